This is an optimization exercise on Yosys and OpenROAD, whose aim is small area, a short achievable clock period and few clock cycles per item, not a production implementation. Where RTL was checked, it was by simulation tests only, not by an equivalence proof against the original. Order is by start time. A run may have started before the one above it ended, and the first run may already hold edits. The series may have gaps, and a smaller design here may also do less where the tests do not look. Only the layout flow was run in runs 2 to 5, 11, 12, 14, 15, 17 to 19 and 27 to 29; the RTL was not checked for function there. Power is estimated from default activity; no workload was simulated.

### flow/design.v
`timescale 1ns / 1ps
module booth_multiplier #(
    parameter int N = 64
)(
    input  logic                    clk,
    input  logic                    rst,
    input  logic                    start,
    input  logic signed [N-1:0]     multiplicand,
    input  logic signed [N-1:0]     multiplier,
    output logic signed [(2*N)-1:0] product,
    output logic                    done
);
    logic signed [N:0]   A;         
    logic signed [N-1:0] Q;         
    logic                Q_1;       
    logic signed [N:0]   M;         
    logic [$clog2(N):0]  count;
    logic signed [N:0]   A_temp;
    always_ff @(posedge clk or posedge rst) begin
        if (rst) begin
            A       <= '0;
            Q       <= '0;
            Q_1     <= 1'b0;
            M       <= '0;
            count   <= '0;
            done    <= 1'b0;
            product <= '0;
        end
        else begin
            if (start) begin
                A      <= '0;
                Q      <= multiplier;
                Q_1    <= 1'b0;
                M      <= {multiplicand[N-1], multiplicand};   
                count  <= N;
                done   <= 1'b0;
            end
            else if (count != 0) begin
                case ({Q[0], Q_1})
                    2'b01: A_temp = A + M;
                    2'b10: A_temp = A - M;
                    default: A_temp = A;
                endcase
                {A, Q, Q_1} <= {A_temp[N], A_temp, Q};
                count <= count - 1;
            end
            else if (!done) begin
                product <= {A[N-1:0], Q};
                done    <= 1'b1;
            end
        end
    end
endmodule
### flow/config.mk
export PLATFORM = sky130hd
export DESIGN_NAME = booth_multiplier
export DESIGN_NICKNAME = booth_multiplier
export VERILOG_FILES = /design/flow/design.v
export SDC_FILE = /design/flow/constraint.sdc
export NUM_CORES = 4
export LEC_CHECK = 0
export CAP_MARGIN = 20
export CORE_MARGIN = 2
export CORE_UTILIZATION = 40
export SLEW_MARGIN = 20
### flow/constraint.sdc
create_clock -name core_clock -period 6.0 [get_ports {clk}]
set_input_delay 1.2000 -clock core_clock [delete_from_list [all_inputs] [get_ports {clk}]]
set_output_delay 1.2000 -clock core_clock [all_outputs]
set_load 0.01 [all_outputs]
### flow/run.sh
#!/bin/bash
# synth_recipe.tcl (not shown) runs the flow's synth.tcl, then flattens the netlist and writes it again
# the make line also repeats each setting of config.mk as NAME=value (left out here)
make -C /OpenROAD-flow-scripts/flow DESIGN_CONFIG=/design/flow/config.mk WORK_HOME=/design/flow/orfs CLKGATE_MAP_FILE= SYNTH_SCRIPT=/design/flow/synth_recipe.tcl finish
==> impl_metrics.csv, run 1 <==
group,metric,value,unit
status,outcome,"timing/DRC/antenna clean",
drt,vias,14600,
clock_tree,cts.sinks,329,
power,p_sw,4.30,mW
place,hpwlAfterDp,36300,µm
drt,drt_iter0_markers,1020,
power,peakVddDrop,257,µV
setup_path,path_class,"reg2reg",
power,clkPwrFrac,0.209,
place,portBuffers,259,
clock_tree,ctsHoldBuffers,0,
setup_path,cp-end-kind,"flop",
setup_path,cpMostUsedCell,"a21o_1",
drt,met3_length,1990,µm
timing,worstMarginPinSlew,1.07,ns
timing,whs,0.503,ns
layout,fin_util,0.497,
min_path,hold_class,"reg2reg",
place,gp_congestion,0.924,
clock_tree,worst_skew_pair.late_latency,0.56,ns
global_routing,grt_pass1_vias,14500,
synth,ys.flop_type,"dfrtp_1",
run,maxCapViolations,0,
layout,fin_nets,2263,
floorplan,die_h,220,µm
floorplan,boundaryPins,260,
timing,drv_slew,0,
clock_tree,cts_buffer_depth,3,
setup_path,crit_buf_inv,0,
setup_path,path_cells,"or4_4 -> nor4_4 -> nand3_2 -> or3_4 -> nor2_1 -> a21oi_1 -> xnor2_1 -> ha_1 -> a21o_1 -> a21o_1 -> a21oi_1 -> o21ai_0 -> a21o_1 -> a31o_2 -> a41o_2 -> a311oi_1 -> xor2_1 -> a211oi_1",
global_routing,track_usage,0.212,
synth,async_reset_ff_frac,1.00,
synth,ys_ff_latch,329,
setup_path,max_stage_delay,0.59,ns
timing,skew,0.0164,ns
power,p_per_area,480,nW/µm²
drt,avgViaCountPerCell,5.43,
drt,wl,51100,µm
clock_tree,htreeDepth,2,
power,combPwrFrac,0.476,
synth,synth_edf_count,0,
synth,syn_avg_cell_area,10.0,µm²
global_routing,gr-total-overflow,0,
setup_path,critPathRequiredTime,6.46,ns
place,place_ws,0.700,ns
drt,drc,0,
timing,layout_setup_ws,0.620,ns
timing,rsz0062_at_grt,"no",
drt,firstDrtPassIters,5,
global_routing,grt_pass1_wl,81300,µm
timing,fin_setup_tns,0,ns
power,swShare,0.389,
clock_tree,ctsResizeCount,0,
floorplan,design.die.area,48300,µm²
clock_tree,cts_tree,"done",
drt,final_antenna_net_count,0,
floorplan,rows,79,
clock_tree,cts_buffers,39,
clock_tree,cts-root-buf,"clkbuf_16",
synth,ys_seq_area_frac,0.442,
timing,max_freq,0.186,GHz
layout,fillers,4296,
power,power,11.0,mW
drt,wl_met2,24400,µm
setup_path,critPathArrivalTime,5.84,ns
global_routing,grt_max_degree,141,
timing,setup_viol,0,
layout,area_growth,23.5,%
setup_path,critPathMaxFanout,7,
drt,routedWlPerCell,18.9,µm
power,seqPwrFrac,0.315,
power,power.leakage,10.1,nW
timing,final_hold_viol_count,0,
floorplan,initial_core_util,0.402,
clock_tree,post_cts_buffers,0,
timing,relSlewSlack,0.286,
synth,yosysWarningCount,1,
setup_path,critPathSlowestCell,"or4_4",
setup_path,start_kind,"flop",
floorplan,dieWidth,220,µm
synth,synth_area,18600,µm²
global_routing,antenna_found_initial,1,
power,p_int,6.74,mW
setup_path,path_delay_family,"compound AO/OA/AOI/OAI gates",
synth,ys_types,80,
clock_tree,clkTransAtPathRegs,0.06,ns
floorplan,core,46300,µm²
synth,netlist_instances,1856,
layout,drive_gt1_frac,0.138,
drt,met1_length,23500,µm
timing,period_minus_slack,5.38,ns
timing,fin_crit_sh,0.897,
drt,routed.top_layer,"met4",
==> layer usage <==
| metal | global-route usage | up-vias |
|---|---|---|
| li1 | - | 7076 |
| met1 | 0.294 | 7203 |
| met2 | 0.343 | 298 |
| met3 | 0.0288 | 72 |
| met4 | 0.0647 | 0 |
| met5 | 0 | - |
==> power by group through the flow <==
stage	Clock [mW]	Combinational (mW)	Sequential [mW]
6_report	2.31	5.26	3.47
5_1_grt	2.47	5.81	3.57
4_1_cts	2.37	5.26	3.49
3_5_place_dp	0	5.23	3.52
3_3_place_gp	0	5.22	3.50
2_1_floorplan	0	3.36	3.48
==> cell usage after synthesis, types with 18 or more instances <==
cell      number  area, µm²
a211oi_1      18        135
a21o_1        40        300
a21oi_1      127        636
clkbuf_1      98        368
dfrtp_1      329       8230
ha_1          67        838
inv_1         36        135
mux2_2       181       2040
mux2i_1       70        701
nand2_1      169        634
nor2_1       133        499
nor3_1        22        110
o211ai_1      35        263
o21ai_0      169        846
xnor2_1       88        771
xor2_1        32        280
==> path summary, 6_finish.rpt <==
path,from,end,slack (ns),cells past startpoint
hold / removal,product[97]$_DFFE_PP0P_,product[97]$_DFFE_PP0P_,0.50,1
setup / recovery,M[15]$_DFFE_PP0P_,A[58]$_DFFE_PP0P_,0.62,18
max in group asynchronous,rst,A[41]$_DFFE_PP0P_,3.57,3
setup reg to reg,M[15]$_DFFE_PP0P_,A[58]$_DFFE_PP0P_,0.62,18
hold reg to reg,product[97]$_DFFE_PP0P_,product[97]$_DFFE_PP0P_,0.50,1
min in group asynchronous,rst,product[54]$_DFFE_PP0P_,1.17,2
==> cell type report <==
cell class	instances	area, µm²	area share
inverter	36	139	0.00604
sequential	329	8230	0.358
timing repair buffer	276	2770	0.121
multi-input combinational	1382	9860	0.429
clock inverter	12	120	0.00522
clock buffer	57	1100	0.0480
antenna	1	2.50	0.000109
tap	607	759	0.0330
==> kinds of logic (layout without fill, tap and decap cells) <==
logic type	Yosys count	count (layout)	synth area share
mux	251	251	0.147
buf+inv	145	381	0.0292
xor+xnor	120	120	0.0565
fa+ha+maj	68	68	0.0461
compound gates	491	491	0.164
flops	329	329	0.442
other cells	0	1	0
simple gates	452	452	0.115
==> placed cells by master (no fill, tap or decap), types with 35 or more instances in the layout <==
master           Yosys  layout
dfrtp_1            329     329
clkdlybuf4s50_1      0     258
mux2_2             181     181
nand2_1            169     169
o21ai_0            169     169
nor2_1             133     132
a21oi_1            127     127
xnor2_1             88      88
mux2i_1             70      70
ha_1                67      66
a21o_1              40      40
clkbuf_16            0      39
inv_1               36      35
o211ai_1            35      35
==> flip-flops by register name, summed over array words and instances, names as in the netlist <==
name,count
product,128
count,7
Q_1,1
M,64
A,64
done,1
Q,64
==> worst register-to-register path: cells and delay by family (launching register included) <==
family	cells	cell delay, ns
AO/OA/AOI/OAI	10	2.26
AND/OR/NAND/NOR	5	1.95
flip-flops	1	0.44
adder cells (fa/ha/maj)	1	0.37
XOR/XNOR	2	0.28
==> per-stage QoR <==
step	instances	instance area, µm²
floorplan	1856	18600
finish	2700	23000
CTS	2699	23000
global route	2699	23000
global placement	2630	21800
detailed placement	2630	21800
Testbench counts, summed over its fixed seeds: cycles 19,008, items 288.
==> inputs of run 2 (changes only) <==
==> flow/design.v (replaced) <==
module booth_multiplier #(
    parameter int N = 64
)(
    input  logic                    clk,
    input  logic                    rst,
    input  logic                    start,
    input  logic signed [N-1:0]     multiplicand,
    input  logic signed [N-1:0]     multiplier,
    output logic signed [(2*N)-1:0] product,
    output logic                    done
);
    logic [63:0]   M;           
    logic [63:0]   Q;           
    logic [65:0]   S, C;        
    logic [7:0]    SL, CL;      
    logic [3:0]    one, two, ng;    
    logic [2:0]    cnt;
    logic          busy, fin;
    logic [8:0]    lsum;
    logic          cout;
    assign lsum = {1'b0, SL} + {1'b0, CL};
    assign cout = lsum[8];
    function automatic logic [2:0] recode(input logic [2:0] b);
        recode[2] = b[1] ^ b[0];
        recode[1] = (b[2] & ~b[1] & ~b[0]) | (~b[2] & b[1] & b[0]);
        recode[0] = b[2];
    endfunction
    logic [8:0] nb;       
    logic [3:0] one_n, two_n, ng_n;
    always_comb begin
        if (start) nb = {multiplier[7:0], 1'b0};
        else       nb = Q[15:7];
        for (int j = 0; j < 4; j++)
            {one_n[j], two_n[j], ng_n[j]} = recode(nb[2*j +: 3]);
    end
    logic [65:0] pp0;
    logic [65:0] pp1;
    logic [65:0] pp2;
    logic [65:0] pp3;
    always_comb begin
        pp0[0] = ng[0] ^ (one[0] & M[0]);
        for (int i = 1; i < 64; i++) pp0[i] = ng[0] ^ ((one[0] & M[i]) | (two[0] & M[i-1]));
        pp0[64] = ng[0] ^ ((one[0] | two[0]) & M[63]);
        pp0[65] = ~pp0[64];
        pp1[0] = ng[1] ^ (one[1] & M[0]);
        for (int i = 1; i < 64; i++) pp1[i] = ng[1] ^ ((one[1] & M[i]) | (two[1] & M[i-1]));
        pp1[64] = ng[1] ^ ((one[1] | two[1]) & M[63]);
        pp1[65] = ~pp1[64];
        pp2[0] = ng[2] ^ (one[2] & M[0]);
        for (int i = 1; i < 64; i++) pp2[i] = ng[2] ^ ((one[2] & M[i]) | (two[2] & M[i-1]));
        pp2[64] = ng[2] ^ ((one[2] | two[2]) & M[63]);
        pp2[65] = ~pp2[64];
        pp3[0] = ng[3] ^ (one[3] & M[0]);
        for (int i = 1; i < 64; i++) pp3[i] = ng[3] ^ ((one[3] & M[i]) | (two[3] & M[i-1]));
        pp3[64] = ng[3] ^ ((one[3] | two[3]) & M[63]);
        pp3[65] = ~pp3[64];
    end
    logic hs0, hc0, hs1, hc1, hs2, hc2, hs3, hc3;
    logic hs4, hc4, hs5, hc5, hs6, hc6, hs7, hc7;
    logic hs8, hc8, hs9, hc9, hs10, hc10, hs11, hc11;
    logic hs12, hc12, hs13, hc13, hs14, hc14, hs15, hc15;
    logic hs16, hc16, hs17, hc17, hs18, hc18, hs19, hc19;
    logic hs20, hc20, hs21, hc21, hs22, hc22, hs23, hc23;
    logic hs24, hc24, hs25, hc25, hs26, hc26, hs27, hc27;
    logic hs28, hc28, hs29, hc29, hs30, hc30, hs31, hc31;
    logic hs32, hc32, hs33, hc33, hs34, hc34, hs35, hc35;
    logic hs36, hc36, hs37, hc37, hs38, hc38, hs39, hc39;
    logic hs40, hc40, hs41, hc41, hs42, hc42, hs43, hc43;
    logic hs44, hc44, hs45, hc45, hs46, hc46, hs47, hc47;
    logic hs48, hc48, hs49, hc49, hs50, hc50, hs51, hc51;
    logic hs52, hc52, hs53, hc53, hs54, hc54, hs55, hc55;
    logic hs56, hc56, hs57, hc57, hs58, hc58, hs59, hc59;
    logic hs60, hc60, hs61, hc61, hs62, hc62, fs63, fc63;
    logic hs64, hc64, fs65, fc65, hs66, hc66, fs67, fc67;
    logic fs68, fc68, fs69, fc69, fs70, fc70, fs71, fc71;
    logic fs72, fc72, fs73, fc73, fs74, fc74, fs75, fc75;
    logic fs76, fc76, fs77, fc77, fs78, fc78, fs79, fc79;
    logic fs80, fc80, fs81, fc81, fs82, fc82, fs83, fc83;
    logic fs84, fc84, fs85, fc85, fs86, fc86, fs87, fc87;
    logic fs88, fc88, fs89, fc89, fs90, fc90, fs91, fc91;
    logic fs92, fc92, fs93, fc93, fs94, fc94, fs95, fc95;
    logic fs96, fc96, fs97, fc97, fs98, fc98, fs99, fc99;
    logic fs100, fc100, fs101, fc101, fs102, fc102, fs103, fc103;
    logic fs104, fc104, fs105, fc105, fs106, fc106, fs107, fc107;
    logic fs108, fc108, fs109, fc109, fs110, fc110, fs111, fc111;
    logic fs112, fc112, fs113, fc113, fs114, fc114, fs115, fc115;
    logic fs116, fc116, fs117, fc117, fs118, fc118, fs119, fc119;
    logic fs120, fc120, fs121, fc121, fs122, fc122, fs123, fc123;
    logic fs124, fc124, fs125, fc125, fs126, fc126, fs127, fc127;
    logic fs128, fc128, fs129, fc129, fs130, fc130, fs131, fc131;
    logic fs132, fc132, fs133, fc133, fs134, fc134, fs135, fc135;
    logic fs136, fc136, fs137, fc137, fs138, fc138, fs139, fc139;
    logic fs140, fc140, fs141, fc141, fs142, fc142, fs143, fc143;
    logic fs144, fc144, fs145, fc145, fs146, fc146, fs147, fc147;
    logic fs148, fc148, fs149, fc149, fs150, fc150, fs151, fc151;
    logic fs152, fc152, fs153, fc153, fs154, fc154, fs155, fc155;
    logic fs156, fc156, fs157, fc157, fs158, fc158, fs159, fc159;
    logic fs160, fc160, fs161, fc161, fs162, fc162, fs163, fc163;
    logic fs164, fc164, fs165, fc165, fs166, fc166, fs167, fc167;
    logic fs168, fc168, fs169, fc169, fs170, fc170, fs171, fc171;
    logic fs172, fc172, fs173, fc173, fs174, fc174, fs175, fc175;
    logic fs176, fc176, fs177, fc177, fs178, fc178, fs179, fc179;
    logic fs180, fc180, fs181, fc181, fs182, fc182, fs183, fc183;
    logic fs184, fc184, fs185, fc185, fs186, fc186, fs187, fc187;
    logic hs188, hc188, hs189, hc189, hs190, hc190, fs191, fc191;
    logic fs192, fc192, fs193, fc193, fs194, fc194, fs195, fc195;
    logic fs196, fc196, fs197, fc197, fs198, fc198, fs199, fc199;
    logic fs200, fc200, fs201, fc201, fs202, fc202, fs203, fc203;
    logic fs204, fc204, fs205, fc205, fs206, fc206, fs207, fc207;
    logic fs208, fc208, fs209, fc209, fs210, fc210, fs211, fc211;
    logic fs212, fc212, fs213, fc213, fs214, fc214, fs215, fc215;
    logic fs216, fc216, fs217, fc217, fs218, fc218, fs219, fc219;
    logic fs220, fc220, fs221, fc221, fs222, fc222, fs223, fc223;
    logic fs224, fc224, fs225, fc225, fs226, fc226, fs227, fc227;
    logic fs228, fc228, fs229, fc229, fs230, fc230, fs231, fc231;
    logic fs232, fc232, fs233, fc233, fs234, fc234, fs235, fc235;
    logic fs236, fc236, fs237, fc237, fs238, fc238, fs239, fc239;
    logic fs240, fc240, fs241, fc241, fs242, fc242, fs243, fc243;
    logic fs244, fc244, fs245, fc245, fs246, fc246, fs247, fc247;
    logic fs248, fc248, fs249, fc249, fs250, fc250, fs251, fc251;
    logic fs252, fc252, fs253, fc253, fs254, fc254, fs255, fc255;
    logic fs256, fc256, fs257, fc257, fs258, fc258, hs259, hc259;
    logic fs260, fc260, fs261, fc261, fs262, fc262, fs263, fc263;
    logic fs264, fc264, fs265, fc265, fs266, fc266, fs267, fc267;
    logic fs268, fc268, fs269, fc269, fs270, fc270, fs271, fc271;
    logic fs272, fc272, fs273, fc273, fs274, fc274, fs275, fc275;
    logic fs276, fc276, fs277, fc277, fs278, fc278, fs279, fc279;
    logic fs280, fc280, fs281, fc281, fs282, fc282, fs283, fc283;
    logic fs284, fc284, fs285, fc285, fs286, fc286, fs287, fc287;
    logic fs288, fc288, fs289, fc289, fs290, fc290, fs291, fc291;
    logic fs292, fc292, fs293, fc293, fs294, fc294, fs295, fc295;
    logic fs296, fc296, fs297, fc297, fs298, fc298, fs299, fc299;
    logic fs300, fc300, fs301, fc301, fs302, fc302, fs303, fc303;
    logic fs304, fc304, fs305, fc305, fs306, fc306, fs307, fc307;
    logic fs308, fc308, fs309, fc309, fs310, fc310, fs311, fc311;
    logic fs312, fc312, fs313, fc313, fs314, fc314, fs315, fc315;
    logic fs316, fc316, fs317, fc317, fs318, fc318, fs319, fc319;
    logic fs320, fc320, fs321, fc321, fs322, fc322, fs323, fc323;
    logic fs324, fc324, fs325, fc325, fs326, fc326, fs327, fc327;
    logic fs328, fc328, hs329, hc329;
    bm_ha u_hs0 (.a(S[6]), .b(C[6]), .s(hs0), .co(hc0));
    bm_ha u_hs1 (.a(S[7]), .b(C[7]), .s(hs1), .co(hc1));
    bm_ha u_hs2 (.a(S[8]), .b(C[8]), .s(hs2), .co(hc2));
    bm_ha u_hs3 (.a(S[9]), .b(C[9]), .s(hs3), .co(hc3));
    bm_ha u_hs4 (.a(S[10]), .b(C[10]), .s(hs4), .co(hc4));
    bm_ha u_hs5 (.a(S[11]), .b(C[11]), .s(hs5), .co(hc5));
    bm_ha u_hs6 (.a(S[12]), .b(C[12]), .s(hs6), .co(hc6));
    bm_ha u_hs7 (.a(S[13]), .b(C[13]), .s(hs7), .co(hc7));
    bm_ha u_hs8 (.a(S[14]), .b(C[14]), .s(hs8), .co(hc8));
    bm_ha u_hs9 (.a(S[15]), .b(C[15]), .s(hs9), .co(hc9));
    bm_ha u_hs10 (.a(S[16]), .b(C[16]), .s(hs10), .co(hc10));
    bm_ha u_hs11 (.a(S[17]), .b(C[17]), .s(hs11), .co(hc11));
    bm_ha u_hs12 (.a(S[18]), .b(C[18]), .s(hs12), .co(hc12));
    bm_ha u_hs13 (.a(S[19]), .b(C[19]), .s(hs13), .co(hc13));
    bm_ha u_hs14 (.a(S[20]), .b(C[20]), .s(hs14), .co(hc14));
    bm_ha u_hs15 (.a(S[21]), .b(C[21]), .s(hs15), .co(hc15));
    bm_ha u_hs16 (.a(S[22]), .b(C[22]), .s(hs16), .co(hc16));
    bm_ha u_hs17 (.a(S[23]), .b(C[23]), .s(hs17), .co(hc17));
    bm_ha u_hs18 (.a(S[24]), .b(C[24]), .s(hs18), .co(hc18));
    bm_ha u_hs19 (.a(S[25]), .b(C[25]), .s(hs19), .co(hc19));
    bm_ha u_hs20 (.a(S[26]), .b(C[26]), .s(hs20), .co(hc20));
    bm_ha u_hs21 (.a(S[27]), .b(C[27]), .s(hs21), .co(hc21));
    bm_ha u_hs22 (.a(S[28]), .b(C[28]), .s(hs22), .co(hc22));
    bm_ha u_hs23 (.a(S[29]), .b(C[29]), .s(hs23), .co(hc23));
    bm_ha u_hs24 (.a(S[30]), .b(C[30]), .s(hs24), .co(hc24));
    bm_ha u_hs25 (.a(S[31]), .b(C[31]), .s(hs25), .co(hc25));
    bm_ha u_hs26 (.a(S[32]), .b(C[32]), .s(hs26), .co(hc26));
    bm_ha u_hs27 (.a(S[33]), .b(C[33]), .s(hs27), .co(hc27));
    bm_ha u_hs28 (.a(S[34]), .b(C[34]), .s(hs28), .co(hc28));
    bm_ha u_hs29 (.a(S[35]), .b(C[35]), .s(hs29), .co(hc29));
    bm_ha u_hs30 (.a(S[36]), .b(C[36]), .s(hs30), .co(hc30));
    bm_ha u_hs31 (.a(S[37]), .b(C[37]), .s(hs31), .co(hc31));
    bm_ha u_hs32 (.a(S[38]), .b(C[38]), .s(hs32), .co(hc32));
    bm_ha u_hs33 (.a(S[39]), .b(C[39]), .s(hs33), .co(hc33));
    bm_ha u_hs34 (.a(S[40]), .b(C[40]), .s(hs34), .co(hc34));
    bm_ha u_hs35 (.a(S[41]), .b(C[41]), .s(hs35), .co(hc35));
    bm_ha u_hs36 (.a(S[42]), .b(C[42]), .s(hs36), .co(hc36));
    bm_ha u_hs37 (.a(S[43]), .b(C[43]), .s(hs37), .co(hc37));
    bm_ha u_hs38 (.a(S[44]), .b(C[44]), .s(hs38), .co(hc38));
    bm_ha u_hs39 (.a(S[45]), .b(C[45]), .s(hs39), .co(hc39));
    bm_ha u_hs40 (.a(S[46]), .b(C[46]), .s(hs40), .co(hc40));
    bm_ha u_hs41 (.a(S[47]), .b(C[47]), .s(hs41), .co(hc41));
    bm_ha u_hs42 (.a(S[48]), .b(C[48]), .s(hs42), .co(hc42));
    bm_ha u_hs43 (.a(S[49]), .b(C[49]), .s(hs43), .co(hc43));
    bm_ha u_hs44 (.a(S[50]), .b(C[50]), .s(hs44), .co(hc44));
    bm_ha u_hs45 (.a(S[51]), .b(C[51]), .s(hs45), .co(hc45));
    bm_ha u_hs46 (.a(S[52]), .b(C[52]), .s(hs46), .co(hc46));
    bm_ha u_hs47 (.a(S[53]), .b(C[53]), .s(hs47), .co(hc47));
    bm_ha u_hs48 (.a(S[54]), .b(C[54]), .s(hs48), .co(hc48));
    bm_ha u_hs49 (.a(S[55]), .b(C[55]), .s(hs49), .co(hc49));
    bm_ha u_hs50 (.a(S[56]), .b(C[56]), .s(hs50), .co(hc50));
    bm_ha u_hs51 (.a(S[57]), .b(C[57]), .s(hs51), .co(hc51));
    bm_ha u_hs52 (.a(S[58]), .b(C[58]), .s(hs52), .co(hc52));
    bm_ha u_hs53 (.a(S[59]), .b(C[59]), .s(hs53), .co(hc53));
    bm_ha u_hs54 (.a(S[60]), .b(C[60]), .s(hs54), .co(hc54));
    bm_ha u_hs55 (.a(S[61]), .b(C[61]), .s(hs55), .co(hc55));
    bm_ha u_hs56 (.a(S[62]), .b(C[62]), .s(hs56), .co(hc56));
    bm_ha u_hs57 (.a(S[63]), .b(C[63]), .s(hs57), .co(hc57));
    bm_ha u_hs58 (.a(S[64]), .b(C[64]), .s(hs58), .co(hc58));
    bm_ha u_hs59 (.a(S[65]), .b(C[65]), .s(hs59), .co(hc59));
    bm_ha u_hs60 (.a(S[0]), .b(C[0]), .s(hs60), .co(hc60));
    bm_ha u_hs61 (.a(S[2]), .b(C[2]), .s(hs61), .co(hc61));
    bm_ha u_hs62 (.a(S[3]), .b(C[3]), .s(hs62), .co(hc62));
    bm_fa u_fs63 (.a(S[4]), .b(C[4]), .c(pp0[4]), .s(fs63), .co(fc63));
    bm_ha u_hs64 (.a(pp1[2]), .b(pp2[0]), .s(hs64), .co(hc64));
    bm_fa u_fs65 (.a(S[5]), .b(C[5]), .c(pp0[5]), .s(fs65), .co(fc65));
    bm_ha u_hs66 (.a(pp1[3]), .b(pp2[1]), .s(hs66), .co(hc66));
    bm_fa u_fs67 (.a(hs0), .b(pp0[6]), .c(pp1[4]), .s(fs67), .co(fc67));
    bm_fa u_fs68 (.a(pp2[2]), .b(pp3[0]), .c(ng[3]), .s(fs68), .co(fc68));
    bm_fa u_fs69 (.a(hc0), .b(hs1), .c(pp0[7]), .s(fs69), .co(fc69));
    bm_fa u_fs70 (.a(pp1[5]), .b(pp2[3]), .c(pp3[1]), .s(fs70), .co(fc70));
    bm_fa u_fs71 (.a(hc1), .b(hs2), .c(pp0[8]), .s(fs71), .co(fc71));
    bm_fa u_fs72 (.a(pp1[6]), .b(pp2[4]), .c(pp3[2]), .s(fs72), .co(fc72));
    bm_fa u_fs73 (.a(hc2), .b(hs3), .c(pp0[9]), .s(fs73), .co(fc73));
    bm_fa u_fs74 (.a(pp1[7]), .b(pp2[5]), .c(pp3[3]), .s(fs74), .co(fc74));
    bm_fa u_fs75 (.a(hc3), .b(hs4), .c(pp0[10]), .s(fs75), .co(fc75));
    bm_fa u_fs76 (.a(pp1[8]), .b(pp2[6]), .c(pp3[4]), .s(fs76), .co(fc76));
    bm_fa u_fs77 (.a(hc4), .b(hs5), .c(pp0[11]), .s(fs77), .co(fc77));
    bm_fa u_fs78 (.a(pp1[9]), .b(pp2[7]), .c(pp3[5]), .s(fs78), .co(fc78));
    bm_fa u_fs79 (.a(hc5), .b(hs6), .c(pp0[12]), .s(fs79), .co(fc79));
    bm_fa u_fs80 (.a(pp1[10]), .b(pp2[8]), .c(pp3[6]), .s(fs80), .co(fc80));
    bm_fa u_fs81 (.a(hc6), .b(hs7), .c(pp0[13]), .s(fs81), .co(fc81));
    bm_fa u_fs82 (.a(pp1[11]), .b(pp2[9]), .c(pp3[7]), .s(fs82), .co(fc82));
    bm_fa u_fs83 (.a(hc7), .b(hs8), .c(pp0[14]), .s(fs83), .co(fc83));
    bm_fa u_fs84 (.a(pp1[12]), .b(pp2[10]), .c(pp3[8]), .s(fs84), .co(fc84));
    bm_fa u_fs85 (.a(hc8), .b(hs9), .c(pp0[15]), .s(fs85), .co(fc85));
    bm_fa u_fs86 (.a(pp1[13]), .b(pp2[11]), .c(pp3[9]), .s(fs86), .co(fc86));
    bm_fa u_fs87 (.a(hc9), .b(hs10), .c(pp0[16]), .s(fs87), .co(fc87));
    bm_fa u_fs88 (.a(pp1[14]), .b(pp2[12]), .c(pp3[10]), .s(fs88), .co(fc88));
    bm_fa u_fs89 (.a(hc10), .b(hs11), .c(pp0[17]), .s(fs89), .co(fc89));
    bm_fa u_fs90 (.a(pp1[15]), .b(pp2[13]), .c(pp3[11]), .s(fs90), .co(fc90));
    bm_fa u_fs91 (.a(hc11), .b(hs12), .c(pp0[18]), .s(fs91), .co(fc91));
    bm_fa u_fs92 (.a(pp1[16]), .b(pp2[14]), .c(pp3[12]), .s(fs92), .co(fc92));
    bm_fa u_fs93 (.a(hc12), .b(hs13), .c(pp0[19]), .s(fs93), .co(fc93));
    bm_fa u_fs94 (.a(pp1[17]), .b(pp2[15]), .c(pp3[13]), .s(fs94), .co(fc94));
    bm_fa u_fs95 (.a(hc13), .b(hs14), .c(pp0[20]), .s(fs95), .co(fc95));
    bm_fa u_fs96 (.a(pp1[18]), .b(pp2[16]), .c(pp3[14]), .s(fs96), .co(fc96));
    bm_fa u_fs97 (.a(hc14), .b(hs15), .c(pp0[21]), .s(fs97), .co(fc97));
    bm_fa u_fs98 (.a(pp1[19]), .b(pp2[17]), .c(pp3[15]), .s(fs98), .co(fc98));
    bm_fa u_fs99 (.a(hc15), .b(hs16), .c(pp0[22]), .s(fs99), .co(fc99));
    bm_fa u_fs100 (.a(pp1[20]), .b(pp2[18]), .c(pp3[16]), .s(fs100), .co(fc100));
    bm_fa u_fs101 (.a(hc16), .b(hs17), .c(pp0[23]), .s(fs101), .co(fc101));
    bm_fa u_fs102 (.a(pp1[21]), .b(pp2[19]), .c(pp3[17]), .s(fs102), .co(fc102));
    bm_fa u_fs103 (.a(hc17), .b(hs18), .c(pp0[24]), .s(fs103), .co(fc103));
    bm_fa u_fs104 (.a(pp1[22]), .b(pp2[20]), .c(pp3[18]), .s(fs104), .co(fc104));
    bm_fa u_fs105 (.a(hc18), .b(hs19), .c(pp0[25]), .s(fs105), .co(fc105));
    bm_fa u_fs106 (.a(pp1[23]), .b(pp2[21]), .c(pp3[19]), .s(fs106), .co(fc106));
    bm_fa u_fs107 (.a(hc19), .b(hs20), .c(pp0[26]), .s(fs107), .co(fc107));
    bm_fa u_fs108 (.a(pp1[24]), .b(pp2[22]), .c(pp3[20]), .s(fs108), .co(fc108));
    bm_fa u_fs109 (.a(hc20), .b(hs21), .c(pp0[27]), .s(fs109), .co(fc109));
    bm_fa u_fs110 (.a(pp1[25]), .b(pp2[23]), .c(pp3[21]), .s(fs110), .co(fc110));
    bm_fa u_fs111 (.a(hc21), .b(hs22), .c(pp0[28]), .s(fs111), .co(fc111));
    bm_fa u_fs112 (.a(pp1[26]), .b(pp2[24]), .c(pp3[22]), .s(fs112), .co(fc112));
    bm_fa u_fs113 (.a(hc22), .b(hs23), .c(pp0[29]), .s(fs113), .co(fc113));
    bm_fa u_fs114 (.a(pp1[27]), .b(pp2[25]), .c(pp3[23]), .s(fs114), .co(fc114));
    bm_fa u_fs115 (.a(hc23), .b(hs24), .c(pp0[30]), .s(fs115), .co(fc115));
    bm_fa u_fs116 (.a(pp1[28]), .b(pp2[26]), .c(pp3[24]), .s(fs116), .co(fc116));
    bm_fa u_fs117 (.a(hc24), .b(hs25), .c(pp0[31]), .s(fs117), .co(fc117));
    bm_fa u_fs118 (.a(pp1[29]), .b(pp2[27]), .c(pp3[25]), .s(fs118), .co(fc118));
    bm_fa u_fs119 (.a(hc25), .b(hs26), .c(pp0[32]), .s(fs119), .co(fc119));
    bm_fa u_fs120 (.a(pp1[30]), .b(pp2[28]), .c(pp3[26]), .s(fs120), .co(fc120));
    bm_fa u_fs121 (.a(hc26), .b(hs27), .c(pp0[33]), .s(fs121), .co(fc121));
    bm_fa u_fs122 (.a(pp1[31]), .b(pp2[29]), .c(pp3[27]), .s(fs122), .co(fc122));
    bm_fa u_fs123 (.a(hc27), .b(hs28), .c(pp0[34]), .s(fs123), .co(fc123));
    bm_fa u_fs124 (.a(pp1[32]), .b(pp2[30]), .c(pp3[28]), .s(fs124), .co(fc124));
    bm_fa u_fs125 (.a(hc28), .b(hs29), .c(pp0[35]), .s(fs125), .co(fc125));
    bm_fa u_fs126 (.a(pp1[33]), .b(pp2[31]), .c(pp3[29]), .s(fs126), .co(fc126));
    bm_fa u_fs127 (.a(hc29), .b(hs30), .c(pp0[36]), .s(fs127), .co(fc127));
    bm_fa u_fs128 (.a(pp1[34]), .b(pp2[32]), .c(pp3[30]), .s(fs128), .co(fc128));
    bm_fa u_fs129 (.a(hc30), .b(hs31), .c(pp0[37]), .s(fs129), .co(fc129));
    bm_fa u_fs130 (.a(pp1[35]), .b(pp2[33]), .c(pp3[31]), .s(fs130), .co(fc130));
    bm_fa u_fs131 (.a(hc31), .b(hs32), .c(pp0[38]), .s(fs131), .co(fc131));
    bm_fa u_fs132 (.a(pp1[36]), .b(pp2[34]), .c(pp3[32]), .s(fs132), .co(fc132));
    bm_fa u_fs133 (.a(hc32), .b(hs33), .c(pp0[39]), .s(fs133), .co(fc133));
    bm_fa u_fs134 (.a(pp1[37]), .b(pp2[35]), .c(pp3[33]), .s(fs134), .co(fc134));
    bm_fa u_fs135 (.a(hc33), .b(hs34), .c(pp0[40]), .s(fs135), .co(fc135));
    bm_fa u_fs136 (.a(pp1[38]), .b(pp2[36]), .c(pp3[34]), .s(fs136), .co(fc136));
    bm_fa u_fs137 (.a(hc34), .b(hs35), .c(pp0[41]), .s(fs137), .co(fc137));
    bm_fa u_fs138 (.a(pp1[39]), .b(pp2[37]), .c(pp3[35]), .s(fs138), .co(fc138));
    bm_fa u_fs139 (.a(hc35), .b(hs36), .c(pp0[42]), .s(fs139), .co(fc139));
    bm_fa u_fs140 (.a(pp1[40]), .b(pp2[38]), .c(pp3[36]), .s(fs140), .co(fc140));
    bm_fa u_fs141 (.a(hc36), .b(hs37), .c(pp0[43]), .s(fs141), .co(fc141));
    bm_fa u_fs142 (.a(pp1[41]), .b(pp2[39]), .c(pp3[37]), .s(fs142), .co(fc142));
    bm_fa u_fs143 (.a(hc37), .b(hs38), .c(pp0[44]), .s(fs143), .co(fc143));
    bm_fa u_fs144 (.a(pp1[42]), .b(pp2[40]), .c(pp3[38]), .s(fs144), .co(fc144));
    bm_fa u_fs145 (.a(hc38), .b(hs39), .c(pp0[45]), .s(fs145), .co(fc145));
    bm_fa u_fs146 (.a(pp1[43]), .b(pp2[41]), .c(pp3[39]), .s(fs146), .co(fc146));
    bm_fa u_fs147 (.a(hc39), .b(hs40), .c(pp0[46]), .s(fs147), .co(fc147));
    bm_fa u_fs148 (.a(pp1[44]), .b(pp2[42]), .c(pp3[40]), .s(fs148), .co(fc148));
    bm_fa u_fs149 (.a(hc40), .b(hs41), .c(pp0[47]), .s(fs149), .co(fc149));
    bm_fa u_fs150 (.a(pp1[45]), .b(pp2[43]), .c(pp3[41]), .s(fs150), .co(fc150));
    bm_fa u_fs151 (.a(hc41), .b(hs42), .c(pp0[48]), .s(fs151), .co(fc151));
    bm_fa u_fs152 (.a(pp1[46]), .b(pp2[44]), .c(pp3[42]), .s(fs152), .co(fc152));
    bm_fa u_fs153 (.a(hc42), .b(hs43), .c(pp0[49]), .s(fs153), .co(fc153));
    bm_fa u_fs154 (.a(pp1[47]), .b(pp2[45]), .c(pp3[43]), .s(fs154), .co(fc154));
    bm_fa u_fs155 (.a(hc43), .b(hs44), .c(pp0[50]), .s(fs155), .co(fc155));
    bm_fa u_fs156 (.a(pp1[48]), .b(pp2[46]), .c(pp3[44]), .s(fs156), .co(fc156));
    bm_fa u_fs157 (.a(hc44), .b(hs45), .c(pp0[51]), .s(fs157), .co(fc157));
    bm_fa u_fs158 (.a(pp1[49]), .b(pp2[47]), .c(pp3[45]), .s(fs158), .co(fc158));
    bm_fa u_fs159 (.a(hc45), .b(hs46), .c(pp0[52]), .s(fs159), .co(fc159));
    bm_fa u_fs160 (.a(pp1[50]), .b(pp2[48]), .c(pp3[46]), .s(fs160), .co(fc160));
    bm_fa u_fs161 (.a(hc46), .b(hs47), .c(pp0[53]), .s(fs161), .co(fc161));
    bm_fa u_fs162 (.a(pp1[51]), .b(pp2[49]), .c(pp3[47]), .s(fs162), .co(fc162));
    bm_fa u_fs163 (.a(hc47), .b(hs48), .c(pp0[54]), .s(fs163), .co(fc163));
    bm_fa u_fs164 (.a(pp1[52]), .b(pp2[50]), .c(pp3[48]), .s(fs164), .co(fc164));
    bm_fa u_fs165 (.a(hc48), .b(hs49), .c(pp0[55]), .s(fs165), .co(fc165));
    bm_fa u_fs166 (.a(pp1[53]), .b(pp2[51]), .c(pp3[49]), .s(fs166), .co(fc166));
    bm_fa u_fs167 (.a(hc49), .b(hs50), .c(pp0[56]), .s(fs167), .co(fc167));
    bm_fa u_fs168 (.a(pp1[54]), .b(pp2[52]), .c(pp3[50]), .s(fs168), .co(fc168));
    bm_fa u_fs169 (.a(hc50), .b(hs51), .c(pp0[57]), .s(fs169), .co(fc169));
    bm_fa u_fs170 (.a(pp1[55]), .b(pp2[53]), .c(pp3[51]), .s(fs170), .co(fc170));
    bm_fa u_fs171 (.a(hc51), .b(hs52), .c(pp0[58]), .s(fs171), .co(fc171));
    bm_fa u_fs172 (.a(pp1[56]), .b(pp2[54]), .c(pp3[52]), .s(fs172), .co(fc172));
    bm_fa u_fs173 (.a(hc52), .b(hs53), .c(pp0[59]), .s(fs173), .co(fc173));
    bm_fa u_fs174 (.a(pp1[57]), .b(pp2[55]), .c(pp3[53]), .s(fs174), .co(fc174));
    bm_fa u_fs175 (.a(hc53), .b(hs54), .c(pp0[60]), .s(fs175), .co(fc175));
    bm_fa u_fs176 (.a(pp1[58]), .b(pp2[56]), .c(pp3[54]), .s(fs176), .co(fc176));
    bm_fa u_fs177 (.a(hc54), .b(hs55), .c(pp0[61]), .s(fs177), .co(fc177));
    bm_fa u_fs178 (.a(pp1[59]), .b(pp2[57]), .c(pp3[55]), .s(fs178), .co(fc178));
    bm_fa u_fs179 (.a(hc55), .b(hs56), .c(pp0[62]), .s(fs179), .co(fc179));
    bm_fa u_fs180 (.a(pp1[60]), .b(pp2[58]), .c(pp3[56]), .s(fs180), .co(fc180));
    bm_fa u_fs181 (.a(hc56), .b(hs57), .c(pp0[63]), .s(fs181), .co(fc181));
    bm_fa u_fs182 (.a(pp1[61]), .b(pp2[59]), .c(pp3[57]), .s(fs182), .co(fc182));
    bm_fa u_fs183 (.a(hc57), .b(hs58), .c(pp0[64]), .s(fs183), .co(fc183));
    bm_fa u_fs184 (.a(pp1[62]), .b(pp2[60]), .c(pp3[58]), .s(fs184), .co(fc184));
    bm_fa u_fs185 (.a(hc58), .b(hs59), .c(pp0[65]), .s(fs185), .co(fc185));
    bm_fa u_fs186 (.a(pp1[63]), .b(pp2[61]), .c(pp3[59]), .s(fs186), .co(fc186));
    bm_fa u_fs187 (.a(hc59), .b(pp1[64]), .c(pp2[62]), .s(fs187), .co(fc187));
    bm_ha u_hs188 (.a(pp3[60]), .b(1'b1), .s(hs188), .co(hc188));
    bm_ha u_hs189 (.a(pp1[65]), .b(pp2[63]), .s(hs189), .co(hc189));
    bm_ha u_hs190 (.a(hs60), .b(pp0[0]), .s(hs190), .co(hc190));
    bm_fa u_fs191 (.a(hc60), .b(S[1]), .c(C[1]), .s(fs191), .co(fc191));
    bm_fa u_fs192 (.a(hs61), .b(pp0[2]), .c(pp1[0]), .s(fs192), .co(fc192));
    bm_fa u_fs193 (.a(hc61), .b(hs62), .c(pp0[3]), .s(fs193), .co(fc193));
    bm_fa u_fs194 (.a(hc62), .b(fs63), .c(hs64), .s(fs194), .co(fc194));
    bm_fa u_fs195 (.a(fc63), .b(hc64), .c(fs65), .s(fs195), .co(fc195));
    bm_fa u_fs196 (.a(fc65), .b(hc66), .c(fs67), .s(fs196), .co(fc196));
    bm_fa u_fs197 (.a(fc67), .b(fc68), .c(fs69), .s(fs197), .co(fc197));
    bm_fa u_fs198 (.a(fc69), .b(fc70), .c(fs71), .s(fs198), .co(fc198));
    bm_fa u_fs199 (.a(fc71), .b(fc72), .c(fs73), .s(fs199), .co(fc199));
    bm_fa u_fs200 (.a(fc73), .b(fc74), .c(fs75), .s(fs200), .co(fc200));
    bm_fa u_fs201 (.a(fc75), .b(fc76), .c(fs77), .s(fs201), .co(fc201));
    bm_fa u_fs202 (.a(fc77), .b(fc78), .c(fs79), .s(fs202), .co(fc202));
    bm_fa u_fs203 (.a(fc79), .b(fc80), .c(fs81), .s(fs203), .co(fc203));
    bm_fa u_fs204 (.a(fc81), .b(fc82), .c(fs83), .s(fs204), .co(fc204));
    bm_fa u_fs205 (.a(fc83), .b(fc84), .c(fs85), .s(fs205), .co(fc205));
    bm_fa u_fs206 (.a(fc85), .b(fc86), .c(fs87), .s(fs206), .co(fc206));
    bm_fa u_fs207 (.a(fc87), .b(fc88), .c(fs89), .s(fs207), .co(fc207));
    bm_fa u_fs208 (.a(fc89), .b(fc90), .c(fs91), .s(fs208), .co(fc208));
    bm_fa u_fs209 (.a(fc91), .b(fc92), .c(fs93), .s(fs209), .co(fc209));
    bm_fa u_fs210 (.a(fc93), .b(fc94), .c(fs95), .s(fs210), .co(fc210));
    bm_fa u_fs211 (.a(fc95), .b(fc96), .c(fs97), .s(fs211), .co(fc211));
    bm_fa u_fs212 (.a(fc97), .b(fc98), .c(fs99), .s(fs212), .co(fc212));
    bm_fa u_fs213 (.a(fc99), .b(fc100), .c(fs101), .s(fs213), .co(fc213));
    bm_fa u_fs214 (.a(fc101), .b(fc102), .c(fs103), .s(fs214), .co(fc214));
    bm_fa u_fs215 (.a(fc103), .b(fc104), .c(fs105), .s(fs215), .co(fc215));
    bm_fa u_fs216 (.a(fc105), .b(fc106), .c(fs107), .s(fs216), .co(fc216));
    bm_fa u_fs217 (.a(fc107), .b(fc108), .c(fs109), .s(fs217), .co(fc217));
    bm_fa u_fs218 (.a(fc109), .b(fc110), .c(fs111), .s(fs218), .co(fc218));
    bm_fa u_fs219 (.a(fc111), .b(fc112), .c(fs113), .s(fs219), .co(fc219));
    bm_fa u_fs220 (.a(fc113), .b(fc114), .c(fs115), .s(fs220), .co(fc220));
    bm_fa u_fs221 (.a(fc115), .b(fc116), .c(fs117), .s(fs221), .co(fc221));
    bm_fa u_fs222 (.a(fc117), .b(fc118), .c(fs119), .s(fs222), .co(fc222));
    bm_fa u_fs223 (.a(fc119), .b(fc120), .c(fs121), .s(fs223), .co(fc223));
    bm_fa u_fs224 (.a(fc121), .b(fc122), .c(fs123), .s(fs224), .co(fc224));
    bm_fa u_fs225 (.a(fc123), .b(fc124), .c(fs125), .s(fs225), .co(fc225));
    bm_fa u_fs226 (.a(fc125), .b(fc126), .c(fs127), .s(fs226), .co(fc226));
    bm_fa u_fs227 (.a(fc127), .b(fc128), .c(fs129), .s(fs227), .co(fc227));
    bm_fa u_fs228 (.a(fc129), .b(fc130), .c(fs131), .s(fs228), .co(fc228));
    bm_fa u_fs229 (.a(fc131), .b(fc132), .c(fs133), .s(fs229), .co(fc229));
    bm_fa u_fs230 (.a(fc133), .b(fc134), .c(fs135), .s(fs230), .co(fc230));
    bm_fa u_fs231 (.a(fc135), .b(fc136), .c(fs137), .s(fs231), .co(fc231));
    bm_fa u_fs232 (.a(fc137), .b(fc138), .c(fs139), .s(fs232), .co(fc232));
    bm_fa u_fs233 (.a(fc139), .b(fc140), .c(fs141), .s(fs233), .co(fc233));
    bm_fa u_fs234 (.a(fc141), .b(fc142), .c(fs143), .s(fs234), .co(fc234));
    bm_fa u_fs235 (.a(fc143), .b(fc144), .c(fs145), .s(fs235), .co(fc235));
    bm_fa u_fs236 (.a(fc145), .b(fc146), .c(fs147), .s(fs236), .co(fc236));
    bm_fa u_fs237 (.a(fc147), .b(fc148), .c(fs149), .s(fs237), .co(fc237));
    bm_fa u_fs238 (.a(fc149), .b(fc150), .c(fs151), .s(fs238), .co(fc238));
    bm_fa u_fs239 (.a(fc151), .b(fc152), .c(fs153), .s(fs239), .co(fc239));
    bm_fa u_fs240 (.a(fc153), .b(fc154), .c(fs155), .s(fs240), .co(fc240));
    bm_fa u_fs241 (.a(fc155), .b(fc156), .c(fs157), .s(fs241), .co(fc241));
    bm_fa u_fs242 (.a(fc157), .b(fc158), .c(fs159), .s(fs242), .co(fc242));
    bm_fa u_fs243 (.a(fc159), .b(fc160), .c(fs161), .s(fs243), .co(fc243));
    bm_fa u_fs244 (.a(fc161), .b(fc162), .c(fs163), .s(fs244), .co(fc244));
    bm_fa u_fs245 (.a(fc163), .b(fc164), .c(fs165), .s(fs245), .co(fc245));
    bm_fa u_fs246 (.a(fc165), .b(fc166), .c(fs167), .s(fs246), .co(fc246));
    bm_fa u_fs247 (.a(fc167), .b(fc168), .c(fs169), .s(fs247), .co(fc247));
    bm_fa u_fs248 (.a(fc169), .b(fc170), .c(fs171), .s(fs248), .co(fc248));
    bm_fa u_fs249 (.a(fc171), .b(fc172), .c(fs173), .s(fs249), .co(fc249));
    bm_fa u_fs250 (.a(fc173), .b(fc174), .c(fs175), .s(fs250), .co(fc250));
    bm_fa u_fs251 (.a(fc175), .b(fc176), .c(fs177), .s(fs251), .co(fc251));
    bm_fa u_fs252 (.a(fc177), .b(fc178), .c(fs179), .s(fs252), .co(fc252));
    bm_fa u_fs253 (.a(fc179), .b(fc180), .c(fs181), .s(fs253), .co(fc253));
    bm_fa u_fs254 (.a(fc181), .b(fc182), .c(fs183), .s(fs254), .co(fc254));
    bm_fa u_fs255 (.a(fc183), .b(fc184), .c(fs185), .s(fs255), .co(fc255));
    bm_fa u_fs256 (.a(fc185), .b(fc186), .c(fs187), .s(fs256), .co(fc256));
    bm_fa u_fs257 (.a(fc187), .b(hc188), .c(hs189), .s(fs257), .co(fc257));
    bm_fa u_fs258 (.a(hc189), .b(pp2[64]), .c(pp3[62]), .s(fs258), .co(fc258));
    bm_ha u_hs259 (.a(hs190), .b(ng[0]), .s(hs259), .co(hc259));
    bm_fa u_fs260 (.a(hc190), .b(fs191), .c(pp0[1]), .s(fs260), .co(fc260));
    bm_fa u_fs261 (.a(fc191), .b(fs192), .c(ng[1]), .s(fs261), .co(fc261));
    bm_fa u_fs262 (.a(fc192), .b(fs193), .c(pp1[1]), .s(fs262), .co(fc262));
    bm_fa u_fs263 (.a(fc193), .b(fs194), .c(ng[2]), .s(fs263), .co(fc263));
    bm_fa u_fs264 (.a(fc194), .b(fs195), .c(hs66), .s(fs264), .co(fc264));
    bm_fa u_fs265 (.a(fc195), .b(fs196), .c(fs68), .s(fs265), .co(fc265));
    bm_fa u_fs266 (.a(fc196), .b(fs197), .c(fs70), .s(fs266), .co(fc266));
    bm_fa u_fs267 (.a(fc197), .b(fs198), .c(fs72), .s(fs267), .co(fc267));
    bm_fa u_fs268 (.a(fc198), .b(fs199), .c(fs74), .s(fs268), .co(fc268));
    bm_fa u_fs269 (.a(fc199), .b(fs200), .c(fs76), .s(fs269), .co(fc269));
    bm_fa u_fs270 (.a(fc200), .b(fs201), .c(fs78), .s(fs270), .co(fc270));
    bm_fa u_fs271 (.a(fc201), .b(fs202), .c(fs80), .s(fs271), .co(fc271));
    bm_fa u_fs272 (.a(fc202), .b(fs203), .c(fs82), .s(fs272), .co(fc272));
    bm_fa u_fs273 (.a(fc203), .b(fs204), .c(fs84), .s(fs273), .co(fc273));
    bm_fa u_fs274 (.a(fc204), .b(fs205), .c(fs86), .s(fs274), .co(fc274));
    bm_fa u_fs275 (.a(fc205), .b(fs206), .c(fs88), .s(fs275), .co(fc275));
    bm_fa u_fs276 (.a(fc206), .b(fs207), .c(fs90), .s(fs276), .co(fc276));
    bm_fa u_fs277 (.a(fc207), .b(fs208), .c(fs92), .s(fs277), .co(fc277));
    bm_fa u_fs278 (.a(fc208), .b(fs209), .c(fs94), .s(fs278), .co(fc278));
    bm_fa u_fs279 (.a(fc209), .b(fs210), .c(fs96), .s(fs279), .co(fc279));
    bm_fa u_fs280 (.a(fc210), .b(fs211), .c(fs98), .s(fs280), .co(fc280));
    bm_fa u_fs281 (.a(fc211), .b(fs212), .c(fs100), .s(fs281), .co(fc281));
    bm_fa u_fs282 (.a(fc212), .b(fs213), .c(fs102), .s(fs282), .co(fc282));
    bm_fa u_fs283 (.a(fc213), .b(fs214), .c(fs104), .s(fs283), .co(fc283));
    bm_fa u_fs284 (.a(fc214), .b(fs215), .c(fs106), .s(fs284), .co(fc284));
    bm_fa u_fs285 (.a(fc215), .b(fs216), .c(fs108), .s(fs285), .co(fc285));
    bm_fa u_fs286 (.a(fc216), .b(fs217), .c(fs110), .s(fs286), .co(fc286));
    bm_fa u_fs287 (.a(fc217), .b(fs218), .c(fs112), .s(fs287), .co(fc287));
    bm_fa u_fs288 (.a(fc218), .b(fs219), .c(fs114), .s(fs288), .co(fc288));
    bm_fa u_fs289 (.a(fc219), .b(fs220), .c(fs116), .s(fs289), .co(fc289));
    bm_fa u_fs290 (.a(fc220), .b(fs221), .c(fs118), .s(fs290), .co(fc290));
    bm_fa u_fs291 (.a(fc221), .b(fs222), .c(fs120), .s(fs291), .co(fc291));
    bm_fa u_fs292 (.a(fc222), .b(fs223), .c(fs122), .s(fs292), .co(fc292));
    bm_fa u_fs293 (.a(fc223), .b(fs224), .c(fs124), .s(fs293), .co(fc293));
    bm_fa u_fs294 (.a(fc224), .b(fs225), .c(fs126), .s(fs294), .co(fc294));
    bm_fa u_fs295 (.a(fc225), .b(fs226), .c(fs128), .s(fs295), .co(fc295));
    bm_fa u_fs296 (.a(fc226), .b(fs227), .c(fs130), .s(fs296), .co(fc296));
    bm_fa u_fs297 (.a(fc227), .b(fs228), .c(fs132), .s(fs297), .co(fc297));
    bm_fa u_fs298 (.a(fc228), .b(fs229), .c(fs134), .s(fs298), .co(fc298));
    bm_fa u_fs299 (.a(fc229), .b(fs230), .c(fs136), .s(fs299), .co(fc299));
    bm_fa u_fs300 (.a(fc230), .b(fs231), .c(fs138), .s(fs300), .co(fc300));
    bm_fa u_fs301 (.a(fc231), .b(fs232), .c(fs140), .s(fs301), .co(fc301));
    bm_fa u_fs302 (.a(fc232), .b(fs233), .c(fs142), .s(fs302), .co(fc302));
    bm_fa u_fs303 (.a(fc233), .b(fs234), .c(fs144), .s(fs303), .co(fc303));
    bm_fa u_fs304 (.a(fc234), .b(fs235), .c(fs146), .s(fs304), .co(fc304));
    bm_fa u_fs305 (.a(fc235), .b(fs236), .c(fs148), .s(fs305), .co(fc305));
    bm_fa u_fs306 (.a(fc236), .b(fs237), .c(fs150), .s(fs306), .co(fc306));
    bm_fa u_fs307 (.a(fc237), .b(fs238), .c(fs152), .s(fs307), .co(fc307));
    bm_fa u_fs308 (.a(fc238), .b(fs239), .c(fs154), .s(fs308), .co(fc308));
    bm_fa u_fs309 (.a(fc239), .b(fs240), .c(fs156), .s(fs309), .co(fc309));
    bm_fa u_fs310 (.a(fc240), .b(fs241), .c(fs158), .s(fs310), .co(fc310));
    bm_fa u_fs311 (.a(fc241), .b(fs242), .c(fs160), .s(fs311), .co(fc311));
    bm_fa u_fs312 (.a(fc242), .b(fs243), .c(fs162), .s(fs312), .co(fc312));
    bm_fa u_fs313 (.a(fc243), .b(fs244), .c(fs164), .s(fs313), .co(fc313));
    bm_fa u_fs314 (.a(fc244), .b(fs245), .c(fs166), .s(fs314), .co(fc314));
    bm_fa u_fs315 (.a(fc245), .b(fs246), .c(fs168), .s(fs315), .co(fc315));
    bm_fa u_fs316 (.a(fc246), .b(fs247), .c(fs170), .s(fs316), .co(fc316));
    bm_fa u_fs317 (.a(fc247), .b(fs248), .c(fs172), .s(fs317), .co(fc317));
    bm_fa u_fs318 (.a(fc248), .b(fs249), .c(fs174), .s(fs318), .co(fc318));
    bm_fa u_fs319 (.a(fc249), .b(fs250), .c(fs176), .s(fs319), .co(fc319));
    bm_fa u_fs320 (.a(fc250), .b(fs251), .c(fs178), .s(fs320), .co(fc320));
    bm_fa u_fs321 (.a(fc251), .b(fs252), .c(fs180), .s(fs321), .co(fc321));
    bm_fa u_fs322 (.a(fc252), .b(fs253), .c(fs182), .s(fs322), .co(fc322));
    bm_fa u_fs323 (.a(fc253), .b(fs254), .c(fs184), .s(fs323), .co(fc323));
    bm_fa u_fs324 (.a(fc254), .b(fs255), .c(fs186), .s(fs324), .co(fc324));
    bm_fa u_fs325 (.a(fc255), .b(fs256), .c(hs188), .s(fs325), .co(fc325));
    bm_fa u_fs326 (.a(fc256), .b(fs257), .c(pp3[61]), .s(fs326), .co(fc326));
    bm_fa u_fs327 (.a(fc257), .b(fs258), .c(1'b1), .s(fs327), .co(fc327));
    bm_fa u_fs328 (.a(fc258), .b(pp2[65]), .c(pp3[63]), .s(fs328), .co(fc328));
    bm_ha u_hs329 (.a(pp3[64]), .b(1'b1), .s(hs329), .co(hc329));
    logic [65:0] S_t, C_t;
    logic [7:0] SL_t, CL_t;
    assign SL_t[0] = hs259;
    assign CL_t[0] = cout;
    assign SL_t[1] = hc259;
    assign CL_t[1] = fs260;
    assign SL_t[2] = fc260;
    assign CL_t[2] = fs261;
    assign SL_t[3] = fc261;
    assign CL_t[3] = fs262;
    assign SL_t[4] = fc262;
    assign CL_t[4] = fs263;
    assign SL_t[5] = fc263;
    assign CL_t[5] = fs264;
    assign SL_t[6] = fc264;
    assign CL_t[6] = fs265;
    assign SL_t[7] = fc265;
    assign CL_t[7] = fs266;
    assign S_t[0] = fc266;
    assign C_t[0] = fs267;
    assign S_t[1] = fc267;
    assign C_t[1] = fs268;
    assign S_t[2] = fc268;
    assign C_t[2] = fs269;
    assign S_t[3] = fc269;
    assign C_t[3] = fs270;
    assign S_t[4] = fc270;
    assign C_t[4] = fs271;
    assign S_t[5] = fc271;
    assign C_t[5] = fs272;
    assign S_t[6] = fc272;
    assign C_t[6] = fs273;
    assign S_t[7] = fc273;
    assign C_t[7] = fs274;
    assign S_t[8] = fc274;
    assign C_t[8] = fs275;
    assign S_t[9] = fc275;
    assign C_t[9] = fs276;
    assign S_t[10] = fc276;
    assign C_t[10] = fs277;
    assign S_t[11] = fc277;
    assign C_t[11] = fs278;
    assign S_t[12] = fc278;
    assign C_t[12] = fs279;
    assign S_t[13] = fc279;
    assign C_t[13] = fs280;
    assign S_t[14] = fc280;
    assign C_t[14] = fs281;
    assign S_t[15] = fc281;
    assign C_t[15] = fs282;
    assign S_t[16] = fc282;
    assign C_t[16] = fs283;
    assign S_t[17] = fc283;
    assign C_t[17] = fs284;
    assign S_t[18] = fc284;
    assign C_t[18] = fs285;
    assign S_t[19] = fc285;
    assign C_t[19] = fs286;
    assign S_t[20] = fc286;
    assign C_t[20] = fs287;
    assign S_t[21] = fc287;
    assign C_t[21] = fs288;
    assign S_t[22] = fc288;
    assign C_t[22] = fs289;
    assign S_t[23] = fc289;
    assign C_t[23] = fs290;
    assign S_t[24] = fc290;
    assign C_t[24] = fs291;
    assign S_t[25] = fc291;
    assign C_t[25] = fs292;
    assign S_t[26] = fc292;
    assign C_t[26] = fs293;
    assign S_t[27] = fc293;
    assign C_t[27] = fs294;
    assign S_t[28] = fc294;
    assign C_t[28] = fs295;
    assign S_t[29] = fc295;
    assign C_t[29] = fs296;
    assign S_t[30] = fc296;
    assign C_t[30] = fs297;
    assign S_t[31] = fc297;
    assign C_t[31] = fs298;
    assign S_t[32] = fc298;
    assign C_t[32] = fs299;
    assign S_t[33] = fc299;
    assign C_t[33] = fs300;
    assign S_t[34] = fc300;
    assign C_t[34] = fs301;
    assign S_t[35] = fc301;
    assign C_t[35] = fs302;
    assign S_t[36] = fc302;
    assign C_t[36] = fs303;
    assign S_t[37] = fc303;
    assign C_t[37] = fs304;
    assign S_t[38] = fc304;
    assign C_t[38] = fs305;
    assign S_t[39] = fc305;
    assign C_t[39] = fs306;
    assign S_t[40] = fc306;
    assign C_t[40] = fs307;
    assign S_t[41] = fc307;
    assign C_t[41] = fs308;
    assign S_t[42] = fc308;
    assign C_t[42] = fs309;
    assign S_t[43] = fc309;
    assign C_t[43] = fs310;
    assign S_t[44] = fc310;
    assign C_t[44] = fs311;
    assign S_t[45] = fc311;
    assign C_t[45] = fs312;
    assign S_t[46] = fc312;
    assign C_t[46] = fs313;
    assign S_t[47] = fc313;
    assign C_t[47] = fs314;
    assign S_t[48] = fc314;
    assign C_t[48] = fs315;
    assign S_t[49] = fc315;
    assign C_t[49] = fs316;
    assign S_t[50] = fc316;
    assign C_t[50] = fs317;
    assign S_t[51] = fc317;
    assign C_t[51] = fs318;
    assign S_t[52] = fc318;
    assign C_t[52] = fs319;
    assign S_t[53] = fc319;
    assign C_t[53] = fs320;
    assign S_t[54] = fc320;
    assign C_t[54] = fs321;
    assign S_t[55] = fc321;
    assign C_t[55] = fs322;
    assign S_t[56] = fc322;
    assign C_t[56] = fs323;
    assign S_t[57] = fc323;
    assign C_t[57] = fs324;
    assign S_t[58] = fc324;
    assign C_t[58] = fs325;
    assign S_t[59] = fc325;
    assign C_t[59] = fs326;
    assign S_t[60] = fc326;
    assign C_t[60] = fs327;
    assign S_t[61] = fc327;
    assign C_t[61] = fs328;
    assign S_t[62] = fc328;
    assign C_t[62] = hs329;
    assign S_t[63] = hc329;
    assign C_t[63] = pp3[65];
    assign S_t[64] = 1'b1;
    assign C_t[64] = 1'b0;
    assign S_t[65] = 1'b0;
    assign C_t[65] = 1'b0;
    logic [71:0] cpa;
    assign cpa = {S[63:0], SL} + {C[63:0], CL};
    localparam logic [65:0] S_INIT = 66'd1 << 65;
    always_ff @(posedge clk) begin
        if (start) begin
            M   <= multiplicand;
            Q   <= multiplier;
            S   <= S_INIT;
            C   <= '0;
            SL  <= '0;
            CL  <= '0;
            cnt <= '0;
        end else if (busy) begin
            Q   <= {lsum[7:0], Q[63:8]};
            S   <= S_t;
            C   <= C_t;
            SL  <= SL_t;
            CL  <= CL_t;
            cnt <= cnt + 1'b1;
        end else begin
            if (fin) Q <= {cpa[7:0], Q[63:8]};
            S   <= {2'd0, cpa[71:8]};
            C   <= '0;
            SL  <= '0;
            CL  <= '0;
        end
        if (start || busy) begin
            one <= one_n;
            two <= two_n;
            ng  <= ng_n;
        end
    end
    always_ff @(posedge clk or posedge rst) begin
        if (rst) begin
            busy <= 1'b0;
            fin  <= 1'b0;
            done <= 1'b0;
        end else begin
            if (start) begin
                busy <= 1'b1;
                fin  <= 1'b0;
                done <= 1'b0;
            end else begin
                if (busy && cnt == 7) begin
                    busy <= 1'b0;
                    fin  <= 1'b1;
                end
                if (fin) begin
                    fin  <= 1'b0;
                    done <= 1'b1;
                end
            end
        end
    end
    assign product = {S[63:0], Q};
endmodule
module bm_fa (input logic a, input logic b, input logic c, output logic s, output logic co);
    assign s  = a ^ b ^ c;
    assign co = (a & b) | (a & c) | (b & c);
endmodule
module bm_ha (input logic a, input logic b, output logic s, output logic co);
    assign s  = a ^ b;
    assign co = a & b;
endmodule
--- a/flow/config.mk
+++ b/flow/config.mk
@@ -9,3 +9,6 @@
 export CORE_MARGIN = 2
 export CORE_UTILIZATION = 40
+export SETUP_SLACK_MARGIN = 3.0
 export SLEW_MARGIN = 20
+export SYNTH_HIERARCHICAL = 1
+export SYNTH_MINIMUM_KEEP_SIZE = 0
==> impl_metrics.csv, run 2 <==
group,metric,value,unit
synth,syn_avg_cell_area,10.6,µm²
status,outcome,"timing/DRC/antenna clean",
power,p_per_area,571,nW/µm²
setup_path,critPathRequiredTime,6.46,ns
clock_tree,clkTransAtPathRegs,0.06,ns
clock_tree,cts_tree,"done",
clock_tree,cts-root-buf,"clkbuf_16",
place,gp_congestion,0.883,
floorplan,design.die.area,65200,µm²
layout,top_register,"S",
timing,rsz0062_at_grt,"yes",
setup_path,cp-end-kind,"flop",
setup_path,critPathArrivalTime,3.69,ns
floorplan,core,62700,µm²
layout,n_antenna_cell,0,
timing,setup_viol,0,
layout,final_cell_mix,"xnor2_1, clkdlybuf4s50_1, a22oi_1, fa_1, nand2_1",
synth,synth_area,25300,µm²
timing,fin_crit_sh,0.540,
power,peakVddDrop,239,µV
layout,drive_gt1_frac,0.186,
setup_path,critPathSlowestCell,"fa_2",
setup_path,cpMostUsedCell,"a211o_1",
synth,ys_top_cells_by_count,"xnor2_1, fa_1, a22oi_1",
synth,netlist_instances,2389,
drt,drt_iter0_markers,1356,
floorplan,initial_core_util,0.403,
place,placed_cells,3239,
setup_path,path_cells,"ha_4 -> inv_2 -> fa_2 -> nor2b_4 -> o2111ai_2 -> a21o_1 -> a211o_1 -> a211o_1 -> a31oi_4 -> a41o_4 -> a21oi_2 -> o2111a_1 -> a221o_1",
global_routing,gr-total-overflow,0,
timing,skew,0.0141,ns
setup_path,critPathMaxFanout,5,
place,hpwlAfterDp,53200,µm
timing,period_minus_slack,3.24,ns
global_routing,grt_max_degree,66,
clock_tree,cts.sinks,292,
clock_tree,htreeDepth,2,
power,power.leakage,11.8,nW
synth,synth_area_leaders,"fa_1, edfxtp_1, dfxtp_1",
layout,largest_reg_flops,66,
floorplan,boundaryPins,260,
setup_path,max_stage_delay,0.36,ns
drt,firstDrtPassIters,7,
layout,fin_nets,3032,
timing,max_freq,0.309,GHz
drt,vias,19100,
synth,ys_types,75,
synth,synth_top_area_frac,0.207,
drt,drc,0,
global_routing,antenna_found_initial,1,
drt,avgViaCountPerCell,5.67,
synth,async_reset_ff_frac,0.0103,
clock_tree,cts_buffer_depth,3,
min_path,hold_class,"reg2reg",
drt,wl,80800,µm
floorplan,die_h,255,µm
layout,layout_commonest_cell,"xnor2_1",
timing,fin_setup_tns,0,ns
setup_path,path_class,"reg2reg",
clock_tree,worst_skew_pair.late_latency,0.57,ns
run,maxCapViolations,0,
layout,fin_cells,3373,
synth,ys_ff_latch,292,
synth,synth_edf_count,140,
timing,drv_slew,0,
clock_tree,cts_buffers,38,
timing,final_hold_viol_count,0,
floorplan,dieWidth,255,µm
layout,area_growth,24.2,%
timing,worstMarginPinSlew,0.966,ns
synth,ys_seq_area_frac,0.287,
global_routing,grt_pass1_wl,115000,µm
global_routing,grt_pass1_vias,19900,
global_routing,track_usage,0.221,
synth,yosysWarningCount,7,
drt,routedWlPerCell,24.0,µm
place,portBuffers,259,
timing,relSlewSlack,0.356,
power,power,17.9,mW
drt,final_antenna_net_count,0,
setup_path,start_kind,"flop",
synth,synth.largest_area_cell,"fa_1",
floorplan,rows,92,
synth,yosysMostFrequentCell,"xnor2_1",
synth,ys.flop_type,"dfxtp_1",
run 2: cell types whose count changed after synthesis, sizes merged, moves of 62 or more:
| cell | delta |
|---|---|
| a22oi | +251 |
| and2 | +75 |
| buf | +111 |
| dfrtp | -326 |
| dfxtp | +149 |
| edfxtp | +140 |
| fa | +260 |
| ha | +76 |
| mux2 | -130 |
| mux2i | -62 |
| nor2 | -65 |
| o21ai | -76 |
| xnor2 | +219 |
run 2: per-module statistics from Yosys (local to each module, per instance):
module            cells inside  copies in the design  flip-flops and latches  cell area, µm²
bm_ha                        1                    70                       0            12.5
booth_multiplier          2059                     1                     292           19200
bm_fa                        1                   260                       0            20.0
run 2: cell families after synthesis:
| family | Yosys count | synth area share |
|---|---|---|
| DFF | 292 | 0.287 |
| buffers and inverters | 318 | 0.0601 |
| other | 2 | 0.000297 |
| xor gates and xnor gates | 327 | 0.113 |
| AOI/OAI and AO/OA | 586 | 0.159 |
| adders and majority gates | 404 | 0.277 |
| muxes | 59 | 0.0259 |
| and+or+nand+nor | 401 | 0.0769 |
run 2: path summary, 6_finish.rpt:
path / start / to / slack (ns) / depth (start not counted)
setup / recovery: SL[0]$_SDFF_PP0_ / S[56]$_SDFF_PP0_ / 2.76 / 13
hold / removal: fin$_DFF_PP0_ / fin$_DFF_PP0_ / 0.48 / 1
setup reg to reg: SL[0]$_SDFF_PP0_ / S[56]$_SDFF_PP0_ / 2.76 / 13
hold reg to reg: fin$_DFF_PP0_ / fin$_DFF_PP0_ / 0.48 / 1
max in group asynchronous: rst / done$_DFFE_PP0P_ / 4.90 / 2
min in group asynchronous: rst / busy$_DFFE_PP0P_ / 0.88 / 2
run 2: routing by layer:
layer,track usage,share of wire,vias up
li1,-,-,8560
met1,0.284,0.40,9628
met2,0.379,0.48,794
met3,0.0438,0.080,157
met4,0.0552,0.034,2
met5,0,0.00042,-
run 2: area by class of cell:
cell class,count,area (µm²)
clock inverter,21,263
tap,846,1060
inverter,39,150
fill,5541,31300
multi-input combinational,1782,17800
sequential,292,7300
clock buffer,49,1040
timing repair buffer,344,3800
run 2: metrics by stage:
stage | util | hold slack, ns | worst slack, ns | area (µm²)
3_5_place_dp | 0.442 | 0.469 | 2.33 | 27700
2_1_floorplan | - | 0.432 | 3.01 | 25300
6_report | 0.500 | 0.484 | 2.76 | 31400
5_1_grt | 0.500 | 0.521 | 2.66 | 31400
4_1_cts | 0.472 | 0.481 | 2.65 | 29600
3_3_place_gp | 0.442 | 0.465 | 2.32 | 27700
run 2: where the power goes:
group	total, mW	switching, mW	internal (mW)	leakage [nW]
Sequential	3.35	0.604	2.75	2.73
Combinational	12.2	6.26	5.90	8.48
Clock	2.40	0.948	1.46	0.635
run 2: worst max-delay path, delay by kind of cell, from the launching register on:
family	cells	cell delay, ns
AO/OA/AOI/OAI	9	2.10
adder cells (fa/ha/maj)	2	0.50
flip-flops	1	0.34
AND/OR/NAND/NOR	1	0.14
buffers and inverters	1	0.04
run 2: what timing repair did:
| item | CTS | global route |
|---|---|---|
| pin swaps | 27 | 113 |
| resized for setup | 100 | 280 |
| hold buffers | 0 | 0 |
| buffers inserted | 16 | 33 |
| endpoints found under the setup margin | 133 | 127 |
| cloned | 0 | 15 |
==> inputs of run 3 (changes only) <==
--- a/flow/config.mk
+++ b/flow/config.mk
@@ -9,5 +9,4 @@
 export CORE_MARGIN = 2
 export CORE_UTILIZATION = 40
-export SETUP_SLACK_MARGIN = 3.0
 export SLEW_MARGIN = 20
 export SYNTH_HIERARCHICAL = 1
==> impl_metrics.csv, run 3 <==
group,metric,value,unit
status,outcome,"timing/DRC/antenna clean",
clock_tree,cts_tree,"done",
run,maxCapViolations,0,
clock_tree,ctsResizeCount,0,
layout,fin_util,0.461,
drt,drt_iter0_markers,1302,
drt,wl,71800,µm
timing,fin_setup_tns,0,ns
synth,synth.largest_area_cell,"fa_1",
layout,layout_commonest_cell,"xnor2_1",
timing,skew,0.0219,ns
drt,avgViaCountPerCell,5.55,
setup_path,critPathArrivalTime,4.07,ns
layout,top_register,"S",
synth,yosysMostFrequentCell,"xnor2_1",
layout,fillers,5843,
global_routing,gr-total-overflow,0,
floorplan,design.die.area,65200,µm²
place,portBuffers,259,
global_routing,track_usage,0.220,
timing,relSlewSlack,0.280,
layout,area_growth,14.4,%
place,hpwlAfterDp,53700,µm
synth,syn_avg_cell_area,10.6,µm²
drt,vias,18400,
drt,firstDrtPassIters,6,
synth,async_reset_ff_frac,0.0103,
clock_tree,cts_buffer_depth,3,
layout,final_cell_mix,"xnor2_1, fa_1, clkdlybuf4s50_1, a22oi_1, nand2_1",
clock_tree,ctsHoldBuffers,0,
clock_tree,cts-root-buf,"clkbuf_16",
clock_tree,cts_buffers,37,
timing,setup_viol,0,
floorplan,core,62700,µm²
setup_path,critPathMaxFanout,8,
synth,ys_ff_latch,292,
timing,fin_crit_sh,0.612,
global_routing,grt_pass1_wl,115000,µm
synth,ys_types,75,
synth,synth_area_leaders,"fa_1, edfxtp_1, dfxtp_1",
drt,routedWlPerCell,21.7,µm
clock_tree,worst_skew_pair.late_latency,0.57,ns
min_path,hold_class,"reg2reg",
floorplan,die_h,255,µm
synth,synth_top_area_frac,0.207,
synth,synth_edf_count,140,
layout,n_antenna_cell,0,
place,gp_congestion,0.907,
floorplan,initial_core_util,0.403,
synth,ys.flop_type,"dfxtp_1",
global_routing,antenna_found_initial,0,
layout,largest_reg_flops,66,
clock_tree,post_cts_buffers,0,
global_routing,grt_max_degree,66,
clock_tree,htreeDepth,2,
timing,rsz0062_at_grt,"no",
floorplan,rows,92,
timing,max_freq,0.272,GHz
floorplan,dieWidth,255,µm
global_routing,grt_pass1_vias,19600,
power,p_per_area,568,nW/µm²
clock_tree,cts.sinks,292,
synth,netlist_instances,2389,
power,peakVddDrop,256,µV
synth,yosysWarningCount,7,
setup_path,start_kind,"flop",
setup_path,critPathRequiredTime,6.40,ns
synth,synth_area,25300,µm²
setup_path,cp-end-kind,"flop",
drt,drc,0,
timing,drv_slew,0,
drt,final_antenna_net_count,0,
timing,final_hold_viol_count,0,
clock_tree,clkTransAtPathRegs,0.06,ns
layout,drive_gt1_frac,0.0614,
power,power.leakage,11.1,nW
floorplan,boundaryPins,260,
timing,period_minus_slack,3.67,ns
setup_path,path_class,"reg2reg",
layout,fin_nets,2969,
timing,worstMarginPinSlew,1.08,ns
synth,ys_top_cells_by_count,"xnor2_1, fa_1, a22oi_1",
synth,ys_seq_area_frac,0.287,
[run 3: final timing paths]
path	from	to	slack, ns	cells past startpoint
min	done$_DFFE_PP0P_	done$_DFFE_PP0P_	0.49	2
max	S[10]$_SDFF_PP0_	S[50]$_SDFF_PP0_	2.33	11
max in group asynchronous	rst	busy$_DFFE_PP0P_	4.93	2
min in group asynchronous	rst	done$_DFFE_PP0P_	0.86	2
min reg2reg	done$_DFFE_PP0P_	done$_DFFE_PP0P_	0.49	2
max reg2reg	S[10]$_SDFF_PP0_	S[50]$_SDFF_PP0_	2.33	11
[run 3: worst max-delay path, cell delays in order, from the launching register on]
cell and delay (ns):
dfxtp_1 0.41, ha_1 0.35, nand4_1 0.21, nor3_1 0.12, and3_1 0.24, a32o_1 0.25, a2111oi_0 0.64, a2111oi_1 0.19
nor3_1 0.67, o21bai_1 0.18, xnor2_1 0.19, o21ai_1 0.07
[run 3: final cells by class]
class | count | area [µm²] | area share
Tap cell | 846 | 1060 | 0.0366
Multi-Input combinational cell | 1782 | 16500 | 0.571
Sequential cell | 292 | 7260 | 0.251
Clock buffer | 49 | 1030 | 0.0356
Clock inverter | 16 | 145 | 0.00502
Timing Repair Buffer | 282 | 2770 | 0.0956
Inverter | 39 | 146 | 0.00506
[run 3: cells by family (layout without fill, tap and decap cells)]
family / after synthesis / in the layout / share of synthesized area
buffers and inverters: 318 / 386 / 0.0601
muxes: 59 / 59 / 0.0259
DFF: 292 / 292 / 0.287
and+or+nand+nor: 401 / 401 / 0.0769
xor gates and xnor gates: 327 / 327 / 0.113
adders and majority gates: 404 / 404 / 0.277
AOI/OAI and AO/OA: 586 / 586 / 0.159
other: 2 / 5 / 0.000297
[run 3: per-module statistics from Yosys (local to each module, per instance)]
module	cells inside	flops+latches	cell area [µm²]
booth_multiplier	2059	292	19200
bm_fa	1	0	20.0
bm_ha	1	0	12.5
[run 3: through the flow]
| stage | total power, mW | setup WS, ns | hold WS (ns) | instances | instance area (µm²) |
|---|---|---|---|---|---|
| floorplan | 10.8 | 1.95 | 0.423 | 2392 | 25300 |
| global placement | 14.3 | 2.25 | 0.478 | 3241 | 27700 |
| detailed placement | 14.3 | 2.19 | 0.491 | 3241 | 27700 |
| CTS | 16.7 | 2.26 | 0.504 | 3306 | 28900 |
| global route | 18.2 | 1.95 | 0.540 | 3306 | 28900 |
| finish | 16.4 | 2.33 | 0.495 | 3306 | 28900 |
[run 3: per-layer routing]
layer | routed length (µm) | vias to the layer above | share of wire | GRT usage
li1 | - | 8404 | - | -
met1 | 30700 | 9190 | 0.43 | 0.288
met2 | 35200 | 659 | 0.49 | 0.375
met3 | 4490 | 105 | 0.062 | 0.0423
met4 | 1510 | 0 | 0.021 | 0.0565
met5 | 0 | - | 0 | 0
[run 3: report_power, final]
| part | switching, mW | internal, mW | total, mW |
|---|---|---|---|
| Sequential | 0.530 | 2.73 | 3.26 |
| Clock | 0.941 | 1.27 | 2.21 |
| Combinational | 5.80 | 5.16 | 11.0 |
| Total | 7.27 | 9.16 | 16.4 |
==> inputs of run 4 (changes only) <==
==> flow/design.v (replaced) <==
module booth_multiplier #(
    parameter int N = 64
)(
    input  logic                    clk,
    input  logic                    rst,
    input  logic                    start,
    input  logic signed [N-1:0]     multiplicand,
    input  logic signed [N-1:0]     multiplier,
    output logic signed [(2*N)-1:0] product,
    output logic                    done
);
    logic [63:0]   M;           
    logic [63:0]   Q;           
    logic [65:0]   S, C;        
    logic [7:0]    SL, CL;      
    logic [3:0]    one, two, ng;    
    logic [2:0]    cnt;
    logic          busy, fin;
    logic [8:0]    lsum;
    logic          cout;
    assign lsum = {1'b0, SL} + {1'b0, CL};
    assign cout = lsum[8];
    function automatic logic [2:0] recode(input logic [2:0] b);
        recode[2] = b[1] ^ b[0];
        recode[1] = (b[2] & ~b[1] & ~b[0]) | (~b[2] & b[1] & b[0]);
        recode[0] = b[2];
    endfunction
    logic [8:0] nb;       
    logic [3:0] one_n, two_n, ng_n;
    always_comb begin
        if (start) nb = {multiplier[7:0], 1'b0};
        else       nb = Q[15:7];
        for (int j = 0; j < 4; j++)
            {one_n[j], two_n[j], ng_n[j]} = recode(nb[2*j +: 3]);
    end
    logic [65:0] pp0;
    logic [65:0] pp1;
    logic [65:0] pp2;
    logic [65:0] pp3;
    always_comb begin
        pp0[0] = ng[0] ^ (one[0] & M[0]);
        for (int i = 1; i < 64; i++) pp0[i] = ng[0] ^ ((one[0] & M[i]) | (two[0] & M[i-1]));
        pp0[64] = ng[0] ^ ((one[0] | two[0]) & M[63]);
        pp0[65] = ~pp0[64];
        pp1[0] = ng[1] ^ (one[1] & M[0]);
        for (int i = 1; i < 64; i++) pp1[i] = ng[1] ^ ((one[1] & M[i]) | (two[1] & M[i-1]));
        pp1[64] = ng[1] ^ ((one[1] | two[1]) & M[63]);
        pp1[65] = ~pp1[64];
        pp2[0] = ng[2] ^ (one[2] & M[0]);
        for (int i = 1; i < 64; i++) pp2[i] = ng[2] ^ ((one[2] & M[i]) | (two[2] & M[i-1]));
        pp2[64] = ng[2] ^ ((one[2] | two[2]) & M[63]);
        pp2[65] = ~pp2[64];
        pp3[0] = ng[3] ^ (one[3] & M[0]);
        for (int i = 1; i < 64; i++) pp3[i] = ng[3] ^ ((one[3] & M[i]) | (two[3] & M[i-1]));
        pp3[64] = ng[3] ^ ((one[3] | two[3]) & M[63]);
        pp3[65] = ~pp3[64];
    end
    logic hs0, hc0, fs1, fc1, fs2, fc2, hs3, hc3;
    logic fs4, fc4, fs5, fc5, fs6, fc6, fs7, fc7;
    logic fs8, fc8, fs9, fc9, fs10, fc10, fs11, fc11;
    logic fs12, fc12, fs13, fc13, fs14, fc14, fs15, fc15;
    logic fs16, fc16, fs17, fc17, fs18, fc18, fs19, fc19;
    logic fs20, fc20, fs21, fc21, fs22, fc22, fs23, fc23;
    logic fs24, fc24, fs25, fc25, fs26, fc26, fs27, fc27;
    logic fs28, fc28, fs29, fc29, fs30, fc30, fs31, fc31;
    logic fs32, fc32, fs33, fc33, fs34, fc34, fs35, fc35;
    logic fs36, fc36, fs37, fc37, fs38, fc38, fs39, fc39;
    logic fs40, fc40, fs41, fc41, fs42, fc42, fs43, fc43;
    logic fs44, fc44, fs45, fc45, fs46, fc46, fs47, fc47;
    logic fs48, fc48, fs49, fc49, fs50, fc50, fs51, fc51;
    logic fs52, fc52, fs53, fc53, fs54, fc54, fs55, fc55;
    logic fs56, fc56, fs57, fc57, fs58, fc58, fs59, fc59;
    logic fs60, fc60, fs61, fc61, fs62, fc62, fs63, fc63;
    logic fs64, fc64, fs65, fc65, fs66, fc66, fs67, fc67;
    logic fs68, fc68, fs69, fc69, fs70, fc70, fs71, fc71;
    logic fs72, fc72, fs73, fc73, fs74, fc74, fs75, fc75;
    logic fs76, fc76, fs77, fc77, fs78, fc78, fs79, fc79;
    logic fs80, fc80, fs81, fc81, fs82, fc82, fs83, fc83;
    logic fs84, fc84, fs85, fc85, fs86, fc86, fs87, fc87;
    logic fs88, fc88, fs89, fc89, fs90, fc90, fs91, fc91;
    logic fs92, fc92, fs93, fc93, fs94, fc94, fs95, fc95;
    logic fs96, fc96, fs97, fc97, fs98, fc98, fs99, fc99;
    logic fs100, fc100, fs101, fc101, fs102, fc102, fs103, fc103;
    logic fs104, fc104, fs105, fc105, fs106, fc106, fs107, fc107;
    logic fs108, fc108, fs109, fc109, fs110, fc110, fs111, fc111;
    logic fs112, fc112, fs113, fc113, fs114, fc114, fs115, fc115;
    logic fs116, fc116, fs117, fc117, fs118, fc118, fs119, fc119;
    logic fs120, fc120, fs121, fc121, fs122, fc122, hs123, hc123;
    logic hs124, hc124, fs125, fc125, fs126, fc126, fs127, fc127;
    logic fs128, fc128, fs129, fc129, fs130, fc130, fs131, fc131;
    logic fs132, fc132, fs133, fc133, fs134, fc134, fs135, fc135;
    logic fs136, fc136, fs137, fc137, fs138, fc138, fs139, fc139;
    logic fs140, fc140, fs141, fc141, fs142, fc142, fs143, fc143;
    logic fs144, fc144, fs145, fc145, fs146, fc146, fs147, fc147;
    logic fs148, fc148, fs149, fc149, fs150, fc150, fs151, fc151;
    logic fs152, fc152, fs153, fc153, fs154, fc154, fs155, fc155;
    logic fs156, fc156, fs157, fc157, fs158, fc158, fs159, fc159;
    logic fs160, fc160, fs161, fc161, fs162, fc162, fs163, fc163;
    logic fs164, fc164, fs165, fc165, fs166, fc166, fs167, fc167;
    logic fs168, fc168, fs169, fc169, fs170, fc170, fs171, fc171;
    logic fs172, fc172, fs173, fc173, fs174, fc174, fs175, fc175;
    logic fs176, fc176, fs177, fc177, fs178, fc178, fs179, fc179;
    logic fs180, fc180, fs181, fc181, fs182, fc182, fs183, fc183;
    logic fs184, fc184, fs185, fc185, fs186, fc186, fs187, fc187;
    logic fs188, fc188, fs189, fc189, fs190, fc190, hs191, hc191;
    logic hs192, hc192, fs193, fc193, fs194, fc194, fs195, fc195;
    logic fs196, fc196, fs197, fc197, fs198, fc198, fs199, fc199;
    logic fs200, fc200, fs201, fc201, fs202, fc202, fs203, fc203;
    logic fs204, fc204, fs205, fc205, fs206, fc206, fs207, fc207;
    logic fs208, fc208, fs209, fc209, fs210, fc210, fs211, fc211;
    logic fs212, fc212, fs213, fc213, fs214, fc214, fs215, fc215;
    logic fs216, fc216, fs217, fc217, fs218, fc218, fs219, fc219;
    logic fs220, fc220, fs221, fc221, fs222, fc222, fs223, fc223;
    logic fs224, fc224, fs225, fc225, fs226, fc226, fs227, fc227;
    logic fs228, fc228, fs229, fc229, fs230, fc230, fs231, fc231;
    logic fs232, fc232, fs233, fc233, fs234, fc234, fs235, fc235;
    logic fs236, fc236, fs237, fc237, fs238, fc238, fs239, fc239;
    logic fs240, fc240, fs241, fc241, fs242, fc242, fs243, fc243;
    logic fs244, fc244, fs245, fc245, fs246, fc246, fs247, fc247;
    logic fs248, fc248, fs249, fc249, fs250, fc250, fs251, fc251;
    logic fs252, fc252, fs253, fc253, fs254, fc254, fs255, fc255;
    logic fs256, fc256, fs257, fc257, fs258, fc258, fs259, fc259;
    logic fs260, fc260, fs261, fc261, hs262, hc262;
    bm_ha u_hs0 (.a(S[4]), .b(C[4]), .s(hs0), .co(hc0));
    bm_fa u_fs1 (.a(S[5]), .b(C[5]), .c(pp0[5]), .s(fs1), .co(fc1));
    bm_fa u_fs2 (.a(S[6]), .b(C[6]), .c(pp0[6]), .s(fs2), .co(fc2));
    bm_ha u_hs3 (.a(pp1[4]), .b(pp2[2]), .s(hs3), .co(hc3));
    bm_fa u_fs4 (.a(S[7]), .b(C[7]), .c(pp0[7]), .s(fs4), .co(fc4));
    bm_fa u_fs5 (.a(pp1[5]), .b(pp2[3]), .c(pp3[1]), .s(fs5), .co(fc5));
    bm_fa u_fs6 (.a(S[8]), .b(C[8]), .c(pp0[8]), .s(fs6), .co(fc6));
    bm_fa u_fs7 (.a(pp1[6]), .b(pp2[4]), .c(pp3[2]), .s(fs7), .co(fc7));
    bm_fa u_fs8 (.a(S[9]), .b(C[9]), .c(pp0[9]), .s(fs8), .co(fc8));
    bm_fa u_fs9 (.a(pp1[7]), .b(pp2[5]), .c(pp3[3]), .s(fs9), .co(fc9));
    bm_fa u_fs10 (.a(S[10]), .b(C[10]), .c(pp0[10]), .s(fs10), .co(fc10));
    bm_fa u_fs11 (.a(pp1[8]), .b(pp2[6]), .c(pp3[4]), .s(fs11), .co(fc11));
    bm_fa u_fs12 (.a(S[11]), .b(C[11]), .c(pp0[11]), .s(fs12), .co(fc12));
    bm_fa u_fs13 (.a(pp1[9]), .b(pp2[7]), .c(pp3[5]), .s(fs13), .co(fc13));
    bm_fa u_fs14 (.a(S[12]), .b(C[12]), .c(pp0[12]), .s(fs14), .co(fc14));
    bm_fa u_fs15 (.a(pp1[10]), .b(pp2[8]), .c(pp3[6]), .s(fs15), .co(fc15));
    bm_fa u_fs16 (.a(S[13]), .b(C[13]), .c(pp0[13]), .s(fs16), .co(fc16));
    bm_fa u_fs17 (.a(pp1[11]), .b(pp2[9]), .c(pp3[7]), .s(fs17), .co(fc17));
    bm_fa u_fs18 (.a(S[14]), .b(C[14]), .c(pp0[14]), .s(fs18), .co(fc18));
    bm_fa u_fs19 (.a(pp1[12]), .b(pp2[10]), .c(pp3[8]), .s(fs19), .co(fc19));
    bm_fa u_fs20 (.a(S[15]), .b(C[15]), .c(pp0[15]), .s(fs20), .co(fc20));
    bm_fa u_fs21 (.a(pp1[13]), .b(pp2[11]), .c(pp3[9]), .s(fs21), .co(fc21));
    bm_fa u_fs22 (.a(S[16]), .b(C[16]), .c(pp0[16]), .s(fs22), .co(fc22));
    bm_fa u_fs23 (.a(pp1[14]), .b(pp2[12]), .c(pp3[10]), .s(fs23), .co(fc23));
    bm_fa u_fs24 (.a(S[17]), .b(C[17]), .c(pp0[17]), .s(fs24), .co(fc24));
    bm_fa u_fs25 (.a(pp1[15]), .b(pp2[13]), .c(pp3[11]), .s(fs25), .co(fc25));
    bm_fa u_fs26 (.a(S[18]), .b(C[18]), .c(pp0[18]), .s(fs26), .co(fc26));
    bm_fa u_fs27 (.a(pp1[16]), .b(pp2[14]), .c(pp3[12]), .s(fs27), .co(fc27));
    bm_fa u_fs28 (.a(S[19]), .b(C[19]), .c(pp0[19]), .s(fs28), .co(fc28));
    bm_fa u_fs29 (.a(pp1[17]), .b(pp2[15]), .c(pp3[13]), .s(fs29), .co(fc29));
    bm_fa u_fs30 (.a(S[20]), .b(C[20]), .c(pp0[20]), .s(fs30), .co(fc30));
    bm_fa u_fs31 (.a(pp1[18]), .b(pp2[16]), .c(pp3[14]), .s(fs31), .co(fc31));
    bm_fa u_fs32 (.a(S[21]), .b(C[21]), .c(pp0[21]), .s(fs32), .co(fc32));
    bm_fa u_fs33 (.a(pp1[19]), .b(pp2[17]), .c(pp3[15]), .s(fs33), .co(fc33));
    bm_fa u_fs34 (.a(S[22]), .b(C[22]), .c(pp0[22]), .s(fs34), .co(fc34));
    bm_fa u_fs35 (.a(pp1[20]), .b(pp2[18]), .c(pp3[16]), .s(fs35), .co(fc35));
    bm_fa u_fs36 (.a(S[23]), .b(C[23]), .c(pp0[23]), .s(fs36), .co(fc36));
    bm_fa u_fs37 (.a(pp1[21]), .b(pp2[19]), .c(pp3[17]), .s(fs37), .co(fc37));
    bm_fa u_fs38 (.a(S[24]), .b(C[24]), .c(pp0[24]), .s(fs38), .co(fc38));
    bm_fa u_fs39 (.a(pp1[22]), .b(pp2[20]), .c(pp3[18]), .s(fs39), .co(fc39));
    bm_fa u_fs40 (.a(S[25]), .b(C[25]), .c(pp0[25]), .s(fs40), .co(fc40));
    bm_fa u_fs41 (.a(pp1[23]), .b(pp2[21]), .c(pp3[19]), .s(fs41), .co(fc41));
    bm_fa u_fs42 (.a(S[26]), .b(C[26]), .c(pp0[26]), .s(fs42), .co(fc42));
    bm_fa u_fs43 (.a(pp1[24]), .b(pp2[22]), .c(pp3[20]), .s(fs43), .co(fc43));
    bm_fa u_fs44 (.a(S[27]), .b(C[27]), .c(pp0[27]), .s(fs44), .co(fc44));
    bm_fa u_fs45 (.a(pp1[25]), .b(pp2[23]), .c(pp3[21]), .s(fs45), .co(fc45));
    bm_fa u_fs46 (.a(S[28]), .b(C[28]), .c(pp0[28]), .s(fs46), .co(fc46));
    bm_fa u_fs47 (.a(pp1[26]), .b(pp2[24]), .c(pp3[22]), .s(fs47), .co(fc47));
    bm_fa u_fs48 (.a(S[29]), .b(C[29]), .c(pp0[29]), .s(fs48), .co(fc48));
    bm_fa u_fs49 (.a(pp1[27]), .b(pp2[25]), .c(pp3[23]), .s(fs49), .co(fc49));
    bm_fa u_fs50 (.a(S[30]), .b(C[30]), .c(pp0[30]), .s(fs50), .co(fc50));
    bm_fa u_fs51 (.a(pp1[28]), .b(pp2[26]), .c(pp3[24]), .s(fs51), .co(fc51));
    bm_fa u_fs52 (.a(S[31]), .b(C[31]), .c(pp0[31]), .s(fs52), .co(fc52));
    bm_fa u_fs53 (.a(pp1[29]), .b(pp2[27]), .c(pp3[25]), .s(fs53), .co(fc53));
    bm_fa u_fs54 (.a(S[32]), .b(C[32]), .c(pp0[32]), .s(fs54), .co(fc54));
    bm_fa u_fs55 (.a(pp1[30]), .b(pp2[28]), .c(pp3[26]), .s(fs55), .co(fc55));
    bm_fa u_fs56 (.a(S[33]), .b(C[33]), .c(pp0[33]), .s(fs56), .co(fc56));
    bm_fa u_fs57 (.a(pp1[31]), .b(pp2[29]), .c(pp3[27]), .s(fs57), .co(fc57));
    bm_fa u_fs58 (.a(S[34]), .b(C[34]), .c(pp0[34]), .s(fs58), .co(fc58));
    bm_fa u_fs59 (.a(pp1[32]), .b(pp2[30]), .c(pp3[28]), .s(fs59), .co(fc59));
    bm_fa u_fs60 (.a(S[35]), .b(C[35]), .c(pp0[35]), .s(fs60), .co(fc60));
    bm_fa u_fs61 (.a(pp1[33]), .b(pp2[31]), .c(pp3[29]), .s(fs61), .co(fc61));
    bm_fa u_fs62 (.a(S[36]), .b(C[36]), .c(pp0[36]), .s(fs62), .co(fc62));
    bm_fa u_fs63 (.a(pp1[34]), .b(pp2[32]), .c(pp3[30]), .s(fs63), .co(fc63));
    bm_fa u_fs64 (.a(S[37]), .b(C[37]), .c(pp0[37]), .s(fs64), .co(fc64));
    bm_fa u_fs65 (.a(pp1[35]), .b(pp2[33]), .c(pp3[31]), .s(fs65), .co(fc65));
    bm_fa u_fs66 (.a(S[38]), .b(C[38]), .c(pp0[38]), .s(fs66), .co(fc66));
    bm_fa u_fs67 (.a(pp1[36]), .b(pp2[34]), .c(pp3[32]), .s(fs67), .co(fc67));
    bm_fa u_fs68 (.a(S[39]), .b(C[39]), .c(pp0[39]), .s(fs68), .co(fc68));
    bm_fa u_fs69 (.a(pp1[37]), .b(pp2[35]), .c(pp3[33]), .s(fs69), .co(fc69));
    bm_fa u_fs70 (.a(S[40]), .b(C[40]), .c(pp0[40]), .s(fs70), .co(fc70));
    bm_fa u_fs71 (.a(pp1[38]), .b(pp2[36]), .c(pp3[34]), .s(fs71), .co(fc71));
    bm_fa u_fs72 (.a(S[41]), .b(C[41]), .c(pp0[41]), .s(fs72), .co(fc72));
    bm_fa u_fs73 (.a(pp1[39]), .b(pp2[37]), .c(pp3[35]), .s(fs73), .co(fc73));
    bm_fa u_fs74 (.a(S[42]), .b(C[42]), .c(pp0[42]), .s(fs74), .co(fc74));
    bm_fa u_fs75 (.a(pp1[40]), .b(pp2[38]), .c(pp3[36]), .s(fs75), .co(fc75));
    bm_fa u_fs76 (.a(S[43]), .b(C[43]), .c(pp0[43]), .s(fs76), .co(fc76));
    bm_fa u_fs77 (.a(pp1[41]), .b(pp2[39]), .c(pp3[37]), .s(fs77), .co(fc77));
    bm_fa u_fs78 (.a(S[44]), .b(C[44]), .c(pp0[44]), .s(fs78), .co(fc78));
    bm_fa u_fs79 (.a(pp1[42]), .b(pp2[40]), .c(pp3[38]), .s(fs79), .co(fc79));
    bm_fa u_fs80 (.a(S[45]), .b(C[45]), .c(pp0[45]), .s(fs80), .co(fc80));
    bm_fa u_fs81 (.a(pp1[43]), .b(pp2[41]), .c(pp3[39]), .s(fs81), .co(fc81));
    bm_fa u_fs82 (.a(S[46]), .b(C[46]), .c(pp0[46]), .s(fs82), .co(fc82));
    bm_fa u_fs83 (.a(pp1[44]), .b(pp2[42]), .c(pp3[40]), .s(fs83), .co(fc83));
    bm_fa u_fs84 (.a(S[47]), .b(C[47]), .c(pp0[47]), .s(fs84), .co(fc84));
    bm_fa u_fs85 (.a(pp1[45]), .b(pp2[43]), .c(pp3[41]), .s(fs85), .co(fc85));
    bm_fa u_fs86 (.a(S[48]), .b(C[48]), .c(pp0[48]), .s(fs86), .co(fc86));
    bm_fa u_fs87 (.a(pp1[46]), .b(pp2[44]), .c(pp3[42]), .s(fs87), .co(fc87));
    bm_fa u_fs88 (.a(S[49]), .b(C[49]), .c(pp0[49]), .s(fs88), .co(fc88));
    bm_fa u_fs89 (.a(pp1[47]), .b(pp2[45]), .c(pp3[43]), .s(fs89), .co(fc89));
    bm_fa u_fs90 (.a(S[50]), .b(C[50]), .c(pp0[50]), .s(fs90), .co(fc90));
    bm_fa u_fs91 (.a(pp1[48]), .b(pp2[46]), .c(pp3[44]), .s(fs91), .co(fc91));
    bm_fa u_fs92 (.a(S[51]), .b(C[51]), .c(pp0[51]), .s(fs92), .co(fc92));
    bm_fa u_fs93 (.a(pp1[49]), .b(pp2[47]), .c(pp3[45]), .s(fs93), .co(fc93));
    bm_fa u_fs94 (.a(S[52]), .b(C[52]), .c(pp0[52]), .s(fs94), .co(fc94));
    bm_fa u_fs95 (.a(pp1[50]), .b(pp2[48]), .c(pp3[46]), .s(fs95), .co(fc95));
    bm_fa u_fs96 (.a(S[53]), .b(C[53]), .c(pp0[53]), .s(fs96), .co(fc96));
    bm_fa u_fs97 (.a(pp1[51]), .b(pp2[49]), .c(pp3[47]), .s(fs97), .co(fc97));
    bm_fa u_fs98 (.a(S[54]), .b(C[54]), .c(pp0[54]), .s(fs98), .co(fc98));
    bm_fa u_fs99 (.a(pp1[52]), .b(pp2[50]), .c(pp3[48]), .s(fs99), .co(fc99));
    bm_fa u_fs100 (.a(S[55]), .b(C[55]), .c(pp0[55]), .s(fs100), .co(fc100));
    bm_fa u_fs101 (.a(pp1[53]), .b(pp2[51]), .c(pp3[49]), .s(fs101), .co(fc101));
    bm_fa u_fs102 (.a(S[56]), .b(C[56]), .c(pp0[56]), .s(fs102), .co(fc102));
    bm_fa u_fs103 (.a(pp1[54]), .b(pp2[52]), .c(pp3[50]), .s(fs103), .co(fc103));
    bm_fa u_fs104 (.a(S[57]), .b(C[57]), .c(pp0[57]), .s(fs104), .co(fc104));
    bm_fa u_fs105 (.a(pp1[55]), .b(pp2[53]), .c(pp3[51]), .s(fs105), .co(fc105));
    bm_fa u_fs106 (.a(S[58]), .b(C[58]), .c(pp0[58]), .s(fs106), .co(fc106));
    bm_fa u_fs107 (.a(pp1[56]), .b(pp2[54]), .c(pp3[52]), .s(fs107), .co(fc107));
    bm_fa u_fs108 (.a(S[59]), .b(C[59]), .c(pp0[59]), .s(fs108), .co(fc108));
    bm_fa u_fs109 (.a(pp1[57]), .b(pp2[55]), .c(pp3[53]), .s(fs109), .co(fc109));
    bm_fa u_fs110 (.a(S[60]), .b(C[60]), .c(pp0[60]), .s(fs110), .co(fc110));
    bm_fa u_fs111 (.a(pp1[58]), .b(pp2[56]), .c(pp3[54]), .s(fs111), .co(fc111));
    bm_fa u_fs112 (.a(S[61]), .b(C[61]), .c(pp0[61]), .s(fs112), .co(fc112));
    bm_fa u_fs113 (.a(pp1[59]), .b(pp2[57]), .c(pp3[55]), .s(fs113), .co(fc113));
    bm_fa u_fs114 (.a(S[62]), .b(C[62]), .c(pp0[62]), .s(fs114), .co(fc114));
    bm_fa u_fs115 (.a(pp1[60]), .b(pp2[58]), .c(pp3[56]), .s(fs115), .co(fc115));
    bm_fa u_fs116 (.a(S[63]), .b(C[63]), .c(pp0[63]), .s(fs116), .co(fc116));
    bm_fa u_fs117 (.a(pp1[61]), .b(pp2[59]), .c(pp3[57]), .s(fs117), .co(fc117));
    bm_fa u_fs118 (.a(S[64]), .b(C[64]), .c(pp0[64]), .s(fs118), .co(fc118));
    bm_fa u_fs119 (.a(pp1[62]), .b(pp2[60]), .c(pp3[58]), .s(fs119), .co(fc119));
    bm_fa u_fs120 (.a(S[65]), .b(C[65]), .c(pp0[65]), .s(fs120), .co(fc120));
    bm_fa u_fs121 (.a(pp1[63]), .b(pp2[61]), .c(pp3[59]), .s(fs121), .co(fc121));
    bm_fa u_fs122 (.a(pp1[64]), .b(pp2[62]), .c(pp3[60]), .s(fs122), .co(fc122));
    bm_ha u_hs123 (.a(S[0]), .b(C[0]), .s(hs123), .co(hc123));
    bm_ha u_hs124 (.a(S[1]), .b(C[1]), .s(hs124), .co(hc124));
    bm_fa u_fs125 (.a(S[2]), .b(C[2]), .c(pp0[2]), .s(fs125), .co(fc125));
    bm_fa u_fs126 (.a(S[3]), .b(C[3]), .c(pp0[3]), .s(fs126), .co(fc126));
    bm_fa u_fs127 (.a(hs0), .b(pp0[4]), .c(pp1[2]), .s(fs127), .co(fc127));
    bm_fa u_fs128 (.a(hc0), .b(fs1), .c(pp1[3]), .s(fs128), .co(fc128));
    bm_fa u_fs129 (.a(fc1), .b(fs2), .c(hs3), .s(fs129), .co(fc129));
    bm_fa u_fs130 (.a(fc2), .b(hc3), .c(fs4), .s(fs130), .co(fc130));
    bm_fa u_fs131 (.a(fc4), .b(fc5), .c(fs6), .s(fs131), .co(fc131));
    bm_fa u_fs132 (.a(fc6), .b(fc7), .c(fs8), .s(fs132), .co(fc132));
    bm_fa u_fs133 (.a(fc8), .b(fc9), .c(fs10), .s(fs133), .co(fc133));
    bm_fa u_fs134 (.a(fc10), .b(fc11), .c(fs12), .s(fs134), .co(fc134));
    bm_fa u_fs135 (.a(fc12), .b(fc13), .c(fs14), .s(fs135), .co(fc135));
    bm_fa u_fs136 (.a(fc14), .b(fc15), .c(fs16), .s(fs136), .co(fc136));
    bm_fa u_fs137 (.a(fc16), .b(fc17), .c(fs18), .s(fs137), .co(fc137));
    bm_fa u_fs138 (.a(fc18), .b(fc19), .c(fs20), .s(fs138), .co(fc138));
    bm_fa u_fs139 (.a(fc20), .b(fc21), .c(fs22), .s(fs139), .co(fc139));
    bm_fa u_fs140 (.a(fc22), .b(fc23), .c(fs24), .s(fs140), .co(fc140));
    bm_fa u_fs141 (.a(fc24), .b(fc25), .c(fs26), .s(fs141), .co(fc141));
    bm_fa u_fs142 (.a(fc26), .b(fc27), .c(fs28), .s(fs142), .co(fc142));
    bm_fa u_fs143 (.a(fc28), .b(fc29), .c(fs30), .s(fs143), .co(fc143));
    bm_fa u_fs144 (.a(fc30), .b(fc31), .c(fs32), .s(fs144), .co(fc144));
    bm_fa u_fs145 (.a(fc32), .b(fc33), .c(fs34), .s(fs145), .co(fc145));
    bm_fa u_fs146 (.a(fc34), .b(fc35), .c(fs36), .s(fs146), .co(fc146));
    bm_fa u_fs147 (.a(fc36), .b(fc37), .c(fs38), .s(fs147), .co(fc147));
    bm_fa u_fs148 (.a(fc38), .b(fc39), .c(fs40), .s(fs148), .co(fc148));
    bm_fa u_fs149 (.a(fc40), .b(fc41), .c(fs42), .s(fs149), .co(fc149));
    bm_fa u_fs150 (.a(fc42), .b(fc43), .c(fs44), .s(fs150), .co(fc150));
    bm_fa u_fs151 (.a(fc44), .b(fc45), .c(fs46), .s(fs151), .co(fc151));
    bm_fa u_fs152 (.a(fc46), .b(fc47), .c(fs48), .s(fs152), .co(fc152));
    bm_fa u_fs153 (.a(fc48), .b(fc49), .c(fs50), .s(fs153), .co(fc153));
    bm_fa u_fs154 (.a(fc50), .b(fc51), .c(fs52), .s(fs154), .co(fc154));
    bm_fa u_fs155 (.a(fc52), .b(fc53), .c(fs54), .s(fs155), .co(fc155));
    bm_fa u_fs156 (.a(fc54), .b(fc55), .c(fs56), .s(fs156), .co(fc156));
    bm_fa u_fs157 (.a(fc56), .b(fc57), .c(fs58), .s(fs157), .co(fc157));
    bm_fa u_fs158 (.a(fc58), .b(fc59), .c(fs60), .s(fs158), .co(fc158));
    bm_fa u_fs159 (.a(fc60), .b(fc61), .c(fs62), .s(fs159), .co(fc159));
    bm_fa u_fs160 (.a(fc62), .b(fc63), .c(fs64), .s(fs160), .co(fc160));
    bm_fa u_fs161 (.a(fc64), .b(fc65), .c(fs66), .s(fs161), .co(fc161));
    bm_fa u_fs162 (.a(fc66), .b(fc67), .c(fs68), .s(fs162), .co(fc162));
    bm_fa u_fs163 (.a(fc68), .b(fc69), .c(fs70), .s(fs163), .co(fc163));
    bm_fa u_fs164 (.a(fc70), .b(fc71), .c(fs72), .s(fs164), .co(fc164));
    bm_fa u_fs165 (.a(fc72), .b(fc73), .c(fs74), .s(fs165), .co(fc165));
    bm_fa u_fs166 (.a(fc74), .b(fc75), .c(fs76), .s(fs166), .co(fc166));
    bm_fa u_fs167 (.a(fc76), .b(fc77), .c(fs78), .s(fs167), .co(fc167));
    bm_fa u_fs168 (.a(fc78), .b(fc79), .c(fs80), .s(fs168), .co(fc168));
    bm_fa u_fs169 (.a(fc80), .b(fc81), .c(fs82), .s(fs169), .co(fc169));
    bm_fa u_fs170 (.a(fc82), .b(fc83), .c(fs84), .s(fs170), .co(fc170));
    bm_fa u_fs171 (.a(fc84), .b(fc85), .c(fs86), .s(fs171), .co(fc171));
    bm_fa u_fs172 (.a(fc86), .b(fc87), .c(fs88), .s(fs172), .co(fc172));
    bm_fa u_fs173 (.a(fc88), .b(fc89), .c(fs90), .s(fs173), .co(fc173));
    bm_fa u_fs174 (.a(fc90), .b(fc91), .c(fs92), .s(fs174), .co(fc174));
    bm_fa u_fs175 (.a(fc92), .b(fc93), .c(fs94), .s(fs175), .co(fc175));
    bm_fa u_fs176 (.a(fc94), .b(fc95), .c(fs96), .s(fs176), .co(fc176));
    bm_fa u_fs177 (.a(fc96), .b(fc97), .c(fs98), .s(fs177), .co(fc177));
    bm_fa u_fs178 (.a(fc98), .b(fc99), .c(fs100), .s(fs178), .co(fc178));
    bm_fa u_fs179 (.a(fc100), .b(fc101), .c(fs102), .s(fs179), .co(fc179));
    bm_fa u_fs180 (.a(fc102), .b(fc103), .c(fs104), .s(fs180), .co(fc180));
    bm_fa u_fs181 (.a(fc104), .b(fc105), .c(fs106), .s(fs181), .co(fc181));
    bm_fa u_fs182 (.a(fc106), .b(fc107), .c(fs108), .s(fs182), .co(fc182));
    bm_fa u_fs183 (.a(fc108), .b(fc109), .c(fs110), .s(fs183), .co(fc183));
    bm_fa u_fs184 (.a(fc110), .b(fc111), .c(fs112), .s(fs184), .co(fc184));
    bm_fa u_fs185 (.a(fc112), .b(fc113), .c(fs114), .s(fs185), .co(fc185));
    bm_fa u_fs186 (.a(fc114), .b(fc115), .c(fs116), .s(fs186), .co(fc186));
    bm_fa u_fs187 (.a(fc116), .b(fc117), .c(fs118), .s(fs187), .co(fc187));
    bm_fa u_fs188 (.a(fc118), .b(fc119), .c(fs120), .s(fs188), .co(fc188));
    bm_fa u_fs189 (.a(fc120), .b(fc121), .c(fs122), .s(fs189), .co(fc189));
    bm_fa u_fs190 (.a(fc122), .b(pp1[65]), .c(pp2[63]), .s(fs190), .co(fc190));
    bm_ha u_hs191 (.a(pp2[64]), .b(pp3[62]), .s(hs191), .co(hc191));
    bm_ha u_hs192 (.a(hs123), .b(pp0[0]), .s(hs192), .co(hc192));
    bm_fa u_fs193 (.a(hc123), .b(hs124), .c(pp0[1]), .s(fs193), .co(fc193));
    bm_fa u_fs194 (.a(hc124), .b(fs125), .c(pp1[0]), .s(fs194), .co(fc194));
    bm_fa u_fs195 (.a(fc125), .b(fs126), .c(pp1[1]), .s(fs195), .co(fc195));
    bm_fa u_fs196 (.a(fc126), .b(fs127), .c(pp2[0]), .s(fs196), .co(fc196));
    bm_fa u_fs197 (.a(fc127), .b(fs128), .c(pp2[1]), .s(fs197), .co(fc197));
    bm_fa u_fs198 (.a(fc128), .b(fs129), .c(pp3[0]), .s(fs198), .co(fc198));
    bm_fa u_fs199 (.a(fc129), .b(fs130), .c(fs5), .s(fs199), .co(fc199));
    bm_fa u_fs200 (.a(fc130), .b(fs131), .c(fs7), .s(fs200), .co(fc200));
    bm_fa u_fs201 (.a(fc131), .b(fs132), .c(fs9), .s(fs201), .co(fc201));
    bm_fa u_fs202 (.a(fc132), .b(fs133), .c(fs11), .s(fs202), .co(fc202));
    bm_fa u_fs203 (.a(fc133), .b(fs134), .c(fs13), .s(fs203), .co(fc203));
    bm_fa u_fs204 (.a(fc134), .b(fs135), .c(fs15), .s(fs204), .co(fc204));
    bm_fa u_fs205 (.a(fc135), .b(fs136), .c(fs17), .s(fs205), .co(fc205));
    bm_fa u_fs206 (.a(fc136), .b(fs137), .c(fs19), .s(fs206), .co(fc206));
    bm_fa u_fs207 (.a(fc137), .b(fs138), .c(fs21), .s(fs207), .co(fc207));
    bm_fa u_fs208 (.a(fc138), .b(fs139), .c(fs23), .s(fs208), .co(fc208));
    bm_fa u_fs209 (.a(fc139), .b(fs140), .c(fs25), .s(fs209), .co(fc209));
    bm_fa u_fs210 (.a(fc140), .b(fs141), .c(fs27), .s(fs210), .co(fc210));
    bm_fa u_fs211 (.a(fc141), .b(fs142), .c(fs29), .s(fs211), .co(fc211));
    bm_fa u_fs212 (.a(fc142), .b(fs143), .c(fs31), .s(fs212), .co(fc212));
    bm_fa u_fs213 (.a(fc143), .b(fs144), .c(fs33), .s(fs213), .co(fc213));
    bm_fa u_fs214 (.a(fc144), .b(fs145), .c(fs35), .s(fs214), .co(fc214));
    bm_fa u_fs215 (.a(fc145), .b(fs146), .c(fs37), .s(fs215), .co(fc215));
    bm_fa u_fs216 (.a(fc146), .b(fs147), .c(fs39), .s(fs216), .co(fc216));
    bm_fa u_fs217 (.a(fc147), .b(fs148), .c(fs41), .s(fs217), .co(fc217));
    bm_fa u_fs218 (.a(fc148), .b(fs149), .c(fs43), .s(fs218), .co(fc218));
    bm_fa u_fs219 (.a(fc149), .b(fs150), .c(fs45), .s(fs219), .co(fc219));
    bm_fa u_fs220 (.a(fc150), .b(fs151), .c(fs47), .s(fs220), .co(fc220));
    bm_fa u_fs221 (.a(fc151), .b(fs152), .c(fs49), .s(fs221), .co(fc221));
    bm_fa u_fs222 (.a(fc152), .b(fs153), .c(fs51), .s(fs222), .co(fc222));
    bm_fa u_fs223 (.a(fc153), .b(fs154), .c(fs53), .s(fs223), .co(fc223));
    bm_fa u_fs224 (.a(fc154), .b(fs155), .c(fs55), .s(fs224), .co(fc224));
    bm_fa u_fs225 (.a(fc155), .b(fs156), .c(fs57), .s(fs225), .co(fc225));
    bm_fa u_fs226 (.a(fc156), .b(fs157), .c(fs59), .s(fs226), .co(fc226));
    bm_fa u_fs227 (.a(fc157), .b(fs158), .c(fs61), .s(fs227), .co(fc227));
    bm_fa u_fs228 (.a(fc158), .b(fs159), .c(fs63), .s(fs228), .co(fc228));
    bm_fa u_fs229 (.a(fc159), .b(fs160), .c(fs65), .s(fs229), .co(fc229));
    bm_fa u_fs230 (.a(fc160), .b(fs161), .c(fs67), .s(fs230), .co(fc230));
    bm_fa u_fs231 (.a(fc161), .b(fs162), .c(fs69), .s(fs231), .co(fc231));
    bm_fa u_fs232 (.a(fc162), .b(fs163), .c(fs71), .s(fs232), .co(fc232));
    bm_fa u_fs233 (.a(fc163), .b(fs164), .c(fs73), .s(fs233), .co(fc233));
    bm_fa u_fs234 (.a(fc164), .b(fs165), .c(fs75), .s(fs234), .co(fc234));
    bm_fa u_fs235 (.a(fc165), .b(fs166), .c(fs77), .s(fs235), .co(fc235));
    bm_fa u_fs236 (.a(fc166), .b(fs167), .c(fs79), .s(fs236), .co(fc236));
    bm_fa u_fs237 (.a(fc167), .b(fs168), .c(fs81), .s(fs237), .co(fc237));
    bm_fa u_fs238 (.a(fc168), .b(fs169), .c(fs83), .s(fs238), .co(fc238));
    bm_fa u_fs239 (.a(fc169), .b(fs170), .c(fs85), .s(fs239), .co(fc239));
    bm_fa u_fs240 (.a(fc170), .b(fs171), .c(fs87), .s(fs240), .co(fc240));
    bm_fa u_fs241 (.a(fc171), .b(fs172), .c(fs89), .s(fs241), .co(fc241));
    bm_fa u_fs242 (.a(fc172), .b(fs173), .c(fs91), .s(fs242), .co(fc242));
    bm_fa u_fs243 (.a(fc173), .b(fs174), .c(fs93), .s(fs243), .co(fc243));
    bm_fa u_fs244 (.a(fc174), .b(fs175), .c(fs95), .s(fs244), .co(fc244));
    bm_fa u_fs245 (.a(fc175), .b(fs176), .c(fs97), .s(fs245), .co(fc245));
    bm_fa u_fs246 (.a(fc176), .b(fs177), .c(fs99), .s(fs246), .co(fc246));
    bm_fa u_fs247 (.a(fc177), .b(fs178), .c(fs101), .s(fs247), .co(fc247));
    bm_fa u_fs248 (.a(fc178), .b(fs179), .c(fs103), .s(fs248), .co(fc248));
    bm_fa u_fs249 (.a(fc179), .b(fs180), .c(fs105), .s(fs249), .co(fc249));
    bm_fa u_fs250 (.a(fc180), .b(fs181), .c(fs107), .s(fs250), .co(fc250));
    bm_fa u_fs251 (.a(fc181), .b(fs182), .c(fs109), .s(fs251), .co(fc251));
    bm_fa u_fs252 (.a(fc182), .b(fs183), .c(fs111), .s(fs252), .co(fc252));
    bm_fa u_fs253 (.a(fc183), .b(fs184), .c(fs113), .s(fs253), .co(fc253));
    bm_fa u_fs254 (.a(fc184), .b(fs185), .c(fs115), .s(fs254), .co(fc254));
    bm_fa u_fs255 (.a(fc185), .b(fs186), .c(fs117), .s(fs255), .co(fc255));
    bm_fa u_fs256 (.a(fc186), .b(fs187), .c(fs119), .s(fs256), .co(fc256));
    bm_fa u_fs257 (.a(fc187), .b(fs188), .c(fs121), .s(fs257), .co(fc257));
    bm_fa u_fs258 (.a(fc188), .b(fs189), .c(1'b1), .s(fs258), .co(fc258));
    bm_fa u_fs259 (.a(fc189), .b(fs190), .c(pp3[61]), .s(fs259), .co(fc259));
    bm_fa u_fs260 (.a(fc190), .b(hs191), .c(1'b1), .s(fs260), .co(fc260));
    bm_fa u_fs261 (.a(hc191), .b(pp2[65]), .c(pp3[63]), .s(fs261), .co(fc261));
    bm_ha u_hs262 (.a(pp3[64]), .b(1'b1), .s(hs262), .co(hc262));
    logic [65:0] S_t, C_t;
    logic [7:0] SL_t, CL_t;
    assign SL_t[0] = hs192;
    assign CL_t[0] = cout;
    assign SL_t[1] = hc192;
    assign CL_t[1] = fs193;
    assign SL_t[2] = fc193;
    assign CL_t[2] = fs194;
    assign SL_t[3] = fc194;
    assign CL_t[3] = fs195;
    assign SL_t[4] = fc195;
    assign CL_t[4] = fs196;
    assign SL_t[5] = fc196;
    assign CL_t[5] = fs197;
    assign SL_t[6] = fc197;
    assign CL_t[6] = fs198;
    assign SL_t[7] = fc198;
    assign CL_t[7] = fs199;
    assign S_t[0] = fc199;
    assign C_t[0] = fs200;
    assign S_t[1] = fc200;
    assign C_t[1] = fs201;
    assign S_t[2] = fc201;
    assign C_t[2] = fs202;
    assign S_t[3] = fc202;
    assign C_t[3] = fs203;
    assign S_t[4] = fc203;
    assign C_t[4] = fs204;
    assign S_t[5] = fc204;
    assign C_t[5] = fs205;
    assign S_t[6] = fc205;
    assign C_t[6] = fs206;
    assign S_t[7] = fc206;
    assign C_t[7] = fs207;
    assign S_t[8] = fc207;
    assign C_t[8] = fs208;
    assign S_t[9] = fc208;
    assign C_t[9] = fs209;
    assign S_t[10] = fc209;
    assign C_t[10] = fs210;
    assign S_t[11] = fc210;
    assign C_t[11] = fs211;
    assign S_t[12] = fc211;
    assign C_t[12] = fs212;
    assign S_t[13] = fc212;
    assign C_t[13] = fs213;
    assign S_t[14] = fc213;
    assign C_t[14] = fs214;
    assign S_t[15] = fc214;
    assign C_t[15] = fs215;
    assign S_t[16] = fc215;
    assign C_t[16] = fs216;
    assign S_t[17] = fc216;
    assign C_t[17] = fs217;
    assign S_t[18] = fc217;
    assign C_t[18] = fs218;
    assign S_t[19] = fc218;
    assign C_t[19] = fs219;
    assign S_t[20] = fc219;
    assign C_t[20] = fs220;
    assign S_t[21] = fc220;
    assign C_t[21] = fs221;
    assign S_t[22] = fc221;
    assign C_t[22] = fs222;
    assign S_t[23] = fc222;
    assign C_t[23] = fs223;
    assign S_t[24] = fc223;
    assign C_t[24] = fs224;
    assign S_t[25] = fc224;
    assign C_t[25] = fs225;
    assign S_t[26] = fc225;
    assign C_t[26] = fs226;
    assign S_t[27] = fc226;
    assign C_t[27] = fs227;
    assign S_t[28] = fc227;
    assign C_t[28] = fs228;
    assign S_t[29] = fc228;
    assign C_t[29] = fs229;
    assign S_t[30] = fc229;
    assign C_t[30] = fs230;
    assign S_t[31] = fc230;
    assign C_t[31] = fs231;
    assign S_t[32] = fc231;
    assign C_t[32] = fs232;
    assign S_t[33] = fc232;
    assign C_t[33] = fs233;
    assign S_t[34] = fc233;
    assign C_t[34] = fs234;
    assign S_t[35] = fc234;
    assign C_t[35] = fs235;
    assign S_t[36] = fc235;
    assign C_t[36] = fs236;
    assign S_t[37] = fc236;
    assign C_t[37] = fs237;
    assign S_t[38] = fc237;
    assign C_t[38] = fs238;
    assign S_t[39] = fc238;
    assign C_t[39] = fs239;
    assign S_t[40] = fc239;
    assign C_t[40] = fs240;
    assign S_t[41] = fc240;
    assign C_t[41] = fs241;
    assign S_t[42] = fc241;
    assign C_t[42] = fs242;
    assign S_t[43] = fc242;
    assign C_t[43] = fs243;
    assign S_t[44] = fc243;
    assign C_t[44] = fs244;
    assign S_t[45] = fc244;
    assign C_t[45] = fs245;
    assign S_t[46] = fc245;
    assign C_t[46] = fs246;
    assign S_t[47] = fc246;
    assign C_t[47] = fs247;
    assign S_t[48] = fc247;
    assign C_t[48] = fs248;
    assign S_t[49] = fc248;
    assign C_t[49] = fs249;
    assign S_t[50] = fc249;
    assign C_t[50] = fs250;
    assign S_t[51] = fc250;
    assign C_t[51] = fs251;
    assign S_t[52] = fc251;
    assign C_t[52] = fs252;
    assign S_t[53] = fc252;
    assign C_t[53] = fs253;
    assign S_t[54] = fc253;
    assign C_t[54] = fs254;
    assign S_t[55] = fc254;
    assign C_t[55] = fs255;
    assign S_t[56] = fc255;
    assign C_t[56] = fs256;
    assign S_t[57] = fc256;
    assign C_t[57] = fs257;
    assign S_t[58] = fc257;
    assign C_t[58] = fs258;
    assign S_t[59] = fc258;
    assign C_t[59] = fs259;
    assign S_t[60] = fc259;
    assign C_t[60] = fs260;
    assign S_t[61] = fc260;
    assign C_t[61] = fs261;
    assign S_t[62] = fc261;
    assign C_t[62] = hs262;
    assign S_t[63] = hc262;
    assign C_t[63] = pp3[65];
    assign S_t[64] = 1'b1;
    assign C_t[64] = 1'b0;
    assign S_t[65] = 1'b0;
    assign C_t[65] = 1'b0;
    logic [71:0] cpa;
    assign cpa = {S[63:0], SL} + {C[63:0], CL};
    localparam logic [65:0] S_INIT = 66'd1 << 65;
    logic [65:0] C_INIT;
    always_comb begin
        C_INIT = '0;
        for (int i = 0; i < 32; i++) C_INIT[2*i] = multiplier[2*i+1];
    end
    always_ff @(posedge clk) begin
        if (start) begin
            M   <= multiplicand;
            Q   <= multiplier;
            S   <= S_INIT;
            C   <= C_INIT;
            SL  <= '0;
            CL  <= '0;
            cnt <= '0;
        end else if (busy) begin
            Q   <= {lsum[7:0], Q[63:8]};
            S   <= S_t;
            C   <= C_t;
            SL  <= SL_t;
            CL  <= CL_t;
            cnt <= cnt + 1'b1;
        end else begin
            if (fin) Q <= {cpa[7:0], Q[63:8]};
            S   <= {2'd0, cpa[71:8]};
            C   <= '0;
            SL  <= '0;
            CL  <= '0;
        end
        if (start || busy) begin
            one <= one_n;
            two <= two_n;
            ng  <= ng_n;
        end
    end
    always_ff @(posedge clk or posedge rst) begin
        if (rst) begin
            busy <= 1'b0;
            fin  <= 1'b0;
            done <= 1'b0;
        end else begin
            if (start) begin
                busy <= 1'b1;
                fin  <= 1'b0;
                done <= 1'b0;
            end else begin
                if (busy && cnt == 7) begin
                    busy <= 1'b0;
                    fin  <= 1'b1;
                end
                if (fin) begin
                    fin  <= 1'b0;
                    done <= 1'b1;
                end
            end
        end
    end
    assign product = {S[63:0], Q};
endmodule
module bm_fa (input logic a, input logic b, input logic c, output logic s, output logic co);
    assign s  = a ^ b ^ c;
    assign co = (a & b) | (a & c) | (b & c);
endmodule
module bm_ha (input logic a, input logic b, output logic s, output logic co);
    assign s  = a ^ b;
    assign co = a & b;
endmodule
--- a/flow/config.mk
+++ b/flow/config.mk
@@ -9,4 +9,5 @@
 export CORE_MARGIN = 2
 export CORE_UTILIZATION = 40
+export SETUP_SLACK_MARGIN = 3.5
 export SLEW_MARGIN = 20
 export SYNTH_HIERARCHICAL = 1
==> impl_metrics.csv, run 4 <==
group,metric,value,unit
setup_path,critPathRequiredTime,6.43,ns
synth,syn_avg_cell_area,10.5,µm²
layout,largest_reg_flops,66,
min_path,hold_class,"reg2reg",
synth,ys_top_cells_by_count,"xnor2_1, fa_1, a22oi_1",
drt,final_antenna_net_count,0,
clock_tree,cts_buffers,39,
power,peakVddDrop,286,µV
floorplan,initial_core_util,0.406,
place,hpwlAfterDp,56900,µm
layout,drive_gt1_frac,0.332,
timing,worstMarginPinSlew,1.03,ns
setup_path,cp_num_cells,13,
timing,max_freq,0.304,GHz
drt,wl,93900,µm
layout,fillers,5056,
clock_tree,clkTransAtPathRegs,0.06,ns
floorplan,core,60500,µm²
place,placed_cells,3124,
layout,final_cell_mix,"xnor2_1, fa_2, a22oi_1, edfxtp_1, clkdlybuf4s50_1",
drt,vias,20000,
setup_path,path_delay_family,"compound AO/OA/AOI/OAI gates",
layout,fin_nets,2977,
synth,yosysMostFrequentCell,"xnor2_1",
timing,fin_setup_tns,0,ns
drt,avgViaCountPerCell,6.02,
floorplan,rows,90,
synth,synth.largest_area_cell,"fa_1",
min_path,min_path_cells,1,
synth,yosysWarningCount,7,
drt,drc,0,
synth,ys_types,73,
timing,rsz0062_at_grt,"yes",
synth,async_reset_ff_frac,0.0103,
synth,ys_ff_latch,292,
synth,ys.flop_type,"dfxtp_1",
drt,routedWlPerCell,28.3,µm
clock_tree,cts_buffer_depth,3,
floorplan,boundaryPins,260,
timing,final_hold_viol_count,0,
synth,synth_area,24500,µm²
setup_path,rr_worst_depth,13,
setup_path,r2r_slack,2.71,ns
timing,period_minus_slack,3.29,ns
synth,ys_seq_area_frac,0.296,
synth,synth_area_leaders,"fa_1, edfxtp_1, dfxtp_1",
setup_path,max_stage_delay,0.55,ns
global_routing,grt_pass1_vias,20900,
synth,netlist_instances,2335,
global_routing,track_usage,0.293,
layout,layout_commonest_cell,"xnor2_1",
clock_tree,cts_tree,"done",
min_path,min_from,"fin$_DFF_PP0_",
power,p_per_area,580,nW/µm²
global_routing,grt_max_degree,67,
setup_path,cp-end-kind,"flop",
place,gp_congestion,0.920,
layout,fin_cells,3324,
timing,relSlewSlack,0.316,
setup_path,path_cells,"ha_4 -> inv_2 -> fa_2 -> nand2b_4 -> a211o_1 -> a211o_1 -> a21oi_4 -> o211ai_4 -> a2111oi_4 -> o211ai_4 -> o31ai_2 -> xnor2_1 -> o21ai_1",
setup_path,crit_buf_inv,1,
clock_tree,htreeDepth,2,
setup_path,critPathSlowestCell,"a2111oi_4",
power,power,18.9,mW
layout,area_growth,32.9,%
synth,synth_top_area_frac,0.210,
global_routing,gr-total-overflow,0,
timing,fin_crit_sh,0.549,
layout,top_register,"S",
power,power.leakage,12.1,nW
setup_path,start_kind,"flop",
synth,synth_edf_count,140,
status,outcome,"timing/DRC/antenna clean",
setup_path,worstReg2RegEnd,"S[58]$_SDFF_PP0_",
timing,skew,0.0221,ns
global_routing,grt_pass1_wl,138000,µm
floorplan,dieWidth,252,µm
setup_path,path_class,"reg2reg",
drt,drt_iter0_markers,1829,
place,portBuffers,259,
global_routing,antenna_found_initial,3,
timing,setup_viol,0,
clock_tree,cts-root-buf,"clkbuf_16",
floorplan,design.die.area,63300,µm²
drt,firstDrtPassIters,8,
run,maxCapViolations,0,
clock_tree,cts.sinks,292,
clock_tree,worst_skew_pair.late_latency,0.57,ns
timing,drv_slew,0,
timing,whs,0.459,ns
floorplan,die_h,252,µm
setup_path,critPathMaxFanout,4,
min_path,min_to,"fin$_DFF_PP0_",
setup_path,rr_startpoint,"SL[0]$_SDFF_PP0_",
setup_path,critPathArrivalTime,3.72,ns
## run 4: cell count changes after synthesis, sizes merged, moves of 7 or more
cell,previous run,this run
ha,143,80
and2,85,49
a22o,2,30
a21o,34,48
clkbuf,157,170
buf,122,110
nand2,150,138
nand3,14,25
xor2,20,30
nor3,13,20
o211ai,5,12
xnor2,307,300
## run 4: Yosys stat by module (local to each module, per instance)
module            cells inside  times used  cell area (µm²)
booth_multiplier          2072           1            19300
bm_fa                        1         256             20.0
bm_ha                        1           7             12.5
## run 4: through the flow
| step | utilization | cell area (µm²) | worst slack, ns |
|---|---|---|---|
| after floorplan | - | 25600 | 3.16 |
| after global routing | 0.539 | 32600 | 2.65 |
| after detailed placement | 0.456 | 27600 | 2.15 |
| after CTS | 0.528 | 31900 | 2.76 |
| final | 0.539 | 32600 | 2.71 |
| after global placement | 0.456 | 27600 | 2.17 |
## run 4: worst max-delay path by stage
| stage | start | end | slack [ns] |
|---|---|---|---|
| after CTS | SL[0]$_SDFF_PP0_ | S[58]$_SDFF_PP0_ | 2.76 |
| after detailed placement | start | S[56]$_SDFF_PP0_ | 2.15 |
| final | SL[0]$_SDFF_PP0_ | S[58]$_SDFF_PP0_ | 2.71 |
| after global routing | SL[0]$_SDFF_PP0_ | S[58]$_SDFF_PP0_ | 2.65 |
| after floorplan | SL[0]$_SDFF_PP0_ | S[58]$_SDFF_PP0_ | 3.16 |
| after global placement | start | S[42]$_SDFF_PP0_ | 2.17 |
## run 4: logic make-up after synthesis
kind of cell / count (synthesis) / synth area share
other: 2 / 0.000306
XOR/XNOR: 330 / 0.118
buffers and inverters: 322 / 0.0624
AO/OA/AOI/OAI: 632 / 0.176
flip-flops: 292 / 0.296
AND/OR/NAND/NOR: 362 / 0.0704
adder cells (fa/ha/maj): 337 / 0.251
multiplexers: 58 / 0.0263
## run 4: what timing repair did
action / 4_1_cts / 5_1_grt
pin swaps: 230 / 106
cloned: 26 / 1
setup buffers: 78 / 21
hold buffers: 0 / 0
endpoints found under the setup margin: 364 / 183
gates resized for setup: 635 / 146
## run 4: area by class of cell
cell class              instances  area [µm²]  share of cell area
well taps                     782         978              0.0300
clock buffers                  57        1200              0.0368
clock inverters                13        92.6             0.00284
flip-flops and latches        292        7400               0.227
diodes                          4        10.0            0.000307
inverters                      42         160             0.00491
multi-input cells            1724       18100               0.556
repair buffers                410        4640               0.142
## run 4: power by group
| part | switching [mW] | total [mW] | internal (mW) |
|---|---|---|---|
| Sequential | 0.814 | 3.62 | 2.80 |
| Clock | 0.958 | 2.38 | 1.43 |
| Combinational | 6.66 | 12.9 | 6.25 |
| Total | 8.43 | 18.9 | 10.5 |
## run 4: routing by layer
metal	GRT usage	wire length, µm	up-vias
met1	0.383	38300	10200
met2	0.473	43500	1032
met5	0	12	-
met3	0.0664	7920	245
met4	0.112	4220	2
li1	-	-	8535
## run 4: worst register-to-register path: stages, from the launching register on
cell and delay, ns:
dfxtp_2 0.34, ha_4 0.13, inv_2 0.03, fa_2 0.33
nand2b_4 0.15, a211o_1 0.30, a211o_1 0.33, a21oi_4 0.19
o211ai_4 0.15, a2111oi_4 0.55, o211ai_4 0.16, o31ai_2 0.23
xnor2_1 0.19, o21ai_1 0.08
==> inputs of run 5 (changes only) <==
--- a/flow/config.mk
+++ b/flow/config.mk
@@ -9,5 +9,5 @@
 export CORE_MARGIN = 2
 export CORE_UTILIZATION = 40
-export SETUP_SLACK_MARGIN = 3.5
+export SETUP_SLACK_MARGIN = 3.0
 export SLEW_MARGIN = 20
 export SYNTH_HIERARCHICAL = 1
==> impl_metrics.csv, run 5 <==
group,metric,value,unit
setup_path,critPathMaxFanout,4,
setup_path,rr_startpoint,"SL[0]$_SDFF_PP0_",
drt,routedWlPerCell,23.4,µm
place,place_area,26900,µm²
global_routing,antenna_found_initial,1,
setup_path,path_cells,"ha_4 -> inv_2 -> fa_2 -> nand2b_4 -> a211o_1 -> a211o_1 -> a21oi_4 -> o211ai_4 -> a2111oi_4 -> o211ai_2 -> o31ai_2 -> xnor2_1 -> o21ai_1",
clock_tree,cts_buffer_depth,3,
clock_tree,cts.sinks,292,
layout,layout_commonest_cell,"xnor2_1",
place,hpwlAfterDp,55700,µm
floorplan,boundaryPins,260,
synth,synth_top_area_frac,0.210,
layout,largest_reg_flops,66,
place,portBuffers,259,
drt,wl,75000,µm
synth,yosysWarningCount,7,
power,p_per_area,578,nW/µm²
global_routing,grt_max_degree,86,
drt,vias,18600,
timing,drv_slew,0,
clock_tree,cts-root-buf,"clkbuf_16",
floorplan,rows,90,
synth,ys_top_cells_by_count,"xnor2_1, fa_1, a22oi_1",
setup_path,path_class,"reg2reg",
synth,yosysMostFrequentCell,"xnor2_1",
timing,max_freq,0.309,GHz
layout,area_growth,17.1,%
power,swShare,0.449,
timing,skew,0.0124,ns
floorplan,die_h,252,µm
timing,fin_setup_tns,0,ns
setup_path,r2r_slack,2.77,ns
power,p_int,9.15,mW
status,outcome,"timing/DRC/antenna clean",
floorplan,core,60500,µm²
synth,ys.flop_type,"dfxtp_1",
global_routing,track_usage,0.233,
layout,post-route-cell-area,28700,µm²
synth,netlist_instances,2335,
min_path,min_from,"done$_DFFE_PP0P_",
timing,setup_viol,0,
drt,drt_iter0_markers,1679,
synth,syn_avg_cell_area,10.5,µm²
setup_path,path_delay_family,"compound AO/OA/AOI/OAI gates",
power,combPwrFrac,0.661,
run,maxCapViolations,0,
power,clkPwrFrac,0.130,
drt,firstDrtPassIters,6,
setup_path,cpMostUsedCell,"a211o_1",
synth,synth.largest_area_cell,"fa_1",
min_path,min_to,"done$_DFFE_PP0P_",
layout,fin_nets,2868,
power,peakVddDrop,258,µV
synth,ys_seq_area_frac,0.296,
drt,avgViaCountPerCell,5.80,
synth,ys_ff_latch,292,
setup_path,critPathArrivalTime,3.66,ns
place,gp_congestion,0.931,
setup_path,worstReg2RegEnd,"S[58]$_SDFF_PP0_",
clock_tree,cts_buffers,36,
timing,period_minus_slack,3.23,ns
setup_path,cp-end-kind,"flop",
power,power.leakage,10.8,nW
setup_path,critPathSlowestCell,"a2111oi_4",
layout,final_cell_mix,"xnor2_1, clkdlybuf4s50_1, fa_1, a22oi_1, dfxtp_1",
setup_path,critPathRequiredTime,6.42,ns
synth,synth_edf_count,140,
clock_tree,htreeDepth,2,
layout,fillers,5489,
global_routing,grt_pass1_wl,115000,µm
min_path,hold_class,"reg2reg",
clock_tree,cts_tree,"done",
synth,synth_area,24500,µm²
setup_path,rr_worst_depth,13,
layout,top_register,"S",
power,seqPwrFrac,0.210,
setup_path,crit_buf_inv,1,
timing,worstMarginPinSlew,1.00,ns
synth,synth_area_leaders,"fa_1, edfxtp_1, dfxtp_1",
setup_path,start_kind,"flop",
synth,async_reset_ff_frac,0.0103,
drt,drc,0,
floorplan,initial_core_util,0.406,
timing,relSlewSlack,0.332,
layout,n_antenna_cell,0,
min_path,min_path_cells,2,
timing,fin_crit_sh,0.539,
global_routing,gr-total-overflow,0,
clock_tree,clkTransAtPathRegs,0.06,ns
clock_tree,worst_skew_pair.late_latency,0.55,ns
floorplan,dieWidth,252,µm
drt,final_antenna_net_count,0,
setup_path,max_stage_delay,0.39,ns
synth,ys_types,73,
power,p_sw,7.46,mW
timing,rsz0062_at_grt,"yes",
floorplan,design.die.area,63300,µm²
timing,final_hold_viol_count,0,
layout,drive_gt1_frac,0.0882,
global_routing,grt_pass1_vias,19000,
[run 5: cell counts after synthesis]
No cell type changed its count.
[run 5: through the flow]
stage | power [mW] | hold WS [ns] | utilization | instances | worst slack [ns]
detailed placement | 14.2 | 0.487 | 0.445 | 3122 | 2.29
floorplan | 10.9 | 0.423 | - | 2338 | 3.00
global route | 18.2 | 0.515 | 0.475 | 3207 | 2.67
CTS | 16.6 | 0.502 | 0.470 | 3197 | 2.65
global placement | 14.2 | 0.478 | 0.445 | 3122 | 2.38
finish | 16.6 | 0.498 | 0.475 | 3207 | 2.77
[run 5: per-module statistics from Yosys (local to each module, per instance)]
module            area (µm²)  times used
booth_multiplier       19300           1
bm_fa                   20.0         256
bm_ha                   12.5           7
[run 5: worst max path at each step]
stage / start / to / cells past startpoint
after global placement: start / S[42]$_SDFF_PP0_ / 6
after floorplan: ng[1]$_DFFE_PP_ / C[26]$_DFF_P_ / 7
after detailed placement: start / S[42]$_SDFF_PP0_ / 6
after global routing: S[1]$_SDFF_PP0_ / S[60]$_SDFF_PP0_ / 13
after CTS: CL[0]$_SDFF_PP0_ / S[58]$_SDFF_PP0_ / 13
final: SL[0]$_SDFF_PP0_ / S[58]$_SDFF_PP0_ / 13
[run 5: cell type report]
class                           instances  area [µm²]  area share
Timing Repair Buffer                  304        3140       0.109
Inverter                               42         160     0.00558
Tap cell                              782         978      0.0341
Clock buffer                           53        1050      0.0365
Clock inverter                         10        80.1     0.00279
Sequential cell                       292        7270       0.253
Multi-Input combinational cell       1724       16000       0.559
[run 5: power groups by stage]
stage                     clock network, mW  logic [mW]  registers (mW)
after global routing                   2.27        12.4            3.55
final                                  2.15        11.0            3.48
after floorplan                           0        7.72            3.15
after global placement                    0        10.6            3.52
after CTS                              2.19        10.9            3.49
after detailed placement                  0        10.7            3.51
[run 5: timing repair]
action | in CTS | in global routing
gates resized for setup | 77 | 46
cloned | 0 | 1
hold endpoints to repair | 0 | 0
buffers inserted | 12 | 9
setup endpoints to repair | 130 | 121
hold buffers | 0 | 0
pin swaps | 19 | 23
[run 5: tightest hold or removal path: cells and delay by family, from the launching register on]
| kind | cells | cell delay [ns] |
|---|---|---|
| flip-flops | 1 | 0.34 |
| AND/OR/NAND/NOR | 2 | 0.12 |
[run 5: per-layer routing]
layer,wire length (µm),GRT usage,vias up
met1,33000,0.327,9446
met2,35500,0.380,733
met5,0,0,-
met4,1830,0.0548,0
li1,-,-,8292
met3,4620,0.0335,122
[run 5: kinds of logic after synthesis]
family / after synthesis / synth area share
XOR/XNOR: 330 / 0.118
AND/OR/NAND/NOR: 362 / 0.0704
multiplexers: 58 / 0.0263
adder cells (fa/ha/maj): 337 / 0.251
AO/OA/AOI/OAI: 632 / 0.176
buffers and inverters: 322 / 0.0624
other: 2 / 0.000306
flip-flops: 292 / 0.296
==> inputs of run 6 (changes only) <==
--- a/flow/design.v
+++ b/flow/design.v
@@ -15,4 +15,6 @@
     logic [7:0]    SL, CL;      
     logic [3:0]    one, two, ng;    
+    logic [3:0]    oneb, twob, ngb;    
+    logic          first;       
     logic [2:0]    cnt;
     logic          busy, fin;
@@ -40,20 +42,26 @@
     always_comb begin
         pp0[0] = ng[0] ^ (one[0] & M[0]);
-        for (int i = 1; i < 64; i++) pp0[i] = ng[0] ^ ((one[0] & M[i]) | (two[0] & M[i-1]));
-        pp0[64] = ng[0] ^ ((one[0] | two[0]) & M[63]);
+        for (int i = 1; i < 33; i++) pp0[i] = ng[0] ^ ((one[0] & M[i]) | (two[0] & M[i-1]));
+        for (int i = 33; i < 64; i++) pp0[i] = ngb[0] ^ ((oneb[0] & M[i]) | (twob[0] & M[i-1]));
+        pp0[64] = ngb[0] ^ ((oneb[0] | twob[0]) & M[63]);
         pp0[65] = ~pp0[64];
         pp1[0] = ng[1] ^ (one[1] & M[0]);
-        for (int i = 1; i < 64; i++) pp1[i] = ng[1] ^ ((one[1] & M[i]) | (two[1] & M[i-1]));
-        pp1[64] = ng[1] ^ ((one[1] | two[1]) & M[63]);
+        for (int i = 1; i < 33; i++) pp1[i] = ng[1] ^ ((one[1] & M[i]) | (two[1] & M[i-1]));
+        for (int i = 33; i < 64; i++) pp1[i] = ngb[1] ^ ((oneb[1] & M[i]) | (twob[1] & M[i-1]));
+        pp1[64] = ngb[1] ^ ((oneb[1] | twob[1]) & M[63]);
         pp1[65] = ~pp1[64];
         pp2[0] = ng[2] ^ (one[2] & M[0]);
-        for (int i = 1; i < 64; i++) pp2[i] = ng[2] ^ ((one[2] & M[i]) | (two[2] & M[i-1]));
-        pp2[64] = ng[2] ^ ((one[2] | two[2]) & M[63]);
+        for (int i = 1; i < 33; i++) pp2[i] = ng[2] ^ ((one[2] & M[i]) | (two[2] & M[i-1]));
+        for (int i = 33; i < 64; i++) pp2[i] = ngb[2] ^ ((oneb[2] & M[i]) | (twob[2] & M[i-1]));
+        pp2[64] = ngb[2] ^ ((oneb[2] | twob[2]) & M[63]);
         pp2[65] = ~pp2[64];
         pp3[0] = ng[3] ^ (one[3] & M[0]);
-        for (int i = 1; i < 64; i++) pp3[i] = ng[3] ^ ((one[3] & M[i]) | (two[3] & M[i-1]));
-        pp3[64] = ng[3] ^ ((one[3] | two[3]) & M[63]);
+        for (int i = 1; i < 33; i++) pp3[i] = ng[3] ^ ((one[3] & M[i]) | (two[3] & M[i-1]));
+        for (int i = 33; i < 64; i++) pp3[i] = ngb[3] ^ ((oneb[3] & M[i]) | (twob[3] & M[i-1]));
+        pp3[64] = ngb[3] ^ ((oneb[3] | twob[3]) & M[63]);
         pp3[65] = ~pp3[64];
     end
+    logic [65:0] Sg;    
+    assign Sg = first ? '0 : S;
     logic hs0, hc0, fs1, fc1, fs2, fc2, hs3, hc3;
     logic fs4, fc4, fs5, fc5, fs6, fc6, fs7, fc7;
@@ -122,131 +130,131 @@
     logic fs256, fc256, fs257, fc257, fs258, fc258, fs259, fc259;
     logic fs260, fc260, fs261, fc261, hs262, hc262;
-    bm_ha u_hs0 (.a(S[4]), .b(C[4]), .s(hs0), .co(hc0));
-    bm_fa u_fs1 (.a(S[5]), .b(C[5]), .c(pp0[5]), .s(fs1), .co(fc1));
-    bm_fa u_fs2 (.a(S[6]), .b(C[6]), .c(pp0[6]), .s(fs2), .co(fc2));
+    bm_ha u_hs0 (.a(Sg[4]), .b(C[4]), .s(hs0), .co(hc0));
+    bm_fa u_fs1 (.a(Sg[5]), .b(C[5]), .c(pp0[5]), .s(fs1), .co(fc1));
+    bm_fa u_fs2 (.a(Sg[6]), .b(C[6]), .c(pp0[6]), .s(fs2), .co(fc2));
     bm_ha u_hs3 (.a(pp1[4]), .b(pp2[2]), .s(hs3), .co(hc3));
-    bm_fa u_fs4 (.a(S[7]), .b(C[7]), .c(pp0[7]), .s(fs4), .co(fc4));
+    bm_fa u_fs4 (.a(Sg[7]), .b(C[7]), .c(pp0[7]), .s(fs4), .co(fc4));
     bm_fa u_fs5 (.a(pp1[5]), .b(pp2[3]), .c(pp3[1]), .s(fs5), .co(fc5));
-    bm_fa u_fs6 (.a(S[8]), .b(C[8]), .c(pp0[8]), .s(fs6), .co(fc6));
+    bm_fa u_fs6 (.a(Sg[8]), .b(C[8]), .c(pp0[8]), .s(fs6), .co(fc6));
     bm_fa u_fs7 (.a(pp1[6]), .b(pp2[4]), .c(pp3[2]), .s(fs7), .co(fc7));
-    bm_fa u_fs8 (.a(S[9]), .b(C[9]), .c(pp0[9]), .s(fs8), .co(fc8));
+    bm_fa u_fs8 (.a(Sg[9]), .b(C[9]), .c(pp0[9]), .s(fs8), .co(fc8));
     bm_fa u_fs9 (.a(pp1[7]), .b(pp2[5]), .c(pp3[3]), .s(fs9), .co(fc9));
-    bm_fa u_fs10 (.a(S[10]), .b(C[10]), .c(pp0[10]), .s(fs10), .co(fc10));
+    bm_fa u_fs10 (.a(Sg[10]), .b(C[10]), .c(pp0[10]), .s(fs10), .co(fc10));
     bm_fa u_fs11 (.a(pp1[8]), .b(pp2[6]), .c(pp3[4]), .s(fs11), .co(fc11));
-    bm_fa u_fs12 (.a(S[11]), .b(C[11]), .c(pp0[11]), .s(fs12), .co(fc12));
+    bm_fa u_fs12 (.a(Sg[11]), .b(C[11]), .c(pp0[11]), .s(fs12), .co(fc12));
     bm_fa u_fs13 (.a(pp1[9]), .b(pp2[7]), .c(pp3[5]), .s(fs13), .co(fc13));
-    bm_fa u_fs14 (.a(S[12]), .b(C[12]), .c(pp0[12]), .s(fs14), .co(fc14));
+    bm_fa u_fs14 (.a(Sg[12]), .b(C[12]), .c(pp0[12]), .s(fs14), .co(fc14));
     bm_fa u_fs15 (.a(pp1[10]), .b(pp2[8]), .c(pp3[6]), .s(fs15), .co(fc15));
-    bm_fa u_fs16 (.a(S[13]), .b(C[13]), .c(pp0[13]), .s(fs16), .co(fc16));
+    bm_fa u_fs16 (.a(Sg[13]), .b(C[13]), .c(pp0[13]), .s(fs16), .co(fc16));
     bm_fa u_fs17 (.a(pp1[11]), .b(pp2[9]), .c(pp3[7]), .s(fs17), .co(fc17));
-    bm_fa u_fs18 (.a(S[14]), .b(C[14]), .c(pp0[14]), .s(fs18), .co(fc18));
+    bm_fa u_fs18 (.a(Sg[14]), .b(C[14]), .c(pp0[14]), .s(fs18), .co(fc18));
     bm_fa u_fs19 (.a(pp1[12]), .b(pp2[10]), .c(pp3[8]), .s(fs19), .co(fc19));
-    bm_fa u_fs20 (.a(S[15]), .b(C[15]), .c(pp0[15]), .s(fs20), .co(fc20));
+    bm_fa u_fs20 (.a(Sg[15]), .b(C[15]), .c(pp0[15]), .s(fs20), .co(fc20));
     bm_fa u_fs21 (.a(pp1[13]), .b(pp2[11]), .c(pp3[9]), .s(fs21), .co(fc21));
-    bm_fa u_fs22 (.a(S[16]), .b(C[16]), .c(pp0[16]), .s(fs22), .co(fc22));
+    bm_fa u_fs22 (.a(Sg[16]), .b(C[16]), .c(pp0[16]), .s(fs22), .co(fc22));
     bm_fa u_fs23 (.a(pp1[14]), .b(pp2[12]), .c(pp3[10]), .s(fs23), .co(fc23));
-    bm_fa u_fs24 (.a(S[17]), .b(C[17]), .c(pp0[17]), .s(fs24), .co(fc24));
+    bm_fa u_fs24 (.a(Sg[17]), .b(C[17]), .c(pp0[17]), .s(fs24), .co(fc24));
     bm_fa u_fs25 (.a(pp1[15]), .b(pp2[13]), .c(pp3[11]), .s(fs25), .co(fc25));
-    bm_fa u_fs26 (.a(S[18]), .b(C[18]), .c(pp0[18]), .s(fs26), .co(fc26));
+    bm_fa u_fs26 (.a(Sg[18]), .b(C[18]), .c(pp0[18]), .s(fs26), .co(fc26));
     bm_fa u_fs27 (.a(pp1[16]), .b(pp2[14]), .c(pp3[12]), .s(fs27), .co(fc27));
-    bm_fa u_fs28 (.a(S[19]), .b(C[19]), .c(pp0[19]), .s(fs28), .co(fc28));
+    bm_fa u_fs28 (.a(Sg[19]), .b(C[19]), .c(pp0[19]), .s(fs28), .co(fc28));
     bm_fa u_fs29 (.a(pp1[17]), .b(pp2[15]), .c(pp3[13]), .s(fs29), .co(fc29));
-    bm_fa u_fs30 (.a(S[20]), .b(C[20]), .c(pp0[20]), .s(fs30), .co(fc30));
+    bm_fa u_fs30 (.a(Sg[20]), .b(C[20]), .c(pp0[20]), .s(fs30), .co(fc30));
     bm_fa u_fs31 (.a(pp1[18]), .b(pp2[16]), .c(pp3[14]), .s(fs31), .co(fc31));
-    bm_fa u_fs32 (.a(S[21]), .b(C[21]), .c(pp0[21]), .s(fs32), .co(fc32));
+    bm_fa u_fs32 (.a(Sg[21]), .b(C[21]), .c(pp0[21]), .s(fs32), .co(fc32));
     bm_fa u_fs33 (.a(pp1[19]), .b(pp2[17]), .c(pp3[15]), .s(fs33), .co(fc33));
-    bm_fa u_fs34 (.a(S[22]), .b(C[22]), .c(pp0[22]), .s(fs34), .co(fc34));
+    bm_fa u_fs34 (.a(Sg[22]), .b(C[22]), .c(pp0[22]), .s(fs34), .co(fc34));
     bm_fa u_fs35 (.a(pp1[20]), .b(pp2[18]), .c(pp3[16]), .s(fs35), .co(fc35));
-    bm_fa u_fs36 (.a(S[23]), .b(C[23]), .c(pp0[23]), .s(fs36), .co(fc36));
+    bm_fa u_fs36 (.a(Sg[23]), .b(C[23]), .c(pp0[23]), .s(fs36), .co(fc36));
     bm_fa u_fs37 (.a(pp1[21]), .b(pp2[19]), .c(pp3[17]), .s(fs37), .co(fc37));
-    bm_fa u_fs38 (.a(S[24]), .b(C[24]), .c(pp0[24]), .s(fs38), .co(fc38));
+    bm_fa u_fs38 (.a(Sg[24]), .b(C[24]), .c(pp0[24]), .s(fs38), .co(fc38));
     bm_fa u_fs39 (.a(pp1[22]), .b(pp2[20]), .c(pp3[18]), .s(fs39), .co(fc39));
-    bm_fa u_fs40 (.a(S[25]), .b(C[25]), .c(pp0[25]), .s(fs40), .co(fc40));
+    bm_fa u_fs40 (.a(Sg[25]), .b(C[25]), .c(pp0[25]), .s(fs40), .co(fc40));
     bm_fa u_fs41 (.a(pp1[23]), .b(pp2[21]), .c(pp3[19]), .s(fs41), .co(fc41));
-    bm_fa u_fs42 (.a(S[26]), .b(C[26]), .c(pp0[26]), .s(fs42), .co(fc42));
+    bm_fa u_fs42 (.a(Sg[26]), .b(C[26]), .c(pp0[26]), .s(fs42), .co(fc42));
     bm_fa u_fs43 (.a(pp1[24]), .b(pp2[22]), .c(pp3[20]), .s(fs43), .co(fc43));
-    bm_fa u_fs44 (.a(S[27]), .b(C[27]), .c(pp0[27]), .s(fs44), .co(fc44));
+    bm_fa u_fs44 (.a(Sg[27]), .b(C[27]), .c(pp0[27]), .s(fs44), .co(fc44));
     bm_fa u_fs45 (.a(pp1[25]), .b(pp2[23]), .c(pp3[21]), .s(fs45), .co(fc45));
-    bm_fa u_fs46 (.a(S[28]), .b(C[28]), .c(pp0[28]), .s(fs46), .co(fc46));
+    bm_fa u_fs46 (.a(Sg[28]), .b(C[28]), .c(pp0[28]), .s(fs46), .co(fc46));
     bm_fa u_fs47 (.a(pp1[26]), .b(pp2[24]), .c(pp3[22]), .s(fs47), .co(fc47));
-    bm_fa u_fs48 (.a(S[29]), .b(C[29]), .c(pp0[29]), .s(fs48), .co(fc48));
+    bm_fa u_fs48 (.a(Sg[29]), .b(C[29]), .c(pp0[29]), .s(fs48), .co(fc48));
     bm_fa u_fs49 (.a(pp1[27]), .b(pp2[25]), .c(pp3[23]), .s(fs49), .co(fc49));
-    bm_fa u_fs50 (.a(S[30]), .b(C[30]), .c(pp0[30]), .s(fs50), .co(fc50));
+    bm_fa u_fs50 (.a(Sg[30]), .b(C[30]), .c(pp0[30]), .s(fs50), .co(fc50));
     bm_fa u_fs51 (.a(pp1[28]), .b(pp2[26]), .c(pp3[24]), .s(fs51), .co(fc51));
-    bm_fa u_fs52 (.a(S[31]), .b(C[31]), .c(pp0[31]), .s(fs52), .co(fc52));
+    bm_fa u_fs52 (.a(Sg[31]), .b(C[31]), .c(pp0[31]), .s(fs52), .co(fc52));
     bm_fa u_fs53 (.a(pp1[29]), .b(pp2[27]), .c(pp3[25]), .s(fs53), .co(fc53));
-    bm_fa u_fs54 (.a(S[32]), .b(C[32]), .c(pp0[32]), .s(fs54), .co(fc54));
+    bm_fa u_fs54 (.a(Sg[32]), .b(C[32]), .c(pp0[32]), .s(fs54), .co(fc54));
     bm_fa u_fs55 (.a(pp1[30]), .b(pp2[28]), .c(pp3[26]), .s(fs55), .co(fc55));
-    bm_fa u_fs56 (.a(S[33]), .b(C[33]), .c(pp0[33]), .s(fs56), .co(fc56));
+    bm_fa u_fs56 (.a(Sg[33]), .b(C[33]), .c(pp0[33]), .s(fs56), .co(fc56));
     bm_fa u_fs57 (.a(pp1[31]), .b(pp2[29]), .c(pp3[27]), .s(fs57), .co(fc57));
-    bm_fa u_fs58 (.a(S[34]), .b(C[34]), .c(pp0[34]), .s(fs58), .co(fc58));
+    bm_fa u_fs58 (.a(Sg[34]), .b(C[34]), .c(pp0[34]), .s(fs58), .co(fc58));
     bm_fa u_fs59 (.a(pp1[32]), .b(pp2[30]), .c(pp3[28]), .s(fs59), .co(fc59));
-    bm_fa u_fs60 (.a(S[35]), .b(C[35]), .c(pp0[35]), .s(fs60), .co(fc60));
+    bm_fa u_fs60 (.a(Sg[35]), .b(C[35]), .c(pp0[35]), .s(fs60), .co(fc60));
     bm_fa u_fs61 (.a(pp1[33]), .b(pp2[31]), .c(pp3[29]), .s(fs61), .co(fc61));
-    bm_fa u_fs62 (.a(S[36]), .b(C[36]), .c(pp0[36]), .s(fs62), .co(fc62));
+    bm_fa u_fs62 (.a(Sg[36]), .b(C[36]), .c(pp0[36]), .s(fs62), .co(fc62));
     bm_fa u_fs63 (.a(pp1[34]), .b(pp2[32]), .c(pp3[30]), .s(fs63), .co(fc63));
-    bm_fa u_fs64 (.a(S[37]), .b(C[37]), .c(pp0[37]), .s(fs64), .co(fc64));
+    bm_fa u_fs64 (.a(Sg[37]), .b(C[37]), .c(pp0[37]), .s(fs64), .co(fc64));
     bm_fa u_fs65 (.a(pp1[35]), .b(pp2[33]), .c(pp3[31]), .s(fs65), .co(fc65));
-    bm_fa u_fs66 (.a(S[38]), .b(C[38]), .c(pp0[38]), .s(fs66), .co(fc66));
+    bm_fa u_fs66 (.a(Sg[38]), .b(C[38]), .c(pp0[38]), .s(fs66), .co(fc66));
     bm_fa u_fs67 (.a(pp1[36]), .b(pp2[34]), .c(pp3[32]), .s(fs67), .co(fc67));
-    bm_fa u_fs68 (.a(S[39]), .b(C[39]), .c(pp0[39]), .s(fs68), .co(fc68));
+    bm_fa u_fs68 (.a(Sg[39]), .b(C[39]), .c(pp0[39]), .s(fs68), .co(fc68));
     bm_fa u_fs69 (.a(pp1[37]), .b(pp2[35]), .c(pp3[33]), .s(fs69), .co(fc69));
-    bm_fa u_fs70 (.a(S[40]), .b(C[40]), .c(pp0[40]), .s(fs70), .co(fc70));
+    bm_fa u_fs70 (.a(Sg[40]), .b(C[40]), .c(pp0[40]), .s(fs70), .co(fc70));
     bm_fa u_fs71 (.a(pp1[38]), .b(pp2[36]), .c(pp3[34]), .s(fs71), .co(fc71));
-    bm_fa u_fs72 (.a(S[41]), .b(C[41]), .c(pp0[41]), .s(fs72), .co(fc72));
+    bm_fa u_fs72 (.a(Sg[41]), .b(C[41]), .c(pp0[41]), .s(fs72), .co(fc72));
     bm_fa u_fs73 (.a(pp1[39]), .b(pp2[37]), .c(pp3[35]), .s(fs73), .co(fc73));
-    bm_fa u_fs74 (.a(S[42]), .b(C[42]), .c(pp0[42]), .s(fs74), .co(fc74));
+    bm_fa u_fs74 (.a(Sg[42]), .b(C[42]), .c(pp0[42]), .s(fs74), .co(fc74));
     bm_fa u_fs75 (.a(pp1[40]), .b(pp2[38]), .c(pp3[36]), .s(fs75), .co(fc75));
-    bm_fa u_fs76 (.a(S[43]), .b(C[43]), .c(pp0[43]), .s(fs76), .co(fc76));
+    bm_fa u_fs76 (.a(Sg[43]), .b(C[43]), .c(pp0[43]), .s(fs76), .co(fc76));
     bm_fa u_fs77 (.a(pp1[41]), .b(pp2[39]), .c(pp3[37]), .s(fs77), .co(fc77));
-    bm_fa u_fs78 (.a(S[44]), .b(C[44]), .c(pp0[44]), .s(fs78), .co(fc78));
+    bm_fa u_fs78 (.a(Sg[44]), .b(C[44]), .c(pp0[44]), .s(fs78), .co(fc78));
     bm_fa u_fs79 (.a(pp1[42]), .b(pp2[40]), .c(pp3[38]), .s(fs79), .co(fc79));
-    bm_fa u_fs80 (.a(S[45]), .b(C[45]), .c(pp0[45]), .s(fs80), .co(fc80));
+    bm_fa u_fs80 (.a(Sg[45]), .b(C[45]), .c(pp0[45]), .s(fs80), .co(fc80));
     bm_fa u_fs81 (.a(pp1[43]), .b(pp2[41]), .c(pp3[39]), .s(fs81), .co(fc81));
-    bm_fa u_fs82 (.a(S[46]), .b(C[46]), .c(pp0[46]), .s(fs82), .co(fc82));
+    bm_fa u_fs82 (.a(Sg[46]), .b(C[46]), .c(pp0[46]), .s(fs82), .co(fc82));
     bm_fa u_fs83 (.a(pp1[44]), .b(pp2[42]), .c(pp3[40]), .s(fs83), .co(fc83));
-    bm_fa u_fs84 (.a(S[47]), .b(C[47]), .c(pp0[47]), .s(fs84), .co(fc84));
+    bm_fa u_fs84 (.a(Sg[47]), .b(C[47]), .c(pp0[47]), .s(fs84), .co(fc84));
     bm_fa u_fs85 (.a(pp1[45]), .b(pp2[43]), .c(pp3[41]), .s(fs85), .co(fc85));
-    bm_fa u_fs86 (.a(S[48]), .b(C[48]), .c(pp0[48]), .s(fs86), .co(fc86));
+    bm_fa u_fs86 (.a(Sg[48]), .b(C[48]), .c(pp0[48]), .s(fs86), .co(fc86));
     bm_fa u_fs87 (.a(pp1[46]), .b(pp2[44]), .c(pp3[42]), .s(fs87), .co(fc87));
-    bm_fa u_fs88 (.a(S[49]), .b(C[49]), .c(pp0[49]), .s(fs88), .co(fc88));
+    bm_fa u_fs88 (.a(Sg[49]), .b(C[49]), .c(pp0[49]), .s(fs88), .co(fc88));
     bm_fa u_fs89 (.a(pp1[47]), .b(pp2[45]), .c(pp3[43]), .s(fs89), .co(fc89));
-    bm_fa u_fs90 (.a(S[50]), .b(C[50]), .c(pp0[50]), .s(fs90), .co(fc90));
+    bm_fa u_fs90 (.a(Sg[50]), .b(C[50]), .c(pp0[50]), .s(fs90), .co(fc90));
     bm_fa u_fs91 (.a(pp1[48]), .b(pp2[46]), .c(pp3[44]), .s(fs91), .co(fc91));
-    bm_fa u_fs92 (.a(S[51]), .b(C[51]), .c(pp0[51]), .s(fs92), .co(fc92));
+    bm_fa u_fs92 (.a(Sg[51]), .b(C[51]), .c(pp0[51]), .s(fs92), .co(fc92));
     bm_fa u_fs93 (.a(pp1[49]), .b(pp2[47]), .c(pp3[45]), .s(fs93), .co(fc93));
-    bm_fa u_fs94 (.a(S[52]), .b(C[52]), .c(pp0[52]), .s(fs94), .co(fc94));
+    bm_fa u_fs94 (.a(Sg[52]), .b(C[52]), .c(pp0[52]), .s(fs94), .co(fc94));
     bm_fa u_fs95 (.a(pp1[50]), .b(pp2[48]), .c(pp3[46]), .s(fs95), .co(fc95));
-    bm_fa u_fs96 (.a(S[53]), .b(C[53]), .c(pp0[53]), .s(fs96), .co(fc96));
+    bm_fa u_fs96 (.a(Sg[53]), .b(C[53]), .c(pp0[53]), .s(fs96), .co(fc96));
     bm_fa u_fs97 (.a(pp1[51]), .b(pp2[49]), .c(pp3[47]), .s(fs97), .co(fc97));
-    bm_fa u_fs98 (.a(S[54]), .b(C[54]), .c(pp0[54]), .s(fs98), .co(fc98));
+    bm_fa u_fs98 (.a(Sg[54]), .b(C[54]), .c(pp0[54]), .s(fs98), .co(fc98));
     bm_fa u_fs99 (.a(pp1[52]), .b(pp2[50]), .c(pp3[48]), .s(fs99), .co(fc99));
-    bm_fa u_fs100 (.a(S[55]), .b(C[55]), .c(pp0[55]), .s(fs100), .co(fc100));
+    bm_fa u_fs100 (.a(Sg[55]), .b(C[55]), .c(pp0[55]), .s(fs100), .co(fc100));
     bm_fa u_fs101 (.a(pp1[53]), .b(pp2[51]), .c(pp3[49]), .s(fs101), .co(fc101));
-    bm_fa u_fs102 (.a(S[56]), .b(C[56]), .c(pp0[56]), .s(fs102), .co(fc102));
+    bm_fa u_fs102 (.a(Sg[56]), .b(C[56]), .c(pp0[56]), .s(fs102), .co(fc102));
     bm_fa u_fs103 (.a(pp1[54]), .b(pp2[52]), .c(pp3[50]), .s(fs103), .co(fc103));
-    bm_fa u_fs104 (.a(S[57]), .b(C[57]), .c(pp0[57]), .s(fs104), .co(fc104));
+    bm_fa u_fs104 (.a(Sg[57]), .b(C[57]), .c(pp0[57]), .s(fs104), .co(fc104));
     bm_fa u_fs105 (.a(pp1[55]), .b(pp2[53]), .c(pp3[51]), .s(fs105), .co(fc105));
-    bm_fa u_fs106 (.a(S[58]), .b(C[58]), .c(pp0[58]), .s(fs106), .co(fc106));
+    bm_fa u_fs106 (.a(Sg[58]), .b(C[58]), .c(pp0[58]), .s(fs106), .co(fc106));
     bm_fa u_fs107 (.a(pp1[56]), .b(pp2[54]), .c(pp3[52]), .s(fs107), .co(fc107));
-    bm_fa u_fs108 (.a(S[59]), .b(C[59]), .c(pp0[59]), .s(fs108), .co(fc108));
+    bm_fa u_fs108 (.a(Sg[59]), .b(C[59]), .c(pp0[59]), .s(fs108), .co(fc108));
     bm_fa u_fs109 (.a(pp1[57]), .b(pp2[55]), .c(pp3[53]), .s(fs109), .co(fc109));
-    bm_fa u_fs110 (.a(S[60]), .b(C[60]), .c(pp0[60]), .s(fs110), .co(fc110));
+    bm_fa u_fs110 (.a(Sg[60]), .b(C[60]), .c(pp0[60]), .s(fs110), .co(fc110));
     bm_fa u_fs111 (.a(pp1[58]), .b(pp2[56]), .c(pp3[54]), .s(fs111), .co(fc111));
-    bm_fa u_fs112 (.a(S[61]), .b(C[61]), .c(pp0[61]), .s(fs112), .co(fc112));
+    bm_fa u_fs112 (.a(Sg[61]), .b(C[61]), .c(pp0[61]), .s(fs112), .co(fc112));
     bm_fa u_fs113 (.a(pp1[59]), .b(pp2[57]), .c(pp3[55]), .s(fs113), .co(fc113));
-    bm_fa u_fs114 (.a(S[62]), .b(C[62]), .c(pp0[62]), .s(fs114), .co(fc114));
+    bm_fa u_fs114 (.a(Sg[62]), .b(C[62]), .c(pp0[62]), .s(fs114), .co(fc114));
     bm_fa u_fs115 (.a(pp1[60]), .b(pp2[58]), .c(pp3[56]), .s(fs115), .co(fc115));
-    bm_fa u_fs116 (.a(S[63]), .b(C[63]), .c(pp0[63]), .s(fs116), .co(fc116));
+    bm_fa u_fs116 (.a(Sg[63]), .b(C[63]), .c(pp0[63]), .s(fs116), .co(fc116));
     bm_fa u_fs117 (.a(pp1[61]), .b(pp2[59]), .c(pp3[57]), .s(fs117), .co(fc117));
-    bm_fa u_fs118 (.a(S[64]), .b(C[64]), .c(pp0[64]), .s(fs118), .co(fc118));
+    bm_fa u_fs118 (.a(Sg[64]), .b(C[64]), .c(pp0[64]), .s(fs118), .co(fc118));
     bm_fa u_fs119 (.a(pp1[62]), .b(pp2[60]), .c(pp3[58]), .s(fs119), .co(fc119));
-    bm_fa u_fs120 (.a(S[65]), .b(C[65]), .c(pp0[65]), .s(fs120), .co(fc120));
+    bm_fa u_fs120 (.a(Sg[65]), .b(C[65]), .c(pp0[65]), .s(fs120), .co(fc120));
     bm_fa u_fs121 (.a(pp1[63]), .b(pp2[61]), .c(pp3[59]), .s(fs121), .co(fc121));
     bm_fa u_fs122 (.a(pp1[64]), .b(pp2[62]), .c(pp3[60]), .s(fs122), .co(fc122));
-    bm_ha u_hs123 (.a(S[0]), .b(C[0]), .s(hs123), .co(hc123));
-    bm_ha u_hs124 (.a(S[1]), .b(C[1]), .s(hs124), .co(hc124));
-    bm_fa u_fs125 (.a(S[2]), .b(C[2]), .c(pp0[2]), .s(fs125), .co(fc125));
-    bm_fa u_fs126 (.a(S[3]), .b(C[3]), .c(pp0[3]), .s(fs126), .co(fc126));
+    bm_ha u_hs123 (.a(Sg[0]), .b(C[0]), .s(hs123), .co(hc123));
+    bm_ha u_hs124 (.a(Sg[1]), .b(C[1]), .s(hs124), .co(hc124));
+    bm_fa u_fs125 (.a(Sg[2]), .b(C[2]), .c(pp0[2]), .s(fs125), .co(fc125));
+    bm_fa u_fs126 (.a(Sg[3]), .b(C[3]), .c(pp0[3]), .s(fs126), .co(fc126));
     bm_fa u_fs127 (.a(hs0), .b(pp0[4]), .c(pp1[2]), .s(fs127), .co(fc127));
     bm_fa u_fs128 (.a(hc0), .b(fs1), .c(pp1[3]), .s(fs128), .co(fc128));
@@ -537,8 +545,8 @@
     logic [71:0] cpa;
     assign cpa = {S[63:0], SL} + {C[63:0], CL};
-    localparam logic [65:0] S_INIT = 66'd1 << 65;
     logic [65:0] C_INIT;
     always_comb begin
         C_INIT = '0;
+        C_INIT[65] = 1'b1;
         for (int i = 0; i < 32; i++) C_INIT[2*i] = multiplier[2*i+1];
     end
@@ -547,20 +555,19 @@
             M   <= multiplicand;
             Q   <= multiplier;
-            S   <= S_INIT;
-            C   <= C_INIT;
-            SL  <= '0;
-            CL  <= '0;
             cnt <= '0;
         end else if (busy) begin
             Q   <= {lsum[7:0], Q[63:8]};
+            cnt <= cnt + 1'b1;
+        end else if (fin) begin
+            Q   <= {cpa[7:0], Q[63:8]};
+        end
+        if (busy) begin
             S   <= S_t;
             C   <= C_t;
             SL  <= SL_t;
             CL  <= CL_t;
-            cnt <= cnt + 1'b1;
         end else begin
-            if (fin) Q <= {cpa[7:0], Q[63:8]};
             S   <= {2'd0, cpa[71:8]};
-            C   <= '0;
+            C   <= start ? C_INIT : '0;
             SL  <= '0;
             CL  <= '0;
@@ -571,11 +578,16 @@
             ng  <= ng_n;
         end
+        oneb <= one_n;
+        twob <= two_n;
+        ngb  <= ng_n;
     end
     always_ff @(posedge clk or posedge rst) begin
         if (rst) begin
-            busy <= 1'b0;
-            fin  <= 1'b0;
-            done <= 1'b0;
+            busy  <= 1'b0;
+            fin   <= 1'b0;
+            done  <= 1'b0;
+            first <= 1'b0;
         end else begin
+            first <= start;
             if (start) begin
                 busy <= 1'b1;
--- a/flow/config.mk
+++ b/flow/config.mk
@@ -9,4 +9,5 @@
 export CORE_MARGIN = 2
 export CORE_UTILIZATION = 40
+export CTS_BUF_LIST = sky130_fd_sc_hd__clkbuf_4 sky130_fd_sc_hd__clkbuf_8
 export SETUP_SLACK_MARGIN = 3.0
 export SLEW_MARGIN = 20
==> impl_metrics.csv, run 6 <==
group,metric,value,unit
timing,drv_slew,0,
drt,final_antenna_net_count,0,
synth,yosys.area_share.simple,0.0917,
synth,ys_seq_area_frac,0.300,
timing,fin_crit_sh,0.516,
synth,ys.flop_type,"dfxtp_1",
clock_tree,worst_skew_pair.late_latency,0.71,ns
drt,avgViaCountPerCell,5.68,
status,outcome,"timing/DRC/antenna clean",
global_routing,gr-total-overflow,0,
synth,synth_compound_area_frac,0.168,
synth,synth_edf_count,140,
floorplan,dieWidth,255,µm
floorplan,initial_core_util,0.406,
drt,drc,0,
layout,reg_top3,"C: 65 flops, S: 65 flops",
run,maxCapViolations,0,
setup_path,critPathMaxFanout,5,
clock_tree,cts_buffers,60,
synth,synthAdderAreaFrac,0.245,
clock_tree,cts.sinks,305,
timing,max_freq,0.323,GHz
setup_path,max_stage_delay,0.42,ns
floorplan,core,61900,µm²
place,hpwlAfterDp,60800,µm
timing,skew,0.0561,ns
setup_path,critPathArrivalTime,3.62,ns
drt,firstDrtPassIters,7,
global_routing,track_usage,0.251,
timing,setup_viol,0,
setup_path,path_cells,"ha_4 -> inv_2 -> fa_2 -> nand2b_4 -> a21oi_4 -> o21ai_4 -> a2111oi_4 -> nor3_2 -> buf_4 -> o211ai_4 -> o21ai_4 -> buf_4 -> o31ai_4 -> xnor2_1 -> o21ai_1",
global_routing,grt_pass1_wl,123000,µm
timing,final_hold_viol_count,0,
timing,rsz0062_at_grt,"yes",
layout,final_cell_mix,"xnor2_1, fa_1, clkdlybuf4s50_1, a22oi_1, nand2_1",
synth,ys_types,71,
setup_path,critPathRequiredTime,6.52,ns
min_path,hold_class,"reg2reg",
global_routing,antenna_found_initial,1,
clock_tree,htreeDepth,2,
place,gp_congestion,0.906,
synth,syn_avg_cell_area,10.2,µm²
clock_tree,cts_tree,"done",
setup_path,start_kind,"flop",
timing,worstMarginPinSlew,1.08,ns
layout,fin_nets,3052,
layout,n_antenna_cell,0,
floorplan,die_h,255,µm
synth,ys_top_cells_by_count,"xnor2_1, fa_1, a22oi_1",
timing,layout_setup_ws,2.90,ns
synth,muxShareOfSynthArea,0.0157,
synth,synth_area,25100,µm²
synth,netlist_instances,2459,
clock_tree,clkTransAtPathRegs,0.07,ns
timing,period_minus_slack,3.10,ns
global_routing,grt_pass1_vias,20100,
synth,synth.largest_area_cell,"fa_1",
drt,routedWlPerCell,24.2,µm
setup_path,critPathSlowestCell,"a2111oi_4",
synth,ys_ff_latch,305,
setup_path,cp-end-kind,"flop",
floorplan,boundaryPins,260,
drt,drt_iter0_markers,1912,
setup_path,path_class,"reg2reg",
synth,synth_top_family_by_area,"adder cells",
clock_tree,cts-root-buf,"clkbuf_8",
synth,synth-xor-area-share,0.117,
synth,synth_top_area_frac,0.205,
layout,drive_gt1_frac,0.141,
timing,relSlewSlack,0.277,
floorplan,design.die.area,64800,µm²
place,place_ws,2.37,ns
place,portBuffers,259,
synth,yosysWarningCount,7,
layout,layout_commonest_cell,"xnor2_1",
drt,wl,84000,µm
timing,fin_setup_tns,0,ns
layout,area_growth,20.0,%
drt,vias,19700,
floorplan,rows,91,
clock_tree,cts_buffer_depth,3,
synth,synth_area_leaders,"fa_1, edfxtp_1, dfxtp_1",
synth,yosysMostFrequentCell,"xnor2_1",
global_routing,grt_max_degree,89,
synth,async_reset_ff_frac,0.0131,
run 6: changes by cell type after synthesis, moves of 6 or more:
cell,before,now
a21oi_1,110,85
inv_1,41,56
a22o_1,30,0
a211oi_1,9,3
o21ai_1,5,14
a21o_1,48,29
mux2_2,51,28
nand3_1,25,15
nor2b_1,3,73
o21ai_0,94,170
nand2_1,138,205
dfxtp_1,149,161
nor2_1,67,49
run 6: per-stage QoR:
| stage | cell area, µm² | util | hold slack [ns] | cells |
|---|---|---|---|---|
| after floorplan | 25100 | - | 0.342 | 2462 |
| after global placement | 27600 | 0.445 | 0.457 | 3298 |
| after detailed placement | 27600 | 0.445 | 0.478 | 3298 |
| after CTS | 29500 | 0.476 | 0.489 | 3440 |
| after global routing | 30100 | 0.487 | 0.513 | 3472 |
| final | 30100 | 0.487 | 0.487 | 3472 |
run 6: critical path, delay by kind of cell, from the launching register on:
kind	cells	cell delay [ns]
xor+xnor	1	0.15
fa+ha+maj	2	0.47
buf+inv	3	0.38
simple gates	2	0.23
compound gates	7	1.36
flops	1	0.34
run 6: cell families after synthesis:
kind of cell | Yosys count
AOI/OAI and AO/OA | 636
and+or+nand+nor | 472
adders and majority gates | 337
buffers and inverters | 336
xor gates and xnor gates | 335
DFF | 305
muxes | 36
other | 2
run 6: what timing repair did:
item,4_1_cts,5_1_grt
hold buffers,0,0
cloned,0,1
pin swaps,23,32
gates resized for setup,90,93
setup buffers,29,31
endpoints found under the setup margin,139,56
run 6: worst paths after layout:
kind | start | endpoint | slack, ns | cells past startpoint
worst min-delay path | fin$_DFF_PP0_ | fin$_DFF_PP0_ | 0.49 | 1
max in group asynchronous | rst | busy$_DFFE_PP0P_ | 5.14 | 2
worst min register to register | fin$_DFF_PP0_ | fin$_DFF_PP0_ | 0.49 | 1
worst max register to register | SL[0]$_SDFF_PN0_ | S[52]$_DFF_P_ | 2.90 | 15
min in group asynchronous | rst | fin$_DFF_PP0_ | 0.68 | 2
worst max-delay path | SL[0]$_SDFF_PN0_ | S[52]$_DFF_P_ | 2.90 | 15
run 6: cell type report:
type	count	area, µm²
Fill cell	5756	31800
Multi-Input combinational cell	1821	16600
Sequential cell	305	7610
Timing Repair Buffer	339	3340
Clock buffer	91	1120
Tap cell	837	1050
Clock inverter	22	219
Inverter	57	214
run 6: per-layer routing:
| layer | vias to the layer above | track usage | wire (µm) | part of all wire |
|---|---|---|---|---|
| li1 | 8712 | - | - | - |
| met1 | 9889 | 0.345 | 35900 | 0.43 |
| met2 | 960 | 0.396 | 39000 | 0.46 |
| met3 | 149 | 0.0542 | 6800 | 0.081 |
| met4 | 2 | 0.0794 | 2290 | 0.027 |
| met5 | - | 0 | 13 | 0.00015 |
run 6: Yosys stat by module (local to each module, per instance):
module / cell area [µm²] / cells / times used
booth_multiplier: 19900 / 2196 / 1
bm_ha: 12.5 / 1 / 7
bm_fa: 20.0 / 1 / 256
Testbench counts for the RTL of run 6, summed over its fixed seeds: cycles 2,880, items 288.
Power of run 6 is not shown: the default activity estimate is doubtful for this run.
==> inputs of run 7 (changes only) <==
--- a/flow/config.mk
+++ b/flow/config.mk
@@ -9,5 +9,4 @@
 export CORE_MARGIN = 2
 export CORE_UTILIZATION = 40
-export CTS_BUF_LIST = sky130_fd_sc_hd__clkbuf_4 sky130_fd_sc_hd__clkbuf_8
 export SETUP_SLACK_MARGIN = 3.0
 export SLEW_MARGIN = 20
==> impl_metrics.csv, run 7 <==
group,metric,value,unit
status,outcome,"timing/DRC/antenna clean",
setup_path,path_delay_family,"compound AO/OA/AOI/OAI gates",
layout,area_growth,19.9,%
setup_path,critPathSlowestCell,"a2111oi_4",
drt,drt_iter0_markers,1882,
setup_path,crit_buf_inv,2,
timing,final_hold_viol_count,0,
place,portBuffers,259,
timing,setup_viol,0,
timing,relSlewSlack,0.268,
place,hpwlAfterDp,60800,µm
synth,ys.flop_type,"dfxtp_1",
drt,drc,0,
setup_path,rr_worst_depth,14,
layout,layout_commonest_cell,"xnor2_1",
clock_tree,cts_tree,"done",
synth,ys_types,71,
setup_path,start_kind,"flop",
timing,max_freq,0.326,GHz
setup_path,path_class,"reg2reg",
synth,netlist_instances,2459,
min_path,hold_class,"reg2reg",
global_routing,grt_pass1_vias,19900,
floorplan,boundaryPins,260,
clock_tree,cts.sinks,305,
setup_path,r2r_slack,2.94,ns
setup_path,cp-end-kind,"flop",
drt,final_antenna_net_count,0,
clock_tree,cts_buffer_depth,3,
timing,worstMarginPinSlew,1.10,ns
setup_path,rr_startpoint,"SL[0]$_SDFF_PN0_",
global_routing,gr-total-overflow,0,
min_path,min_to,"fin$_DFF_PP0_",
timing,period_minus_slack,3.06,ns
floorplan,design.die.area,64800,µm²
synth,yosysMostFrequentCell,"xnor2_1",
clock_tree,cts_buffers,40,
clock_tree,ctsHoldBuffers,0,
setup_path,cpMostUsedCell,"o21ai_4",
synth,ys_top_cells_by_count,"xnor2_1, fa_1, a22oi_1",
timing,rsz0062_at_grt,"yes",
place,gp_congestion,0.906,
clock_tree,worst_skew_pair.late_latency,0.59,ns
floorplan,die_h,255,µm
setup_path,critPathRequiredTime,6.42,ns
setup_path,max_stage_delay,0.42,ns
setup_path,critPathArrivalTime,3.48,ns
layout,drive_gt1_frac,0.120,
drt,routedWlPerCell,24.4,µm
synth,synth.largest_area_cell,"fa_1",
timing,drv_slew,0,
drt,vias,19600,
synth,synth_top_area_frac,0.205,
global_routing,grt_max_degree,89,
min_path,min_path_cells,1,
floorplan,dieWidth,255,µm
global_routing,antenna_found_initial,1,
floorplan,rows,91,
synth,async_reset_ff_frac,0.0131,
layout,final_cell_mix,"xnor2_1, clkdlybuf4s50_1, fa_1, a22oi_1, nand2_1",
clock_tree,htreeDepth,2,
layout,reg_top3,"C: 65 flops, S: 65 flops",
setup_path,critPathMaxFanout,5,
synth,ys_ff_latch,305,
synth,syn_avg_cell_area,10.2,µm²
timing,skew,0.0288,ns
timing,fin_setup_tns,0,ns
drt,firstDrtPassIters,6,
synth,synth_edf_count,140,
run,maxCapViolations,0,
layout,fin_nets,3027,
floorplan,initial_core_util,0.406,
timing,fin_crit_sh,0.511,
synth,synth_area_leaders,"fa_1, edfxtp_1, dfxtp_1",
global_routing,track_usage,0.250,
clock_tree,cts-root-buf,"clkbuf_16",
clock_tree,clkTransAtPathRegs,0.06,ns
floorplan,core,61900,µm²
setup_path,worstReg2RegEnd,"S[56]$_DFF_P_",
drt,avgViaCountPerCell,5.71,
setup_path,path_cells,"ha_4 -> inv_2 -> fa_2 -> nand2b_4 -> a21oi_4 -> o21ai_4 -> a2111oi_4 -> nor3_2 -> buf_4 -> o211ai_4 -> o21ai_4 -> o41ai_4 -> xnor2_1 -> o21ai_1",
synth,ys_seq_area_frac,0.300,
layout,n_antenna_cell,0,
synth,synth_area,25100,µm²
synth,yosysWarningCount,7,
drt,wl,83600,µm
global_routing,grt_pass1_wl,123000,µm
min_path,min_from,"fin$_DFF_PP0_",
run 7: cell count changes in the layout (fill, tap and decap cells not counted), sizes merged:
| cell | before | now |
|---|---|---|
| clkbuf | 91 | 55 |
| buf | 81 | 76 |
| clkdlybuf4s50 | 253 | 258 |
| inv | 57 | 58 |
| dlymetal6s2s | 2 | 0 |
| dlygate4sd2 | 3 | 0 |
| clkinvlp | 4 | 3 |
| clkinv | 15 | 11 |
run 7: kinds of logic after synthesis:
group / count (synthesis) / synth area share
muxes: 36 / 0.0157
and+or+nand+nor: 472 / 0.0917
adders and majority gates: 337 / 0.245
AOI/OAI and AO/OA: 636 / 0.168
DFF: 305 / 0.300
other: 2 / 0.000299
xor gates and xnor gates: 335 / 0.117
buffers and inverters: 336 / 0.0631
run 7: per-layer routing:
layer | wire, µm | global-route usage
met5 | 13 | 0
met4 | 2300 | 0.0742
met3 | 6740 | 0.0522
met2 | 38800 | 0.395
met1 | 35700 | 0.346
run 7: area by class of cell:
type / count / area [µm²]
clock inverters: 18 / 199
multi-input cells: 1821 / 16600
well taps: 837 / 1050
repair buffers: 334 / 3330
fillers: 5740 / 31800
inverters: 57 / 214
clock buffers: 55 / 1160
flip-flops and latches: 305 / 7610
run 7: timing repair:
action	in CTS	in global routing
endpoints found under the setup margin	132	41
gates cloned	0	0
resized for setup	79	86
pin swaps	18	32
buffers inserted	27	29
run 7: how the worst max path moves through the flow:
stage                                start            end  cells past startpoint
after floorplan             ngb[1]$_DFF_P_  S[58]$_DFF_P_                      8
after global placement     twob[1]$_DFF_P_  C[44]$_DFF_P_                      7
after detailed placement   twob[0]$_DFF_P_  S[58]$_DFF_P_                      8
after CTS                 CL[0]$_SDFF_PN0_  S[56]$_DFF_P_                     14
after global routing         S[16]$_DFF_P_  S[56]$_DFF_P_                     12
final                     SL[0]$_SDFF_PN0_  S[56]$_DFF_P_                     14
run 7: per-stage QoR:
| step | util | cell area, µm² | setup WS (ns) | cells | hold WS [ns] |
|---|---|---|---|---|---|
| final | 0.486 | 30100 | 2.94 | 3427 | 0.487 |
| after detailed placement | 0.445 | 27600 | 2.37 | 3298 | 0.478 |
| after floorplan | - | 25100 | 3.14 | 2462 | 0.342 |
| after global routing | 0.486 | 30100 | 2.81 | 3427 | 0.511 |
| after global placement | 0.445 | 27600 | 2.42 | 3298 | 0.457 |
| after CTS | 0.476 | 29500 | 2.91 | 3398 | 0.488 |
run 7: modules after synthesis, one instance, submodules excluded:
module,flip-flops and latches,cells
bm_fa,0,1
bm_ha,0,1
booth_multiplier,305,2196
run 7: worst reg2reg max path: cells and delay by family, from the launching register on:
family	cells	cell delay, ns
AO/OA/AOI/OAI	7	1.48
AND/OR/NAND/NOR	2	0.23
XOR/XNOR	1	0.17
flip-flops	1	0.34
adder cells (fa/ha/maj)	2	0.47
buffers and inverters	2	0.21
Power of run 7 is not shown: the default activity estimate is doubtful for this run.
==> inputs of run 8 (changes only) <==
==> flow/flow/run.sh (new file) <==
#!/bin/bash
# Own layout flow: the standard flow, with the port buffers made from
# sky130_fd_sc_hd__buf_2 cells instead of the default cell.
set -e
cp standard.sh standard_sh.txt
echo "export BUFFER_PORTS_ARGS = -buffer_cell sky130_fd_sc_hd__buf_2" >> config.mk
bash standard.sh > standard.log 2>&1
==> flow/standard.sh (new file) <==
#!/bin/bash
# synth_recipe.tcl (not shown) runs the flow's synth.tcl, then flattens the netlist and writes it again
# the make line also repeats each setting of config.mk as NAME=value (left out here)
make -C /OpenROAD-flow-scripts/flow DESIGN_CONFIG=/design/flow/config.mk WORK_HOME=/design/flow/orfs CLKGATE_MAP_FILE= SYNTH_SCRIPT=/design/flow/synth_recipe.tcl "${@:-finish}"
--- a/flow/config.mk
+++ b/flow/config.mk
@@ -13,2 +13,3 @@
 export SYNTH_HIERARCHICAL = 1
 export SYNTH_MINIMUM_KEEP_SIZE = 0
+export BUFFER_PORTS_ARGS = -buffer_cell sky130_fd_sc_hd__buf_2
removed: flow/run.sh
==> impl_metrics.csv, run 8 <==
group,metric,value,unit
setup_path,cp-end-kind,"flop",
clock_tree,clkTransAtPathRegs,0.06,ns
setup_path,critPathRequiredTime,6.47,ns
clock_tree,ctsHoldBuffers,0,
synth,synth_area_leaders,"fa_1, edfxtp_1, dfxtp_1",
floorplan,dieWidth,255,µm
synth,yosysMostFrequentCell,"xnor2_1",
place,portBuffers,259,
setup_path,critPathMaxFanout,8,
floorplan,core,61900,µm²
timing,worstMarginPinSlew,0.861,ns
timing,layout_setup_ws,3.01,ns
drt,drc,0,
clock_tree,cts_tree,"done",
floorplan,design.die.area,64800,µm²
drt,routedWlPerCell,23.8,µm
timing,final_hold_viol_count,0,
timing,skew,0.0308,ns
timing,period_minus_slack,2.99,ns
synth,synth_edf_count,140,
drt,firstDrtPassIters,6,
synth,synth.largest_area_cell,"fa_1",
clock_tree,htreeDepth,2,
synth,ys_types,71,
clock_tree,cts-root-buf,"clkbuf_16",
timing,setup_viol,0,
clock_tree,cts.sinks,305,
layout,fin_nets,3005,
layout,drive_gt1_frac,0.227,
floorplan,rows,91,
layout,n_antenna_cell,0,
setup_path,path_delay_family,"adder cells",
setup_path,critPathSlowestCell,"edfxtp_1",
timing,relSlewSlack,0.426,
timing,fin_crit_sh,0.498,
drt,final_antenna_net_count,0,
layout,reg_top3,"C: 65 flops, S: 65 flops",
min_path,hold_class,"in2async",
clock_tree,cts_buffers,41,
setup_path,crit_buf_inv,1,
drt,wl,80900,µm
clock_tree,worst_skew_pair.late_latency,0.59,ns
place,gp_congestion,0.933,
synth,async_reset_ff_frac,0.0131,
layout,area_growth,14.5,%
synth,synth_top_area_frac,0.205,
setup_path,path_cells,"o21ai_0 -> xnor2_1 -> inv_1 -> fa_1 -> fa_1 -> fa_1 -> and2_1 -> a31o_1",
synth,ys_seq_area_frac,0.300,
layout,layout_commonest_cell,"xnor2_1",
drt,avgViaCountPerCell,5.69,
synth,ys_top_cells_by_count,"xnor2_1, fa_1, a22oi_1",
global_routing,grt_pass1_vias,19600,
setup_path,start_kind,"flop",
synth,netlist_instances,2459,
floorplan,initial_core_util,0.406,
timing,fin_setup_tns,0,ns
drt,drt_iter0_markers,1742,
place,place_ws,2.49,ns
setup_path,path_class,"reg2reg",
synth,ys_ff_latch,305,
synth,yosysWarningCount,7,
place,hpwlAfterDp,60600,µm
global_routing,gr-total-overflow,0,
drt,vias,19400,
setup_path,critPathArrivalTime,3.46,ns
timing,drv_slew,0,
setup_path,max_stage_delay,0.60,ns
global_routing,antenna_found_initial,0,
synth,syn_avg_cell_area,10.2,µm²
global_routing,grt_pass1_wl,122000,µm
timing,max_freq,0.335,GHz
clock_tree,cts_buffer_depth,3,
global_routing,track_usage,0.247,
floorplan,die_h,255,µm
status,outcome,"timing/DRC/antenna clean",
setup_path,cpMostUsedCell,"fa_1",
run,maxCapViolations,0,
synth,ys.flop_type,"dfxtp_1",
floorplan,boundaryPins,260,
global_routing,grt_max_degree,100,
layout,final_cell_mix,"xnor2_1, buf_2, fa_1, a22oi_1, nand2_1",
synth,synth_area,25100,µm²
timing,rsz0062_at_grt,"yes",
## run 8: cell counts after synthesis
Identical to the previous run, type by type.
## run 8: Yosys stat by module (local to each module, per instance)
module | flip-flops and latches | cell area (µm²) | cells | times used
bm_fa | 0 | 20.0 | 1 | 256
booth_multiplier | 305 | 19900 | 2196 | 1
bm_ha | 0 | 12.5 | 1 | 7
## run 8: per-layer routing
| metal | vias to the layer above | track usage | share of wire |
|---|---|---|---|
| li1 | 8608 | - | - |
| met1 | 9772 | 0.343 | 0.42 |
| met2 | 901 | 0.401 | 0.47 |
| met3 | 91 | 0.0442 | 0.081 |
| met4 | 0 | 0.0571 | 0.020 |
| met5 | - | 0 | 0 |
## run 8: final timing paths
kind / depth (start not counted) / startpoint / endpoint / slack (ns)
max in group asynchronous: 2 / rst / first$_DFF_PP0_ / 5.36
worst min-delay path: 2 / rst / done$_DFFE_PP0P_ / 0.48
min in group core_clock: 1 / fin$_DFF_PP0_ / fin$_DFF_PP0_ / 0.48
worst max-delay path: 8 / M[63]$_DFFE_PP_ / S[58]$_DFF_P_ / 3.01
worst min register to register: 1 / fin$_DFF_PP0_ / fin$_DFF_PP0_ / 0.48
worst max register to register: 8 / M[63]$_DFFE_PP_ / S[58]$_DFF_P_ / 3.01
## run 8: kinds of logic (layout without fill, tap and decap cells)
family,Yosys count,in the layout,share of synthesized area
mux,36,36,0.0157
other cells,2,5,0.000299
compound gates,636,636,0.168
fa+ha+maj,337,337,0.245
flops,305,305,0.300
xor+xnor,335,335,0.117
simple gates,472,472,0.0917
buf+inv,336,444,0.0631
## run 8: final cells by class
type	instances	area [µm²]
Clock buffer	56	1140
Clock inverter	20	196
Fill cell	5797	33200
Inverter	57	214
Multi-Input combinational cell	1821	16700
Sequential cell	305	7620
Tap cell	837	1050
Timing Repair Buffer	311	1810
## run 8: worst reg2reg max path, stage by stage (launching register included)
cell and delay, ns:
edfxtp_1 0.60, o21ai_0 0.20, xnor2_1 0.30, inv_1 0.10, fa_1 0.50, fa_1 0.44, fa_1 0.39, and2_1 0.17
a31o_1 0.18
## run 8: timing repair
action,in CTS,in global routing
pin swaps,23,28
setup buffers,12,17
endpoints found under the setup margin,131,59
resized for setup,96,132
## run 8: through the flow
stage / cells / utilization / hold WS, ns / cell area (µm²)
after floorplan: 2462 / - / 0.342 / 25100
after global placement: 3301 / 0.424 / 0.446 / 26300
after detailed placement: 3301 / 0.425 / 0.468 / 26300
after CTS: 3389 / 0.454 / 0.453 / 28100
after global routing: 3407 / 0.464 / 0.483 / 28800
final: 3407 / 0.464 / 0.477 / 28800
Power of run 8 is not shown: the default activity estimate is doubtful for this run.
==> inputs of run 9 (changes only) <==
--- a/flow/config.mk
+++ b/flow/config.mk
@@ -9,5 +9,5 @@
 export CORE_MARGIN = 2
 export CORE_UTILIZATION = 40
-export SETUP_SLACK_MARGIN = 3.0
+export SETUP_SLACK_MARGIN = 3.3
 export SLEW_MARGIN = 20
 export SYNTH_HIERARCHICAL = 1
==> impl_metrics.csv, run 9 <==
group,metric,value,unit
status,outcome,"timing/DRC/antenna clean",
timing,rsz0062_at_grt,"yes",
clock_tree,cts_buffers,40,
layout,reg_top3,"C: 65 flops, S: 65 flops",
synth,synth_area,25100,µm²
synth,syn_avg_cell_area,10.2,µm²
synth,yosysWarningCount,7,
global_routing,grt_pass1_vias,20800,
floorplan,initial_core_util,0.406,
floorplan,boundaryPins,260,
drt,avgViaCountPerCell,5.72,
drt,wl,86900,µm
clock_tree,ctsHoldBuffers,0,
synth,synth_top_area_frac,0.205,
floorplan,die_h,255,µm
synth,synth_area_leaders,"fa_1, edfxtp_1, dfxtp_1",
timing,drv_slew,0,
synth,synth-xor-area-share,0.117,
global_routing,grt_pass1_wl,130000,µm
layout,area_growth,28.2,%
synth,synth.largest_area_cell,"fa_1",
timing,period_minus_slack,3.02,ns
synth,yosys.area_share.simple,0.0917,
timing,setup_viol,0,
setup_path,max_stage_delay,0.35,ns
global_routing,grt_max_degree,102,
setup_path,path_class,"reg2reg",
layout,n_antenna_cell,0,
drt,routedWlPerCell,24.5,µm
timing,skew,0.0132,ns
setup_path,critPathArrivalTime,3.47,ns
timing,fin_crit_sh,0.503,
floorplan,dieWidth,255,µm
global_routing,track_usage,0.266,
setup_path,critPathMaxFanout,2,
layout,fillers,5512,
setup_path,start_kind,"flop",
synth,synth_top_family_by_area,"adder cells",
setup_path,path_delay_family,"compound AO/OA/AOI/OAI gates",
timing,fin_setup_tns,0,ns
timing,final_hold_viol_count,0,
floorplan,core,61900,µm²
synth,synthAdderAreaFrac,0.245,
layout,layout_commonest_cell,"buf_2",
drt,vias,20300,
synth,ys_types,71,
layout,drive_gt1_frac,0.412,
drt,drc,0,
synth,ys_ff_latch,305,
synth,async_reset_ff_frac,0.0131,
synth,ys.flop_type,"dfxtp_1",
setup_path,crit_buf_inv,1,
global_routing,antenna_found_initial,1,
synth,ys_top_cells_by_count,"xnor2_1, fa_1, a22oi_1",
setup_path,cp-end-kind,"flop",
setup_path,critPathRequiredTime,6.46,ns
clock_tree,cts-root-buf,"clkbuf_16",
drt,drt_iter0_markers,1760,
run,maxCapViolations,0,
synth,netlist_instances,2459,
drt,firstDrtPassIters,7,
min_path,hold_class,"reg2reg",
place,gp_congestion,0.883,
drt,final_antenna_net_count,0,
global_routing,gr-total-overflow,0,
layout,final_cell_mix,"buf_2, xnor2_1, nand2_1, edfxtp_1",
timing,max_freq,0.332,GHz
synth,ys_seq_area_frac,0.300,
place,portBuffers,259,
synth,synth_edf_count,140,
clock_tree,cts_tree,"done",
floorplan,rows,91,
clock_tree,cts.sinks,305,
timing,relSlewSlack,0.256,
setup_path,path_cells,"ha_4 -> a21o_1 -> or2_4 -> o21ai_4 -> a2111oi_4 -> buf_4 -> o311a_4 -> o21ai_4 -> nand2_4 -> o211ai_1 -> nand3_1 -> a31o_1",
clock_tree,clkTransAtPathRegs,0.06,ns
clock_tree,htreeDepth,2,
layout,fin_nets,3148,
synth,synth_compound_area_frac,0.168,
synth,yosysMostFrequentCell,"xnor2_1",
setup_path,cpMostUsedCell,"o21ai_4",
synth,muxShareOfSynthArea,0.0157,
place,hpwlAfterDp,60200,µm
clock_tree,cts_buffer_depth,3,
timing,worstMarginPinSlew,1.12,ns
clock_tree,worst_skew_pair.late_latency,0.57,ns
floorplan,design.die.area,64800,µm²
setup_path,critPathSlowestCell,"o311a_4",
run 9: cell counts after synthesis:
Identical to the previous run, type by type.
run 9: worst paths after layout:
kind | slack (ns) | start | to | depth (start not counted)
max | 2.98 | CL[5]$_SDFF_PN0_ | S[58]$_DFF_P_ | 12
min in group asynchronous | 0.51 | rst | done$_DFFE_PP0P_ | 2
min reg2reg | 0.46 | fin$_DFF_PP0_ | fin$_DFF_PP0_ | 1
min | 0.46 | fin$_DFF_PP0_ | fin$_DFF_PP0_ | 1
max in group asynchronous | 5.32 | rst | busy$_DFFE_PP0P_ | 2
max reg2reg | 2.98 | CL[5]$_SDFF_PN0_ | S[58]$_DFF_P_ | 12
run 9: kinds of logic after synthesis:
group	after synthesis
AOI/OAI and AO/OA	636
and+or+nand+nor	472
adders and majority gates	337
buffers and inverters	336
xor gates and xnor gates	335
DFF	305
muxes	36
other	2
run 9: area by class of cell:
class,count,area [µm²],area share
multi-input cells,1821,18500,0.575
repair buffers,455,3500,0.109
clock inverters,15,123,0.00381
well taps,837,1050,0.0325
inverters,57,214,0.00664
clock buffers,56,1120,0.0348
flip-flops and latches,305,7690,0.239
run 9: what timing repair did:
action                                  4_1_cts  5_1_grt
pin swaps                                   240      222
resized for setup                           506      263
setup buffers                               119       48
endpoints found under the setup margin      134      130
cloned                                        7        0
run 9: metal layers:
metal | vias to the layer above | global-route usage | share of wire
met3 | 170 | 0.0400 | 0.077
li1 | 8910 | - | -
met5 | - | 0 | 0
met2 | 971 | 0.430 | 0.47
met1 | 10200 | 0.364 | 0.42
met4 | 0 | 0.0924 | 0.034
run 9: per-module statistics from Yosys, one instance, submodules excluded:
module	cells	cell area [µm²]	times used
bm_fa	1	20.0	256
booth_multiplier	2196	19900	1
bm_ha	1	12.5	7
run 9: metrics by stage:
stage	util	instance area (µm²)	std cells	setup slack (ns)	hold WS, ns
5_1_grt	0.520	32200	3546	2.91	0.479
4_1_cts	0.497	30800	3497	3.00	0.462
6_report	0.520	32200	3546	2.98	0.463
2_1_floorplan	-	25200	2462	3.32	0.342
3_5_place_dp	0.425	26300	3300	2.50	0.450
3_3_place_gp	0.425	26300	3300	2.26	0.446
Power of run 9 is not shown: the default activity estimate is doubtful for this run.
==> inputs of run 10 (changes only) <==
--- a/flow/config.mk
+++ b/flow/config.mk
@@ -8,6 +8,6 @@
 export CAP_MARGIN = 20
 export CORE_MARGIN = 2
-export CORE_UTILIZATION = 40
-export SETUP_SLACK_MARGIN = 3.3
+export CORE_UTILIZATION = 60
+export SETUP_SLACK_MARGIN = 3.0
 export SLEW_MARGIN = 20
 export SYNTH_HIERARCHICAL = 1
==> impl_metrics.csv, run 10 <==
group,metric,value,unit
place,gp_congestion,0.970,
setup_path,crit_buf_inv,1,
timing,rsz0062_at_grt,"yes",
setup_path,max_stage_delay,0.42,ns
synth,ys_seq_area_frac,0.300,
global_routing,met1_usage,0.486,
layout,fin_cells,3100,
synth,yosysWarningCount,7,
drt,drt_iter0_markers,2166,
run,maxCapViolations,0,
timing,final_hold_viol_count,0,
synth,synth.largest_area_cell,"fa_1",
setup_path,worstReg2RegEnd,"S[46]$_DFF_P_",
synth,ys_ff_latch,305,
setup_path,rr_worst_depth,13,
timing,period_minus_slack,3.06,ns
floorplan,core,41100,µm²
global_routing,grt_pass1_vias,20000,
setup_path,cp-end-kind,"flop",
clock_tree,cts_buffer_depth,3,
timing,max_freq,0.327,GHz
timing,drv_slew,0,
setup_path,critPathSlowestCell,"a2111oi_4",
setup_path,path_cells,"ha_4 -> inv_2 -> fa_2 -> nand2b_4 -> a21oi_4 -> o21ai_4 -> a2111oi_4 -> o311a_1 -> nor2_4 -> o31ai_4 -> a21bo_2 -> xnor2_2 -> o21ai_1",
global_routing,track_usage,0.351,
global_routing,met3_usage,0.0718,
clock_tree,cts-root-buf,"clkbuf_16",
floorplan,boundaryPins,260,
min_path,min_from,"fin$_DFF_PP0_",
place,portBuffers,259,
clock_tree,cts_tree,"done",
setup_path,r2r_slack,2.94,ns
synth,ys.flop_type,"dfxtp_1",
timing,skew,0.0251,ns
place,hpwlAfterDp,55800,µm
setup_path,rr_startpoint,"CL[0]$_SDFF_PN0_",
synth,synth_area,25100,µm²
timing,relSlewSlack,0.260,
floorplan,initial_core_util,0.611,
global_routing,antenna_found_initial,2,
synth,synth_area_leaders,"fa_1, edfxtp_1, dfxtp_1",
global_routing,met2_usage,0.544,
layout,area_growth,11.6,%
status,outcome,"timing/DRC/antenna clean",
timing,setup_viol,0,
min_path,min_path_cells,1,
drt,final_antenna_net_count,0,
setup_path,critPathArrivalTime,3.48,ns
timing,whs,0.483,ns
floorplan,dieWidth,209,µm
clock_tree,cts_buffers,38,
drt,wl,76700,µm
place,placed_cells,3001,
drt,routedWlPerCell,24.7,µm
layout,drive_gt1_frac,0.212,
layout,post-route-cell-area,28000,µm²
drt,vias,19500,
setup_path,path_delay_family,"compound AO/OA/AOI/OAI gates",
clock_tree,ctsHoldBuffers,0,
synth,syn_avg_cell_area,10.2,µm²
drt,firstDrtPassIters,6,
layout,layout_commonest_cell,"xnor2_1",
clock_tree,worst_skew_pair.late_latency,0.58,ns
layout,layout.area.seq,7590,µm²
setup_path,start_kind,"flop",
synth,async_reset_ff_frac,0.0131,
layout,multi_input_area,16500,µm²
layout,fillers,3237,
min_path,hold_class,"reg2reg",
floorplan,design.die.area,43500,µm²
setup_path,critPathMaxFanout,3,
drt,drc,0,
min_path,min_to,"fin$_DFF_PP0_",
place,place_area,26000,µm²
timing,fin_setup_tns,0,ns
clock_tree,cts.sinks,305,
floorplan,rows,74,
global_routing,grt_pass1_wl,117000,µm
synth,synth_top_area_frac,0.205,
clock_tree,clkTransAtPathRegs,0.06,ns
drt,avgViaCountPerCell,6.30,
synth,ys_types,71,
global_routing,gr-total-overflow,0,
timing,worstMarginPinSlew,1.11,ns
layout,reg_top3,"C: 65 flops, S: 65 flops",
layout,final_cell_mix,"xnor2_1, buf_2, fa_1, a22oi_1, nand2_1",
setup_path,path_class,"reg2reg",
synth,yosysMostFrequentCell,"xnor2_1",
floorplan,die_h,209,µm
synth,synth_edf_count,140,
synth,ys_top_cells_by_count,"xnor2_1, fa_1, a22oi_1",
timing,fin_crit_sh,0.510,
synth,netlist_instances,2459,
setup_path,critPathRequiredTime,6.42,ns
clock_tree,htreeDepth,2,
layout,fin_nets,3006,
global_routing,busiest_layer,"met2",
global_routing,grt_max_degree,91,
[run 10: Yosys stat by module (local to each module, per instance)]
module | cells inside | area [µm²]
booth_multiplier | 2196 | 19900
bm_ha | 1 | 12.5
bm_fa | 1 | 20.0
[run 10: logic make-up (layout without fill, tap and decap cells)]
kind of cell    after synthesis  after routing  share of synthesized area
buf+inv                     336            441                     0.0631
fa+ha+maj                   337            337                      0.245
compound gates              636            636                      0.168
simple gates                472            472                     0.0917
xor+xnor                    335            335                      0.117
mux                          36             36                     0.0157
flops                       305            305                      0.300
other cells                   2              6                   0.000299
[run 10: final cells by class]
class	instances	share of cell area
antenna	1	0.0000893
clock buffer	45	0.0352
clock inverter	24	0.00817
inverter	57	0.00763
multi-input combinational	1821	0.589
sequential	305	0.271
tap	532	0.0237
timing repair buffer	315	0.0658
[run 10: timing repair]
item / in CTS / in global routing
gates resized for setup: 48 / 119
pin swaps: 11 / 32
endpoints found under the hold margin: 0 / 0
setup buffers: 5 / 24
setup endpoints to repair: 131 / 92
[run 10: worst register-to-register path: cells and delay by family, from the launching register on]
| family | cells | cell delay [ns] |
|---|---|---|
| adder cells (fa/ha/maj) | 2 | 0.50 |
| buffers and inverters | 1 | 0.04 |
| AND/OR/NAND/NOR | 2 | 0.24 |
| flip-flops | 1 | 0.34 |
| XOR/XNOR | 1 | 0.12 |
| AO/OA/AOI/OAI | 7 | 1.67 |
[run 10: layer usage]
| layer | up-vias | share of wire |
|---|---|---|
| met1 | 9656 | 0.42 |
| met3 | 198 | 0.088 |
| li1 | 8604 | - |
| met2 | 1071 | 0.46 |
| met5 | - | 0.00017 |
| met4 | 2 | 0.035 |
[run 10: per-stage QoR]
stage           util  setup WS, ns
2_1_floorplan      -          3.14
3_3_place_gp   0.631          2.64
3_5_place_dp   0.631          2.61
4_1_cts        0.666          2.93
5_1_grt        0.682          2.83
6_report       0.682          2.94
[run 10: worst max-delay path by stage]
stage / startpoint / to / slack [ns] / depth (start not counted)
6_report: CL[0]$_SDFF_PN0_ / S[46]$_DFF_P_ / 2.94 / 13
5_1_grt: CL[0]$_SDFF_PN0_ / S[58]$_DFF_P_ / 2.83 / 14
4_1_cts: SL[0]$_SDFF_PN0_ / S[58]$_DFF_P_ / 2.93 / 14
3_5_place_dp: start / one[3]$_DFFE_PP_ / 2.61 / 5
3_3_place_gp: two[0]$_DFFE_PP_ / C[12]$_DFF_P_ / 2.64 / 7
2_1_floorplan: ngb[1]$_DFF_P_ / S[58]$_DFF_P_ / 3.14 / 8
Power of run 10 is not shown: the default activity estimate is doubtful for this run.
==> inputs of run 11 (changes only) <==
--- a/flow/design.v
+++ b/flow/design.v
@@ -28,12 +28,17 @@
         recode[0] = b[2];
     endfunction
-    logic [8:0] nb;       
-    logic [3:0] one_n, two_n, ng_n;
+    logic [8:0] nbi, nbq;
+    logic [3:0] one_i, two_i, ng_i, one_q, two_q, ng_q, one_n, two_n, ng_n;
+    assign nbi = {multiplier[7:0], 1'b0};
+    assign nbq = Q[15:7];
     always_comb begin
-        if (start) nb = {multiplier[7:0], 1'b0};
-        else       nb = Q[15:7];
-        for (int j = 0; j < 4; j++)
-            {one_n[j], two_n[j], ng_n[j]} = recode(nb[2*j +: 3]);
+        for (int j = 0; j < 4; j++) begin
+            {one_i[j], two_i[j], ng_i[j]} = recode(nbi[2*j +: 3]);
+            {one_q[j], two_q[j], ng_q[j]} = recode(nbq[2*j +: 3]);
+        end
     end
+    assign one_n = start ? one_i : one_q;
+    assign two_n = start ? two_i : two_q;
+    assign ng_n  = start ? ng_i  : ng_q;
     logic [65:0] pp0;
     logic [65:0] pp1;
--- a/flow/config.mk
+++ b/flow/config.mk
@@ -9,5 +9,5 @@
 export CORE_MARGIN = 2
 export CORE_UTILIZATION = 60
-export SETUP_SLACK_MARGIN = 3.0
+export SETUP_SLACK_MARGIN = 2.7
 export SLEW_MARGIN = 20
 export SYNTH_HIERARCHICAL = 1
==> impl_metrics.csv, run 11 <==
group,metric,value,unit
clock_tree,cts_tree,"done",
clock_tree,htreeDepth,2,
floorplan,dieWidth,210,µm
synth,ys_seq_area_frac,0.296,
synth,synth_top_area_frac,0.202,
layout,layout_commonest_cell,"xnor2_1",
place,hpwlAfterDp,56000,µm
place,place_area,26200,µm²
layout,post-route-cell-area,27500,µm²
synth,synth_area,25400,µm²
timing,skew,0.0128,ns
drt,avgViaCountPerCell,6.28,
setup_path,path_delay_family,"compound AO/OA/AOI/OAI gates",
timing,fin_setup_tns,0,ns
setup_path,path_cells,"ha_1 -> and3_1 -> nand4_2 -> or2_1 -> a2111oi_4 -> o311ai_4 -> o211ai_2 -> nand2_1 -> o2111a_1 -> a221o_1",
layout,n_antenna_cell,0,
synth,ys.flop_type,"dfxtp_1",
synth,synth-xor-area-share,0.111,
setup_path,start_kind,"flop",
clock_tree,clkTransAtPathRegs,0.06,ns
floorplan,initial_core_util,0.607,
layout,fin_cells,3131,
synth,syn_avg_cell_area,10.1,µm²
clock_tree,cts-root-buf,"clkbuf_16",
global_routing,antenna_found_initial,0,
timing,rsz0062_at_grt,"yes",
timing,relSlewSlack,0.288,
setup_path,critPathSlowestCell,"ha_1",
setup_path,critPathArrivalTime,3.63,ns
global_routing,grt_pass1_wl,117000,µm
setup_path,path_class,"reg2reg",
timing,period_minus_slack,3.18,ns
synth,yosys.area_share.simple,0.0991,
floorplan,boundaryPins,260,
layout,area_growth,8.27,%
global_routing,busiest_layer,"met2",
drt,drc,0,
global_routing,grt_max_degree,154,
place,portBuffers,259,
floorplan,core,41900,µm²
synth,ys_ff_latch,305,
timing,final_hold_viol_count,0,
drt,firstDrtPassIters,6,
synth,synth_top_family_by_area,"adder cells",
synth,ys_top_cells_by_count,"xnor2_1, fa_1, a22oi_1",
clock_tree,ctsHoldBuffers,0,
clock_tree,cts.sinks,305,
floorplan,rows,75,
drt,drt_iter0_markers,1808,
synth,synth_area_leaders,"fa_1, edfxtp_1, dfxtp_1",
setup_path,cp-end-kind,"flop",
drt,wl,75000,µm
synth,synth.largest_area_cell,"fa_1",
global_routing,gr-total-overflow,0,
setup_path,critPathRequiredTime,6.45,ns
timing,worstMarginPinSlew,1.07,ns
min_path,hold_class,"reg2reg",
synth,yosysMostFrequentCell,"xnor2_1",
setup_path,max_stage_delay,0.46,ns
layout,drive_gt1_frac,0.155,
status,outcome,"timing/DRC/antenna clean",
timing,setup_viol,0,
synth,async_reset_ff_frac,0.0131,
synth,yosysWarningCount,7,
global_routing,met1_usage,0.463,
layout,reg_top3,"C: 65 flops, S: 65 flops",
clock_tree,cts_buffer_depth,3,
layout,fin_util,0.657,
drt,final_antenna_net_count,0,
timing,fin_crit_sh,0.531,
global_routing,met2_usage,0.576,
layout,final_cell_mix,"xnor2_1, buf_2, fa_1, a22oi_1, nand2_1",
clock_tree,worst_skew_pair.late_latency,0.56,ns
run,maxCapViolations,0,
timing,drv_slew,0,
drt,routedWlPerCell,23.9,µm
floorplan,design.die.area,44100,µm²
place,gp_congestion,0.961,
drt,vias,19700,
place,placed_cells,3059,
timing,max_freq,0.314,GHz
global_routing,grt_pass1_vias,20100,
setup_path,crit_buf_inv,0,
synth,muxShareOfSynthArea,0.0164,
clock_tree,cts_buffers,39,
synth,synthAdderAreaFrac,0.242,
synth,synth_compound_area_frac,0.173,
synth,ys_types,75,
global_routing,met3_usage,0.0531,
floorplan,die_h,210,µm
synth,synth_edf_count,140,
synth,netlist_instances,2521,
layout,fin_nets,3030,
global_routing,track_usage,0.344,
setup_path,critPathMaxFanout,7,
## run 11: cell types whose count changed in the layout (fill, tap and decap cells not counted), moves of 20 or more
cell and change:
nor2_1 +25, a21oi_1 +29, dfxtp_2 -29, ha_1 +26, ha_2 -20, dfxtp_1 +31
## run 11: logic make-up (layout without fill, tap and decap cells)
family	Yosys count	count (layout)
mux	38	38
buf+inv	339	407
xor+xnor	323	323
flops	305	305
simple gates	515	515
other cells	2	5
compound gates	662	662
fa+ha+maj	337	337
## run 11: Yosys stat by module (local to each module, per instance)
module	area, µm²	times used
booth_multiplier	20200	1
bm_ha	12.5	7
bm_fa	20.0	256
## run 11: worst paths after layout
check	depth (start not counted)	slack, ns	end	from
worst max register to register	10	2.82	S[60]$_DFF_P_	S[8]$_DFF_P_
worst min-delay path	1	0.47	fin$_DFF_PP0_	fin$_DFF_PP0_
max in group asynchronous	2	5.30	busy$_DFFE_PP0P_	rst
worst min register to register	1	0.47	fin$_DFF_PP0_	fin$_DFF_PP0_
min in group asynchronous	2	0.53	first$_DFF_PP0_	rst
worst max-delay path	10	2.82	S[60]$_DFF_P_	S[8]$_DFF_P_
## run 11: cell type report
class	instances	area, µm²
repair buffers	286	1520
flip-flops and latches	305	7540
multi-input cells	1880	16400
clock buffers	63	1180
well taps	539	674
inverters	50	188
fillers	3486	14400
clock inverters	8	48.8
## run 11: per-stage QoR
step,worst slack [ns],hold WS [ns]
6_report,2.82,0.467
3_5_place_dp,2.65,0.448
5_1_grt,2.66,0.489
4_1_cts,2.73,0.462
3_3_place_gp,2.66,0.444
2_1_floorplan,3.05,0.417
## run 11: layer usage
layer	share of wire	wire length, µm
met1	0.42	31500
met2	0.49	36400
met3	0.063	4760
met4	0.030	2250
met5	0	0
## run 11: timing repair
action	CTS	global route
pin swaps	0	3
endpoints found under the setup margin	8	20
setup buffers	0	1
gates resized for setup	4	10
Power of run 11 is not shown: the default activity estimate is doubtful for this run.
==> inputs of run 12 (changes only) <==
--- a/flow/config.mk
+++ b/flow/config.mk
@@ -9,5 +9,5 @@
 export CORE_MARGIN = 2
 export CORE_UTILIZATION = 60
-export SETUP_SLACK_MARGIN = 2.7
+export SETUP_SLACK_MARGIN = 3.0
 export SLEW_MARGIN = 20
 export SYNTH_HIERARCHICAL = 1
==> impl_metrics.csv, run 12 <==
group,metric,value,unit
synth,ys_seq_area_frac,0.296,
setup_path,critPathRequiredTime,6.42,ns
layout,final_cell_mix,"xnor2_1, buf_2, a22oi_1, fa_1, nand2_1",
setup_path,rr_worst_depth,11,
place,gp_congestion,0.961,
timing,worstMarginPinSlew,1.07,ns
timing,setup_viol,0,
drt,firstDrtPassIters,6,
setup_path,critPathMaxFanout,6,
clock_tree,cts.sinks,305,
timing,skew,0.0148,ns
layout,layout_commonest_cell,"xnor2_1",
synth,netlist_instances,2521,
global_routing,track_usage,0.347,
drt,routedWlPerCell,24.1,µm
synth,synth_edf_count,140,
status,outcome,"timing/DRC/antenna clean",
floorplan,core,41900,µm²
timing,final_hold_viol_count,0,
setup_path,cp-end-kind,"flop",
synth,syn_avg_cell_area,10.1,µm²
timing,drv_slew,0,
floorplan,die_h,210,µm
clock_tree,clkTransAtPathRegs,0.06,ns
min_path,min_path_cells,1,
run,maxCapViolations,0,
drt,wl,75900,µm
floorplan,rows,75,
place,portBuffers,259,
floorplan,boundaryPins,260,
clock_tree,cts_buffer_depth,3,
place,place_ws,2.65,ns
layout,fin_nets,3051,
layout,drive_gt1_frac,0.196,
global_routing,grt_pass1_wl,118000,µm
synth,yosysMostFrequentCell,"xnor2_1",
floorplan,design.die.area,44100,µm²
place,placed_cells,3059,
synth,yosysWarningCount,7,
synth,ys_ff_latch,305,
timing,period_minus_slack,3.05,ns
layout,reg_top3,"C: 65 flops, S: 65 flops",
synth,synth.largest_area_cell,"fa_1",
layout,post-route-cell-area,28300,µm²
synth,async_reset_ff_frac,0.0131,
place,hpwlAfterDp,56000,µm
min_path,hold_class,"reg2reg",
clock_tree,cts_tree,"done",
timing,rsz0062_at_grt,"yes",
setup_path,path_class,"reg2reg",
layout,n_antenna_cell,0,
synth,synth_area,25400,µm²
clock_tree,cts-root-buf,"clkbuf_16",
layout,fin_cells,3152,
setup_path,critPathArrivalTime,3.47,ns
global_routing,grt_pass1_vias,20200,
clock_tree,worst_skew_pair.late_latency,0.56,ns
timing,max_freq,0.328,GHz
layout,fillers,3399,
clock_tree,cts_buffers,39,
drt,drc,0,
drt,drt_iter0_markers,1697,
global_routing,antenna_found_initial,0,
synth,ys_types,75,
floorplan,initial_core_util,0.607,
drt,avgViaCountPerCell,6.28,
timing,layout_setup_ws,2.95,ns
global_routing,gr-total-overflow,0,
floorplan,dieWidth,210,µm
layout,area_growth,11.2,%
timing,fin_crit_sh,0.508,
drt,final_antenna_net_count,0,
synth,ys.flop_type,"dfxtp_1",
clock_tree,htreeDepth,2,
timing,relSlewSlack,0.289,
place,place_area,26200,µm²
synth,synth_area_leaders,"fa_1, edfxtp_1, dfxtp_1",
global_routing,grt_max_degree,154,
setup_path,start_kind,"flop",
synth,synth_top_area_frac,0.202,
drt,vias,19800,
synth,ys_top_cells_by_count,"xnor2_1, fa_1, a22oi_1",
timing,fin_setup_tns,0,ns
clock_tree,ctsHoldBuffers,0,
-- run 12: cell counts after synthesis --
Identical to the previous run, type by type.
-- run 12: timing repair --
action	CTS	global route
setup endpoints to repair	132	44
setup buffers	6	16
pin swaps	8	25
endpoints found under the hold margin	0	0
gates resized for setup	38	128
-- run 12: kinds of logic after synthesis --
| group | Yosys count | synth area share |
|---|---|---|
| AO/OA/AOI/OAI | 662 | 0.173 |
| AND/OR/NAND/NOR | 515 | 0.0991 |
| buffers and inverters | 339 | 0.0626 |
| adder cells (fa/ha/maj) | 337 | 0.242 |
| XOR/XNOR | 323 | 0.111 |
| flip-flops | 305 | 0.296 |
| multiplexers | 38 | 0.0164 |
| other | 2 | 0.000295 |
-- run 12: cell type report --
class                   instances  area [µm²]  area share
well taps                     539         674      0.0238
clock inverters                 8        48.8     0.00172
clock buffers                  63        1180      0.0418
multi-input cells            1880       16800       0.594
flip-flops and latches        305        7600       0.269
inverters                      50         188     0.00663
repair buffers                307        1790      0.0632
-- run 12: critical path, cell delays in order (launching register included) --
cell and delay (ns):
dfxtp_1 0.44, ha_1 0.36, nand4_1 0.17, nor2_1 0.08, o2bb2ai_2 0.13, a41o_1 0.28
o311ai_4 0.43, o211ai_2 0.18, buf_4 0.17, a311o_1 0.37, xnor2_1 0.21, o21ai_1 0.07
-- run 12: modules after synthesis, one instance, submodules excluded --
module	flops+latches	times used	cells	cell area, µm²
booth_multiplier	305	1	2258	20200
bm_ha	0	7	1	12.5
bm_fa	0	256	1	20.0
-- run 12: final timing paths --
| path | startpoint | end | slack (ns) |
|---|---|---|---|
| worst max-delay path | S[14]$_DFF_P_ | S[48]$_DFF_P_ | 2.95 |
| worst min-delay path | fin$_DFF_PP0_ | fin$_DFF_PP0_ | 0.46 |
| worst max register to register | S[14]$_DFF_P_ | S[48]$_DFF_P_ | 2.95 |
| worst min register to register | fin$_DFF_PP0_ | fin$_DFF_PP0_ | 0.46 |
| max in group asynchronous | rst | busy$_DFFE_PP0P_ | 5.29 |
| min in group asynchronous | rst | done$_DFFE_PP0P_ | 0.53 |
-- run 12: metal layers --
layer / track usage / routed length, µm / vias up
met3: 0.0554 / 5380 / 139
li1: - / - / 8851
met5: 0 / 0 / -
met1: 0.464 / 31400 / 9978
met4: 0.106 / 2080 / 0
met2: 0.583 / 37000 / 837
-- run 12: per-stage QoR --
stage          hold slack (ns)  utilization
2_1_floorplan            0.417            -
3_3_place_gp             0.444        0.626
3_5_place_dp             0.448        0.626
4_1_cts                  0.462        0.660
5_1_grt                  0.489        0.674
6_report                 0.464        0.674
Power of run 12 is not shown: the default activity estimate is doubtful for this run.
==> inputs of run 13 (changes only) <==
--- a/flow/design.v
+++ b/flow/design.v
@@ -28,17 +28,12 @@
         recode[0] = b[2];
     endfunction
-    logic [8:0] nbi, nbq;
-    logic [3:0] one_i, two_i, ng_i, one_q, two_q, ng_q, one_n, two_n, ng_n;
-    assign nbi = {multiplier[7:0], 1'b0};
-    assign nbq = Q[15:7];
+    logic [8:0] nb;       
+    logic [3:0] one_n, two_n, ng_n;
     always_comb begin
-        for (int j = 0; j < 4; j++) begin
-            {one_i[j], two_i[j], ng_i[j]} = recode(nbi[2*j +: 3]);
-            {one_q[j], two_q[j], ng_q[j]} = recode(nbq[2*j +: 3]);
-        end
+        if (start) nb = {multiplier[7:0], 1'b0};
+        else       nb = Q[15:7];
+        for (int j = 0; j < 4; j++)
+            {one_n[j], two_n[j], ng_n[j]} = recode(nb[2*j +: 3]);
     end
-    assign one_n = start ? one_i : one_q;
-    assign two_n = start ? two_i : two_q;
-    assign ng_n  = start ? ng_i  : ng_q;
     logic [65:0] pp0;
     logic [65:0] pp1;
--- a/flow/config.mk
+++ b/flow/config.mk
@@ -9,4 +9,6 @@
 export CORE_MARGIN = 2
 export CORE_UTILIZATION = 60
+export CTS_BUF_LIST = sky130_fd_sc_hd__clkbuf_8
+export CTS_CLUSTER_SIZE = 40
 export SETUP_SLACK_MARGIN = 3.0
 export SLEW_MARGIN = 20
==> impl_metrics.csv, run 13 <==
group,metric,value,unit
clock_tree,cts_tree,"done",
setup_path,path_cells,"ha_2 -> and3_1 -> and4_1 -> o21ai_2 -> nand3_2 -> a21oi_4 -> o31ai_4 -> buf_4 -> a31o_4 -> a31oi_1 -> xnor2_1 -> o21ai_0",
layout,reg_top3,"C: 65 flops, S: 65 flops",
global_routing,gr-total-overflow,0,
synth,ys_top_cells_by_count,"xnor2_1, fa_1, a22oi_1",
drt,drt_iter0_markers,2133,
synth,synth_top_family_by_area,"adder cells",
setup_path,crit_buf_inv,1,
place,hpwlAfterDp,55800,µm
timing,layout_setup_ws,3.03,ns
layout,fin_nets,3025,
drt,routedWlPerCell,24.9,µm
global_routing,antenna_found_initial,0,
synth,ys_seq_area_frac,0.300,
floorplan,rows,74,
synth,muxShareOfSynthArea,0.0157,
synth,yosysMostFrequentCell,"xnor2_1",
synth,synth_edf_count,140,
setup_path,critPathSlowestCell,"dfxtp_4",
floorplan,design.die.area,43500,µm²
clock_tree,cts-root-buf,"clkbuf_8",
place,portBuffers,259,
synth,yosysWarningCount,7,
synth,synth.largest_area_cell,"fa_1",
timing,skew,0.0337,ns
synth,ys_types,71,
run,maxCapViolations,0,
setup_path,critPathRequiredTime,6.49,ns
global_routing,grt_max_degree,91,
clock_tree,clkTransAtPathRegs,0.07,ns
timing,fin_crit_sh,0.495,
layout,drive_gt1_frac,0.213,
place,gp_congestion,0.970,
clock_tree,worst_skew_pair.late_latency,0.66,ns
global_routing,grt_pass1_vias,20000,
global_routing,grt_pass1_wl,119000,µm
drt,drc,0,
layout,fin_util,0.679,
synth,syn_avg_cell_area,10.2,µm²
synth,synth_top_area_frac,0.205,
synth,synth_area_leaders,"fa_1, edfxtp_1, dfxtp_1",
synth,synth_compound_area_frac,0.168,
status,outcome,"timing/DRC/antenna clean",
clock_tree,cts_buffer_depth,3,
place,placed_cells,3001,
clock_tree,cts.sinks,305,
clock_tree,cts_buffers,55,
layout,area_growth,11.1,%
drt,final_antenna_net_count,0,
floorplan,die_h,209,µm
timing,relSlewSlack,0.266,
synth,netlist_instances,2459,
floorplan,boundaryPins,260,
setup_path,max_stage_delay,0.39,ns
layout,layout_commonest_cell,"xnor2_1",
synth,async_reset_ff_frac,0.0131,
setup_path,critPathArrivalTime,3.46,ns
floorplan,dieWidth,209,µm
drt,vias,19800,
layout,final_cell_mix,"xnor2_1, buf_2, fa_1, a22oi_1, nand2_1",
layout,fin_cells,3134,
setup_path,cp-end-kind,"flop",
drt,firstDrtPassIters,6,
synth,synth_area,25100,µm²
drt,wl,78100,µm
synth,synth-xor-area-share,0.117,
global_routing,track_usage,0.353,
setup_path,start_kind,"flop",
synth,ys_ff_latch,305,
synth,ys.flop_type,"dfxtp_1",
timing,worstMarginPinSlew,1.10,ns
setup_path,path_class,"reg2reg",
timing,setup_viol,0,
synth,yosys.area_share.simple,0.0917,
floorplan,initial_core_util,0.611,
floorplan,core,41100,µm²
setup_path,critPathMaxFanout,6,
timing,rsz0062_at_grt,"yes",
min_path,hold_class,"in2async",
setup_path,path_delay_family,"compound AO/OA/AOI/OAI gates",
place,place_ws,2.61,ns
timing,period_minus_slack,2.97,ns
clock_tree,htreeDepth,2,
timing,drv_slew,0,
drt,avgViaCountPerCell,6.33,
timing,fin_setup_tns,0,ns
timing,final_hold_viol_count,0,
synth,synthAdderAreaFrac,0.245,
timing,max_freq,0.337,GHz
run 13: cell types whose count changed in the layout (fill, tap and decap cells not counted), moves of 17 or more:
cell       change
clkbuf_1      -17
clkbuf_16     -41
clkbuf_8      +58
inv_1         +27
nor2_1        -25
run 13: final timing paths:
check,startpoint,end,slack (ns),depth (start not counted)
setup reg to reg,C[2]$_DFF_P_,S[51]$_DFF_P_,3.03,12
min in group core_clock,fin$_DFF_PP0_,fin$_DFF_PP0_,0.49,1
max in group asynchronous,rst,busy$_DFFE_PP0P_,5.42,2
hold / removal,rst,first$_DFF_PP0_,0.41,2
hold reg to reg,fin$_DFF_PP0_,fin$_DFF_PP0_,0.49,1
setup / recovery,C[2]$_DFF_P_,S[51]$_DFF_P_,3.03,12
run 13: per-module statistics from Yosys, one instance, submodules excluded:
module,copies in the design,area [µm²],flip-flops and latches
booth_multiplier,1,19900,305
bm_ha,7,12.5,0
bm_fa,256,20.0,0
run 13: repair_timing:
| action | CTS | global route |
|---|---|---|
| cloned | 0 | 2 |
| hold buffers | 0 | 0 |
| resized for setup | 43 | 125 |
| setup buffers | 5 | 24 |
| pin swaps | 9 | 20 |
| endpoints found under the setup margin | 132 | 83 |
run 13: area by class of cell:
class / instances / area, µm²
Antenna cell: 1 / 2.50
Clock buffer: 60 / 826
Clock inverter: 41 / 219
Fill cell: 3265 / 13200
Inverter: 57 / 214
Multi-Input combinational cell: 1821 / 16500
Sequential cell: 305 / 7590
Tap cell: 532 / 666
Timing Repair Buffer: 317 / 1900
run 13: per-stage QoR:
stage	area [µm²]	hold WS (ns)
global route	27900	0.401
floorplan	25100	0.342
CTS	27200	0.366
global placement	25900	0.444
detailed placement	26000	0.462
finish	27900	0.406
run 13: layer usage:
layer	share of wire	GRT usage	vias to the layer above
met2	0.46	0.553	1180
met5	0	0	-
met1	0.41	0.489	9815
met4	0.034	0.126	0
met3	0.097	0.0741	193
li1	-	-	8649
run 13: cell families after synthesis:
logic type,count (synthesis)
and+or+nand+nor,472
DFF,305
xor gates and xnor gates,335
AOI/OAI and AO/OA,636
muxes,36
buffers and inverters,336
adders and majority gates,337
other,2
run 13: worst reg2reg max path: cells and delay by family (launching register included):
kind	cells	cell delay (ns)
AOI/OAI and AO/OA	6	1.11
and+or+nand+nor	3	0.61
DFF	1	0.39
adders and majority gates	1	0.32
buffers and inverters	1	0.19
xor gates and xnor gates	1	0.18
Testbench counts for the RTL of run 13, summed over its fixed seeds: cycles 2,880, items 288.
Power of run 13 is not shown: the default activity estimate is doubtful for this run.
==> inputs of run 14 (changes only) <==
--- a/flow/design.v
+++ b/flow/design.v
@@ -16,5 +16,4 @@
     logic [3:0]    one, two, ng;    
     logic [3:0]    oneb, twob, ngb;    
-    logic          first;       
     logic [2:0]    cnt;
     logic          busy, fin;
@@ -63,5 +62,5 @@
     end
     logic [65:0] Sg;    
-    assign Sg = first ? '0 : S;
+    assign Sg = S;
     logic hs0, hc0, fs1, fc1, fs2, fc2, hs3, hc3;
     logic fs4, fc4, fs5, fc5, fs6, fc6, fs7, fc7;
@@ -568,5 +567,5 @@
             CL  <= CL_t;
         end else begin
-            S   <= {2'd0, cpa[71:8]};
+            S   <= start ? '0 : {2'd0, cpa[71:8]};
             C   <= start ? C_INIT : '0;
             SL  <= '0;
@@ -587,7 +586,5 @@
             fin   <= 1'b0;
             done  <= 1'b0;
-            first <= 1'b0;
         end else begin
-            first <= start;
             if (start) begin
                 busy <= 1'b1;
==> flow/flow/run.sh (replaced) <==
#!/bin/bash
# Own layout flow: the standard flow, with the port buffers made from
# sky130_fd_sc_hd__buf_1 cells instead of the default cell.
set -e
cp standard.sh standard_sh.txt
echo "export BUFFER_PORTS_ARGS = -buffer_cell sky130_fd_sc_hd__buf_1" >> config.mk
bash standard.sh > standard.log 2>&1
--- a/flow/config.mk
+++ b/flow/config.mk
@@ -9,9 +9,7 @@
 export CORE_MARGIN = 2
 export CORE_UTILIZATION = 60
-export CTS_BUF_LIST = sky130_fd_sc_hd__clkbuf_8
-export CTS_CLUSTER_SIZE = 40
 export SETUP_SLACK_MARGIN = 3.0
 export SLEW_MARGIN = 20
 export SYNTH_HIERARCHICAL = 1
 export SYNTH_MINIMUM_KEEP_SIZE = 0
-export BUFFER_PORTS_ARGS = -buffer_cell sky130_fd_sc_hd__buf_2
+export BUFFER_PORTS_ARGS = -buffer_cell sky130_fd_sc_hd__buf_1
==> impl_metrics.csv, run 14 <==
group,metric,value,unit
clock_tree,cts_tree,"done",
synth,netlist_instances,2379,
floorplan,die_h,207,µm
layout,area_growth,11.9,%
layout,final_cell_mix,"xnor2_1, buf_1, fa_1, a22oi_1, nand2_1",
global_routing,grt_max_degree,92,
drt,vias,19300,
global_routing,antenna_found_initial,0,
layout,top_register,"C",
layout,layout_commonest_cell,"xnor2_1",
setup_path,start_kind,"flop",
drt,drc,0,
clock_tree,cts_buffer_depth,3,
synth,yosysWarningCount,7,
drt,final_antenna_net_count,0,
clock_tree,cts.sinks,304,
timing,worstMarginPinSlew,0.769,ns
timing,period_minus_slack,3.39,ns
clock_tree,htreeDepth,2,
setup_path,max_stage_delay,0.35,ns
layout,largest_reg_flops,65,
floorplan,boundaryPins,260,
setup_path,critPathArrivalTime,3.83,ns
timing,drv_slew,0,
layout,fin_cells,3042,
timing,relSlewSlack,0.487,
place,portBuffers,259,
layout,fin_util,0.678,
synth,synth.largest_area_cell,"fa_1",
setup_path,critPathSlowestCell,"fa_2",
drt,wl,76200,µm
floorplan,core,40600,µm²
timing,whs,0.475,ns
timing,skew,0.0204,ns
setup_path,critPathMaxFanout,3,
setup_path,path_cells,"ha_4 -> inv_2 -> fa_2 -> and2b_2 -> o2111ai_4 -> buf_6 -> buf_6 -> a211oi_4 -> nor2_4 -> o22a_4 -> a21o_1 -> o31a_1 -> or3_4 -> nand4_1 -> o311ai_2",
synth,synth_edf_count,140,
run,maxCapViolations,0,
place,gp_congestion,0.916,
synth,synth_top_area_frac,0.209,
setup_path,crit_buf_inv,3,
timing,fin_setup_tns,0,ns
clock_tree,ctsHoldBuffers,0,
layout,n_antenna_cell,0,
synth,ys_types,71,
setup_path,path_class,"reg2reg",
timing,setup_viol,0,
clock_tree,cts_buffers,38,
synth,ys_top_cells_by_count,"xnor2_1, fa_1, a22oi_1",
synth,ys.flop_type,"dfxtp_1",
global_routing,grt_pass1_vias,19400,
floorplan,design.die.area,42700,µm²
synth,synth_area,24600,µm²
drt,avgViaCountPerCell,6.36,
global_routing,track_usage,0.351,
drt,firstDrtPassIters,6,
setup_path,cp-end-kind,"flop",
floorplan,initial_core_util,0.606,
setup_path,path_delay_family,"compound AO/OA/AOI/OAI gates",
synth,ys_ff_latch,304,
min_path,hold_class,"in2async",
timing,max_freq,0.295,GHz
timing,rsz0062_at_grt,"yes",
drt,drt_iter0_markers,1965,
global_routing,grt_pass1_wl,114000,µm
clock_tree,worst_skew_pair.late_latency,0.57,ns
synth,yosysMostFrequentCell,"xnor2_1",
clock_tree,clkTransAtPathRegs,0.06,ns
floorplan,rows,74,
setup_path,cpMostUsedCell,"buf_6",
clock_tree,cts-root-buf,"clkbuf_16",
floorplan,dieWidth,207,µm
global_routing,gr-total-overflow,0,
timing,final_hold_viol_count,0,
drt,routedWlPerCell,25.0,µm
setup_path,critPathRequiredTime,6.44,ns
place,placed_cells,2925,
place,hpwlAfterDp,55400,µm
synth,async_reset_ff_frac,0.00987,
synth,ys_seq_area_frac,0.305,
layout,fin_nets,2949,
status,outcome,"timing/DRC/antenna clean",
synth,syn_avg_cell_area,10.4,µm²
timing,fin_crit_sh,0.565,
layout,drive_gt1_frac,0.104,
synth,synth_area_leaders,"fa_1, edfxtp_1, dfxtp_1",
==> run 14: cell types whose count changed in the layout (fill, tap and decap cells not counted), sizes merged, moves of 7 or more <==
cell	delta
o21ai	-24
a211oi	+8
a21o	+8
o21a	+8
a22o	+8
nand2	-15
clkbuf	-7
o31ai	+10
inv	-17
buf	+21
clkinv	-8
nor2b	-68
o211ai	-8
==> run 14: routing by layer <==
metal,vias up,GRT usage,wire length [µm]
met2,1027,0.562,35600
met1,9668,0.491,31800
met3,169,0.0631,6400
li1,8470,-,-
met4,0,0.103,2410
met5,-,0,0
==> run 14: repair_timing <==
action,CTS,global route
resized for setup,82,83
pin swaps,23,32
setup endpoints to repair,86,59
setup buffers,25,21
gates cloned,0,1
==> run 14: final cells by class <==
class / instances / area, µm²
clock inverter: 16 / 123
inverter: 57 / 214
clock buffer: 53 / 1090
timing repair buffer: 338 / 1810
fill: 3182 / 13100
multi-input combinational: 1742 / 16100
tap: 532 / 666
sequential: 304 / 7530
==> run 14: path summary, 6_finish.rpt <==
kind	slack, ns	depth (start not counted)	startpoint	endpoint
hold / removal	0.47	2	rst	busy$_DFFE_PP0P_
min in group core_clock	0.48	1	fin$_DFF_PP0_	fin$_DFF_PP0_
max in group asynchronous	5.37	2	rst	busy$_DFFE_PP0P_
setup reg to reg	2.61	15	CL[0]$_SDFF_PN0_	product[124]$_DFF_P_
hold reg to reg	0.47	1	fin$_DFF_PP0_	fin$_DFF_PP0_
setup / recovery	2.61	15	CL[0]$_SDFF_PN0_	product[124]$_DFF_P_
==> run 14: modules after synthesis (local to each module, per instance) <==
module / times used / cell area, µm²
booth_multiplier: 1 / 19400
bm_ha: 7 / 12.5
bm_fa: 256 / 20.0
==> run 14: cell families (layout without fill, tap and decap cells) <==
| kind of cell | count (synthesis) | in the layout | share of synthesized area |
|---|---|---|---|
| AOI/OAI and AO/OA | 647 | 647 | 0.175 |
| xor gates and xnor gates | 329 | 329 | 0.117 |
| adders and majority gates | 337 | 337 | 0.250 |
| buffers and inverters | 336 | 464 | 0.0641 |
| DFF | 304 | 304 | 0.305 |
| muxes | 34 | 34 | 0.0152 |
| other | 2 | 5 | 0.000305 |
| and+or+nand+nor | 390 | 390 | 0.0738 |
==> run 14: through the flow <==
stage	setup slack (ns)	area, µm²
6_report	2.61	27500
5_1_grt	2.54	27500
3_3_place_gp	2.42	25200
4_1_cts	2.55	27000
2_1_floorplan	2.90	24700
3_5_place_dp	2.41	25200
Power of run 14 is not shown: the default activity estimate is doubtful for this run.
==> inputs of run 15 (changes only) <==
--- a/flow/config.mk
+++ b/flow/config.mk
@@ -9,4 +9,5 @@
 export CORE_MARGIN = 2
 export CORE_UTILIZATION = 60
+export CTS_BUF_LIST = sky130_fd_sc_hd__clkbuf_4
 export SETUP_SLACK_MARGIN = 3.0
 export SLEW_MARGIN = 20
==> impl_metrics.csv, run 15 <==
group,metric,value,unit
run,maxCapViolations,0,
timing,worstMarginPinSlew,0.769,ns
timing,setup_viol,0,
layout,area_growth,12.0,%
layout,fin_nets,3005,
status,outcome,"timing/DRC/antenna clean",
setup_path,cp-end-kind,"flop",
layout,largest_reg_flops,65,
clock_tree,cts-root-buf,"clkbuf_4",
setup_path,start_kind,"flop",
layout,top_register,"C",
synth,async_reset_ff_frac,0.00987,
timing,skew,0.0352,ns
floorplan,die_h,207,µm
timing,fin_setup_tns,0,ns
floorplan,boundaryPins,260,
layout,final_cell_mix,"xnor2_1, buf_1, fa_1, a22oi_1, nand2_1",
synth,synth_top_area_frac,0.209,
clock_tree,worst_skew_pair.late_latency,0.83,ns
timing,rsz0062_at_grt,"yes",
synth,ys_seq_area_frac,0.305,
global_routing,grt_pass1_vias,19900,
synth,ys_ff_latch,304,
drt,met1_length,31400,µm
synth,ys_types,71,
setup_path,max_stage_delay,0.36,ns
place,place_area,25200,µm²
drt,wl_met2,36300,µm
layout,layout_commonest_cell,"xnor2_1",
drt,drt_iter0_markers,2000,
drt,wl,77800,µm
timing,period_minus_slack,3.56,ns
place,gp_congestion,0.916,
clock_tree,cts_tree,"done",
synth,yosysMostFrequentCell,"xnor2_1",
clock_tree,ctsHoldBuffers,0,
clock_tree,cts_buffer_depth,3,
timing,fin_crit_sh,0.593,
place,hpwlAfterDp,55400,µm
setup_path,path_cells,"ha_4 -> inv_2 -> fa_2 -> and2b_2 -> o2111ai_4 -> buf_6 -> buf_6 -> buf_6 -> a211oi_4 -> nor2_4 -> o22a_2 -> a21o_1 -> o31a_1 -> or3_4 -> nand4_1 -> o311ai_2",
timing,max_freq,0.281,GHz
floorplan,core,40600,µm²
setup_path,critPathRequiredTime,6.69,ns
synth,synth_edf_count,140,
layout,post-route-cell-area,27600,µm²
drt,final_antenna_net_count,0,
setup_path,cpMostUsedCell,"buf_6",
floorplan,dieWidth,207,µm
synth,yosysWarningCount,7,
synth,synth_area_leaders,"fa_1, edfxtp_1, dfxtp_1",
synth,synth_area,24600,µm²
synth,ys_top_cells_by_count,"xnor2_1, fa_1, a22oi_1",
clock_tree,clkTransAtPathRegs,0.08,ns
setup_path,critPathMaxFanout,3,
setup_path,rr_worst_depth,16,
synth,syn_avg_cell_area,10.4,µm²
layout,drive_gt1_frac,0.133,
synth,ys.flop_type,"dfxtp_1",
min_path,hold_class,"in2async",
global_routing,grt_pass1_wl,115000,µm
place,portBuffers,259,
clock_tree,cts.sinks,304,
global_routing,antenna_found_initial,2,
synth,synth.largest_area_cell,"fa_1",
synth,netlist_instances,2379,
drt,vias,19800,
timing,final_hold_viol_count,0,
timing,relSlewSlack,0.487,
clock_tree,htreeDepth,3,
global_routing,grt_max_degree,92,
setup_path,critPathSlowestCell,"or3_4",
global_routing,gr-total-overflow,0,
clock_tree,cts_buffers,89,
drt,routed.top_layer,"met4",
setup_path,path_class,"reg2reg",
floorplan,rows,74,
timing,drv_slew,0,
drt,firstDrtPassIters,6,
floorplan,initial_core_util,0.606,
drt,routedWlPerCell,24.7,µm
drt,avgViaCountPerCell,6.30,
global_routing,track_usage,0.355,
drt,drc,0,
drt,met3_length,7190,µm
floorplan,design.die.area,42700,µm²
setup_path,critPathArrivalTime,4.25,ns
==> run 15: final timing paths <==
check                                 startpoint              endpoint  slack [ns]
worst max-delay path            CL[0]$_SDFF_PN0_  product[124]$_DFF_P_        2.44
worst min-delay path                         rst      busy$_DFFE_PP0P_        0.23
worst max register to register  CL[0]$_SDFF_PN0_  product[124]$_DFF_P_        2.44
worst min register to register     fin$_DFF_PP0_         fin$_DFF_PP0_        0.48
max in group asynchronous                    rst      busy$_DFFE_PP0P_        5.62
min in group core_clock            fin$_DFF_PP0_         fin$_DFF_PP0_        0.48
==> run 15: critical path, delay by kind of cell (launching register included) <==
kind	cells	cell delay, ns
AOI/OAI and AO/OA	6	1.41
and+or+nand+nor	4	0.80
adders and majority gates	2	0.46
buffers and inverters	4	0.40
DFF	1	0.34
==> run 15: logic make-up (layout without fill, tap and decap cells) <==
family	Yosys count	count (layout)	synth area share
multiplexers	34	34	0.0152
buffers and inverters	336	568	0.0641
AND/OR/NAND/NOR	390	390	0.0738
flip-flops	304	304	0.305
XOR/XNOR	329	329	0.117
AO/OA/AOI/OAI	647	647	0.175
adder cells (fa/ha/maj)	337	337	0.250
other	2	6	0.000305
==> run 15: timing repair <==
| action | in CTS | in global routing |
|---|---|---|
| endpoints found under the setup margin | 82 | 59 |
| resized for setup | 76 | 94 |
| cloned | 0 | 3 |
| pin swaps | 30 | 35 |
| setup buffers | 28 | 21 |
==> run 15: layout make-up <==
cell class	count	area, µm²
well taps	532	666
clock buffers	124	931
inverters	57	214
flip-flops and latches	304	7540
multi-input cells	1742	16100
diodes	1	2.50
repair buffers	343	1910
fillers	3264	13100
clock inverters	44	258
==> run 15: per-module statistics from Yosys, one instance, submodules excluded <==
module / copies in the design / cells / cell area (µm²)
bm_fa: 256 / 1 / 20.0
booth_multiplier: 1 / 2116 / 19400
bm_ha: 7 / 1 / 12.5
==> run 15: metal layers <==
metal / GRT usage / up-vias
met5: 0 / -
met4: 0.124 / 0
li1: - / 8636
met2: 0.568 / 1129
met3: 0.0780 / 213
met1: 0.479 / 9853
==> run 15: through the flow <==
stage               std cells  hold slack (ns)  utilization  setup slack, ns
detailed placement       2925            0.462        0.620             2.41
CTS                      3121            0.165        0.663             2.47
global placement         2925            0.446        0.620             2.42
finish                   3147            0.227        0.679             2.44
floorplan                2382            0.402            -             2.90
global route             3147            0.185        0.679             2.41
Power of run 15 is not shown: the default activity estimate is doubtful for this run.
==> inputs of run 16 (changes only) <==
--- a/flow/design.v
+++ b/flow/design.v
@@ -16,4 +16,5 @@
     logic [3:0]    one, two, ng;    
     logic [3:0]    oneb, twob, ngb;    
+    logic          first;       
     logic [2:0]    cnt;
     logic          busy, fin;
@@ -62,5 +63,5 @@
     end
     logic [65:0] Sg;    
-    assign Sg = S;
+    assign Sg = first ? '0 : S;
     logic hs0, hc0, fs1, fc1, fs2, fc2, hs3, hc3;
     logic fs4, fc4, fs5, fc5, fs6, fc6, fs7, fc7;
@@ -567,5 +568,5 @@
             CL  <= CL_t;
         end else begin
-            S   <= start ? '0 : {2'd0, cpa[71:8]};
+            S   <= {2'd0, cpa[71:8]};
             C   <= start ? C_INIT : '0;
             SL  <= '0;
@@ -586,5 +587,7 @@
             fin   <= 1'b0;
             done  <= 1'b0;
+            first <= 1'b0;
         end else begin
+            first <= start;
             if (start) begin
                 busy <= 1'b1;
--- a/flow/config.mk
+++ b/flow/config.mk
@@ -9,5 +9,4 @@
 export CORE_MARGIN = 2
 export CORE_UTILIZATION = 60
-export CTS_BUF_LIST = sky130_fd_sc_hd__clkbuf_4
 export SETUP_SLACK_MARGIN = 3.0
 export SLEW_MARGIN = 20
==> impl_metrics.csv, run 16 <==
group,metric,value,unit
status,outcome,"timing/DRC/antenna clean",
setup_path,crit_start,"SL[0]$_SDFF_PN0_",
clock_tree,cts.sinks,305,
global_routing,grt_pass1_wl,119000,µm
timing,skew,0.0227,ns
layout,drive_gt1_frac,0.0945,
place,portBuffers,259,
clock_tree,cts_tree,"done",
synth,synthAdderAreaFrac,0.245,
floorplan,design.die.area,43500,µm²
setup_path,critPathMaxFanout,5,
floorplan,die_h,209,µm
setup_path,critPathSlowestCell,"a2111oi_4",
layout,n_antenna_cell,0,
drt,final_antenna_net_count,0,
layout,reg_top3,"C: 65 flops, S: 65 flops",
setup_path,cpMostUsedCell,"o21ai_4",
clock_tree,cts_buffer_depth,3,
place,place_area,25600,µm²
timing,setup_viol,0,
setup_path,critPathArrivalTime,3.39,ns
setup_path,crit_buf_inv,1,
timing,final_hold_viol_count,0,
drt,vias,19600,
min_path,hold_class,"reg2reg",
clock_tree,clkTransAtPathRegs,0.06,ns
floorplan,dieWidth,209,µm
layout,area_growth,9.50,%
floorplan,rows,74,
setup_path,max_stage_delay,0.40,ns
drt,wl,77700,µm
setup_path,start_kind,"flop",
global_routing,track_usage,0.355,
timing,fin_setup_tns,0,ns
synth,synth.largest_area_cell,"fa_1",
synth,synth_edf_count,140,
synth,synth_compound_area_frac,0.168,
setup_path,path_delay_family,"compound AO/OA/AOI/OAI gates",
global_routing,grt_max_degree,132,
place,place_ws,2.62,ns
timing,fin_crit_sh,0.494,
setup_path,rr_startpoint,"SL[0]$_SDFF_PN0_",
synth,netlist_instances,2459,
floorplan,boundaryPins,260,
clock_tree,cts-root-buf,"clkbuf_16",
layout,fillers,3378,
timing,max_freq,0.337,GHz
drt,routedWlPerCell,25.1,µm
timing,worstMarginPinSlew,1.10,ns
floorplan,initial_core_util,0.611,
synth,synth_top_area_frac,0.205,
clock_tree,htreeDepth,2,
drt,firstDrtPassIters,6,
synth,ys_seq_area_frac,0.300,
setup_path,cp-end-kind,"flop",
synth,ys_ff_latch,305,
global_routing,antenna_found_initial,2,
floorplan,core,41100,µm²
timing,rsz0062_at_grt,"yes",
synth,muxShareOfSynthArea,0.0157,
timing,relSlewSlack,0.267,
synth,syn_avg_cell_area,10.2,µm²
run,maxCapViolations,0,
synth,yosys.area_share.simple,0.0917,
place,gp_congestion,0.955,
clock_tree,ctsHoldBuffers,0,
synth,synth_top_family_by_area,"adder cells",
timing,drv_slew,0,
setup_path,path_cells,"ha_4 -> inv_2 -> fa_2 -> nand2b_4 -> a21oi_4 -> o21ai_4 -> a2111oi_4 -> nor3_4 -> o211ai_2 -> o21ai_4 -> o41ai_4 -> xnor2_1 -> o21ai_1",
place,hpwlAfterDp,55500,µm
synth,ys_top_cells_by_count,"xnor2_1, fa_1, a22oi_1",
global_routing,gr-total-overflow,0,
min_path,min_path_cells,1,
synth,synth_area_leaders,"fa_1, edfxtp_1, dfxtp_1",
synth,yosysWarningCount,7,
clock_tree,cts_buffers,38,
synth,synth-xor-area-share,0.117,
setup_path,critPathRequiredTime,6.42,ns
layout,fin_nets,2999,
synth,yosysMostFrequentCell,"xnor2_1",
layout,post-route-cell-area,27500,µm²
min_path,min_from,"fin$_DFF_PP0_",
layout,final_cell_mix,"xnor2_1, buf_1, fa_1, a22oi_1, nand2_1",
clock_tree,worst_skew_pair.late_latency,0.57,ns
setup_path,rr_worst_depth,13,
setup_path,path_class,"reg2reg",
synth,ys_types,71,
drt,drc,0,
setup_path,cp_num_cells,13,
synth,synth_area,25100,µm²
global_routing,grt_pass1_vias,20200,
synth,async_reset_ff_frac,0.0131,
timing,period_minus_slack,2.96,ns
layout,layout_commonest_cell,"xnor2_1",
drt,avgViaCountPerCell,6.35,
synth,ys.flop_type,"dfxtp_1",
timing,layout_setup_ws,3.04,ns
drt,drt_iter0_markers,2367,
run 16: changes by cell type in the layout (fill, tap and decap cells not counted), sizes merged, moves of 15 or more:
cell,before,now
o21ai,162,186
nand2,190,205
buf,338,305
nor2b,5,73
clkinv,36,12
clkbuf,129,57
run 16: cell type report:
class / count / area (µm²) / share of cell area
Timing Repair Buffer: 308 / 1510 / 0.0549
Clock buffer: 54 / 1090 / 0.0397
Clock inverter: 15 / 82.6 / 0.00300
Tap cell: 532 / 666 / 0.0242
Inverter: 57 / 214 / 0.00778
Multi-Input combinational cell: 1821 / 16400 / 0.595
Sequential cell: 305 / 7570 / 0.275
run 16: worst register-to-register path: stages, from the launching register on:
cell	delay, ns
dfxtp_2	0.34
ha_4	0.13
inv_2	0.04
fa_2	0.35
nand2b_4	0.16
a21oi_4	0.22
o21ai_4	0.11
a2111oi_4	0.40
nor3_4	0.10
o211ai_2	0.21
o21ai_4	0.16
o41ai_4	0.37
xnor2_1	0.16
o21ai_1	0.07
run 16: metrics by stage:
step,utilization,hold slack [ns],std cells
2_1_floorplan,-,0.342,2462
3_3_place_gp,0.623,0.446,2999
3_5_place_dp,0.623,0.451,2999
4_1_cts,0.659,0.458,3075
5_1_grt,0.669,0.493,3092
6_report,0.669,0.455,3092
run 16: metal layers:
layer,track usage,wire [µm],part of all wire
met3,0.0828,7370,0.095
met5,0,22,0.00028
met1,0.490,32000,0.41
met4,0.132,2520,0.032
met2,0.551,35900,0.46
run 16: worst paths after layout:
| path | end | slack [ns] |
|---|---|---|
| min in group asynchronous | first$_DFF_PP0_ | 0.49 |
| worst min-delay path | fin$_DFF_PP0_ | 0.45 |
| max in group asynchronous | busy$_DFFE_PP0P_ | 5.33 |
| worst max-delay path | S[56]$_DFF_P_ | 3.04 |
| worst min register to register | fin$_DFF_PP0_ | 0.45 |
| worst max register to register | S[56]$_DFF_P_ | 3.04 |
run 16: kinds of logic after synthesis:
kind of cell    after synthesis
mux                          36
simple gates                472
fa+ha+maj                   337
buf+inv                     336
xor+xnor                    335
compound gates              636
flops                       305
other cells                   2
run 16: Yosys stat by module (local to each module, per instance):
| module | cells | times used | flops+latches | area (µm²) |
|---|---|---|---|---|
| bm_fa | 1 | 256 | 0 | 20.0 |
| bm_ha | 1 | 7 | 0 | 12.5 |
| booth_multiplier | 2196 | 1 | 305 | 19900 |
run 16: repair_timing:
action                     4_1_cts  5_1_grt
resized for setup               54       86
pin swaps                       15       21
setup endpoints to repair      113       68
setup buffers                    7       16
gates cloned                     0        1
Testbench counts for the RTL of run 16, summed over its fixed seeds: cycles 2,880, items 288.
Power of run 16 is not shown: the default activity estimate is doubtful for this run.
==> inputs of run 17 (changes only) <==
--- a/flow/design.v
+++ b/flow/design.v
@@ -14,5 +14,5 @@
     logic [65:0]   S, C;        
     logic [7:0]    SL, CL;      
-    logic [3:0]    one, two, ng;    
+    logic [3:0]    one, two, ng;       
     logic [3:0]    oneb, twob, ngb;    
     logic          first;       
@@ -20,7 +20,7 @@
     logic          busy, fin;
     logic [8:0]    lsum;
-    logic          cout;
-    assign lsum = {1'b0, SL} + {1'b0, CL};
-    assign cout = lsum[8];
+    logic          cout_g;
+    assign lsum   = {1'b0, SL} + {1'b0, CL};
+    assign cout_g = first ? 1'b0 : lsum[8];
     function automatic logic [2:0] recode(input logic [2:0] b);
         recode[2] = b[1] ^ b[0];
@@ -62,6 +62,12 @@
         pp3[65] = ~pp3[64];
     end
-    logic [65:0] Sg;    
+    logic [65:0] Sg, Cg, C_INIT;
+    always_comb begin
+        C_INIT = '0;
+        C_INIT[65] = 1'b1;
+        for (int i = 0; i < 32; i++) C_INIT[2*i] = Q[2*i+1];
+    end
     assign Sg = first ? '0 : S;
+    assign Cg = first ? C_INIT : C;
     logic hs0, hc0, fs1, fc1, fs2, fc2, hs3, hc3;
     logic fs4, fc4, fs5, fc5, fs6, fc6, fs7, fc7;
@@ -130,131 +136,131 @@
     logic fs256, fc256, fs257, fc257, fs258, fc258, fs259, fc259;
     logic fs260, fc260, fs261, fc261, hs262, hc262;
-    bm_ha u_hs0 (.a(Sg[4]), .b(C[4]), .s(hs0), .co(hc0));
-    bm_fa u_fs1 (.a(Sg[5]), .b(C[5]), .c(pp0[5]), .s(fs1), .co(fc1));
-    bm_fa u_fs2 (.a(Sg[6]), .b(C[6]), .c(pp0[6]), .s(fs2), .co(fc2));
+    bm_ha u_hs0 (.a(Sg[4]), .b(Cg[4]), .s(hs0), .co(hc0));
+    bm_fa u_fs1 (.a(Sg[5]), .b(Cg[5]), .c(pp0[5]), .s(fs1), .co(fc1));
+    bm_fa u_fs2 (.a(Sg[6]), .b(Cg[6]), .c(pp0[6]), .s(fs2), .co(fc2));
     bm_ha u_hs3 (.a(pp1[4]), .b(pp2[2]), .s(hs3), .co(hc3));
-    bm_fa u_fs4 (.a(Sg[7]), .b(C[7]), .c(pp0[7]), .s(fs4), .co(fc4));
+    bm_fa u_fs4 (.a(Sg[7]), .b(Cg[7]), .c(pp0[7]), .s(fs4), .co(fc4));
     bm_fa u_fs5 (.a(pp1[5]), .b(pp2[3]), .c(pp3[1]), .s(fs5), .co(fc5));
-    bm_fa u_fs6 (.a(Sg[8]), .b(C[8]), .c(pp0[8]), .s(fs6), .co(fc6));
+    bm_fa u_fs6 (.a(Sg[8]), .b(Cg[8]), .c(pp0[8]), .s(fs6), .co(fc6));
     bm_fa u_fs7 (.a(pp1[6]), .b(pp2[4]), .c(pp3[2]), .s(fs7), .co(fc7));
-    bm_fa u_fs8 (.a(Sg[9]), .b(C[9]), .c(pp0[9]), .s(fs8), .co(fc8));
+    bm_fa u_fs8 (.a(Sg[9]), .b(Cg[9]), .c(pp0[9]), .s(fs8), .co(fc8));
     bm_fa u_fs9 (.a(pp1[7]), .b(pp2[5]), .c(pp3[3]), .s(fs9), .co(fc9));
-    bm_fa u_fs10 (.a(Sg[10]), .b(C[10]), .c(pp0[10]), .s(fs10), .co(fc10));
+    bm_fa u_fs10 (.a(Sg[10]), .b(Cg[10]), .c(pp0[10]), .s(fs10), .co(fc10));
     bm_fa u_fs11 (.a(pp1[8]), .b(pp2[6]), .c(pp3[4]), .s(fs11), .co(fc11));
-    bm_fa u_fs12 (.a(Sg[11]), .b(C[11]), .c(pp0[11]), .s(fs12), .co(fc12));
+    bm_fa u_fs12 (.a(Sg[11]), .b(Cg[11]), .c(pp0[11]), .s(fs12), .co(fc12));
     bm_fa u_fs13 (.a(pp1[9]), .b(pp2[7]), .c(pp3[5]), .s(fs13), .co(fc13));
-    bm_fa u_fs14 (.a(Sg[12]), .b(C[12]), .c(pp0[12]), .s(fs14), .co(fc14));
+    bm_fa u_fs14 (.a(Sg[12]), .b(Cg[12]), .c(pp0[12]), .s(fs14), .co(fc14));
     bm_fa u_fs15 (.a(pp1[10]), .b(pp2[8]), .c(pp3[6]), .s(fs15), .co(fc15));
-    bm_fa u_fs16 (.a(Sg[13]), .b(C[13]), .c(pp0[13]), .s(fs16), .co(fc16));
+    bm_fa u_fs16 (.a(Sg[13]), .b(Cg[13]), .c(pp0[13]), .s(fs16), .co(fc16));
     bm_fa u_fs17 (.a(pp1[11]), .b(pp2[9]), .c(pp3[7]), .s(fs17), .co(fc17));
-    bm_fa u_fs18 (.a(Sg[14]), .b(C[14]), .c(pp0[14]), .s(fs18), .co(fc18));
+    bm_fa u_fs18 (.a(Sg[14]), .b(Cg[14]), .c(pp0[14]), .s(fs18), .co(fc18));
     bm_fa u_fs19 (.a(pp1[12]), .b(pp2[10]), .c(pp3[8]), .s(fs19), .co(fc19));
-    bm_fa u_fs20 (.a(Sg[15]), .b(C[15]), .c(pp0[15]), .s(fs20), .co(fc20));
+    bm_fa u_fs20 (.a(Sg[15]), .b(Cg[15]), .c(pp0[15]), .s(fs20), .co(fc20));
     bm_fa u_fs21 (.a(pp1[13]), .b(pp2[11]), .c(pp3[9]), .s(fs21), .co(fc21));
-    bm_fa u_fs22 (.a(Sg[16]), .b(C[16]), .c(pp0[16]), .s(fs22), .co(fc22));
+    bm_fa u_fs22 (.a(Sg[16]), .b(Cg[16]), .c(pp0[16]), .s(fs22), .co(fc22));
     bm_fa u_fs23 (.a(pp1[14]), .b(pp2[12]), .c(pp3[10]), .s(fs23), .co(fc23));
-    bm_fa u_fs24 (.a(Sg[17]), .b(C[17]), .c(pp0[17]), .s(fs24), .co(fc24));
+    bm_fa u_fs24 (.a(Sg[17]), .b(Cg[17]), .c(pp0[17]), .s(fs24), .co(fc24));
     bm_fa u_fs25 (.a(pp1[15]), .b(pp2[13]), .c(pp3[11]), .s(fs25), .co(fc25));
-    bm_fa u_fs26 (.a(Sg[18]), .b(C[18]), .c(pp0[18]), .s(fs26), .co(fc26));
+    bm_fa u_fs26 (.a(Sg[18]), .b(Cg[18]), .c(pp0[18]), .s(fs26), .co(fc26));
     bm_fa u_fs27 (.a(pp1[16]), .b(pp2[14]), .c(pp3[12]), .s(fs27), .co(fc27));
-    bm_fa u_fs28 (.a(Sg[19]), .b(C[19]), .c(pp0[19]), .s(fs28), .co(fc28));
+    bm_fa u_fs28 (.a(Sg[19]), .b(Cg[19]), .c(pp0[19]), .s(fs28), .co(fc28));
     bm_fa u_fs29 (.a(pp1[17]), .b(pp2[15]), .c(pp3[13]), .s(fs29), .co(fc29));
-    bm_fa u_fs30 (.a(Sg[20]), .b(C[20]), .c(pp0[20]), .s(fs30), .co(fc30));
+    bm_fa u_fs30 (.a(Sg[20]), .b(Cg[20]), .c(pp0[20]), .s(fs30), .co(fc30));
     bm_fa u_fs31 (.a(pp1[18]), .b(pp2[16]), .c(pp3[14]), .s(fs31), .co(fc31));
-    bm_fa u_fs32 (.a(Sg[21]), .b(C[21]), .c(pp0[21]), .s(fs32), .co(fc32));
+    bm_fa u_fs32 (.a(Sg[21]), .b(Cg[21]), .c(pp0[21]), .s(fs32), .co(fc32));
     bm_fa u_fs33 (.a(pp1[19]), .b(pp2[17]), .c(pp3[15]), .s(fs33), .co(fc33));
-    bm_fa u_fs34 (.a(Sg[22]), .b(C[22]), .c(pp0[22]), .s(fs34), .co(fc34));
+    bm_fa u_fs34 (.a(Sg[22]), .b(Cg[22]), .c(pp0[22]), .s(fs34), .co(fc34));
     bm_fa u_fs35 (.a(pp1[20]), .b(pp2[18]), .c(pp3[16]), .s(fs35), .co(fc35));
-    bm_fa u_fs36 (.a(Sg[23]), .b(C[23]), .c(pp0[23]), .s(fs36), .co(fc36));
+    bm_fa u_fs36 (.a(Sg[23]), .b(Cg[23]), .c(pp0[23]), .s(fs36), .co(fc36));
     bm_fa u_fs37 (.a(pp1[21]), .b(pp2[19]), .c(pp3[17]), .s(fs37), .co(fc37));
-    bm_fa u_fs38 (.a(Sg[24]), .b(C[24]), .c(pp0[24]), .s(fs38), .co(fc38));
+    bm_fa u_fs38 (.a(Sg[24]), .b(Cg[24]), .c(pp0[24]), .s(fs38), .co(fc38));
     bm_fa u_fs39 (.a(pp1[22]), .b(pp2[20]), .c(pp3[18]), .s(fs39), .co(fc39));
-    bm_fa u_fs40 (.a(Sg[25]), .b(C[25]), .c(pp0[25]), .s(fs40), .co(fc40));
+    bm_fa u_fs40 (.a(Sg[25]), .b(Cg[25]), .c(pp0[25]), .s(fs40), .co(fc40));
     bm_fa u_fs41 (.a(pp1[23]), .b(pp2[21]), .c(pp3[19]), .s(fs41), .co(fc41));
-    bm_fa u_fs42 (.a(Sg[26]), .b(C[26]), .c(pp0[26]), .s(fs42), .co(fc42));
+    bm_fa u_fs42 (.a(Sg[26]), .b(Cg[26]), .c(pp0[26]), .s(fs42), .co(fc42));
     bm_fa u_fs43 (.a(pp1[24]), .b(pp2[22]), .c(pp3[20]), .s(fs43), .co(fc43));
-    bm_fa u_fs44 (.a(Sg[27]), .b(C[27]), .c(pp0[27]), .s(fs44), .co(fc44));
+    bm_fa u_fs44 (.a(Sg[27]), .b(Cg[27]), .c(pp0[27]), .s(fs44), .co(fc44));
     bm_fa u_fs45 (.a(pp1[25]), .b(pp2[23]), .c(pp3[21]), .s(fs45), .co(fc45));
-    bm_fa u_fs46 (.a(Sg[28]), .b(C[28]), .c(pp0[28]), .s(fs46), .co(fc46));
+    bm_fa u_fs46 (.a(Sg[28]), .b(Cg[28]), .c(pp0[28]), .s(fs46), .co(fc46));
     bm_fa u_fs47 (.a(pp1[26]), .b(pp2[24]), .c(pp3[22]), .s(fs47), .co(fc47));
-    bm_fa u_fs48 (.a(Sg[29]), .b(C[29]), .c(pp0[29]), .s(fs48), .co(fc48));
+    bm_fa u_fs48 (.a(Sg[29]), .b(Cg[29]), .c(pp0[29]), .s(fs48), .co(fc48));
     bm_fa u_fs49 (.a(pp1[27]), .b(pp2[25]), .c(pp3[23]), .s(fs49), .co(fc49));
-    bm_fa u_fs50 (.a(Sg[30]), .b(C[30]), .c(pp0[30]), .s(fs50), .co(fc50));
+    bm_fa u_fs50 (.a(Sg[30]), .b(Cg[30]), .c(pp0[30]), .s(fs50), .co(fc50));
     bm_fa u_fs51 (.a(pp1[28]), .b(pp2[26]), .c(pp3[24]), .s(fs51), .co(fc51));
-    bm_fa u_fs52 (.a(Sg[31]), .b(C[31]), .c(pp0[31]), .s(fs52), .co(fc52));
+    bm_fa u_fs52 (.a(Sg[31]), .b(Cg[31]), .c(pp0[31]), .s(fs52), .co(fc52));
     bm_fa u_fs53 (.a(pp1[29]), .b(pp2[27]), .c(pp3[25]), .s(fs53), .co(fc53));
-    bm_fa u_fs54 (.a(Sg[32]), .b(C[32]), .c(pp0[32]), .s(fs54), .co(fc54));
+    bm_fa u_fs54 (.a(Sg[32]), .b(Cg[32]), .c(pp0[32]), .s(fs54), .co(fc54));
     bm_fa u_fs55 (.a(pp1[30]), .b(pp2[28]), .c(pp3[26]), .s(fs55), .co(fc55));
-    bm_fa u_fs56 (.a(Sg[33]), .b(C[33]), .c(pp0[33]), .s(fs56), .co(fc56));
+    bm_fa u_fs56 (.a(Sg[33]), .b(Cg[33]), .c(pp0[33]), .s(fs56), .co(fc56));
     bm_fa u_fs57 (.a(pp1[31]), .b(pp2[29]), .c(pp3[27]), .s(fs57), .co(fc57));
-    bm_fa u_fs58 (.a(Sg[34]), .b(C[34]), .c(pp0[34]), .s(fs58), .co(fc58));
+    bm_fa u_fs58 (.a(Sg[34]), .b(Cg[34]), .c(pp0[34]), .s(fs58), .co(fc58));
     bm_fa u_fs59 (.a(pp1[32]), .b(pp2[30]), .c(pp3[28]), .s(fs59), .co(fc59));
-    bm_fa u_fs60 (.a(Sg[35]), .b(C[35]), .c(pp0[35]), .s(fs60), .co(fc60));
+    bm_fa u_fs60 (.a(Sg[35]), .b(Cg[35]), .c(pp0[35]), .s(fs60), .co(fc60));
     bm_fa u_fs61 (.a(pp1[33]), .b(pp2[31]), .c(pp3[29]), .s(fs61), .co(fc61));
-    bm_fa u_fs62 (.a(Sg[36]), .b(C[36]), .c(pp0[36]), .s(fs62), .co(fc62));
+    bm_fa u_fs62 (.a(Sg[36]), .b(Cg[36]), .c(pp0[36]), .s(fs62), .co(fc62));
     bm_fa u_fs63 (.a(pp1[34]), .b(pp2[32]), .c(pp3[30]), .s(fs63), .co(fc63));
-    bm_fa u_fs64 (.a(Sg[37]), .b(C[37]), .c(pp0[37]), .s(fs64), .co(fc64));
+    bm_fa u_fs64 (.a(Sg[37]), .b(Cg[37]), .c(pp0[37]), .s(fs64), .co(fc64));
     bm_fa u_fs65 (.a(pp1[35]), .b(pp2[33]), .c(pp3[31]), .s(fs65), .co(fc65));
-    bm_fa u_fs66 (.a(Sg[38]), .b(C[38]), .c(pp0[38]), .s(fs66), .co(fc66));
+    bm_fa u_fs66 (.a(Sg[38]), .b(Cg[38]), .c(pp0[38]), .s(fs66), .co(fc66));
     bm_fa u_fs67 (.a(pp1[36]), .b(pp2[34]), .c(pp3[32]), .s(fs67), .co(fc67));
-    bm_fa u_fs68 (.a(Sg[39]), .b(C[39]), .c(pp0[39]), .s(fs68), .co(fc68));
+    bm_fa u_fs68 (.a(Sg[39]), .b(Cg[39]), .c(pp0[39]), .s(fs68), .co(fc68));
     bm_fa u_fs69 (.a(pp1[37]), .b(pp2[35]), .c(pp3[33]), .s(fs69), .co(fc69));
-    bm_fa u_fs70 (.a(Sg[40]), .b(C[40]), .c(pp0[40]), .s(fs70), .co(fc70));
+    bm_fa u_fs70 (.a(Sg[40]), .b(Cg[40]), .c(pp0[40]), .s(fs70), .co(fc70));
     bm_fa u_fs71 (.a(pp1[38]), .b(pp2[36]), .c(pp3[34]), .s(fs71), .co(fc71));
-    bm_fa u_fs72 (.a(Sg[41]), .b(C[41]), .c(pp0[41]), .s(fs72), .co(fc72));
+    bm_fa u_fs72 (.a(Sg[41]), .b(Cg[41]), .c(pp0[41]), .s(fs72), .co(fc72));
     bm_fa u_fs73 (.a(pp1[39]), .b(pp2[37]), .c(pp3[35]), .s(fs73), .co(fc73));
-    bm_fa u_fs74 (.a(Sg[42]), .b(C[42]), .c(pp0[42]), .s(fs74), .co(fc74));
+    bm_fa u_fs74 (.a(Sg[42]), .b(Cg[42]), .c(pp0[42]), .s(fs74), .co(fc74));
     bm_fa u_fs75 (.a(pp1[40]), .b(pp2[38]), .c(pp3[36]), .s(fs75), .co(fc75));
-    bm_fa u_fs76 (.a(Sg[43]), .b(C[43]), .c(pp0[43]), .s(fs76), .co(fc76));
+    bm_fa u_fs76 (.a(Sg[43]), .b(Cg[43]), .c(pp0[43]), .s(fs76), .co(fc76));
     bm_fa u_fs77 (.a(pp1[41]), .b(pp2[39]), .c(pp3[37]), .s(fs77), .co(fc77));
-    bm_fa u_fs78 (.a(Sg[44]), .b(C[44]), .c(pp0[44]), .s(fs78), .co(fc78));
+    bm_fa u_fs78 (.a(Sg[44]), .b(Cg[44]), .c(pp0[44]), .s(fs78), .co(fc78));
     bm_fa u_fs79 (.a(pp1[42]), .b(pp2[40]), .c(pp3[38]), .s(fs79), .co(fc79));
-    bm_fa u_fs80 (.a(Sg[45]), .b(C[45]), .c(pp0[45]), .s(fs80), .co(fc80));
+    bm_fa u_fs80 (.a(Sg[45]), .b(Cg[45]), .c(pp0[45]), .s(fs80), .co(fc80));
     bm_fa u_fs81 (.a(pp1[43]), .b(pp2[41]), .c(pp3[39]), .s(fs81), .co(fc81));
-    bm_fa u_fs82 (.a(Sg[46]), .b(C[46]), .c(pp0[46]), .s(fs82), .co(fc82));
+    bm_fa u_fs82 (.a(Sg[46]), .b(Cg[46]), .c(pp0[46]), .s(fs82), .co(fc82));
     bm_fa u_fs83 (.a(pp1[44]), .b(pp2[42]), .c(pp3[40]), .s(fs83), .co(fc83));
-    bm_fa u_fs84 (.a(Sg[47]), .b(C[47]), .c(pp0[47]), .s(fs84), .co(fc84));
+    bm_fa u_fs84 (.a(Sg[47]), .b(Cg[47]), .c(pp0[47]), .s(fs84), .co(fc84));
     bm_fa u_fs85 (.a(pp1[45]), .b(pp2[43]), .c(pp3[41]), .s(fs85), .co(fc85));
-    bm_fa u_fs86 (.a(Sg[48]), .b(C[48]), .c(pp0[48]), .s(fs86), .co(fc86));
+    bm_fa u_fs86 (.a(Sg[48]), .b(Cg[48]), .c(pp0[48]), .s(fs86), .co(fc86));
     bm_fa u_fs87 (.a(pp1[46]), .b(pp2[44]), .c(pp3[42]), .s(fs87), .co(fc87));
-    bm_fa u_fs88 (.a(Sg[49]), .b(C[49]), .c(pp0[49]), .s(fs88), .co(fc88));
+    bm_fa u_fs88 (.a(Sg[49]), .b(Cg[49]), .c(pp0[49]), .s(fs88), .co(fc88));
     bm_fa u_fs89 (.a(pp1[47]), .b(pp2[45]), .c(pp3[43]), .s(fs89), .co(fc89));
-    bm_fa u_fs90 (.a(Sg[50]), .b(C[50]), .c(pp0[50]), .s(fs90), .co(fc90));
+    bm_fa u_fs90 (.a(Sg[50]), .b(Cg[50]), .c(pp0[50]), .s(fs90), .co(fc90));
     bm_fa u_fs91 (.a(pp1[48]), .b(pp2[46]), .c(pp3[44]), .s(fs91), .co(fc91));
-    bm_fa u_fs92 (.a(Sg[51]), .b(C[51]), .c(pp0[51]), .s(fs92), .co(fc92));
+    bm_fa u_fs92 (.a(Sg[51]), .b(Cg[51]), .c(pp0[51]), .s(fs92), .co(fc92));
     bm_fa u_fs93 (.a(pp1[49]), .b(pp2[47]), .c(pp3[45]), .s(fs93), .co(fc93));
-    bm_fa u_fs94 (.a(Sg[52]), .b(C[52]), .c(pp0[52]), .s(fs94), .co(fc94));
+    bm_fa u_fs94 (.a(Sg[52]), .b(Cg[52]), .c(pp0[52]), .s(fs94), .co(fc94));
     bm_fa u_fs95 (.a(pp1[50]), .b(pp2[48]), .c(pp3[46]), .s(fs95), .co(fc95));
-    bm_fa u_fs96 (.a(Sg[53]), .b(C[53]), .c(pp0[53]), .s(fs96), .co(fc96));
+    bm_fa u_fs96 (.a(Sg[53]), .b(Cg[53]), .c(pp0[53]), .s(fs96), .co(fc96));
     bm_fa u_fs97 (.a(pp1[51]), .b(pp2[49]), .c(pp3[47]), .s(fs97), .co(fc97));
-    bm_fa u_fs98 (.a(Sg[54]), .b(C[54]), .c(pp0[54]), .s(fs98), .co(fc98));
+    bm_fa u_fs98 (.a(Sg[54]), .b(Cg[54]), .c(pp0[54]), .s(fs98), .co(fc98));
     bm_fa u_fs99 (.a(pp1[52]), .b(pp2[50]), .c(pp3[48]), .s(fs99), .co(fc99));
-    bm_fa u_fs100 (.a(Sg[55]), .b(C[55]), .c(pp0[55]), .s(fs100), .co(fc100));
+    bm_fa u_fs100 (.a(Sg[55]), .b(Cg[55]), .c(pp0[55]), .s(fs100), .co(fc100));
     bm_fa u_fs101 (.a(pp1[53]), .b(pp2[51]), .c(pp3[49]), .s(fs101), .co(fc101));
-    bm_fa u_fs102 (.a(Sg[56]), .b(C[56]), .c(pp0[56]), .s(fs102), .co(fc102));
+    bm_fa u_fs102 (.a(Sg[56]), .b(Cg[56]), .c(pp0[56]), .s(fs102), .co(fc102));
     bm_fa u_fs103 (.a(pp1[54]), .b(pp2[52]), .c(pp3[50]), .s(fs103), .co(fc103));
-    bm_fa u_fs104 (.a(Sg[57]), .b(C[57]), .c(pp0[57]), .s(fs104), .co(fc104));
+    bm_fa u_fs104 (.a(Sg[57]), .b(Cg[57]), .c(pp0[57]), .s(fs104), .co(fc104));
     bm_fa u_fs105 (.a(pp1[55]), .b(pp2[53]), .c(pp3[51]), .s(fs105), .co(fc105));
-    bm_fa u_fs106 (.a(Sg[58]), .b(C[58]), .c(pp0[58]), .s(fs106), .co(fc106));
+    bm_fa u_fs106 (.a(Sg[58]), .b(Cg[58]), .c(pp0[58]), .s(fs106), .co(fc106));
     bm_fa u_fs107 (.a(pp1[56]), .b(pp2[54]), .c(pp3[52]), .s(fs107), .co(fc107));
-    bm_fa u_fs108 (.a(Sg[59]), .b(C[59]), .c(pp0[59]), .s(fs108), .co(fc108));
+    bm_fa u_fs108 (.a(Sg[59]), .b(Cg[59]), .c(pp0[59]), .s(fs108), .co(fc108));
     bm_fa u_fs109 (.a(pp1[57]), .b(pp2[55]), .c(pp3[53]), .s(fs109), .co(fc109));
-    bm_fa u_fs110 (.a(Sg[60]), .b(C[60]), .c(pp0[60]), .s(fs110), .co(fc110));
+    bm_fa u_fs110 (.a(Sg[60]), .b(Cg[60]), .c(pp0[60]), .s(fs110), .co(fc110));
     bm_fa u_fs111 (.a(pp1[58]), .b(pp2[56]), .c(pp3[54]), .s(fs111), .co(fc111));
-    bm_fa u_fs112 (.a(Sg[61]), .b(C[61]), .c(pp0[61]), .s(fs112), .co(fc112));
+    bm_fa u_fs112 (.a(Sg[61]), .b(Cg[61]), .c(pp0[61]), .s(fs112), .co(fc112));
     bm_fa u_fs113 (.a(pp1[59]), .b(pp2[57]), .c(pp3[55]), .s(fs113), .co(fc113));
-    bm_fa u_fs114 (.a(Sg[62]), .b(C[62]), .c(pp0[62]), .s(fs114), .co(fc114));
+    bm_fa u_fs114 (.a(Sg[62]), .b(Cg[62]), .c(pp0[62]), .s(fs114), .co(fc114));
     bm_fa u_fs115 (.a(pp1[60]), .b(pp2[58]), .c(pp3[56]), .s(fs115), .co(fc115));
-    bm_fa u_fs116 (.a(Sg[63]), .b(C[63]), .c(pp0[63]), .s(fs116), .co(fc116));
+    bm_fa u_fs116 (.a(Sg[63]), .b(Cg[63]), .c(pp0[63]), .s(fs116), .co(fc116));
     bm_fa u_fs117 (.a(pp1[61]), .b(pp2[59]), .c(pp3[57]), .s(fs117), .co(fc117));
-    bm_fa u_fs118 (.a(Sg[64]), .b(C[64]), .c(pp0[64]), .s(fs118), .co(fc118));
+    bm_fa u_fs118 (.a(Sg[64]), .b(Cg[64]), .c(pp0[64]), .s(fs118), .co(fc118));
     bm_fa u_fs119 (.a(pp1[62]), .b(pp2[60]), .c(pp3[58]), .s(fs119), .co(fc119));
-    bm_fa u_fs120 (.a(Sg[65]), .b(C[65]), .c(pp0[65]), .s(fs120), .co(fc120));
+    bm_fa u_fs120 (.a(Sg[65]), .b(Cg[65]), .c(pp0[65]), .s(fs120), .co(fc120));
     bm_fa u_fs121 (.a(pp1[63]), .b(pp2[61]), .c(pp3[59]), .s(fs121), .co(fc121));
     bm_fa u_fs122 (.a(pp1[64]), .b(pp2[62]), .c(pp3[60]), .s(fs122), .co(fc122));
-    bm_ha u_hs123 (.a(Sg[0]), .b(C[0]), .s(hs123), .co(hc123));
-    bm_ha u_hs124 (.a(Sg[1]), .b(C[1]), .s(hs124), .co(hc124));
-    bm_fa u_fs125 (.a(Sg[2]), .b(C[2]), .c(pp0[2]), .s(fs125), .co(fc125));
-    bm_fa u_fs126 (.a(Sg[3]), .b(C[3]), .c(pp0[3]), .s(fs126), .co(fc126));
+    bm_ha u_hs123 (.a(Sg[0]), .b(Cg[0]), .s(hs123), .co(hc123));
+    bm_ha u_hs124 (.a(Sg[1]), .b(Cg[1]), .s(hs124), .co(hc124));
+    bm_fa u_fs125 (.a(Sg[2]), .b(Cg[2]), .c(pp0[2]), .s(fs125), .co(fc125));
+    bm_fa u_fs126 (.a(Sg[3]), .b(Cg[3]), .c(pp0[3]), .s(fs126), .co(fc126));
     bm_fa u_fs127 (.a(hs0), .b(pp0[4]), .c(pp1[2]), .s(fs127), .co(fc127));
     bm_fa u_fs128 (.a(hc0), .b(fs1), .c(pp1[3]), .s(fs128), .co(fc128));
@@ -396,5 +402,5 @@
     logic [7:0] SL_t, CL_t;
     assign SL_t[0] = hs192;
-    assign CL_t[0] = cout;
+    assign CL_t[0] = cout_g;
     assign SL_t[1] = hc192;
     assign CL_t[1] = fs193;
@@ -545,10 +551,4 @@
     logic [71:0] cpa;
     assign cpa = {S[63:0], SL} + {C[63:0], CL};
-    logic [65:0] C_INIT;
-    always_comb begin
-        C_INIT = '0;
-        C_INIT[65] = 1'b1;
-        for (int i = 0; i < 32; i++) C_INIT[2*i] = multiplier[2*i+1];
-    end
     always_ff @(posedge clk) begin
         if (start) begin
@@ -561,16 +561,10 @@
         end else if (fin) begin
             Q   <= {cpa[7:0], Q[63:8]};
+            M   <= cpa[71:8];
         end
-        if (busy) begin
-            S   <= S_t;
-            C   <= C_t;
-            SL  <= SL_t;
-            CL  <= CL_t;
-        end else begin
-            S   <= {2'd0, cpa[71:8]};
-            C   <= start ? C_INIT : '0;
-            SL  <= '0;
-            CL  <= '0;
-        end
+        S  <= S_t;
+        C  <= C_t;
+        SL <= SL_t;
+        CL <= CL_t;
         if (start || busy) begin
             one <= one_n;
@@ -606,5 +600,5 @@
         end
     end
-    assign product = {S[63:0], Q};
+    assign product = {M, Q};
 endmodule
 module bm_fa (input logic a, input logic b, input logic c, output logic s, output logic co);
==> impl_metrics.csv, run 17 <==
group,metric,value,unit
drt,avgViaCountPerCell,6.43,
timing,period_minus_slack,3.24,ns
synth,ys_types,75,
min_path,hold_class,"in2async",
place,portBuffers,259,
clock_tree,cts_tree,"done",
floorplan,core,40800,µm²
global_routing,grt_pass1_wl,119000,µm
drt,drt_iter0_markers,1953,
setup_path,cpMostUsedCell,"buf_4",
synth,syn_avg_cell_area,10.6,µm²
drt,firstDrtPassIters,5,
drt,drc,0,
synth,synth.largest_area_cell,"fa_1",
synth,synth_area_leaders,"fa_1, edfxtp_1, dfxtp_1",
status,outcome,"timing/DRC/antenna clean",
clock_tree,cts.sinks,303,
timing,drv_slew,0,
synth,ys_top_cells_by_count,"xnor2_1, fa_1, a22oi_1",
synth,yosysMostFrequentCell,"xnor2_1",
global_routing,track_usage,0.359,
global_routing,met1_usage,0.497,
clock_tree,cts_buffer_depth,3,
timing,relSlewSlack,0.249,
global_routing,met3_usage,0.0610,
setup_path,path_class,"reg2reg",
floorplan,boundaryPins,260,
timing,worstMarginPinSlew,1.13,ns
layout,layout_commonest_cell,"xnor2_1",
drt,routedWlPerCell,25.6,µm
setup_path,path_cells,"ha_4 -> inv_2 -> fa_2 -> nor2b_4 -> o2111ai_4 -> buf_4 -> a21o_1 -> a211oi_4 -> o211ai_1 -> a21oi_2 -> o21ai_2 -> buf_4 -> a21oi_1 -> a311oi_1",
layout,fin_nets,2956,
layout,area_growth,13.8,%
setup_path,start_kind,"flop",
run,maxCapViolations,0,
drt,vias,19600,
setup_path,cp-end-kind,"flop",
layout,drive_gt1_frac,0.141,
timing,max_freq,0.309,GHz
global_routing,busiest_layer,"met2",
clock_tree,clkTransAtPathRegs,0.07,ns
clock_tree,worst_skew_pair.late_latency,0.56,ns
setup_path,critPathRequiredTime,6.30,ns
timing,skew,0.0240,ns
global_routing,grt_pass1_vias,19900,
synth,async_reset_ff_frac,0.0132,
floorplan,rows,74,
global_routing,antenna_found_initial,3,
timing,final_hold_viol_count,0,
synth,ys_seq_area_frac,0.301,
floorplan,dieWidth,207,µm
synth,ys.flop_type,"dfxtp_1",
global_routing,met2_usage,0.575,
setup_path,critPathMaxFanout,4,
drt,final_antenna_net_count,0,
synth,synth_edf_count,140,
clock_tree,cts_buffers,37,
setup_path,critPathSlowestCell,"fa_2",
global_routing,grt_max_degree,124,
timing,fin_crit_sh,0.540,
clock_tree,cts-root-buf,"clkbuf_16",
synth,yosysWarningCount,7,
place,hpwlAfterDp,55500,µm
synth,netlist_instances,2339,
setup_path,max_stage_delay,0.38,ns
clock_tree,ctsHoldBuffers,0,
timing,rsz0062_at_grt,"yes",
global_routing,gr-total-overflow,0,
floorplan,initial_core_util,0.608,
synth,ys_ff_latch,303,
floorplan,design.die.area,43000,µm²
synth,synth_area,24800,µm²
timing,fin_setup_tns,0,ns
floorplan,die_h,207,µm
clock_tree,htreeDepth,2,
setup_path,critPathArrivalTime,3.54,ns
place,gp_congestion,0.955,
drt,wl,78200,µm
layout,final_cell_mix,"xnor2_1, buf_1, fa_1, a22oi_1, edfxtp_1",
synth,synth_top_area_frac,0.207,
timing,setup_viol,0,
run 17: changes by cell type after synthesis, moves of 9 or more:
| cell | previous run | this run |
|---|---|---|
| buf_4 | 64 | 6 |
| inv_1 | 56 | 45 |
| and2_1 | 52 | 7 |
| o21ai_1 | 14 | 3 |
| nor2_1 | 49 | 66 |
| xnor2_1 | 303 | 291 |
| nand2_1 | 205 | 140 |
| a21o_1 | 29 | 43 |
| o21ai_0 | 170 | 103 |
| mux2_2 | 28 | 85 |
| xor2_1 | 32 | 23 |
| nor2b_1 | 73 | 102 |
| buf_1 | 35 | 18 |
run 17: final timing paths:
kind	cells after the start	slack, ns	start	to
min	2	0.48	rst	first$_DFF_PP0_
min in group core_clock	1	0.52	fin$_DFF_PP0_	fin$_DFF_PP0_
min reg2reg	1	0.52	fin$_DFF_PP0_	fin$_DFF_PP0_
max in group asynchronous	2	5.35	rst	first$_DFF_PP0_
max reg2reg	14	2.76	CL[0]$_SDFF_PP0_	M[52]$_DFFE_PP_
max	14	2.76	CL[0]$_SDFF_PP0_	M[52]$_DFFE_PP_
run 17: layout make-up:
| type | count | area, µm² |
|---|---|---|
| clock inverter | 16 | 146 |
| antenna | 1 | 2.50 |
| timing repair inverter | 1 | 5.00 |
| inverter | 45 | 173 |
| fill | 3175 | 12600 |
| multi-input combinational | 1781 | 17100 |
| timing repair buffer | 319 | 1550 |
| clock buffer | 52 | 1070 |
| tap | 532 | 666 |
| sequential | 303 | 7530 |
run 17: cells by family after synthesis:
group | count (synthesis) | share of synthesized area
AO/OA/AOI/OAI | 618 | 0.172
buffers and inverters | 258 | 0.0435
multiplexers | 93 | 0.0418
flip-flops | 303 | 0.301
other | 2 | 0.000302
adder cells (fa/ha/maj) | 337 | 0.247
AND/OR/NAND/NOR | 414 | 0.0828
XOR/XNOR | 314 | 0.111
run 17: repair_timing:
| action | in CTS | in global routing |
|---|---|---|
| pin swaps | 29 | 54 |
| resized for setup | 92 | 105 |
| cloned | 1 | 0 |
| endpoints found under the setup margin | 128 | 65 |
| setup buffers | 17 | 21 |
run 17: worst max-delay path, delay by kind of cell (launching register included):
kind,cells,cell delay (ns)
AOI/OAI and AO/OA,8,1.58
adders and majority gates,2,0.52
buffers and inverters,3,0.38
DFF,1,0.34
and+or+nand+nor,1,0.16
run 17: routing by layer:
layer / part of all wire / vias to the layer above
li1: - / 8565
met1: 0.41 / 9806
met2: 0.47 / 1054
met3: 0.086 / 180
met4: 0.036 / 0
met5: 0 / -
run 17: per-stage QoR:
stage | util | hold slack [ns] | cell area, µm² | cells | setup slack, ns
final | 0.692 | 0.481 | 28300 | 3050 | 2.76
after global routing | 0.692 | 0.479 | 28300 | 3050 | 2.67
after CTS | 0.677 | 0.464 | 27700 | 3027 | 2.93
after detailed placement | 0.632 | 0.513 | 25800 | 2941 | 2.32
after global placement | 0.632 | 0.480 | 25800 | 2941 | 2.40
after floorplan | - | 0.465 | 24900 | 2342 | 3.05
run 17: modules after synthesis (local to each module, per instance):
module            cell area, µm²  cells  flops+latches
booth_multiplier           19600   2076            303
bm_fa                       20.0      1              0
bm_ha                       12.5      1              0
Power of run 17 is not shown: the default activity estimate is doubtful for this run.
## Run 18: large edit since run 17, in outline
flow/design.v: 611 -> 1366 lines; modules unchanged: 2
  booth_multiplier: edited, 603 -> 603 lines
  bm_cpa: new, 730 lines, not shown
  bm_x: new, 3 lines
  bm_xn: new, 3 lines
  bm_gp: new, 4 lines
  bm_aoi: new, 3 lines
  bm_oai: new, 3 lines
  bm_nand: new, 3 lines
  bm_nor: new, 3 lines
  bm_inv: new, 3 lines
==> module booth_multiplier, changes in run 18 <==
@@ -550,5 +550,5 @@
     assign C_t[65] = 1'b0;
     logic [71:0] cpa;
-    assign cpa = {S[63:0], SL} + {C[63:0], CL};
+    bm_cpa u_cpa (.a({S[63:0], SL}), .b({C[63:0], CL}), .s(cpa));
     always_ff @(posedge clk) begin
         if (start) begin
==> module bm_x as of run 18 <==
module bm_x (input logic a, input logic b, output logic y);
    assign y = a ^ b;
endmodule
==> module bm_xn as of run 18 <==
module bm_xn (input logic a, input logic b, output logic y);
    assign y = ~(a ^ b);
endmodule
==> module bm_gp as of run 18 <==
module bm_gp (input logic a, input logic b, output logic gn, output logic pn);
    assign gn = ~(a & b);
    assign pn = ~(a | b);
endmodule
==> module bm_aoi as of run 18 <==
module bm_aoi (input logic g1, input logic p1, input logic g0, output logic y);
    assign y = ~(g1 | (p1 & g0));
endmodule
==> module bm_oai as of run 18 <==
module bm_oai (input logic g1, input logic p1, input logic g0, output logic y);
    assign y = ~(g1 & (p1 | g0));
endmodule
==> module bm_nand as of run 18 <==
module bm_nand (input logic a, input logic b, output logic y);
    assign y = ~(a & b);
endmodule
==> module bm_nor as of run 18 <==
module bm_nor (input logic a, input logic b, output logic y);
    assign y = ~(a | b);
endmodule
==> module bm_inv as of run 18 <==
module bm_inv (input logic a, output logic y);
    assign y = ~a;
endmodule
==> impl_metrics.csv, run 18 <==
group,metric,value,unit
place,place_ws,2.44,ns
timing,rsz0062_at_grt,"no",
setup_path,critPathSlowestCell,"buf_4",
setup_path,critPathMaxFanout,51,
status,outcome,"timing/DRC/antenna clean",
synth,syn_avg_cell_area,10.5,µm²
timing,fin_crit_sh,0.484,
clock_tree,clkTransAtPathRegs,0.06,ns
layout,final_cell_mix,"xnor2_1, buf_1, fa_1, a22oi_1, nor2_1",
clock_tree,htreeDepth,2,
place,placed_cells,3056,
synth,yosysWarningCount,7,
synth,netlist_instances,2409,
clock_tree,cts_tree,"done",
clock_tree,cts.sinks,303,
timing,whs,0.511,ns
setup_path,cp-end-kind,"flop",
drt,wl,73800,µm
synth,synth_area,25200,µm²
timing,final_hold_viol_count,0,
clock_tree,worst_skew_pair.late_latency,0.55,ns
place,gp_congestion,0.913,
timing,worstMarginPinSlew,1.07,ns
timing,drv_slew,0,
global_routing,gr-total-overflow,0,
floorplan,initial_core_util,0.605,
global_routing,antenna_found_initial,0,
layout,fin_nets,2964,
drt,firstDrtPassIters,6,
global_routing,grt_max_degree,65,
floorplan,boundaryPins,260,
global_routing,grt_pass1_vias,19000,
layout,n_antenna_cell,0,
floorplan,rows,75,
timing,max_freq,0.345,GHz
setup_path,path_cells,"clkbuf_4 -> buf_4 -> nor2_1 -> a22o_1 -> or3b_1",
layout,area_growth,9.00,%
timing,fin_setup_tns,0,ns
drt,vias,18700,
floorplan,die_h,209,µm
place,portBuffers,259,
place,hpwlAfterDp,54800,µm
setup_path,path_delay_family,"buffers and inverters",
setup_path,max_stage_delay,0.61,ns
timing,relSlewSlack,0.289,
drt,routedWlPerCell,23.6,µm
setup_path,critPathArrivalTime,3.20,ns
setup_path,start_kind,"primary input",
timing,layout_setup_ws,3.10,ns
layout,fin_cells,3124,
clock_tree,cts_buffers,35,
timing,setup_viol,0,
clock_tree,cts-root-buf,"clkbuf_16",
global_routing,grt_pass1_wl,114000,µm
floorplan,core,41700,µm²
global_routing,track_usage,0.342,
floorplan,dieWidth,209,µm
clock_tree,ctsHoldBuffers,0,
clock_tree,cts_buffer_depth,3,
layout,fillers,3420,
drt,drc,0,
min_path,hold_class,"reg2reg",
setup_path,crit_buf_inv,2,
setup_path,path_class,"in2reg",
timing,period_minus_slack,2.90,ns
timing,skew,0.0147,ns
drt,drt_iter0_markers,1744,
run,maxCapViolations,0,
drt,avgViaCountPerCell,5.99,
setup_path,critPathRequiredTime,6.30,ns
drt,final_antenna_net_count,0,
layout,layout_commonest_cell,"xnor2_1",
layout,drive_gt1_frac,0.142,
floorplan,design.die.area,43700,µm²
## run 18: through the flow
step	util	area (µm²)
global placement	0.628	26200
floorplan	-	25200
finish	0.659	27500
CTS	0.659	27500
global route	0.659	27500
detailed placement	0.628	26200
## run 18: area by class of cell
class	instances	area, µm²	area share
Clock inverter	15	134	0.00487
Multi-Input combinational cell	1780	16300	0.594
Sequential cell	303	7510	0.273
Tap cell	539	674	0.0246
Inverter	150	563	0.0205
Clock buffer	48	1040	0.0378
Timing Repair Buffer	289	1250	0.0455
## run 18: final timing paths
path,from,to,slack [ns],depth (start not counted)
hold / removal,cnt[2]$_SDFFE_PP0P_,cnt[2]$_SDFFE_PP0P_,0.51,2
setup / recovery,start,Q[63]$_DFFE_PP_,3.10,5
max in group asynchronous,rst,first$_DFF_PP0_,5.29,2
min in group asynchronous,rst,first$_DFF_PP0_,0.53,2
hold reg to reg,cnt[2]$_SDFFE_PP0P_,cnt[2]$_SDFFE_PP0P_,0.51,2
setup reg to reg,S[1]$_DFF_P_,M[57]$_DFFE_PP_,3.16,11
## run 18: metal layers
metal | GRT usage | routed length [µm] | part of all wire | vias to the layer above
met5 | 0 | 0 | 0 | -
met4 | 0.0739 | 1560 | 0.021 | 0
met3 | 0.0517 | 5060 | 0.069 | 104
met2 | 0.557 | 35200 | 0.48 | 766
met1 | 0.487 | 32000 | 0.43 | 9463
li1 | - | - | - | 8380
## run 18: repair_timing
| action | CTS | global route |
|---|---|---|
| endpoints found under the hold margin | 0 | 0 |
| cloned | 0 | 0 |
| buffers inserted | 5 | 0 |
| gates resized for setup | 4 | 5 |
| endpoints found under the setup margin | 85 | 28 |
## run 18: worst min-delay path, delay by kind of cell, from the launching register on
family	cells	cell delay (ns)
mux	1	0.07
simple gates	1	0.07
flops	1	0.33
Power of run 18 is not shown: the default activity estimate is doubtful for this run.
==> inputs of run 19 (changes only) <==
--- a/flow/config.mk
+++ b/flow/config.mk
@@ -9,5 +9,5 @@
 export CORE_MARGIN = 2
 export CORE_UTILIZATION = 60
-export SETUP_SLACK_MARGIN = 3.0
+export SETUP_SLACK_MARGIN = 3.3
 export SLEW_MARGIN = 20
 export SYNTH_HIERARCHICAL = 1
==> impl_metrics.csv, run 19 <==
group,metric,value,unit
timing,setup_viol,0,
status,outcome,"timing/DRC/antenna clean",
clock_tree,clkTransAtPathRegs,0.06,ns
global_routing,track_usage,0.345,
place,hpwlAfterDp,54300,µm
setup_path,critPathArrivalTime,3.31,ns
setup_path,cp-end-kind,"flop",
floorplan,dieWidth,209,µm
synth,syn_avg_cell_area,10.5,µm²
timing,drv_slew,0,
drt,avgViaCountPerCell,6.09,
setup_path,path_class,"reg2reg",
clock_tree,cts.sinks,303,
synth,netlist_instances,2409,
setup_path,critPathMaxFanout,9,
run,maxCapViolations,0,
floorplan,rows,75,
global_routing,antenna_found_initial,0,
synth,yosysWarningCount,7,
timing,max_freq,0.357,GHz
global_routing,grt_max_degree,65,
clock_tree,cts_buffer_depth,3,
timing,skew,0.0281,ns
layout,fin_nets,2996,
place,portBuffers,259,
drt,routedWlPerCell,24.9,µm
floorplan,initial_core_util,0.605,
drt,wl,78500,µm
layout,area_growth,13.5,%
floorplan,design.die.area,43700,µm²
timing,fin_setup_tns,0,ns
clock_tree,ctsHoldBuffers,0,
drt,vias,19200,
drt,drt_iter0_markers,1677,
global_routing,grt_pass1_vias,19100,
clock_tree,worst_skew_pair.late_latency,0.57,ns
place,gp_congestion,0.874,
clock_tree,htreeDepth,2,
setup_path,critPathRequiredTime,6.51,ns
timing,worstMarginPinSlew,1.09,ns
timing,final_hold_viol_count,0,
floorplan,die_h,209,µm
layout,layout.area.seq,7520,µm²
layout,multi_input_area,16700,µm²
layout,final_cell_mix,"xnor2_1, buf_1, a22oi_1, fa_1, nand2_1",
timing,whs,0.507,ns
timing,relSlewSlack,0.273,
global_routing,gr-total-overflow,0,
floorplan,boundaryPins,260,
timing,period_minus_slack,2.80,ns
layout,n_antenna_cell,0,
clock_tree,cts-root-buf,"clkbuf_16",
global_routing,grt_pass1_wl,115000,µm
floorplan,core,41700,µm²
layout,layout_commonest_cell,"xnor2_1",
timing,rsz0062_at_grt,"yes",
layout,fin_util,0.686,
min_path,hold_class,"in2async",
layout,fillers,3310,
clock_tree,cts_buffers,38,
timing,fin_crit_sh,0.467,
layout,drive_gt1_frac,0.206,
synth,synth_area,25200,µm²
drt,final_antenna_net_count,0,
drt,firstDrtPassIters,6,
drt,drc,0,
setup_path,start_kind,"flop",
clock_tree,cts_tree,"done",
==> run 19: metal layers <==
metal | GRT usage | vias to the layer above | share of wire
li1 | - | 8450 | -
met1 | 0.489 | 9655 | 0.41
met2 | 0.548 | 968 | 0.47
met3 | 0.0500 | 166 | 0.083
met4 | 0.118 | 0 | 0.039
met5 | 0 | - | 0
==> run 19: through the flow <==
step / instance area (µm²) / std cells / setup WS, ns
floorplan: 25200 / 2412 / 3.36
global placement: 26200 / 3054 / 2.60
finish: 28600 / 3159 / 3.20
global route: 28600 / 3159 / 3.16
detailed placement: 26200 / 3054 / 2.57
CTS: 27800 / 3133 / 3.20
==> run 19: critical path, stage by stage, from the launching register on <==
cell and delay (ns):
dfrtp_4 0.55, buf_12 0.14, buf_16 0.14, mux2_2 0.36
fa_2 0.55, fa_2 0.45, fa_2 0.53
==> run 19: final timing paths <==
| path | from | end | slack, ns | cells past startpoint |
|---|---|---|---|---|
| min in group core_clock | fin$_DFF_PP0_ | fin$_DFF_PP0_ | 0.51 | 1 |
| max in group asynchronous | rst | first$_DFF_PP0_ | 5.28 | 2 |
| worst max-delay path | first$_DFF_PP0_ | C[52]$_DFF_P_ | 3.20 | 6 |
| worst min-delay path | rst | first$_DFF_PP0_ | 0.51 | 2 |
| worst max register to register | first$_DFF_PP0_ | C[52]$_DFF_P_ | 3.20 | 6 |
| worst min register to register | fin$_DFF_PP0_ | fin$_DFF_PP0_ | 0.51 | 1 |
==> run 19: final cells by class <==
class | count | share of cell area
sequential | 303 | 0.263
tap | 539 | 0.0236
timing repair buffer | 318 | 0.0644
inverter | 150 | 0.0197
clock inverter | 15 | 0.00499
multi-input combinational | 1780 | 0.585
clock buffer | 54 | 0.0393
==> run 19: what timing repair did <==
item | in CTS | in global routing
buffers inserted | 7 | 20
endpoints found under the setup margin | 152 | 164
gates cloned | 3 | 6
pin swaps | 8 | 38
resized for setup | 52 | 156
Power of run 19 is not shown: the default activity estimate is doubtful for this run.
==> inputs of run 20 (changes only) <==
--- a/flow/design.v
+++ b/flow/design.v
@@ -31,6 +31,6 @@
     logic [3:0] one_n, two_n, ng_n;
     always_comb begin
-        if (start) nb = {multiplier[7:0], 1'b0};
-        else       nb = Q[15:7];
+        if (busy) nb = Q[15:7];
+        else      nb = {multiplier[7:0], 1'b0};
         for (int j = 0; j < 4; j++)
             {one_n[j], two_n[j], ng_n[j]} = recode(nb[2*j +: 3]);
@@ -552,15 +552,12 @@
     bm_cpa u_cpa (.a({S[63:0], SL}), .b({C[63:0], CL}), .s(cpa));
     always_ff @(posedge clk) begin
-        if (start) begin
-            M   <= multiplicand;
-            Q   <= multiplier;
+        if (start || fin)
+            M <= fin ? cpa[71:8] : multiplicand;
+        if (start || busy || fin)
+            Q <= (busy || fin) ? {lsum[7:0], Q[63:8]} : multiplier;
+        if (start)
             cnt <= '0;
-        end else if (busy) begin
-            Q   <= {lsum[7:0], Q[63:8]};
+        else if (busy)
             cnt <= cnt + 1'b1;
-        end else if (fin) begin
-            Q   <= {cpa[7:0], Q[63:8]};
-            M   <= cpa[71:8];
-        end
         S  <= S_t;
         C  <= C_t;
==> impl_metrics.csv, run 20 <==
group,metric,value,unit
min_path,hold_class,"in2async",
floorplan,design.die.area,43200,µm²
clock_tree,cts_tree,"done",
timing,worstMarginPinSlew,1.02,ns
setup_path,rr_worst_depth,6,
clock_tree,cts_buffers,38,
setup_path,cp_num_cells,6,
timing,max_freq,0.351,GHz
layout,layout_commonest_cell,"xnor2_1",
drt,vias,19000,
synth,yosysWarningCount,7,
setup_path,critPathRequiredTime,6.43,ns
global_routing,grt_pass1_wl,116000,µm
global_routing,track_usage,0.347,
setup_path,max_stage_delay,0.59,ns
clock_tree,worst_skew_pair.late_latency,0.57,ns
timing,skew,0.0211,ns
synth,syn_avg_cell_area,10.5,µm²
status,outcome,"timing/DRC/antenna clean",
setup_path,start_kind,"flop",
global_routing,grt_pass1_vias,19300,
timing,fin_setup_tns,0,ns
setup_path,cpMostUsedCell,"fa_2",
clock_tree,cts-root-buf,"clkbuf_16",
clock_tree,cts.sinks,303,
timing,whs,0.487,ns
timing,setup_viol,0,
clock_tree,htreeDepth,2,
clock_tree,cts_buffer_depth,3,
setup_path,crit_buf_inv,2,
timing,fin_crit_sh,0.475,
clock_tree,clkTransAtPathRegs,0.06,ns
layout,n_antenna_cell,0,
setup_path,path_delay_family,"adder cells",
place,portBuffers,259,
setup_path,cp-end-kind,"flop",
floorplan,dieWidth,208,µm
layout,area_growth,14.0,%
place,gp_congestion,0.924,
timing,relSlewSlack,0.320,
drt,drc,0,
synth,synth_area,25000,µm²
place,hpwlAfterDp,54600,µm
setup_path,critPathMaxFanout,8,
layout,final_cell_mix,"xnor2_1, buf_1, a22oi_1, fa_1, nand2_1",
timing,rsz0062_at_grt,"yes",
floorplan,initial_core_util,0.610,
timing,period_minus_slack,2.85,ns
floorplan,boundaryPins,260,
drt,firstDrtPassIters,6,
setup_path,path_class,"reg2reg",
global_routing,grt_max_degree,65,
run,maxCapViolations,0,
floorplan,core,40900,µm²
global_routing,gr-total-overflow,0,
setup_path,critPathArrivalTime,3.28,ns
synth,netlist_instances,2380,
layout,drive_gt1_frac,0.171,
drt,wl,76700,µm
floorplan,die_h,208,µm
drt,drt_iter0_markers,1824,
drt,final_antenna_net_count,0,
layout,fin_nets,2970,
drt,routedWlPerCell,24.5,µm
floorplan,rows,74,
drt,avgViaCountPerCell,6.06,
setup_path,path_cells,"buf_12 -> buf_4 -> mux2_4 -> fa_2 -> fa_2 -> fa_1",
global_routing,antenna_found_initial,3,
timing,final_hold_viol_count,0,
timing,drv_slew,0,
setup_path,critPathSlowestCell,"fa_2",
-- run 20: stage by stage --
stage,utilization,instances,area [µm²],worst slack (ns)
after floorplan,-,2383,25000,3.33
after global placement,0.635,3019,26000,2.66
after global routing,0.695,3127,28500,3.16
final,0.695,3127,28500,3.15
after detailed placement,0.635,3019,26000,2.59
after CTS,0.677,3104,27700,3.17
-- run 20: worst paths after layout --
kind,endpoint,startpoint,slack [ns]
hold / removal,busy$_DFFE_PP0P_,rst,0.49
hold reg to reg,done$_DFFE_PP0P_,done$_DFFE_PP0P_,0.52
setup reg to reg,C[40]$_DFF_P_,first$_DFF_PP0_,3.15
setup / recovery,C[40]$_DFF_P_,first$_DFF_PP0_,3.15
min in group core_clock,done$_DFFE_PP0P_,done$_DFFE_PP0P_,0.52
max in group asynchronous,fin$_DFF_PP0_,rst,5.34
-- run 20: area by class of cell --
type | count | area, µm²
clock buffers | 56 | 1060
clock inverters | 14 | 145
fillers | 3169 | 12500
inverters | 133 | 499
multi-input cells | 1769 | 16800
flip-flops and latches | 303 | 7530
well taps | 532 | 666
repair buffers | 320 | 1770
-- run 20: repair_timing --
item                       in CTS  in global routing
gates cloned                    2                  2
pin swaps                      28                 47
setup buffers                  13                 21
resized for setup             107                160
hold buffers                    0                  0
setup endpoints to repair     224                136
-- run 20: worst register-to-register path, stage by stage (launching register included) --
cell,delay [ns]
dfrtp_4,0.58
buf_12,0.20
buf_4,0.14
mux2_4,0.31
fa_2,0.59
fa_2,0.46
fa_1,0.45
-- run 20: metal layers --
layer | routed length (µm) | GRT usage | up-vias | share of wire
met5 | 38 | 0 | - | 0.00050
met4 | 2480 | 0.118 | 6 | 0.032
met3 | 6080 | 0.0515 | 165 | 0.079
met2 | 36200 | 0.561 | 947 | 0.47
met1 | 31900 | 0.482 | 9463 | 0.42
li1 | - | - | 8380 | -
Testbench counts for the RTL of run 20, summed over its fixed seeds: cycles 2,880, items 288.
Power of run 20 is left out: the tool's default activity adds up to more than one toggle a clock period on the data nets, which glitch-free logic cannot reach.
==> inputs of run 21 (changes only) <==
--- a/flow/config.mk
+++ b/flow/config.mk
@@ -9,5 +9,5 @@
 export CORE_MARGIN = 2
 export CORE_UTILIZATION = 60
-export SETUP_SLACK_MARGIN = 3.3
+export SETUP_SLACK_MARGIN = 3.0
 export SLEW_MARGIN = 20
 export SYNTH_HIERARCHICAL = 1
==> impl_metrics.csv, run 21 <==
group,metric,value,unit
clock_tree,cts_buffer_depth,3,
global_routing,met1_usage,0.482,
layout,fillers,3317,
setup_path,r2r_slack,3.13,ns
global_routing,met3_usage,0.0463,
layout,layout_commonest_cell,"xnor2_1",
floorplan,dieWidth,208,µm
timing,relSlewSlack,0.321,
setup_path,path_class,"reg2reg",
synth,netlist_instances,2380,
setup_path,path_cells,"nor2_1 -> nor2_1 -> nand2_1 -> nor2_1 -> nand2_1 -> nor2_1 -> nand2_1 -> o21ai_2 -> a21oi_2 -> xnor2_1 -> mux2_1",
layout,area_growth,9.52,%
drt,vias,18600,
timing,fin_setup_tns,0,ns
clock_tree,clkTransAtPathRegs,0.06,ns
drt,wl,73600,µm
global_routing,grt_max_degree,65,
place,gp_congestion,0.924,
drt,final_antenna_net_count,0,
timing,setup_viol,0,
global_routing,track_usage,0.342,
floorplan,design.die.area,43200,µm²
clock_tree,cts_tree,"done",
global_routing,grt_pass1_wl,114000,µm
clock_tree,cts-root-buf,"clkbuf_16",
setup_path,cp-end-kind,"flop",
drt,firstDrtPassIters,6,
timing,rsz0062_at_grt,"no",
setup_path,critPathMaxFanout,4,
layout,drive_gt1_frac,0.0935,
run,maxCapViolations,0,
floorplan,initial_core_util,0.610,
clock_tree,cts_buffers,38,
setup_path,critPathRequiredTime,6.32,ns
setup_path,max_stage_delay,0.43,ns
place,hpwlAfterDp,54600,µm
timing,final_hold_viol_count,0,
timing,period_minus_slack,2.87,ns
synth,syn_avg_cell_area,10.5,µm²
clock_tree,worst_skew_pair.late_latency,0.57,ns
timing,max_freq,0.349,GHz
min_path,hold_class,"in2async",
global_routing,grt_pass1_vias,19100,
global_routing,gr-total-overflow,0,
floorplan,core,40900,µm²
drt,routedWlPerCell,23.8,µm
layout,fin_nets,2941,
setup_path,cpMostUsedCell,"nor2_1",
timing,worstMarginPinSlew,1.02,ns
timing,fin_crit_sh,0.478,
layout,n_antenna_cell,0,
drt,drt_iter0_markers,1795,
floorplan,boundaryPins,260,
drt,avgViaCountPerCell,6.01,
synth,synth_area,25000,µm²
clock_tree,cts.sinks,303,
drt,drc,0,
global_routing,met2_usage,0.549,
setup_path,path_delay_family,"simple AND/OR/NAND/NOR gates",
timing,skew,0.0217,ns
global_routing,antenna_found_initial,1,
status,outcome,"timing/DRC/antenna clean",
floorplan,die_h,208,µm
setup_path,critPathSlowestCell,"dfxtp_1",
synth,yosysWarningCount,7,
setup_path,start_kind,"flop",
setup_path,critPathArrivalTime,3.19,ns
global_routing,busiest_layer,"met2",
floorplan,rows,74,
timing,drv_slew,0,
layout,final_cell_mix,"xnor2_1, buf_1, fa_1, a22oi_1, nor2_1",
place,portBuffers,259,
clock_tree,htreeDepth,2,
setup_path,crit_buf_inv,0,
run 21: path summary, 6_finish.rpt:
kind                                       start                to  depth (start not counted)
worst max register to register     C[37]$_DFF_P_   M[61]$_DFFE_PP_                         11
worst max-delay path               C[37]$_DFF_P_   M[61]$_DFFE_PP_                         11
worst min register to register  done$_DFFE_PP0P_  done$_DFFE_PP0P_                          2
min in group core_clock         done$_DFFE_PP0P_  done$_DFFE_PP0P_                          2
worst min-delay path                         rst  busy$_DFFE_PP0P_                          2
max in group asynchronous                    rst     fin$_DFF_PP0_                          2
run 21: timing repair:
action / CTS / global route
resized for setup: 6 / 8
pin swaps: 0 / 1
endpoints found under the setup margin: 99 / 26
setup buffers: 4 / 5
hold buffers: 0 / 0
run 21: layout make-up:
| type | count | area (µm²) | area share |
|---|---|---|---|
| flip-flops and latches | 303 | 7520 | 0.275 |
| inverters | 133 | 499 | 0.0183 |
| clock buffers | 56 | 1060 | 0.0388 |
| well taps | 532 | 666 | 0.0244 |
| multi-input cells | 1769 | 16200 | 0.593 |
| repair buffers | 291 | 1240 | 0.0454 |
| clock inverters | 14 | 145 | 0.00531 |
run 21: layer usage:
layer / wire [µm] / vias to the layer above
li1: - / 8319
met1: 31500 / 9278
met2: 34800 / 862
met3: 5090 / 144
met4: 2230 / 2
met5: 13 / -
run 21: worst reg2reg max path, stage by stage, from the launching register on:
cell and delay (ns):
dfxtp_1 0.43, nor2_1 0.11, nor2_1 0.31, nand2_1 0.17
nor2_1 0.26, nand2_1 0.13, nor2_1 0.19, nand2_1 0.09
o21ai_2 0.37, a21oi_2 0.11, xnor2_1 0.15, mux2_1 0.30
run 21: metrics by stage:
step	cells	hold WS [ns]	worst slack [ns]	utilization	cell area, µm²
final	3098	0.488	3.13	0.668	27300
after global routing	3098	0.504	3.00	0.668	27300
after CTS	3093	0.475	3.04	0.666	27300
after detailed placement	3019	0.496	2.59	0.635	26000
after global placement	3019	0.476	2.66	0.635	26000
after floorplan	2383	0.465	3.33	-	25000
Power of run 21 is left out for the same reason.
==> inputs of run 22 (changes only) <==
--- a/flow/design.v
+++ b/flow/design.v
@@ -17,4 +17,5 @@
     logic [3:0]    oneb, twob, ngb;    
     logic          first;       
+    logic          firstc;      
     logic [2:0]    cnt;
     logic          busy, fin;
@@ -69,5 +70,5 @@
     end
     assign Sg = first ? '0 : S;
-    assign Cg = first ? C_INIT : C;
+    assign Cg = firstc ? C_INIT : C;
     logic hs0, hc0, fs1, fc1, fs2, fc2, hs3, hc3;
     logic fs4, fc4, fs5, fc5, fs6, fc6, fs7, fc7;
@@ -560,4 +561,5 @@
         else if (busy)
             cnt <= cnt + 1'b1;
+        firstc <= start;
         S  <= S_t;
         C  <= C_t;
--- a/flow/config.mk
+++ b/flow/config.mk
@@ -9,5 +9,5 @@
 export CORE_MARGIN = 2
 export CORE_UTILIZATION = 60
-export SETUP_SLACK_MARGIN = 3.0
+export SETUP_SLACK_MARGIN = 3.15
 export SLEW_MARGIN = 20
 export SYNTH_HIERARCHICAL = 1
==> impl_metrics.csv, run 22 <==
group,metric,value,unit
status,outcome,"timing/DRC/antenna clean",
timing,fin_setup_tns,0,ns
layout,final_cell_mix,"xnor2_1, buf_1, fa_1, a22oi_1, nor2_1",
setup_path,start_kind,"flop",
clock_tree,clkTransAtPathRegs,0.06,ns
setup_path,path_class,"reg2reg",
clock_tree,cts-root-buf,"clkbuf_16",
clock_tree,cts_buffers,36,
floorplan,dieWidth,208,µm
clock_tree,cts_tree,"done",
clock_tree,ctsHoldBuffers,0,
layout,drive_gt1_frac,0.0953,
global_routing,gr-total-overflow,0,
min_path,hold_class,"in2async",
drt,final_antenna_net_count,0,
global_routing,grt_pass1_vias,19000,
drt,routedWlPerCell,24.1,µm
setup_path,critPathArrivalTime,3.22,ns
layout,n_antenna_cell,0,
layout,layout_commonest_cell,"xnor2_1",
layout,area_growth,9.83,%
timing,whs,0.499,ns
timing,final_hold_viol_count,0,
place,place_ws,2.52,ns
setup_path,critPathRequiredTime,6.44,ns
synth,synth_area,25000,µm²
synth,netlist_instances,2381,
drt,firstDrtPassIters,6,
timing,setup_viol,0,
timing,drv_slew,0,
timing,fin_crit_sh,0.464,
place,gp_congestion,0.922,
global_routing,grt_max_degree,67,
run,maxCapViolations,0,
timing,layout_setup_ws,3.22,ns
setup_path,critPathMaxFanout,33,
global_routing,track_usage,0.346,
global_routing,grt_pass1_wl,115000,µm
layout,fin_nets,2938,
floorplan,boundaryPins,260,
place,portBuffers,259,
floorplan,rows,74,
clock_tree,worst_skew_pair.late_latency,0.56,ns
drt,wl,74500,µm
drt,avgViaCountPerCell,6.05,
timing,skew,0.0117,ns
timing,period_minus_slack,2.78,ns
floorplan,core,40900,µm²
timing,worstMarginPinSlew,1.09,ns
timing,max_freq,0.359,GHz
setup_path,cp-end-kind,"flop",
drt,drc,0,
floorplan,initial_core_util,0.610,
synth,yosysWarningCount,7,
global_routing,antenna_found_initial,1,
synth,syn_avg_cell_area,10.5,µm²
drt,vias,18700,
layout,fillers,3317,
timing,relSlewSlack,0.273,
timing,rsz0062_at_grt,"yes",
floorplan,design.die.area,43300,µm²
clock_tree,htreeDepth,2,
place,hpwlAfterDp,54800,µm
drt,drt_iter0_markers,1616,
clock_tree,cts_buffer_depth,3,
clock_tree,cts.sinks,304,
floorplan,die_h,208,µm
run 22: changes by cell type in the layout (fill, tap and decap cells not counted), sizes merged:
| cell | before | now |
|---|---|---|
| clkbuf | 56 | 46 |
| inv | 134 | 136 |
| dfxtp | 159 | 160 |
| clkinv | 11 | 8 |
| nor2 | 169 | 170 |
| clkinvlp | 0 | 5 |
| buf | 291 | 288 |
| bufinv | 2 | 4 |
run 22: timing repair:
item | 4_1_cts | 5_1_grt
gates cloned | 1 | 0
endpoints found under the setup margin | 158 | 25
resized for setup | 16 | 20
pin swaps | 1 | 1
buffers inserted | 3 | 3
run 22: area by class of cell:
| cell class | instances | area, µm² | area share |
|---|---|---|---|
| multi-input cells | 1770 | 16300 | 0.593 |
| flip-flops and latches | 304 | 7540 | 0.275 |
| repair buffers | 288 | 1250 | 0.0457 |
| clock buffers | 46 | 993 | 0.0362 |
| well taps | 532 | 666 | 0.0243 |
| inverters | 133 | 499 | 0.0182 |
| clock inverters | 20 | 220 | 0.00803 |
run 22: per-stage QoR:
step,utilization,instances,area (µm²)
after detailed placement,0.636,3020,26000
final,0.670,3093,27400
after CTS,0.668,3090,27300
after global placement,0.636,3020,26000
after floorplan,-,2384,25000
after global routing,0.670,3093,27400
run 22: worst paths after layout:
kind | endpoint | slack, ns | cells after the start | from
setup / recovery | C[13]$_DFF_P_ | 3.22 | 5 | ng[2]$_DFFE_PP_
max in group asynchronous | fin$_DFF_PP0_ | 5.31 | 2 | rst
setup reg to reg | C[13]$_DFF_P_ | 3.22 | 5 | ng[2]$_DFFE_PP_
min in group core_clock | cnt[2]$_SDFFE_PP0P_ | 0.52 | 2 | cnt[2]$_SDFFE_PP0P_
hold reg to reg | cnt[2]$_SDFFE_PP0P_ | 0.52 | 2 | cnt[2]$_SDFFE_PP0P_
hold / removal | done$_DFFE_PP0P_ | 0.50 | 2 | rst
run 22: metal layers:
layer / global-route usage / routed length [µm] / share of wire / vias to the layer above
met2: 0.560 / 35600 / 0.48 / 831
met4: 0.122 / 2400 / 0.032 / 2
li1: - / - / - / 8320
met1: 0.469 / 31000 / 0.42 / 9422
met3: 0.0635 / 5550 / 0.074 / 136
met5: 0 / 13 / 0.00017 / -
run 22: critical path, stage by stage (launching register included):
cell	delay, ns
edfxtp_1	0.32
buf_4	0.58
xnor2_1	0.22
fa_1	0.48
fa_1	0.59
fa_1	0.44
Testbench counts for the RTL of run 22, summed over its fixed seeds: cycles 2,880, items 288.
Power of run 22 is left out for the same reason.
==> inputs of run 23 (changes only) <==
--- a/flow/config.mk
+++ b/flow/config.mk
@@ -9,5 +9,5 @@
 export CORE_MARGIN = 2
 export CORE_UTILIZATION = 60
-export SETUP_SLACK_MARGIN = 3.15
+export SETUP_SLACK_MARGIN = 3.4
 export SLEW_MARGIN = 20
 export SYNTH_HIERARCHICAL = 1
==> impl_metrics.csv, run 23 <==
group,metric,value,unit
drt,wl,80900,µm
place,hpwlAfterDp,54800,µm
floorplan,rows,74,
global_routing,track_usage,0.361,
timing,skew,0.0137,ns
global_routing,grt_max_degree,67,
synth,syn_avg_cell_area,10.5,µm²
drt,drc,0,
layout,drive_gt1_frac,0.239,
timing,fin_setup_tns,0,ns
timing,period_minus_slack,2.69,ns
setup_path,path_cells,"clkbuf_2 -> buf_1",
global_routing,grt_pass1_vias,19700,
drt,vias,19600,
layout,multi_input_area,17300,µm²
clock_tree,cts.sinks,304,
floorplan,design.die.area,43300,µm²
min_path,hold_class,"in2async",
floorplan,core,40900,µm²
floorplan,initial_core_util,0.610,
layout,fillers,3058,
setup_path,cp-end-kind,"output pin",
setup_path,r2r_slack,3.31,ns
clock_tree,ctsHoldBuffers,0,
setup_path,critPathArrivalTime,1.49,ns
clock_tree,clkTransAtPathRegs,0.06,ns
timing,max_freq,0.371,GHz
clock_tree,cts_tree,"done",
setup_path,critPathRequiredTime,4.80,ns
drt,routedWlPerCell,25.4,µm
setup_path,rr_worst_depth,6,
setup_path,path_class,"reg2out",
layout,final_cell_mix,"xnor2_1, buf_1, fa_1, a22oi_1, nand2_1",
timing,setup_viol,0,
global_routing,antenna_found_initial,2,
clock_tree,cts_buffers,36,
timing,relSlewSlack,0.265,
layout,area_growth,18.7,%
floorplan,die_h,208,µm
layout,n_antenna_cell,0,
run,maxCapViolations,0,
clock_tree,cts-root-buf,"clkbuf_16",
drt,firstDrtPassIters,5,
layout,fin_nets,3034,
status,outcome,"timing/DRC/antenna clean",
clock_tree,worst_skew_pair.late_latency,0.57,ns
layout,layout.area.seq,7580,µm²
timing,fin_crit_sh,0.449,
setup_path,max_stage_delay,0.52,ns
global_routing,grt_pass1_wl,119000,µm
setup_path,start_kind,"flop",
clock_tree,htreeDepth,2,
synth,netlist_instances,2381,
drt,drt_iter0_markers,1861,
place,gp_congestion,0.922,
drt,avgViaCountPerCell,6.15,
global_routing,gr-total-overflow,0,
timing,final_hold_viol_count,0,
synth,synth_area,25000,µm²
setup_path,worstReg2RegEnd,"C[4]$_DFF_P_",
setup_path,critPathMaxFanout,6,
setup_path,critPathSlowestCell,"edfxtp_1",
timing,rsz0062_at_grt,"yes",
drt,final_antenna_net_count,0,
clock_tree,cts_buffer_depth,3,
synth,yosysWarningCount,7,
place,portBuffers,259,
timing,drv_slew,0,
timing,worstMarginPinSlew,1.10,ns
layout,layout_commonest_cell,"xnor2_1",
floorplan,dieWidth,208,µm
setup_path,rr_startpoint,"firstc$_DFF_P_",
floorplan,boundaryPins,260,
## run 23: metal layers
layer / vias to the layer above / global-route usage / part of all wire
met5: - / 0 / 0.00032
met3: 254 / 0.0820 / 0.086
met4: 4 / 0.152 / 0.046
li1: 8517 / - / -
met1: 9838 / 0.470 / 0.39
met2: 994 / 0.582 / 0.48
## run 23: how the worst max path moves through the flow
stage | startpoint | to | slack [ns] | depth (start not counted)
after floorplan | firstc$_DFF_P_ | C[0]$_DFF_P_ | 3.38 | 6
after global placement | firstc$_DFF_P_ | C[38]$_DFF_P_ | 2.59 | 5
after detailed placement | firstc$_DFF_P_ | C[42]$_DFF_P_ | 2.52 | 5
after CTS | firstc$_DFF_P_ | C[46]$_DFF_P_ | 3.32 | 6
after global routing | two[0]$_DFFE_PP_ | C[8]$_DFF_P_ | 3.26 | 6
final | M[41]$_DFFE_PP_ | product[105] | 3.31 | 2
## run 23: repair_timing
item / in CTS / in global routing
setup endpoints to repair: 236 / 157
setup buffers: 38 / 57
pin swaps: 47 / 117
gates resized for setup: 166 / 259
gates cloned: 4 / 4
## run 23: final cells by class
class | count | share of cell area
Multi-Input combinational cell | 1770 | 0.582
Timing Repair Buffer | 384 | 0.0821
Sequential cell | 304 | 0.256
Inverter | 133 | 0.0168
Clock buffer | 46 | 0.0335
Clock inverter | 20 | 0.00743
Tap cell | 532 | 0.0224
## run 23: per-stage QoR
step	utilization	area, µm²	hold WS, ns	setup WS (ns)	std cells
2_1_floorplan	-	25000	0.465	3.38	2384
6_report	0.725	29700	0.497	3.31	3189
3_5_place_dp	0.636	26000	0.501	2.52	3020
4_1_cts	0.690	28200	0.481	3.32	3128
3_3_place_gp	0.636	26000	0.479	2.59	3020
5_1_grt	0.725	29700	0.502	3.26	3189
## run 23: critical path, delay by kind of cell, from the launching register on
| kind | cells | cell delay [ns] |
|---|---|---|
| flip-flops | 1 | 0.52 |
| buffers and inverters | 2 | 0.41 |
Power of run 23 is left out for the same reason.
==> inputs of run 24 (changes only) <==
--- a/flow/config.mk
+++ b/flow/config.mk
@@ -9,5 +9,5 @@
 export CORE_MARGIN = 2
 export CORE_UTILIZATION = 60
-export SETUP_SLACK_MARGIN = 3.4
+export SETUP_SLACK_MARGIN = 3.25
 export SLEW_MARGIN = 20
 export SYNTH_HIERARCHICAL = 1
==> impl_metrics.csv, run 24 <==
group,metric,value,unit
status,outcome,"timing/DRC/antenna clean",
layout,layout_commonest_cell,"xnor2_1",
layout,fin_nets,2939,
drt,routedWlPerCell,24.4,µm
timing,setup_viol,0,
global_routing,grt_pass1_wl,115000,µm
setup_path,critPathSlowestCell,"dfxtp_1",
setup_path,path_class,"reg2reg",
drt,wl,75400,µm
floorplan,die_h,208,µm
layout,area_growth,10.7,%
global_routing,track_usage,0.346,
setup_path,path_delay_family,"simple AND/OR/NAND/NOR gates",
setup_path,cp-end-kind,"flop",
global_routing,gr-total-overflow,0,
run,maxCapViolations,0,
drt,drt_iter0_markers,1626,
timing,rsz0062_at_grt,"yes",
place,portBuffers,259,
global_routing,grt_max_degree,67,
layout,fillers,3292,
setup_path,path_cells,"nor2_1 -> nor2_2 -> nand2_1 -> nor2_1 -> nand2_1 -> nor2_1 -> nand2_1 -> o21ai_4 -> a21oi_2 -> xnor2_1 -> mux2_1",
timing,period_minus_slack,2.69,ns
timing,relSlewSlack,0.271,
clock_tree,worst_skew_pair.late_latency,0.56,ns
timing,fin_crit_sh,0.449,
drt,vias,18800,
setup_path,start_kind,"flop",
min_path,hold_class,"in2async",
synth,netlist_instances,2381,
synth,yosysWarningCount,7,
clock_tree,cts.sinks,304,
clock_tree,cts-root-buf,"clkbuf_16",
layout,layout.area.seq,7550,µm²
setup_path,critPathMaxFanout,4,
global_routing,antenna_found_initial,1,
clock_tree,ctsHoldBuffers,0,
drt,avgViaCountPerCell,6.08,
timing,worstMarginPinSlew,1.09,ns
clock_tree,cts_buffer_depth,3,
clock_tree,clkTransAtPathRegs,0.06,ns
synth,syn_avg_cell_area,10.5,µm²
floorplan,boundaryPins,260,
timing,final_hold_viol_count,0,
setup_path,max_stage_delay,0.47,ns
place,place_ws,2.52,ns
floorplan,dieWidth,208,µm
floorplan,core,40900,µm²
timing,max_freq,0.371,GHz
layout,drive_gt1_frac,0.112,
layout,final_cell_mix,"xnor2_1, buf_1, fa_1, a22oi_1, nand2_1",
timing,fin_setup_tns,0,ns
floorplan,rows,74,
clock_tree,cts_buffers,36,
drt,drc,0,
layout,n_antenna_cell,0,
place,hpwlAfterDp,54800,µm
clock_tree,htreeDepth,2,
place,gp_congestion,0.922,
synth,synth_area,25000,µm²
global_routing,grt_pass1_vias,19000,
drt,firstDrtPassIters,6,
floorplan,design.die.area,43300,µm²
drt,final_antenna_net_count,0,
timing,drv_slew,0,
layout,multi_input_area,16400,µm²
setup_path,crit_buf_inv,0,
setup_path,critPathRequiredTime,6.31,ns
floorplan,initial_core_util,0.610,
clock_tree,cts_tree,"done",
setup_path,critPathArrivalTime,3.00,ns
timing,skew,0.0107,ns
timing,layout_setup_ws,3.31,ns
[run 24: final cells by class]
class                           count  share of cell area
Multi-Input combinational cell   1770               0.592
Sequential cell                   304               0.273
Timing Repair Buffer              289              0.0488
Clock buffer                       46              0.0359
Tap cell                          532              0.0241
Inverter                          133              0.0181
Clock inverter                     20             0.00797
[run 24: final timing paths]
kind,startpoint,end,slack (ns),depth (start not counted)
setup / recovery,C[16]$_DFF_P_,M[59]$_DFFE_PP_,3.31,11
max in group asynchronous,rst,fin$_DFF_PP0_,5.32,2
hold reg to reg,cnt[2]$_SDFFE_PP0P_,cnt[2]$_SDFFE_PP0P_,0.52,2
hold / removal,rst,done$_DFFE_PP0P_,0.50,2
min in group core_clock,cnt[2]$_SDFFE_PP0P_,cnt[2]$_SDFFE_PP0P_,0.52,2
setup reg to reg,C[16]$_DFF_P_,M[59]$_DFFE_PP_,3.31,11
[run 24: metrics by stage]
stage / util / cell area [µm²] / instances / hold slack, ns
final: 0.675 / 27600 / 3094 / 0.495
after CTS: 0.669 / 27400 / 3091 / 0.481
after floorplan: - / 25000 / 2384 / 0.465
after global routing: 0.675 / 27600 / 3094 / 0.501
after detailed placement: 0.636 / 26000 / 3020 / 0.501
after global placement: 0.636 / 26000 / 3020 / 0.479
[run 24: layer usage]
metal  part of all wire  track usage  vias up
met3              0.080       0.0646      159
li1                   -            -     8326
met5            0.00017            0        -
met2               0.48        0.560      876
met1               0.41        0.469     9462
met4              0.036        0.123        2
[run 24: worst register-to-register path, stage by stage (launching register included)]
cell	delay [ns]
dfxtp_1	0.47
nor2_1	0.12
nor2_2	0.19
nand2_1	0.14
nor2_1	0.23
nand2_1	0.14
nor2_1	0.18
nand2_1	0.11
o21ai_4	0.28
a21oi_2	0.10
xnor2_1	0.17
mux2_1	0.30
[run 24: what timing repair did]
action,4_1_cts,5_1_grt
setup endpoints to repair,178,114
gates resized for setup,27,68
cloned,1,1
pin swaps,1,3
setup buffers,4,2
Power of run 24 is left out for the same reason.
==> inputs of run 25 (changes only) <==
--- a/flow/config.mk
+++ b/flow/config.mk
@@ -8,5 +8,5 @@
 export CAP_MARGIN = 20
 export CORE_MARGIN = 2
-export CORE_UTILIZATION = 60
+export CORE_UTILIZATION = 70
 export SETUP_SLACK_MARGIN = 3.25
 export SLEW_MARGIN = 20
==> impl_metrics.csv, run 25 <==
group,metric,value,unit
clock_tree,htreeDepth,2,
min_path,hold_class,"in2async",
setup_path,critPathRequiredTime,6.43,ns
timing,max_freq,0.367,GHz
timing,worstMarginPinSlew,0.997,ns
setup_path,max_stage_delay,0.56,ns
synth,yosysWarningCount,7,
timing,final_hold_viol_count,0,
synth,syn_avg_cell_area,10.5,µm²
place,placed_cells,2953,
floorplan,core,35400,µm²
global_routing,gr-total-overflow,0,
layout,final_cell_mix,"xnor2_1, buf_1, fa_1, a22oi_1, dfxtp_1",
setup_path,path_delay_family,"adder cells",
drt,routedWlPerCell,25.1,µm
layout,fillers,2405,
floorplan,rows,69,
drt,wl,76000,µm
setup_path,critPathMaxFanout,23,
layout,fin_cells,3032,
clock_tree,clkTransAtPathRegs,0.06,ns
timing,fin_setup_tns,0,ns
global_routing,antenna_found_initial,5,
clock_tree,cts-root-buf,"clkbuf_16",
global_routing,grt_pass1_wl,114000,µm
setup_path,path_cells,"buf_6 -> a22oi_1 -> xnor2_1 -> fa_1 -> fa_1 -> fa_1",
layout,area_growth,10.9,%
status,outcome,"timing/DRC/antenna clean",
timing,setup_viol,0,
place,hpwlAfterDp,53200,µm
layout,post-route-cell-area,27700,µm²
clock_tree,worst_skew_pair.late_latency,0.56,ns
global_routing,grt_max_degree,65,
floorplan,die_h,193,µm
setup_path,start_kind,"flop",
floorplan,boundaryPins,260,
floorplan,design.die.area,37200,µm²
layout,drive_gt1_frac,0.115,
setup_path,cpMostUsedCell,"fa_1",
timing,rsz0062_at_grt,"yes",
clock_tree,cts_buffers,36,
setup_path,critPathSlowestCell,"fa_1",
drt,drc,0,
setup_path,crit_buf_inv,1,
drt,vias,19600,
timing,period_minus_slack,2.72,ns
drt,avgViaCountPerCell,6.48,
clock_tree,cts.sinks,304,
timing,skew,0.0147,ns
drt,firstDrtPassIters,6,
run,maxCapViolations,0,
setup_path,cp-end-kind,"flop",
synth,synth_area,25000,µm²
clock_tree,cts_tree,"done",
drt,final_antenna_net_count,0,
synth,netlist_instances,2381,
timing,drv_slew,0,
layout,fin_nets,2950,
drt,drt_iter0_markers,2090,
place,gp_congestion,0.935,
setup_path,path_class,"reg2reg",
floorplan,dieWidth,193,µm
timing,relSlewSlack,0.335,
floorplan,initial_core_util,0.706,
timing,fin_crit_sh,0.454,
place,place_area,26000,µm²
setup_path,critPathArrivalTime,3.16,ns
place,portBuffers,259,
layout,layout_commonest_cell,"xnor2_1",
clock_tree,cts_buffer_depth,3,
global_routing,grt_pass1_vias,20100,
global_routing,track_usage,0.411,
-- run 25: worst paths after layout --
kind / startpoint / endpoint / slack, ns / depth (start not counted)
min in group core_clock: done$_DFFE_PP0P_ / done$_DFFE_PP0P_ / 0.52 / 2
min: rst / busy$_DFFE_PP0P_ / 0.49 / 2
max: two[0]$_DFFE_PP_ / C[13]$_DFF_P_ / 3.28 / 6
min reg2reg: done$_DFFE_PP0P_ / done$_DFFE_PP0P_ / 0.52 / 2
max in group asynchronous: rst / first$_DFF_PP0_ / 5.34 / 2
max reg2reg: two[0]$_DFFE_PP_ / C[13]$_DFF_P_ / 3.28 / 6
-- run 25: through the flow --
step,worst slack [ns],util,hold slack [ns]
2_1_floorplan,3.38,-,0.465
3_3_place_gp,2.61,0.733,0.479
3_5_place_dp,2.57,0.733,0.500
4_1_cts,3.26,0.775,0.470
5_1_grt,3.21,0.782,0.496
6_report,3.28,0.782,0.487
-- run 25: final cells by class --
type	instances	area, µm²	share of cell area
Antenna cell	1	2.50	0.0000904
Clock buffer	52	1100	0.0399
Clock inverter	11	114	0.00411
Inverter	133	499	0.0180
Multi-Input combinational cell	1771	16400	0.593
Sequential cell	304	7530	0.272
Tap cell	461	577	0.0208
Timing Repair Buffer	299	1440	0.0520
-- run 25: layer usage --
layer  vias to the layer above  track usage  routed length, µm
met5                         -            0                 39
met4                         6        0.216               4240
met3                       283       0.0833               7170
met2                      1254        0.662              35900
met1                      9785        0.527              28700
li1                       8321            -                  -
-- run 25: timing repair --
action	in CTS	in global routing
gates resized for setup	34	76
cloned	1	1
endpoints found under the setup margin	308	88
setup buffers	11	2
hold buffers	0	0
pin swaps	1	3
Power of run 25 is left out for the same reason.
==> inputs of run 26 (changes only) <==
--- a/flow/config.mk
+++ b/flow/config.mk
@@ -8,6 +8,6 @@
 export CAP_MARGIN = 20
 export CORE_MARGIN = 2
-export CORE_UTILIZATION = 70
-export SETUP_SLACK_MARGIN = 3.25
+export CORE_UTILIZATION = 60
+export SETUP_SLACK_MARGIN = 3.3
 export SLEW_MARGIN = 20
 export SYNTH_HIERARCHICAL = 1
==> impl_metrics.csv, run 26 <==
group,metric,value,unit
timing,max_freq,0.378,GHz
setup_path,worstReg2RegEnd,"C[42]$_DFF_P_",
floorplan,rows,74,
place,hpwlAfterDp,54800,µm
clock_tree,ctsHoldBuffers,0,
setup_path,critPathMaxFanout,32,
layout,final_cell_mix,"xnor2_1, buf_1, fa_1, a22oi_1, nand2_1",
setup_path,start_kind,"flop",
synth,netlist_instances,2381,
setup_path,critPathArrivalTime,3.08,ns
global_routing,grt_pass1_vias,19000,
drt,routedWlPerCell,24.5,µm
clock_tree,htreeDepth,2,
clock_tree,clkTransAtPathRegs,0.06,ns
setup_path,r2r_slack,3.35,ns
setup_path,path_class,"reg2reg",
timing,layout_setup_ws,3.35,ns
clock_tree,cts_buffer_depth,3,
setup_path,max_stage_delay,0.74,ns
floorplan,initial_core_util,0.610,
timing,drv_slew,0,
global_routing,antenna_found_initial,1,
place,gp_congestion,0.922,
synth,synth_area,25000,µm²
clock_tree,cts.sinks,304,
drt,avgViaCountPerCell,6.10,
min_path,hold_class,"in2async",
setup_path,cp-end-kind,"flop",
drt,vias,18900,
floorplan,core,40900,µm²
setup_path,path_delay_family,"adder cells",
clock_tree,cts-root-buf,"clkbuf_16",
timing,fin_setup_tns,0,ns
synth,yosysWarningCount,7,
layout,fillers,3245,
setup_path,path_cells,"xnor2_1 -> fa_1 -> fa_1 -> fa_1",
drt,firstDrtPassIters,8,
setup_path,critPathRequiredTime,6.44,ns
timing,setup_viol,0,
place,place_ws,2.52,ns
drt,drt_iter0_markers,1704,
setup_path,critPathSlowestCell,"dfxtp_4",
clock_tree,cts_buffers,36,
global_routing,grt_pass1_wl,115000,µm
status,outcome,"timing/DRC/antenna clean",
global_routing,track_usage,0.346,
layout,drive_gt1_frac,0.136,
synth,syn_avg_cell_area,10.5,µm²
layout,fin_nets,2949,
timing,relSlewSlack,0.286,
clock_tree,cts_tree,"done",
global_routing,grt_max_degree,67,
timing,worstMarginPinSlew,1.07,ns
place,portBuffers,259,
global_routing,gr-total-overflow,0,
drt,final_antenna_net_count,0,
setup_path,cpMostUsedCell,"fa_1",
run,maxCapViolations,0,
drt,drc,0,
timing,rsz0062_at_grt,"yes",
setup_path,rr_worst_depth,4,
setup_path,rr_startpoint,"ngb[3]$_DFF_P_",
layout,n_antenna_cell,0,
setup_path,crit_buf_inv,0,
drt,wl,76100,µm
clock_tree,worst_skew_pair.late_latency,0.56,ns
floorplan,design.die.area,43300,µm²
timing,skew,0.00973,ns
timing,fin_crit_sh,0.441,
timing,final_hold_viol_count,0,
layout,area_growth,11.9,%
floorplan,dieWidth,208,µm
floorplan,die_h,208,µm
floorplan,boundaryPins,260,
timing,period_minus_slack,2.65,ns
layout,layout_commonest_cell,"xnor2_1",
run 26: worst max-delay path by stage:
stage                          startpoint  cells past startpoint  slack [ns]               to
after CTS                 oneb[1]$_DFF_P_                      6        3.30    C[38]$_DFF_P_
after global placement     firstc$_DFF_P_                      5        2.59    C[38]$_DFF_P_
after detailed placement   firstc$_DFF_P_                      5        2.52    C[42]$_DFF_P_
after global routing         C[0]$_DFF_P_                     11        3.24  M[61]$_DFFE_PP_
final                      ngb[3]$_DFF_P_                      4        3.35    C[42]$_DFF_P_
after floorplan            firstc$_DFF_P_                      6        3.38     C[0]$_DFF_P_
run 26: timing repair:
| item | in CTS | in global routing |
|---|---|---|
| setup endpoints to repair | 219 | 99 |
| cloned | 1 | 1 |
| resized for setup | 42 | 119 |
| setup buffers | 4 | 12 |
| pin swaps | 1 | 13 |
run 26: per-layer routing:
| metal | track usage | vias up | routed length [µm] |
|---|---|---|---|
| li1 | - | 8342 | - |
| met4 | 0.123 | 2 | 2800 |
| met3 | 0.0651 | 171 | 6190 |
| met2 | 0.561 | 913 | 36300 |
| met1 | 0.468 | 9511 | 30800 |
| met5 | 0 | - | 13 |
run 26: layout make-up:
cell class                      instances  area (µm²)  area share
Clock inverter                         20         220     0.00788
Tap cell                              532         666      0.0238
Inverter                              133         499      0.0179
Sequential cell                       304        7560       0.270
Timing Repair Buffer                  299        1500      0.0537
Multi-Input combinational cell       1770       16500       0.591
Clock buffer                           46         993      0.0355
run 26: per-stage QoR:
step            util  std cells  hold slack [ns]  cell area (µm²)
2_1_floorplan      -       2384            0.465            25000
3_3_place_gp   0.636       3020            0.479            26000
3_5_place_dp   0.636       3020            0.501            26000
4_1_cts        0.671       3091            0.481            27400
5_1_grt        0.683       3104            0.501            28000
6_report       0.683       3104            0.501            28000
Power of run 26 is left out for the same reason.
==> inputs of run 27 (changes only) <==
--- a/flow/design.v
+++ b/flow/design.v
@@ -610,5 +610,5 @@
 endmodule
 module bm_cpa (input logic [71:0] a, input logic [71:0] b, output logic [71:0] s);
-    logic G0, G1, P1, G2, P2, G3, P3, G4, P4, G5, P5, G6, P6, G7, P7, G8, P8, G9, P9, G10, P10, G11, P11, G12, P12, G13, P13, G14, P14, G15, P15, G16, P16, G17, P17, G18, P18, G19, P19, G20, P20, G21, P21, G22, P22, G23, P23, G24, P24, G25, P25, G26, P26, G27, P27, G28, P28, G29, P29, G30, P30, G31, P31, G32, P32, G33, P33, G34, P34, G35, P35, G36, G37, P37, G38, P38, G39, P39, G40, P40, G41, P41, G42, P42, G43, P43, G44, P44, G45, P45, G46, P46, G47, P47, G48, P48, G49, P49, G50, P50, G51, P51, G52, P52, G53, P53, G54, P54, G55, P55, G56, P56, G57, P57, G58, P58, G59, P59, G60, P60, G61, P61, G62, P62, G63, P63, G64, P64, G65, P65, G66, P66, G67, P67, G68, P68, G69, P69, G70, P70, I71, G72, G73, G74, P74, G75, P75, G76, P76, G77, P77, G78, P78, G79, P79, G80, P80, G81, P81, G82, P82, G83, P83, G84, P84, G85, P85, G86, P86, G87, P87, G88, P88, G89, P89, G90, P90, G91, P91, G92, P92, G93, P93, G94, P94, G95, P95, G96, P96, G97, P97, G98, P98, G99, P99, G100, P100, G101, P101, G102, P102, G103, P103, G104, P104, G105, P105, I106, I107, G108, G109, G110, G111, G112, P112, G113, P113, G114, P114, G115, P115, G116, P116, G117, P117, G118, P118, G119, P119, G120, P120, G121, P121, G122, P122, G123, P123, G124, P124, G125, P125, G126, P126, G127, P127, G128, P128, G129, P129, G130, P130, G131, P131, G132, P132, G133, P133, G134, P134, G135, P135, G136, P136, G137, P137, G138, P138, G139, P139, I140, I141, I142, I143, G144, G145, G146, G147, G148, G149, G150, G151, G152, P152, G153, P153, G154, P154, G155, P155, G156, P156, G157, P157, G158, P158, G159, P159, G160, P160, G161, P161, G162, P162, G163, P163, G164, P164, G165, P165, G166, P166, G167, P167, G168, P168, G169, P169, G170, P170, G171, P171, I172, I173, I174, I175, I176, I177, I178, I179, G180, G181, G182, G183, G184, G185, G186, G187, G188, G189, G190, G191, G192, G193, G194, G195, G196, P196, G197, P197, G198, P198, G199, P199, I200, I201, I202, I203, I204, I205, I206, I207, I208, I209, I210, I211, I212, I213, I214, I215, G216, G217, G218, G219, I220, I221, I222, I223, I224, I225, I226, I227, I228, I229, I230, I231, I232, I233, I234, I235, I236, I237, I238, I239, I240, I241, I242, I243, I244, I245, I246, I247, I248, I249, I250, I251, I252, J252, G253, I254, J254, G255, I256, J256, G257, I258, J258, G259, I260, J260, G261, I262, J262, G263, I264, J264, G265, I266, J266, G267, I268, J268, G269, I270, J270, G271, I272, J272, G273, I274, J274, G275, I276, J276, G277, I278, J278, G279, I280, J280, G281, I282, J282, G283, I284, J284, G285, I286, J286, G287, I288, J288, G289, I290, J290, G291, I292, J292, G293, I294, J294, G295, I296, J296, G297, I298, J298, G299, I300, J300, G301, I302, J302, G303, I304, J304, G305, I306, J306, G307, I308, J308, G309, I310, J310, G311, I312, J312, G313, I314, J314, G315, I316, J316, G317, I318, J318, G319, I320, J320, G321;
+    logic G0, G1, P1, G2, P2, G3, P3, G4, P4, G5, P5, G6, P6, G7, P7, G8, P8, G9, P9, G10, P10, G11, P11, G12, P12, G13, P13, G14, P14, G15, P15, G16, P16, G17, P17, G18, P18, G19, P19, G20, P20, G21, P21, G22, P22, G23, P23, G24, P24, G25, P25, G26, P26, G27, P27, G28, P28, G29, P29, G30, P30, G31, P31, G32, P32, G33, P33, G34, P34, G35, P35, G36, G37, P37, G38, P38, G39, P39, G40, P40, G41, P41, G42, P42, G43, P43, G44, P44, G45, P45, G46, P46, G47, P47, G48, P48, G49, P49, G50, P50, G51, P51, G52, P52, G53, P53, G54, P54, G55, P55, G56, P56, G57, P57, G58, P58, G59, P59, G60, P60, G61, P61, G62, P62, G63, P63, G64, P64, G65, P65, G66, P66, G67, P67, G68, P68, G69, P69, G70, P70, I71, G72, G73, G74, P74, G75, P75, G76, P76, G77, P77, G78, P78, G79, P79, G80, P80, G81, P81, G82, P82, G83, P83, G84, P84, G85, P85, G86, P86, G87, P87, G88, P88, G89, P89, G90, P90, G91, P91, G92, P92, G93, P93, G94, P94, G95, P95, G96, P96, G97, P97, G98, P98, G99, P99, G100, P100, G101, P101, G102, P102, G103, P103, G104, P104, G105, P105, G106, I107, G108, G109, G110, G111, P111, G112, P112, G113, P113, G114, P114, G115, P115, G116, P116, G117, P117, G118, P118, G119, P119, G120, P120, G121, P121, G122, P122, G123, P123, G124, P124, G125, P125, G126, P126, G127, P127, G128, P128, G129, P129, G130, P130, G131, P131, G132, P132, G133, P133, G134, P134, G135, P135, G136, P136, G137, P137, G138, P138, G139, G140, I141, G142, I143, G144, G145, G146, G147, G148, G149, P149, G150, P150, G151, P151, G152, P152, G153, P153, G154, P154, G155, P155, G156, P156, G157, P157, G158, P158, G159, P159, G160, P160, G161, P161, G162, P162, G163, P163, G164, P164, G165, P165, G166, P166, G167, P167, G168, P168, G169, G170, G171, G172, I173, G174, I175, G176, I177, G178, I179, G180, G181, G182, G183, G184, G185, G186, G187, G188, G189, P189, G190, P190, G191, P191, G192, P192, G193, G194, G195, G196, G197, G198, G199, G200, G201, G202, G203, G204, I205, G206, I207, G208, I209, G210, I211, G212, I213, G214, I215, G216, I217, G218, I219, G220, G221, G222, G223, G224, G225, G226, G227, G228, G229, G230, G231, G232, G233, G234, G235, G236, I237, G238, I239, G240, I241, G242;
     logic [71:0] p, gn, pn;
     bm_x  ux0 (.a(a[0]), .b(b[0]), .y(p[0]));
@@ -963,379 +963,265 @@
     bm_oai u_G105 (.g1(G70), .p1(P70), .g0(G68), .y(G105));
     bm_nor u_P105 (.a(P70), .b(P68), .y(P105));
-    bm_inv u_I106 (.a(I71), .y(I106));
+    bm_aoi u_G106 (.g1(G74), .p1(P74), .g0(G0), .y(G106));
     bm_inv u_I107 (.a(G36), .y(I107));
-    bm_aoi u_G108 (.g1(G74), .p1(P74), .g0(I106), .y(G108));
-    bm_aoi u_G109 (.g1(G75), .p1(P75), .g0(I107), .y(G109));
-    bm_aoi u_G110 (.g1(G76), .p1(P76), .g0(G72), .y(G110));
-    bm_aoi u_G111 (.g1(G77), .p1(P77), .g0(G73), .y(G111));
-    bm_aoi u_G112 (.g1(G78), .p1(P78), .g0(G74), .y(G112));
-    bm_nand u_P112 (.a(P78), .b(P74), .y(P112));
-    bm_aoi u_G113 (.g1(G79), .p1(P79), .g0(G75), .y(G113));
-    bm_nand u_P113 (.a(P79), .b(P75), .y(P113));
-    bm_aoi u_G114 (.g1(G80), .p1(P80), .g0(G76), .y(G114));
-    bm_nand u_P114 (.a(P80), .b(P76), .y(P114));
-    bm_aoi u_G115 (.g1(G81), .p1(P81), .g0(G77), .y(G115));
-    bm_nand u_P115 (.a(P81), .b(P77), .y(P115));
-    bm_aoi u_G116 (.g1(G82), .p1(P82), .g0(G78), .y(G116));
-    bm_nand u_P116 (.a(P82), .b(P78), .y(P116));
-    bm_aoi u_G117 (.g1(G83), .p1(P83), .g0(G79), .y(G117));
-    bm_nand u_P117 (.a(P83), .b(P79), .y(P117));
-    bm_aoi u_G118 (.g1(G84), .p1(P84), .g0(G80), .y(G118));
-    bm_nand u_P118 (.a(P84), .b(P80), .y(P118));
-    bm_aoi u_G119 (.g1(G85), .p1(P85), .g0(G81), .y(G119));
-    bm_nand u_P119 (.a(P85), .b(P81), .y(P119));
-    bm_aoi u_G120 (.g1(G86), .p1(P86), .g0(G82), .y(G120));
-    bm_nand u_P120 (.a(P86), .b(P82), .y(P120));
-    bm_aoi u_G121 (.g1(G87), .p1(P87), .g0(G83), .y(G121));
-    bm_nand u_P121 (.a(P87), .b(P83), .y(P121));
-    bm_aoi u_G122 (.g1(G88), .p1(P88), .g0(G84), .y(G122));
-    bm_nand u_P122 (.a(P88), .b(P84), .y(P122));
-    bm_aoi u_G123 (.g1(G89), .p1(P89), .g0(G85), .y(G123));
-    bm_nand u_P123 (.a(P89), .b(P85), .y(P123));
-    bm_aoi u_G124 (.g1(G90), .p1(P90), .g0(G86), .y(G124));
-    bm_nand u_P124 (.a(P90), .b(P86), .y(P124));
-    bm_aoi u_G125 (.g1(G91), .p1(P91), .g0(G87), .y(G125));
-    bm_nand u_P125 (.a(P91), .b(P87), .y(P125));
-    bm_aoi u_G126 (.g1(G92), .p1(P92), .g0(G88), .y(G126));
-    bm_nand u_P126 (.a(P92), .b(P88), .y(P126));
-    bm_aoi u_G127 (.g1(G93), .p1(P93), .g0(G89), .y(G127));
-    bm_nand u_P127 (.a(P93), .b(P89), .y(P127));
-    bm_aoi u_G128 (.g1(G94), .p1(P94), .g0(G90), .y(G128));
-    bm_nand u_P128 (.a(P94), .b(P90), .y(P128));
-    bm_aoi u_G129 (.g1(G95), .p1(P95), .g0(G91), .y(G129));
-    bm_nand u_P129 (.a(P95), .b(P91), .y(P129));
-    bm_aoi u_G130 (.g1(G96), .p1(P96), .g0(G92), .y(G130));
-    bm_nand u_P130 (.a(P96), .b(P92), .y(P130));
-    bm_aoi u_G131 (.g1(G97), .p1(P97), .g0(G93), .y(G131));
-    bm_nand u_P131 (.a(P97), .b(P93), .y(P131));
-    bm_aoi u_G132 (.g1(G98), .p1(P98), .g0(G94), .y(G132));
-    bm_nand u_P132 (.a(P98), .b(P94), .y(P132));
-    bm_aoi u_G133 (.g1(G99), .p1(P99), .g0(G95), .y(G133));
-    bm_nand u_P133 (.a(P99), .b(P95), .y(P133));
-    bm_aoi u_G134 (.g1(G100), .p1(P100), .g0(G96), .y(G134));
-    bm_nand u_P134 (.a(P100), .b(P96), .y(P134));
-    bm_aoi u_G135 (.g1(G101), .p1(P101), .g0(G97), .y(G135));
-    bm_nand u_P135 (.a(P101), .b(P97), .y(P135));
-    bm_aoi u_G136 (.g1(G102), .p1(P102), .g0(G98), .y(G136));
-    bm_nand u_P136 (.a(P102), .b(P98), .y(P136));
-    bm_aoi u_G137 (.g1(G103), .p1(P103), .g0(G99), .y(G137));
-    bm_nand u_P137 (.a(P103), .b(P99), .y(P137));
-    bm_aoi u_G138 (.g1(G104), .p1(P104), .g0(G100), .y(G138));
-    bm_nand u_P138 (.a(P104), .b(P100), .y(P138));
-    bm_aoi u_G139 (.g1(G105), .p1(P105), .g0(G101), .y(G139));
-    bm_nand u_P139 (.a(P105), .b(P101), .y(P139));
-    bm_inv u_I140 (.a(I106), .y(I140));
-    bm_inv u_I141 (.a(I107), .y(I141));
-    bm_inv u_I142 (.a(G72), .y(I142));
+    bm_aoi u_G108 (.g1(G75), .p1(P75), .g0(I107), .y(G108));
+    bm_aoi u_G109 (.g1(G76), .p1(P76), .g0(G72), .y(G109));
+    bm_aoi u_G110 (.g1(G77), .p1(P77), .g0(G73), .y(G110));
+    bm_aoi u_G111 (.g1(G78), .p1(P78), .g0(G74), .y(G111));
+    bm_nand u_P111 (.a(P78), .b(P74), .y(P111));
+    bm_aoi u_G112 (.g1(G79), .p1(P79), .g0(G75), .y(G112));
+    bm_nand u_P112 (.a(P79), .b(P75), .y(P112));
+    bm_aoi u_G113 (.g1(G80), .p1(P80), .g0(G76), .y(G113));
+    bm_nand u_P113 (.a(P80), .b(P76), .y(P113));
+    bm_aoi u_G114 (.g1(G81), .p1(P81), .g0(G77), .y(G114));
+    bm_nand u_P114 (.a(P81), .b(P77), .y(P114));
+    bm_aoi u_G115 (.g1(G82), .p1(P82), .g0(G78), .y(G115));
+    bm_nand u_P115 (.a(P82), .b(P78), .y(P115));
+    bm_aoi u_G116 (.g1(G83), .p1(P83), .g0(G79), .y(G116));
+    bm_nand u_P116 (.a(P83), .b(P79), .y(P116));
+    bm_aoi u_G117 (.g1(G84), .p1(P84), .g0(G80), .y(G117));
+    bm_nand u_P117 (.a(P84), .b(P80), .y(P117));
+    bm_aoi u_G118 (.g1(G85), .p1(P85), .g0(G81), .y(G118));
+    bm_nand u_P118 (.a(P85), .b(P81), .y(P118));
+    bm_aoi u_G119 (.g1(G86), .p1(P86), .g0(G82), .y(G119));
+    bm_nand u_P119 (.a(P86), .b(P82), .y(P119));
+    bm_aoi u_G120 (.g1(G87), .p1(P87), .g0(G83), .y(G120));
+    bm_nand u_P120 (.a(P87), .b(P83), .y(P120));
+    bm_aoi u_G121 (.g1(G88), .p1(P88), .g0(G84), .y(G121));
+    bm_nand u_P121 (.a(P88), .b(P84), .y(P121));
+    bm_aoi u_G122 (.g1(G89), .p1(P89), .g0(G85), .y(G122));
+    bm_nand u_P122 (.a(P89), .b(P85), .y(P122));
+    bm_aoi u_G123 (.g1(G90), .p1(P90), .g0(G86), .y(G123));
+    bm_nand u_P123 (.a(P90), .b(P86), .y(P123));
+    bm_aoi u_G124 (.g1(G91), .p1(P91), .g0(G87), .y(G124));
+    bm_nand u_P124 (.a(P91), .b(P87), .y(P124));
+    bm_aoi u_G125 (.g1(G92), .p1(P92), .g0(G88), .y(G125));
+    bm_nand u_P125 (.a(P92), .b(P88), .y(P125));
+    bm_aoi u_G126 (.g1(G93), .p1(P93), .g0(G89), .y(G126));
+    bm_nand u_P126 (.a(P93), .b(P89), .y(P126));
+    bm_aoi u_G127 (.g1(G94), .p1(P94), .g0(G90), .y(G127));
+    bm_nand u_P127 (.a(P94), .b(P90), .y(P127));
+    bm_aoi u_G128 (.g1(G95), .p1(P95), .g0(G91), .y(G128));
+    bm_nand u_P128 (.a(P95), .b(P91), .y(P128));
+    bm_aoi u_G129 (.g1(G96), .p1(P96), .g0(G92), .y(G129));
+    bm_nand u_P129 (.a(P96), .b(P92), .y(P129));
+    bm_aoi u_G130 (.g1(G97), .p1(P97), .g0(G93), .y(G130));
+    bm_nand u_P130 (.a(P97), .b(P93), .y(P130));
+    bm_aoi u_G131 (.g1(G98), .p1(P98), .g0(G94), .y(G131));
+    bm_nand u_P131 (.a(P98), .b(P94), .y(P131));
+    bm_aoi u_G132 (.g1(G99), .p1(P99), .g0(G95), .y(G132));
+    bm_nand u_P132 (.a(P99), .b(P95), .y(P132));
+    bm_aoi u_G133 (.g1(G100), .p1(P100), .g0(G96), .y(G133));
+    bm_nand u_P133 (.a(P100), .b(P96), .y(P133));
+    bm_aoi u_G134 (.g1(G101), .p1(P101), .g0(G97), .y(G134));
+    bm_nand u_P134 (.a(P101), .b(P97), .y(P134));
+    bm_aoi u_G135 (.g1(G102), .p1(P102), .g0(G98), .y(G135));
+    bm_nand u_P135 (.a(P102), .b(P98), .y(P135));
+    bm_aoi u_G136 (.g1(G103), .p1(P103), .g0(G99), .y(G136));
+    bm_nand u_P136 (.a(P103), .b(P99), .y(P136));
+    bm_aoi u_G137 (.g1(G104), .p1(P104), .g0(G100), .y(G137));
+    bm_nand u_P137 (.a(P104), .b(P100), .y(P137));
+    bm_aoi u_G138 (.g1(G105), .p1(P105), .g0(G101), .y(G138));
+    bm_nand u_P138 (.a(P105), .b(P101), .y(P138));
+    bm_oai u_G139 (.g1(G111), .p1(P111), .g0(I71), .y(G139));
+    bm_oai u_G140 (.g1(G112), .p1(P112), .g0(G36), .y(G140));
+    bm_inv u_I141 (.a(G72), .y(I141));
+    bm_oai u_G142 (.g1(G113), .p1(P113), .g0(I141), .y(G142));
     bm_inv u_I143 (.a(G73), .y(I143));
-    bm_oai u_G144 (.g1(G112), .p1(P112), .g0(I140), .y(G144));
-    bm_oai u_G145 (.g1(G113), .p1(P113), .g0(I141), .y(G145));
-    bm_oai u_G146 (.g1(G114), .p1(P114), .g0(I142), .y(G146));
-    bm_oai u_G147 (.g1(G115), .p1(P115), .g0(I143), .y(G147));
-    bm_oai u_G148 (.g1(G116), .p1(P116), .g0(G108), .y(G148));
-    bm_oai u_G149 (.g1(G117), .p1(P117), .g0(G109), .y(G149));
-    bm_oai u_G150 (.g1(G118), .p1(P118), .g0(G110), .y(G150));
-    bm_oai u_G151 (.g1(G119), .p1(P119), .g0(G111), .y(G151));
-    bm_oai u_G152 (.g1(G120), .p1(P120), .g0(G112), .y(G152));
-    bm_nor u_P152 (.a(P120), .b(P112), .y(P152));
-    bm_oai u_G153 (.g1(G121), .p1(P121), .g0(G113), .y(G153));
-    bm_nor u_P153 (.a(P121), .b(P113), .y(P153));
-    bm_oai u_G154 (.g1(G122), .p1(P122), .g0(G114), .y(G154));
-    bm_nor u_P154 (.a(P122), .b(P114), .y(P154));
-    bm_oai u_G155 (.g1(G123), .p1(P123), .g0(G115), .y(G155));
-    bm_nor u_P155 (.a(P123), .b(P115), .y(P155));
-    bm_oai u_G156 (.g1(G124), .p1(P124), .g0(G116), .y(G156));
-    bm_nor u_P156 (.a(P124), .b(P116), .y(P156));
-    bm_oai u_G157 (.g1(G125), .p1(P125), .g0(G117), .y(G157));
-    bm_nor u_P157 (.a(P125), .b(P117), .y(P157));
-    bm_oai u_G158 (.g1(G126), .p1(P126), .g0(G118), .y(G158));
-    bm_nor u_P158 (.a(P126), .b(P118), .y(P158));
-    bm_oai u_G159 (.g1(G127), .p1(P127), .g0(G119), .y(G159));
-    bm_nor u_P159 (.a(P127), .b(P119), .y(P159));
-    bm_oai u_G160 (.g1(G128), .p1(P128), .g0(G120), .y(G160));
-    bm_nor u_P160 (.a(P128), .b(P120), .y(P160));
-    bm_oai u_G161 (.g1(G129), .p1(P129), .g0(G121), .y(G161));
-    bm_nor u_P161 (.a(P129), .b(P121), .y(P161));
-    bm_oai u_G162 (.g1(G130), .p1(P130), .g0(G122), .y(G162));
-    bm_nor u_P162 (.a(P130), .b(P122), .y(P162));
-    bm_oai u_G163 (.g1(G131), .p1(P131), .g0(G123), .y(G163));
-    bm_nor u_P163 (.a(P131), .b(P123), .y(P163));
-    bm_oai u_G164 (.g1(G132), .p1(P132), .g0(G124), .y(G164));
-    bm_nor u_P164 (.a(P132), .b(P124), .y(P164));
-    bm_oai u_G165 (.g1(G133), .p1(P133), .g0(G125), .y(G165));
-    bm_nor u_P165 (.a(P133), .b(P125), .y(P165));
-    bm_oai u_G166 (.g1(G134), .p1(P134), .g0(G126), .y(G166));
-    bm_nor u_P166 (.a(P134), .b(P126), .y(P166));
-    bm_oai u_G167 (.g1(G135), .p1(P135), .g0(G127), .y(G167));
-    bm_nor u_P167 (.a(P135), .b(P127), .y(P167));
-    bm_oai u_G168 (.g1(G136), .p1(P136), .g0(G128), .y(G168));
-    bm_nor u_P168 (.a(P136), .b(P128), .y(P168));
-    bm_oai u_G169 (.g1(G137), .p1(P137), .g0(G129), .y(G169));
-    bm_nor u_P169 (.a(P137), .b(P129), .y(P169));
-    bm_oai u_G170 (.g1(G138), .p1(P138), .g0(G130), .y(G170));
-    bm_nor u_P170 (.a(P138), .b(P130), .y(P170));
-    bm_oai u_G171 (.g1(G139), .p1(P139), .g0(G131), .y(G171));
-    bm_nor u_P171 (.a(P139), .b(P131), .y(P171));
-    bm_inv u_I172 (.a(I140), .y(I172));
-    bm_inv u_I173 (.a(I141), .y(I173));
-    bm_inv u_I174 (.a(I142), .y(I174));
-    bm_inv u_I175 (.a(I143), .y(I175));
-    bm_inv u_I176 (.a(G108), .y(I176));
+    bm_oai u_G144 (.g1(G114), .p1(P114), .g0(I143), .y(G144));
+    bm_oai u_G145 (.g1(G115), .p1(P115), .g0(G106), .y(G145));
+    bm_oai u_G146 (.g1(G116), .p1(P116), .g0(G108), .y(G146));
+    bm_oai u_G147 (.g1(G117), .p1(P117), .g0(G109), .y(G147));
+    bm_oai u_G148 (.g1(G118), .p1(P118), .g0(G110), .y(G148));
+    bm_oai u_G149 (.g1(G119), .p1(P119), .g0(G111), .y(G149));
+    bm_nor u_P149 (.a(P119), .b(P111), .y(P149));
+    bm_oai u_G150 (.g1(G120), .p1(P120), .g0(G112), .y(G150));
+    bm_nor u_P150 (.a(P120), .b(P112), .y(P150));
+    bm_oai u_G151 (.g1(G121), .p1(P121), .g0(G113), .y(G151));
+    bm_nor u_P151 (.a(P121), .b(P113), .y(P151));
+    bm_oai u_G152 (.g1(G122), .p1(P122), .g0(G114), .y(G152));
+    bm_nor u_P152 (.a(P122), .b(P114), .y(P152));
+    bm_oai u_G153 (.g1(G123), .p1(P123), .g0(G115), .y(G153));
+    bm_nor u_P153 (.a(P123), .b(P115), .y(P153));
+    bm_oai u_G154 (.g1(G124), .p1(P124), .g0(G116), .y(G154));
+    bm_nor u_P154 (.a(P124), .b(P116), .y(P154));
+    bm_oai u_G155 (.g1(G125), .p1(P125), .g0(G117), .y(G155));
+    bm_nor u_P155 (.a(P125), .b(P117), .y(P155));
+    bm_oai u_G156 (.g1(G126), .p1(P126), .g0(G118), .y(G156));
+    bm_nor u_P156 (.a(P126), .b(P118), .y(P156));
+    bm_oai u_G157 (.g1(G127), .p1(P127), .g0(G119), .y(G157));
+    bm_nor u_P157 (.a(P127), .b(P119), .y(P157));
+    bm_oai u_G158 (.g1(G128), .p1(P128), .g0(G120), .y(G158));
+    bm_nor u_P158 (.a(P128), .b(P120), .y(P158));
+    bm_oai u_G159 (.g1(G129), .p1(P129), .g0(G121), .y(G159));
+    bm_nor u_P159 (.a(P129), .b(P121), .y(P159));
+    bm_oai u_G160 (.g1(G130), .p1(P130), .g0(G122), .y(G160));
+    bm_nor u_P160 (.a(P130), .b(P122), .y(P160));
+    bm_oai u_G161 (.g1(G131), .p1(P131), .g0(G123), .y(G161));
+    bm_nor u_P161 (.a(P131), .b(P123), .y(P161));
+    bm_oai u_G162 (.g1(G132), .p1(P132), .g0(G124), .y(G162));
+    bm_nor u_P162 (.a(P132), .b(P124), .y(P162));
+    bm_oai u_G163 (.g1(G133), .p1(P133), .g0(G125), .y(G163));
+    bm_nor u_P163 (.a(P133), .b(P125), .y(P163));
+    bm_oai u_G164 (.g1(G134), .p1(P134), .g0(G126), .y(G164));
+    bm_nor u_P164 (.a(P134), .b(P126), .y(P164));
+    bm_oai u_G165 (.g1(G135), .p1(P135), .g0(G127), .y(G165));
+    bm_nor u_P165 (.a(P135), .b(P127), .y(P165));
+    bm_oai u_G166 (.g1(G136), .p1(P136), .g0(G128), .y(G166));
+    bm_nor u_P166 (.a(P136), .b(P128), .y(P166));
+    bm_oai u_G167 (.g1(G137), .p1(P137), .g0(G129), .y(G167));
+    bm_nor u_P167 (.a(P137), .b(P129), .y(P167));
+    bm_oai u_G168 (.g1(G138), .p1(P138), .g0(G130), .y(G168));
+    bm_nor u_P168 (.a(P138), .b(P130), .y(P168));
+    bm_aoi u_G169 (.g1(G149), .p1(P149), .g0(G0), .y(G169));
+    bm_aoi u_G170 (.g1(G150), .p1(P150), .g0(I107), .y(G170));
+    bm_aoi u_G171 (.g1(G151), .p1(P151), .g0(G72), .y(G171));
+    bm_aoi u_G172 (.g1(G152), .p1(P152), .g0(G73), .y(G172));
+    bm_inv u_I173 (.a(G106), .y(I173));
+    bm_aoi u_G174 (.g1(G153), .p1(P153), .g0(I173), .y(G174));
+    bm_inv u_I175 (.a(G108), .y(I175));
+    bm_aoi u_G176 (.g1(G154), .p1(P154), .g0(I175), .y(G176));
     bm_inv u_I177 (.a(G109), .y(I177));
-    bm_inv u_I178 (.a(G110), .y(I178));
-    bm_inv u_I179 (.a(G111), .y(I179));
-    bm_aoi u_G180 (.g1(G152), .p1(P152), .g0(I172), .y(G180));
-    bm_aoi u_G181 (.g1(G153), .p1(P153), .g0(I173), .y(G181));
-    bm_aoi u_G182 (.g1(G154), .p1(P154), .g0(I174), .y(G182));
-    bm_aoi u_G183 (.g1(G155), .p1(P155), .g0(I175), .y(G183));
-    bm_aoi u_G184 (.g1(G156), .p1(P156), .g0(I176), .y(G184));
-    bm_aoi u_G185 (.g1(G157), .p1(P157), .g0(I177), .y(G185));
-    bm_aoi u_G186 (.g1(G158), .p1(P158), .g0(I178), .y(G186));
-    bm_aoi u_G187 (.g1(G159), .p1(P159), .g0(I179), .y(G187));
-    bm_aoi u_G188 (.g1(G160), .p1(P160), .g0(G144), .y(G188));
-    bm_aoi u_G189 (.g1(G161), .p1(P161), .g0(G145), .y(G189));
-    bm_aoi u_G190 (.g1(G162), .p1(P162), .g0(G146), .y(G190));
-    bm_aoi u_G191 (.g1(G163), .p1(P163), .g0(G147), .y(G191));
-    bm_aoi u_G192 (.g1(G164), .p1(P164), .g0(G148), .y(G192));
-    bm_aoi u_G193 (.g1(G165), .p1(P165), .g0(G149), .y(G193));
-    bm_aoi u_G194 (.g1(G166), .p1(P166), .g0(G150), .y(G194));
-    bm_aoi u_G195 (.g1(G167), .p1(P167), .g0(G151), .y(G195));
-    bm_aoi u_G196 (.g1(G168), .p1(P168), .g0(G152), .y(G196));
-    bm_nand u_P196 (.a(P168), .b(P152), .y(P196));
-    bm_aoi u_G197 (.g1(G169), .p1(P169), .g0(G153), .y(G197));
-    bm_nand u_P197 (.a(P169), .b(P153), .y(P197));
-    bm_aoi u_G198 (.g1(G170), .p1(P170), .g0(G154), .y(G198));
-    bm_nand u_P198 (.a(P170), .b(P154), .y(P198));
-    bm_aoi u_G199 (.g1(G171), .p1(P171), .g0(G155), .y(G199));
-    bm_nand u_P199 (.a(P171), .b(P155), .y(P199));
-    bm_inv u_I200 (.a(I172), .y(I200));
-    bm_inv u_I201 (.a(I173), .y(I201));
-    bm_inv u_I202 (.a(I174), .y(I202));
-    bm_inv u_I203 (.a(I175), .y(I203));
-    bm_inv u_I204 (.a(I176), .y(I204));
-    bm_inv u_I205 (.a(I177), .y(I205));
-    bm_inv u_I206 (.a(I178), .y(I206));
-    bm_inv u_I207 (.a(I179), .y(I207));
-    bm_inv u_I208 (.a(G144), .y(I208));
-    bm_inv u_I209 (.a(G145), .y(I209));
-    bm_inv u_I210 (.a(G146), .y(I210));
-    bm_inv u_I211 (.a(G147), .y(I211));
-    bm_inv u_I212 (.a(G148), .y(I212));
-    bm_inv u_I213 (.a(G149), .y(I213));
-    bm_inv u_I214 (.a(G150), .y(I214));
-    bm_inv u_I215 (.a(G151), .y(I215));
-    bm_oai u_G216 (.g1(G196), .p1(P196), .g0(I200), .y(G216));
-    bm_oai u_G217 (.g1(G197), .p1(P197), .g0(I201), .y(G217));
-    bm_oai u_G218 (.g1(G198), .p1(P198), .g0(I202), .y(G218));
-    bm_oai u_G219 (.g1(G199), .p1(P199), .g0(I203), .y(G219));
-    bm_inv u_I220 (.a(I200), .y(I220));
-    bm_inv u_I221 (.a(I201), .y(I221));
-    bm_inv u_I222 (.a(I202), .y(I222));
-    bm_inv u_I223 (.a(I203), .y(I223));
-    bm_inv u_I224 (.a(I204), .y(I224));
-    bm_inv u_I225 (.a(I205), .y(I225));
-    bm_inv u_I226 (.a(I206), .y(I226));
-    bm_inv u_I227 (.a(I207), .y(I227));
-    bm_inv u_I228 (.a(I208), .y(I228));
-    bm_inv u_I229 (.a(I209), .y(I229));
-    bm_inv u_I230 (.a(I210), .y(I230));
-    bm_inv u_I231 (.a(I211), .y(I231));
-    bm_inv u_I232 (.a(I212), .y(I232));
-    bm_inv u_I233 (.a(I213), .y(I233));
-    bm_inv u_I234 (.a(I214), .y(I234));
-    bm_inv u_I235 (.a(I215), .y(I235));
-    bm_inv u_I236 (.a(G180), .y(I236));
-    bm_inv u_I237 (.a(G181), .y(I237));
-    bm_inv u_I238 (.a(G182), .y(I238));
-    bm_inv u_I239 (.a(G183), .y(I239));
-    bm_inv u_I240 (.a(G184), .y(I240));
-    bm_inv u_I241 (.a(G185), .y(I241));
-    bm_inv u_I242 (.a(G186), .y(I242));
-    bm_inv u_I243 (.a(G187), .y(I243));
-    bm_inv u_I244 (.a(G188), .y(I244));
-    bm_inv u_I245 (.a(G189), .y(I245));
-    bm_inv u_I246 (.a(G190), .y(I246));
-    bm_inv u_I247 (.a(G191), .y(I247));
-    bm_inv u_I248 (.a(G192), .y(I248));
-    bm_inv u_I249 (.a(G193), .y(I249));
-    bm_inv u_I250 (.a(G194), .y(I250));
-    bm_inv u_I251 (.a(G195), .y(I251));
-    bm_inv u_I252 (.a(gn[2]), .y(I252));
-    bm_inv u_J252 (.a(pn[2]), .y(J252));
-    bm_aoi u_G253 (.g1(I252), .p1(J252), .g0(I220), .y(G253));
-    bm_inv u_I254 (.a(gn[4]), .y(I254));
-    bm_inv u_J254 (.a(pn[4]), .y(J254));
-    bm_aoi u_G255 (.g1(I254), .p1(J254), .g0(I221), .y(G255));
-    bm_inv u_I256 (.a(gn[6]), .y(I256));
-    bm_inv u_J256 (.a(pn[6]), .y(J256));
-    bm_aoi u_G257 (.g1(I256), .p1(J256), .g0(I222), .y(G257));
-    bm_inv u_I258 (.a(gn[8]), .y(I258));
-    bm_inv u_J258 (.a(pn[8]), .y(J258));
-    bm_aoi u_G259 (.g1(I258), .p1(J258), .g0(I223), .y(G259));
-    bm_inv u_I260 (.a(gn[10]), .y(I260));
-    bm_inv u_J260 (.a(pn[10]), .y(J260));
-    bm_aoi u_G261 (.g1(I260), .p1(J260), .g0(I224), .y(G261));
-    bm_inv u_I262 (.a(gn[12]), .y(I262));
-    bm_inv u_J262 (.a(pn[12]), .y(J262));
-    bm_aoi u_G263 (.g1(I262), .p1(J262), .g0(I225), .y(G263));
-    bm_inv u_I264 (.a(gn[14]), .y(I264));
-    bm_inv u_J264 (.a(pn[14]), .y(J264));
-    bm_aoi u_G265 (.g1(I264), .p1(J264), .g0(I226), .y(G265));
-    bm_inv u_I266 (.a(gn[16]), .y(I266));
-    bm_inv u_J266 (.a(pn[16]), .y(J266));
-    bm_aoi u_G267 (.g1(I266), .p1(J266), .g0(I227), .y(G267));
-    bm_inv u_I268 (.a(gn[18]), .y(I268));
-    bm_inv u_J268 (.a(pn[18]), .y(J268));
-    bm_aoi u_G269 (.g1(I268), .p1(J268), .g0(I228), .y(G269));
-    bm_inv u_I270 (.a(gn[20]), .y(I270));
-    bm_inv u_J270 (.a(pn[20]), .y(J270));
-    bm_aoi u_G271 (.g1(I270), .p1(J270), .g0(I229), .y(G271));
-    bm_inv u_I272 (.a(gn[22]), .y(I272));
-    bm_inv u_J272 (.a(pn[22]), .y(J272));
-    bm_aoi u_G273 (.g1(I272), .p1(J272), .g0(I230), .y(G273));
-    bm_inv u_I274 (.a(gn[24]), .y(I274));
-    bm_inv u_J274 (.a(pn[24]), .y(J274));
-    bm_aoi u_G275 (.g1(I274), .p1(J274), .g0(I231), .y(G275));
-    bm_inv u_I276 (.a(gn[26]), .y(I276));
-    bm_inv u_J276 (.a(pn[26]), .y(J276));
-    bm_aoi u_G277 (.g1(I276), .p1(J276), .g0(I232), .y(G277));
-    bm_inv u_I278 (.a(gn[28]), .y(I278));
-    bm_inv u_J278 (.a(pn[28]), .y(J278));
-    bm_aoi u_G279 (.g1(I278), .p1(J278), .g0(I233), .y(G279));
-    bm_inv u_I280 (.a(gn[30]), .y(I280));
-    bm_inv u_J280 (.a(pn[30]), .y(J280));
-    bm_aoi u_G281 (.g1(I280), .p1(J280), .g0(I234), .y(G281));
-    bm_inv u_I282 (.a(gn[32]), .y(I282));
-    bm_inv u_J282 (.a(pn[32]), .y(J282));
-    bm_aoi u_G283 (.g1(I282), .p1(J282), .g0(I235), .y(G283));
-    bm_inv u_I284 (.a(gn[34]), .y(I284));
-    bm_inv u_J284 (.a(pn[34]), .y(J284));
-    bm_aoi u_G285 (.g1(I284), .p1(J284), .g0(I236), .y(G285));
-    bm_inv u_I286 (.a(gn[36]), .y(I286));
-    bm_inv u_J286 (.a(pn[36]), .y(J286));
-    bm_aoi u_G287 (.g1(I286), .p1(J286), .g0(I237), .y(G287));
-    bm_inv u_I288 (.a(gn[38]), .y(I288));
-    bm_inv u_J288 (.a(pn[38]), .y(J288));
-    bm_aoi u_G289 (.g1(I288), .p1(J288), .g0(I238), .y(G289));
-    bm_inv u_I290 (.a(gn[40]), .y(I290));
-    bm_inv u_J290 (.a(pn[40]), .y(J290));
-    bm_aoi u_G291 (.g1(I290), .p1(J290), .g0(I239), .y(G291));
-    bm_inv u_I292 (.a(gn[42]), .y(I292));
-    bm_inv u_J292 (.a(pn[42]), .y(J292));
-    bm_aoi u_G293 (.g1(I292), .p1(J292), .g0(I240), .y(G293));
-    bm_inv u_I294 (.a(gn[44]), .y(I294));
-    bm_inv u_J294 (.a(pn[44]), .y(J294));
-    bm_aoi u_G295 (.g1(I294), .p1(J294), .g0(I241), .y(G295));
-    bm_inv u_I296 (.a(gn[46]), .y(I296));
-    bm_inv u_J296 (.a(pn[46]), .y(J296));
-    bm_aoi u_G297 (.g1(I296), .p1(J296), .g0(I242), .y(G297));
-    bm_inv u_I298 (.a(gn[48]), .y(I298));
-    bm_inv u_J298 (.a(pn[48]), .y(J298));
-    bm_aoi u_G299 (.g1(I298), .p1(J298), .g0(I243), .y(G299));
-    bm_inv u_I300 (.a(gn[50]), .y(I300));
-    bm_inv u_J300 (.a(pn[50]), .y(J300));
-    bm_aoi u_G301 (.g1(I300), .p1(J300), .g0(I244), .y(G301));
-    bm_inv u_I302 (.a(gn[52]), .y(I302));
-    bm_inv u_J302 (.a(pn[52]), .y(J302));
-    bm_aoi u_G303 (.g1(I302), .p1(J302), .g0(I245), .y(G303));
-    bm_inv u_I304 (.a(gn[54]), .y(I304));
-    bm_inv u_J304 (.a(pn[54]), .y(J304));
-    bm_aoi u_G305 (.g1(I304), .p1(J304), .g0(I246), .y(G305));
-    bm_inv u_I306 (.a(gn[56]), .y(I306));
-    bm_inv u_J306 (.a(pn[56]), .y(J306));
-    bm_aoi u_G307 (.g1(I306), .p1(J306), .g0(I247), .y(G307));
-    bm_inv u_I308 (.a(gn[58]), .y(I308));
-    bm_inv u_J308 (.a(pn[58]), .y(J308));
-    bm_aoi u_G309 (.g1(I308), .p1(J308), .g0(I248), .y(G309));
-    bm_inv u_I310 (.a(gn[60]), .y(I310));
-    bm_inv u_J310 (.a(pn[60]), .y(J310));
-    bm_aoi u_G311 (.g1(I310), .p1(J310), .g0(I249), .y(G311));
-    bm_inv u_I312 (.a(gn[62]), .y(I312));
-    bm_inv u_J312 (.a(pn[62]), .y(J312));
-    bm_aoi u_G313 (.g1(I312), .p1(J312), .g0(I250), .y(G313));
-    bm_inv u_I314 (.a(gn[64]), .y(I314));
-    bm_inv u_J314 (.a(pn[64]), .y(J314));
-    bm_aoi u_G315 (.g1(I314), .p1(J314), .g0(I251), .y(G315));
-    bm_inv u_I316 (.a(gn[66]), .y(I316));
-    bm_inv u_J316 (.a(pn[66]), .y(J316));
-    bm_aoi u_G317 (.g1(I316), .p1(J316), .g0(G216), .y(G317));
-    bm_inv u_I318 (.a(gn[68]), .y(I318));
-    bm_inv u_J318 (.a(pn[68]), .y(J318));
-    bm_aoi u_G319 (.g1(I318), .p1(J318), .g0(G217), .y(G319));
-    bm_inv u_I320 (.a(gn[70]), .y(I320));
-    bm_inv u_J320 (.a(pn[70]), .y(J320));
-    bm_aoi u_G321 (.g1(I320), .p1(J320), .g0(G218), .y(G321));
+    bm_aoi u_G178 (.g1(G155), .p1(P155), .g0(I177), .y(G178));
+    bm_inv u_I179 (.a(G110), .y(I179));
+    bm_aoi u_G180 (.g1(G156), .p1(P156), .g0(I179), .y(G180));
+    bm_aoi u_G181 (.g1(G157), .p1(P157), .g0(G139), .y(G181));
+    bm_aoi u_G182 (.g1(G158), .p1(P158), .g0(G140), .y(G182));
+    bm_aoi u_G183 (.g1(G159), .p1(P159), .g0(G142), .y(G183));
+    bm_aoi u_G184 (.g1(G160), .p1(P160), .g0(G144), .y(G184));
+    bm_aoi u_G185 (.g1(G161), .p1(P161), .g0(G145), .y(G185));
+    bm_aoi u_G186 (.g1(G162), .p1(P162), .g0(G146), .y(G186));
+    bm_aoi u_G187 (.g1(G163), .p1(P163), .g0(G147), .y(G187));
+    bm_aoi u_G188 (.g1(G164), .p1(P164), .g0(G148), .y(G188));
+    bm_aoi u_G189 (.g1(G165), .p1(P165), .g0(G149), .y(G189));
+    bm_nand u_P189 (.a(P165), .b(P149), .y(P189));
+    bm_aoi u_G190 (.g1(G166), .p1(P166), .g0(G150), .y(G190));
+    bm_nand u_P190 (.a(P166), .b(P150), .y(P190));
+    bm_aoi u_G191 (.g1(G167), .p1(P167), .g0(G151), .y(G191));
+    bm_nand u_P191 (.a(P167), .b(P151), .y(P191));
+    bm_aoi u_G192 (.g1(G168), .p1(P168), .g0(G152), .y(G192));
+    bm_nand u_P192 (.a(P168), .b(P152), .y(P192));
+    bm_oai u_G193 (.g1(G189), .p1(P189), .g0(I71), .y(G193));
+    bm_oai u_G194 (.g1(G190), .p1(P190), .g0(G36), .y(G194));
+    bm_oai u_G195 (.g1(G191), .p1(P191), .g0(I141), .y(G195));
+    bm_oai u_G196 (.g1(G192), .p1(P192), .g0(I143), .y(G196));
+    bm_oai u_G197 (.g1(gn[2]), .p1(pn[2]), .g0(I71), .y(G197));
+    bm_oai u_G198 (.g1(gn[4]), .p1(pn[4]), .g0(G36), .y(G198));
+    bm_oai u_G199 (.g1(gn[6]), .p1(pn[6]), .g0(I141), .y(G199));
+    bm_oai u_G200 (.g1(gn[8]), .p1(pn[8]), .g0(I143), .y(G200));
+    bm_oai u_G201 (.g1(gn[10]), .p1(pn[10]), .g0(G106), .y(G201));
+    bm_oai u_G202 (.g1(gn[12]), .p1(pn[12]), .g0(G108), .y(G202));
+    bm_oai u_G203 (.g1(gn[14]), .p1(pn[14]), .g0(G109), .y(G203));
+    bm_oai u_G204 (.g1(gn[16]), .p1(pn[16]), .g0(G110), .y(G204));
+    bm_inv u_I205 (.a(G139), .y(I205));
+    bm_oai u_G206 (.g1(gn[18]), .p1(pn[18]), .g0(I205), .y(G206));
+    bm_inv u_I207 (.a(G140), .y(I207));
+    bm_oai u_G208 (.g1(gn[20]), .p1(pn[20]), .g0(I207), .y(G208));
+    bm_inv u_I209 (.a(G142), .y(I209));
+    bm_oai u_G210 (.g1(gn[22]), .p1(pn[22]), .g0(I209), .y(G210));
+    bm_inv u_I211 (.a(G144), .y(I211));
+    bm_oai u_G212 (.g1(gn[24]), .p1(pn[24]), .g0(I211), .y(G212));
+    bm_inv u_I213 (.a(G145), .y(I213));
+    bm_oai u_G214 (.g1(gn[26]), .p1(pn[26]), .g0(I213), .y(G214));
+    bm_inv u_I215 (.a(G146), .y(I215));
+    bm_oai u_G216 (.g1(gn[28]), .p1(pn[28]), .g0(I215), .y(G216));
+    bm_inv u_I217 (.a(G147), .y(I217));
+    bm_oai u_G218 (.g1(gn[30]), .p1(pn[30]), .g0(I217), .y(G218));
+    bm_inv u_I219 (.a(G148), .y(I219));
+    bm_oai u_G220 (.g1(gn[32]), .p1(pn[32]), .g0(I219), .y(G220));
+    bm_oai u_G221 (.g1(gn[34]), .p1(pn[34]), .g0(G169), .y(G221));
+    bm_oai u_G222 (.g1(gn[36]), .p1(pn[36]), .g0(G170), .y(G222));
+    bm_oai u_G223 (.g1(gn[38]), .p1(pn[38]), .g0(G171), .y(G223));
+    bm_oai u_G224 (.g1(gn[40]), .p1(pn[40]), .g0(G172), .y(G224));
+    bm_oai u_G225 (.g1(gn[42]), .p1(pn[42]), .g0(G174), .y(G225));
+    bm_oai u_G226 (.g1(gn[44]), .p1(pn[44]), .g0(G176), .y(G226));
+    bm_oai u_G227 (.g1(gn[46]), .p1(pn[46]), .g0(G178), .y(G227));
+    bm_oai u_G228 (.g1(gn[48]), .p1(pn[48]), .g0(G180), .y(G228));
+    bm_oai u_G229 (.g1(gn[50]), .p1(pn[50]), .g0(G181), .y(G229));
+    bm_oai u_G230 (.g1(gn[52]), .p1(pn[52]), .g0(G182), .y(G230));
+    bm_oai u_G231 (.g1(gn[54]), .p1(pn[54]), .g0(G183), .y(G231));
+    bm_oai u_G232 (.g1(gn[56]), .p1(pn[56]), .g0(G184), .y(G232));
+    bm_oai u_G233 (.g1(gn[58]), .p1(pn[58]), .g0(G185), .y(G233));
+    bm_oai u_G234 (.g1(gn[60]), .p1(pn[60]), .g0(G186), .y(G234));
+    bm_oai u_G235 (.g1(gn[62]), .p1(pn[62]), .g0(G187), .y(G235));
+    bm_oai u_G236 (.g1(gn[64]), .p1(pn[64]), .g0(G188), .y(G236));
+    bm_inv u_I237 (.a(G193), .y(I237));
+    bm_oai u_G238 (.g1(gn[66]), .p1(pn[66]), .g0(I237), .y(G238));
+    bm_inv u_I239 (.a(G194), .y(I239));
+    bm_oai u_G240 (.g1(gn[68]), .p1(pn[68]), .g0(I239), .y(G240));
+    bm_inv u_I241 (.a(G195), .y(I241));
+    bm_oai u_G242 (.g1(gn[70]), .p1(pn[70]), .g0(I241), .y(G242));
     assign s[0] = p[0];
     bm_xn us1 (.a(p[1]), .b(gn[0]), .y(s[1]));
-    bm_x  us2 (.a(p[2]), .b(I220), .y(s[2]));
-    bm_xn us3 (.a(p[3]), .b(G253), .y(s[3]));
-    bm_x  us4 (.a(p[4]), .b(I221), .y(s[4]));
-    bm_xn us5 (.a(p[5]), .b(G255), .y(s[5]));
-    bm_x  us6 (.a(p[6]), .b(I222), .y(s[6]));
-    bm_xn us7 (.a(p[7]), .b(G257), .y(s[7]));
-    bm_x  us8 (.a(p[8]), .b(I223), .y(s[8]));
-    bm_xn us9 (.a(p[9]), .b(G259), .y(s[9]));
-    bm_x  us10 (.a(p[10]), .b(I224), .y(s[10]));
-    bm_xn us11 (.a(p[11]), .b(G261), .y(s[11]));
-    bm_x  us12 (.a(p[12]), .b(I225), .y(s[12]));
-    bm_xn us13 (.a(p[13]), .b(G263), .y(s[13]));
-    bm_x  us14 (.a(p[14]), .b(I226), .y(s[14]));
-    bm_xn us15 (.a(p[15]), .b(G265), .y(s[15]));
-    bm_x  us16 (.a(p[16]), .b(I227), .y(s[16]));
-    bm_xn us17 (.a(p[17]), .b(G267), .y(s[17]));
-    bm_x  us18 (.a(p[18]), .b(I228), .y(s[18]));
-    bm_xn us19 (.a(p[19]), .b(G269), .y(s[19]));
-    bm_x  us20 (.a(p[20]), .b(I229), .y(s[20]));
-    bm_xn us21 (.a(p[21]), .b(G271), .y(s[21]));
-    bm_x  us22 (.a(p[22]), .b(I230), .y(s[22]));
-    bm_xn us23 (.a(p[23]), .b(G273), .y(s[23]));
-    bm_x  us24 (.a(p[24]), .b(I231), .y(s[24]));
-    bm_xn us25 (.a(p[25]), .b(G275), .y(s[25]));
-    bm_x  us26 (.a(p[26]), .b(I232), .y(s[26]));
-    bm_xn us27 (.a(p[27]), .b(G277), .y(s[27]));
-    bm_x  us28 (.a(p[28]), .b(I233), .y(s[28]));
-    bm_xn us29 (.a(p[29]), .b(G279), .y(s[29]));
-    bm_x  us30 (.a(p[30]), .b(I234), .y(s[30]));
-    bm_xn us31 (.a(p[31]), .b(G281), .y(s[31]));
-    bm_x  us32 (.a(p[32]), .b(I235), .y(s[32]));
-    bm_xn us33 (.a(p[33]), .b(G283), .y(s[33]));
-    bm_x  us34 (.a(p[34]), .b(I236), .y(s[34]));
-    bm_xn us35 (.a(p[35]), .b(G285), .y(s[35]));
-    bm_x  us36 (.a(p[36]), .b(I237), .y(s[36]));
-    bm_xn us37 (.a(p[37]), .b(G287), .y(s[37]));
-    bm_x  us38 (.a(p[38]), .b(I238), .y(s[38]));
-    bm_xn us39 (.a(p[39]), .b(G289), .y(s[39]));
-    bm_x  us40 (.a(p[40]), .b(I239), .y(s[40]));
-    bm_xn us41 (.a(p[41]), .b(G291), .y(s[41]));
-    bm_x  us42 (.a(p[42]), .b(I240), .y(s[42]));
-    bm_xn us43 (.a(p[43]), .b(G293), .y(s[43]));
-    bm_x  us44 (.a(p[44]), .b(I241), .y(s[44]));
-    bm_xn us45 (.a(p[45]), .b(G295), .y(s[45]));
-    bm_x  us46 (.a(p[46]), .b(I242), .y(s[46]));
-    bm_xn us47 (.a(p[47]), .b(G297), .y(s[47]));
-    bm_x  us48 (.a(p[48]), .b(I243), .y(s[48]));
-    bm_xn us49 (.a(p[49]), .b(G299), .y(s[49]));
-    bm_x  us50 (.a(p[50]), .b(I244), .y(s[50]));
-    bm_xn us51 (.a(p[51]), .b(G301), .y(s[51]));
-    bm_x  us52 (.a(p[52]), .b(I245), .y(s[52]));
-    bm_xn us53 (.a(p[53]), .b(G303), .y(s[53]));
-    bm_x  us54 (.a(p[54]), .b(I246), .y(s[54]));
-    bm_xn us55 (.a(p[55]), .b(G305), .y(s[55]));
-    bm_x  us56 (.a(p[56]), .b(I247), .y(s[56]));
-    bm_xn us57 (.a(p[57]), .b(G307), .y(s[57]));
-    bm_x  us58 (.a(p[58]), .b(I248), .y(s[58]));
-    bm_xn us59 (.a(p[59]), .b(G309), .y(s[59]));
-    bm_x  us60 (.a(p[60]), .b(I249), .y(s[60]));
-    bm_xn us61 (.a(p[61]), .b(G311), .y(s[61]));
-    bm_x  us62 (.a(p[62]), .b(I250), .y(s[62]));
-    bm_xn us63 (.a(p[63]), .b(G313), .y(s[63]));
-    bm_x  us64 (.a(p[64]), .b(I251), .y(s[64]));
-    bm_xn us65 (.a(p[65]), .b(G315), .y(s[65]));
-    bm_x  us66 (.a(p[66]), .b(G216), .y(s[66]));
-    bm_xn us67 (.a(p[67]), .b(G317), .y(s[67]));
-    bm_x  us68 (.a(p[68]), .b(G217), .y(s[68]));
-    bm_xn us69 (.a(p[69]), .b(G319), .y(s[69]));
-    bm_x  us70 (.a(p[70]), .b(G218), .y(s[70]));
-    bm_xn us71 (.a(p[71]), .b(G321), .y(s[71]));
+    bm_x  us2 (.a(p[2]), .b(G0), .y(s[2]));
+    bm_x  us3 (.a(p[3]), .b(G197), .y(s[3]));
+    bm_xn us4 (.a(p[4]), .b(G36), .y(s[4]));
+    bm_x  us5 (.a(p[5]), .b(G198), .y(s[5]));
+    bm_x  us6 (.a(p[6]), .b(G72), .y(s[6]));
+    bm_x  us7 (.a(p[7]), .b(G199), .y(s[7]));
+    bm_x  us8 (.a(p[8]), .b(G73), .y(s[8]));
+    bm_x  us9 (.a(p[9]), .b(G200), .y(s[9]));
+    bm_xn us10 (.a(p[10]), .b(G106), .y(s[10]));
+    bm_x  us11 (.a(p[11]), .b(G201), .y(s[11]));
+    bm_xn us12 (.a(p[12]), .b(G108), .y(s[12]));
+    bm_x  us13 (.a(p[13]), .b(G202), .y(s[13]));
+    bm_xn us14 (.a(p[14]), .b(G109), .y(s[14]));
+    bm_x  us15 (.a(p[15]), .b(G203), .y(s[15]));
+    bm_xn us16 (.a(p[16]), .b(G110), .y(s[16]));
+    bm_x  us17 (.a(p[17]), .b(G204), .y(s[17]));
+    bm_x  us18 (.a(p[18]), .b(G139), .y(s[18]));
+    bm_x  us19 (.a(p[19]), .b(G206), .y(s[19]));
+    bm_x  us20 (.a(p[20]), .b(G140), .y(s[20]));
+    bm_x  us21 (.a(p[21]), .b(G208), .y(s[21]));
+    bm_x  us22 (.a(p[22]), .b(G142), .y(s[22]));
+    bm_x  us23 (.a(p[23]), .b(G210), .y(s[23]));
+    bm_x  us24 (.a(p[24]), .b(G144), .y(s[24]));
+    bm_x  us25 (.a(p[25]), .b(G212), .y(s[25]));
+    bm_x  us26 (.a(p[26]), .b(G145), .y(s[26]));
+    bm_x  us27 (.a(p[27]), .b(G214), .y(s[27]));
+    bm_x  us28 (.a(p[28]), .b(G146), .y(s[28]));
+    bm_x  us29 (.a(p[29]), .b(G216), .y(s[29]));
+    bm_x  us30 (.a(p[30]), .b(G147), .y(s[30]));
+    bm_x  us31 (.a(p[31]), .b(G218), .y(s[31]));
+    bm_x  us32 (.a(p[32]), .b(G148), .y(s[32]));
+    bm_x  us33 (.a(p[33]), .b(G220), .y(s[33]));
+    bm_xn us34 (.a(p[34]), .b(G169), .y(s[34]));
+    bm_x  us35 (.a(p[35]), .b(G221), .y(s[35]));
+    bm_xn us36 (.a(p[36]), .b(G170), .y(s[36]));
+    bm_x  us37 (.a(p[37]), .b(G222), .y(s[37]));
+    bm_xn us38 (.a(p[38]), .b(G171), .y(s[38]));
+    bm_x  us39 (.a(p[39]), .b(G223), .y(s[39]));
+    bm_xn us40 (.a(p[40]), .b(G172), .y(s[40]));
+    bm_x  us41 (.a(p[41]), .b(G224), .y(s[41]));
+    bm_xn us42 (.a(p[42]), .b(G174), .y(s[42]));
+    bm_x  us43 (.a(p[43]), .b(G225), .y(s[43]));
+    bm_xn us44 (.a(p[44]), .b(G176), .y(s[44]));
+    bm_x  us45 (.a(p[45]), .b(G226), .y(s[45]));
+    bm_xn us46 (.a(p[46]), .b(G178), .y(s[46]));
+    bm_x  us47 (.a(p[47]), .b(G227), .y(s[47]));
+    bm_xn us48 (.a(p[48]), .b(G180), .y(s[48]));
+    bm_x  us49 (.a(p[49]), .b(G228), .y(s[49]));
+    bm_xn us50 (.a(p[50]), .b(G181), .y(s[50]));
+    bm_x  us51 (.a(p[51]), .b(G229), .y(s[51]));
+    bm_xn us52 (.a(p[52]), .b(G182), .y(s[52]));
+    bm_x  us53 (.a(p[53]), .b(G230), .y(s[53]));
+    bm_xn us54 (.a(p[54]), .b(G183), .y(s[54]));
+    bm_x  us55 (.a(p[55]), .b(G231), .y(s[55]));
+    bm_xn us56 (.a(p[56]), .b(G184), .y(s[56]));
+    bm_x  us57 (.a(p[57]), .b(G232), .y(s[57]));
+    bm_xn us58 (.a(p[58]), .b(G185), .y(s[58]));
+    bm_x  us59 (.a(p[59]), .b(G233), .y(s[59]));
+    bm_xn us60 (.a(p[60]), .b(G186), .y(s[60]));
+    bm_x  us61 (.a(p[61]), .b(G234), .y(s[61]));
+    bm_xn us62 (.a(p[62]), .b(G187), .y(s[62]));
+    bm_x  us63 (.a(p[63]), .b(G235), .y(s[63]));
+    bm_xn us64 (.a(p[64]), .b(G188), .y(s[64]));
+    bm_x  us65 (.a(p[65]), .b(G236), .y(s[65]));
+    bm_x  us66 (.a(p[66]), .b(G193), .y(s[66]));
+    bm_x  us67 (.a(p[67]), .b(G238), .y(s[67]));
+    bm_x  us68 (.a(p[68]), .b(G194), .y(s[68]));
+    bm_x  us69 (.a(p[69]), .b(G240), .y(s[69]));
+    bm_x  us70 (.a(p[70]), .b(G195), .y(s[70]));
+    bm_x  us71 (.a(p[71]), .b(G242), .y(s[71]));
 endmodule
 module bm_x (input logic a, input logic b, output logic y);
==> impl_metrics.csv, run 27 <==
group,metric,value,unit
setup_path,start_kind,"flop",
timing,max_freq,0.369,GHz
synth,synth_area,24500,µm²
setup_path,path_class,"reg2reg",
floorplan,dieWidth,206,µm
clock_tree,cts_tree,"done",
timing,worstMarginPinSlew,1.02,ns
synth,syn_avg_cell_area,10.7,µm²
global_routing,gr-total-overflow,0,
drt,vias,18800,
layout,area_growth,14.4,%
timing,fin_setup_tns,0,ns
global_routing,grt_pass1_wl,114000,µm
timing,setup_viol,0,
setup_path,rr_startpoint,"S[18]$_DFF_P_",
drt,firstDrtPassIters,8,
floorplan,boundaryPins,260,
timing,final_hold_viol_count,0,
floorplan,rows,73,
layout,fillers,3077,
status,outcome,"timing/DRC/antenna clean",
layout,layout_commonest_cell,"xnor2_1",
clock_tree,worst_skew_pair.late_latency,0.57,ns
floorplan,design.die.area,42400,µm²
timing,fin_crit_sh,0.452,
drt,routedWlPerCell,25.9,µm
clock_tree,cts.sinks,304,
drt,drt_iter0_markers,1801,
min_path,hold_class,"in2async",
clock_tree,clkTransAtPathRegs,0.06,ns
setup_path,crit_start,"S[18]$_DFF_P_",
clock_tree,cts_buffers,37,
timing,rsz0062_at_grt,"yes",
floorplan,initial_core_util,0.612,
timing,period_minus_slack,2.71,ns
drt,final_antenna_net_count,0,
place,hpwlAfterDp,53800,µm
global_routing,grt_pass1_vias,18800,
place,placed_cells,2912,
drt,wl,78300,µm
run,maxCapViolations,0,
place,gp_congestion,0.903,
layout,fin_cells,3025,
global_routing,antenna_found_initial,2,
clock_tree,cts_buffer_depth,3,
drt,avgViaCountPerCell,6.22,
place,portBuffers,259,
layout,final_cell_mix,"xnor2_1, buf_1, fa_1, a22oi_1, mux2_1",
setup_path,critPathMaxFanout,4,
timing,drv_slew,0,
synth,yosysWarningCount,7,
drt,drc,0,
setup_path,critPathRequiredTime,6.32,ns
setup_path,critPathArrivalTime,3.03,ns
layout,drive_gt1_frac,0.149,
clock_tree,cts-root-buf,"clkbuf_16",
timing,skew,0.0220,ns
clock_tree,ctsHoldBuffers,0,
floorplan,die_h,206,µm
clock_tree,htreeDepth,2,
timing,relSlewSlack,0.319,
setup_path,cp-end-kind,"flop",
floorplan,core,40000,µm²
timing,whs,0.509,ns
global_routing,track_usage,0.362,
global_routing,grt_max_degree,46,
layout,fin_util,0.700,
layout,fin_nets,2874,
synth,netlist_instances,2276,
run 27: critical path: stages (launching register included):
cell     delay (ns)
dfxtp_1        0.42
nor2_1         0.10
nor2_2         0.22
nand2_1        0.22
nor2_4         0.19
nand2_1        0.14
nor2_2         0.16
nand2_1        0.11
o21ai_4        0.21
inv_1          0.06
o21ai_1        0.18
xor2_1         0.14
mux2_1         0.31
run 27: layout make-up:
class	instances	area, µm²	area share
Inverter	28	105	0.00375
Clock buffer	51	1120	0.0402
Multi-Input combinational cell	1772	16600	0.595
Antenna cell	2	5.00	0.000179
Clock inverter	17	149	0.00532
Sequential cell	304	7570	0.270
Tap cell	525	657	0.0235
Timing Repair Buffer	326	1740	0.0620
run 27: timing repair:
| action | 4_1_cts | 5_1_grt |
|---|---|---|
| setup endpoints to repair | 339 | 135 |
| gates cloned | 3 | 1 |
| setup buffers | 12 | 27 |
| pin swaps | 3 | 12 |
| gates resized for setup | 62 | 165 |
run 27: worst paths after layout:
path | end | slack, ns | depth (start not counted)
max in group asynchronous | first$_DFF_PP0_ | 5.29 | 2
min in group core_clock | cnt[1]$_SDFFE_PP0P_ | 0.52 | 2
worst min-delay path | done$_DFFE_PP0P_ | 0.51 | 2
worst min register to register | cnt[1]$_SDFFE_PP0P_ | 0.52 | 2
worst max register to register | M[59]$_DFFE_PP_ | 3.29 | 12
worst max-delay path | M[59]$_DFFE_PP_ | 3.29 | 12
run 27: metrics by stage:
stage / worst slack (ns) / cell area (µm²)
floorplan: 3.38 / 24500
global placement: 2.58 / 25500
detailed placement: 2.54 / 25500
CTS: 3.22 / 27200
global route: 3.20 / 28000
finish: 3.29 / 28000
run 27: layer usage:
metal,part of all wire,track usage,up-vias
met5,0,0,-
met3,0.082,0.0585,145
met4,0.033,0.114,0
met2,0.48,0.598,916
met1,0.40,0.491,9571
li1,-,-,8192
Power of run 27 is left out for the same reason.
==> inputs of run 28 (changes only) <==
--- a/flow/config.mk
+++ b/flow/config.mk
@@ -9,5 +9,5 @@
 export CORE_MARGIN = 2
 export CORE_UTILIZATION = 60
-export SETUP_SLACK_MARGIN = 3.3
+export SETUP_SLACK_MARGIN = 3.15
 export SLEW_MARGIN = 20
 export SYNTH_HIERARCHICAL = 1
==> impl_metrics.csv, run 28 <==
group,metric,value,unit
status,outcome,"timing/DRC/antenna clean",
timing,fin_setup_tns,0,ns
global_routing,grt_max_degree,65,
layout,final_cell_mix,"xnor2_1, buf_1, fa_1, a22oi_1, dfxtp_1",
setup_path,worstReg2RegEnd,"M[39]$_DFFE_PP_",
layout,layout_commonest_cell,"xnor2_1",
floorplan,dieWidth,206,µm
floorplan,die_h,206,µm
synth,yosysWarningCount,7,
setup_path,path_delay_family,"compound AO/OA/AOI/OAI gates",
clock_tree,htreeDepth,2,
global_routing,gr-total-overflow,0,
drt,routedWlPerCell,25.2,µm
drt,wl,75400,µm
timing,worstMarginPinSlew,1.10,ns
synth,netlist_instances,2276,
setup_path,crit_buf_inv,1,
setup_path,max_stage_delay,0.38,ns
min_path,hold_class,"in2async",
synth,synth_area,24500,µm²
layout,area_growth,11.2,%
floorplan,boundaryPins,260,
timing,max_freq,0.356,GHz
timing,skew,0.0255,ns
setup_path,cpMostUsedCell,"a21oi_2",
clock_tree,cts_buffers,37,
floorplan,initial_core_util,0.612,
global_routing,grt_pass1_wl,114000,µm
setup_path,critPathMaxFanout,4,
layout,drive_gt1_frac,0.102,
timing,drv_slew,0,
run,maxCapViolations,0,
global_routing,track_usage,0.358,
setup_path,cp-end-kind,"flop",
floorplan,core,40000,µm²
setup_path,path_class,"reg2reg",
global_routing,grt_pass1_vias,18600,
drt,drt_iter0_markers,1771,
timing,setup_viol,0,
timing,fin_crit_sh,0.469,
setup_path,critPathSlowestCell,"a21oi_2",
clock_tree,cts_buffer_depth,3,
floorplan,rows,73,
setup_path,start_kind,"flop",
drt,final_antenna_net_count,0,
setup_path,crit_start,"C[5]$_DFF_P_",
place,portBuffers,259,
setup_path,critPathArrivalTime,3.12,ns
drt,vias,18500,
clock_tree,cts_tree,"done",
clock_tree,ctsHoldBuffers,0,
setup_path,rr_startpoint,"C[5]$_DFF_P_",
drt,drc,0,
layout,fin_util,0.680,
clock_tree,cts-root-buf,"clkbuf_16",
setup_path,path_cells,"nor2_1 -> o21ai_2 -> a21oi_2 -> o21ai_1 -> a21oi_2 -> inv_1 -> a21oi_2 -> o21ai_1 -> xor2_1 -> mux2_1",
clock_tree,cts.sinks,304,
drt,firstDrtPassIters,6,
setup_path,r2r_slack,3.19,ns
setup_path,cp_num_cells,10,
floorplan,design.die.area,42400,µm²
drt,avgViaCountPerCell,6.19,
layout,fin_nets,2845,
clock_tree,clkTransAtPathRegs,0.06,ns
timing,rsz0062_at_grt,"yes",
timing,final_hold_viol_count,0,
timing,period_minus_slack,2.81,ns
timing,relSlewSlack,0.269,
synth,syn_avg_cell_area,10.7,µm²
place,gp_congestion,0.903,
global_routing,antenna_found_initial,2,
clock_tree,worst_skew_pair.late_latency,0.57,ns
place,hpwlAfterDp,53800,µm
setup_path,critPathRequiredTime,6.31,ns
setup_path,rr_worst_depth,10,
-- run 28: what timing repair did --
action | 4_1_cts | 5_1_grt
resized for setup | 24 | 48
gates cloned | 2 | 0
endpoints found under the setup margin | 258 | 41
buffers inserted | 6 | 6
pin swaps | 2 | 1
-- run 28: final cells by class --
cell class	instances	area, µm²
Clock buffer	51	1120
Tap cell	525	657
Sequential cell	304	7530
Multi-Input combinational cell	1771	16300
Timing Repair Buffer	298	1360
Fill cell	3158	12800
Inverter	28	105
Clock inverter	17	149
Antenna cell	2	5.00
-- run 28: worst register-to-register path, cell delays in order, from the launching register on --
cell     delay [ns]
dfxtp_1        0.34
nor2_1         0.27
o21ai_2        0.16
a21oi_2        0.16
o21ai_1        0.14
a21oi_2        0.38
inv_1          0.11
a21oi_2        0.31
o21ai_1        0.16
xor2_1         0.21
mux2_1         0.31
-- run 28: layer usage --
| metal | up-vias | global-route usage | share of wire |
|---|---|---|---|
| li1 | 8129 | - | - |
| met1 | 9407 | 0.493 | 0.41 |
| met2 | 868 | 0.590 | 0.48 |
| met3 | 142 | 0.0547 | 0.076 |
| met4 | 0 | 0.107 | 0.031 |
| met5 | - | 0 | 0 |
-- run 28: how the worst max path moves through the flow --
stage                     slack (ns)              end
after CTS                       3.02  M[59]$_DFFE_PP_
after global routing            3.07  M[59]$_DFFE_PP_
after detailed placement        2.54     C[0]$_DFF_P_
final                           3.19  M[39]$_DFFE_PP_
after global placement          2.58    CL[6]$_DFF_P_
after floorplan                 3.38     C[0]$_DFF_P_
-- run 28: metrics by stage --
stage | hold slack [ns] | instance area (µm²) | cells | worst slack [ns]
5_1_grt | 0.504 | 27200 | 2996 | 3.07
4_1_cts | 0.497 | 27000 | 2988 | 3.02
3_3_place_gp | 0.480 | 25500 | 2912 | 2.58
2_1_floorplan | 0.465 | 24500 | 2279 | 3.38
3_5_place_dp | 0.506 | 25500 | 2912 | 2.54
6_report | 0.512 | 27200 | 2996 | 3.19
Power of run 28 is left out for the same reason.
==> inputs of run 29 (changes only) <==
--- a/flow/config.mk
+++ b/flow/config.mk
@@ -9,5 +9,5 @@
 export CORE_MARGIN = 2
 export CORE_UTILIZATION = 60
-export SETUP_SLACK_MARGIN = 3.15
+export SETUP_SLACK_MARGIN = 3.25
 export SLEW_MARGIN = 20
 export SYNTH_HIERARCHICAL = 1
==> impl_metrics.csv, run 29 <==
group,metric,value,unit
setup_path,rr_startpoint,"S[6]$_DFF_P_",
timing,final_hold_viol_count,0,
layout,fin_util,0.687,
setup_path,r2r_slack,3.19,ns
global_routing,track_usage,0.360,
clock_tree,worst_skew_pair.late_latency,0.57,ns
timing,drv_slew,0,
clock_tree,cts.sinks,304,
place,gp_congestion,0.903,
setup_path,rr_worst_depth,10,
global_routing,grt_pass1_wl,114000,µm
timing,layout_setup_ws,3.19,ns
setup_path,critPathArrivalTime,3.11,ns
place,place_ws,2.54,ns
floorplan,dieWidth,206,µm
drt,drc,0,
setup_path,start_kind,"flop",
drt,drt_iter0_markers,1740,
timing,period_minus_slack,2.81,ns
setup_path,critPathRequiredTime,6.30,ns
drt,wl,76700,µm
timing,worstMarginPinSlew,0.998,ns
timing,relSlewSlack,0.335,
layout,final_cell_mix,"xnor2_1, buf_1, fa_1, a22oi_1",
place,hpwlAfterDp,53800,µm
synth,yosysWarningCount,7,
floorplan,core,40000,µm²
layout,multi_input_area,16400,µm²
setup_path,path_class,"reg2reg",
timing,skew,0.0256,ns
timing,fin_crit_sh,0.469,
setup_path,cp-end-kind,"flop",
clock_tree,clkTransAtPathRegs,0.06,ns
floorplan,initial_core_util,0.612,
layout,drive_gt1_frac,0.116,
drt,vias,18500,
global_routing,grt_max_degree,65,
layout,layout.area.seq,7540,µm²
layout,area_growth,12.4,%
run,maxCapViolations,0,
layout,layout_commonest_cell,"xnor2_1",
layout,fillers,3122,
floorplan,design.die.area,42400,µm²
drt,avgViaCountPerCell,6.17,
setup_path,worstReg2RegEnd,"M[45]$_DFFE_PP_",
timing,setup_viol,0,
timing,max_freq,0.356,GHz
timing,rsz0062_at_grt,"yes",
layout,fin_nets,2852,
min_path,hold_class,"in2async",
setup_path,path_cells,"nor2_1 -> nor2_2 -> nand2_1 -> nor2_1 -> nand2_1 -> o21ai_1 -> a21oi_2 -> o21ai_1 -> xor2_1 -> mux2_1",
floorplan,die_h,206,µm
clock_tree,cts_buffer_depth,3,
clock_tree,cts_buffers,37,
timing,fin_setup_tns,0,ns
clock_tree,cts-root-buf,"clkbuf_16",
clock_tree,cts_tree,"done",
setup_path,critPathMaxFanout,4,
setup_path,path_delay_family,"compound AO/OA/AOI/OAI gates",
synth,netlist_instances,2276,
global_routing,antenna_found_initial,2,
clock_tree,ctsHoldBuffers,0,
synth,synth_area,24500,µm²
status,outcome,"timing/DRC/antenna clean",
setup_path,crit_buf_inv,0,
timing,whs,0.516,ns
synth,syn_avg_cell_area,10.7,µm²
global_routing,gr-total-overflow,0,
drt,routedWlPerCell,25.5,µm
floorplan,boundaryPins,260,
place,portBuffers,259,
floorplan,rows,73,
setup_path,max_stage_delay,0.43,ns
drt,final_antenna_net_count,0,
setup_path,critPathSlowestCell,"dfxtp_1",
clock_tree,htreeDepth,2,
drt,firstDrtPassIters,7,
global_routing,grt_pass1_vias,18700,
[run 29: changes by cell type in the layout (fill, tap and decap cells not counted), sizes merged]
cell | previous run | this run
buf | 298 | 302
or3 | 2 | 3
clkbuf | 51 | 53
[run 29: layout make-up]
type | count | area share
Sequential cell | 304 | 0.274
Multi-Input combinational cell | 1772 | 0.598
Timing Repair Buffer | 304 | 0.0540
Clock buffer | 51 | 0.0409
Antenna cell | 2 | 0.000182
Inverter | 28 | 0.00382
Clock inverter | 17 | 0.00541
Tap cell | 525 | 0.0239
[run 29: routing by layer]
metal | GRT usage | routed length, µm | vias up
li1 | - | - | 8153
met1 | 0.491 | 31400 | 9385
met2 | 0.595 | 37000 | 846
met3 | 0.0579 | 5630 | 153
met4 | 0.104 | 2650 | 0
met5 | 0 | 0 | -
[run 29: worst max-delay path by stage]
stage,slack (ns),cells past startpoint,to,from
2_1_floorplan,3.38,6,C[0]$_DFF_P_,firstc$_DFF_P_
3_3_place_gp,2.58,5,CL[6]$_DFF_P_,firstc$_DFF_P_
3_5_place_dp,2.54,5,C[0]$_DFF_P_,firstc$_DFF_P_
4_1_cts,3.25,12,M[59]$_DFFE_PP_,C[26]$_DFF_P_
5_1_grt,3.15,12,M[59]$_DFFE_PP_,C[0]$_DFF_P_
6_report,3.19,10,M[45]$_DFFE_PP_,S[6]$_DFF_P_
[run 29: metrics by stage]
stage	instances	area, µm²
floorplan	2279	24500
global placement	2912	25500
detailed placement	2912	25500
CTS	2994	27100
global route	3003	27500
finish	3003	27500
[run 29: timing repair]
action / in CTS / in global routing
endpoints found under the setup margin: 335 / 175
resized for setup: 47 / 84
cloned: 2 / 1
pin swaps: 3 / 2
setup buffers: 12 / 6
Power of run 29 is left out for the same reason.
==> inputs of run 30 (changes only) <==
==> flow/design.v: back to that of run 22 <==
--- a/flow/config.mk
+++ b/flow/config.mk
@@ -8,6 +8,6 @@
 export CAP_MARGIN = 20
 export CORE_MARGIN = 2
-export CORE_UTILIZATION = 60
-export SETUP_SLACK_MARGIN = 3.25
+export CORE_UTILIZATION = 50
+export SETUP_SLACK_MARGIN = 3.3
 export SLEW_MARGIN = 20
 export SYNTH_HIERARCHICAL = 1
==> impl_metrics.csv, run 30 <==
group,metric,value,unit
clock_tree,worst_skew_pair.late_latency,0.56,ns
timing,fin_setup_tns,0,ns
floorplan,die_h,228,µm
floorplan,design.die.area,51800,µm²
timing,relSlewSlack,0.292,
drt,firstDrtPassIters,6,
synth,syn_avg_cell_area,10.5,µm²
timing,max_freq,0.374,GHz
run,maxCapViolations,0,
drt,drt_iter0_markers,1493,
timing,skew,0.0149,ns
layout,layout.area.seq,7540,µm²
layout,fillers,4316,
status,outcome,"timing/DRC/antenna clean",
place,portBuffers,259,
clock_tree,cts_buffer_depth,3,
clock_tree,cts_tree,"done",
timing,setup_viol,0,
synth,yosysWarningCount,7,
floorplan,dieWidth,228,µm
global_routing,antenna_found_initial,1,
setup_path,worstReg2RegEnd,"C[25]$_DFF_P_",
synth,netlist_instances,2381,
clock_tree,cts_buffers,38,
timing,layout_setup_ws,3.33,ns
setup_path,cp-end-kind,"flop",
timing,fin_crit_sh,0.445,
place,gp_congestion,0.909,
timing,final_hold_viol_count,0,
setup_path,critPathArrivalTime,3.11,ns
drt,vias,18700,
global_routing,grt_max_degree,74,
setup_path,critPathMaxFanout,17,
floorplan,rows,81,
floorplan,boundaryPins,260,
drt,wl,77000,µm
layout,fin_nets,2951,
layout,layout_commonest_cell,"xnor2_1",
setup_path,rr_worst_depth,6,
setup_path,r2r_slack,3.33,ns
drt,drc,0,
drt,final_antenna_net_count,0,
layout,final_cell_mix,"xnor2_1, buf_1, fa_1, a22oi_1, nand2_1",
clock_tree,htreeDepth,2,
timing,period_minus_slack,2.67,ns
layout,fin_cells,3239,
place,placed_cells,3153,
global_routing,gr-total-overflow,0,
layout,multi_input_area,16400,µm²
min_path,hold_class,"in2async",
floorplan,core,49200,µm²
timing,rsz0062_at_grt,"yes",
drt,routedWlPerCell,23.8,µm
layout,area_growth,12.3,%
timing,drv_slew,0,
layout,n_antenna_cell,0,
floorplan,initial_core_util,0.508,
global_routing,track_usage,0.298,
place,place_ws,2.48,ns
setup_path,path_class,"reg2reg",
setup_path,rr_startpoint,"twob[0]$_DFF_P_",
layout,drive_gt1_frac,0.122,
global_routing,grt_pass1_vias,18900,
timing,whs,0.484,ns
place,hpwlAfterDp,56100,µm
setup_path,start_kind,"flop",
global_routing,grt_pass1_wl,115000,µm
clock_tree,ctsHoldBuffers,0,
clock_tree,clkTransAtPathRegs,0.06,ns
drt,avgViaCountPerCell,5.78,
setup_path,critPathRequiredTime,6.44,ns
clock_tree,cts.sinks,304,
clock_tree,cts-root-buf,"clkbuf_16",
timing,worstMarginPinSlew,1.06,ns
synth,synth_area,25000,µm²
[run 30: per-layer routing]
layer | routed length, µm | global-route usage | part of all wire | up-vias
li1 | - | - | - | 8326
met1 | 33000 | 0.413 | 0.43 | 9496
met2 | 37100 | 0.488 | 0.48 | 798
met3 | 5080 | 0.0461 | 0.066 | 106
met4 | 1910 | 0.0793 | 0.025 | 2
met5 | 9 | 0 | 0.00012 | -
[run 30: worst max-delay path by stage]
stage               startpoint             to  slack (ns)
2_1_floorplan   firstc$_DFF_P_   C[0]$_DFF_P_        3.38
3_3_place_gp    firstc$_DFF_P_  CL[6]$_DFF_P_        2.52
3_5_place_dp    firstc$_DFF_P_  C[14]$_DFF_P_        2.48
4_1_cts        oneb[0]$_DFF_P_  C[57]$_DFF_P_        3.30
5_1_grt        twob[2]$_DFF_P_  C[54]$_DFF_P_        3.28
6_report       twob[0]$_DFF_P_  C[25]$_DFF_P_        3.33
[run 30: critical path: stages (launching register included)]
cell and delay [ns]:
dfxtp_4 0.53, buf_8 0.24, a22oi_1 0.12, xnor2_1 0.21
fa_1 0.49, fa_1 0.53, fa_1 0.41
[run 30: repair_timing]
action / 4_1_cts / 5_1_grt
gates resized for setup: 28 / 96
buffers inserted: 12 / 5
setup endpoints to repair: 182 / 109
pin swaps: 0 / 5
hold endpoints to repair: 0 / 0
[run 30: stage by stage]
| stage | cell area, µm² | util |
|---|---|---|
| 5_1_grt | 28100 | 0.571 |
| 4_1_cts | 27700 | 0.564 |
| 3_5_place_dp | 26200 | 0.533 |
| 3_3_place_gp | 26200 | 0.533 |
| 6_report | 28100 | 0.571 |
| 2_1_floorplan | 25000 | - |
[run 30: layout make-up]
type / count / area share
well taps: 664 / 0.0296
inverters: 133 / 0.0178
clock buffers: 54 / 0.0379
repair buffers: 300 / 0.0523
flip-flops and latches: 304 / 0.269
clock inverters: 15 / 0.00740
multi-input cells: 1769 / 0.586
Testbench counts for the RTL of run 30, summed over its fixed seeds: cycles 2,880, items 288.
Power of run 30 is left out for the same reason.
==> inputs of run 31 (changes only) <==
--- a/flow/config.mk
+++ b/flow/config.mk
@@ -8,5 +8,6 @@
 export CAP_MARGIN = 20
 export CORE_MARGIN = 2
-export CORE_UTILIZATION = 50
+export CORE_UTILIZATION = 60
+export PLACE_DENSITY = 0.7
 export SETUP_SLACK_MARGIN = 3.3
 export SLEW_MARGIN = 20
==> impl_metrics.csv, run 31 <==
group,metric,value,unit
place,place_area,26000,µm²
clock_tree,cts_tree,"done",
drt,firstDrtPassIters,6,
place,gp_congestion,0.943,
timing,skew,0.0234,ns
layout,drive_gt1_frac,0.117,
layout,layout_commonest_cell,"xnor2_1",
clock_tree,cts-root-buf,"clkbuf_16",
timing,period_minus_slack,2.66,ns
drt,final_antenna_net_count,0,
drt,wl,74600,µm
setup_path,worstReg2RegEnd,"C[58]$_DFF_P_",
setup_path,critPathMaxFanout,32,
synth,synth_area,25000,µm²
setup_path,path_class,"reg2reg",
place,portBuffers,259,
clock_tree,cts.sinks,304,
layout,final_cell_mix,"xnor2_1, buf_1, fa_1, a22oi_1, nand2_1",
global_routing,gr-total-overflow,0,
synth,yosysWarningCount,7,
floorplan,rows,74,
layout,fillers,3264,
timing,final_hold_viol_count,0,
floorplan,design.die.area,43300,µm²
timing,layout_setup_ws,3.34,ns
global_routing,grt_pass1_vias,19400,
synth,netlist_instances,2381,
global_routing,track_usage,0.339,
global_routing,grt_pass1_wl,114000,µm
clock_tree,worst_skew_pair.late_latency,0.57,ns
drt,routedWlPerCell,24.0,µm
floorplan,die_h,208,µm
layout,area_growth,11.8,%
setup_path,rr_startpoint,"twob[2]$_DFF_P_",
timing,rsz0062_at_grt,"yes",
status,outcome,"timing/DRC/antenna clean",
min_path,hold_class,"in2async",
setup_path,rr_worst_depth,6,
global_routing,grt_max_degree,66,
place,hpwlAfterDp,53600,µm
floorplan,core,40900,µm²
timing,drv_slew,0,
clock_tree,cts_buffers,37,
timing,fin_crit_sh,0.444,
setup_path,r2r_slack,3.34,ns
place,place_ws,2.53,ns
setup_path,critPathRequiredTime,6.44,ns
clock_tree,clkTransAtPathRegs,0.06,ns
global_routing,antenna_found_initial,1,
clock_tree,htreeDepth,2,
timing,max_freq,0.375,GHz
timing,worstMarginPinSlew,1.02,ns
synth,syn_avg_cell_area,10.5,µm²
floorplan,boundaryPins,260,
timing,relSlewSlack,0.318,
setup_path,critPathArrivalTime,3.11,ns
drt,vias,19100,
layout,post-route-cell-area,27900,µm²
floorplan,dieWidth,208,µm
clock_tree,cts_buffer_depth,3,
setup_path,start_kind,"flop",
drt,drt_iter0_markers,1808,
layout,fin_util,0.682,
timing,setup_viol,0,
timing,fin_setup_tns,0,ns
layout,fin_nets,2958,
drt,drc,0,
floorplan,initial_core_util,0.610,
setup_path,cp-end-kind,"flop",
run,maxCapViolations,0,
drt,avgViaCountPerCell,6.14,
run 31: per-stage QoR:
step / cells / hold WS, ns
after floorplan: 2384 / 0.465
after global placement: 3021 / 0.480
after detailed placement: 3021 / 0.506
after CTS: 3097 / 0.465
after global routing: 3113 / 0.497
final: 3114 / 0.480
run 31: layer usage:
layer	vias to the layer above	wire, µm	track usage
li1	8349	-	-
met1	9607	30100	0.460
met2	977	35300	0.552
met3	172	6260	0.0555
met4	2	2990	0.128
met5	-	13	0
run 31: critical path, stage by stage, from the launching register on:
cell and delay [ns]:
dfxtp_1 0.33, clkbuf_8 0.33, a22oi_1 0.17, xnor2_1 0.28, fa_1 0.48, fa_1 0.52
fa_1 0.42
run 31: area by class of cell:
type / instances / area, µm² / share of cell area
Multi-Input combinational cell: 1769 / 16400 / 0.587
Timing Repair Buffer: 308 / 1570 / 0.0561
Antenna cell: 1 / 2.50 / 0.0000896
Sequential cell: 304 / 7540 / 0.270
Inverter: 133 / 499 / 0.0179
Tap cell: 532 / 666 / 0.0238
Clock buffer: 58 / 1150 / 0.0412
Clock inverter: 9 / 104 / 0.00372
run 31: worst max-delay path by stage:
stage	from	endpoint	slack (ns)	depth (start not counted)
floorplan	firstc$_DFF_P_	C[0]$_DFF_P_	3.38	6
global placement	firstc$_DFF_P_	CL[6]$_DFF_P_	2.58	5
detailed placement	firstc$_DFF_P_	C[20]$_DFF_P_	2.53	5
CTS	two[2]$_DFFE_PP_	C[20]$_DFF_P_	3.30	6
global route	one[2]$_DFFE_PP_	C[11]$_DFF_P_	3.23	6
finish	twob[2]$_DFF_P_	C[58]$_DFF_P_	3.34	6
run 31: timing repair:
| action | CTS | global route |
|---|---|---|
| buffers inserted | 9 | 16 |
| endpoints found under the setup margin | 174 | 162 |
| pin swaps | 1 | 3 |
| hold buffers | 0 | 0 |
| endpoints found under the hold margin | 0 | 0 |
| resized for setup | 31 | 75 |
Power of run 31 is left out for the same reason.

[afterwards: timing with drivers on the ports]
No port has a modelled driver above. Below, the same layouts with a new extraction and two added sets of constraints. Step 1: set_driving_cell puts a clkbuf_16 on clk and a buf_2 on each other input, an assumption about the parent block. Step 2, shift: input delay + t, output delay - t, t = (earliest + latest rising clock arrival at the registers) / 2. This alone moves slack from input paths to output paths. Three values: ideal, step 1, step 2; two values: the first two.
run	t (ns)	slack for setup (ns)	hold WS [ns]	worst register clock-pin slew, ns
run 1	0.609	0.620 / 0.620 / 0.620	0.503 / 0.503 / 0.503	0.06 / 0.06
run 2	0.627	2.762 / 2.762 / 2.562	0.484 / 0.484 / 0.484	0.06 / 0.06
run 3	0.625	2.329 / 2.329 / 2.199	0.495 / 0.495 / 0.495	0.06 / 0.06
run 4	0.620	2.706 / 2.706 / 2.493	0.459 / 0.459 / 0.459	0.06 / 0.06
run 5	0.607	2.765 / 2.765 / 2.253	0.498 / 0.498 / 0.498	0.06 / 0.06
run 6	0.742	2.903 / 2.903 / 2.558	0.487 / 0.487 / 0.487	0.07 / 0.07
run 7	0.637	2.936 / 2.936 / 2.610	0.487 / 0.487 / 0.487	0.06 / 0.06
run 8	0.635	3.014 / 3.014 / 2.539	0.477 / 0.451 / 0.477	0.06 / 0.06
run 9	0.625	2.985 / 2.985 / 2.954	0.463 / 0.463 / 0.463	0.06 / 0.06
run 10	0.621	2.941 / 2.941 / 2.606	0.483 / 0.483 / 0.483	0.07 / 0.07
run 11	0.611	2.815 / 2.815 / 2.739	0.467 / 0.467 / 0.467	0.06 / 0.06
run 12	0.611	2.952 / 2.952 / 2.775	0.464 / 0.464 / 0.464	0.06 / 0.06
run 13	0.702	3.032 / 3.032 / 2.620	0.406 / 0.405 / 0.486	0.07 / 0.07
run 14	0.615	2.610 / 2.610 / 2.435	0.475 / 0.459 / 0.479	0.06 / 0.06
run 15	0.872	2.443 / 2.443 / 2.435	0.227 / 0.212 / 0.480	0.08 / 0.08
run 16	0.617	3.035 / 3.035 / 2.586	0.455 / 0.455 / 0.455	0.06 / 0.06
run 17	0.602	2.759 / 2.759 / 2.711	0.481 / 0.485 / 0.522	0.07 / 0.07
run 18	0.605	3.097 / 3.130 / 2.525	0.511 / 0.491 / 0.511	0.07 / 0.07
run 19	0.615	3.197 / 3.197 / 2.927	0.507 / 0.476 / 0.509	0.06 / 0.06
run 20	0.619	3.152 / 3.152 / 2.792	0.487 / 0.462 / 0.518	0.06 / 0.06
run 21	0.619	3.131 / 3.131 / 2.637	0.488 / 0.459 / 0.518	0.06 / 0.06
run 22	0.616	3.216 / 3.216 / 2.671	0.499 / 0.461 / 0.516	0.06 / 0.06
run 23	0.623	3.307 / 3.250 / 2.964	0.497 / 0.459 / 0.514	0.07 / 0.07
run 24	0.615	3.308 / 3.308 / 2.950	0.495 / 0.457 / 0.516	0.06 / 0.06
run 25	0.609	3.276 / 3.276 / 2.998	0.487 / 0.472 / 0.524	0.07 / 0.07
run 26	0.615	3.354 / 3.313 / 2.953	0.501 / 0.462 / 0.515	0.06 / 0.06
run 27	0.620	3.287 / 3.287 / 2.973	0.509 / 0.467 / 0.524	0.06 / 0.06
run 28	0.617	3.189 / 3.189 / 2.899	0.512 / 0.474 / 0.515	0.07 / 0.07
run 29	0.615	3.188 / 3.188 / 2.891	0.516 / 0.478 / 0.516	0.06 / 0.06
run 30	0.615	3.328 / 3.328 / 2.910	0.484 / 0.465 / 0.509	0.06 / 0.06
run 31	0.617	3.336 / 3.329 / 2.938	0.480 / 0.464 / 0.515	0.06 / 0.06
After both steps every run listed still meets setup and hold. For run 18, which loses most, drivers alone change the setup slack by +0.033 ns; drivers and shift together by -0.572 ns.
